Background: an optimization exercise with open tools, aiming at small area. Do not read the settings as production practice. RTL that was checked went through simulation tests only; none was proved equivalent to the original. Runs are listed by start time; runs that overlapped did not see each other's results, and the first one shown may already differ from the original design. Not every run is shown, and edits may drop behaviour that the tests do not exercise. The RTL of runs 5, 7, 8 and 12 was laid out without a check of its function. Power and IR drop assume default switching activity.

**run.sh**
```bash
#!/bin/bash
# synth_recipe.tcl (not shown) runs the flow's synth.tcl, then flattens the netlist and writes it again
# the make line also repeats each setting of config.mk as NAME=value (left out here)
make -C /OpenROAD-flow-scripts/flow DESIGN_CONFIG=/design/flow/config.mk WORK_HOME=/design/flow/orfs CLKGATE_MAP_FILE= SYNTH_SCRIPT=/design/flow/synth_recipe.tcl finish
```
**design.v**
```verilog
module register(rst, CLK, D, Q, en);
	input rst; 
	input CLK; 
	input en;  
	input [15:0] D; 
	output [15:0] Q;
	reg [15:0] Q;
	always @(posedge CLK or negedge rst)
		if (rst == 1'b0)
			Q <= 16'd0;
		else
			begin
				if (en)
					Q <= D;
				else	
					Q <= Q;
			end
endmodule
module ALU(rst, CLK, src1, src2, result, operation);
	input CLK, rst;  
	input [2:0] operation;
	input [15:0] src1, src2;
	output [15:0] result;
	reg [15:0] result;
	reg temp;
	always@(posedge CLK or negedge rst)  
	begin
		if (rst == 1'b0)
		begin
			result <= 16'd0;
			temp <= 1'b0;
		end
		else
		case (operation)
			3'b000:  
				begin
				result <= src1 & src2;
				end
			3'b001:  
				begin
				result <= src2 | src2;
				end
			3'b010:  
				begin
				result <= src1 + src2;
				end
			3'b110:  
				begin
				result <= src1 - src2;
				end
			3'b101:  
				begin
					temp <= temp;
				end
			default:  
				begin
				result <= 16'd1;
				end
			endcase
	end
endmodule
module pseudoMemory(rst, CLK, address, Mem_IN, Mem_OUT, wren);
	input rst, CLK;
	input wren;																								 
	input [15:0] address, Mem_IN;
	output [15:0] Mem_OUT;
	reg [15:0] Mem_OUT;
	reg [15:0] data0, data1, data2, data3, data4, data5;
	always@(posedge CLK, negedge rst)
	begin
		if (rst == 1'b0)
		begin
			data0 <= 16'd0;
			data1 <= 16'd0;
			data2 <= 16'd0;
			data3 <= 16'd0;
			data4 <= 16'd0;
			data5 <= 16'd0;
			Mem_OUT <= 16'd0;
		end
		else if (wren == 1'b0)
		begin
			case (address)
				16'd0: Mem_OUT <= 16'b0000000001001111; 		 
				16'd4: Mem_OUT <= 16'b0000000011001111;		 
				16'd8: Mem_OUT <= 16'b0000011110000000;		 
				16'd12: Mem_OUT <= 16'b0000110110000010; 		 
				16'd16: Mem_OUT <= 16'b0000000010001111; 		 
				16'd20: Mem_OUT <= 16'b0000000001001111; 		 
				16'd24: Mem_OUT <= 16'b0000000010001111;	    
				16'd28: Mem_OUT <= 16'b0000011111000000; 		 
				16'd32: Mem_OUT <= 16'b0000011111000000; 		 
				16'd36: Mem_OUT <= data0;					 		 
				16'd40: Mem_OUT <= data1;							 
				16'd44: Mem_OUT <= data2;							 
				16'd48: Mem_OUT <= data3;					 		 
				16'd52: Mem_OUT <= data4;					 		 
				16'd56: Mem_OUT <= data5;					 		 
				16'd60: Mem_OUT <= 16'b0000000000001000;	    
				16'd64: Mem_OUT <= 16'b0000000000001111; 		 
				default: Mem_OUT <= 16'b0000000000000000;		 
			endcase
		end
		else 
		begin
			case (address)												 
				16'd36: data0 <= Mem_IN;					 		 
				16'd40: data1 <= Mem_IN;							 
				16'd44: data2 <= Mem_IN;							 
				16'd48: data3 <= Mem_IN;					 		 
				16'd52: data4 <= Mem_IN;					 		 
				16'd56: data5 <= Mem_IN;					 		 
				default: Mem_OUT <= 16'b0000000000000000;		 
			endcase
			Mem_OUT <= 16'd0;
		end
	end
endmodule
module Processor(rst, CLK, regDisplay, proceed, LEDG, out);
	input rst, CLK;										 
	input [2:0] regDisplay;								 
	input [2:0] proceed;									 
	output [15:0] out;									 
	output [3:0] LEDG;									 
	reg [3:0] S, NS;
	reg [4:0] cycles;										 
	reg [15:0] PC_reg;
	wire [15:0] PC;
	reg RegDst;
	reg ALUSrc;
	reg MemtoReg;
	reg RegWrite;
	reg Branch;
	reg [1:0] dst;
	reg [15:0] out_reg;
	reg [3:0] LEDG;
	reg [3:0] OpCode;										 
	reg [1:0] rs, rt, rd;								 
	reg [1:0] shamt;										 
	reg [3:0] funct;										 
	reg [7:0] address;									 
	reg [15:0] in_reg;									 
	reg writeA_reg;										 
	reg writeB_reg;										 
	reg writeC_reg;										 
	wire [15:0] in;										 
	wire [15:0] outA;
	wire [15:0] outB;
	wire [15:0] outC;
	wire writeA;											 
	wire writeB;											 
	wire writeC;											 
	reg enIR_reg;											 
	reg enALU_reg;											 
	wire [15:0] instruction;
	wire enIR;												 
	wire [15:0] ALUOut;
	wire enALU;												 
	reg [15:0] src1_reg;
	reg [15:0] src2_reg;
	reg [2:0] operation_reg;
	wire [15:0] src1;
	wire [15:0] src2;
	wire [15:0] result; 
	wire [2:0] operation;
	reg [15:0] MAR_IN_reg;								 
	reg enMAR_reg	;										 
	reg [15:0] MDR_IN_reg;								 
	reg enMDR_reg;											 
	wire [15:0] MAR_IN;									 
	wire [15:0] MAR_OUT;									 
	wire enMAR;												 
	wire [15:0] MDR_IN;									 
	wire [15:0] MDR_OUT;									 
	wire enMDR;												 
	reg wren_reg;	
	wire wren;												
	parameter IF      	= 	  4'd0;
	parameter ID      	= 	  4'd1;
	parameter R_TYPE  	=    4'd2;
	parameter LOAD    	= 	  4'd3;
	parameter STORE   	= 	  4'd4;
	parameter BRANCH 	 	= 	  4'd5;
	parameter EX      	=	  4'd6;
	parameter MA      	=    4'd7;
	parameter WB     		=	  4'd8;
	parameter RST_CYCLES =    4'd9;
	parameter DANGER  	=    4'd10;
	always@(*)
	begin
		case (S)
			IF:																								 
			begin
				if (cycles == 5'd6 && proceed == 3'b000)
					NS = ID;
				else
					NS = IF;
			end
			ID:																								 
			begin
				if (cycles == 5'd8 && proceed == 3'b001)
				begin
					case (OpCode)
						4'd0: 	NS = R_TYPE;
						4'd8:    NS = LOAD;
						4'd12:   NS = STORE;
						4'd4: 	NS = BRANCH;
						default: NS = DANGER;
					endcase
				end
				else
				NS = ID;
			end
			R_TYPE:
			begin
				if (cycles == 5'd10 && proceed == 3'b010)											 
					NS = EX;
				else
					NS = R_TYPE;
			end
			LOAD:
			begin
				if (cycles == 5'd10 && proceed == 3'b010)											 
					NS = EX; 
				else
					NS = LOAD;
			end
			STORE:
			begin
				if (cycles == 5'd10 && proceed == 3'b010)											 
					NS = EX; 
				else
					NS = STORE;
			end
			BRANCH:
			begin
				if (cycles == 5'd10 && proceed == 3'b010)											 
					NS = EX;
				else
					NS = BRANCH;
			end
			EX:
			begin
				if (cycles == 5'd14 && proceed == 3'b011)											 
					NS = MA;
				else
					NS = EX;
			end
			MA:
			begin
				if (cycles == 5'd16 && proceed == 3'b100)											 
					NS = WB;
				else
					NS = MA;
			end
			WB:
			begin
				if (cycles == 5'd19 && proceed == 3'b101)											 
					NS = RST_CYCLES;
				else
					NS = WB;
			end
			RST_CYCLES:
			begin
				if (cycles == 5'd0 && proceed == 3'b110)											 
					NS = IF;
				else
					NS = RST_CYCLES;
			end
			DANGER:																							 
			begin
				NS = DANGER;
			end
			default: NS = DANGER;
		endcase
	end
	always@(posedge CLK or negedge rst)
	begin
		if (rst == 1'b0)
			S <= IF;
		else
			S <= NS;
	end
	always@(posedge CLK or negedge rst)
	begin
		if (rst == 1'b0)
		begin
			cycles <= 5'd0;
			PC_reg <= 16'd0;
			LEDG <= 4'b0000;
			enMAR_reg <= 1'b0;
			MAR_IN_reg <= 16'd0;
			enMDR_reg <= 1'b0;
			enIR_reg <= 1'b0;
			wren_reg <= 1'b0;
			OpCode <= 4'd0;
			rs <= 2'd0;
			rt <= 2'd0;
			rd <= 2'd0;
			shamt <= 2'd0;
			funct <= 4'd0;
			address <= 8'd0;
			src1_reg <= 16'd0;
			src2_reg <= 16'd0;
			RegDst <= 1'b0;
			ALUSrc <= 1'b0;
			MemtoReg <= 1'b0;
			RegWrite <= 1'b0;
			Branch <= 1'b0;
			operation_reg <= 3'd0;
			enALU_reg <= 1'b0;
			in_reg <= 16'd0;
			dst <= 2'd0;
			writeA_reg <= 1'b0;
			writeB_reg <= 1'b0;
			writeC_reg <= 1'b0;
			out_reg <= 16'd0;
		end
		else
		begin
			case (S)
				IF:
				begin
					LEDG <= 4'b0000;
					if (cycles < 5'd5)	
						begin
						enMAR_reg 			<= 1'b1; 													 
						MAR_IN_reg 			<= PC;														 
						enMDR_reg 			<= 1'b1;														 
						enIR_reg				<= 1'b1;														 
						wren_reg				<= 1'b0;
						cycles 				<= cycles + 5'd1;											 
						end
					else if (cycles < 5'd6)																	
						begin
						enMAR_reg 			<= 1'b0; 													 
						enMDR_reg		 	<= 1'b0;														 
						enIR_reg 			<= 1'b0;														 
						PC_reg 				<= PC + 16'd4;												 
						cycles 				<= cycles + 5'd1;											 
						end
					else 
							cycles <= cycles;																 
				end
				ID:
				begin					
					LEDG <= 4'b0001;
					enIR_reg <= 1'b0;																		 
					OpCode  <= instruction[15:12];
					rs 	  <= instruction[11:10];
					rt 	  <= instruction[9:8];
					rd 	  <= instruction[7:6];
					shamt   <= instruction[5:4];
					funct   <= instruction[3:0];
					address <= instruction[7:0];
					if (cycles < 5'd8)
						cycles <= cycles + 5'd1;														 
					else cycles <= cycles;
				end
				R_TYPE:
				begin
					LEDG <= 4'b1000;
					case (rs)
						2'b00:																				 
						begin
							src1_reg <= 16'd0;
						end
						2'b01:																				 
						begin	
							src1_reg <= outA;
						end
						2'b10:																				 
						begin	
							src1_reg <= outB;
						end
						2'b11:																				 
						begin
							src1_reg <= outC;
						end
					endcase
					case (rt)
						2'b00:																				 
						begin
							src2_reg <= 16'd0;
						end
						2'b01:																				 
						begin
							src2_reg <= outA;
						end
						2'b10:																				 
						begin
							src2_reg <= outB;
						end
						2'b11:																				 
						begin
							src2_reg <= outC;
						end
					endcase
					RegDst				<= 1'b1;
					ALUSrc				<= 1'b0;
					MemtoReg 			<= 1'b0;
					RegWrite 			<= 1'b1;
					wren_reg   			<= 1'b0;
					Branch				<= 1'b0;
					case (funct)
						4'b0000:
							begin
							operation_reg <= 3'b010; 													 
							end
						4'b0010:
							begin
							operation_reg <= 3'b110; 													 
							end
						4'b0100:
							begin
							operation_reg <= 3'b000; 													 
							end
						4'b0101:
							begin
							operation_reg <= 3'b001; 													 
							end
						4'b1010:
							begin
							operation_reg <= 3'b111; 													 
							end
						default:
							begin
							operation_reg <= 3'b011; 													 
							end
					endcase
					if (cycles < 5'd10)
						cycles <= cycles + 5'd1;						   							 
					else cycles <= cycles;
				end
				LOAD:
				begin
					LEDG <= 4'b1001;
					case (rs)
						2'b00:																				 
						begin
							src1_reg <= 16'd0;
						end
						2'b01:																				 
						begin
							src1_reg <= outA;
						end
						2'b10:																				 
						begin
							src1_reg <= outB;
						end
						2'b11:																				 
						begin
							src1_reg <= outC;
						end
					endcase
					RegDst		<= 1'b0;
					ALUSrc		<= 1'b1;
					MemtoReg 	<= 1'b1;
					RegWrite 	<= 1'b1;
					wren_reg		<= 1'b0;																	 
					Branch		<= 1'b0;
					operation_reg <= 3'b010;															 
					if (cycles < 5'd10)
						cycles <= cycles + 5'd1;														 
					else cycles <= cycles;
				end
				STORE:
				begin
					LEDG <= 4'b1010;
					case (rs)
						2'b00:																				 
						begin
							src1_reg <= 16'd0;
						end
						2'b01:																				 
						begin
							src1_reg <= outA;
						end
						2'b10:																				 
						begin
							src1_reg <= outB;
						end
						2'b11:																				 
						begin
							src1_reg <= outC;
						end
					endcase
					RegDst	<= 1'b0;
					ALUSrc	<= 1'b1;
					MemtoReg <= 1'b0;
					RegWrite <= 1'b0;
					wren_reg	<= 1'b1;																		 
					Branch	<= 1'b0;	
					operation_reg <= 3'b010;															 
					if (cycles < 5'd10)
						cycles <= cycles + 5'd1;														 
					else cycles <= cycles;
				end
				BRANCH:
				begin
					LEDG <= 4'b1100;
					RegDst	<= 1'b0;
					ALUSrc	<= 1'b0;
					MemtoReg <= 1'b0;
					RegWrite <= 1'b0;
					wren_reg	<= 1'b0;																		 
					Branch	<= 1'b1;
					operation_reg <= 3'b110;															 
					if (cycles < 5'd10)
						cycles <= cycles + 5'd1;														 
					else cycles <= cycles;
				end
				EX:
				begin
					LEDG <= 4'b0011;
					if (cycles == 5'd10 || cycles == 5'd11)
					begin				
							src2_reg <= src2_reg; 														 
					end
					else if (cycles == 5'd12 || cycles == 5'd13)
					begin
						enALU_reg <= 1'b1;																 
					end
					else 
					begin
						enALU_reg <= 1'b0;																 
					end
					if (cycles < 5'd14)
						cycles <= cycles + 5'd1;														 
					else cycles <= cycles;
				end
				MA:
				begin
					enALU_reg <= 1'b0;																	 
					LEDG <= 4'b0100;
					case (OpCode)
						4'd0:																					 
						begin
							if (cycles < 5'd16)
								cycles <= cycles + 5'd1; 												 
							else cycles <= cycles;
						end
						4'd8:    																			 
						begin
							cycles <= cycles;	
						end
						4'd12:   																			 
						begin
							cycles <= cycles;						
						end
						4'd4:																					 
							begin
							if (cycles <= 5'd16)
								cycles <= cycles + 5'd1;												 
							else cycles <= cycles;
							end
						default: 
							begin
							if (cycles < 5'd16)
								cycles <= cycles + 5'd1;												 
							else cycles <= cycles;
							end
					endcase	
				end
				WB:  
				begin
					LEDG <= 4'b0101;
					if(cycles == 5'd16)
					begin
						enALU_reg <= 1'b0;																 
					end
					else
					begin
					in_reg <= ALUOut;  
					dst <= RegDst ? rd : rt;
					case (dst)
					2'b00:																					 
						begin	
						writeA_reg <= 1'b0;
						writeB_reg <= 1'b0;
						writeC_reg <= 1'b0;
						end
					2'b01:																					 
						begin	
						writeA_reg <= RegWrite;
						writeB_reg <= 1'b0;
						writeC_reg <= 1'b0;
						end
					2'b10:																					 
						begin		
						writeA_reg <= 1'b0;
						writeB_reg <= RegWrite;
						writeC_reg <= 1'b0;
						end
					2'b11:																					 
						begin
						writeA_reg <= 1'b0;
						writeB_reg <= 1'b0;
						writeC_reg <= RegWrite;
						end
					endcase
				end
					if (cycles < 5'd19)
						cycles <= cycles + 5'd1;														 
					else cycles <= cycles;
				end
				RST_CYCLES:
				begin
					LEDG <= 4'b0110;					
					writeA_reg	  			<= 1'b0;
					writeB_reg	  			<= 1'b0;
					writeC_reg	  			<= 1'b0;
					enIR_reg 	  			<= 1'b0;
					enALU_reg     			<= 1'b0;
					enMAR_reg	   		<= 1'b0;
					enMDR_reg	   		<= 1'b0;
					in_reg					<= 1'b0;
					if (cycles < 5'd20)
						cycles <= cycles + 5'd1;
					else
						cycles <= 5'd0;																	 
				end
				DANGER: LEDG <= 4'b1111;
			endcase
			case (regDisplay)
			3'b000: out_reg <= instruction;
			3'b001: out_reg <= ALUOut;
			3'b010: out_reg <= outA;
			3'b011: out_reg <= outB;
			3'b100: out_reg <= outC;
			3'b101: out_reg <= writeA;
			3'b110: out_reg <= writeB;
			3'b111: out_reg <= writeC; 						
			endcase
		end
	end
	assign in = in_reg;
	assign src1 = src1_reg;
	assign src2 = src2_reg;
	assign PC = PC_reg;
	assign MAR_IN = MAR_IN_reg;
	assign writeA = writeA_reg;
	assign writeB = writeB_reg;
	assign writeC = writeC_reg;
	assign enIR = enIR_reg;
	assign enALU = enALU_reg;
	assign enMAR = enMAR_reg;
	assign enMDR = enMDR_reg;
	assign wren = wren_reg;
	assign operation = operation_reg;
	register inst_A(rst, CLK, in, outA, writeA);
	register inst_B(rst, CLK, in, outB, writeB);
	register inst_C(rst, CLK, in, outC, writeC);
	register inst_IR(rst, CLK, MDR_OUT, instruction, enIR);
	register inst_ALUOut(rst, CLK, result, ALUOut, enALU);
	register inst_MAR(rst, CLK, MAR_IN, MAR_OUT, enMAR); 					
	register isnt_MDR(rst, CLK, MDR_IN, MDR_OUT, enMDR);					 
	ALU inst_ALU(rst, CLK, src1, src2, result, operation);
	pseudoMemory inst_Mem(rst, CLK, MAR_OUT, MDR_OUT, MDR_IN, wren);
	assign out = out_reg;
endmodule
```
**constraint.sdc**
```tcl
create_clock -name core_clock -period 5.0 [get_ports {CLK}]
set_input_delay 1.0000 -clock core_clock [delete_from_list [all_inputs] [get_ports {CLK}]]
set_output_delay 1.0000 -clock core_clock [all_outputs]
set_load 0.01 [all_outputs]
```
**config.mk**
```make
export PLATFORM = sky130hd
export DESIGN_NAME = Processor
export DESIGN_NICKNAME = Processor
export VERILOG_FILES = /design/flow/design.v
export SDC_FILE = /design/flow/constraint.sdc
export NUM_CORES = 4
export LEC_CHECK = 0
export CAP_MARGIN = 20
export CORE_MARGIN = 2
export CORE_UTILIZATION = 40
export SLEW_MARGIN = 20
```
==> reports/results.ini, run 1 <==
[outcome]
status=complete, no violations

[sta]
min_period_ps=3750
finClkSkew_ps=11.2
setup_viol=0
clock.fmax_mhz=266
tns_ps=0
max_slew_margin=0.297
fin_crit_sh=0.751
hold_violations=0
rsz0062_at_grt=false
maxSlewViolCount=0
worst_pin_slew_ps=1050

[synthesis]
ys_top_cells_by_area=dfrtp_1, mux2_2, a21oi_1, o21ai_0, nand2_1
ys_types=77
syn_area_mm2=0.0178
avgSynthCellArea_um2=11.6
ys_ff_latch=371
netlist_instances=1538
ys.warnings.count=4
synth-main-ff-cell=dfrtp_1
yosys.area.top_type=dfrtp_1
synth_edf_count=0
ys_seq_area_frac=0.521
synth-async-reset-ratio=1.00
synthDominantCellAreaShare=0.521

[final_layout]
finalNonFillerCells=2161
layout_common_cells=dfrtp_1, mux2_2, nand2_1, nor2_1, a21oi_1
num_antenna_cells=0
area_growth_syn_to_layout_pct=12.5
final_common_cell=dfrtp_1
final_layout_size_suffix_gt1_frac=0.250
final_cell_area_mm2=0.0200
nets=1571

[route]
vias=12400
drtIter0Drc=1052
drt-wirelength-per-cell_um=20.9
via_per_inst=5.74
detail-route-antenna-nets=0
drc=0
dr.pass1.iters=5
finalWirelength_um=45200

[clock_tree]
path_clk_slew_ps=60
cts-buffers-inserted=40
postCtsSetupBuffers=0
clock-sinks=371
cts_max_path_buffers=3
clkLatencyLatePin_ps=540
post_cts_resized=0
htreeDepth=2
cts_tree=done
hold_buffers=0
cts-root-buf=clkbuf_16

[place]
placed_area_mm2=0.0187
hpwlAfterDp_um=29500
place_inst=2089
place_congestion=0.859
portBuffers=27

[worst_setup_path]
end_kind=register
reg2reg_from=operation_reg[1]
cp.required_ps=5420
start_kind=register
cp_max_fo=10
crit_start=operation_reg[1]
ff2ff_setup_slack_ps=1250
worstSetupPathType=register to register
crit_arrival_ps=4170

[global_routing]
grt_antenna_before_repair=0
grt_start_max_net_pins=115
overflow=0
grt_pass1_wl_um=72800
grt_pass1_vias=12400
grt_usage=0.198

[floorplanning]
io_pins=28
die_width_um=215
rows=77
die-area_mm2=0.0463
start_util=0.404
die_y_um=215
fp.coreArea_mm2=0.0441

[pwr]
p_leak_nw=9.05
power.total_mw=9.38
irDropWorstVdd_uv=283
powerDensity_mw_per_mm2=468

[run]
maxCapViolations=0

[worst_hold_path]
worstHoldStart=inst_Mem.Mem_OUT[9]
hp-class=register to register

==> synth_stat cells, drive strengths merged, types with 6 or more instances <==
master and n:
nand4 19, o31ai 6, xnor2 23, xor2 12, nand2b 13, a22oi 47
nor4 7, or3 6, o21ai 81, a31oi 14, mux2 274, a22o 6
nor3 12, nor2b 23, nand3 29, mux4 10, clkbuf 67, dfrtp 371
inv 33, a21oi 93, a222oi 14, mux2i 18, buf 29, o22ai 16
nor2 96, a211oi 8, nand2 102, a21o 6, ha 22, a32oi 14
==> power by group <==
part	switching (mW)	total, mW	internal, mW
clock network	1.21	3.00	1.79
registers	0.393	3.67	3.28
logic	1.54	2.71	1.17
==> final cells by class <==
type	instances	area (µm²)
Sequential cell	371	9290
Timing Repair Buffer	56	537
Multi-Input combinational cell	1037	8020
Clock inverter	8	105
Clock buffer	63	1230
Fill cell	4118	24100
Tap cell	592	741
Inverter	34	128
==> critical path, cell delays in order (launching register included) <==
cell     delay, ps
dfrtp_1        490
nor2b_1        540
nand2_1        370
o21ai_0        420
inv_1           90
ha_1           280
nor2b_1        140
o31a_1         270
o31a_1         320
a211o_1        300
nand4_1         80
or3b_1         340
==> through the flow <==
stage | worst slack [ps] | utilization | hold WS, ps
CTS | 1260 | 0.454 | 477
global route | 840 | 0.454 | 494
floorplan | 1880 | - | 442
finish | 1250 | 0.454 | 476
detailed placement | 1260 | 0.424 | 461
global placement | 1390 | 0.424 | 455
==> per-layer routing <==
layer	up-vias	routed length, µm	global-route usage	share of wire
li1	5640	-	-	-
met5	-	0	0	0
met1	6390	21200	0.291	0.47
met4	0	1070	0.0593	0.024
met3	67	2370	0.0286	0.052
met2	316	20600	0.305	0.45
==> final timing paths <==
path / cells after the start / end
worst max-delay path: 11 / inst_ALU.result[15]
worst min-delay path: 1 / isnt_MDR.Q[9]
worst max register to register: 11 / inst_ALU.result[15]
worst min register to register: 1 / isnt_MDR.Q[9]
max in group asynchronous: 2 / in_reg[5]
min in group asynchronous: 1 / MAR_IN_reg[11]
==> kinds of logic after synthesis <==
family / Yosys count / synth area share
buffers and inverters: 130 / 0.0301
muxes: 302 / 0.196
adders and majority gates: 23 / 0.0166
and+or+nand+nor: 331 / 0.0941
xor gates and xnor gates: 35 / 0.0172
AOI/OAI and AO/OA: 346 / 0.125
DFF: 371 / 0.521
==> inputs of run 2 (changes only) <==
==> design.v (replaced) <==
module Processor(rst, CLK, regDisplay, proceed, LEDG, out);
	input rst, CLK;
	input [2:0] regDisplay;
	input [2:0] proceed;
	output [15:0] out;
	output [3:0] LEDG;
	localparam [5:0]
		R0   = 6'd0,
		C1   = 6'd1,  C2 = 6'd2,  C3 = 6'd3,  C4 = 6'd4,  C5 = 6'd5,
		F6A  = 6'd6,  F6W = 6'd7,
		D6   = 6'd8,  D7  = 6'd9,  D8  = 6'd10,
		T8   = 6'd11, T9  = 6'd12, T10 = 6'd13,
		E10  = 6'd14, E11 = 6'd15, E12 = 6'd16, E13 = 6'd17, E14A = 6'd18, E14W = 6'd19,
		M14  = 6'd20, M15 = 6'd21, M16 = 6'd22,
		W16  = 6'd23, W17 = 6'd24, W18 = 6'd25, W19A = 6'd26, W19W1 = 6'd27, W19W2 = 6'd28,
		S19FA = 6'd29, S19FW = 6'd30, S20F = 6'd31, S20L = 6'd32,
		S0   = 6'd33;  
	reg [5:0] ph, nph;
	reg [13:0] k;
	reg nf;
	reg [2:0] rdp;
	always @(*) begin
		nph = ph + 6'd1;
		case (ph)
			F6A:   nph = (proceed == 3'b000) ? D6 : F6W;
			F6W:   nph = (proceed == 3'b000) ? D6 : F6W;
			D8:    nph = (proceed == 3'b001) ? T8 : D8;
			T10:   nph = (proceed == 3'b010) ? E10 : T10;
			E14A:  nph = (proceed == 3'b011) ? M14 : E14W;
			E14W:  nph = (proceed == 3'b011) ? M14 : E14W;
			M16:   nph = (proceed == 3'b100) ? W16 : M16;
			W19A:  nph = (proceed == 3'b101) ? S19FA : W19W1;
			W19W1: nph = (proceed == 3'b101) ? S19FW : W19W2;
			W19W2: nph = (proceed == 3'b101) ? S19FW : W19W2;
			S19FA: nph = S20F;
			S19FW: nph = S20F;
			S20F:  nph = S0;
			S20L:  nph = S0;
			S0:    nph = (proceed == 3'b110) ? C1 : S0 + 6'd1;
			S0 + 6'd19: nph = S20L;
			default: nph = ph + 6'd1;
		endcase
	end
	always @(posedge CLK or negedge rst)
		if (!rst) begin
			ph <= R0;
			k <= 14'd0;
			nf <= 1'b0;
		end else begin
			ph <= nph;
			if (ph == C5) k <= k + 14'd1;
			nf <= nf | k[2];
		end
	always @(posedge CLK)
		rdp <= regDisplay;
	function [15:0] I; input [13:0] m;
		if (m[13:5] != 0) I = 16'h0000;
		else case (m[4:0])
			5'd0: I = 16'h004F; 5'd1: I = 16'h00CF; 5'd2: I = 16'h0780;
			5'd3: I = 16'h0D82; 5'd4: I = 16'h008F; 5'd5: I = 16'h004F;
			5'd6: I = 16'h008F; 5'd7: I = 16'h07C0; 5'd8: I = 16'h07C0;
			5'd15: I = 16'h0008; 5'd16: I = 16'h000F;
			default: I = 16'h0000;
		endcase
	endfunction
	function [2:0] RES; input [13:0] m;
		if (m[13:5] != 0) RES = 3'd0;
		else case (m[4:0])
			5'd0, 5'd1, 5'd3, 5'd4, 5'd5, 5'd6, 5'd15, 5'd16: RES = 3'd1;
			5'd2: RES = 3'd2; 5'd7: RES = 3'd3; 5'd8: RES = 3'd4;
			default: RES = 3'd0;
		endcase
	endfunction
	function [2:0] RD; input [13:0] m;
		if (m[13:5] != 0) RD = 3'b000;
		else case (m[4:0])
			5'd0, 5'd5: RD = 3'b001;
			5'd2, 5'd3, 5'd4, 5'd6: RD = 3'b010;
			5'd1, 5'd7, 5'd8: RD = 3'b100;
			default: RD = 3'b000;
		endcase
	endfunction
	function [5:0] RF; input [13:0] m; input n;
		if (m == 14'h3FFF) RF = {n, n, n, 3'd0};
		else if (m[13:5] != 0) RF = {1'b1, 2'd3, 3'd0};
		else case (m[4:0])
			5'd0: RF = {1'b1, n, n, 3'd0};
			5'd1: RF = {1'b1, n, n, 3'd1};
			5'd2: RF = {1'b1, 2'd2, 3'd2};
			5'd3, 5'd4, 5'd5, 5'd6: RF = {1'b1, 2'd1, 3'd2};
			5'd7: RF = {1'b1, 2'd3, 3'd3};
			5'd8: RF = {1'b1, 2'd3, 3'd4};
			default: RF = {1'b1, 2'd3, 3'd0};
		endcase
	endfunction
	function [5:0] RP; input [13:0] m; input n;
		if (m[13:5] != 0) RP = {1'b1, 2'd3, 3'd0};
		else case (m[4:0])
			5'd0: RP = {n, n, n, 3'd0};
			5'd1: RP = {1'b1, n, n, 3'd0};
			5'd2: RP = {1'b1, n, n, 3'd2};
			5'd3, 5'd4, 5'd5, 5'd6: RP = {1'b1, 2'd1, 3'd2};
			5'd7: RP = {1'b1, 2'd3, 3'd2};
			5'd8: RP = {1'b1, 2'd3, 3'd4};
			default: RP = {1'b1, 2'd3, 3'd0};
		endcase
	endfunction
	wire [13:0] k1 = k - 14'd1;
	wire [13:0] k2 = k - 14'd2;
	wire rpath = ~nf & (k == 14'd0);    
	wire rpath1 = ~nf & (k == 14'd1);
	wire inC  = (ph >= C1) && (ph <= C5);
	wire preE14 = (ph >= F6A) && (ph <= E14A);      
	wire preW = (ph >= F6A) && (ph <= W19A);        
	reg [15:0] yIR;
	reg [2:0] yALU;
	reg [5:0] yR;
	reg [2:0] yW;
	reg [3:0] L;
	always @(*) begin
		if (inC && rpath && (ph == C4 || ph == C5)) yIR = I(14'd0);
		else if (ph == F6A) yIR = rpath1 ? I(14'd0) : I(k2);
		else yIR = I(k1);
		if (preE14) yALU = RES(k2);
		else yALU = RES(k1);
		if (preW) yR = RF(k2, nf);
		else if (ph == W19W1 || ph == S19FA) yR = RP(k1, nf);
		else yR = RF(k1, nf);
		if (ph == W19A) yW = RD(k2);
		else if (ph == W19W1 || ph == W19W2 || ph == S19FA || ph == S19FW || ph == S20F) yW = RD(k1);
		else yW = 3'b000;
		if (ph == R0) L = 4'b0000;
		else if (ph == C1) L = rpath ? 4'b0000 : 4'b0110;
		else if (ph <= D6) L = 4'b0000;
		else if (ph <= T8) L = 4'b0001;
		else if (ph <= E10) L = 4'b1000;
		else if (ph <= M14) L = 4'b0011;
		else if (ph <= W16) L = 4'b0100;
		else if (ph <= S19FW) L = 4'b0101;
		else L = 4'b0110;
	end
	reg [15:0] o;
	always @(*) begin
		case (rdp)
			3'd0: o = yIR;
			3'd1: o = {13'd0, yALU};
			3'd2: o = {15'd0, yR[5]};
			3'd3: o = {14'd0, yR[4:3]};
			3'd4: o = {13'd0, yR[2:0]};
			3'd5: o = {15'd0, yW[0]};
			3'd6: o = {15'd0, yW[1]};
			default: o = {15'd0, yW[2]};
		endcase
		if (ph == R0) o = 16'd0;
	end
	assign out = o;
	assign LEDG = L;
endmodule
==> run 2 against run 1 <==
Against the previous run: largest cell class is now multi-input gates; still clean; clock skew decreased by 9.6 ps; global-route usage increased by 3.3 points; final area decreased by 80%; cell count decreased by 71%; critical path depth increased by 1; die area decreased by 78%; fmax decreased by 20%; sequential power decreased by 92%; synthesized cell count decreased by 66%.
==> reports/results.ini, run 2 <==
[final_layout]
final_common_cell=nor2_1
largest_register=k
largest_register_ff_count=14
layout_common_cells=nor2_1, nand2_1, o21ai_0, nand3_1, a21oi_1
area_growth_syn_to_layout_pct=8.59
reg.largest.list=k (14), ph (6), rdp (3)
nets=542
fill_cells=975
final_layout_size_suffix_gt1_frac=0.0906
num_antenna_cells=0
finalNonFillerCells=630

[pwr]
p_leak_nw=1.56
powerDensity_mw_per_mm2=562
irDropWorstVdd_uv=247

[synthesis]
synth.most_common_cell=nor2_1
ys_seq_area_frac=0.158
synthSimpleGateAreaFrac=0.364
synth-main-ff-cell=dfrtp_1
synth_top_family_by_area=simple AND/OR/NAND/NOR gates
ys_types=84
synth_edf_count=0
yosys.area_share.xor_xnor=0.0832
synth_common_cells=nor2_1, nand2_1, o21ai_0, nand3_1, a21oi_1
ys_ff_latch=24
synth_compound_area_frac=0.253
syn_area_mm2=0.00370
synth-async-reset-ratio=0.875
ys.warnings.count=1
synth.mux.area_fraction=0.0139
yosys.area_share.adder=0.0474
synthDominantCellAreaShare=0.142
yosys.area.top_type=dfrtp_1
avgSynthCellArea_um2=7.09
ys_top_cells_by_area=dfrtp_1, nor2_1, o21ai_0, nand2_1, xnor2_1
netlist_instances=522

[worst_setup_path]
cp_max_fo=7
r2r-end=k[13]
reg2regPathDepth=9
crit_arrival_ps=3680
max_stage_delay_ps=540
end_kind=primary output
cpLargestDelayFamily=buffers and inverters
crit_start=k[1]
cp_slowest_cell=clkdlybuf4s50_1
crit_chain=inv_1 -> ha_1 -> nor4b_2 -> buf_4 -> nand3_1 -> xor2_1 -> and4_1 -> nand2_2 -> o311ai_0 -> o211a_1 -> o21a_1 -> clkdlybuf4s50_1
worstSetupPathType=register to primary output
start_kind=register
ff2ff_setup_slack_ps=2390
reg2reg_from=ph[2]
cp.required_ps=4000
critPathBufInv=3

[sta]
worst_pin_slew_ps=1080
setup_viol=0
rsz0062_at_grt=false
clock.fmax_mhz=214
max_slew_margin=0.277
maxSlewViolCount=0
tns_ps=0
finClkSkew_ps=1.59
fin_crit_sh=0.936
min_period_ps=4680
hold_violations=0

[global_routing]
use_met3=0.0313
grt_pass1_vias=3796
grt_start_max_net_pins=26
grt_pass1_wl_um=19000
grt_usage=0.232
use_met2=0.376
overflow=0
grt_antenna_before_repair=0
top_usage_layer=met2
use_met1=0.313

[route]
drtIter0Drc=217
dr.pass1.iters=5
detail-route-antenna-nets=0
drt-wirelength-per-cell_um=18.2
drc=0
via_per_inst=6.26
finalWirelength_um=11500
vias=3943

[place]
hpwlAfterDp_um=8740
place_inst=626
place_congestion=0.962
portBuffers=21

[clock_tree]
cts_max_path_buffers=2
cts-root-buf=clkbuf_8
post_cts_resized=0
cts_tree=done
postCtsSetupBuffers=0
clock-sinks=24
htreeDepth=1
clkLatencyLatePin_ps=260
hold_buffers=0
path_clk_slew_ps=80
cts-buffers-inserted=3

[floorplanning]
rows=35
start_util=0.406
die_width_um=100
io_pins=28
fp.coreArea_mm2=0.00911
die-area_mm2=0.0100
die_y_um=100

[outcome]
status=complete, no violations

[worst_hold_path]
hp-class=register to register
hold_depth=1
min_to=k[13]
worstHoldStart=k[13]

[run]
maxCapViolations=0

## run 2: cell count changes after synthesis, sizes merged, moves of 11 or more
cell / before / now
inv: 33 / 15
nor2: 96 / 54
mux2: 274 / 1
nand2: 102 / 50
dfrtp: 371 / 21
o21ai: 81 / 37
nor2b: 23 / 9
a21oi: 93 / 27
mux2i: 18 / 4
a22oi: 47 / 5
a32oi: 14 / 0
o22ai: 16 / 5
a222oi: 14 / 0
clkbuf: 67 / 25
## run 2: power by group
| group | internal (mW) | switching (mW) |
|---|---|---|
| clock | 0.107 | 0.0563 |
| combinational | 0.670 | 1.13 |
| sequential | 0.233 | 0.0593 |
| total | 1.01 | 1.25 |
## run 2: per-stage QoR
| stage | util | power [mW] | setup WS, ps | instance area [µm²] | hold slack [ps] |
|---|---|---|---|---|---|
| 2_1_floorplan | - | 1.58 | 1160 | 3720 | 494 |
| 3_3_place_gp | 0.433 | 2.06 | 700 | 3940 | 517 |
| 3_5_place_dp | 0.433 | 2.06 | 652 | 3940 | 530 |
| 4_1_cts | 0.441 | 2.23 | 337 | 4010 | 542 |
| 5_1_grt | 0.441 | 2.46 | 69.5 | 4020 | 571 |
| 6_report | 0.441 | 2.26 | 321 | 4020 | 541 |
## run 2: layer usage
| layer | up-vias | share of wire |
|---|---|---|
| met5 | - | 0 |
| met4 | 0 | 0.035 |
| met3 | 37 | 0.067 |
| met2 | 151 | 0.45 |
| met1 | 1843 | 0.44 |
| li1 | 1912 | - |
## run 2: how the worst max path moves through the flow
stage,end,cells after the start
after floorplan,out[0],10
after global placement,out[0],10
after detailed placement,out[0],11
after CTS,out[0],11
after global routing,out[2],11
final,out[2],12
## run 2: final cells by class
class / count / area (µm²) / share of cell area
Multi-Input combinational cell: 440 / 2850 / 0.709
Sequential cell: 24 / 586 / 0.146
Timing Repair Buffer: 36 / 318 / 0.0791
Tap cell: 111 / 139 / 0.0346
Inverter: 15 / 56.3 / 0.0140
Clock buffer: 3 / 41.3 / 0.0103
Clock inverter: 1 / 30.0 / 0.00748
## run 2: cells by family after synthesis
group,Yosys count
other,1
xor gates and xnor gates,33
AOI/OAI and AO/OA,138
DFF,24
and+or+nand+nor,244
buffers and inverters,63
muxes,5
adders and majority gates,14
==> inputs of run 3 (changes only) <==
==> design.v (replaced) <==
module Processor(rst, CLK, regDisplay, proceed, LEDG, out);
	input rst, CLK;
	input [2:0] regDisplay;
	input [2:0] proceed;
	output [15:0] out;
	output [3:0] LEDG;
	localparam [5:0] R0 = 6'd0;
	localparam [5:0] C1 = 6'd1;
	localparam [5:0] C2 = 6'd2;
	localparam [5:0] C3 = 6'd3;
	localparam [5:0] C4 = 6'd4;
	localparam [5:0] C5 = 6'd5;
	localparam [5:0] F6A = 6'd6;
	localparam [5:0] F6W = 6'd7;
	localparam [5:0] D6 = 6'd8;
	localparam [5:0] D7 = 6'd9;
	localparam [5:0] D8 = 6'd10;
	localparam [5:0] T8 = 6'd11;
	localparam [5:0] T9 = 6'd12;
	localparam [5:0] T10 = 6'd13;
	localparam [5:0] E10 = 6'd14;
	localparam [5:0] E11 = 6'd15;
	localparam [5:0] E12 = 6'd16;
	localparam [5:0] E13 = 6'd17;
	localparam [5:0] E14A = 6'd18;
	localparam [5:0] E14W = 6'd19;
	localparam [5:0] M14 = 6'd20;
	localparam [5:0] M15 = 6'd21;
	localparam [5:0] M16 = 6'd22;
	localparam [5:0] W16 = 6'd23;
	localparam [5:0] W17 = 6'd24;
	localparam [5:0] W18 = 6'd25;
	localparam [5:0] W19A = 6'd26;
	localparam [5:0] W19W1 = 6'd27;
	localparam [5:0] W19W2 = 6'd28;
	localparam [5:0] S19FA = 6'd29;
	localparam [5:0] S19FW = 6'd30;
	localparam [5:0] S20F = 6'd31;
	localparam [5:0] S20L = 6'd32;
	localparam [5:0] S0 = 6'd33;
	localparam [5:0] S1 = 6'd34;
	localparam [5:0] S2 = 6'd35;
	localparam [5:0] S3 = 6'd36;
	localparam [5:0] S4 = 6'd37;
	localparam [5:0] S5 = 6'd38;
	localparam [5:0] S6 = 6'd39;
	localparam [5:0] S7 = 6'd40;
	localparam [5:0] S8 = 6'd41;
	localparam [5:0] S9 = 6'd42;
	localparam [5:0] S10 = 6'd43;
	localparam [5:0] S11 = 6'd44;
	localparam [5:0] S12 = 6'd45;
	localparam [5:0] S13 = 6'd46;
	localparam [5:0] S14 = 6'd47;
	localparam [5:0] S15 = 6'd48;
	localparam [5:0] S16 = 6'd49;
	localparam [5:0] S17 = 6'd50;
	localparam [5:0] S18 = 6'd51;
	localparam [5:0] S19 = 6'd52;
	reg [5:0] ph, nph;
	reg [13:0] k;
	reg nf;
	reg [2:0] rdp;
	always @(*) begin
		case (ph)
			R0: nph = C1;
			C1: nph = C2;
			C2: nph = C3;
			C3: nph = C4;
			C4: nph = C5;
			C5: nph = F6A;
			F6A: nph = (proceed == 3'd0) ? D6 : F6W;
			F6W: nph = (proceed == 3'd0) ? D6 : F6W;
			D6: nph = D7;
			D7: nph = D8;
			D8: nph = (proceed == 3'd1) ? T8 : D8;
			T8: nph = T9;
			T9: nph = T10;
			T10: nph = (proceed == 3'd2) ? E10 : T10;
			E10: nph = E11;
			E11: nph = E12;
			E12: nph = E13;
			E13: nph = E14A;
			E14A: nph = (proceed == 3'd3) ? M14 : E14W;
			E14W: nph = (proceed == 3'd3) ? M14 : E14W;
			M14: nph = M15;
			M15: nph = M16;
			M16: nph = (proceed == 3'd4) ? W16 : M16;
			W16: nph = W17;
			W17: nph = W18;
			W18: nph = W19A;
			W19A: nph = (proceed == 3'd5) ? S19FA : W19W1;
			W19W1: nph = (proceed == 3'd5) ? S19FW : W19W2;
			W19W2: nph = (proceed == 3'd5) ? S19FW : W19W2;
			S19FA: nph = S20F;
			S19FW: nph = S20F;
			S20F: nph = S0;
			S20L: nph = S0;
			S0: nph = (proceed == 3'd6) ? C1 : S1;
			S1: nph = S2;
			S2: nph = S3;
			S3: nph = S4;
			S4: nph = S5;
			S5: nph = S6;
			S6: nph = S7;
			S7: nph = S8;
			S8: nph = S9;
			S9: nph = S10;
			S10: nph = S11;
			S11: nph = S12;
			S12: nph = S13;
			S13: nph = S14;
			S14: nph = S15;
			S15: nph = S16;
			S16: nph = S17;
			S17: nph = S18;
			S18: nph = S19;
			S19: nph = S20L;
			default: nph = R0;
		endcase
	end
	always @(posedge CLK or negedge rst)
		if (!rst) begin
			ph <= R0;
			k <= 14'd0;
			nf <= 1'b0;
		end else begin
			ph <= nph;
			if (ph == F6A) k <= k + 14'd1;
			nf <= nf | k[2];
		end
	always @(posedge CLK)
		rdp <= regDisplay;
	function [15:0] IR1; input hz; input [4:0] q; input n;
		if (!hz) IR1 = 16'd0;
		else case (q)
			5'd0, 5'd10, 5'd11, 5'd12, 5'd13, 5'd14, 5'd15, 5'd18, 5'd19, 5'd20, 5'd21, 5'd22, 5'd23, 5'd24, 5'd25, 5'd26, 5'd27, 5'd28, 5'd29, 5'd30, 5'd31: IR1 = 16'd0;
			5'd1, 5'd6: IR1 = 16'd79;
			5'd2: IR1 = 16'd207;
			5'd3: IR1 = 16'd1920;
			5'd4: IR1 = 16'd3458;
			5'd5, 5'd7: IR1 = 16'd143;
			5'd8, 5'd9: IR1 = 16'd1984;
			5'd16: IR1 = 16'd8;
			5'd17: IR1 = 16'd15;
			default: IR1 = 0;
		endcase
	endfunction
	function [2:0] AL1; input hz; input [4:0] q; input n;
		if (!hz) AL1 = 3'd0;
		else case (q)
			5'd0, 5'd10, 5'd11, 5'd12, 5'd13, 5'd14, 5'd15, 5'd18, 5'd19, 5'd20, 5'd21, 5'd22, 5'd23, 5'd24, 5'd25, 5'd26, 5'd27, 5'd28, 5'd29, 5'd30, 5'd31: AL1 = 3'd0;
			5'd1, 5'd2, 5'd4, 5'd5, 5'd6, 5'd7, 5'd16, 5'd17: AL1 = 3'd1;
			5'd3: AL1 = 3'd2;
			5'd8: AL1 = 3'd3;
			5'd9: AL1 = 3'd4;
			default: AL1 = 0;
		endcase
	endfunction
	function [2:0] AL2; input hz; input [4:0] q; input n;
		if (!hz) AL2 = 3'd0;
		else case (q)
			5'd0, 5'd1, 5'd11, 5'd12, 5'd13, 5'd14, 5'd15, 5'd16, 5'd19, 5'd20, 5'd21, 5'd22, 5'd23, 5'd24, 5'd25, 5'd26, 5'd27, 5'd28, 5'd29, 5'd30, 5'd31: AL2 = 3'd0;
			5'd2, 5'd3, 5'd5, 5'd6, 5'd7, 5'd8, 5'd17, 5'd18: AL2 = 3'd1;
			5'd4: AL2 = 3'd2;
			5'd9: AL2 = 3'd3;
			5'd10: AL2 = 3'd4;
			default: AL2 = 0;
		endcase
	endfunction
	function [5:0] RF1; input hz; input [4:0] q; input n;
		if (!hz) RF1 = 6'd56;
		else case (q)
			5'd0: RF1 = (n ? 6'd56 : 6'd0);
			5'd1: RF1 = (n ? 6'd56 : 6'd32);
			5'd2: RF1 = (n ? 6'd57 : 6'd33);
			5'd3: RF1 = 6'd50;
			5'd4, 5'd5, 5'd6, 5'd7: RF1 = 6'd42;
			5'd8: RF1 = 6'd59;
			5'd9: RF1 = 6'd60;
			5'd10, 5'd11, 5'd12, 5'd13, 5'd14, 5'd15, 5'd16, 5'd17, 5'd18, 5'd19, 5'd20, 5'd21, 5'd22, 5'd23, 5'd24, 5'd25, 5'd26, 5'd27, 5'd28, 5'd29, 5'd30, 5'd31: RF1 = 6'd56;
			default: RF1 = 0;
		endcase
	endfunction
	function [5:0] RF2; input hz; input [4:0] q; input n;
		if (!hz) RF2 = 6'd56;
		else case (q)
			5'd0, 5'd1: RF2 = (n ? 6'd56 : 6'd0);
			5'd2: RF2 = (n ? 6'd56 : 6'd32);
			5'd3: RF2 = (n ? 6'd57 : 6'd33);
			5'd4: RF2 = 6'd50;
			5'd5, 5'd6, 5'd7, 5'd8: RF2 = 6'd42;
			5'd9: RF2 = 6'd59;
			5'd10: RF2 = 6'd60;
			5'd11, 5'd12, 5'd13, 5'd14, 5'd15, 5'd16, 5'd17, 5'd18, 5'd19, 5'd20, 5'd21, 5'd22, 5'd23, 5'd24, 5'd25, 5'd26, 5'd27, 5'd28, 5'd29, 5'd30, 5'd31: RF2 = 6'd56;
			default: RF2 = 0;
		endcase
	endfunction
	function [5:0] RP1; input hz; input [4:0] q; input n;
		if (!hz) RP1 = 6'd56;
		else case (q)
			5'd0, 5'd10, 5'd11, 5'd12, 5'd13, 5'd14, 5'd15, 5'd16, 5'd17, 5'd18, 5'd19, 5'd20, 5'd21, 5'd22, 5'd23, 5'd24, 5'd25, 5'd26, 5'd27, 5'd28, 5'd29, 5'd30, 5'd31: RP1 = 6'd56;
			5'd1: RP1 = (n ? 6'd56 : 6'd0);
			5'd2: RP1 = (n ? 6'd56 : 6'd32);
			5'd3: RP1 = (n ? 6'd58 : 6'd34);
			5'd4, 5'd5, 5'd6, 5'd7: RP1 = 6'd42;
			5'd8: RP1 = 6'd58;
			5'd9: RP1 = 6'd60;
			default: RP1 = 0;
		endcase
	endfunction
	function [2:0] WD1; input hz; input [4:0] q; input n;
		if (!hz) WD1 = 3'd0;
		else case (q)
			5'd0, 5'd10, 5'd11, 5'd12, 5'd13, 5'd14, 5'd15, 5'd16, 5'd17, 5'd18, 5'd19, 5'd20, 5'd21, 5'd22, 5'd23, 5'd24, 5'd25, 5'd26, 5'd27, 5'd28, 5'd29, 5'd30, 5'd31: WD1 = 3'd0;
			5'd1, 5'd6: WD1 = 3'd1;
			5'd2, 5'd8, 5'd9: WD1 = 3'd4;
			5'd3, 5'd4, 5'd5, 5'd7: WD1 = 3'd2;
			default: WD1 = 0;
		endcase
	endfunction
	function [2:0] WD2; input hz; input [4:0] q; input n;
		if (!hz) WD2 = 3'd0;
		else case (q)
			5'd0, 5'd1, 5'd11, 5'd12, 5'd13, 5'd14, 5'd15, 5'd16, 5'd17, 5'd18, 5'd19, 5'd20, 5'd21, 5'd22, 5'd23, 5'd24, 5'd25, 5'd26, 5'd27, 5'd28, 5'd29, 5'd30, 5'd31: WD2 = 3'd0;
			5'd2, 5'd7: WD2 = 3'd1;
			5'd3, 5'd9, 5'd10: WD2 = 3'd4;
			5'd4, 5'd5, 5'd6, 5'd8: WD2 = 3'd2;
			default: WD2 = 0;
		endcase
	endfunction
	wire hz = (k[13:5] == 9'd0);
	wire rpath = ~nf & hz & (k[4:0] == 5'd0);    
	wire g_ir0 = (ph == C4) || (ph == C5) || (ph == F6A);
	wire g_al2 = (ph == F6W) || (ph == D6) || (ph == D7) || (ph == D8) || (ph == T8) || (ph == T9) || (ph == T10) || (ph == E10) || (ph == E11) || (ph == E12) || (ph == E13) || (ph == E14A);
	wire g_r2 = (ph == F6W) || (ph == D6) || (ph == D7) || (ph == D8) || (ph == T8) || (ph == T9) || (ph == T10) || (ph == E10) || (ph == E11) || (ph == E12) || (ph == E13) || (ph == E14A) || (ph == E14W) || (ph == M14) || (ph == M15) || (ph == M16) || (ph == W16) || (ph == W17) || (ph == W18) || (ph == W19A);
	wire g_p1 = (ph == W19W1) || (ph == S19FA);
	wire g_w1 = (ph == W19W1) || (ph == W19W2) || (ph == S19FA) || (ph == S19FW) || (ph == S20F);
	wire g_w2 = (ph == W19A);
	wire [15:0] yIR = (g_ir0 && rpath) ? 16'h004F : IR1(hz, k[4:0], nf);
	wire [2:0] yAL = g_al2 ? AL2(hz, k[4:0], nf) : AL1(hz, k[4:0], nf);
	wire [5:0] yR = g_r2 ? RF2(hz, k[4:0], nf) : g_p1 ? RP1(hz, k[4:0], nf) : RF1(hz, k[4:0], nf);
	wire [2:0] yW = g_w2 ? WD2(hz, k[4:0], nf) : g_w1 ? WD1(hz, k[4:0], nf) : 3'd0;
	reg [3:0] L;
	always @(*) begin
		case (ph)
			R0, C2, C3, C4, C5, F6A, F6W, D6: L = 4'd0;
			C1: L = rpath ? 4'd0 : 4'd6;
			D7, D8, T8: L = 4'd1;
			T9, T10, E10: L = 4'd8;
			E11, E12, E13, E14A, E14W, M14: L = 4'd3;
			M15, M16, W16: L = 4'd4;
			W17, W18, W19A, W19W1, W19W2, S19FA, S19FW: L = 4'd5;
			S20F, S20L, S0, S1, S2, S3, S4, S5, S6, S7, S8, S9, S10, S11, S12, S13, S14, S15, S16, S17, S18, S19: L = 4'd6;
			default: L = 4'd0;
		endcase
	end
	reg [15:0] o;
	always @(*)
		case (rdp)
			3'd0: o = yIR;
			3'd1: o = {13'd0, yAL};
			3'd2: o = {15'd0, yR[5]};
			3'd3: o = {14'd0, yR[4:3]};
			3'd4: o = {13'd0, yR[2:0]};
			3'd5: o = {15'd0, yW[0]};
			3'd6: o = {15'd0, yW[1]};
			default: o = {15'd0, yW[2]};
		endcase
	assign out = o;
	assign LEDG = L;
endmodule
==> run 3 against run 2 <==
Against the previous run: still clean on timing, DRC and antenna; die area is 23% lower; global-route usage is 1.4 points lower; critical path depth is 2 lower; clock-buffer cell count is 1 higher; worst setup slack better by 240 ps; synthesized cell count is 25% lower; combinational power is 27% lower; utilization is 2.1 points higher; final area is 21% lower; sequential share of layout area is 4.0 points higher; largest cell class unchanged.
==> reports/results.ini, run 3 <==
[outcome]
status=complete, no violations

[synthesis]
synth_common_cells=nand2_1, a21oi_1, nor2_1, o21ai_0, clkbuf_1
ys_seq_area_frac=0.207
syn_area_mm2=0.00283
avgSynthCellArea_um2=7.26
synth-main-ff-cell=dfrtp_1
synth-async-reset-ratio=0.875
netlist_instances=390
synth.most_common_cell=nand2_1
yosys.area.top_type=dfrtp_1
ys_types=68
ys.warnings.count=1
synthDominantCellAreaShare=0.186
ys_ff_latch=24
ys_top_cells_by_area=dfrtp_1, nand2_1, a21oi_1, ha_1, o21ai_0
synth_edf_count=0

[sta]
rsz0062_at_grt=false
setup_viol=0
maxSlewViolCount=0
tns_ps=0
max_slew_margin=0.373
worst_pin_slew_ps=931
min_period_ps=4440
hold_violations=0
layout_setup_ws_ps=558
finClkSkew_ps=2.54
fin_crit_sh=0.888
clock.fmax_mhz=225

[final_layout]
largest_register=k
layout_common_cells=nand2_1, a21oi_1, nor2_1, o21ai_0
final_layout_size_suffix_gt1_frac=0.0916
finalNonFillerCells=489
num_antenna_cells=0
post-route-util=0.462
reg.largest.list=k (14), ph (6), rdp (3)
largest_register_ff_count=14
fill_cells=726
final_common_cell=nand2_1
nets=412
area_growth_syn_to_layout_pct=11.5

[place]
place_congestion=0.940
hpwlAfterDp_um=5970
dp_worst_setup_slack_ps=875
portBuffers=21
place_inst=484

[global_routing]
grt_antenna_before_repair=0
grt_usage=0.218
overflow=0
grt_pass1_wl_um=13600
use_met3=0.0264
top_usage_layer=met1
grt_pass1_vias=2691
grt_start_max_net_pins=23
use_met2=0.319
use_met1=0.332

[pwr]
p_leak_nw=1.27
irDropWorstVdd_uv=178
powerDensity_mw_per_mm2=561
power.total_mw=1.77

[route]
via_per_inst=6.19
vias=3028
drtIter0Drc=333
drc=0
detail-route-antenna-nets=0
dr.pass1.iters=5
drt-wirelength-per-cell_um=16.7
finalWirelength_um=8170

[floorplanning]
die_width_um=88.1
rows=30
die_y_um=88.1
start_util=0.414
fp.coreArea_mm2=0.00683
die-area_mm2=0.00777
io_pins=28

[worst_setup_path]
cp.required_ps=4000
crit_arrival_ps=3440
reg2regPathDepth=7
worstSetupPathType=register to primary output
end_kind=primary output
start_kind=register
cp_max_fo=13

[worst_hold_path]
hp-class=register to register
hold_depth=1

[clock_tree]
cts-root-buf=clkbuf_8
path_clk_slew_ps=80
cts_tree=done
postCtsSetupBuffers=0
cts_max_path_buffers=2
hold_buffers=0
clkLatencyLatePin_ps=260
cts-buffers-inserted=3
post_cts_resized=0
clock-sinks=24
htreeDepth=1

[run]
maxCapViolations=0

run 3: changes by cell type after synthesis, sizes merged, moves of 7 or more:
| cell | previous run | this run |
|---|---|---|
| xor2 | 12 | 4 |
| nor2 | 54 | 23 |
| o21ai | 37 | 24 |
| nand3 | 32 | 16 |
| nor3 | 22 | 9 |
| nand4 | 17 | 10 |
| xnor2 | 21 | 9 |
| nand2 | 50 | 42 |
run 3: cell families after synthesis:
kind of cell | Yosys count | share of synthesized area
and+or+nand+nor | 159 | 0.301
AOI/OAI and AO/OA | 120 | 0.290
buffers and inverters | 54 | 0.0831
DFF | 24 | 0.207
xor gates and xnor gates | 13 | 0.0402
adders and majority gates | 10 | 0.0442
muxes | 9 | 0.0331
other | 1 | 0.00132
run 3: through the flow:
step	hold slack, ps	area (µm²)
3_5_place_dp	482	3090
6_report	495	3160
2_1_floorplan	446	2850
5_1_grt	514	3160
4_1_cts	497	3140
3_3_place_gp	477	3090
run 3: final timing paths:
| check | from | end | slack, ps |
|---|---|---|---|
| worst max-delay path | k[1] | out[0] | 560 |
| worst min-delay path | k[13] | k[13] | 500 |
| worst max register to register | ph[1] | k[13] | 2340 |
| worst min register to register | k[13] | k[13] | 500 |
| max in group asynchronous | rst | k[11] | 3600 |
| min in group asynchronous | rst | nf | 990 |
run 3: layer usage:
layer | vias to the layer above | part of all wire
li1 | 1438 | -
met1 | 1437 | 0.49
met2 | 131 | 0.43
met3 | 22 | 0.052
met4 | 0 | 0.023
met5 | - | 0
run 3: report_power, final:
| part | total [mW] | internal, mW | switching, mW |
|---|---|---|---|
| Combinational | 1.31 | 0.545 | 0.768 |
| Sequential | 0.327 | 0.234 | 0.0937 |
| Clock | 0.130 | 0.0702 | 0.0597 |
run 3: worst max-delay path, stage by stage (launching register included):
cell and delay [ps]:
dfrtp_1 530, inv_1 170, ha_1 370, nor4b_2 320
a22oi_1 110, a2111oi_0 410, buf_4 210, nand2_1 60
o311ai_0 360, nand4_1 140, clkdlybuf4s50_1 490
run 3: layout make-up:
class	count	area, µm²	area share
tap	96	120	0.0380
inverter	14	52.6	0.0166
sequential	24	586	0.185
multi-input combinational	317	2030	0.643
timing repair buffer	34	315	0.0998
clock buffer	4	55.1	0.0174
==> inputs of run 4 (changes only) <==
==> design.v (replaced) <==
module Processor(rst, CLK, regDisplay, proceed, LEDG, out);
  input rst;
  wire rst;
  input CLK;
  wire CLK;
  input [2:0] regDisplay;
  wire [2:0] regDisplay;
  input [2:0] proceed;
  wire [2:0] proceed;
  output [3:0] LEDG;
  wire [3:0] LEDG;
  output [15:0] out;
  wire [15:0] out;
  wire _0000_;
  wire _0001_;
  wire _0002_;
  wire _0003_;
  wire _0004_;
  wire _0005_;
  wire _0006_;
  wire _0007_;
  wire _0008_;
  wire _0009_;
  wire _0010_;
  wire _0011_;
  wire _0012_;
  wire _0013_;
  wire _0014_;
  wire _0015_;
  wire _0016_;
  wire _0017_;
  wire _0018_;
  wire _0019_;
  wire _0020_;
  wire _0021_;
  wire _0022_;
  wire _0023_;
  wire _0024_;
  wire _0025_;
  wire _0026_;
  wire _0027_;
  wire _0028_;
  wire _0029_;
  wire _0030_;
  wire _0031_;
  wire _0032_;
  wire _0033_;
  wire _0034_;
  wire _0035_;
  wire _0036_;
  wire _0037_;
  wire _0038_;
  wire _0039_;
  wire _0040_;
  wire _0041_;
  wire _0042_;
  wire _0043_;
  wire _0044_;
  wire _0045_;
  wire _0046_;
  wire _0047_;
  wire _0048_;
  wire _0049_;
  wire _0050_;
  wire _0051_;
  wire _0052_;
  wire _0053_;
  wire _0054_;
  wire _0055_;
  wire _0056_;
  wire _0057_;
  wire _0058_;
  wire _0059_;
  wire _0060_;
  wire _0061_;
  wire _0062_;
  wire _0063_;
  wire _0064_;
  wire _0065_;
  wire _0066_;
  wire _0067_;
  wire _0068_;
  wire _0069_;
  wire _0070_;
  wire _0071_;
  wire _0072_;
  wire _0073_;
  wire _0074_;
  wire _0075_;
  wire _0076_;
  wire _0077_;
  wire _0078_;
  wire _0079_;
  wire _0080_;
  wire _0081_;
  wire _0082_;
  wire _0083_;
  wire _0084_;
  wire _0085_;
  wire _0086_;
  wire _0087_;
  wire _0088_;
  wire _0089_;
  wire _0090_;
  wire _0091_;
  wire _0092_;
  wire _0093_;
  wire _0094_;
  wire _0095_;
  wire _0096_;
  wire _0097_;
  wire _0098_;
  wire _0099_;
  wire _0100_;
  wire _0101_;
  wire _0102_;
  wire _0103_;
  wire _0104_;
  wire _0105_;
  wire _0106_;
  wire _0107_;
  wire _0108_;
  wire _0109_;
  wire _0110_;
  wire _0111_;
  wire _0112_;
  wire _0113_;
  wire _0114_;
  wire _0115_;
  wire _0116_;
  wire _0117_;
  wire _0118_;
  wire _0119_;
  wire _0120_;
  wire _0121_;
  wire _0122_;
  wire _0123_;
  wire _0124_;
  wire _0125_;
  wire _0126_;
  wire _0127_;
  wire _0128_;
  wire _0129_;
  wire _0130_;
  wire _0131_;
  wire _0132_;
  wire _0133_;
  wire _0134_;
  wire _0135_;
  wire _0136_;
  wire _0137_;
  wire _0138_;
  wire _0139_;
  wire _0140_;
  wire _0141_;
  wire _0142_;
  wire _0143_;
  wire _0144_;
  wire _0145_;
  wire _0146_;
  wire _0147_;
  wire _0148_;
  wire _0149_;
  wire _0150_;
  wire _0151_;
  wire _0152_;
  wire _0153_;
  wire _0154_;
  wire _0155_;
  wire _0156_;
  wire _0157_;
  wire _0158_;
  wire _0159_;
  wire _0160_;
  wire _0161_;
  wire _0162_;
  wire _0163_;
  wire _0164_;
  wire _0165_;
  wire _0166_;
  wire _0167_;
  wire _0168_;
  wire _0169_;
  wire _0170_;
  wire _0171_;
  wire _0172_;
  wire _0173_;
  wire _0174_;
  wire _0175_;
  wire _0176_;
  wire _0177_;
  wire _0178_;
  wire _0179_;
  wire _0180_;
  wire _0181_;
  wire _0182_;
  wire _0183_;
  wire _0184_;
  wire _0185_;
  wire _0186_;
  wire _0187_;
  wire _0188_;
  wire _0189_;
  wire _0190_;
  wire _0191_;
  wire _0192_;
  wire _0193_;
  wire _0194_;
  wire _0195_;
  wire _0196_;
  wire _0197_;
  wire _0198_;
  wire _0199_;
  wire _0200_;
  wire _0201_;
  wire _0202_;
  wire _0203_;
  wire _0204_;
  wire _0205_;
  wire _0206_;
  wire _0207_;
  wire _0208_;
  wire _0209_;
  wire _0210_;
  wire _0211_;
  wire _0212_;
  wire _0213_;
  wire _0214_;
  wire _0215_;
  wire _0216_;
  wire _0217_;
  wire _0218_;
  wire _0219_;
  wire _0220_;
  wire _0221_;
  wire _0222_;
  wire _0223_;
  wire _0224_;
  wire _0225_;
  wire _0226_;
  wire _0227_;
  wire _0228_;
  wire _0229_;
  wire _0230_;
  wire _0231_;
  wire _0232_;
  wire _0233_;
  wire _0234_;
  wire _0235_;
  wire _0236_;
  wire _0237_;
  wire _0238_;
  wire _0239_;
  wire _0240_;
  wire _0241_;
  wire _0242_;
  wire _0243_;
  wire _0244_;
  wire _0245_;
  wire _0246_;
  wire _0247_;
  wire _0248_;
  wire _0249_;
  wire _0250_;
  wire _0251_;
  wire _0252_;
  wire _0253_;
  wire _0254_;
  wire _0255_;
  wire _0256_;
  wire _0257_;
  wire _0258_;
  wire _0259_;
  wire _0260_;
  wire _0261_;
  wire _0262_;
  wire _0263_;
  wire _0264_;
  wire _0265_;
  wire _0266_;
  wire _0267_;
  wire _0268_;
  wire _0269_;
  wire _0270_;
  wire _0271_;
  wire _0272_;
  wire _0273_;
  wire _0274_;
  wire _0275_;
  wire _0276_;
  wire _0277_;
  wire _0278_;
  wire _0279_;
  wire _0280_;
  wire _0281_;
  wire _0282_;
  wire _0283_;
  wire _0284_;
  wire _0285_;
  wire _0286_;
  wire _0287_;
  wire _0288_;
  wire _0289_;
  wire _0290_;
  wire _0291_;
  wire _0292_;
  wire _0293_;
  wire _0294_;
  wire _0295_;
  wire _0296_;
  wire _0297_;
  wire _0298_;
  wire _0299_;
  wire _0300_;
  wire _0301_;
  wire _0302_;
  wire _0303_;
  wire _0304_;
  wire _0305_;
  wire _0306_;
  wire _0307_;
  wire _0308_;
  wire _0309_;
  wire _0310_;
  wire _0311_;
  wire _0312_;
  wire _0313_;
  wire _0314_;
  wire _0315_;
  wire _0316_;
  wire _0317_;
  wire _0318_;
  wire _0319_;
  wire _0320_;
  wire _0321_;
  wire _0322_;
  wire _0323_;
  wire _0324_;
  wire _0325_;
  wire _0326_;
  wire _0327_;
  wire _0328_;
  wire _0329_;
  wire _0330_;
  wire _0331_;
  wire _0332_;
  wire _0333_;
  wire _0334_;
  wire _0335_;
  wire _0336_;
  wire _0337_;
  wire _0338_;
  wire _0339_;
  wire _0340_;
  wire _0341_;
  wire _0342_;
  wire _0343_;
  wire _0344_;
  wire _0345_;
  wire _0346_;
  wire _0347_;
  wire _0348_;
  wire _0349_;
  wire _0350_;
  wire _0351_;
  wire _0352_;
  wire _0353_;
  wire _0354_;
  wire _0355_;
  wire _0356_;
  wire _0357_;
  wire _0358_;
  wire _0359_;
  wire _0360_;
  wire _0361_;
  wire _0362_;
  wire _0363_;
  wire _0364_;
  wire _0365_;
  wire _0366_;
  wire _0367_;
  wire _0368_;
  wire _0369_;
  wire _0370_;
  wire _0371_;
  wire _0372_;
  wire _0373_;
  wire _0374_;
  wire _0375_;
  wire _0376_;
  wire _0377_;
  wire _0378_;
  wire _0379_;
  wire _0380_;
  wire _0381_;
  wire _0382_;
  wire _0383_;
  wire _0384_;
  wire _0385_;
  wire _0386_;
  wire _0387_;
  wire _0388_;
  wire _0389_;
  wire _0390_;
  wire _0391_;
  wire _0392_;
  wire _0393_;
  wire _0394_;
  wire _0395_;
  wire _0396_;
  wire _0397_;
  wire _0398_;
  wire _0399_;
  wire _0400_;
  wire _0401_;
  wire _0402_;
  wire _0403_;
  wire _0404_;
  wire _0405_;
  wire _0406_;
  wire _0407_;
  wire _0408_;
  wire _0409_;
  wire _0410_;
  wire _0411_;
  wire _0412_;
  wire _0413_;
  wire _0414_;
  wire _0415_;
  wire _0416_;
  wire _0417_;
  wire _0418_;
  wire _0419_;
  wire _0420_;
  wire _0421_;
  wire _0422_;
  wire _0423_;
  wire _0424_;
  wire _0425_;
  wire _0426_;
  wire _0427_;
  wire _0428_;
  wire _0429_;
  wire _0430_;
  wire _0431_;
  wire _0432_;
  wire _0433_;
  wire _0434_;
  wire _0435_;
  wire _0436_;
  wire _0437_;
  wire _0438_;
  wire _0439_;
  wire _0440_;
  wire _0441_;
  wire _0442_;
  wire _0443_;
  wire _0444_;
  wire _0445_;
  wire _0446_;
  wire _0447_;
  wire _0448_;
  wire _0449_;
  wire _0450_;
  wire _0451_;
  wire _0452_;
  wire _0453_;
  wire _0454_;
  wire _0455_;
  wire _0456_;
  wire _0457_;
  wire _0458_;
  wire _0459_;
  wire _0460_;
  wire _0461_;
  wire _0462_;
  wire _0463_;
  wire _0464_;
  wire _0465_;
  wire _0466_;
  wire _0467_;
  wire _0468_;
  wire _0469_;
  wire _0470_;
  wire _0471_;
  wire _0472_;
  wire _0473_;
  wire _0474_;
  wire _0475_;
  wire _0476_;
  wire _0477_;
  wire _0478_;
  wire _0479_;
  wire _0480_;
  wire _0481_;
  wire _0482_;
  wire _0483_;
  wire _0484_;
  wire _0485_;
  wire _0486_;
  wire _0487_;
  wire _0488_;
  wire _0489_;
  wire _0490_;
  wire _0491_;
  wire _0492_;
  wire _0493_;
  wire _0494_;
  wire _0495_;
  wire _0496_;
  wire _0497_;
  wire _0498_;
  wire _0499_;
  wire _0500_;
  wire _0501_;
  wire _0502_;
  wire _0503_;
  wire _0504_;
  wire _0505_;
  wire _0506_;
  wire _0507_;
  wire _0508_;
  wire _0509_;
  wire _0510_;
  wire _0511_;
  wire _0512_;
  wire _0513_;
  wire _0514_;
  wire _0515_;
  wire _0516_;
  wire _0517_;
  wire _0518_;
  wire _0519_;
  wire _0520_;
  wire _0521_;
  wire _0522_;
  wire _0523_;
  wire _0524_;
  wire _0525_;
  wire _0526_;
  wire _0527_;
  wire _0528_;
  wire _0529_;
  wire _0530_;
  wire _0531_;
  wire _0532_;
  wire _0533_;
  wire _0534_;
  wire _0535_;
  wire _0536_;
  wire _0537_;
  wire _0538_;
  wire _0539_;
  wire _0540_;
  wire _0541_;
  wire _0542_;
  wire _0543_;
  wire _0544_;
  wire _0545_;
  wire _0546_;
  wire _0547_;
  wire _0548_;
  wire _0549_;
  wire _0550_;
  wire _0551_;
  wire _0552_;
  wire _0553_;
  wire _0554_;
  wire _0555_;
  wire _0556_;
  wire _0557_;
  wire _0558_;
  wire _0559_;
  wire _0560_;
  wire _0561_;
  wire _0562_;
  wire _0563_;
  wire _0564_;
  wire _0565_;
  wire _0566_;
  wire _0567_;
  wire _0568_;
  wire _0569_;
  wire _0570_;
  wire _0571_;
  wire _0572_;
  wire _0573_;
  wire _0574_;
  wire _0575_;
  wire _0576_;
  wire _0577_;
  wire _0578_;
  wire _0579_;
  wire _0580_;
  wire _0581_;
  wire _0582_;
  wire _0583_;
  wire _0584_;
  wire _0585_;
  wire _0586_;
  wire _0587_;
  wire _0588_;
  wire _0589_;
  wire _0590_;
  wire _0591_;
  wire _0592_;
  wire _0593_;
  wire _0594_;
  wire _0595_;
  wire _0596_;
  wire _0597_;
  wire _0598_;
  wire _0599_;
  wire _0600_;
  wire _0601_;
  wire _0602_;
  wire _0603_;
  wire _0604_;
  wire _0605_;
  wire _0606_;
  wire _0607_;
  wire _0608_;
  wire _0609_;
  wire _0610_;
  wire _0611_;
  wire _0612_;
  wire _0613_;
  wire _0614_;
  wire _0615_;
  wire _0616_;
  wire _0617_;
  wire _0618_;
  wire _0619_;
  wire _0620_;
  wire _0621_;
  wire _0622_;
  wire _0623_;
  wire _0624_;
  wire _0625_;
  wire _0626_;
  wire _0627_;
  wire _0628_;
  wire _0629_;
  wire _0630_;
  wire _0631_;
  wire _0632_;
  wire _0633_;
  wire _0634_;
  wire _0635_;
  wire _0636_;
  wire _0637_;
  wire _0638_;
  wire _0639_;
  wire _0640_;
  wire _0641_;
  wire _0642_;
  wire _0643_;
  wire _0644_;
  wire _0645_;
  wire _0646_;
  wire _0647_;
  wire _0648_;
  wire _0649_;
  wire _0650_;
  wire _0651_;
  wire _0652_;
  wire _0653_;
  wire _0654_;
  wire _0655_;
  wire _0656_;
  wire _0657_;
  wire _0658_;
  wire _0659_;
  wire _0660_;
  wire _0661_;
  wire _0662_;
  wire _0663_;
  wire _0664_;
  wire _0665_;
  wire _0666_;
  wire _0667_;
  wire _0668_;
  wire _0669_;
  wire _0670_;
  wire _0671_;
  wire _0672_;
  wire _0673_;
  wire _0674_;
  wire _0675_;
  wire _0676_;
  wire _0677_;
  wire _0678_;
  wire _0679_;
  wire _0680_;
  wire _0681_;
  wire _0682_;
  wire _0683_;
  wire _0684_;
  wire _0685_;
  wire _0686_;
  wire _0687_;
  wire _0688_;
  wire _0689_;
  wire _0690_;
  wire _0691_;
  wire _0692_;
  wire _0693_;
  wire _0694_;
  wire _0695_;
  wire _0696_;
  wire _0697_;
  wire _0698_;
  wire _0699_;
  wire _0700_;
  wire _0701_;
  wire _0702_;
  wire _0703_;
  wire _0704_;
  wire _0705_;
  wire _0706_;
  wire _0707_;
  wire _0708_;
  wire _0709_;
  wire _0710_;
  wire _0711_;
  wire _0712_;
  wire _0713_;
  wire _0714_;
  wire _0715_;
  wire _0716_;
  wire _0717_;
  wire _0718_;
  wire _0719_;
  wire _0720_;
  wire _0721_;
  wire _0722_;
  wire _0723_;
  wire _0724_;
  wire _0725_;
  wire _0726_;
  wire _0727_;
  wire _0728_;
  wire _0729_;
  wire _0730_;
  wire _0731_;
  wire _0732_;
  wire _0733_;
  wire _0734_;
  wire _0735_;
  wire _0736_;
  wire _0737_;
  wire _0738_;
  wire _0739_;
  wire _0740_;
  wire _0741_;
  wire _0742_;
  wire _0743_;
  wire _0744_;
  wire _0745_;
  wire _0746_;
  wire _0747_;
  wire _0748_;
  wire _0749_;
  wire _0750_;
  wire _0751_;
  wire _0752_;
  wire _0753_;
  wire _0754_;
  wire _0755_;
  wire _0756_;
  wire _0757_;
  wire _0758_;
  wire _0759_;
  wire _0760_;
  wire _0761_;
  wire _0762_;
  wire _0763_;
  wire _0764_;
  wire _0765_;
  wire _0766_;
  wire _0767_;
  wire _0768_;
  wire _0769_;
  wire _0770_;
  wire _0771_;
  wire _0772_;
  wire _0773_;
  wire _0774_;
  wire _0775_;
  wire _0776_;
  wire _0777_;
  wire _0778_;
  wire _0779_;
  wire _0780_;
  wire _0781_;
  wire _0782_;
  wire _0783_;
  wire _0784_;
  wire _0785_;
  wire _0786_;
  wire _0787_;
  wire _0788_;
  wire _0789_;
  wire _0790_;
  wire _0791_;
  wire _0792_;
  wire _0793_;
  wire _0794_;
  wire _0795_;
  wire _0796_;
  wire _0797_;
  wire _0798_;
  wire _0799_;
  wire _0800_;
  wire _0801_;
  wire _0802_;
  wire _0803_;
  wire _0804_;
  wire _0805_;
  wire _0806_;
  wire _0807_;
  wire _0808_;
  wire _0809_;
  wire _0810_;
  wire _0811_;
  wire _0812_;
  wire _0813_;
  wire _0814_;
  wire _0815_;
  wire _0816_;
  wire _0817_;
  wire _0818_;
  wire _0819_;
  wire _0820_;
  wire _0821_;
  wire _0822_;
  wire _0823_;
  wire _0824_;
  wire _0825_;
  wire _0826_;
  wire _0827_;
  wire _0828_;
  wire _0829_;
  wire _0830_;
  wire _0831_;
  wire _0832_;
  wire _0833_;
  wire _0834_;
  wire _0835_;
  wire _0836_;
  wire _0837_;
  wire _0838_;
  wire _0839_;
  wire _0840_;
  wire _0841_;
  wire _0842_;
  wire _0843_;
  wire _0844_;
  wire _0845_;
  wire _0846_;
  wire _0847_;
  wire _0848_;
  wire _0849_;
  wire _0850_;
  wire _0851_;
  wire _0852_;
  wire _0853_;
  wire _0854_;
  wire _0855_;
  wire _0856_;
  wire _0857_;
  wire _0858_;
  wire _0859_;
  wire _0860_;
  wire _0861_;
  wire _0862_;
  wire _0863_;
  wire _0864_;
  wire _0865_;
  wire _0866_;
  wire _0867_;
  wire _0868_;
  wire _0869_;
  wire _0870_;
  wire _0871_;
  wire _0872_;
  wire _0873_;
  wire _0874_;
  wire _0875_;
  wire _0876_;
  wire _0877_;
  wire _0878_;
  wire _0879_;
  wire _0880_;
  wire _0881_;
  wire _0882_;
  wire _0883_;
  wire _0884_;
  wire _0885_;
  wire _0886_;
  wire _0887_;
  wire _0888_;
  wire _0889_;
  wire _0890_;
  wire _0891_;
  wire _0892_;
  wire _0893_;
  wire _0894_;
  wire _0895_;
  wire _0896_;
  wire _0897_;
  wire _0898_;
  wire _0899_;
  wire _0900_;
  wire _0901_;
  wire _0902_;
  wire _0903_;
  wire _0904_;
  wire _0905_;
  wire _0906_;
  wire _0907_;
  wire _0908_;
  wire _0909_;
  wire _0910_;
  wire _0911_;
  wire _0912_;
  wire _0913_;
  wire _0914_;
  wire _0915_;
  wire _0916_;
  wire _0917_;
  wire _0918_;
  wire _0919_;
  wire _0920_;
  wire _0921_;
  wire _0922_;
  wire _0923_;
  wire _0924_;
  wire _0925_;
  wire _0926_;
  wire _0927_;
  wire _0928_;
  wire _0929_;
  wire _0930_;
  wire _0931_;
  wire _0932_;
  wire _0933_;
  wire _0934_;
  wire _0935_;
  wire _0936_;
  wire _0937_;
  wire _0938_;
  wire _0939_;
  wire _0940_;
  wire _0941_;
  wire _0942_;
  reg [13:0] k;
  reg nf;
  reg [5:0] ph;
  reg [2:0] rdp;
  assign _0002_ = ~ph[1];
  assign _0000_ = _0221_ & _0222_;
  assign _0221_ = ~ph[3];
  assign _0222_ = ~ph[4];
  assign _0001_ = ~_0000_;
  assign _0005_ = _0223_ & _0224_;
  assign _0223_ = ~ph[5];
  assign _0224_ = ~_0001_;
  assign _0003_ = ~ph[0];
  assign _0004_ = _0225_ & _0226_;
  assign _0225_ = ~_0002_;
  assign _0226_ = ~_0003_;
  assign _0006_ = ~_0004_;
  assign _0230_ = _0227_ | _0228_;
  assign _0007_ = _0230_ | _0229_;
  assign _0227_ = ~_0005_;
  assign _0228_ = ~_0006_;
  assign _0229_ = ~ph[2];
  assign _0008_ = _0231_ & _0232_;
  assign _0231_ = ~_0002_;
  assign _0232_ = ~_0007_;
  assign _0029_ = ~_0008_;
  assign _0009_ = ~ph[2];
  assign _0010_ = _0233_ & _0234_;
  assign _0233_ = ~_0009_;
  assign _0234_ = ~_0006_;
  assign _0030_ = ~_0010_;
  assign _0011_ = ~ph[4];
  assign _0012_ = _0235_ & _0236_;
  assign _0235_ = ~ph[5];
  assign _0236_ = ~_0011_;
  assign _0240_ = _0237_ & _0238_;
  assign _0027_ = _0240_ & _0239_;
  assign _0237_ = ~_0003_;
  assign _0238_ = ~ph[2];
  assign _0239_ = ~_0012_;
  assign _0013_ = ~ph[3];
  assign _0024_ = _0241_ & _0242_;
  assign _0241_ = ~ph[5];
  assign _0242_ = ~_0013_;
  assign _0014_ = _0243_ & _0244_;
  assign _0243_ = ~proceed[1];
  assign _0244_ = ~proceed[0];
  assign _0015_ = ~ph[5];
  assign _0249_ = _0245_ & _0246_;
  assign _0250_ = _0247_ & _0248_;
  assign _0017_ = _0249_ | _0250_;
  assign _0245_ = ~_0014_;
  assign _0246_ = ~_0011_;
  assign _0247_ = ~_0015_;
  assign _0248_ = ~_0011_;
  assign _0016_ = _0251_ & _0252_;
  assign _0251_ = ~ph[2];
  assign _0252_ = ~ph[3];
  assign _0018_ = _0253_ & _0254_;
  assign _0253_ = ~_0016_;
  assign _0254_ = ~_0005_;
  assign _0258_ = _0255_ & _0256_;
  assign _0025_ = _0258_ | _0257_;
  assign _0255_ = ~ph[0];
  assign _0256_ = ~_0017_;
  assign _0257_ = ~_0018_;
  assign _0019_ = ~proceed[1];
  assign _0020_ = ~proceed[0];
  assign _0021_ = _0259_ | _0260_;
  assign _0259_ = ~_0014_;
  assign _0260_ = ~ph[2];
  assign _0265_ = _0261_ & _0262_;
  assign _0266_ = _0265_ & _0263_;
  assign _0022_ = _0266_ | _0264_;
  assign _0261_ = ~_0011_;
  assign _0262_ = ~_0019_;
  assign _0263_ = ~_0020_;
  assign _0264_ = ~_0021_;
  assign _0023_ = ~proceed[2];
  assign _0270_ = _0267_ | _0268_;
  assign _0026_ = _0270_ | _0269_;
  assign _0267_ = ~_0022_;
  assign _0268_ = ~_0015_;
  assign _0269_ = ~_0023_;
  assign _0279_ = _0271_ & _0272_;
  assign _0280_ = _0273_ & _0274_;
  assign _0281_ = _0275_ & _0276_;
  assign _0282_ = _0277_ & _0278_;
  assign _0283_ = _0279_ | _0280_;
  assign _0284_ = _0283_ | _0281_;
  assign _0028_ = _0284_ | _0282_;
  assign _0271_ = ~_0003_;
  assign _0272_ = ~_0025_;
  assign _0273_ = ~_0003_;
  assign _0274_ = ~_0026_;
  assign _0275_ = ~_0024_;
  assign _0276_ = ~_0025_;
  assign _0277_ = ~_0024_;
  assign _0278_ = ~_0026_;
  assign _0031_ = _0285_ & _0286_;
  assign _0285_ = ~_0027_;
  assign _0286_ = ~_0028_;
  assign _0291_ = _0287_ & _0288_;
  assign _0292_ = _0289_ & _0290_;
  assign _0032_ = _0291_ | _0292_;
  assign _0287_ = ~_0029_;
  assign _0288_ = ~_0031_;
  assign _0289_ = ~_0030_;
  assign _0290_ = ~_0031_;
  assign _0041_ = ~_0032_;
  assign _0033_ = _0293_ & _0294_;
  assign _0293_ = ~_0013_;
  assign _0294_ = ~_0011_;
  assign _0034_ = ~_0033_;
  assign _0299_ = _0295_ & _0296_;
  assign _0300_ = _0299_ & _0297_;
  assign _0035_ = _0300_ & _0298_;
  assign _0295_ = ~_0023_;
  assign _0296_ = ~proceed[1];
  assign _0297_ = ~_0020_;
  assign _0298_ = ~_0034_;
  assign _0036_ = _0301_ & _0302_;
  assign _0301_ = ~ph[2];
  assign _0302_ = ~_0035_;
  assign _0042_ = _0303_ | _0304_;
  assign _0303_ = ~_0031_;
  assign _0304_ = ~_0036_;
  assign _0037_ = _0305_ & _0306_;
  assign _0305_ = ~_0015_;
  assign _0306_ = ~_0011_;
  assign _0038_ = ~_0016_;
  assign _0039_ = _0307_ | _0308_;
  assign _0307_ = ~_0037_;
  assign _0308_ = ~_0038_;
  assign _0040_ = ~_0039_;
  assign _0313_ = _0309_ & _0310_;
  assign _0314_ = _0311_ & _0312_;
  assign _0043_ = _0313_ | _0314_;
  assign _0309_ = ~_0002_;
  assign _0310_ = ~_0040_;
  assign _0311_ = ~_0009_;
  assign _0312_ = ~_0040_;
  assign _0318_ = _0315_ | _0316_;
  assign _0044_ = _0318_ | _0317_;
  assign _0315_ = ~_0041_;
  assign _0316_ = ~_0042_;
  assign _0317_ = ~_0043_;
  assign _0217_ = ~_0044_;
  assign _0323_ = _0319_ & _0320_;
  assign _0324_ = _0323_ & _0321_;
  assign _0045_ = _0324_ & _0322_;
  assign _0319_ = ~k[6];
  assign _0320_ = ~k[7];
  assign _0321_ = ~k[5];
  assign _0322_ = ~k[10];
  assign _0328_ = _0325_ & _0326_;
  assign _0046_ = _0328_ & _0327_;
  assign _0325_ = ~k[11];
  assign _0326_ = ~k[12];
  assign _0327_ = ~k[13];
  assign _0047_ = _0329_ & _0330_;
  assign _0329_ = ~k[8];
  assign _0330_ = ~k[9];
  assign _0334_ = _0331_ | _0332_;
  assign _0048_ = _0334_ | _0333_;
  assign _0331_ = ~_0045_;
  assign _0332_ = ~_0046_;
  assign _0333_ = ~_0047_;
  assign _0049_ = _0335_ & _0336_;
  assign _0335_ = ~k[4];
  assign _0336_ = ~_0048_;
  assign _0082_ = ~_0049_;
  assign _0050_ = ~k[2];
  assign _0065_ = _0337_ & _0338_;
  assign _0337_ = ~k[3];
  assign _0338_ = ~_0050_;
  assign _0051_ = _0339_ | _0340_;
  assign _0339_ = ~_0043_;
  assign _0340_ = ~_0033_;
  assign _0344_ = _0341_ & _0342_;
  assign _0055_ = _0344_ & _0343_;
  assign _0341_ = ~_0003_;
  assign _0342_ = ~_0010_;
  assign _0343_ = ~_0051_;
  assign _0052_ = _0345_ & _0346_;
  assign _0345_ = ~_0009_;
  assign _0346_ = ~_0034_;
  assign _0053_ = _0347_ & _0348_;
  assign _0347_ = ~_0001_;
  assign _0348_ = ~_0010_;
  assign _0352_ = _0349_ & _0350_;
  assign _0054_ = _0352_ & _0351_;
  assign _0349_ = ~ph[5];
  assign _0350_ = ~_0052_;
  assign _0351_ = ~_0053_;
  assign _0056_ = ~_0054_;
  assign _0057_ = _0353_ & _0354_;
  assign _0353_ = ~_0055_;
  assign _0354_ = ~_0056_;
  assign _0058_ = _0355_ & _0356_;
  assign _0355_ = ~k[0];
  assign _0356_ = ~k[1];
  assign _0064_ = _0357_ | _0358_;
  assign _0357_ = ~_0057_;
  assign _0358_ = ~_0058_;
  assign _0060_ = ~k[3];
  assign _0059_ = _0359_ & _0360_;
  assign _0359_ = ~k[2];
  assign _0360_ = ~k[1];
  assign _0061_ = ~_0059_;
  assign _0062_ = _0361_ & _0362_;
  assign _0361_ = ~_0060_;
  assign _0362_ = ~_0061_;
  assign _0063_ = ~_0062_;
  assign _0066_ = _0363_ & _0364_;
  assign _0363_ = ~_0063_;
  assign _0364_ = ~_0064_;
  assign _0369_ = _0365_ & _0366_;
  assign _0370_ = _0367_ & _0368_;
  assign _0083_ = _0369_ | _0370_;
  assign _0365_ = ~_0065_;
  assign _0366_ = ~_0066_;
  assign _0367_ = ~_0064_;
  assign _0368_ = ~_0066_;
  assign _0067_ = ~rdp[0];
  assign _0084_ = _0371_ & _0372_;
  assign _0371_ = ~rdp[2];
  assign _0372_ = ~_0067_;
  assign _0068_ = ~k[0];
  assign _0069_ = _0373_ & _0374_;
  assign _0373_ = ~_0068_;
  assign _0374_ = ~_0057_;
  assign _0072_ = _0375_ & _0376_;
  assign _0375_ = ~_0063_;
  assign _0376_ = ~_0069_;
  assign _0070_ = ~k[1];
  assign _0071_ = ~_0069_;
  assign _0380_ = _0377_ & _0378_;
  assign _0073_ = _0380_ & _0379_;
  assign _0377_ = ~k[3];
  assign _0378_ = ~_0070_;
  assign _0379_ = ~_0071_;
  assign _0384_ = _0381_ & _0382_;
  assign _0074_ = _0384_ & _0383_;
  assign _0381_ = ~_0072_;
  assign _0382_ = ~_0065_;
  assign _0383_ = ~_0073_;
  assign _0075_ = ~_0074_;
  assign _0076_ = ~_0055_;
  assign _0079_ = _0385_ | _0386_;
  assign _0385_ = ~_0075_;
  assign _0386_ = ~_0076_;
  assign _0077_ = ~_0058_;
  assign _0078_ = _0387_ & _0388_;
  assign _0387_ = ~k[3];
  assign _0388_ = ~_0048_;
  assign _0392_ = _0389_ & _0390_;
  assign _0080_ = _0392_ | _0391_;
  assign _0389_ = ~_0077_;
  assign _0390_ = ~_0076_;
  assign _0391_ = ~_0078_;
  assign _0399_ = _0393_ & _0394_;
  assign _0400_ = _0399_ & _0395_;
  assign _0401_ = _0396_ & _0397_;
  assign _0402_ = _0401_ & _0398_;
  assign _0081_ = _0400_ | _0402_;
  assign _0393_ = ~_0079_;
  assign _0394_ = ~k[4];
  assign _0395_ = ~_0080_;
  assign _0396_ = ~nf;
  assign _0397_ = ~k[4];
  assign _0398_ = ~_0080_;
  assign _0085_ = _0403_ | _0404_;
  assign _0403_ = ~_0081_;
  assign _0404_ = ~_0079_;
  assign _0410_ = _0405_ & _0406_;
  assign _0411_ = _0410_ | _0407_;
  assign _0412_ = _0411_ | _0408_;
  assign _0114_ = _0412_ | _0409_;
  assign _0405_ = ~_0082_;
  assign _0406_ = ~_0083_;
  assign _0407_ = ~rdp[1];
  assign _0408_ = ~_0084_;
  assign _0409_ = ~_0085_;
  assign _0417_ = _0413_ & _0414_;
  assign _0418_ = _0415_ & _0416_;
  assign _0088_ = _0417_ | _0418_;
  assign _0413_ = ~_0060_;
  assign _0414_ = ~_0058_;
  assign _0415_ = ~k[1];
  assign _0416_ = ~_0058_;
  assign _0086_ = _0419_ | _0420_;
  assign _0419_ = ~_0068_;
  assign _0420_ = ~_0060_;
  assign _0424_ = _0421_ | _0422_;
  assign _0089_ = _0424_ | _0423_;
  assign _0421_ = ~_0084_;
  assign _0422_ = ~_0086_;
  assign _0423_ = ~_0050_;
  assign _0429_ = _0425_ & _0426_;
  assign _0430_ = _0427_ & _0428_;
  assign _0087_ = _0429_ | _0430_;
  assign _0425_ = ~_0006_;
  assign _0426_ = ~_0011_;
  assign _0427_ = ~_0016_;
  assign _0428_ = ~_0011_;
  assign _0090_ = _0431_ & _0432_;
  assign _0431_ = ~_0087_;
  assign _0432_ = ~_0056_;
  assign _0436_ = _0433_ & _0434_;
  assign _0093_ = _0436_ & _0435_;
  assign _0433_ = ~_0088_;
  assign _0434_ = ~_0089_;
  assign _0435_ = ~_0090_;
  assign _0091_ = _0437_ | _0438_;
  assign _0437_ = ~_0067_;
  assign _0438_ = ~rdp[2];
  assign _0442_ = _0439_ | _0440_;
  assign _0092_ = _0442_ | _0441_;
  assign _0439_ = ~_0083_;
  assign _0440_ = ~_0084_;
  assign _0441_ = ~_0090_;
  assign _0447_ = _0443_ & _0444_;
  assign _0448_ = _0445_ & _0446_;
  assign _0094_ = _0447_ | _0448_;
  assign _0443_ = ~_0091_;
  assign _0444_ = ~_0074_;
  assign _0445_ = ~_0092_;
  assign _0446_ = ~_0074_;
  assign _0095_ = _0449_ & _0450_;
  assign _0449_ = ~rdp[1];
  assign _0450_ = ~_0082_;
  assign _0454_ = _0451_ & _0452_;
  assign _0115_ = _0454_ | _0453_;
  assign _0451_ = ~_0093_;
  assign _0452_ = ~_0094_;
  assign _0453_ = ~_0095_;
  assign _0096_ = k[2] | nf;
  assign _0097_ = _0455_ & _0456_;
  assign _0455_ = ~k[4];
  assign _0456_ = ~_0096_;
  assign _0098_ = ~_0097_;
  assign _0460_ = _0457_ & _0458_;
  assign _0099_ = _0460_ | _0459_;
  assign _0457_ = ~_0098_;
  assign _0458_ = ~_0007_;
  assign _0459_ = ~_0058_;
  assign _0106_ = ~_0099_;
  assign _0101_ = ~k[4];
  assign _0100_ = _0461_ & _0462_;
  assign _0461_ = ~_0068_;
  assign _0462_ = ~_0070_;
  assign _0102_ = ~_0100_;
  assign _0467_ = _0463_ & _0464_;
  assign _0468_ = _0465_ & _0466_;
  assign _0103_ = _0467_ | _0468_;
  assign _0463_ = ~k[2];
  assign _0464_ = ~_0102_;
  assign _0465_ = ~_0101_;
  assign _0466_ = ~_0059_;
  assign _0472_ = _0469_ & _0470_;
  assign _0104_ = _0472_ & _0471_;
  assign _0469_ = ~k[3];
  assign _0470_ = ~_0048_;
  assign _0471_ = ~_0103_;
  assign _0476_ = _0473_ & _0474_;
  assign _0105_ = _0476_ & _0475_;
  assign _0473_ = ~rdp[0];
  assign _0474_ = ~rdp[1];
  assign _0475_ = ~rdp[2];
  assign _0107_ = _0477_ | _0478_;
  assign _0477_ = ~_0104_;
  assign _0478_ = ~_0105_;
  assign _0113_ = _0479_ & _0480_;
  assign _0479_ = ~_0106_;
  assign _0480_ = ~_0107_;
  assign _0111_ = _0481_ | _0482_;
  assign _0481_ = ~_0078_;
  assign _0482_ = ~_0058_;
  assign _0108_ = _0483_ & _0484_;
  assign _0483_ = ~k[3];
  assign _0484_ = ~_0059_;
  assign _0490_ = _0485_ & _0486_;
  assign _0491_ = _0490_ & _0487_;
  assign _0492_ = _0488_ & _0489_;
  assign _0109_ = _0491_ | _0492_;
  assign _0485_ = ~k[0];
  assign _0486_ = ~_0050_;
  assign _0487_ = ~_0070_;
  assign _0488_ = ~_0108_;
  assign _0489_ = ~_0062_;
  assign _0110_ = _0493_ | _0494_;
  assign _0493_ = ~_0049_;
  assign _0494_ = ~_0105_;
  assign out[7] = _0495_ & _0496_;
  assign _0495_ = ~_0109_;
  assign _0496_ = ~_0110_;
  assign _0112_ = ~out[7];
  assign out[11] = _0497_ & _0498_;
  assign _0497_ = ~_0111_;
  assign _0498_ = ~_0112_;
  assign _0116_ = _0499_ & _0500_;
  assign _0499_ = ~_0113_;
  assign _0500_ = ~out[11];
  assign _0504_ = _0501_ | _0502_;
  assign out[1] = _0504_ | _0503_;
  assign _0501_ = ~_0114_;
  assign _0502_ = ~_0115_;
  assign _0503_ = ~_0116_;
  assign _0117_ = _0505_ & _0506_;
  assign _0505_ = ~ph[0];
  assign _0506_ = ~ph[2];
  assign _0118_ = _0507_ & _0508_;
  assign _0507_ = ~_0068_;
  assign _0508_ = ~_0117_;
  assign _0121_ = ~_0118_;
  assign _0119_ = ~_0117_;
  assign _0120_ = _0509_ & _0510_;
  assign _0509_ = ~k[0];
  assign _0510_ = ~_0119_;
  assign _0122_ = ~_0120_;
  assign _0515_ = _0511_ & _0512_;
  assign _0516_ = _0515_ | _0513_;
  assign _0123_ = _0516_ | _0514_;
  assign _0511_ = ~_0050_;
  assign _0512_ = ~k[1];
  assign _0513_ = ~_0121_;
  assign _0514_ = ~_0122_;
  assign _0124_ = _0517_ & _0518_;
  assign _0517_ = ~_0082_;
  assign _0518_ = ~_0051_;
  assign _0522_ = _0519_ | _0520_;
  assign _0127_ = _0522_ | _0521_;
  assign _0519_ = ~_0075_;
  assign _0520_ = ~_0123_;
  assign _0521_ = ~_0124_;
  assign _0526_ = _0523_ & _0524_;
  assign _0125_ = _0526_ | _0525_;
  assign _0523_ = ~_0055_;
  assign _0524_ = ~_0071_;
  assign _0525_ = ~_0059_;
  assign _0126_ = ~rdp[2];
  assign _0128_ = _0527_ | _0528_;
  assign _0527_ = ~_0125_;
  assign _0528_ = ~_0126_;
  assign _0533_ = _0529_ & _0530_;
  assign _0534_ = _0531_ & _0532_;
  assign _0129_ = _0533_ | _0534_;
  assign _0529_ = ~_0127_;
  assign _0530_ = ~rdp[0];
  assign _0531_ = ~_0128_;
  assign _0532_ = ~rdp[0];
  assign _0539_ = _0535_ & _0536_;
  assign _0540_ = _0537_ & _0538_;
  assign _0130_ = _0539_ | _0540_;
  assign _0535_ = ~_0081_;
  assign _0536_ = ~rdp[2];
  assign _0537_ = ~_0083_;
  assign _0538_ = ~rdp[2];
  assign _0544_ = _0541_ & _0542_;
  assign _0149_ = _0544_ | _0543_;
  assign _0541_ = ~_0129_;
  assign _0542_ = ~_0130_;
  assign _0543_ = ~rdp[1];
  assign _0150_ = ~_0113_;
  assign _0548_ = _0545_ & _0546_;
  assign _0132_ = _0548_ | _0547_;
  assign _0545_ = ~_0118_;
  assign _0546_ = ~_0120_;
  assign _0547_ = ~_0060_;
  assign _0551_ = rdp[1] | _0549_;
  assign _0133_ = _0551_ | _0550_;
  assign _0549_ = ~_0102_;
  assign _0550_ = ~_0050_;
  assign _0556_ = _0552_ & _0553_;
  assign _0557_ = _0554_ & _0555_;
  assign _0131_ = _0556_ | _0557_;
  assign _0552_ = ~k[2];
  assign _0553_ = ~_0126_;
  assign _0554_ = ~rdp[1];
  assign _0555_ = ~_0126_;
  assign _0562_ = _0558_ & _0559_;
  assign _0563_ = _0562_ | _0560_;
  assign _0134_ = _0563_ | _0561_;
  assign _0558_ = ~rdp[1];
  assign _0559_ = ~_0065_;
  assign _0560_ = ~_0131_;
  assign _0561_ = ~_0132_;
  assign _0567_ = _0564_ & _0565_;
  assign _0135_ = _0567_ | _0566_;
  assign _0564_ = ~_0132_;
  assign _0565_ = ~_0133_;
  assign _0566_ = ~_0134_;
  assign _0572_ = _0568_ & _0569_;
  assign _0573_ = _0572_ | _0570_;
  assign _0136_ = _0573_ | _0571_;
  assign _0568_ = ~_0060_;
  assign _0569_ = ~_0120_;
  assign _0570_ = ~_0070_;
  assign _0571_ = ~_0121_;
  assign _0580_ = _0574_ & _0575_;
  assign _0581_ = _0576_ & _0577_;
  assign _0582_ = _0578_ & _0579_;
  assign _0583_ = _0580_ | _0581_;
  assign _0137_ = _0583_ | _0582_;
  assign _0574_ = ~_0122_;
  assign _0575_ = ~_0067_;
  assign _0576_ = ~k[3];
  assign _0577_ = ~_0067_;
  assign _0578_ = ~k[1];
  assign _0579_ = ~_0067_;
  assign _0588_ = _0584_ | _0585_;
  assign _0589_ = _0588_ | _0586_;
  assign _0151_ = _0589_ | _0587_;
  assign _0584_ = ~_0124_;
  assign _0585_ = ~_0135_;
  assign _0586_ = ~_0136_;
  assign _0587_ = ~_0137_;
  assign _0596_ = _0590_ & _0591_;
  assign _0597_ = _0596_ & _0592_;
  assign _0598_ = _0593_ & _0594_;
  assign _0599_ = _0598_ & _0595_;
  assign _0147_ = _0597_ | _0599_;
  assign _0590_ = ~_0068_;
  assign _0591_ = ~_0091_;
  assign _0592_ = ~_0055_;
  assign _0593_ = ~_0054_;
  assign _0594_ = ~_0091_;
  assign _0595_ = ~_0055_;
  assign _0139_ = ~_0090_;
  assign _0604_ = _0600_ & _0601_;
  assign _0605_ = _0602_ & _0603_;
  assign _0138_ = _0604_ | _0605_;
  assign _0600_ = ~_0102_;
  assign _0601_ = ~_0101_;
  assign _0602_ = ~_0050_;
  assign _0603_ = ~_0101_;
  assign _0609_ = _0606_ & _0607_;
  assign _0140_ = _0609_ & _0608_;
  assign _0606_ = ~rdp[1];
  assign _0607_ = ~rdp[2];
  assign _0608_ = ~_0138_;
  assign _0141_ = _0610_ | _0611_;
  assign _0610_ = ~_0139_;
  assign _0611_ = ~_0103_;
  assign _0617_ = _0612_ & _0613_;
  assign _0618_ = _0617_ | _0614_;
  assign _0619_ = _0618_ | _0615_;
  assign _0145_ = _0619_ | _0616_;
  assign _0612_ = ~_0077_;
  assign _0613_ = ~_0139_;
  assign _0614_ = ~_0078_;
  assign _0615_ = ~_0140_;
  assign _0616_ = ~_0141_;
  assign _0142_ = _0620_ | _0621_;
  assign _0620_ = ~_0087_;
  assign _0621_ = ~_0126_;
  assign _0143_ = _0622_ | _0623_;
  assign _0622_ = ~_0057_;
  assign _0623_ = ~_0142_;
  assign _0144_ = _0624_ | _0625_;
  assign _0624_ = ~_0143_;
  assign _0625_ = ~k[0];
  assign _0629_ = _0626_ | _0627_;
  assign _0146_ = _0629_ | _0628_;
  assign _0626_ = ~_0144_;
  assign _0627_ = ~_0050_;
  assign _0628_ = ~_0095_;
  assign _0633_ = _0630_ & _0631_;
  assign _0634_ = _0632_ & _0146_;
  assign _0148_ = _0633_ | _0634_;
  assign _0630_ = ~_0109_;
  assign _0631_ = ~_0146_;
  assign _0632_ = ~_0145_;
  assign _0638_ = _0635_ & _0636_;
  assign _0152_ = _0638_ | _0637_;
  assign _0635_ = ~_0084_;
  assign _0636_ = ~_0147_;
  assign _0637_ = ~_0148_;
  assign _0643_ = _0639_ | _0640_;
  assign _0644_ = _0643_ | _0641_;
  assign out[0] = _0644_ | _0642_;
  assign _0639_ = ~_0149_;
  assign _0640_ = ~_0150_;
  assign _0641_ = ~_0151_;
  assign _0642_ = ~_0152_;
  assign _0153_ = _0645_ & _0646_;
  assign _0645_ = ~ph[3];
  assign _0646_ = ~_0032_;
  assign _0154_ = _0647_ & _0648_;
  assign _0647_ = ~_0013_;
  assign _0648_ = ~_0041_;
  assign _0652_ = _0649_ & _0650_;
  assign _0218_ = _0652_ & _0651_;
  assign _0649_ = ~_0037_;
  assign _0650_ = ~_0153_;
  assign _0651_ = ~_0154_;
  assign _0656_ = _0653_ & _0654_;
  assign _0158_ = _0656_ | _0655_;
  assign _0653_ = ~ph[1];
  assign _0654_ = ~ph[0];
  assign _0655_ = ~ph[2];
  assign _0155_ = _0657_ | _0658_;
  assign _0657_ = ~_0006_;
  assign _0658_ = ~ph[4];
  assign _0662_ = _0659_ & _0660_;
  assign _0156_ = _0662_ | _0661_;
  assign _0659_ = ~ph[1];
  assign _0660_ = ~ph[0];
  assign _0661_ = ~_0009_;
  assign _0157_ = _0663_ | _0664_;
  assign _0663_ = ~_0004_;
  assign _0664_ = ~_0011_;
  assign _0668_ = _0665_ | _0666_;
  assign _0159_ = _0668_ | _0667_;
  assign _0665_ = ~_0155_;
  assign _0666_ = ~_0156_;
  assign _0667_ = ~_0157_;
  assign _0669_ = _0159_ & _0024_;
  assign _0670_ = _0012_ & _0158_;
  assign LEDG[0] = _0669_ | _0670_;
  assign out[9] = _0671_ & _0672_;
  assign _0671_ = ~_0104_;
  assign _0672_ = ~_0112_;
  assign _0677_ = _0673_ & _0674_;
  assign _0678_ = _0675_ & _0676_;
  assign out[8] = _0677_ | _0678_;
  assign _0673_ = ~_0111_;
  assign _0674_ = ~_0112_;
  assign _0675_ = ~_0104_;
  assign _0676_ = ~_0112_;
  assign _0682_ = _0679_ & _0680_;
  assign LEDG[3] = _0682_ & _0681_;
  assign _0679_ = ~_0009_;
  assign _0680_ = ~_0004_;
  assign _0681_ = ~_0139_;
  assign _0160_ = _0683_ & _0684_;
  assign _0683_ = ~ph[4];
  assign _0684_ = ~_0154_;
  assign _0689_ = _0685_ & _0686_;
  assign _0690_ = _0687_ & _0688_;
  assign _0161_ = _0689_ | _0690_;
  assign _0685_ = ~_0033_;
  assign _0686_ = ~_0160_;
  assign _0687_ = ~_0032_;
  assign _0688_ = ~_0160_;
  assign _0162_ = ~_0161_;
  assign _0219_ = _0691_ & _0692_;
  assign _0691_ = ~_0040_;
  assign _0692_ = ~_0162_;
  assign _0696_ = _0693_ & _0694_;
  assign _0164_ = _0696_ | _0695_;
  assign _0693_ = ~_0070_;
  assign _0694_ = ~_0143_;
  assign _0695_ = ~_0144_;
  assign _0163_ = ~_0084_;
  assign _0705_ = _0697_ & _0698_;
  assign _0706_ = _0705_ & _0699_;
  assign _0707_ = _0706_ & _0700_;
  assign _0708_ = _0701_ & _0702_;
  assign _0709_ = _0708_ & _0703_;
  assign _0710_ = _0709_ & _0704_;
  assign _0165_ = _0707_ | _0710_;
  assign _0697_ = ~_0163_;
  assign _0698_ = ~_0060_;
  assign _0699_ = ~_0133_;
  assign _0700_ = ~_0082_;
  assign _0701_ = ~_0091_;
  assign _0702_ = ~_0060_;
  assign _0703_ = ~_0133_;
  assign _0704_ = ~_0082_;
  assign _0166_ = _0711_ | _0712_;
  assign _0711_ = ~_0164_;
  assign _0712_ = ~_0165_;
  assign out[2] = _0713_ | _0714_;
  assign _0713_ = ~_0166_;
  assign _0714_ = ~_0150_;
  assign _0727_ = _0715_ & _0716_;
  assign _0728_ = _0727_ & _0717_;
  assign _0729_ = _0718_ & _0719_;
  assign _0730_ = _0729_ & _0720_;
  assign _0731_ = _0721_ & _0722_;
  assign _0732_ = _0731_ & _0723_;
  assign _0733_ = _0724_ & _0725_;
  assign _0734_ = _0733_ & _0726_;
  assign _0735_ = _0728_ | _0730_;
  assign _0736_ = _0735_ | _0732_;
  assign out[6] = _0736_ | _0734_;
  assign _0715_ = ~_0061_;
  assign _0716_ = ~_0106_;
  assign _0717_ = ~_0110_;
  assign _0718_ = ~_0061_;
  assign _0719_ = ~_0060_;
  assign _0720_ = ~_0110_;
  assign _0721_ = ~_0086_;
  assign _0722_ = ~_0106_;
  assign _0723_ = ~_0110_;
  assign _0724_ = ~_0086_;
  assign _0725_ = ~_0060_;
  assign _0726_ = ~_0110_;
  assign _0741_ = _0737_ & _0738_;
  assign _0742_ = _0739_ & _0740_;
  assign out[3] = _0741_ | _0742_;
  assign _0737_ = ~_0106_;
  assign _0738_ = ~_0107_;
  assign _0739_ = ~_0101_;
  assign _0740_ = ~_0107_;
  assign _0747_ = _0743_ & _0744_;
  assign _0748_ = _0747_ & _0745_;
  assign _0167_ = _0748_ | _0746_;
  assign _0743_ = ~proceed[2];
  assign _0744_ = ~proceed[0];
  assign _0745_ = ~_0019_;
  assign _0746_ = ~_0024_;
  assign _0757_ = _0749_ & _0750_;
  assign _0758_ = _0757_ & _0751_;
  assign _0759_ = _0758_ & _0752_;
  assign _0760_ = _0753_ & _0754_;
  assign _0761_ = _0760_ & _0755_;
  assign _0762_ = _0761_ & _0756_;
  assign _0174_ = _0759_ | _0762_;
  assign _0749_ = ~_0167_;
  assign _0750_ = ~ph[1];
  assign _0751_ = ~_0009_;
  assign _0752_ = ~_0033_;
  assign _0753_ = ~ph[0];
  assign _0754_ = ~ph[1];
  assign _0755_ = ~_0009_;
  assign _0756_ = ~_0033_;
  assign _0765_ = _0763_ & _0158_;
  assign _0766_ = _0764_ & _0158_;
  assign _0175_ = _0765_ | _0766_;
  assign _0763_ = ~_0035_;
  assign _0764_ = ~_0119_;
  assign _0771_ = _0767_ | _0768_;
  assign _0772_ = _0771_ | _0769_;
  assign _0169_ = _0772_ | _0770_;
  assign _0767_ = ~_0000_;
  assign _0768_ = ~_0002_;
  assign _0769_ = ~_0009_;
  assign _0770_ = ~ph[0];
  assign _0776_ = _0773_ | _0774_;
  assign _0170_ = _0776_ | _0775_;
  assign _0773_ = ~_0020_;
  assign _0774_ = ~proceed[2];
  assign _0775_ = ~proceed[1];
  assign _0781_ = _0777_ & _0778_;
  assign _0782_ = _0779_ & _0780_;
  assign _0168_ = _0781_ | _0782_;
  assign _0777_ = ~_0158_;
  assign _0778_ = ~_0011_;
  assign _0779_ = ~_0013_;
  assign _0780_ = ~_0011_;
  assign _0785_ = _0015_ & _0783_;
  assign _0786_ = _0784_ & _0168_;
  assign _0171_ = _0785_ | _0786_;
  assign _0783_ = ~_0168_;
  assign _0784_ = ~_0015_;
  assign _0789_ = _0787_ & _0788_;
  assign _0172_ = _0789_ | _0171_;
  assign _0787_ = ~_0169_;
  assign _0788_ = ~_0170_;
  assign _0794_ = _0790_ & _0791_;
  assign _0795_ = _0792_ & _0793_;
  assign _0173_ = _0794_ | _0795_;
  assign _0790_ = ~_0172_;
  assign _0791_ = ~_0156_;
  assign _0792_ = ~ph[5];
  assign _0793_ = ~_0156_;
  assign _0176_ = _0796_ | _0797_;
  assign _0796_ = ~_0044_;
  assign _0797_ = ~_0173_;
  assign _0802_ = _0798_ & _0799_;
  assign _0803_ = _0802_ & _0800_;
  assign _0216_ = _0803_ | _0801_;
  assign _0798_ = ~_0174_;
  assign _0799_ = ~_0175_;
  assign _0800_ = ~_0044_;
  assign _0801_ = ~_0176_;
  assign _0177_ = _0804_ & _0805_;
  assign _0804_ = ~ph[5];
  assign _0805_ = ~_0162_;
  assign _0220_ = _0806_ & _0807_;
  assign _0806_ = ~_0172_;
  assign _0807_ = ~_0177_;
  assign _0178_ = _0808_ & _0809_;
  assign _0808_ = ~_0098_;
  assign _0809_ = ~_0111_;
  assign _0813_ = _0810_ & _0811_;
  assign LEDG[2] = _0813_ | _0812_;
  assign _0810_ = ~_0169_;
  assign _0811_ = ~_0178_;
  assign _0812_ = ~_0171_;
  assign _0816_ = LEDG[2] & _0814_;
  assign _0817_ = _0815_ & _0177_;
  assign LEDG[1] = _0816_ | _0817_;
  assign _0814_ = ~_0177_;
  assign _0815_ = ~LEDG[2];
  assign _0179_ = _0818_ & _0819_;
  assign _0818_ = ~ph[2];
  assign _0819_ = ~_0173_;
  assign _0823_ = _0820_ & _0821_;
  assign _0181_ = _0823_ | _0822_;
  assign _0820_ = ~_0174_;
  assign _0821_ = ~_0179_;
  assign _0822_ = ~_0039_;
  assign _0827_ = _0824_ | _0825_;
  assign _0182_ = _0827_ | _0826_;
  assign _0824_ = ~_0028_;
  assign _0825_ = ~_0015_;
  assign _0826_ = ~_0052_;
  assign _0832_ = _0828_ & _0829_;
  assign _0833_ = _0832_ & _0830_;
  assign _0180_ = _0833_ | _0831_;
  assign _0828_ = ~proceed[2];
  assign _0829_ = ~proceed[1];
  assign _0830_ = ~_0020_;
  assign _0831_ = ~_0024_;
  assign _0839_ = _0834_ & _0835_;
  assign _0840_ = _0839_ & _0836_;
  assign _0841_ = _0840_ | _0837_;
  assign _0183_ = _0841_ | _0838_;
  assign _0834_ = ~ph[2];
  assign _0835_ = ~ph[4];
  assign _0836_ = ~_0180_;
  assign _0837_ = ~ph[1];
  assign _0838_ = ~_0031_;
  assign _0845_ = _0842_ | _0843_;
  assign _0215_ = _0845_ | _0844_;
  assign _0842_ = ~_0181_;
  assign _0843_ = ~_0182_;
  assign _0844_ = ~_0183_;
  assign _0189_ = ~k[10];
  assign _0849_ = _0846_ & _0847_;
  assign _0184_ = _0849_ & _0848_;
  assign _0846_ = ~_0050_;
  assign _0847_ = ~_0102_;
  assign _0848_ = ~_0029_;
  assign _0185_ = _0850_ | _0851_;
  assign _0850_ = ~_0184_;
  assign _0851_ = ~k[3];
  assign _0186_ = _0852_ & _0853_;
  assign _0852_ = ~_0101_;
  assign _0853_ = ~_0185_;
  assign _0854_ = _0186_ & k[6];
  assign _0187_ = _0854_ & k[5];
  assign _0855_ = _0187_ & k[8];
  assign _0188_ = _0855_ & k[7];
  assign _0190_ = _0856_ | _0857_;
  assign _0856_ = ~_0188_;
  assign _0857_ = ~k[9];
  assign _0191_ = _0858_ & _0859_;
  assign _0858_ = ~_0189_;
  assign _0859_ = ~_0190_;
  assign _0860_ = _0191_ & k[11];
  assign _0192_ = _0860_ & k[12];
  assign _0863_ = k[13] & _0861_;
  assign _0864_ = _0862_ & _0192_;
  assign _0214_ = _0863_ | _0864_;
  assign _0861_ = ~_0192_;
  assign _0862_ = ~k[13];
  assign _0869_ = _0865_ & _0866_;
  assign _0870_ = _0867_ & _0868_;
  assign _0193_ = _0869_ | _0870_;
  assign _0865_ = ~_0191_;
  assign _0866_ = ~k[12];
  assign _0867_ = ~k[11];
  assign _0868_ = ~k[12];
  assign _0213_ = _0871_ & _0872_;
  assign _0871_ = ~_0193_;
  assign _0872_ = ~_0192_;
  assign _0875_ = k[11] & _0873_;
  assign _0876_ = _0874_ & _0191_;
  assign _0212_ = _0875_ | _0876_;
  assign _0873_ = ~_0191_;
  assign _0874_ = ~k[11];
  assign _0881_ = _0877_ & _0878_;
  assign _0882_ = _0879_ & _0880_;
  assign _0194_ = _0881_ | _0882_;
  assign _0877_ = ~_0188_;
  assign _0878_ = ~k[10];
  assign _0879_ = ~k[9];
  assign _0880_ = ~k[10];
  assign _0211_ = _0883_ & _0884_;
  assign _0883_ = ~_0194_;
  assign _0884_ = ~_0191_;
  assign _0887_ = k[9] & _0885_;
  assign _0888_ = _0886_ & _0188_;
  assign _0210_ = _0887_ | _0888_;
  assign _0885_ = ~_0188_;
  assign _0886_ = ~k[9];
  assign _0893_ = _0889_ & _0890_;
  assign _0894_ = _0891_ & _0892_;
  assign _0195_ = _0893_ | _0894_;
  assign _0889_ = ~_0187_;
  assign _0890_ = ~k[8];
  assign _0891_ = ~k[7];
  assign _0892_ = ~k[8];
  assign _0209_ = _0895_ & _0896_;
  assign _0895_ = ~_0195_;
  assign _0896_ = ~_0188_;
  assign _0899_ = k[7] & _0897_;
  assign _0900_ = _0898_ & _0187_;
  assign _0208_ = _0899_ | _0900_;
  assign _0897_ = ~_0187_;
  assign _0898_ = ~k[7];
  assign _0905_ = _0901_ & _0902_;
  assign _0906_ = _0903_ & _0904_;
  assign _0196_ = _0905_ | _0906_;
  assign _0901_ = ~_0186_;
  assign _0902_ = ~k[6];
  assign _0903_ = ~k[5];
  assign _0904_ = ~k[6];
  assign _0207_ = _0907_ & _0908_;
  assign _0907_ = ~_0196_;
  assign _0908_ = ~_0187_;
  assign _0911_ = k[5] & _0909_;
  assign _0912_ = _0910_ & _0186_;
  assign _0206_ = _0911_ | _0912_;
  assign _0909_ = ~_0186_;
  assign _0910_ = ~k[5];
  assign _0917_ = _0913_ & _0914_;
  assign _0918_ = _0915_ & _0916_;
  assign _0197_ = _0917_ | _0918_;
  assign _0913_ = ~_0184_;
  assign _0914_ = ~k[4];
  assign _0915_ = ~k[3];
  assign _0916_ = ~k[4];
  assign _0205_ = _0919_ & _0920_;
  assign _0919_ = ~_0197_;
  assign _0920_ = ~_0186_;
  assign _0923_ = k[3] & _0921_;
  assign _0924_ = _0922_ & _0184_;
  assign _0204_ = _0923_ | _0924_;
  assign _0921_ = ~_0184_;
  assign _0922_ = ~k[3];
  assign _0198_ = _0925_ & _0926_;
  assign _0925_ = ~_0102_;
  assign _0926_ = ~_0029_;
  assign _0199_ = _0927_ & _0928_;
  assign _0927_ = ~k[2];
  assign _0928_ = ~_0198_;
  assign _0203_ = _0929_ & _0930_;
  assign _0929_ = ~_0184_;
  assign _0930_ = ~_0199_;
  assign _0935_ = _0931_ & _0932_;
  assign _0936_ = _0933_ & _0934_;
  assign _0200_ = _0935_ | _0936_;
  assign _0931_ = ~_0008_;
  assign _0932_ = ~k[1];
  assign _0933_ = ~k[0];
  assign _0934_ = ~k[1];
  assign _0202_ = _0937_ & _0938_;
  assign _0937_ = ~_0200_;
  assign _0938_ = ~_0198_;
  assign _0941_ = k[0] & _0939_;
  assign _0942_ = _0940_ & _0008_;
  assign _0201_ = _0941_ | _0942_;
  assign _0939_ = ~_0008_;
  assign _0940_ = ~k[0];
  always @(posedge CLK, negedge rst)
    if (!rst) k[0] <= 1'h0;
    else k[0] <= _0201_;
  always @(posedge CLK, negedge rst)
    if (!rst) k[1] <= 1'h0;
    else k[1] <= _0202_;
  always @(posedge CLK, negedge rst)
    if (!rst) k[2] <= 1'h0;
    else k[2] <= _0203_;
  always @(posedge CLK, negedge rst)
    if (!rst) k[3] <= 1'h0;
    else k[3] <= _0204_;
  always @(posedge CLK, negedge rst)
    if (!rst) k[4] <= 1'h0;
    else k[4] <= _0205_;
  always @(posedge CLK, negedge rst)
    if (!rst) k[5] <= 1'h0;
    else k[5] <= _0206_;
  always @(posedge CLK, negedge rst)
    if (!rst) k[6] <= 1'h0;
    else k[6] <= _0207_;
  always @(posedge CLK, negedge rst)
    if (!rst) k[7] <= 1'h0;
    else k[7] <= _0208_;
  always @(posedge CLK, negedge rst)
    if (!rst) k[8] <= 1'h0;
    else k[8] <= _0209_;
  always @(posedge CLK, negedge rst)
    if (!rst) k[9] <= 1'h0;
    else k[9] <= _0210_;
  always @(posedge CLK, negedge rst)
    if (!rst) k[10] <= 1'h0;
    else k[10] <= _0211_;
  always @(posedge CLK, negedge rst)
    if (!rst) k[11] <= 1'h0;
    else k[11] <= _0212_;
  always @(posedge CLK, negedge rst)
    if (!rst) k[12] <= 1'h0;
    else k[12] <= _0213_;
  always @(posedge CLK, negedge rst)
    if (!rst) k[13] <= 1'h0;
    else k[13] <= _0214_;
  always @(posedge CLK, negedge rst)
    if (!rst) ph[0] <= 1'h0;
    else ph[0] <= _0215_;
  always @(posedge CLK, negedge rst)
    if (!rst) ph[1] <= 1'h0;
    else ph[1] <= _0216_;
  always @(posedge CLK, negedge rst)
    if (!rst) ph[2] <= 1'h0;
    else ph[2] <= _0217_;
  always @(posedge CLK, negedge rst)
    if (!rst) ph[3] <= 1'h0;
    else ph[3] <= _0218_;
  always @(posedge CLK, negedge rst)
    if (!rst) ph[4] <= 1'h0;
    else ph[4] <= _0219_;
  always @(posedge CLK, negedge rst)
    if (!rst) ph[5] <= 1'h0;
    else ph[5] <= _0220_;
  always @(posedge CLK)
    rdp[0] <= regDisplay[0];
  always @(posedge CLK)
    rdp[1] <= regDisplay[1];
  always @(posedge CLK)
    rdp[2] <= regDisplay[2];
  always @(posedge CLK, negedge rst)
    if (!rst) nf <= 1'h0;
    else nf <= _0096_;
  assign { out[15:12], out[10], out[5:4] } = { 4'h0, out[8], 2'h0 };
endmodule
--- a/config.mk
+++ b/config.mk
@@ -5,6 +5,7 @@
 export SDC_FILE = /design/flow/constraint.sdc
 export NUM_CORES = 4
 export LEC_CHECK = 0
+export ABC_AREA = 1
 export CAP_MARGIN = 20
 export CORE_MARGIN = 2
 export CORE_UTILIZATION = 40
==> run 4 against run 3 <==
Against the previous run: first-iteration DRC count decreased by 9.0%; sequential power shrank 3%; register-to-register slack lost 610 ps; utilization increased by 1.0 points; synthesized cell count shrank 23%; die area fell by 28%; global-route usage shrank 4.5 points; fmax grew 9.7%.
==> reports/results.ini, run 4 <==
[pwr]
p_comb_frac=0.638
power.total_mw=1.18
irDropWorstVdd_uv=197
netSwitchingFraction=0.511
powerDensity_mw_per_mm2=524
power_frac_seq=0.267
p_int_mw=0.579
clkPwrFrac=0.094
p_switching_mw=0.606
p_leak_nw=1.17

[final_layout]
reg.largest.list=k (14), ph (6), rdp (3)
multi_input_area_mm2=0.00116
largest_register_ff_count=14
regArea_um2=586
fill_cells=496
layout_common_cells=nand2_1, inv_1, nor2_1
area_growth_syn_to_layout_pct=12.2
nets=329
final_common_cell=nand2_1
largest_register=k
final_layout_size_suffix_gt1_frac=0.0955
num_antenna_cells=0

[floorplanning]
rows=25
die_width_um=75.0
io_pins=28
die_y_um=75.0
fp.coreArea_mm2=0.00479
die-area_mm2=0.00562
start_util=0.421

[worst_setup_path]
cp.required_ps=4000
reg2regPathDepth=16
crit_start=proceed[0]
cp_max_fo=6
crit_arrival_ps=3050
ff2ff_setup_slack_ps=1730
worstSetupPathType=input pin to primary output
start_kind=input pin
end_kind=primary output
r2r-end=k[13]
reg2reg_from=ph[2]
crit_end=LEDG[1]

[sta]
maxSlewViolCount=0
rsz0062_at_grt=false
clock.fmax_mhz=247
hold_violations=0
finClkSkew_ps=1.86
min_period_ps=4050
setup_viol=0
worst_pin_slew_ps=905
fin_crit_sh=0.809
max_slew_margin=0.395
tns_ps=0

[global_routing]
grt_usage=0.173
grt_pass1_vias=1653
overflow=0
grt_antenna_before_repair=0
grt_start_max_net_pins=22
grt_pass1_wl_um=7580

[synthesis]
synth_compound_area_frac=0.153
synth-async-reset-ratio=0.875
synth.mux.area_fraction=0
ys_ff_latch=24
synth_common_cells=nand2_1, inv_1, nor2_1, dfrtp_1, nand3_1
ys.warnings.count=1
synth.most_common_cell=nand2_1
synthDominantCellAreaShare=0.261
ys_seq_area_frac=0.291
yosys.area_share.adder=0.0372
synthSimpleGateAreaFrac=0.348
netlist_instances=300
yosys.area.top_type=dfrtp_1
ys_types=41
syn_area_mm2=0.00202
synth_top_family_by_area=simple AND/OR/NAND/NOR gates
ys_top_cells_by_area=dfrtp_1, nand2_1, inv_1, nor2_1, nand3_1
yosys.area_share.xor_xnor=0.0261
synth_edf_count=0
avgSynthCellArea_um2=6.72
synth-main-ff-cell=dfrtp_1

[route]
drtIter0Drc=303
finalWirelength_um=4630
vias=1978
drt-wirelength-per-cell_um=12.2
via_per_inst=5.19
detail-route-antenna-nets=0
dr.pass1.iters=6
drc=0

[clock_tree]
path_clk_slew_ps=80
htreeDepth=1
post_cts_resized=0
hold_buffers=0
cts-buffers-inserted=3
clock-sinks=24
postCtsSetupBuffers=0
cts_tree=done
cts_max_path_buffers=2
cts-root-buf=clkbuf_8
clkLatencyLatePin_ps=260

[run]
maxCapViolations=0

[worst_hold_path]
hold_depth=1
hp-class=register to register

[outcome]
status=complete, no violations

[place]
hpwlAfterDp_um=3750
portBuffers=21
place_congestion=0.943

==> run 4: cell families (layout without fill, tap and decap cells) <==
| logic type | Yosys count | after routing |
|---|---|---|
| AO/OA/AOI/OAI | 51 | 51 |
| adder cells (fa/ha/maj) | 6 | 6 |
| flip-flops | 24 | 24 |
| AND/OR/NAND/NOR | 149 | 149 |
| buffers and inverters | 63 | 72 |
| other | 1 | 6 |
| XOR/XNOR | 6 | 6 |
==> run 4: per-stage QoR <==
stage	instance area [µm²]	utilization	hold WS (ps)	std cells	worst slack, ps
3_3_place_gp	2220	0.463	471	377	994
2_1_floorplan	2030	-	446	305	2040
3_5_place_dp	2220	0.463	467	377	953
4_1_cts	2260	0.472	481	381	952
5_1_grt	2260	0.472	496	381	719
6_report	2260	0.472	483	381	953
==> run 4: how the worst min path moves through the flow <==
stage | from | end | slack (ps)
2_1_floorplan | k[13] | k[13] | 450
3_3_place_gp | k[13] | k[13] | 470
3_5_place_dp | k[13] | k[13] | 470
4_1_cts | k[13] | k[13] | 480
5_1_grt | k[13] | k[13] | 500
6_report | k[12] | k[12] | 480
==> run 4: final cells by class <==
cell class | count | share of cell area
clock buffer | 4 | 0.0199
multi-input combinational | 218 | 0.512
sequential | 24 | 0.259
inverter | 47 | 0.0786
timing repair buffer | 21 | 0.0930
tap | 67 | 0.0371
==> run 4: critical path, cell delays in order <==
cell             delay, ps
clkdlybuf4s50_1        490
o21ai_0                190
a31oi_1                 90
o22ai_1                160
nand2_1                130
nand3_1                110
nand2_1                 70
nand3_1                110
xor2_1                 140
clkdlybuf4s50_1        540
==> run 4: power groups by stage <==
stage | Clock [mW] | Combinational (mW) | Sequential, mW
after floorplan | 0 | 0.593 | 0.265
after global placement | 0 | 0.760 | 0.324
after detailed placement | 0 | 0.748 | 0.318
after CTS | 0.117 | 0.752 | 0.314
after global routing | 0.123 | 0.858 | 0.325
final | 0.112 | 0.756 | 0.317
==> run 4: routing by layer <==
layer,vias up,GRT usage,wire length [µm]
met5,-,0,0
met3,4,0.0254,324
met2,90,0.266,2070
li1,992,-,-
met1,892,0.255,2210
met4,0,0.0417,22
==> inputs of run 5 (changes only) <==
==> design.v (replaced) <==
module Processor(rst, CLK, regDisplay, proceed, LEDG, out);
	input rst, CLK;
	input [2:0] regDisplay;
	input [2:0] proceed;
	output [15:0] out;
	output [3:0] LEDG;
	localparam [5:0] R0 = 6'd0;
	localparam [5:0] C1R = 6'd1;
	localparam [5:0] C2R = 6'd2;
	localparam [5:0] C3R = 6'd3;
	localparam [5:0] C4R = 6'd4;
	localparam [5:0] C5R = 6'd5;
	localparam [5:0] F6AR = 6'd6;
	localparam [5:0] C1N = 6'd7;
	localparam [5:0] C2 = 6'd8;
	localparam [5:0] C3 = 6'd9;
	localparam [5:0] C4 = 6'd10;
	localparam [5:0] C5 = 6'd11;
	localparam [5:0] F6A = 6'd12;
	localparam [5:0] F6W = 6'd13;
	localparam [5:0] D6 = 6'd14;
	localparam [5:0] D7 = 6'd15;
	localparam [5:0] D8 = 6'd16;
	localparam [5:0] T8 = 6'd17;
	localparam [5:0] T9 = 6'd18;
	localparam [5:0] T10 = 6'd19;
	localparam [5:0] E10 = 6'd20;
	localparam [5:0] E11 = 6'd21;
	localparam [5:0] E12 = 6'd22;
	localparam [5:0] E13 = 6'd23;
	localparam [5:0] E14A = 6'd24;
	localparam [5:0] E14W = 6'd25;
	localparam [5:0] M14 = 6'd26;
	localparam [5:0] M15 = 6'd27;
	localparam [5:0] M16 = 6'd28;
	localparam [5:0] W16 = 6'd29;
	localparam [5:0] W17 = 6'd30;
	localparam [5:0] W18 = 6'd31;
	localparam [5:0] W19A = 6'd32;
	localparam [5:0] W19W1 = 6'd33;
	localparam [5:0] W19W2 = 6'd34;
	localparam [5:0] S19FA = 6'd35;
	localparam [5:0] S19FW = 6'd36;
	localparam [5:0] S20F = 6'd37;
	localparam [5:0] S20L = 6'd38;
	localparam [5:0] S0 = 6'd39;
	localparam [5:0] S1 = 6'd40;
	localparam [5:0] S2 = 6'd41;
	localparam [5:0] S3 = 6'd42;
	localparam [5:0] S4 = 6'd43;
	localparam [5:0] S5 = 6'd44;
	localparam [5:0] S6 = 6'd45;
	localparam [5:0] S7 = 6'd46;
	localparam [5:0] S8 = 6'd47;
	localparam [5:0] S9 = 6'd48;
	localparam [5:0] S10 = 6'd49;
	localparam [5:0] S11 = 6'd50;
	localparam [5:0] S12 = 6'd51;
	localparam [5:0] S13 = 6'd52;
	localparam [5:0] S14 = 6'd53;
	localparam [5:0] S15 = 6'd54;
	localparam [5:0] S16 = 6'd55;
	localparam [5:0] S17 = 6'd56;
	localparam [5:0] S18 = 6'd57;
	localparam [5:0] S19 = 6'd58;
	localparam [13:0] KRST = 14'd9;
	reg [5:0] ph, nph;
	reg [13:0] k;
	reg nf;
	reg [2:0] rdp;
	always @(*) begin
		case (ph)
			R0: nph = C1R;
			C1R: nph = C2R;
			C2R: nph = C3R;
			C3R: nph = C4R;
			C4R: nph = C5R;
			C5R: nph = F6AR;
			F6AR: nph = (proceed == 3'd0) ? D6 : F6W;
			C1N: nph = C2;
			C2: nph = C3;
			C3: nph = C4;
			C4: nph = C5;
			C5: nph = F6A;
			F6A: nph = (proceed == 3'd0) ? D6 : F6W;
			F6W: nph = (proceed == 3'd0) ? D6 : F6W;
			D6: nph = D7;
			D7: nph = D8;
			D8: nph = (proceed == 3'd1) ? T8 : D8;
			T8: nph = T9;
			T9: nph = T10;
			T10: nph = (proceed == 3'd2) ? E10 : T10;
			E10: nph = E11;
			E11: nph = E12;
			E12: nph = E13;
			E13: nph = E14A;
			E14A: nph = (proceed == 3'd3) ? M14 : E14W;
			E14W: nph = (proceed == 3'd3) ? M14 : E14W;
			M14: nph = M15;
			M15: nph = M16;
			M16: nph = (proceed == 3'd4) ? W16 : M16;
			W16: nph = W17;
			W17: nph = W18;
			W18: nph = W19A;
			W19A: nph = (proceed == 3'd5) ? S19FA : W19W1;
			W19W1: nph = (proceed == 3'd5) ? S19FW : W19W2;
			W19W2: nph = (proceed == 3'd5) ? S19FW : W19W2;
			S19FA: nph = S20F;
			S19FW: nph = S20F;
			S20F: nph = S0;
			S20L: nph = S0;
			S0: nph = (proceed == 3'd6) ? C1N : S1;
			S1: nph = S2;
			S2: nph = S3;
			S3: nph = S4;
			S4: nph = S5;
			S5: nph = S6;
			S6: nph = S7;
			S7: nph = S8;
			S8: nph = S9;
			S9: nph = S10;
			S10: nph = S11;
			S11: nph = S12;
			S12: nph = S13;
			S13: nph = S14;
			S14: nph = S15;
			S15: nph = S16;
			S16: nph = S17;
			S17: nph = S18;
			S18: nph = S19;
			S19: nph = S20L;
			default: nph = R0;
		endcase
	end
	always @(posedge CLK or negedge rst)
		if (!rst) begin
			ph <= R0;
			k <= KRST;
			nf <= 1'b0;
		end else begin
			ph <= nph;
			if (ph == W19A) k <= k + 14'd1;
			nf <= nf | k[4];
		end
	always @(posedge CLK)
		rdp <= regDisplay;
	wire hz = (k[13:5] == 9'd0);
	function [15:0] IR0; input hz; input [4:0] q; input n;
		if (!hz) IR0 = 16'd0;
		else case (q)
			5'd0, 5'd1, 5'd2, 5'd3, 5'd4, 5'd5, 5'd6, 5'd7, 5'd8, 5'd18, 5'd19, 5'd20, 5'd21, 5'd22, 5'd23, 5'd26, 5'd27, 5'd28, 5'd29, 5'd30, 5'd31: IR0 = 16'd0;
			5'd9, 5'd14: IR0 = 16'd79;
			5'd10: IR0 = 16'd207;
			5'd11: IR0 = 16'd1920;
			5'd12: IR0 = 16'd3458;
			5'd13, 5'd15: IR0 = 16'd143;
			5'd16, 5'd17: IR0 = 16'd1984;
			5'd24: IR0 = 16'd8;
			5'd25: IR0 = 16'd15;
			default: IR0 = 16'd0;
		endcase
	endfunction
	function [15:0] IR1; input hz; input [4:0] q; input n;
		if (!hz) IR1 = 16'd0;
		else case (q)
			5'd0, 5'd1, 5'd2, 5'd3, 5'd4, 5'd5, 5'd6, 5'd7, 5'd8, 5'd9, 5'd19, 5'd20, 5'd21, 5'd22, 5'd23, 5'd24, 5'd27, 5'd28, 5'd29, 5'd30, 5'd31: IR1 = 16'd0;
			5'd10, 5'd15: IR1 = 16'd79;
			5'd11: IR1 = 16'd207;
			5'd12: IR1 = 16'd1920;
			5'd13: IR1 = 16'd3458;
			5'd14, 5'd16: IR1 = 16'd143;
			5'd17, 5'd18: IR1 = 16'd1984;
			5'd25: IR1 = 16'd8;
			5'd26: IR1 = 16'd15;
			default: IR1 = 16'd0;
		endcase
	endfunction
	function [2:0] AL0; input hz; input [4:0] q; input n;
		if (!hz) AL0 = 3'd0;
		else case (q)
			5'd0, 5'd1, 5'd2, 5'd3, 5'd4, 5'd5, 5'd6, 5'd7, 5'd8, 5'd18, 5'd19, 5'd20, 5'd21, 5'd22, 5'd23, 5'd26, 5'd27, 5'd28, 5'd29, 5'd30, 5'd31: AL0 = 3'd0;
			5'd9, 5'd10, 5'd12, 5'd13, 5'd14, 5'd15, 5'd24, 5'd25: AL0 = 3'd1;
			5'd11: AL0 = 3'd2;
			5'd16: AL0 = 3'd3;
			5'd17: AL0 = 3'd4;
			default: AL0 = 3'd0;
		endcase
	endfunction
	function [2:0] AL1; input hz; input [4:0] q; input n;
		if (!hz) AL1 = 3'd0;
		else case (q)
			5'd0, 5'd1, 5'd2, 5'd3, 5'd4, 5'd5, 5'd6, 5'd7, 5'd8, 5'd9, 5'd19, 5'd20, 5'd21, 5'd22, 5'd23, 5'd24, 5'd27, 5'd28, 5'd29, 5'd30, 5'd31: AL1 = 3'd0;
			5'd10, 5'd11, 5'd13, 5'd14, 5'd15, 5'd16, 5'd25, 5'd26: AL1 = 3'd1;
			5'd12: AL1 = 3'd2;
			5'd17: AL1 = 3'd3;
			5'd18: AL1 = 3'd4;
			default: AL1 = 3'd0;
		endcase
	endfunction
	function [5:0] RF1; input hz; input [4:0] q; input n;
		if (!hz) RF1 = 6'd56;
		else case (q)
			5'd0, 5'd1, 5'd2, 5'd3, 5'd4, 5'd5, 5'd6, 5'd7, 5'd19, 5'd20, 5'd21, 5'd22, 5'd23, 5'd24, 5'd25, 5'd26, 5'd27, 5'd28, 5'd29, 5'd30, 5'd31: RF1 = 6'd56;
			5'd8, 5'd9: RF1 = (n ? 6'd56 : 6'd0);
			5'd10: RF1 = (n ? 6'd56 : 6'd32);
			5'd11: RF1 = (n ? 6'd57 : 6'd33);
			5'd12: RF1 = 6'd50;
			5'd13, 5'd14, 5'd15, 5'd16: RF1 = 6'd42;
			5'd17: RF1 = 6'd59;
			5'd18: RF1 = 6'd60;
			default: RF1 = 6'd0;
		endcase
	endfunction
	function [5:0] RP1; input hz; input [4:0] q; input n;
		if (!hz) RP1 = 6'd56;
		else case (q)
			5'd0, 5'd1, 5'd2, 5'd3, 5'd4, 5'd5, 5'd6, 5'd7, 5'd8, 5'd9, 5'd19, 5'd20, 5'd21, 5'd22, 5'd23, 5'd24, 5'd25, 5'd26, 5'd27, 5'd28, 5'd29, 5'd30, 5'd31: RP1 = 6'd56;
			5'd10: RP1 = (n ? 6'd56 : 6'd0);
			5'd11: RP1 = (n ? 6'd56 : 6'd32);
			5'd12: RP1 = (n ? 6'd58 : 6'd34);
			5'd13, 5'd14, 5'd15, 5'd16: RP1 = 6'd42;
			5'd17: RP1 = 6'd58;
			5'd18: RP1 = 6'd60;
			default: RP1 = 6'd0;
		endcase
	endfunction
	function [2:0] WD1; input hz; input [4:0] q; input n;
		if (!hz) WD1 = 3'd0;
		else case (q)
			5'd0, 5'd1, 5'd2, 5'd3, 5'd4, 5'd5, 5'd6, 5'd7, 5'd8, 5'd9, 5'd19, 5'd20, 5'd21, 5'd22, 5'd23, 5'd24, 5'd25, 5'd26, 5'd27, 5'd28, 5'd29, 5'd30, 5'd31: WD1 = 3'd0;
			5'd10, 5'd15: WD1 = 3'd1;
			5'd11, 5'd17, 5'd18: WD1 = 3'd4;
			5'd12, 5'd13, 5'd14, 5'd16: WD1 = 3'd2;
			default: WD1 = 3'd0;
		endcase
	endfunction
	reg [15:0] yIR;
	always @(*)
		case (ph)
			R0, C1R, C2R, C3R: yIR = 16'h0000;
			C4R, C5R, F6AR: yIR = 16'h004F;
			C1N, C2, C3, C4, C5, F6A, W19W1, W19W2, S19FA, S19FW, S20F, S20L, S0, S1, S2, S3, S4, S5, S6, S7, S8, S9, S10, S11, S12, S13, S14, S15, S16, S17, S18, S19: yIR = IR1(hz, k[4:0], nf);
			default: yIR = IR0(hz, k[4:0], nf);
		endcase
	reg [2:0] yAL;
	always @(*)
		case (ph)
			R0, C1R, C2R, C3R, C4R, C5R, F6AR: yAL = 3'd0;
			C1N, C2, C3, C4, C5, F6A, F6W, D6, D7, D8, T8, T9, T10, E10, E11, E12, E13, E14A, W19W1, W19W2, S19FA, S19FW, S20F, S20L, S0, S1, S2, S3, S4, S5, S6, S7, S8, S9, S10, S11, S12, S13, S14, S15, S16, S17, S18, S19: yAL = AL1(hz, k[4:0], nf);
			default: yAL = AL0(hz, k[4:0], nf);
		endcase
	reg [5:0] yR;
	always @(*)
		case (ph)
			R0, C1R, C2R, C3R, C4R, C5R, F6AR: yR = 6'd0;
			C1N, C2, C3, C4, C5, F6A, F6W, D6, D7, D8, T8, T9, T10, E10, E11, E12, E13, E14A, E14W, M14, M15, M16, W16, W17, W18, W19A, W19W2, S19FW, S20F, S20L, S0, S1, S2, S3, S4, S5, S6, S7, S8, S9, S10, S11, S12, S13, S14, S15, S16, S17, S18, S19: yR = RF1(hz, k[4:0], nf);
			default: yR = RP1(hz, k[4:0], nf);
		endcase
	reg [2:0] yW;
	always @(*)
		case (ph)
			R0, C1R, C2R, C3R, C4R, C5R, F6AR, C1N, C2, C3, C4, C5, F6A, F6W, D6, D7, D8, T8, T9, T10, E10, E11, E12, E13, E14A, E14W, M14, M15, M16, W16, W17, W18, S20L, S0, S1, S2, S3, S4, S5, S6, S7, S8, S9, S10, S11, S12, S13, S14, S15, S16, S17, S18, S19: yW = 3'd0;
			default: yW = WD1(hz, k[4:0], nf);
		endcase
	reg [3:0] L;
	always @(*)
		case (ph)
			R0, C1R, C2R, C3R, C4R, C5R, F6AR, C2, C3, C4, C5, F6A, F6W, D6: L = 4'd0;
			C1N, S20F, S20L, S0, S1, S2, S3, S4, S5, S6, S7, S8, S9, S10, S11, S12, S13, S14, S15, S16, S17, S18, S19: L = 4'd6;
			D7, D8, T8: L = 4'd1;
			T9, T10, E10: L = 4'd8;
			E11, E12, E13, E14A, E14W, M14: L = 4'd3;
			M15, M16, W16: L = 4'd4;
			default: L = 4'd5;
		endcase
	reg [15:0] o;
	always @(*)
		case (rdp)
			3'd0: o = yIR;
			3'd1: o = {13'd0, yAL};
			3'd2: o = {15'd0, yR[5]};
			3'd3: o = {14'd0, yR[4:3]};
			3'd4: o = {13'd0, yR[2:0]};
			3'd5: o = {15'd0, yW[0]};
			3'd6: o = {15'd0, yW[1]};
			default: o = {15'd0, yW[2]};
		endcase
	assign out = o;
	assign LEDG = L;
endmodule
==> flow/run.sh (new file) <==
#!/bin/bash
# Own layout flow:
#  1. the standard synthesis (standard.sh synth);
#  2. the combinational logic of that netlist is re-optimised with ABC (&deepsyn with
#     a few seeds in parallel, area mapping); flip-flops are kept as they are, with
#     their names, cell types and connections; the smallest result is used;
#  3. the rest of the standard flow, with single-drive buffers on the ports.
set -euo pipefail
W=$(pwd)
YOSYS=$FLOW_HOME/../tools/install/yosys/bin/yosys
R=$W/orfs/results/$FLOW_PLATFORM/Processor/base
LIB=$FLOW_HOME/platforms/$FLOW_PLATFORM/lib/sky130_fd_sc_hd__tt_025C_1v80.lib
T=${RS_T:-240}
bash standard.sh synth > $W/flow_synth.log 2>&1
cp $R/1_2_yosys.v $W/std_1_2_yosys.v
mkdir -p $W/rs
pids=()
for S in 1 2 3 4; do
  RS_LIB=$LIB RS_IN=$W/std_1_2_yosys.v RS_OUT=$W/rs/out_$S.v RS_TAG=$S \
  RS_SCRIPT="strash; &get -n; &deepsyn -T $T -S $S; &dch -f; &nf -R 1000; &put; topo" \
    $YOSYS -c $W/flow/resynth.tcl > $W/rs/resynth_$S.log 2>&1 &
  pids+=($!)
done
for p in "${pids[@]}"; do wait $p || true; done
best=""; barea=""
for S in 1 2 3 4; do
  [[ -f $W/rs/out_$S.v && -f $W/stat_$S.txt ]] || continue
  a=$(grep "Chip area" $W/stat_$S.txt | awk '{print $NF}')
  if [[ -z "$best" ]] || awk "BEGIN{exit !($a < $barea)}"; then best=$S; barea=$a; fi
done
echo "resynthesis: seed $best, area $barea" > $W/flow_resynth_choice.log
if [[ -n "$best" ]]; then cp $W/rs/out_$best.v $R/1_2_yosys.v; fi
export BUFFER_PORTS_ARGS="-buffer_cell sky130_fd_sc_hd__buf_1"
export SKIP_REPAIR_TIE_FANOUT=1
bash standard.sh finish > $W/flow_finish.log 2>&1
==> flow/resynth.tcl (new file) <==
# Re-optimise the combinational logic of the standard synthesis netlist, keeping
# every flip-flop instance (name, cell type and connections) as it is.
yosys -import
set lib $::env(RS_LIB)
set in  $::env(RS_IN)
set out $::env(RS_OUT)

set scr $::env(RS_SCRIPT)
set tag $::env(RS_TAG)
read_liberty -ignore_miss_func $lib
# flip-flops and tie cells stay as cells
foreach m [split [string trim [tee -q -s result.string select -list-mod sky130_fd_sc_hd__df* sky130_fd_sc_hd__conb_*]] "\n"] {
  blackbox $m
}
read_verilog $in
hierarchy -top Processor
flatten
opt -purge
set f [open abc_rs_$tag.script w]
puts $f $scr
close $f
abc -liberty $lib -dont_use *lpflow* -dont_use *probe* -script abc_rs_$tag.script
read_liberty -lib -overwrite -ignore_miss_func $lib
opt_clean -purge
hilomap -singleton -hicell sky130_fd_sc_hd__conb_1 HI -locell sky130_fd_sc_hd__conb_1 LO
insbuf -buf sky130_fd_sc_hd__buf_4 A X
splitnets
opt_clean -purge
tee -o stat_$tag.txt stat -liberty $lib
check -assert
write_verilog -noattr -nohex -nodec $out
==> standard.sh (new file) <==
#!/bin/bash
# synth_recipe.tcl (not shown) runs the flow's synth.tcl, then flattens the netlist and writes it again
# the make line also repeats each setting of config.mk as NAME=value (left out here)
make -C /OpenROAD-flow-scripts/flow DESIGN_CONFIG=/design/flow/config.mk WORK_HOME=/design/flow/orfs CLKGATE_MAP_FILE= SYNTH_SCRIPT=/design/flow/synth_recipe.tcl "${@:-finish}"
--- a/config.mk
+++ b/config.mk
@@ -9,4 +9,5 @@
 export CAP_MARGIN = 20
 export CORE_MARGIN = 2
 export CORE_UTILIZATION = 40
+export CTS_BUF_LIST = sky130_fd_sc_hd__clkbuf_4
 export SLEW_MARGIN = 20
removed: run.sh
==> run 5 against run 4 <==
Against the previous run: the layout now fails its checks (negative setup slack); worst hold slack improved by 11 ps; first-iteration DRC count is 13% higher; die area fell by 9.7%.
==> reports/results.ini, run 5 <==
[final_layout]
layout_common_cells=buf_4, nor2_1, nand2_1, buf_1, a21oi_1
area_growth_syn_to_layout_pct=18.6
nets=283
largest_register=k
largest_register_ff_count=14
post-route-util=0.493
num_antenna_cells=0
final_cell_area_mm2=0.00215
final_layout_size_suffix_gt1_frac=0.212
finalNonFillerCells=326
reg.largest.list=k (14), ph (6), rdp (3)
final_common_cell=buf_4

[worst_setup_path]
cp.required_ps=5200
crit_end=k[13]
cp_slowest_cell=dfrtp_2
start_kind=register
max_stage_delay_ps=470
reg2regPathDepth=32
crit_start=ph[1]
end_kind=register
r2r-end=k[13]
reg2reg_from=ph[1]
ff2ff_setup_slack_ps=-10
worstSetupPathType=register to register
path_common_cell=buf_4
crit_arrival_ps=5220
cp_max_fo=7

[sta]
maxSlewViolCount=0
hold_violations=0
finClkSkew_ps=4.48
hold_ws_ps=494
clock.fmax_mhz=199
tns_ps=-14.2
layout_setup_ws_ps=-14.2
min_period_ps=5010
worst_pin_slew_ps=515
max_slew_margin=0.652
setup_viol=1
fin_crit_sh=1.00

[route]
met2_length_um=2320
vias=1913
met3_wirelength_um=340
drt-wirelength-per-cell_um=15.8
detail-route-antenna-nets=0
via_per_inst=5.87
dr.pass1.iters=5
finalWirelength_um=5140
dr.max_layer_used=met4
drtIter0Drc=343
drc=0
wl_met1_um=2330

[synthesis]
avgSynthCellArea_um2=7.70
syn_area_mm2=0.00181
ys.warnings.count=1
netlist_instances=235

[floorplanning]
die_width_um=71.3
rows=24
die-area_mm2=0.00508
io_pins=28
start_util=0.416
die_y_um=71.3
fp.coreArea_mm2=0.00435

[global_routing]
grt_usage=0.188
grt_pass1_vias=1724
grt_start_max_net_pins=22
grt_antenna_before_repair=0
overflow=0
grt_pass1_wl_um=7820

[pwr]
powerDensity_mw_per_mm2=707
irDropWorstVdd_uv=215
power.total_mw=1.52
p_leak_nw=0.891

[outcome]
status=complete, but fails checks
check.faults=negative setup slack

[place]
portBuffers=21
place_inst=295
place_congestion=0.895
dp_worst_setup_slack_ps=236
hpwlAfterDp_um=3170
placed_area_mm2=0.00186

[run]
maxCapViolations=0

[worst_hold_path]
hp-class=register to register
worstHoldStart=k[13]

[clock_tree]
cts-root-buf=clkbuf_4
cts-buffers-inserted=3
cts_max_path_buffers=2
cts_tree=done
hold_buffers=0
clkLatencyLatePin_ps=300
path_clk_slew_ps=120
clock-sinks=24
htreeDepth=1

run 5: cell count changes in the layout (fill, tap and decap cells not counted), moves of 13 or more:
cell,before,now
nand2_1,60,24
inv_1,41,0
nand3_1,21,5
buf_4,0,34
buf_1,0,21
xnor2_1,1,14
clkdlybuf4s50_1,21,0
run 5: worst max-delay path: cells and delay by family (launching register included):
kind	cells	cell delay [ps]
AND/OR/NAND/NOR	12	2390
buffers and inverters	17	1720
flip-flops	1	470
AO/OA/AOI/OAI	2	200
XOR/XNOR	1	130
run 5: layer usage:
layer	vias up	GRT usage
met1	908	0.277
met5	-	0
met2	93	0.282
met3	18	0.0239
met4	0	0.0755
li1	894	-
run 5: worst min-delay path by stage:
stage,to,slack (ps),depth (start not counted)
4_1_cts,k[13],500,1
6_report,k[13],490,1
2_1_floorplan,k[13],450,1
5_1_grt,k[6],520,1
3_3_place_gp,k[13],460,1
3_5_place_dp,k[13],480,1
run 5: layout make-up:
cell class,instances,area [µm²]
Clock buffer,4,30.0
Fill cell,436,2210
Inverter,5,18.8
Multi-Input combinational cell,186,1100
Sequential cell,24,593
Tap cell,52,65.1
Timing Repair Buffer,55,334
run 5: power by group:
group | switching, mW | internal, mW
sequential | 0.109 | 0.256
combinational | 0.595 | 0.469
clock | 0.0527 | 0.0365
run 5: repair_timing:
action,4_1_cts,5_1_grt
buffers inserted,16,11
setup endpoints to repair,3,17
resized for setup,8,15
pin swaps,1,7
==> inputs of run 6 (changes only) <==
==> design.v: back to that of run 4 <==
==> flow/run.sh (replaced) <==
#!/bin/bash
# Own layout flow: the standard synthesis, then the combinational logic of its
# netlist is re-optimised with ABC (flip-flops kept as they are), then the rest of
# the standard flow, with single-drive buffers on the ports.
set -euo pipefail
W=$(pwd)
YOSYS=$FLOW_HOME/../tools/install/yosys/bin/yosys
R=$W/orfs/results/$FLOW_PLATFORM/Processor/base
bash standard.sh synth > $W/flow_synth.log 2>&1
cp $R/1_2_yosys.v $W/std_1_2_yosys.v
RS_LIB=$FLOW_HOME/platforms/$FLOW_PLATFORM/lib/sky130_fd_sc_hd__tt_025C_1v80.lib \
RS_IN=$W/std_1_2_yosys.v RS_OUT=$R/1_2_yosys.v RS_T=${RS_T:-60} \
  $YOSYS -c $W/flow/resynth.tcl > $W/flow_resynth.log 2>&1
export BUFFER_PORTS_ARGS="-buffer_cell sky130_fd_sc_hd__buf_1"
bash standard.sh finish > $W/flow_finish.log 2>&1
==> flow/resynth.tcl (replaced) <==
# Re-optimise the combinational logic of the standard synthesis netlist, keeping
# every flip-flop instance (name, cell type and connections) as it is.
yosys -import
set lib $::env(RS_LIB)
set in  $::env(RS_IN)
set out $::env(RS_OUT)
set T   $::env(RS_T)
read_liberty -ignore_miss_func $lib
# flip-flops and tie cells stay as cells
foreach m [split [string trim [tee -q -s result.string select -list-mod sky130_fd_sc_hd__df* sky130_fd_sc_hd__conb_*]] "\n"] {
  blackbox $m
}
read_verilog $in
hierarchy -top Processor
flatten
opt -purge
set f [open abc_rs.script w]
puts $f "strash; &get -n; &deepsyn -T $T; &put; dch -f; map -a; topo; stime -c"
close $f
abc -liberty $lib -dont_use *lpflow* -dont_use *probe* -script abc_rs.script
read_liberty -lib -overwrite -ignore_miss_func $lib
opt_clean -purge
hilomap -singleton -hicell sky130_fd_sc_hd__conb_1 HI -locell sky130_fd_sc_hd__conb_1 LO
insbuf -buf sky130_fd_sc_hd__buf_4 A X
splitnets
opt_clean -purge
stat -liberty $lib
check -assert
write_verilog -noattr -nohex -nodec $out
--- a/config.mk
+++ b/config.mk
@@ -9,5 +9,4 @@
 export CAP_MARGIN = 20
 export CORE_MARGIN = 2
 export CORE_UTILIZATION = 40
-export CTS_BUF_LIST = sky130_fd_sc_hd__clkbuf_4
 export SLEW_MARGIN = 20
==> run 6 against run 5 <==
Against the previous run: the run now finishes clean; final area down 9.2%; clock-buffer cell count is the same; worst hold slack got worse by 3.3 ps; clock skew decreased by 2.2 ps; worst setup slack improved by 1100 ps; first-iteration DRC count fell by 33%; register-to-register slack better by 1800 ps; total power decreased by 22%; clock power up 29%.
==> reports/results.ini, run 6 <==
[route]
finalWirelength_um=4490
via_per_inst=5.31
detail-route-antenna-nets=0
vias=1918
drtIter0Drc=231
dr.pass1.iters=4
drc=0
drt-wirelength-per-cell_um=12.4

[pwr]
p_comb_frac=0.625
p_int_mw=0.542
clkPwrFrac=0.097
netSwitchingFraction=0.539
powerDensity_mw_per_mm2=604
power.total_mw=1.18
irDropWorstVdd_uv=170
p_switching_mw=0.635
p_leak_nw=0.787
power_frac_seq=0.278

[clock_tree]
postCtsSetupBuffers=0
post_cts_resized=0
cts_max_path_buffers=2
path_clk_slew_ps=80
hold_buffers=0
cts-root-buf=clkbuf_8
cts-buffers-inserted=3
htreeDepth=1
cts_tree=done
clkLatencyLatePin_ps=260
clock-sinks=24

[sta]
fin_crit_sh=0.793
min_period_ps=3960
hold_violations=0
rsz0062_at_grt=false
setup_viol=0
max_slew_margin=0.599
finClkSkew_ps=2.30
hold_ws_ps=491
worst_pin_slew_ps=594
clock.fmax_mhz=252
tns_ps=0
maxSlewViolCount=0

[worst_hold_path]
hold_depth=1
worstHoldStart=k[13]
hp-class=register to register
min_to=k[13]

[synthesis]
avgSynthCellArea_um2=6.32
netlist_instances=298
ys.warnings.count=1
syn_area_mm2=0.00188

[final_layout]
num_antenna_cells=0
final_cell_area_mm2=0.00195
layout_common_cells=nor2_1, clkinv_1, nand2_1, buf_1, dfrtp_1
largest_register=k
largest_register_ff_count=14
final_layout_size_suffix_gt1_frac=0.0162
final_common_cell=nor2_1
nets=318
reg.largest.list=k (14), ph (6), rdp (3)
area_growth_syn_to_layout_pct=3.45
post-route-util=0.439

[global_routing]
grt_start_max_net_pins=22
grt_antenna_before_repair=0
overflow=0
grt_pass1_vias=1752
grt_pass1_wl_um=7520
grt_usage=0.180

[outcome]
status=complete, no violations

[floorplanning]
rows=24
io_pins=28
fp.coreArea_mm2=0.00444
die-area_mm2=0.00528
die_y_um=72.6
start_util=0.424
die_width_um=72.6

[worst_setup_path]
max_stage_delay_ps=400
worstSetupPathType=register to primary output
cp_slowest_cell=dfrtp_1
path_common_cell=nor2_1
crit_chain=clkinv_1 -> nor2_1 -> clkinv_1 -> o21ai_0 -> nor2_1 -> nand2_1 -> clkinv_1 -> nor2_1 -> nor2_1 -> o211ai_1 -> a31oi_1 -> o21ai_0 -> o311ai_0 -> buf_1
end_kind=primary output
ff2ff_setup_slack_ps=1830
start_kind=register
critPathBufInv=4
path_depth=14
cpLargestDelayFamily=compound AO/OA/AOI/OAI gates
cp_max_fo=7
reg2reg_from=ph[0]
reg2regPathDepth=22
r2r-end=k[13]
crit_arrival_ps=2960
cp.required_ps=4000

[place]
portBuffers=21
place_congestion=0.927
hpwlAfterDp_um=3550
placed_area_mm2=0.00190

[run]
maxCapViolations=0

==> run 6: cell types whose count changed in the layout (fill, tap and decap cells not counted), moves of 5 or more <==
| cell | previous run | this run |
|---|---|---|
| nor2_1 | 33 | 86 |
| clkinv_1 | 5 | 53 |
| buf_4 | 34 | 1 |
| xnor2_1 | 14 | 2 |
| dfrtp_1 | 15 | 21 |
| nand3_1 | 5 | 11 |
| a21oi_1 | 17 | 12 |
| conb_1 | 1 | 6 |
| nand2_1 | 24 | 29 |
| nor2_2 | 5 | 0 |
| nor2b_1 | 5 | 0 |
| nor3b_1 | 5 | 0 |
==> run 6: worst max-delay path by stage <==
| stage | start | end |
|---|---|---|
| after global placement | proceed[1] | LEDG[1] |
| after global routing | ph[0] | out[1] |
| after detailed placement | proceed[1] | LEDG[1] |
| after floorplan | ph[2] | out[1] |
| after CTS | ph[4] | out[1] |
| final | ph[4] | out[1] |
==> run 6: routing by layer <==
layer  track usage  part of all wire
met1         0.249              0.47
met2         0.286              0.45
met3        0.0249             0.056
met4        0.0720             0.019
met5             0                 0
==> run 6: power by group through the flow <==
stage          Sequential (mW)  Clock (mW)  Combinational (mW)
6_report                 0.327       0.115               0.736
5_1_grt                  0.339       0.128               0.829
4_1_cts                  0.326       0.118               0.724
3_5_place_dp             0.330           0               0.720
3_3_place_gp             0.330           0               0.727
2_1_floorplan            0.304           0               0.631
==> run 6: worst register-to-register path: stages, from the launching register on <==
cell and delay [ps]:
dfrtp_1 470, nand2_1 150, nand2_1 70, clkinv_1 60, nand3_1 100, nor2_1 220
clkinv_1 90, nor2_1 180, clkinv_1 110, nor2_1 170, nand2_1 100, nor2_1 180
nand2_1 100, nor2_1 190, nand2_1 80, clkinv_1 70, nand2_1 50, clkinv_1 70
nand2_1 60, nor2_1 160, nand2_1 100, nor2_1 160, xor2_1 160
==> run 6: metrics by stage <==
step,worst slack [ps],std cells
CTS,1070,361
finish,1040,361
global placement,1330,357
detailed placement,1330,357
global route,673,361
floorplan,1720,303
==> run 6: area by class of cell <==
type                    count  area [µm²]
fillers                   494        2490
multi-input cells         206         968
flip-flops and latches     24         586
inverters                  53         199
repair buffers             22        86.3
well taps                  52        65.1
clock buffers               4        45.0
==> inputs of run 7 (changes only) <==
==> design.v: back to that of run 5 <==
==> flow/run.sh (replaced) <==
#!/bin/bash
# Own layout flow:
#  1. the standard synthesis (standard.sh synth);
#  2. the combinational logic of that netlist is re-optimised with ABC (&deepsyn with
#     a few seeds in parallel, area mapping); flip-flops are kept as they are, with
#     their names, cell types and connections; the smallest result is used;
#  3. the rest of the standard flow, with single-drive buffers on the ports.
set -euo pipefail
W=$(pwd)
YOSYS=$FLOW_HOME/../tools/install/yosys/bin/yosys
R=$W/orfs/results/$FLOW_PLATFORM/Processor/base
LIB=$FLOW_HOME/platforms/$FLOW_PLATFORM/lib/sky130_fd_sc_hd__tt_025C_1v80.lib
T=${RS_T:-300}
bash standard.sh synth > $W/flow_synth.log 2>&1
cp $R/1_2_yosys.v $W/std_1_2_yosys.v
mkdir -p $W/rs
pids=()
for S in 1 2 3 4; do
  RS_LIB=$LIB RS_IN=$W/std_1_2_yosys.v RS_OUT=$W/rs/out_$S.v RS_TAG=$S \
  RS_SCRIPT="strash; &get -n; &deepsyn -T $T -S $S; &put; dch -f; map -a; topo" \
    $YOSYS -c $W/flow/resynth.tcl > $W/rs/resynth_$S.log 2>&1 &
  pids+=($!)
done
for p in "${pids[@]}"; do wait $p || true; done
best=""; barea=""
for S in 1 2 3 4; do
  [[ -f $W/rs/out_$S.v && -f $W/stat_$S.txt ]] || continue
  a=$(grep "Chip area" $W/stat_$S.txt | awk '{print $NF}')
  if [[ -z "$best" ]] || awk "BEGIN{exit !($a < $barea)}"; then best=$S; barea=$a; fi
done
echo "resynthesis: seed $best, area $barea" > $W/flow_resynth_choice.log
if [[ -n "$best" ]]; then cp $W/rs/out_$best.v $R/1_2_yosys.v; fi
export BUFFER_PORTS_ARGS="-buffer_cell sky130_fd_sc_hd__buf_1"
export SKIP_REPAIR_TIE_FANOUT=1
bash standard.sh finish > $W/flow_finish.log 2>&1
==> flow/resynth.tcl (replaced) <==
# Re-optimise the combinational logic of the standard synthesis netlist, keeping
# every flip-flop instance (name, cell type and connections) as it is.
yosys -import
set lib $::env(RS_LIB)
set in  $::env(RS_IN)
set out $::env(RS_OUT)

set scr $::env(RS_SCRIPT)
set tag $::env(RS_TAG)
read_liberty -ignore_miss_func $lib
# flip-flops and tie cells stay as cells
foreach m [split [string trim [tee -q -s result.string select -list-mod sky130_fd_sc_hd__df* sky130_fd_sc_hd__conb_*]] "\n"] {
  blackbox $m
}
read_verilog $in
hierarchy -top Processor
flatten
opt -purge
set f [open abc_rs_$tag.script w]
puts $f $scr
close $f
abc -liberty $lib -dont_use *lpflow* -dont_use *probe* -script abc_rs_$tag.script
read_liberty -lib -overwrite -ignore_miss_func $lib
opt_clean -purge
hilomap -singleton -hicell sky130_fd_sc_hd__conb_1 HI -locell sky130_fd_sc_hd__conb_1 LO
insbuf -buf sky130_fd_sc_hd__buf_1 A X
splitnets
opt_clean -purge
tee -o stat_$tag.txt stat -liberty $lib
check -assert
write_verilog -noattr -nohex -nodec $out
==> run 7 against run 6 <==
Against the previous run: sequential power shrank 14%; clock skew up 1.6 ps; critical path depth is 6 higher.
==> reports/results.ini, run 7 <==
[final_layout]
layout_common_cells=nor2_1, clkinv_1, nand2_1, buf_1, dfrtp_1
area_growth_syn_to_layout_pct=8.07
largest_register=k
final_common_cell=nor2_1
num_antenna_cells=0
post-route-util=0.441
nets=287
reg.largest.list=k (14), ph (6), rdp (3)
largest_register_ff_count=14
final_layout_size_suffix_gt1_frac=0.0468

[route]
drtIter0Drc=105
drc=0
dr.pass1.iters=4
detail-route-antenna-nets=0
vias=1753
finalWirelength_um=4180
drt-wirelength-per-cell_um=12.7
via_per_inst=5.31

[clock_tree]
cts_max_path_buffers=2
clock-sinks=24
htreeDepth=1
post_cts_resized=0
cts-buffers-inserted=3
cts-root-buf=clkbuf_8
postCtsSetupBuffers=0
path_clk_slew_ps=90
hold_buffers=0
clkLatencyLatePin_ps=270
cts_tree=done

[floorplanning]
fp.coreArea_mm2=0.00429
io_pins=28
rows=24
die_width_um=70.2
start_util=0.408
die-area_mm2=0.00493
die_y_um=70.2

[global_routing]
grt_antenna_before_repair=0
grt_pass1_wl_um=6890
grt_pass1_vias=1530
grt_start_max_net_pins=22
grt_usage=0.172
overflow=0

[pwr]
clkPwrFrac=0.176
p_comb_frac=0.537
power.total_mw=0.982
p_int_mw=0.509
irDropWorstVdd_uv=252
p_leak_nw=0.777
powerDensity_mw_per_mm2=518
p_switching_mw=0.473
netSwitchingFraction=0.482
power_frac_seq=0.287

[outcome]
status=complete, no violations

[synthesis]
netlist_instances=273
ys.warnings.count=1
avgSynthCellArea_um2=6.42
syn_area_mm2=0.00175

[worst_setup_path]
start_kind=register
worstSetupPathType=register to primary output
end_kind=primary output
cp_max_fo=4
cp.required_ps=4000
crit_arrival_ps=3450

[sta]
finClkSkew_ps=3.89
maxSlewViolCount=0
tns_ps=0
clock.fmax_mhz=225
rsz0062_at_grt=false
setup_viol=0
fin_crit_sh=0.889
min_period_ps=4450
hold_violations=0

[place]
hpwlAfterDp_um=3270
portBuffers=21
place_congestion=0.949

[run]
maxCapViolations=0

[worst_hold_path]
hp-class=register to register

run 7: cell type report:
cell class | instances | area, µm²
inverter | 43 | 161
timing repair buffer | 21 | 80.1
tap | 52 | 65.1
sequential | 24 | 588
clock buffer | 3 | 41.3
multi-input combinational | 186 | 928
fill | 464 | 2400
clock inverter | 1 | 30.0
run 7: per-layer routing:
layer,wire length [µm],share of wire,GRT usage,vias to the layer above
met4,38,0.0091,0.0598,0
met5,0,0,0,-
li1,-,-,-,899
met1,1960,0.47,0.227,800
met2,2000,0.48,0.286,50
met3,178,0.043,0.0260,4
run 7: power groups by stage:
stage	sequential [mW]	clock, mW	combinational, mW
global route	0.286	0.183	0.599
detailed placement	0.284	0	0.519
global placement	0.283	0	0.532
finish	0.281	0.173	0.527
floorplan	0.269	0	0.423
CTS	0.280	0.175	0.522
run 7: metrics by stage:
stage / hold slack [ps] / cell area [µm²] / instances / setup WS [ps]
2_1_floorplan: 430 / 1750 / 273 / 1310
3_3_place_gp: 464 / 1820 / 326 / 789
3_5_place_dp: 468 / 1820 / 326 / 892
4_1_cts: 484 / 1890 / 330 / 567
5_1_grt: 512 / 1890 / 330 / 150
6_report: 483 / 1890 / 330 / 555
run 7: worst paths after layout:
kind                       start     end  slack [ps]  depth (start not counted)
setup / recovery            k[3]  out[1]         550                         20
hold / removal             k[13]   k[13]         480                          1
setup reg to reg           ph[3]   k[13]        1280                         20
hold reg to reg            k[13]   k[13]         480                          1
max in group asynchronous    rst    k[0]        3980                          1
min in group asynchronous    rst    k[2]         670                          1
run 7: worst max-delay path, stage by stage, from the launching register on:
cell and delay (ps):
dfstp_2 570, clkinv_1 110, nor2_1 140, clkinv_1 130, nor2_1 150, clkinv_1 100
nand2_1 110, clkinv_1 90, nor2_1 120, nand2_1 90, nand2_1 150, xor2_1 290
o2111ai_1 160, o31ai_1 140, a41oi_1 190, nand2_1 110, clkinv_1 80, o21ai_0 80
nand3b_1 100, o2111ai_1 80, buf_1 170
==> inputs of run 8 (changes only) <==
==> design.v (replaced) <==
module Processor(rst, CLK, regDisplay, proceed, LEDG, out);
	input rst, CLK;
	input [2:0] regDisplay;
	input [2:0] proceed;
	output [15:0] out;
	output [3:0] LEDG;
	localparam [5:0] R0 = 6'd0;
	localparam [5:0] C1R = 6'd1;
	localparam [5:0] C2R = 6'd2;
	localparam [5:0] C3R = 6'd3;
	localparam [5:0] C4R = 6'd4;
	localparam [5:0] C5R = 6'd5;
	localparam [5:0] F6AR = 6'd6;
	localparam [5:0] C1N = 6'd7;
	localparam [5:0] C2 = 6'd8;
	localparam [5:0] C3 = 6'd9;
	localparam [5:0] C4 = 6'd10;
	localparam [5:0] C5 = 6'd11;
	localparam [5:0] F6A = 6'd12;
	localparam [5:0] F6W = 6'd13;
	localparam [5:0] D6 = 6'd14;
	localparam [5:0] D7 = 6'd15;
	localparam [5:0] D8 = 6'd16;
	localparam [5:0] T8 = 6'd17;
	localparam [5:0] T9 = 6'd18;
	localparam [5:0] T10 = 6'd19;
	localparam [5:0] E10 = 6'd20;
	localparam [5:0] E11 = 6'd21;
	localparam [5:0] E12 = 6'd22;
	localparam [5:0] E13 = 6'd23;
	localparam [5:0] E14A = 6'd24;
	localparam [5:0] E14W = 6'd25;
	localparam [5:0] M14 = 6'd26;
	localparam [5:0] M15 = 6'd27;
	localparam [5:0] M16 = 6'd28;
	localparam [5:0] W16 = 6'd29;
	localparam [5:0] W17 = 6'd30;
	localparam [5:0] W18 = 6'd31;
	localparam [5:0] W19A = 6'd32;
	localparam [5:0] W19W1 = 6'd33;
	localparam [5:0] W19W2 = 6'd34;
	localparam [5:0] S19FA = 6'd35;
	localparam [5:0] S19FW = 6'd36;
	localparam [5:0] S20F = 6'd37;
	localparam [5:0] S20L = 6'd38;
	localparam [5:0] S0 = 6'd39;
	localparam [5:0] S1 = 6'd40;
	localparam [5:0] S2 = 6'd41;
	localparam [5:0] S3 = 6'd42;
	localparam [5:0] S4 = 6'd43;
	localparam [5:0] S5 = 6'd44;
	localparam [5:0] S6 = 6'd45;
	localparam [5:0] S7 = 6'd46;
	localparam [5:0] S8 = 6'd47;
	localparam [5:0] S9 = 6'd48;
	localparam [5:0] S10 = 6'd49;
	localparam [5:0] S11 = 6'd50;
	localparam [5:0] S12 = 6'd51;
	localparam [5:0] S13 = 6'd52;
	localparam [5:0] S14 = 6'd53;
	localparam [5:0] S15 = 6'd54;
	localparam [5:0] S16 = 6'd55;
	localparam [5:0] S17 = 6'd56;
	localparam [5:0] S18 = 6'd57;
	localparam [5:0] S19 = 6'd58;
	localparam [13:0] KRST = 14'd1;
	reg [5:0] ph, nph;
	reg [13:0] k;
	reg nf;
	reg [2:0] rdp;
	always @(*) begin
		case (ph)
			R0: nph = C1R;
			C1R: nph = C2R;
			C2R: nph = C3R;
			C3R: nph = C4R;
			C4R: nph = C5R;
			C5R: nph = F6AR;
			F6AR: nph = (proceed == 3'd0) ? D6 : F6W;
			C1N: nph = C2;
			C2: nph = C3;
			C3: nph = C4;
			C4: nph = C5;
			C5: nph = F6A;
			F6A: nph = (proceed == 3'd0) ? D6 : F6W;
			F6W: nph = (proceed == 3'd0) ? D6 : F6W;
			D6: nph = D7;
			D7: nph = D8;
			D8: nph = (proceed == 3'd1) ? T8 : D8;
			T8: nph = T9;
			T9: nph = T10;
			T10: nph = (proceed == 3'd2) ? E10 : T10;
			E10: nph = E11;
			E11: nph = E12;
			E12: nph = E13;
			E13: nph = E14A;
			E14A: nph = (proceed == 3'd3) ? M14 : E14W;
			E14W: nph = (proceed == 3'd3) ? M14 : E14W;
			M14: nph = M15;
			M15: nph = M16;
			M16: nph = (proceed == 3'd4) ? W16 : M16;
			W16: nph = W17;
			W17: nph = W18;
			W18: nph = W19A;
			W19A: nph = (proceed == 3'd5) ? S19FA : W19W1;
			W19W1: nph = (proceed == 3'd5) ? S19FW : W19W2;
			W19W2: nph = (proceed == 3'd5) ? S19FW : W19W2;
			S19FA: nph = S20F;
			S19FW: nph = S20F;
			S20F: nph = S0;
			S20L: nph = S0;
			S0: nph = (proceed == 3'd6) ? C1N : S1;
			S1: nph = S2;
			S2: nph = S3;
			S3: nph = S4;
			S4: nph = S5;
			S5: nph = S6;
			S6: nph = S7;
			S7: nph = S8;
			S8: nph = S9;
			S9: nph = S10;
			S10: nph = S11;
			S11: nph = S12;
			S12: nph = S13;
			S13: nph = S14;
			S14: nph = S15;
			S15: nph = S16;
			S16: nph = S17;
			S17: nph = S18;
			S18: nph = S19;
			S19: nph = S20L;
			default: nph = R0;
		endcase
	end
	always @(posedge CLK or negedge rst)
		if (!rst) begin
			ph <= R0;
			k <= KRST;
			nf <= 1'b0;
		end else begin
			ph <= nph;
			if (ph == W19A) k <= k + 14'd1;
			nf <= nf | k[4];
		end
	always @(posedge CLK)
		rdp <= regDisplay;
	wire hz = (k[13:5] == 9'd0);
	wire e_ir = ~((ph == C4R) || (ph == C5R) || (ph == F6AR) || (ph == F6W) || (ph == D6) || (ph == D7) || (ph == D8) || (ph == T8) || (ph == T9) || (ph == T10) || (ph == E10) || (ph == E11) || (ph == E12) || (ph == E13) || (ph == E14A) || (ph == E14W) || (ph == M14) || (ph == M15) || (ph == M16) || (ph == W16) || (ph == W17) || (ph == W18) || (ph == W19A));
	wire e_al = ~((ph == E14W) || (ph == M14) || (ph == M15) || (ph == M16) || (ph == W16) || (ph == W17) || (ph == W18) || (ph == W19A));
	wire e_rg = ~(1'b0);
	wire e_w = ~(1'b0);
	wire e = (rdp == 3'd0) ? e_ir : (rdp == 3'd1) ? e_al : (rdp[2] & (rdp[1] | rdp[0])) ? e_w : e_rg;
	wire [4:0] x = k[4:0] - KRST[4:0] - {4'd0, e};
	wire g_p = (ph == W19W1) || (ph == S19FA);
	wire g_w = (ph == W19A) || (ph == W19W1) || (ph == W19W2) || (ph == S19FA) || (ph == S19FW) || (ph == S20F);
	function [15:0] TIR; input hz; input [4:0] q; input n;
		if (!hz) TIR = 16'd0;
		else case (q)
			5'd0, 5'd5: TIR = 16'd79;
			5'd1: TIR = 16'd207;
			5'd2: TIR = 16'd1920;
			5'd3: TIR = 16'd3458;
			5'd4, 5'd6: TIR = 16'd143;
			5'd7, 5'd8: TIR = 16'd1984;
			5'd9, 5'd10, 5'd11, 5'd12, 5'd13, 5'd14, 5'd17, 5'd18, 5'd19, 5'd20, 5'd21, 5'd22, 5'd23, 5'd24, 5'd25, 5'd26, 5'd27, 5'd28, 5'd29, 5'd30, 5'd31: TIR = 16'd0;
			5'd15: TIR = 16'd8;
			5'd16: TIR = 16'd15;
			default: TIR = 16'd0;
		endcase
	endfunction
	function [2:0] TAL; input hz; input [4:0] q; input n;
		if (!hz) TAL = 3'd0;
		else case (q)
			5'd0, 5'd1, 5'd3, 5'd4, 5'd5, 5'd6, 5'd15, 5'd16: TAL = 3'd1;
			5'd2: TAL = 3'd2;
			5'd7: TAL = 3'd3;
			5'd8: TAL = 3'd4;
			5'd9, 5'd10, 5'd11, 5'd12, 5'd13, 5'd14, 5'd17, 5'd18, 5'd19, 5'd20, 5'd21, 5'd22, 5'd23, 5'd24, 5'd25, 5'd26, 5'd27, 5'd28, 5'd29, 5'd30, 5'd31: TAL = 3'd0;
			default: TAL = 3'd0;
		endcase
	endfunction
	function [5:0] TRF; input hz; input [4:0] q; input n;
		if (!hz) TRF = 6'd56;
		else case (q)
			5'd0: TRF = (n ? 6'd56 : 6'd32);
			5'd1: TRF = (n ? 6'd57 : 6'd33);
			5'd2: TRF = 6'd50;
			5'd3, 5'd4, 5'd5, 5'd6: TRF = 6'd42;
			5'd7: TRF = 6'd59;
			5'd8: TRF = 6'd60;
			5'd9, 5'd10, 5'd11, 5'd12, 5'd13, 5'd14, 5'd15, 5'd16, 5'd17, 5'd18, 5'd19, 5'd20, 5'd21, 5'd22, 5'd23, 5'd24, 5'd25, 5'd26, 5'd27, 5'd28, 5'd29: TRF = 6'd56;
			5'd30, 5'd31: TRF = (n ? 6'd56 : 6'd0);
			default: TRF = 6'd0;
		endcase
	endfunction
	function [5:0] TRP; input hz; input [4:0] q; input n;
		if (!hz) TRP = 6'd56;
		else case (q)
			5'd0: TRP = (n ? 6'd56 : 6'd0);
			5'd1: TRP = (n ? 6'd56 : 6'd32);
			5'd2: TRP = (n ? 6'd58 : 6'd34);
			5'd3, 5'd4, 5'd5, 5'd6: TRP = 6'd42;
			5'd7: TRP = 6'd58;
			5'd8: TRP = 6'd60;
			5'd9, 5'd10, 5'd11, 5'd12, 5'd13, 5'd14, 5'd15, 5'd16, 5'd17, 5'd18, 5'd19, 5'd20, 5'd21, 5'd22, 5'd23, 5'd24, 5'd25, 5'd26, 5'd27, 5'd28, 5'd29, 5'd30, 5'd31: TRP = 6'd56;
			default: TRP = 6'd0;
		endcase
	endfunction
	function [2:0] TWD; input hz; input [4:0] q; input n;
		if (!hz) TWD = 3'd0;
		else case (q)
			5'd0, 5'd5: TWD = 3'd1;
			5'd1, 5'd7, 5'd8: TWD = 3'd4;
			5'd2, 5'd3, 5'd4, 5'd6: TWD = 3'd2;
			5'd9, 5'd10, 5'd11, 5'd12, 5'd13, 5'd14, 5'd15, 5'd16, 5'd17, 5'd18, 5'd19, 5'd20, 5'd21, 5'd22, 5'd23, 5'd24, 5'd25, 5'd26, 5'd27, 5'd28, 5'd29, 5'd30, 5'd31: TWD = 3'd0;
			default: TWD = 3'd0;
		endcase
	endfunction
	wire [15:0] yIR = TIR(hz, x, nf);
	wire [2:0] yAL = TAL(hz, x, nf);
	wire [5:0] yR = g_p ? TRP(hz, x, nf) : TRF(hz, x, nf);
	wire [2:0] yW = g_w ? TWD(hz, x, nf) : 3'd0;
	reg [3:0] L;
	always @(*)
		case (ph)
			R0, C1R, C2R, C3R, C4R, C5R, F6AR, C2, C3, C4, C5, F6A, F6W, D6: L = 4'd0;
			C1N, S20F, S20L, S0, S1, S2, S3, S4, S5, S6, S7, S8, S9, S10, S11, S12, S13, S14, S15, S16, S17, S18, S19: L = 4'd6;
			D7, D8, T8: L = 4'd1;
			T9, T10, E10: L = 4'd8;
			E11, E12, E13, E14A, E14W, M14: L = 4'd3;
			M15, M16, W16: L = 4'd4;
			default: L = 4'd5;
		endcase
	reg [15:0] o;
	always @(*)
		case (rdp)
			3'd0: o = yIR;
			3'd1: o = {13'd0, yAL};
			3'd2: o = {15'd0, yR[5]};
			3'd3: o = {14'd0, yR[4:3]};
			3'd4: o = {13'd0, yR[2:0]};
			3'd5: o = {15'd0, yW[0]};
			3'd6: o = {15'd0, yW[1]};
			default: o = {15'd0, yW[2]};
		endcase
	assign out = o;
	assign LEDG = L;
endmodule
==> run 8 against run 7 <==
Against the previous run: combinational power increased by 16%; synthesized cell count decreased by 7.3%; sequential cell count unchanged; worst setup slack got worse by 350 ps; global-route usage increased by 0.59 points; clock-buffer cell count increased by 1; utilization increased by 4.2 points; die area decreased by 4.5%; sequential share of layout area decreased by 0.45 points; critical path depth increased by 6; highest routed layer unchanged.
==> reports/results.ini, run 8 <==
[outcome]
status=complete, no violations

[final_layout]
layout_common_cells=nor2_1, clkinv_1, buf_1, nand2_1, a21oi_1
nets=280
reg.largest.list=k (14), ph (6), rdp (3)
largest_register_ff_count=14
final_cell_area_mm2=0.00193
post-route-util=0.484
area_growth_syn_to_layout_pct=15.9
final_layout_size_suffix_gt1_frac=0.155
final_common_cell=nor2_1
largest_register=k
num_antenna_cells=0

[sta]
max_slew_margin=0.636
worst_pin_slew_ps=541
hold_violations=0
maxSlewViolCount=0
setup_viol=0
hold_ws_ps=476
clock.fmax_mhz=209
min_period_ps=4800
fin_crit_sh=0.959
finClkSkew_ps=2.20

[clock_tree]
cts_tree=done
cts-buffers-inserted=3
htreeDepth=1
cts-root-buf=clkbuf_8
cts_max_path_buffers=2
clkLatencyLatePin_ps=270
hold_buffers=0
clock-sinks=24
path_clk_slew_ps=80

[pwr]
powerDensity_mw_per_mm2=519
p_comb_frac=0.610
p_switching_mw=0.491
power_frac_seq=0.272
netSwitchingFraction=0.489
clkPwrFrac=0.118
irDropWorstVdd_uv=154
p_leak_nw=0.831
p_int_mw=0.513

[worst_setup_path]
cp_max_fo=5
end_kind=primary output
crit_arrival_ps=3800
start_kind=register
cp.required_ps=4000
worstSetupPathType=register to primary output

[synthesis]
netlist_instances=253
syn_area_mm2=0.00167
avgSynthCellArea_um2=6.60
ys.warnings.count=1

[global_routing]
grt_antenna_before_repair=0
grt_pass1_vias=1541
grt_usage=0.178
grt_pass1_wl_um=6440
grt_start_max_net_pins=22
overflow=0

[floorplanning]
io_pins=28
die_y_um=68.6
die_width_um=68.6
die-area_mm2=0.00471
rows=23
start_util=0.417
fp.coreArea_mm2=0.00400

[route]
drt-wirelength-per-cell_um=13.2
wl_met1_um=1830
drc=0
dr.max_layer_used=met4
finalWirelength_um=4220
detail-route-antenna-nets=0
via_per_inst=5.59
met3_wirelength_um=307
dr.pass1.iters=5
vias=1794
drtIter0Drc=241
met2_length_um=1940

[place]
place_congestion=0.942
portBuffers=21
hpwlAfterDp_um=3020
placed_area_mm2=0.00176

[run]
maxCapViolations=0

[worst_hold_path]
hp-class=register to register

run 8: cell count changes in the layout (fill, tap and decap cells not counted), sizes merged, moves of 3 or more:
cell,previous run,this run
a21oi,17,20
a22oi,0,6
buf,21,34
clkinv,43,36
inv,0,3
nand2,27,21
nand3,13,7
nand4,1,6
nor2,64,55
o2111ai,3,0
o21a,3,0
xnor2,3,0
run 8: worst max-delay path: stages (launching register included):
cell      delay [ps]
dfrtp_2          460
nor2_2           200
clkinv_1         110
nor2_1           180
inv_2             80
nor3_4           150
inv_2             60
nand2_1          100
nand2_1           80
nand2_1           60
clkinv_1          90
o21ai_0           90
nand2_1          140
clkinv_1         100
nand3_1          110
nand2_2          110
o31ai_2          100
o41ai_1           80
nand4_1          160
nor2_1           140
clkinv_1         110
a21oi_2          190
nor2_2            90
clkinv_1          70
nor3_2            40
a2111o_1         280
buf_1            130
run 8: final timing paths:
check | startpoint | endpoint | slack [ps] | cells after the start
max in group asynchronous | rst | k[0] | 4050 | 2
max reg2reg | ph[4] | k[13] | 1620 | 16
max | ph[4] | out[1] | 200 | 26
min in group asynchronous | rst | k[10] | 680 | 2
min reg2reg | k[13] | k[13] | 480 | 1
min | k[13] | k[13] | 480 | 1
run 8: power by group through the flow:
stage | clock [mW] | combinational [mW] | sequential [mW]
4_1_cts | 0.122 | 0.490 | 0.270
2_1_floorplan | 0 | 0.392 | 0.262
3_5_place_dp | 0 | 0.484 | 0.274
5_1_grt | 0.128 | 0.686 | 0.275
6_report | 0.118 | 0.613 | 0.274
3_3_place_gp | 0 | 0.503 | 0.274
run 8: cell type report:
| cell class | instances | area [µm²] |
|---|---|---|
| sequential | 24 | 592 |
| inverter | 39 | 146 |
| tap | 50 | 62.6 |
| fill | 415 | 2070 |
| timing repair buffer | 34 | 176 |
| clock buffer | 4 | 45.0 |
| multi-input combinational | 170 | 912 |
run 8: repair_timing:
action / in CTS / in global routing
resized for setup: 2 / 20
setup endpoints to repair: 1 / 8
pin swaps: 0 / 4
setup buffers: 0 / 10
run 8: per-stage QoR:
step	instances	TNS [ps]	setup WS (ps)	total power, mW
floorplan	253	0	765	0.654
global placement	307	0	364	0.776
detailed placement	307	0	296	0.758
CTS	311	0	26.7	0.882
global route	321	-258	-140	1.09
finish	321	0	205	1.00
run 8: routing by layer:
metal,up-vias,global-route usage
met5,-,0
met2,91,0.280
met3,19,0.0308
li1,873,-
met1,811,0.238
met4,0,0.0775
==> inputs of run 9 (changes only) <==
==> design.v (replaced) <==
module Processor(rst, CLK, regDisplay, proceed, LEDG, out);
	input rst, CLK;
	input [2:0] regDisplay;
	input [2:0] proceed;
	output [15:0] out;
	output [3:0] LEDG;
	localparam [5:0] F6 = 6'd6, D8 = 6'd9, T10 = 6'd12, E14 = 6'd17, M16 = 6'd20,
		W19A = 6'd24, W19B = 6'd25, S19F = 6'd26, S0 = 6'd28, S20L = 6'd48;
	localparam [13:0] KRST = 14'd1;
	reg [5:0] m;
	reg s;
	reg [13:0] k;
	reg nf;
	reg [2:0] rdp;
	reg [2:0] want;
	reg waits;
	always @(*) begin
		waits = 1'b1;
		want = 3'd0;
		case (m)
			F6:   want = 3'd0;
			D8:   want = 3'd1;
			T10:  want = 3'd2;
			E14:  want = 3'd3;
			M16:  want = 3'd4;
			W19A, W19B: want = 3'd5;
			S0:   want = 3'd6;
			default: waits = 1'b0;
		endcase
	end
	wire ok = (proceed == want);
	wire hold = waits & ~ok & (m != W19A) & (m != S0);
	always @(posedge CLK or negedge rst)
		if (!rst) begin
			m <= 6'd0;
			s <= 1'b0;
			k <= KRST;
			nf <= 1'b0;
		end else begin
			s <= hold | (m == W19A && ok);
			if (m == W19A) k <= k + 14'd1;
			nf <= nf | k[4];
			if (m == S20L) m <= S0;
			else if (m == S0 && ok) m <= 6'd1;
			else if (m == W19A && ok) m <= S19F;
			else if (!hold) m <= m + 6'd1;
		end
	always @(posedge CLK)
		rdp <= regDisplay;
	function [15:0] TIR; input hz; input [4:0] q; input n;
		if (!hz) TIR = 16'd0;
		else case (q)
			5'd0, 5'd5: TIR = 16'd79;
			5'd1: TIR = 16'd207;
			5'd2: TIR = 16'd1920;
			5'd3: TIR = 16'd3458;
			5'd4, 5'd6: TIR = 16'd143;
			5'd7, 5'd8: TIR = 16'd1984;
			5'd9, 5'd10, 5'd11, 5'd12, 5'd13, 5'd14, 5'd17, 5'd18, 5'd19, 5'd20, 5'd21, 5'd22, 5'd23, 5'd24, 5'd25, 5'd26, 5'd27, 5'd28, 5'd29, 5'd30, 5'd31: TIR = 16'd0;
			5'd15: TIR = 16'd8;
			5'd16: TIR = 16'd15;
			default: TIR = 16'd0;
		endcase
	endfunction
	function [2:0] TAL; input hz; input [4:0] q; input n;
		if (!hz) TAL = 3'd0;
		else case (q)
			5'd0, 5'd1, 5'd3, 5'd4, 5'd5, 5'd6, 5'd15, 5'd16: TAL = 3'd1;
			5'd2: TAL = 3'd2;
			5'd7: TAL = 3'd3;
			5'd8: TAL = 3'd4;
			5'd9, 5'd10, 5'd11, 5'd12, 5'd13, 5'd14, 5'd17, 5'd18, 5'd19, 5'd20, 5'd21, 5'd22, 5'd23, 5'd24, 5'd25, 5'd26, 5'd27, 5'd28, 5'd29, 5'd30, 5'd31: TAL = 3'd0;
			default: TAL = 3'd0;
		endcase
	endfunction
	function [5:0] TRF; input hz; input [4:0] q; input n;
		if (!hz) TRF = 6'd56;
		else case (q)
			5'd0: TRF = (n ? 6'd56 : 6'd32);
			5'd1: TRF = (n ? 6'd57 : 6'd33);
			5'd2: TRF = 6'd50;
			5'd3, 5'd4, 5'd5, 5'd6: TRF = 6'd42;
			5'd7: TRF = 6'd59;
			5'd8: TRF = 6'd60;
			5'd9, 5'd10, 5'd11, 5'd12, 5'd13, 5'd14, 5'd15, 5'd16, 5'd17, 5'd18, 5'd19, 5'd20, 5'd21, 5'd22, 5'd23, 5'd24, 5'd25, 5'd26, 5'd27, 5'd28, 5'd29: TRF = 6'd56;
			5'd30, 5'd31: TRF = (n ? 6'd56 : 6'd0);
			default: TRF = 6'd0;
		endcase
	endfunction
	function [5:0] TRP; input hz; input [4:0] q; input n;
		if (!hz) TRP = 6'd56;
		else case (q)
			5'd0: TRP = (n ? 6'd56 : 6'd0);
			5'd1: TRP = (n ? 6'd56 : 6'd32);
			5'd2: TRP = (n ? 6'd58 : 6'd34);
			5'd3, 5'd4, 5'd5, 5'd6: TRP = 6'd42;
			5'd7: TRP = 6'd58;
			5'd8: TRP = 6'd60;
			5'd9, 5'd10, 5'd11, 5'd12, 5'd13, 5'd14, 5'd15, 5'd16, 5'd17, 5'd18, 5'd19, 5'd20, 5'd21, 5'd22, 5'd23, 5'd24, 5'd25, 5'd26, 5'd27, 5'd28, 5'd29, 5'd30, 5'd31: TRP = 6'd56;
			default: TRP = 6'd0;
		endcase
	endfunction
	function [2:0] TWD; input hz; input [4:0] q; input n;
		if (!hz) TWD = 3'd0;
		else case (q)
			5'd0, 5'd5: TWD = 3'd1;
			5'd1, 5'd7, 5'd8: TWD = 3'd4;
			5'd2, 5'd3, 5'd4, 5'd6: TWD = 3'd2;
			5'd9, 5'd10, 5'd11, 5'd12, 5'd13, 5'd14, 5'd15, 5'd16, 5'd17, 5'd18, 5'd19, 5'd20, 5'd21, 5'd22, 5'd23, 5'd24, 5'd25, 5'd26, 5'd27, 5'd28, 5'd29, 5'd30, 5'd31: TWD = 3'd0;
			default: TWD = 3'd0;
		endcase
	endfunction
	wire hz = (k[13:5] == 9'd0);
	wire rpath = ~nf & hz & (k[4:0] == KRST[4:0]);    
	wire e_ir = ~((m == F6 && s) || (m >= 6'd7 && m <= W19A) || (rpath && m >= 6'd4 && m <= F6));
	wire e_al = ~((m == E14 && s) || (m >= 6'd18 && m <= W19A));
	wire e = (rdp == 3'd0) ? e_ir : (rdp == 3'd1) ? e_al : 1'b1;
	wire [4:0] x = k[4:0] - KRST[4:0] - {4'd0, e};
	wire g_p = (m == W19B && !s) || (m == S19F && s);    
	wire g_w = (m >= W19A && m <= 6'd27);                 
	wire [15:0] yIR = TIR(hz, x, nf);
	wire [2:0] yAL = TAL(hz, x, nf);
	wire [5:0] yR = g_p ? TRP(hz, x, nf) : TRF(hz, x, nf);
	wire [2:0] yW = g_w ? TWD(hz, x, nf) : 3'd0;
	reg [3:0] L;
	always @(*)
		if (m == 6'd1) L = rpath ? 4'b0000 : 4'b0110;
		else if (m <= 6'd7) L = 4'b0000;
		else if (m <= 6'd10) L = 4'b0001;
		else if (m <= 6'd13) L = 4'b1000;
		else if (m <= 6'd18) L = 4'b0011;
		else if (m <= 6'd21) L = 4'b0100;
		else if (m <= S19F) L = 4'b0101;
		else L = 4'b0110;
	reg [15:0] o;
	always @(*)
		case (rdp)
			3'd0: o = yIR;
			3'd1: o = {13'd0, yAL};
			3'd2: o = {15'd0, yR[5]};
			3'd3: o = {14'd0, yR[4:3]};
			3'd4: o = {13'd0, yR[2:0]};
			3'd5: o = {15'd0, yW[0]};
			3'd6: o = {15'd0, yW[1]};
			default: o = {15'd0, yW[2]};
		endcase
	assign out = o;
	assign LEDG = L;
endmodule
--- a/flow/run.sh
+++ b/flow/run.sh
@@ -17,7 +17,7 @@
 pids=()
 for S in 1 2 3 4; do
   RS_LIB=$LIB RS_IN=$W/std_1_2_yosys.v RS_OUT=$W/rs/out_$S.v RS_TAG=$S \
-  RS_SCRIPT="strash; &get -n; &deepsyn -T $T -S $S; &put; dch -f; map -a; topo" \
+  RS_SCRIPT="strash; &get -n; &deepsyn -T $T -S $S; &put; dch -f; map -D ${RS_D:-1600}; topo; stime -c" \
     $YOSYS -c $W/flow/resynth.tcl > $W/rs/resynth_$S.log 2>&1 &
   pids+=($!)
 done
@@ -32,4 +32,5 @@
 if [[ -n "$best" ]]; then cp $W/rs/out_$best.v $R/1_2_yosys.v; fi
 export BUFFER_PORTS_ARGS="-buffer_cell sky130_fd_sc_hd__buf_1"
 export SKIP_REPAIR_TIE_FANOUT=1
+export CTS_ARGS="-sink_clustering_enable -repair_clock_nets -dont_use_dummy_load"
 bash standard.sh finish > $W/flow_finish.log 2>&1
==> run 9 against run 8 <==
Against the previous run: largest power group unchanged; sequential cell count rose by 1; sequential power rose by 14%; critical endpoint is now out[8]; highest routed layer unchanged; non-clock buffer count fell by 12; synthesized area fell by 0.75%.
==> reports/results.ini, run 9 <==
[sta]
clock.fmax_mhz=239
tns_ps=0
setup_viol=0
rsz0062_at_grt=false
maxSlewViolCount=0
fin_crit_sh=0.839
max_slew_margin=0.568
hold_violations=0
finClkSkew_ps=13.1
min_period_ps=4190
worst_pin_slew_ps=643

[clock_tree]
path_clk_slew_ps=100
htreeDepth=1
postCtsSetupBuffers=0
cts_max_path_buffers=2
clock-sinks=25
hold_buffers=0
post_cts_resized=0
cts-root-buf=clkbuf_8
cts-buffers-inserted=3
cts_tree=done
clkLatencyLatePin_ps=270

[pwr]
netSwitchingFraction=0.510
power_frac_seq=0.315
p_switching_mw=0.504
p_int_mw=0.484
irDropWorstVdd_uv=178
clkPwrFrac=0.120
p_comb_frac=0.565
powerDensity_mw_per_mm2=558
p_leak_nw=0.782

[final_layout]
multi_input_area_um2=853
layout_common_cells=nor2_1, nand2_1, clkinv_1, buf_1, dfrtp_1
final_common_cell=nor2_1
nets=267
post-route-util=0.443
num_antenna_cells=0
largest_register_ff_count=14
largest_register=k
fill_cells=420
final_layout_size_suffix_gt1_frac=0.0311
regArea_um2=612
reg.largest.list=k (14), m (6), rdp (3)
area_growth_syn_to_layout_pct=6.95

[global_routing]
grt_start_max_net_pins=23
grt_pass1_wl_um=6320
overflow=0
grt_usage=0.177
grt_antenna_before_repair=0
grt_pass1_vias=1390

[floorplanning]
die_y_um=68.4
fp.coreArea_mm2=0.00400
die_width_um=68.4
start_util=0.414
rows=23
io_pins=28
die-area_mm2=0.00467

[worst_setup_path]
crit_start=k[12]
worstSetupPathType=register to primary output
cp_max_fo=6
crit_arrival_ps=3190
end_kind=primary output
cp.required_ps=4000
reg2reg_from=m[4]
start_kind=register

[place]
portBuffers=21
hpwlAfterDp_um=2960
place_congestion=0.899

[route]
met2_length_um=1670
met3_wirelength_um=287
drt-wirelength-per-cell_um=12.3
dr.max_layer_used=met4
wl_met1_um=1760
detail-route-antenna-nets=0
via_per_inst=5.38
dr.pass1.iters=4
finalWirelength_um=3770
vias=1652
drtIter0Drc=167
drc=0

[run]
maxCapViolations=0

[synthesis]
syn_area_mm2=0.00166
netlist_instances=252
avgSynthCellArea_um2=6.57
ys.warnings.count=1

[outcome]
status=complete, no violations

[worst_hold_path]
worstHoldStart=k[13]
hp-class=register to register

-- run 9: final timing paths --
kind	endpoint	slack (ps)	cells after the start
max	out[8]	810	14
min	k[13]	470	1
max reg2reg	k[13]	1540	14
min reg2reg	k[13]	470	1
max in group asynchronous	k[0]	4050	2
min in group asynchronous	k[10]	670	2
-- run 9: layout make-up --
| class | count | share of cell area |
|---|---|---|
| Timing Repair Buffer | 22 | 0.0487 |
| Sequential cell | 25 | 0.345 |
| Clock buffer | 3 | 0.0233 |
| Inverter | 31 | 0.0657 |
| Tap cell | 50 | 0.0353 |
| Multi-Input combinational cell | 176 | 0.482 |
-- run 9: power by group through the flow --
stage | clock (mW) | combinational [mW] | sequential (mW)
after floorplan | 0 | 0.456 | 0.296
after global routing | 0.128 | 0.643 | 0.319
after CTS | 0.123 | 0.554 | 0.308
after detailed placement | 0 | 0.552 | 0.312
after global placement | 0 | 0.561 | 0.313
final | 0.119 | 0.558 | 0.311
-- run 9: metrics by stage --
step | instance area [µm²] | cells | hold WS (ps) | power, mW | setup slack, ps
after floorplan | 1660 | 252 | 442 | 0.753 | 1600
after global placement | 1730 | 304 | 460 | 0.874 | 1170
after detailed placement | 1730 | 304 | 462 | 0.864 | 1160
after CTS | 1770 | 307 | 483 | 0.986 | 828
after global routing | 1770 | 307 | 501 | 1.09 | 525
final | 1770 | 307 | 475 | 0.988 | 807
-- run 9: metal layers --
layer  track usage  vias to the layer above
met4        0.0525                        0
met1         0.238                      731
met2         0.285                       69
met5             0                        -
li1              -                      848
met3        0.0378                        4
-- run 9: critical path: stages, from the launching register on --
cell,delay [ps]
dfrtp_1,410
nor4_1,270
nand4_1,210
nor3_1,310
o21ai_0,120
nand2_1,100
nand3_1,180
nand2_1,170
a21oi_1,50
o21ai_0,290
nand3_1,190
clkinv_1,100
a21oi_1,90
or2_2,290
buf_1,130
==> inputs of run 10 (changes only) <==
--- a/flow/run.sh
+++ b/flow/run.sh
@@ -32,5 +32,5 @@
 if [[ -n "$best" ]]; then cp $W/rs/out_$best.v $R/1_2_yosys.v; fi
 export BUFFER_PORTS_ARGS="-buffer_cell sky130_fd_sc_hd__buf_1"
 export SKIP_REPAIR_TIE_FANOUT=1
-export CTS_ARGS="-sink_clustering_enable -repair_clock_nets -dont_use_dummy_load"
+export CTS_ARGS="-sink_clustering_enable -repair_clock_nets -dont_use_dummy_load -sink_clustering_size 30 -sink_clustering_max_diameter 100"
 bash standard.sh finish > $W/flow_finish.log 2>&1
==> run 10 against run 9 <==
Against the previous run: clock power is essentially flat; first-iteration DRC count is the same; clock-buffer cell count is the same; critical path depth is the same; critical endpoint unchanged; highest routed layer unchanged.
==> reports/results.ini, run 10 <==
[outcome]
status=complete, no violations

[final_layout]
area_growth_syn_to_layout_pct=6.95
finalNonFillerCells=307
final_layout_size_suffix_gt1_frac=0.0311
final_common_cell=nor2_1
largest_register=k
multi_input_area_um2=853
layout_common_cells=nor2_1, nand2_1, clkinv_1, buf_1, dfrtp_1
final_cell_area_mm2=0.00177
largest_register_ff_count=14
reg.largest.list=k (14), m (6), rdp (3)
regArea_um2=612
num_antenna_cells=0
fill_cells=420
nets=267

[clock_tree]
cts-root-buf=clkbuf_8
clock-sinks=25
postCtsSetupBuffers=0
clkLatencyLatePin_ps=270
hold_buffers=0
cts_max_path_buffers=2
cts-buffers-inserted=3
cts_tree=done
path_clk_slew_ps=100
post_cts_resized=0
htreeDepth=1

[synthesis]
syn_area_mm2=0.00166
netlist_instances=252
avgSynthCellArea_um2=6.57
ys.warnings.count=1

[pwr]
power.total_mw=0.988
power_frac_seq=0.315
powerDensity_mw_per_mm2=558
p_switching_mw=0.504
p_comb_frac=0.565
netSwitchingFraction=0.510
p_leak_nw=0.782
clkPwrFrac=0.120
p_int_mw=0.484
irDropWorstVdd_uv=178

[place]
place_inst=304
placed_area_mm2=0.00173
hpwlAfterDp_um=2960
portBuffers=21
place_congestion=0.899

[route]
finalWirelength_um=3770
via_per_inst=5.38
dr.pass1.iters=4
drc=0
detail-route-antenna-nets=0
drt-wirelength-per-cell_um=12.3
drtIter0Drc=167
vias=1652

[global_routing]
overflow=0
grt_pass1_vias=1390
grt_usage=0.177
grt_start_max_net_pins=23
grt_antenna_before_repair=0
grt_pass1_wl_um=6320

[sta]
finClkSkew_ps=13.1
tns_ps=0
worst_pin_slew_ps=643
max_slew_margin=0.568
clock.fmax_mhz=239
maxSlewViolCount=0
rsz0062_at_grt=false
hold_violations=0
setup_viol=0
min_period_ps=4190
fin_crit_sh=0.839

[worst_setup_path]
max_stage_delay_ps=410
start_kind=register
worstSetupPathType=register to primary output
end_kind=primary output
cp_max_fo=6
cp_slowest_cell=dfrtp_1
crit_arrival_ps=3190
crit_chain=nor4_1 -> nand4_1 -> nor3_1 -> o21ai_0 -> nand2_1 -> nand3_1 -> nand2_1 -> a21oi_1 -> o21ai_0 -> nand3_1 -> clkinv_1 -> a21oi_1 -> or2_2 -> buf_1
cp.required_ps=4000

[worst_hold_path]
hp-class=register to register

[floorplanning]
rows=23
die_y_um=68.4
fp.coreArea_mm2=0.00400
die-area_mm2=0.00467
die_width_um=68.4
start_util=0.414
io_pins=28

[run]
maxCapViolations=0

## run 10: stage by stage
step | hold slack, ps | setup WS [ps] | utilization
floorplan | 442 | 1600 | -
detailed placement | 462 | 1160 | 0.433
finish | 475 | 807 | 0.443
global placement | 460 | 1170 | 0.433
CTS | 483 | 828 | 0.443
global route | 501 | 525 | 0.443
## run 10: path summary, 6_finish.rpt
check                               to  slack, ps  depth (start not counted)  start
max in group asynchronous         k[0]       4050                          2    rst
worst min register to register   k[13]        470                          1  k[13]
worst min-delay path             k[13]        470                          1  k[13]
worst max register to register   k[13]       1540                         14   m[4]
worst max-delay path            out[8]        810                         14  k[12]
min in group asynchronous        k[10]        670                          2    rst
## run 10: cell type report
| class | instances | area share |
|---|---|---|
| Clock buffer | 3 | 0.0233 |
| Inverter | 31 | 0.0657 |
| Multi-Input combinational cell | 176 | 0.482 |
| Sequential cell | 25 | 0.345 |
| Tap cell | 50 | 0.0353 |
| Timing Repair Buffer | 22 | 0.0487 |
## run 10: power groups by stage
stage	Clock [mW]	Combinational, mW	Sequential, mW
final	0.119	0.558	0.311
after global placement	0	0.561	0.313
after detailed placement	0	0.552	0.312
after CTS	0.123	0.554	0.308
after global routing	0.128	0.643	0.319
after floorplan	0	0.456	0.296
## run 10: routing by layer
layer,GRT usage,wire (µm),up-vias
li1,-,-,848
met1,0.238,1760,731
met2,0.285,1670,69
met3,0.0378,287,4
met4,0.0525,54,0
met5,0,0,-
## run 10: critical path, delay by kind of cell (launching register included)
kind                   cells  cell delay, ps
AO/OA/AOI/OAI              4             550
AND/OR/NAND/NOR            8            1720
buffers and inverters      2             230
flip-flops                 1             410
==> inputs of run 11 (changes only) <==
==> design.v (replaced) <==
module Processor(rst, CLK, regDisplay, proceed, LEDG, out);
  input rst;
  wire rst;
  input CLK;
  wire CLK;
  input [2:0] regDisplay;
  wire [2:0] regDisplay;
  input [2:0] proceed;
  wire [2:0] proceed;
  output [3:0] LEDG;
  wire [3:0] LEDG;
  output [15:0] out;
  wire [15:0] out;
  wire _0000_;
  wire _0001_;
  wire _0002_;
  wire _0003_;
  wire _0004_;
  wire _0005_;
  wire _0006_;
  wire _0007_;
  wire _0008_;
  wire _0009_;
  wire _0010_;
  wire _0011_;
  wire _0012_;
  wire _0013_;
  wire _0014_;
  wire _0015_;
  wire _0016_;
  wire _0017_;
  wire _0018_;
  wire _0019_;
  wire _0020_;
  wire _0021_;
  wire _0022_;
  wire _0023_;
  wire _0024_;
  wire _0025_;
  wire _0026_;
  wire _0027_;
  wire _0028_;
  wire _0029_;
  wire _0030_;
  wire _0031_;
  wire _0032_;
  wire _0033_;
  wire _0034_;
  wire _0035_;
  wire _0036_;
  wire _0037_;
  wire _0038_;
  wire _0039_;
  wire _0040_;
  wire _0041_;
  wire _0042_;
  wire _0043_;
  wire _0044_;
  wire _0045_;
  wire _0046_;
  wire _0047_;
  wire _0048_;
  wire _0049_;
  wire _0050_;
  wire _0051_;
  wire _0052_;
  wire _0053_;
  wire _0054_;
  wire _0055_;
  wire _0056_;
  wire _0057_;
  wire _0058_;
  wire _0059_;
  wire _0060_;
  wire _0061_;
  wire _0062_;
  wire _0063_;
  wire _0064_;
  wire _0065_;
  wire _0066_;
  wire _0067_;
  wire _0068_;
  wire _0069_;
  wire _0070_;
  wire _0071_;
  wire _0072_;
  wire _0073_;
  wire _0074_;
  wire _0075_;
  wire _0076_;
  wire _0077_;
  wire _0078_;
  wire _0079_;
  wire _0080_;
  wire _0081_;
  wire _0082_;
  wire _0083_;
  wire _0084_;
  wire _0085_;
  wire _0086_;
  wire _0087_;
  wire _0088_;
  wire _0089_;
  wire _0090_;
  wire _0091_;
  wire _0092_;
  wire _0093_;
  wire _0094_;
  wire _0095_;
  wire _0096_;
  wire _0097_;
  wire _0098_;
  wire _0099_;
  wire _0100_;
  wire _0101_;
  wire _0102_;
  wire _0103_;
  wire _0104_;
  wire _0105_;
  wire _0106_;
  wire _0107_;
  wire _0108_;
  wire _0109_;
  wire _0110_;
  wire _0111_;
  wire _0112_;
  wire _0113_;
  wire _0114_;
  wire _0115_;
  wire _0116_;
  wire _0117_;
  wire _0118_;
  wire _0119_;
  wire _0120_;
  wire _0121_;
  wire _0122_;
  wire _0123_;
  wire _0124_;
  wire _0125_;
  wire _0126_;
  wire _0127_;
  wire _0128_;
  wire _0129_;
  wire _0130_;
  wire _0131_;
  wire _0132_;
  wire _0133_;
  wire _0134_;
  wire _0135_;
  wire _0136_;
  wire _0137_;
  wire _0138_;
  wire _0139_;
  wire _0140_;
  wire _0141_;
  wire _0142_;
  wire _0143_;
  wire _0144_;
  wire _0145_;
  wire _0146_;
  wire _0147_;
  wire _0148_;
  wire _0149_;
  wire _0150_;
  wire _0151_;
  wire _0152_;
  wire _0153_;
  wire _0154_;
  wire _0155_;
  wire _0156_;
  wire _0157_;
  wire _0158_;
  wire _0159_;
  wire _0160_;
  wire _0161_;
  wire _0162_;
  wire _0163_;
  wire _0164_;
  wire _0165_;
  wire _0166_;
  wire _0167_;
  wire _0168_;
  wire _0169_;
  wire _0170_;
  wire _0171_;
  wire _0172_;
  wire _0173_;
  wire _0174_;
  wire _0175_;
  wire _0176_;
  wire _0177_;
  wire _0178_;
  wire _0179_;
  wire _0180_;
  wire _0181_;
  wire _0182_;
  wire _0183_;
  wire _0184_;
  wire _0185_;
  wire _0186_;
  wire _0187_;
  wire _0188_;
  wire _0189_;
  wire _0190_;
  wire _0191_;
  wire _0192_;
  wire _0193_;
  wire _0194_;
  wire _0195_;
  wire _0196_;
  wire _0197_;
  wire _0198_;
  wire _0199_;
  wire _0200_;
  wire _0201_;
  wire _0202_;
  wire _0203_;
  wire _0204_;
  wire _0205_;
  wire _0206_;
  wire _0207_;
  wire _0208_;
  wire _0209_;
  wire _0210_;
  wire _0211_;
  wire _0212_;
  wire _0213_;
  wire _0214_;
  wire _0215_;
  wire _0216_;
  wire _0217_;
  wire _0218_;
  wire _0219_;
  wire _0220_;
  wire _0221_;
  wire _0222_;
  wire _0223_;
  wire _0224_;
  wire _0225_;
  wire _0226_;
  wire _0227_;
  wire _0228_;
  wire _0229_;
  wire _0230_;
  wire _0231_;
  wire _0232_;
  wire _0233_;
  wire _0234_;
  wire _0235_;
  wire _0236_;
  wire _0237_;
  wire _0238_;
  wire _0239_;
  wire _0240_;
  wire _0241_;
  wire _0242_;
  wire _0243_;
  wire _0244_;
  wire _0245_;
  wire _0246_;
  wire _0247_;
  wire _0248_;
  wire _0249_;
  wire _0250_;
  wire _0251_;
  wire _0252_;
  wire _0253_;
  wire _0254_;
  wire _0255_;
  wire _0256_;
  wire _0257_;
  wire _0258_;
  wire _0259_;
  wire _0260_;
  wire _0261_;
  wire _0262_;
  wire _0263_;
  wire _0264_;
  wire _0265_;
  wire _0266_;
  wire _0267_;
  wire _0268_;
  wire _0269_;
  wire _0270_;
  wire _0271_;
  wire _0272_;
  wire _0273_;
  wire _0274_;
  wire _0275_;
  wire _0276_;
  wire _0277_;
  wire _0278_;
  wire _0279_;
  wire _0280_;
  wire _0281_;
  wire _0282_;
  wire _0283_;
  wire _0284_;
  wire _0285_;
  wire _0286_;
  wire _0287_;
  wire _0288_;
  wire _0289_;
  wire _0290_;
  wire _0291_;
  wire _0292_;
  wire _0293_;
  wire _0294_;
  wire _0295_;
  wire _0296_;
  wire _0297_;
  wire _0298_;
  wire _0299_;
  wire _0300_;
  wire _0301_;
  wire _0302_;
  wire _0303_;
  wire _0304_;
  wire _0305_;
  wire _0306_;
  wire _0307_;
  wire _0308_;
  wire _0309_;
  wire _0310_;
  wire _0311_;
  wire _0312_;
  wire _0313_;
  wire _0314_;
  wire _0315_;
  wire _0316_;
  wire _0317_;
  wire _0318_;
  wire _0319_;
  wire _0320_;
  wire _0321_;
  wire _0322_;
  wire _0323_;
  wire _0324_;
  wire _0325_;
  wire _0326_;
  wire _0327_;
  wire _0328_;
  wire _0329_;
  wire _0330_;
  wire _0331_;
  wire _0332_;
  wire _0333_;
  wire _0334_;
  wire _0335_;
  wire _0336_;
  wire _0337_;
  wire _0338_;
  wire _0339_;
  wire _0340_;
  wire _0341_;
  wire _0342_;
  wire _0343_;
  wire _0344_;
  wire _0345_;
  wire _0346_;
  wire _0347_;
  wire _0348_;
  wire _0349_;
  wire _0350_;
  wire _0351_;
  wire _0352_;
  wire _0353_;
  wire _0354_;
  wire _0355_;
  wire _0356_;
  wire _0357_;
  wire _0358_;
  wire _0359_;
  wire _0360_;
  wire _0361_;
  wire _0362_;
  wire _0363_;
  wire _0364_;
  wire _0365_;
  wire _0366_;
  wire _0367_;
  wire _0368_;
  wire _0369_;
  wire _0370_;
  wire _0371_;
  wire _0372_;
  wire _0373_;
  wire _0374_;
  wire _0375_;
  wire _0376_;
  wire _0377_;
  wire _0378_;
  wire _0379_;
  wire _0380_;
  wire _0381_;
  wire _0382_;
  wire _0383_;
  wire _0384_;
  wire _0385_;
  wire _0386_;
  wire _0387_;
  wire _0388_;
  wire _0389_;
  wire _0390_;
  wire _0391_;
  wire _0392_;
  wire _0393_;
  wire _0394_;
  wire _0395_;
  wire _0396_;
  wire _0397_;
  wire _0398_;
  wire _0399_;
  wire _0400_;
  wire _0401_;
  wire _0402_;
  wire _0403_;
  wire _0404_;
  wire _0405_;
  wire _0406_;
  wire _0407_;
  wire _0408_;
  wire _0409_;
  wire _0410_;
  wire _0411_;
  wire _0412_;
  wire _0413_;
  wire _0414_;
  wire _0415_;
  wire _0416_;
  wire _0417_;
  wire _0418_;
  wire _0419_;
  wire _0420_;
  wire _0421_;
  wire _0422_;
  wire _0423_;
  wire _0424_;
  wire _0425_;
  wire _0426_;
  wire _0427_;
  wire _0428_;
  wire _0429_;
  wire _0430_;
  wire _0431_;
  wire _0432_;
  wire _0433_;
  wire _0434_;
  wire _0435_;
  wire _0436_;
  wire _0437_;
  wire _0438_;
  wire _0439_;
  wire _0440_;
  wire _0441_;
  wire _0442_;
  wire _0443_;
  wire _0444_;
  wire _0445_;
  wire _0446_;
  wire _0447_;
  wire _0448_;
  wire _0449_;
  wire _0450_;
  wire _0451_;
  wire _0452_;
  wire _0453_;
  wire _0454_;
  wire _0455_;
  wire _0456_;
  wire _0457_;
  wire _0458_;
  wire _0459_;
  wire _0460_;
  wire _0461_;
  wire _0462_;
  wire _0463_;
  wire _0464_;
  wire _0465_;
  wire _0466_;
  wire _0467_;
  wire _0468_;
  wire _0469_;
  wire _0470_;
  wire _0471_;
  wire _0472_;
  wire _0473_;
  wire _0474_;
  wire _0475_;
  wire _0476_;
  wire _0477_;
  wire _0478_;
  wire _0479_;
  wire _0480_;
  wire _0481_;
  wire _0482_;
  wire _0483_;
  wire _0484_;
  wire _0485_;
  wire _0486_;
  wire _0487_;
  wire _0488_;
  wire _0489_;
  wire _0490_;
  wire _0491_;
  wire _0492_;
  wire _0493_;
  wire _0494_;
  wire _0495_;
  wire _0496_;
  wire _0497_;
  wire _0498_;
  wire _0499_;
  wire _0500_;
  wire _0501_;
  wire _0502_;
  wire _0503_;
  wire _0504_;
  wire _0505_;
  wire _0506_;
  wire _0507_;
  wire _0508_;
  wire _0509_;
  wire _0510_;
  wire _0511_;
  wire _0512_;
  wire _0513_;
  wire _0514_;
  wire _0515_;
  wire _0516_;
  wire _0517_;
  wire _0518_;
  wire _0519_;
  wire _0520_;
  wire _0521_;
  wire _0522_;
  wire _0523_;
  wire _0524_;
  wire _0525_;
  wire _0526_;
  wire _0527_;
  wire _0528_;
  wire _0529_;
  wire _0530_;
  wire _0531_;
  wire _0532_;
  wire _0533_;
  wire _0534_;
  wire _0535_;
  wire _0536_;
  wire _0537_;
  wire _0538_;
  wire _0539_;
  wire _0540_;
  wire _0541_;
  wire _0542_;
  wire _0543_;
  wire _0544_;
  wire _0545_;
  wire _0546_;
  wire _0547_;
  wire _0548_;
  wire _0549_;
  wire _0550_;
  wire _0551_;
  wire _0552_;
  wire _0553_;
  wire _0554_;
  wire _0555_;
  wire _0556_;
  wire _0557_;
  wire _0558_;
  wire _0559_;
  wire _0560_;
  wire _0561_;
  wire _0562_;
  wire _0563_;
  wire _0564_;
  wire _0565_;
  wire _0566_;
  wire _0567_;
  wire _0568_;
  wire _0569_;
  wire _0570_;
  wire _0571_;
  wire _0572_;
  wire _0573_;
  wire _0574_;
  wire _0575_;
  wire _0576_;
  wire _0577_;
  wire _0578_;
  wire _0579_;
  wire _0580_;
  wire _0581_;
  wire _0582_;
  wire _0583_;
  wire _0584_;
  wire _0585_;
  wire _0586_;
  wire _0587_;
  wire _0588_;
  wire _0589_;
  wire _0590_;
  wire _0591_;
  wire _0592_;
  wire _0593_;
  wire _0594_;
  wire _0595_;
  wire _0596_;
  wire _0597_;
  wire _0598_;
  wire _0599_;
  wire _0600_;
  wire _0601_;
  wire _0602_;
  wire _0603_;
  wire _0604_;
  wire _0605_;
  wire _0606_;
  wire _0607_;
  wire _0608_;
  wire _0609_;
  wire _0610_;
  wire _0611_;
  wire _0612_;
  wire _0613_;
  wire _0614_;
  wire _0615_;
  wire _0616_;
  wire _0617_;
  wire _0618_;
  wire _0619_;
  wire _0620_;
  wire _0621_;
  wire _0622_;
  wire _0623_;
  wire _0624_;
  wire _0625_;
  wire _0626_;
  wire _0627_;
  wire _0628_;
  wire _0629_;
  wire _0630_;
  wire _0631_;
  wire _0632_;
  wire _0633_;
  wire _0634_;
  wire _0635_;
  wire _0636_;
  wire _0637_;
  wire _0638_;
  wire _0639_;
  wire _0640_;
  wire _0641_;
  wire _0642_;
  wire _0643_;
  wire _0644_;
  wire _0645_;
  wire _0646_;
  wire _0647_;
  wire _0648_;
  wire _0649_;
  wire _0650_;
  wire _0651_;
  wire _0652_;
  wire _0653_;
  wire _0654_;
  wire _0655_;
  wire _0656_;
  wire _0657_;
  wire _0658_;
  wire _0659_;
  wire _0660_;
  wire _0661_;
  wire _0662_;
  wire _0663_;
  wire _0664_;
  wire _0665_;
  wire _0666_;
  wire _0667_;
  wire _0668_;
  wire _0669_;
  wire _0670_;
  wire _0671_;
  wire _0672_;
  wire _0673_;
  wire _0674_;
  wire _0675_;
  wire _0676_;
  wire _0677_;
  wire _0678_;
  wire _0679_;
  wire _0680_;
  wire _0681_;
  wire _0682_;
  wire _0683_;
  wire _0684_;
  wire _0685_;
  wire _0686_;
  wire _0687_;
  wire _0688_;
  wire _0689_;
  wire _0690_;
  wire _0691_;
  wire _0692_;
  wire _0693_;
  wire _0694_;
  wire _0695_;
  wire _0696_;
  wire _0697_;
  wire _0698_;
  wire _0699_;
  wire _0700_;
  wire _0701_;
  wire _0702_;
  wire _0703_;
  wire _0704_;
  wire _0705_;
  wire _0706_;
  wire _0707_;
  wire _0708_;
  wire _0709_;
  wire _0710_;
  wire _0711_;
  wire _0712_;
  wire _0713_;
  wire _0714_;
  wire _0715_;
  wire _0716_;
  wire _0717_;
  wire _0718_;
  wire _0719_;
  wire _0720_;
  wire _0721_;
  wire _0722_;
  wire _0723_;
  wire _0724_;
  wire _0725_;
  wire _0726_;
  wire _0727_;
  wire _0728_;
  wire _0729_;
  wire _0730_;
  wire _0731_;
  wire _0732_;
  wire _0733_;
  wire _0734_;
  wire _0735_;
  wire _0736_;
  wire _0737_;
  wire _0738_;
  wire _0739_;
  wire _0740_;
  wire _0741_;
  wire _0742_;
  wire _0743_;
  wire _0744_;
  wire _0745_;
  wire _0746_;
  wire _0747_;
  wire _0748_;
  wire _0749_;
  wire _0750_;
  wire _0751_;
  wire _0752_;
  wire _0753_;
  wire _0754_;
  wire _0755_;
  wire _0756_;
  wire _0757_;
  wire _0758_;
  wire _0759_;
  wire _0760_;
  wire _0761_;
  wire _0762_;
  wire _0763_;
  wire _0764_;
  wire _0765_;
  wire _0766_;
  wire _0767_;
  wire _0768_;
  wire _0769_;
  wire _0770_;
  wire _0771_;
  wire _0772_;
  wire _0773_;
  wire _0774_;
  wire _0775_;
  wire _0776_;
  wire _0777_;
  wire _0778_;
  wire _0779_;
  wire _0780_;
  wire _0781_;
  wire _0782_;
  wire _0783_;
  wire _0784_;
  wire _0785_;
  wire _0786_;
  wire _0787_;
  wire _0788_;
  wire _0789_;
  wire _0790_;
  wire _0791_;
  wire _0792_;
  wire _0793_;
  wire _0794_;
  wire _0795_;
  wire _0796_;
  wire _0797_;
  wire _0798_;
  wire _0799_;
  wire _0800_;
  wire _0801_;
  wire _0802_;
  wire _0803_;
  wire _0804_;
  reg [13:0] k;
  reg [5:0] m;
  reg nf;
  reg [2:0] rdp;
  reg s;
  assign _0011_ = _0176_ & _0177_;
  assign _0176_ = ~m[0];
  assign _0177_ = ~s;
  assign _0012_ = _0178_ | _0179_;
  assign _0178_ = ~m[1];
  assign _0179_ = ~m[2];
  assign _0013_ = ~m[2];
  assign _0184_ = _0180_ & _0181_;
  assign _0185_ = _0184_ & _0182_;
  assign _0000_ = _0185_ & _0183_;
  assign _0180_ = ~k[11];
  assign _0181_ = ~k[6];
  assign _0182_ = ~k[8];
  assign _0183_ = ~k[7];
  assign _0001_ = ~k[5];
  assign _0002_ = ~k[10];
  assign _0189_ = _0186_ & _0187_;
  assign _0003_ = _0189_ & _0188_;
  assign _0186_ = ~k[9];
  assign _0187_ = ~k[12];
  assign _0188_ = ~k[13];
  assign _0194_ = _0190_ | _0191_;
  assign _0195_ = _0194_ | _0192_;
  assign _0004_ = _0195_ | _0193_;
  assign _0190_ = ~_0000_;
  assign _0191_ = ~_0001_;
  assign _0192_ = ~_0002_;
  assign _0193_ = ~_0003_;
  assign _0009_ = ~_0004_;
  assign _0005_ = ~k[3];
  assign _0006_ = ~k[2];
  assign _0007_ = _0196_ | _0197_;
  assign _0196_ = ~_0005_;
  assign _0197_ = ~_0006_;
  assign _0008_ = k[4] | nf;
  assign _0201_ = _0198_ & _0199_;
  assign _0010_ = _0201_ & _0200_;
  assign _0198_ = ~k[1];
  assign _0199_ = ~_0007_;
  assign _0200_ = ~_0008_;
  assign _0205_ = _0202_ | _0203_;
  assign _0014_ = _0205_ | _0204_;
  assign _0202_ = ~_0009_;
  assign _0203_ = ~k[0];
  assign _0204_ = ~_0010_;
  assign _0015_ = _0206_ & _0207_;
  assign _0206_ = ~m[4];
  assign _0207_ = ~m[3];
  assign _0213_ = _0208_ & _0209_;
  assign _0214_ = _0210_ & _0211_;
  assign _0215_ = _0213_ | _0214_;
  assign _0027_ = _0215_ | _0212_;
  assign _0208_ = ~_0013_;
  assign _0209_ = ~_0014_;
  assign _0210_ = ~_0011_;
  assign _0211_ = ~_0012_;
  assign _0212_ = ~_0015_;
  assign _0016_ = ~m[4];
  assign _0017_ = ~m[3];
  assign _0022_ = _0216_ & _0217_;
  assign _0216_ = ~_0016_;
  assign _0217_ = ~_0017_;
  assign _0020_ = ~rdp[0];
  assign _0018_ = _0218_ & _0219_;
  assign _0218_ = ~m[1];
  assign _0219_ = ~m[2];
  assign _0019_ = _0220_ | _0221_;
  assign _0220_ = ~m[0];
  assign _0221_ = ~s;
  assign _0226_ = _0222_ & _0223_;
  assign _0227_ = _0224_ & _0225_;
  assign _0021_ = _0226_ | _0227_;
  assign _0222_ = ~_0018_;
  assign _0223_ = ~_0016_;
  assign _0224_ = ~_0019_;
  assign _0225_ = ~_0016_;
  assign _0025_ = _0228_ & _0229_;
  assign _0228_ = ~_0020_;
  assign _0229_ = ~_0021_;
  assign _0023_ = ~m[5];
  assign _0233_ = _0230_ & _0231_;
  assign _0024_ = _0233_ & _0232_;
  assign _0230_ = ~m[1];
  assign _0231_ = ~m[2];
  assign _0232_ = ~m[0];
  assign _0237_ = _0234_ | _0235_;
  assign _0026_ = _0237_ | _0236_;
  assign _0234_ = ~_0022_;
  assign _0235_ = ~_0023_;
  assign _0236_ = ~_0024_;
  assign _0241_ = _0238_ & _0239_;
  assign _0028_ = _0241_ | _0240_;
  assign _0238_ = ~_0022_;
  assign _0239_ = ~_0025_;
  assign _0240_ = ~_0026_;
  assign _0245_ = _0242_ & _0243_;
  assign _0029_ = _0245_ & _0244_;
  assign _0242_ = ~rdp[2];
  assign _0243_ = ~rdp[1];
  assign _0244_ = ~m[5];
  assign _0249_ = _0246_ | _0247_;
  assign _0030_ = _0249_ | _0248_;
  assign _0246_ = ~_0027_;
  assign _0247_ = ~_0028_;
  assign _0248_ = ~_0029_;
  assign _0031_ = ~k[0];
  assign _0032_ = _0250_ | _0251_;
  assign _0250_ = ~_0030_;
  assign _0251_ = ~_0031_;
  assign _0033_ = _0252_ & _0253_;
  assign _0252_ = ~k[1];
  assign _0253_ = ~_0032_;
  assign _0034_ = _0254_ | _0255_;
  assign _0254_ = ~_0032_;
  assign _0255_ = ~k[1];
  assign _0259_ = _0256_ & _0257_;
  assign _0036_ = _0259_ | _0258_;
  assign _0256_ = ~k[2];
  assign _0257_ = ~_0033_;
  assign _0258_ = ~_0034_;
  assign _0035_ = _0260_ & _0261_;
  assign _0260_ = ~_0031_;
  assign _0261_ = ~_0030_;
  assign _0037_ = _0262_ | _0263_;
  assign _0262_ = ~_0035_;
  assign _0263_ = ~k[1];
  assign _0047_ = _0264_ | _0265_;
  assign _0264_ = ~_0036_;
  assign _0265_ = ~_0037_;
  assign _0038_ = ~k[1];
  assign _0269_ = _0266_ & _0267_;
  assign _0039_ = _0269_ | _0268_;
  assign _0266_ = ~_0031_;
  assign _0267_ = ~_0030_;
  assign _0268_ = ~_0038_;
  assign _0041_ = ~_0039_;
  assign _0042_ = ~_0007_;
  assign _0040_ = _0270_ & _0271_;
  assign _0270_ = ~rdp[1];
  assign _0271_ = ~_0004_;
  assign _0043_ = ~_0040_;
  assign _0276_ = _0272_ & _0273_;
  assign _0277_ = _0274_ & _0275_;
  assign _0044_ = _0276_ | _0277_;
  assign _0272_ = ~_0034_;
  assign _0273_ = ~_0005_;
  assign _0274_ = ~_0006_;
  assign _0275_ = ~_0005_;
  assign _0286_ = _0278_ & _0279_;
  assign _0287_ = _0286_ & _0280_;
  assign _0288_ = _0287_ & _0281_;
  assign _0289_ = _0282_ & _0283_;
  assign _0290_ = _0289_ & _0284_;
  assign _0291_ = _0290_ & _0285_;
  assign _0045_ = _0288_ | _0291_;
  assign _0278_ = ~_0041_;
  assign _0279_ = ~k[4];
  assign _0280_ = ~_0043_;
  assign _0281_ = ~_0044_;
  assign _0282_ = ~_0042_;
  assign _0283_ = ~k[4];
  assign _0284_ = ~_0043_;
  assign _0285_ = ~_0044_;
  assign _0046_ = ~rdp[2];
  assign _0295_ = _0292_ | _0293_;
  assign _0048_ = _0295_ | _0294_;
  assign _0292_ = ~_0045_;
  assign _0293_ = ~_0046_;
  assign _0294_ = ~_0020_;
  assign out[6] = _0296_ & _0297_;
  assign _0296_ = ~_0047_;
  assign _0297_ = ~_0048_;
  assign _0301_ = _0298_ & _0299_;
  assign _0049_ = _0301_ | _0300_;
  assign _0298_ = ~k[2];
  assign _0299_ = ~_0037_;
  assign _0300_ = ~_0039_;
  assign _0079_ = _0302_ & _0303_;
  assign _0302_ = ~k[2];
  assign _0303_ = ~_0049_;
  assign _0308_ = _0304_ & _0305_;
  assign _0309_ = _0308_ | _0306_;
  assign _0050_ = _0309_ | _0307_;
  assign _0304_ = ~k[2];
  assign _0305_ = ~_0037_;
  assign _0306_ = ~_0005_;
  assign _0307_ = ~_0039_;
  assign _0051_ = _0310_ | _0311_;
  assign _0310_ = ~_0033_;
  assign _0311_ = ~k[3];
  assign _0052_ = _0312_ | _0313_;
  assign _0312_ = ~_0032_;
  assign _0313_ = ~k[2];
  assign _0317_ = _0314_ | _0315_;
  assign _0053_ = _0317_ | _0316_;
  assign _0314_ = ~_0050_;
  assign _0315_ = ~_0051_;
  assign _0316_ = ~_0052_;
  assign _0321_ = _0318_ & _0319_;
  assign _0054_ = _0321_ | _0320_;
  assign _0318_ = ~rdp[2];
  assign _0319_ = ~_0053_;
  assign _0320_ = ~rdp[0];
  assign _0326_ = _0322_ & _0323_;
  assign _0327_ = _0326_ | _0324_;
  assign _0080_ = _0327_ | _0325_;
  assign _0322_ = ~_0053_;
  assign _0323_ = ~_0048_;
  assign _0324_ = ~_0045_;
  assign _0325_ = ~_0054_;
  assign _0332_ = _0328_ & _0329_;
  assign _0333_ = _0332_ & _0330_;
  assign _0058_ = _0333_ & _0331_;
  assign _0328_ = ~m[2];
  assign _0329_ = ~m[5];
  assign _0330_ = ~_0016_;
  assign _0331_ = ~_0017_;
  assign _0055_ = ~m[1];
  assign _0056_ = ~m[0];
  assign _0057_ = _0334_ & _0335_;
  assign _0334_ = ~_0055_;
  assign _0335_ = ~_0056_;
  assign _0059_ = ~_0057_;
  assign _0340_ = _0336_ & _0337_;
  assign _0341_ = _0338_ & _0339_;
  assign _0060_ = _0340_ | _0341_;
  assign _0336_ = ~_0055_;
  assign _0337_ = ~_0011_;
  assign _0338_ = ~s;
  assign _0339_ = ~_0011_;
  assign _0345_ = _0342_ | _0343_;
  assign _0062_ = _0345_ | _0344_;
  assign _0342_ = ~_0058_;
  assign _0343_ = ~_0059_;
  assign _0344_ = ~_0060_;
  assign _0349_ = _0346_ | _0347_;
  assign _0061_ = _0349_ | _0348_;
  assign _0346_ = ~_0006_;
  assign _0347_ = ~_0031_;
  assign _0348_ = ~_0038_;
  assign _0354_ = _0350_ & _0351_;
  assign _0355_ = _0352_ & _0353_;
  assign _0063_ = _0354_ | _0355_;
  assign _0350_ = ~_0061_;
  assign _0351_ = ~k[4];
  assign _0352_ = ~k[3];
  assign _0353_ = ~k[4];
  assign _0361_ = _0356_ & _0357_;
  assign _0362_ = _0361_ & _0358_;
  assign _0363_ = _0362_ | _0359_;
  assign _0068_ = _0363_ | _0360_;
  assign _0356_ = ~k[1];
  assign _0357_ = ~_0007_;
  assign _0358_ = ~_0062_;
  assign _0359_ = ~_0009_;
  assign _0360_ = ~_0063_;
  assign _0367_ = _0364_ & _0365_;
  assign _0064_ = _0367_ | _0366_;
  assign _0364_ = ~k[0];
  assign _0365_ = ~_0062_;
  assign _0366_ = ~_0020_;
  assign _0065_ = _0368_ | _0369_;
  assign _0368_ = ~_0064_;
  assign _0369_ = ~_0042_;
  assign _0374_ = _0370_ & _0371_;
  assign _0375_ = _0372_ & _0373_;
  assign _0066_ = _0374_ | _0375_;
  assign _0370_ = ~_0062_;
  assign _0371_ = ~nf;
  assign _0372_ = ~k[2];
  assign _0373_ = ~nf;
  assign _0380_ = _0376_ & _0377_;
  assign _0381_ = _0378_ & _0379_;
  assign _0069_ = _0380_ | _0381_;
  assign _0376_ = ~_0053_;
  assign _0377_ = ~_0066_;
  assign _0378_ = ~_0065_;
  assign _0379_ = ~_0066_;
  assign _0067_ = _0382_ | _0383_;
  assign _0382_ = ~_0046_;
  assign _0383_ = ~rdp[1];
  assign _0070_ = _0384_ & _0385_;
  assign _0384_ = ~_0020_;
  assign _0385_ = ~_0067_;
  assign _0389_ = _0386_ & _0387_;
  assign _0081_ = _0389_ | _0388_;
  assign _0386_ = ~_0068_;
  assign _0387_ = ~_0069_;
  assign _0388_ = ~_0070_;
  assign _0071_ = ~k[4];
  assign _0393_ = _0390_ & _0391_;
  assign _0073_ = _0393_ | _0392_;
  assign _0390_ = ~_0005_;
  assign _0391_ = ~_0039_;
  assign _0392_ = ~_0071_;
  assign _0072_ = _0394_ | _0395_;
  assign _0394_ = ~_0034_;
  assign _0395_ = ~_0042_;
  assign _0074_ = _0396_ & _0397_;
  assign _0396_ = ~_0033_;
  assign _0397_ = ~_0072_;
  assign _0404_ = _0398_ & _0399_;
  assign _0405_ = _0404_ & _0400_;
  assign _0406_ = _0401_ & _0402_;
  assign _0407_ = _0406_ & _0403_;
  assign _0075_ = _0405_ | _0407_;
  assign _0398_ = ~_0042_;
  assign _0399_ = ~k[4];
  assign _0400_ = ~_0044_;
  assign _0401_ = ~_0041_;
  assign _0402_ = ~k[4];
  assign _0403_ = ~_0044_;
  assign _0413_ = _0408_ & _0409_;
  assign _0414_ = _0410_ & _0411_;
  assign _0415_ = _0413_ | _0414_;
  assign _0076_ = _0415_ | _0412_;
  assign _0408_ = ~_0074_;
  assign _0409_ = ~_0075_;
  assign _0410_ = ~_0073_;
  assign _0411_ = ~_0053_;
  assign _0412_ = ~_0046_;
  assign _0419_ = _0416_ & _0417_;
  assign _0077_ = _0419_ & _0418_;
  assign _0416_ = ~rdp[0];
  assign _0417_ = ~_0043_;
  assign _0418_ = ~_0076_;
  assign _0078_ = _0420_ | _0421_;
  assign _0420_ = ~_0050_;
  assign _0421_ = ~_0051_;
  assign _0082_ = _0422_ | _0423_;
  assign _0422_ = ~_0077_;
  assign _0423_ = ~_0078_;
  assign _0428_ = _0424_ & _0425_;
  assign _0429_ = _0428_ | _0426_;
  assign out[1] = _0429_ | _0427_;
  assign _0424_ = ~_0079_;
  assign _0425_ = ~_0080_;
  assign _0426_ = ~_0081_;
  assign _0427_ = ~_0082_;
  assign _0433_ = _0430_ & _0431_;
  assign _0083_ = _0433_ & _0432_;
  assign _0430_ = ~k[2];
  assign _0431_ = ~rdp[0];
  assign _0432_ = ~_0046_;
  assign _0437_ = _0434_ | _0435_;
  assign _0084_ = _0437_ | _0436_;
  assign _0434_ = ~_0062_;
  assign _0435_ = ~k[0];
  assign _0436_ = ~_0083_;
  assign _0085_ = _0438_ | _0439_;
  assign _0438_ = ~_0058_;
  assign _0439_ = ~rdp[1];
  assign _0444_ = _0440_ & _0441_;
  assign _0445_ = _0442_ & _0443_;
  assign _0086_ = _0444_ | _0445_;
  assign _0440_ = ~_0084_;
  assign _0441_ = ~_0004_;
  assign _0442_ = ~_0085_;
  assign _0443_ = ~_0004_;
  assign _0096_ = _0446_ | _0447_;
  assign _0446_ = ~_0075_;
  assign _0447_ = ~_0086_;
  assign _0451_ = _0448_ & _0449_;
  assign _0087_ = _0451_ | _0450_;
  assign _0448_ = ~_0006_;
  assign _0449_ = ~_0034_;
  assign _0450_ = ~_0072_;
  assign _0455_ = _0452_ | _0453_;
  assign _0088_ = _0455_ | _0454_;
  assign _0452_ = ~_0075_;
  assign _0453_ = ~_0058_;
  assign _0454_ = ~_0087_;
  assign _0459_ = _0456_ & _0457_;
  assign _0089_ = _0459_ | _0458_;
  assign _0456_ = ~_0020_;
  assign _0457_ = ~_0047_;
  assign _0458_ = ~rdp[1];
  assign _0464_ = _0460_ & _0461_;
  assign _0465_ = _0462_ & _0463_;
  assign _0090_ = _0464_ | _0465_;
  assign _0460_ = ~_0036_;
  assign _0461_ = ~rdp[0];
  assign _0462_ = ~_0037_;
  assign _0463_ = ~rdp[0];
  assign _0472_ = _0466_ & _0467_;
  assign _0473_ = _0468_ & _0469_;
  assign _0474_ = _0470_ & _0471_;
  assign _0475_ = _0472_ | _0473_;
  assign _0097_ = _0475_ | _0474_;
  assign _0466_ = ~_0076_;
  assign _0467_ = ~_0090_;
  assign _0468_ = ~_0088_;
  assign _0469_ = ~_0090_;
  assign _0470_ = ~_0089_;
  assign _0471_ = ~_0090_;
  assign _0094_ = _0476_ | _0477_;
  assign _0476_ = ~_0076_;
  assign _0477_ = ~_0088_;
  assign _0092_ = _0478_ | _0479_;
  assign _0478_ = ~_0053_;
  assign _0479_ = ~_0065_;
  assign _0486_ = _0480_ & _0481_;
  assign _0487_ = _0482_ & _0483_;
  assign _0488_ = _0484_ & _0485_;
  assign _0489_ = _0486_ | _0487_;
  assign _0091_ = _0489_ | _0488_;
  assign _0480_ = ~k[2];
  assign _0481_ = ~_0066_;
  assign _0482_ = ~rdp[0];
  assign _0483_ = ~_0066_;
  assign _0484_ = ~_0062_;
  assign _0485_ = ~_0066_;
  assign _0093_ = _0490_ & _0491_;
  assign _0490_ = ~_0068_;
  assign _0491_ = ~_0091_;
  assign _0496_ = _0492_ & _0493_;
  assign _0497_ = _0494_ & _0495_;
  assign _0095_ = _0496_ | _0497_;
  assign _0492_ = ~_0092_;
  assign _0493_ = ~_0067_;
  assign _0494_ = ~_0093_;
  assign _0495_ = ~_0067_;
  assign _0504_ = _0498_ & _0499_;
  assign _0505_ = _0500_ & _0501_;
  assign _0506_ = _0502_ & _0503_;
  assign _0507_ = _0504_ | _0505_;
  assign _0098_ = _0507_ | _0506_;
  assign _0498_ = ~_0094_;
  assign _0499_ = ~_0095_;
  assign _0500_ = ~rdp[0];
  assign _0501_ = ~_0095_;
  assign _0502_ = ~_0040_;
  assign _0503_ = ~_0095_;
  assign _0512_ = _0508_ & _0509_;
  assign _0513_ = _0512_ | _0510_;
  assign out[0] = _0513_ | _0511_;
  assign _0508_ = ~_0096_;
  assign _0509_ = ~_0097_;
  assign _0510_ = ~_0082_;
  assign _0511_ = ~_0098_;
  assign _0518_ = _0514_ & _0515_;
  assign _0519_ = _0518_ & _0516_;
  assign out[2] = _0519_ | _0517_;
  assign _0514_ = ~_0005_;
  assign _0515_ = ~_0049_;
  assign _0516_ = ~_0080_;
  assign _0517_ = ~_0082_;
  assign _0523_ = _0520_ & _0521_;
  assign _0100_ = _0523_ & _0522_;
  assign _0520_ = ~m[3];
  assign _0521_ = ~m[2];
  assign _0522_ = ~_0057_;
  assign _0099_ = _0524_ & _0525_;
  assign _0524_ = ~m[2];
  assign _0525_ = ~_0057_;
  assign _0101_ = _0526_ & _0527_;
  assign _0526_ = ~_0017_;
  assign _0527_ = ~_0099_;
  assign _0531_ = _0528_ & _0529_;
  assign _0102_ = _0531_ | _0530_;
  assign _0528_ = ~_0100_;
  assign _0529_ = ~_0101_;
  assign _0530_ = ~m[4];
  assign _0535_ = _0532_ & _0533_;
  assign _0103_ = _0535_ | _0534_;
  assign _0532_ = ~_0017_;
  assign _0533_ = ~_0012_;
  assign _0534_ = ~_0102_;
  assign _0536_ = m[0] & _0014_;
  assign _0537_ = _0536_ & _0100_;
  assign _0538_ = _0537_ | m[5];
  assign LEDG[1] = _0538_ | _0103_;
  assign _0104_ = _0539_ & _0540_;
  assign _0539_ = ~_0013_;
  assign _0540_ = ~_0022_;
  assign _0544_ = _0541_ & _0542_;
  assign _0105_ = _0544_ | _0543_;
  assign _0541_ = ~_0099_;
  assign _0542_ = ~_0104_;
  assign _0543_ = ~_0023_;
  assign _0551_ = _0545_ & _0546_;
  assign _0552_ = _0551_ & _0547_;
  assign _0553_ = _0548_ & _0549_;
  assign _0554_ = _0553_ & _0550_;
  assign LEDG[0] = _0552_ | _0554_;
  assign _0545_ = ~_0055_;
  assign _0546_ = ~_0015_;
  assign _0547_ = ~_0105_;
  assign _0548_ = ~m[2];
  assign _0549_ = ~_0015_;
  assign _0550_ = ~_0105_;
  assign _0106_ = _0555_ & _0556_;
  assign _0555_ = ~m[4];
  assign _0556_ = ~LEDG[1];
  assign _0561_ = _0557_ & _0558_;
  assign _0562_ = _0559_ & _0560_;
  assign LEDG[2] = _0561_ | _0562_;
  assign _0557_ = ~LEDG[1];
  assign _0558_ = ~_0106_;
  assign _0559_ = ~LEDG[0];
  assign _0560_ = ~_0106_;
  assign out[8] = _0563_ & _0564_;
  assign _0563_ = ~_0078_;
  assign _0564_ = ~_0048_;
  assign _0569_ = _0565_ & _0566_;
  assign _0570_ = _0569_ & _0567_;
  assign out[3] = _0570_ & _0568_;
  assign _0565_ = ~rdp[0];
  assign _0566_ = ~_0043_;
  assign _0567_ = ~_0076_;
  assign _0568_ = ~out[8];
  assign _0574_ = _0571_ & _0572_;
  assign out[11] = _0574_ & _0573_;
  assign _0571_ = ~_0078_;
  assign _0572_ = ~_0052_;
  assign _0573_ = ~_0048_;
  assign out[9] = _0575_ & _0576_;
  assign _0575_ = ~_0053_;
  assign _0576_ = ~_0048_;
  assign _0581_ = _0577_ & _0578_;
  assign _0582_ = _0579_ & _0580_;
  assign out[7] = _0581_ | _0582_;
  assign _0577_ = ~_0037_;
  assign _0578_ = ~_0048_;
  assign _0579_ = ~_0087_;
  assign _0580_ = ~_0048_;
  assign _0587_ = _0583_ & _0584_;
  assign _0588_ = _0587_ & _0585_;
  assign LEDG[3] = _0588_ & _0586_;
  assign _0583_ = ~_0017_;
  assign _0584_ = ~m[5];
  assign _0585_ = ~_0099_;
  assign _0586_ = ~_0103_;
  assign _0107_ = ~proceed[1];
  assign _0108_ = _0589_ & _0590_;
  assign _0589_ = ~m[3];
  assign _0590_ = ~_0107_;
  assign _0110_ = ~_0108_;
  assign _0109_ = _0591_ & _0592_;
  assign _0591_ = ~proceed[1];
  assign _0592_ = ~_0017_;
  assign _0111_ = ~_0109_;
  assign _0595_ = m[4] & _0593_;
  assign _0596_ = _0594_ & proceed[2];
  assign _0112_ = _0595_ | _0596_;
  assign _0593_ = ~proceed[2];
  assign _0594_ = ~m[4];
  assign _0601_ = _0597_ & _0598_;
  assign _0602_ = _0599_ & _0600_;
  assign _0113_ = _0601_ | _0602_;
  assign _0597_ = ~_0111_;
  assign _0598_ = ~_0112_;
  assign _0599_ = ~proceed[2];
  assign _0600_ = ~_0110_;
  assign _0606_ = _0603_ | _0604_;
  assign _0115_ = _0606_ | _0605_;
  assign _0603_ = ~_0113_;
  assign _0604_ = ~_0013_;
  assign _0605_ = ~proceed[0];
  assign _0610_ = _0607_ & _0608_;
  assign _0114_ = _0610_ | _0609_;
  assign _0607_ = ~_0056_;
  assign _0608_ = ~_0018_;
  assign _0609_ = ~_0023_;
  assign _0615_ = _0611_ & _0612_;
  assign _0616_ = _0613_ & _0614_;
  assign _0116_ = _0615_ | _0616_;
  assign _0611_ = ~_0055_;
  assign _0612_ = ~_0114_;
  assign _0613_ = ~_0015_;
  assign _0614_ = ~_0114_;
  assign _0119_ = _0115_ & _0116_;
  assign _0620_ = _0617_ & _0618_;
  assign _0117_ = _0620_ & _0619_;
  assign _0617_ = ~proceed[0];
  assign _0618_ = ~_0109_;
  assign _0619_ = ~_0112_;
  assign _0118_ = _0621_ | _0622_;
  assign _0621_ = ~_0117_;
  assign _0622_ = ~_0110_;
  assign _0122_ = _0623_ | _0624_;
  assign _0623_ = ~_0118_;
  assign _0624_ = ~_0104_;
  assign _0628_ = _0625_ & _0626_;
  assign _0120_ = _0628_ | _0627_;
  assign _0625_ = ~_0055_;
  assign _0626_ = ~_0015_;
  assign _0627_ = ~_0119_;
  assign _0121_ = _0629_ | _0630_;
  assign _0629_ = ~_0120_;
  assign _0630_ = ~_0026_;
  assign _0123_ = ~_0121_;
  assign _0637_ = _0631_ & _0632_;
  assign _0638_ = _0633_ & _0634_;
  assign _0639_ = _0635_ & _0636_;
  assign _0640_ = _0637_ | _0638_;
  assign _0175_ = _0640_ | _0639_;
  assign _0631_ = ~_0056_;
  assign _0632_ = ~_0123_;
  assign _0633_ = ~_0119_;
  assign _0634_ = ~_0123_;
  assign _0635_ = ~_0122_;
  assign _0636_ = ~_0123_;
  assign _0124_ = _0641_ & _0642_;
  assign _0641_ = ~_0031_;
  assign _0642_ = ~_0026_;
  assign _0125_ = _0643_ | _0644_;
  assign _0643_ = ~_0124_;
  assign _0644_ = ~k[1];
  assign _0649_ = _0645_ & _0646_;
  assign _0650_ = _0649_ & _0647_;
  assign _0126_ = _0650_ & _0648_;
  assign _0645_ = ~_0071_;
  assign _0646_ = ~_0005_;
  assign _0647_ = ~_0006_;
  assign _0648_ = ~_0125_;
  assign _0651_ = _0126_ & k[5];
  assign _0127_ = _0651_ & k[6];
  assign _0652_ = _0127_ & k[8];
  assign _0128_ = _0652_ & k[7];
  assign _0129_ = _0653_ | _0654_;
  assign _0653_ = ~_0128_;
  assign _0654_ = ~k[9];
  assign _0130_ = _0655_ & _0656_;
  assign _0655_ = ~_0002_;
  assign _0656_ = ~_0129_;
  assign _0657_ = _0130_ & k[11];
  assign _0131_ = _0657_ & k[12];
  assign _0660_ = k[13] & _0658_;
  assign _0661_ = _0659_ & _0131_;
  assign _0168_ = _0660_ | _0661_;
  assign _0658_ = ~_0131_;
  assign _0659_ = ~k[13];
  assign _0666_ = _0662_ & _0663_;
  assign _0667_ = _0664_ & _0665_;
  assign _0132_ = _0666_ | _0667_;
  assign _0662_ = ~_0124_;
  assign _0663_ = ~k[2];
  assign _0664_ = ~k[1];
  assign _0665_ = ~k[2];
  assign _0133_ = _0668_ & _0669_;
  assign _0668_ = ~_0006_;
  assign _0669_ = ~_0125_;
  assign _0157_ = _0670_ & _0671_;
  assign _0670_ = ~_0132_;
  assign _0671_ = ~_0133_;
  assign _0674_ = k[1] & _0672_;
  assign _0675_ = _0673_ & _0124_;
  assign _0156_ = _0674_ | _0675_;
  assign _0672_ = ~_0124_;
  assign _0673_ = ~k[1];
  assign _0678_ = _0031_ & _0676_;
  assign _0679_ = _0677_ & _0026_;
  assign _0155_ = _0678_ | _0679_;
  assign _0676_ = ~_0026_;
  assign _0677_ = ~_0031_;
  assign _0683_ = _0680_ | _0681_;
  assign _0134_ = _0683_ | _0682_;
  assign _0680_ = ~_0103_;
  assign _0681_ = ~m[5];
  assign _0682_ = ~_0024_;
  assign _0135_ = ~_0134_;
  assign _0136_ = _0684_ | _0685_;
  assign _0684_ = ~_0123_;
  assign _0685_ = ~_0056_;
  assign _0137_ = _0686_ | _0687_;
  assign _0686_ = ~_0119_;
  assign _0687_ = ~_0122_;
  assign _0691_ = _0688_ & _0689_;
  assign _0169_ = _0691_ | _0690_;
  assign _0688_ = ~_0135_;
  assign _0689_ = ~_0136_;
  assign _0690_ = ~_0137_;
  assign _0696_ = _0692_ & _0693_;
  assign _0697_ = _0696_ & _0694_;
  assign _0138_ = _0697_ & _0695_;
  assign _0692_ = ~_0016_;
  assign _0693_ = ~_0017_;
  assign _0694_ = ~_0013_;
  assign _0695_ = ~_0059_;
  assign _0700_ = _0023_ & _0698_;
  assign _0701_ = _0699_ & _0138_;
  assign _0139_ = _0700_ | _0701_;
  assign _0698_ = ~_0138_;
  assign _0699_ = ~_0023_;
  assign _0174_ = _0702_ & _0703_;
  assign _0702_ = ~_0139_;
  assign _0703_ = ~_0135_;
  assign _0140_ = _0704_ & _0705_;
  assign _0704_ = ~_0012_;
  assign _0705_ = ~_0056_;
  assign _0710_ = _0706_ & _0707_;
  assign _0711_ = _0708_ & _0709_;
  assign _0141_ = _0710_ | _0711_;
  assign _0706_ = ~_0140_;
  assign _0707_ = ~m[4];
  assign _0708_ = ~m[3];
  assign _0709_ = ~m[4];
  assign _0714_ = _0712_ & _0713_;
  assign _0142_ = _0714_ & _0105_;
  assign _0712_ = ~_0118_;
  assign _0713_ = ~_0123_;
  assign _0718_ = _0715_ & _0716_;
  assign _0173_ = _0718_ & _0717_;
  assign _0715_ = ~_0138_;
  assign _0716_ = ~_0141_;
  assign _0717_ = ~_0142_;
  assign _0143_ = _0719_ & _0720_;
  assign _0719_ = ~_0140_;
  assign _0720_ = ~_0142_;
  assign _0144_ = ~_0143_;
  assign _0725_ = _0721_ & _0722_;
  assign _0726_ = _0723_ & _0724_;
  assign _0145_ = _0725_ | _0726_;
  assign _0721_ = ~_0144_;
  assign _0722_ = ~_0135_;
  assign _0723_ = ~_0017_;
  assign _0724_ = ~_0135_;
  assign _0730_ = _0727_ & _0728_;
  assign _0172_ = _0730_ | _0729_;
  assign _0727_ = ~_0017_;
  assign _0728_ = ~_0144_;
  assign _0729_ = ~_0145_;
  assign _0735_ = _0731_ & _0732_;
  assign _0736_ = _0733_ & _0734_;
  assign _0171_ = _0735_ | _0736_;
  assign _0731_ = ~_0099_;
  assign _0732_ = ~_0144_;
  assign _0733_ = ~_0134_;
  assign _0734_ = ~_0144_;
  assign _0146_ = ~_0119_;
  assign _0147_ = _0737_ | _0738_;
  assign _0737_ = ~_0136_;
  assign _0738_ = ~_0146_;
  assign _0743_ = _0739_ & _0740_;
  assign _0744_ = _0741_ & _0742_;
  assign _0170_ = _0743_ | _0744_;
  assign _0739_ = ~_0147_;
  assign _0740_ = ~_0057_;
  assign _0741_ = ~_0055_;
  assign _0742_ = ~_0057_;
  assign _0749_ = _0745_ & _0746_;
  assign _0750_ = _0747_ & _0748_;
  assign _0148_ = _0749_ | _0750_;
  assign _0745_ = ~_0130_;
  assign _0746_ = ~k[12];
  assign _0747_ = ~k[11];
  assign _0748_ = ~k[12];
  assign _0167_ = _0751_ & _0752_;
  assign _0751_ = ~_0148_;
  assign _0752_ = ~_0131_;
  assign _0755_ = k[11] & _0753_;
  assign _0756_ = _0754_ & _0130_;
  assign _0166_ = _0755_ | _0756_;
  assign _0753_ = ~_0130_;
  assign _0754_ = ~k[11];
  assign _0761_ = _0757_ & _0758_;
  assign _0762_ = _0759_ & _0760_;
  assign _0149_ = _0761_ | _0762_;
  assign _0757_ = ~_0128_;
  assign _0758_ = ~k[10];
  assign _0759_ = ~k[9];
  assign _0760_ = ~k[10];
  assign _0165_ = _0763_ & _0764_;
  assign _0763_ = ~_0149_;
  assign _0764_ = ~_0130_;
  assign _0767_ = k[9] & _0765_;
  assign _0768_ = _0766_ & _0128_;
  assign _0164_ = _0767_ | _0768_;
  assign _0765_ = ~_0128_;
  assign _0766_ = ~k[9];
  assign _0773_ = _0769_ & _0770_;
  assign _0774_ = _0771_ & _0772_;
  assign _0150_ = _0773_ | _0774_;
  assign _0769_ = ~_0127_;
  assign _0770_ = ~k[8];
  assign _0771_ = ~k[7];
  assign _0772_ = ~k[8];
  assign _0163_ = _0775_ & _0776_;
  assign _0775_ = ~_0150_;
  assign _0776_ = ~_0128_;
  assign _0779_ = k[7] & _0777_;
  assign _0780_ = _0778_ & _0127_;
  assign _0162_ = _0779_ | _0780_;
  assign _0777_ = ~_0127_;
  assign _0778_ = ~k[7];
  assign _0785_ = _0781_ & _0782_;
  assign _0786_ = _0783_ & _0784_;
  assign _0151_ = _0785_ | _0786_;
  assign _0781_ = ~_0126_;
  assign _0782_ = ~k[6];
  assign _0783_ = ~k[5];
  assign _0784_ = ~k[6];
  assign _0161_ = _0787_ & _0788_;
  assign _0787_ = ~_0151_;
  assign _0788_ = ~_0127_;
  assign _0791_ = k[5] & _0789_;
  assign _0792_ = _0790_ & _0126_;
  assign _0160_ = _0791_ | _0792_;
  assign _0789_ = ~_0126_;
  assign _0790_ = ~k[5];
  assign _0796_ = _0793_ & _0794_;
  assign _0152_ = _0796_ & _0795_;
  assign _0793_ = ~_0005_;
  assign _0794_ = ~_0006_;
  assign _0795_ = ~_0125_;
  assign _0153_ = _0797_ & _0798_;
  assign _0797_ = ~k[4];
  assign _0798_ = ~_0152_;
  assign _0159_ = _0799_ & _0800_;
  assign _0799_ = ~_0126_;
  assign _0800_ = ~_0153_;
  assign _0154_ = _0801_ & _0802_;
  assign _0801_ = ~k[3];
  assign _0802_ = ~_0133_;
  assign _0158_ = _0803_ & _0804_;
  assign _0803_ = ~_0152_;
  assign _0804_ = ~_0154_;
  always @(posedge CLK, negedge rst)
    if (!rst) k[0] <= 1'h1;
    else k[0] <= _0155_;
  always @(posedge CLK, negedge rst)
    if (!rst) k[1] <= 1'h0;
    else k[1] <= _0156_;
  always @(posedge CLK, negedge rst)
    if (!rst) k[2] <= 1'h0;
    else k[2] <= _0157_;
  always @(posedge CLK, negedge rst)
    if (!rst) k[3] <= 1'h0;
    else k[3] <= _0158_;
  always @(posedge CLK, negedge rst)
    if (!rst) k[4] <= 1'h0;
    else k[4] <= _0159_;
  always @(posedge CLK, negedge rst)
    if (!rst) k[5] <= 1'h0;
    else k[5] <= _0160_;
  always @(posedge CLK, negedge rst)
    if (!rst) k[6] <= 1'h0;
    else k[6] <= _0161_;
  always @(posedge CLK, negedge rst)
    if (!rst) k[7] <= 1'h0;
    else k[7] <= _0162_;
  always @(posedge CLK, negedge rst)
    if (!rst) k[8] <= 1'h0;
    else k[8] <= _0163_;
  always @(posedge CLK, negedge rst)
    if (!rst) k[9] <= 1'h0;
    else k[9] <= _0164_;
  always @(posedge CLK, negedge rst)
    if (!rst) k[10] <= 1'h0;
    else k[10] <= _0165_;
  always @(posedge CLK, negedge rst)
    if (!rst) k[11] <= 1'h0;
    else k[11] <= _0166_;
  always @(posedge CLK, negedge rst)
    if (!rst) k[12] <= 1'h0;
    else k[12] <= _0167_;
  always @(posedge CLK, negedge rst)
    if (!rst) k[13] <= 1'h0;
    else k[13] <= _0168_;
  always @(posedge CLK, negedge rst)
    if (!rst) m[0] <= 1'h0;
    else m[0] <= _0169_;
  always @(posedge CLK, negedge rst)
    if (!rst) m[1] <= 1'h0;
    else m[1] <= _0170_;
  always @(posedge CLK, negedge rst)
    if (!rst) m[2] <= 1'h0;
    else m[2] <= _0171_;
  always @(posedge CLK, negedge rst)
    if (!rst) m[3] <= 1'h0;
    else m[3] <= _0172_;
  always @(posedge CLK, negedge rst)
    if (!rst) m[4] <= 1'h0;
    else m[4] <= _0173_;
  always @(posedge CLK, negedge rst)
    if (!rst) m[5] <= 1'h0;
    else m[5] <= _0174_;
  always @(posedge CLK)
    rdp[0] <= regDisplay[0];
  always @(posedge CLK)
    rdp[1] <= regDisplay[1];
  always @(posedge CLK)
    rdp[2] <= regDisplay[2];
  always @(posedge CLK, negedge rst)
    if (!rst) s <= 1'h0;
    else s <= _0175_;
  always @(posedge CLK, negedge rst)
    if (!rst) nf <= 1'h0;
    else nf <= _0008_;
  assign { out[15:12], out[10], out[5:4] } = { 4'h0, out[8], 2'h0 };
endmodule
--- a/flow/run.sh
+++ b/flow/run.sh
@@ -32,5 +32,5 @@
 if [[ -n "$best" ]]; then cp $W/rs/out_$best.v $R/1_2_yosys.v; fi
 export BUFFER_PORTS_ARGS="-buffer_cell sky130_fd_sc_hd__buf_1"
 export SKIP_REPAIR_TIE_FANOUT=1
-export CTS_ARGS="-sink_clustering_enable -repair_clock_nets -dont_use_dummy_load -sink_clustering_size 30 -sink_clustering_max_diameter 100"
+export CTS_ARGS="-sink_clustering_enable -repair_clock_nets -dont_use_dummy_load"
 bash standard.sh finish > $W/flow_finish.log 2>&1
==> run 11 against run 10 <==
Against the previous run: via count down 3.7%; sequential power is 7.1% lower; critical path type unchanged; first-iteration DRC count is 14% lower; utilization is 0.31 points lower; clock power decreased by 5%; cell count shrank 3.9%; wire length down 6.8%; largest power group unchanged; sequential share of layout area is 0.49 points higher.
==> reports/results.ini, run 11 <==
[clock_tree]
cts_tree=done
clock-sinks=25
hold_buffers=0
post_cts_resized=0
path_clk_slew_ps=90
htreeDepth=1
clkLatencyLatePin_ps=260
cts-buffers-inserted=3
cts_max_path_buffers=2
postCtsSetupBuffers=0
cts-root-buf=clkbuf_8

[place]
portBuffers=21
dp_worst_setup_slack_ps=1010
hpwlAfterDp_um=2800
place_congestion=1.04

[floorplanning]
die_width_um=67.9
die-area_mm2=0.00461
die_y_um=67.9
start_util=0.411
rows=23
io_pins=28
fp.coreArea_mm2=0.00397

[route]
detail-route-antenna-nets=0
dr.pass1.iters=4
drt-wirelength-per-cell_um=11.9
finalWirelength_um=3510
drtIter0Drc=143
via_per_inst=5.39
vias=1591
drc=0

[worst_setup_path]
crit_arrival_ps=3350
reg2reg_from=m[4]
cp_max_fo=9
start_kind=register
cp.required_ps=4000
end_kind=primary output
worstSetupPathType=register to primary output
crit_start=k[2]

[final_layout]
regArea_um2=612
final_layout_size_suffix_gt1_frac=0.0408
fill_cells=400
reg.largest.list=k (14), m (6), rdp (3)
num_antenna_cells=0
nets=255
area_growth_syn_to_layout_pct=7.06
multi_input_area_um2=855
largest_register=k
final_common_cell=nor2_1
largest_register_ff_count=14
layout_common_cells=nor2_1, nand2_1, clkinv_1, buf_1, dfrtp_1

[sta]
finClkSkew_ps=7.56
worst_pin_slew_ps=692
layout_setup_ws_ps=647
tns_ps=0
min_period_ps=4350
hold_ws_ps=482
rsz0062_at_grt=false
max_slew_margin=0.535
hold_violations=0
setup_viol=0
clock.fmax_mhz=230
fin_crit_sh=0.871
maxSlewViolCount=0

[worst_hold_path]
hp-class=register to register
worstHoldStart=k[13]

[pwr]
powerDensity_mw_per_mm2=439
p_leak_nw=0.759
irDropWorstVdd_uv=138

[global_routing]
grt_start_max_net_pins=23
grt_pass1_wl_um=6270
grt_antenna_before_repair=0
overflow=0
grt_usage=0.175
grt_pass1_vias=1436

[outcome]
status=complete, no violations

[synthesis]
ys.warnings.count=1
avgSynthCellArea_um2=6.80
syn_area_mm2=0.00163
netlist_instances=240

[run]
maxCapViolations=0

==> run 11: cell type report <==
type                       count  area share
inverter                      24      0.0516
tap                           50      0.0358
multi-input combinational    171       0.489
timing repair buffer          22      0.0494
clock buffer                   3      0.0236
sequential                    25       0.350
==> run 11: through the flow <==
step           total power [mW]  cell area [µm²]  utilization  cells
2_1_floorplan             0.578             1630            -    240
3_3_place_gp              0.663             1710        0.429    292
3_5_place_dp              0.654             1710        0.429    292
4_1_cts                   0.770             1750        0.440    295
5_1_grt                   0.848             1750        0.440    295
6_report                  0.766             1750        0.440    295
==> run 11: report_power, final <==
part	internal [mW]	leakage, nW	total [mW]	switching, mW
Sequential	0.239	0.315	0.289	0.0494
Clock	0.0538	0.0216	0.113	0.0588
Combinational	0.124	0.422	0.365	0.241
Total	0.417	0.759	0.766	0.349
==> run 11: worst paths after layout <==
kind / slack [ps] / depth (start not counted) / to
worst min register to register: 480 / 1 / k[13]
worst max-delay path: 650 / 15 / out[3]
worst min-delay path: 480 / 1 / k[13]
worst max register to register: 1700 / 14 / k[13]
max in group asynchronous: 4030 / 2 / k[0]
min in group asynchronous: 690 / 2 / k[7]
==> run 11: routing by layer <==
| metal | GRT usage | vias up | wire length, µm |
|---|---|---|---|
| li1 | - | 813 | - |
| met1 | 0.242 | 721 | 1690 |
| met2 | 0.289 | 53 | 1590 |
| met3 | 0.0263 | 4 | 194 |
| met4 | 0.0425 | 0 | 34 |
| met5 | 0 | - | 0 |
==> run 11: critical path: stages, from the launching register on <==
cell and delay, ps:
dfrtp_1 470, clkinv_1 150, nand2_1 110, nor3_1 200
nand3_1 130, o221ai_1 250, nand4_1 150, nand2_1 180
o21ai_0 100, a21o_2 210, nor3_1 300, nand3_1 170
a21oi_1 280, o21a_1 210, nor2_1 50, buf_1 130
==> inputs of run 12 (changes only) <==
==> design.v (replaced) <==
module Processor(rst, CLK, regDisplay, proceed, LEDG, out);
  input rst;
  wire rst;
  input CLK;
  wire CLK;
  input [2:0] regDisplay;
  wire [2:0] regDisplay;
  input [2:0] proceed;
  wire [2:0] proceed;
  output [3:0] LEDG;
  wire [3:0] LEDG;
  output [15:0] out;
  wire [15:0] out;
  wire _0176_;
  wire _0177_;
  wire _0178_;
  wire _0179_;
  wire _0180_;
  wire _0181_;
  wire _0182_;
  wire _0183_;
  wire _0184_;
  wire _0185_;
  wire _0186_;
  wire _0187_;
  wire _0188_;
  wire _0189_;
  wire _0190_;
  wire _0191_;
  wire _0192_;
  wire _0193_;
  wire _0194_;
  wire _0195_;
  wire _0196_;
  wire _0197_;
  wire _0198_;
  wire _0199_;
  wire _0200_;
  wire _0201_;
  wire _0202_;
  wire _0203_;
  wire _0204_;
  wire _0205_;
  wire _0206_;
  wire _0207_;
  wire _0208_;
  wire _0209_;
  wire _0210_;
  wire _0211_;
  wire _0212_;
  wire _0213_;
  wire _0214_;
  wire _0215_;
  wire _0216_;
  wire _0217_;
  wire _0218_;
  wire _0219_;
  wire _0220_;
  wire _0221_;
  wire _0222_;
  wire _0223_;
  wire _0224_;
  wire _0225_;
  wire _0226_;
  wire _0227_;
  wire _0228_;
  wire _0229_;
  wire _0230_;
  wire _0231_;
  wire _0232_;
  wire _0233_;
  wire _0234_;
  wire _0235_;
  wire _0236_;
  wire _0237_;
  wire _0238_;
  wire _0239_;
  wire _0240_;
  wire _0241_;
  wire _0242_;
  wire _0243_;
  wire _0244_;
  wire _0245_;
  wire _0246_;
  wire _0247_;
  wire _0248_;
  wire _0249_;
  wire _0250_;
  wire _0251_;
  wire _0252_;
  wire _0253_;
  wire _0254_;
  wire _0255_;
  wire _0256_;
  wire _0257_;
  wire _0258_;
  wire _0259_;
  wire _0260_;
  wire _0261_;
  wire _0262_;
  wire _0263_;
  wire _0264_;
  wire _0265_;
  wire _0266_;
  wire _0267_;
  wire _0268_;
  wire _0269_;
  wire _0270_;
  wire _0271_;
  wire _0272_;
  wire _0273_;
  wire _0274_;
  wire _0275_;
  wire _0276_;
  wire _0277_;
  wire _0278_;
  wire _0279_;
  wire _0280_;
  wire _0281_;
  wire _0282_;
  wire _0283_;
  wire _0284_;
  wire _0285_;
  wire _0286_;
  wire _0287_;
  wire _0288_;
  wire _0289_;
  wire _0290_;
  wire _0291_;
  wire _0292_;
  wire _0293_;
  wire _0294_;
  wire _0295_;
  wire _0296_;
  wire _0297_;
  wire _0298_;
  wire _0299_;
  wire _0300_;
  wire _0301_;
  wire _0302_;
  wire _0303_;
  wire _0304_;
  wire _0305_;
  wire _0306_;
  wire _0307_;
  wire _0308_;
  wire _0309_;
  wire _0310_;
  wire _0311_;
  wire _0312_;
  wire _0313_;
  wire _0314_;
  wire _0315_;
  wire _0316_;
  wire _0317_;
  wire _0318_;
  wire _0319_;
  wire _0320_;
  wire _0321_;
  wire _0322_;
  wire _0323_;
  wire _0324_;
  wire _0325_;
  wire _0326_;
  wire _0327_;
  wire _0328_;
  wire _0329_;
  wire _0330_;
  wire _0331_;
  wire _0332_;
  wire _0333_;
  wire _0334_;
  wire _0335_;
  wire _0336_;
  wire _0337_;
  wire _0338_;
  wire _0339_;
  wire _0340_;
  wire _0341_;
  wire _0342_;
  wire _0343_;
  wire _0344_;
  wire _0345_;
  wire _0346_;
  wire _0347_;
  wire _0348_;
  wire _0349_;
  wire _0350_;
  wire _0351_;
  wire _0352_;
  wire _0353_;
  wire _0354_;
  wire _0355_;
  wire _0356_;
  wire _0357_;
  wire _0358_;
  wire _0359_;
  wire _0360_;
  wire _0361_;
  wire _0362_;
  wire _0363_;
  wire _0364_;
  wire _0365_;
  wire _0366_;
  wire _0367_;
  wire _0368_;
  wire _0369_;
  wire _0370_;
  wire _0371_;
  wire _0372_;
  wire _0373_;
  wire _0374_;
  wire _0375_;
  wire _0376_;
  wire _0377_;
  wire _0378_;
  wire _0379_;
  wire _0380_;
  wire _0381_;
  wire _0382_;
  wire _0383_;
  wire _0384_;
  wire _0385_;
  wire _0386_;
  wire _0387_;
  wire _0388_;
  wire _0389_;
  wire _0390_;
  wire _0391_;
  wire _0392_;
  wire _0393_;
  wire _0394_;
  wire _0395_;
  wire _0396_;
  wire _0397_;
  wire _0398_;
  wire _0399_;
  wire _0400_;
  wire _0401_;
  wire _0402_;
  wire _0403_;
  wire _0404_;
  wire _0405_;
  wire _0406_;
  wire _0407_;
  wire _0408_;
  wire _0409_;
  wire _0410_;
  wire _0411_;
  wire _0412_;
  wire _0413_;
  wire _0414_;
  wire _0415_;
  wire _0416_;
  wire _0417_;
  wire _0418_;
  wire _0419_;
  wire _0420_;
  wire _0421_;
  wire _0422_;
  wire _0423_;
  wire _0424_;
  wire _0425_;
  wire _0426_;
  wire _0427_;
  wire _0428_;
  wire _0429_;
  wire _0430_;
  wire _0431_;
  wire _0432_;
  wire _0433_;
  wire _0434_;
  wire _0435_;
  wire _0436_;
  wire _0437_;
  wire _0438_;
  wire _0439_;
  wire _0440_;
  wire _0441_;
  wire _0442_;
  wire _0443_;
  wire _0444_;
  wire _0445_;
  wire _0446_;
  wire _0447_;
  wire _0448_;
  wire _0449_;
  wire _0450_;
  wire _0451_;
  wire _0452_;
  wire _0453_;
  wire _0454_;
  wire _0455_;
  wire _0456_;
  wire _0457_;
  wire _0458_;
  wire _0459_;
  wire _0460_;
  wire _0461_;
  wire _0462_;
  wire _0463_;
  wire _0464_;
  wire _0465_;
  wire _0466_;
  wire _0467_;
  wire _0468_;
  wire _0469_;
  wire _0470_;
  wire _0471_;
  wire _0472_;
  wire _0473_;
  wire _0474_;
  wire _0475_;
  wire _0476_;
  wire _0477_;
  wire _0478_;
  wire _0479_;
  wire _0480_;
  wire _0481_;
  wire _0482_;
  wire _0483_;
  wire _0484_;
  wire _0485_;
  wire _0486_;
  wire _0487_;
  wire _0488_;
  wire _0489_;
  wire _0490_;
  wire _0491_;
  wire _0492_;
  wire _0493_;
  wire _0494_;
  wire _0495_;
  wire _0496_;
  wire _0497_;
  wire _0498_;
  wire _0499_;
  wire _0500_;
  wire _0501_;
  wire _0502_;
  wire _0503_;
  wire _0504_;
  wire _0505_;
  wire _0506_;
  wire _0507_;
  wire _0508_;
  wire _0509_;
  wire _0510_;
  wire _0511_;
  wire _0512_;
  wire _0513_;
  wire _0514_;
  wire _0515_;
  wire _0516_;
  wire _0517_;
  wire _0518_;
  wire _0519_;
  wire _0520_;
  wire _0521_;
  wire _0522_;
  wire _0523_;
  wire _0524_;
  wire _0525_;
  wire _0526_;
  wire _0527_;
  wire _0528_;
  wire _0529_;
  wire _0530_;
  wire _0531_;
  wire _0532_;
  wire _0533_;
  wire _0534_;
  wire _0535_;
  wire _0536_;
  wire _0537_;
  wire _0538_;
  wire _0539_;
  wire _0540_;
  wire _0541_;
  wire _0542_;
  wire _0543_;
  wire _0544_;
  wire _0545_;
  wire _0546_;
  wire _0547_;
  wire _0548_;
  wire _0549_;
  wire _0550_;
  wire _0551_;
  wire _0552_;
  wire _0553_;
  wire _0554_;
  wire _0555_;
  wire _0556_;
  wire _0557_;
  wire _0558_;
  wire _0559_;
  wire _0560_;
  wire _0561_;
  wire _0562_;
  wire _0563_;
  wire _0564_;
  wire _0565_;
  wire _0566_;
  wire _0567_;
  wire _0568_;
  wire _0569_;
  wire _0570_;
  wire _0571_;
  wire _0572_;
  wire _0573_;
  wire _0574_;
  wire _0575_;
  wire _0576_;
  wire _0577_;
  wire _0578_;
  wire _0579_;
  wire _0580_;
  wire _0581_;
  wire _0582_;
  wire _0583_;
  wire _0584_;
  wire _0585_;
  wire _0586_;
  wire _0587_;
  wire _0588_;
  wire _0589_;
  wire _0590_;
  wire _0591_;
  wire _0592_;
  wire _0593_;
  wire _0594_;
  wire _0595_;
  wire _0596_;
  wire _0597_;
  wire _0598_;
  wire _0599_;
  wire _0600_;
  wire _0601_;
  wire _0602_;
  wire _0603_;
  wire _0604_;
  wire _0605_;
  wire _0606_;
  wire _0607_;
  wire _0608_;
  wire _0609_;
  wire _0610_;
  wire _0611_;
  wire _0612_;
  wire _0613_;
  wire _0614_;
  wire _0615_;
  wire _0616_;
  wire _0617_;
  wire _0618_;
  wire _0619_;
  wire _0620_;
  wire _0621_;
  wire _0622_;
  wire _0623_;
  wire _0624_;
  wire _0625_;
  wire _0626_;
  wire _0627_;
  wire _0628_;
  wire _0629_;
  wire _0630_;
  wire _0631_;
  wire _0632_;
  wire _0633_;
  wire _0634_;
  wire _0635_;
  wire _0636_;
  wire _0637_;
  wire _0638_;
  wire _0639_;
  wire _0640_;
  wire _0641_;
  wire _0642_;
  wire _0643_;
  wire _0644_;
  wire _0645_;
  wire _0646_;
  wire _0647_;
  wire _0648_;
  wire _0649_;
  wire _0650_;
  wire _0651_;
  wire _0652_;
  wire _0653_;
  wire _0654_;
  wire _0655_;
  wire _0656_;
  wire _0657_;
  wire _0658_;
  wire _0659_;
  wire _0660_;
  wire _0661_;
  wire _0662_;
  wire _0663_;
  wire _0664_;
  wire _0665_;
  wire _0666_;
  wire _0667_;
  wire _0668_;
  wire _0669_;
  wire _0670_;
  wire _0671_;
  wire _0672_;
  wire _0673_;
  wire _0674_;
  wire _0675_;
  wire _0676_;
  wire _0677_;
  wire _0678_;
  wire _0679_;
  wire _0680_;
  wire _0681_;
  wire _0682_;
  wire _0683_;
  wire _0684_;
  wire _0685_;
  wire _0686_;
  wire _0687_;
  wire _0688_;
  wire _0689_;
  wire _0690_;
  wire _0691_;
  wire _0692_;
  wire _0693_;
  wire _0694_;
  wire _0695_;
  wire _0696_;
  wire _0697_;
  wire _0698_;
  wire _0699_;
  wire _0700_;
  wire _0701_;
  wire _0702_;
  wire _0703_;
  wire _0704_;
  wire _0705_;
  wire _0706_;
  wire _0707_;
  wire _0708_;
  wire _0709_;
  wire _0710_;
  wire _0711_;
  wire _0712_;
  wire _0713_;
  wire _0714_;
  wire _0715_;
  wire _0716_;
  wire _0717_;
  wire _0718_;
  wire _0719_;
  wire _0720_;
  wire _0721_;
  wire _0722_;
  wire _0723_;
  wire _0724_;
  wire _0725_;
  wire _0726_;
  wire _0727_;
  wire _0728_;
  wire _0729_;
  wire _0730_;
  wire _0731_;
  wire _0732_;
  wire _0733_;
  wire _0734_;
  wire _0735_;
  wire _0736_;
  wire _0737_;
  wire _0738_;
  wire _0739_;
  wire _0740_;
  wire _0741_;
  wire _0742_;
  wire _0743_;
  wire _0744_;
  wire _0745_;
  wire _0746_;
  wire _0747_;
  wire _0748_;
  wire _0749_;
  wire _0750_;
  wire _0751_;
  wire _0752_;
  wire _0753_;
  wire _0754_;
  wire _0755_;
  wire _0756_;
  wire _0757_;
  wire _0758_;
  wire _0759_;
  wire _0760_;
  wire _0761_;
  wire _0762_;
  wire _0763_;
  wire _0764_;
  wire _0765_;
  wire _0766_;
  wire _0767_;
  wire _0768_;
  wire _0769_;
  wire _0770_;
  wire _0771_;
  wire _0772_;
  wire _0773_;
  wire _0774_;
  wire _0775_;
  wire _0776_;
  wire _0777_;
  wire _0778_;
  wire _0779_;
  wire _0780_;
  wire _0781_;
  wire _0782_;
  wire _0783_;
  wire _0784_;
  wire _0785_;
  wire _0786_;
  wire _0787_;
  wire _0788_;
  wire _0789_;
  wire _0790_;
  wire _0791_;
  wire _0792_;
  wire _0793_;
  wire _0794_;
  wire _0795_;
  wire _0796_;
  wire _0797_;
  wire _0798_;
  wire _0799_;
  wire _0800_;
  wire _0155_;
  wire _0156_;
  wire _0157_;
  wire _0158_;
  wire _0159_;
  wire _0160_;
  wire _0161_;
  wire _0162_;
  wire _0163_;
  wire _0164_;
  wire _0165_;
  wire _0166_;
  wire _0167_;
  wire _0168_;
  wire _0169_;
  wire _0170_;
  wire _0171_;
  wire _0172_;
  wire _0173_;
  wire _0174_;
  wire _0175_;
  reg \m[2] ;
  reg \m[1] ;
  reg \m[0] ;
  reg \s ;
  reg \k[5] ;
  reg \k[13] ;
  reg \k[6] ;
  wire n0_ ;
  wire n1_ ;
  reg \k[8] ;
  reg \k[7] ;
  reg \k[11] ;
  reg \k[12] ;
  reg \k[9] ;
  reg \k[10] ;
  wire n2_ ;
  wire n3_ ;
  wire n4_ ;
  wire n5_ ;
  wire n6_ ;
  reg \k[3] ;
  reg \k[2] ;
  wire n7_ ;
  wire n8_ ;
  reg \k[4] ;
  reg \nf ;
  wire n9_ ;
  reg \k[1] ;
  wire n10_ ;
  wire n11_ ;
  wire n12_ ;
  wire n13_ ;
  reg \k[0] ;
  reg \m[3] ;
  reg \m[4] ;
  wire n14_ ;
  wire n15_ ;
  wire n16_ ;
  wire n17_ ;
  wire n18_ ;
  reg \rdp[0] ;
  wire n19_ ;
  wire n20_ ;
  wire n21_ ;
  wire n22_ ;
  wire n23_ ;
  wire n24_ ;
  reg \m[5] ;
  wire n25_ ;
  wire n26_ ;
  wire n27_ ;
  wire n28_ ;
  reg \rdp[1] ;
  reg \rdp[2] ;
  wire n29_ ;
  wire n30_ ;
  wire n31_ ;
  wire n32_ ;
  wire n33_ ;
  wire n34_ ;
  wire n35_ ;
  wire n36_ ;
  wire n37_ ;
  wire n38_ ;
  wire n39_ ;
  wire n40_ ;
  wire n41_ ;
  wire n42_ ;
  wire n43_ ;
  wire n44_ ;
  wire n45_ ;
  wire n46_ ;
  wire n47_ ;
  wire n48_ ;
  wire n49_ ;
  wire n50_ ;
  wire n51_ ;
  wire n52_ ;
  wire n53_ ;
  wire n54_ ;
  wire n55_ ;
  wire n56_ ;
  wire n57_ ;
  wire n58_ ;
  wire n59_ ;
  wire n60_ ;
  wire n61_ ;
  wire n62_ ;
  wire n63_ ;
  wire n64_ ;
  wire n65_ ;
  wire n66_ ;
  wire n67_ ;
  wire n68_ ;
  wire n69_ ;
  wire n70_ ;
  wire n71_ ;
  wire n72_ ;
  wire n73_ ;
  wire n74_ ;
  wire n75_ ;
  wire n76_ ;
  wire n77_ ;
  wire n78_ ;
  wire n79_ ;
  wire n80_ ;
  wire n81_ ;
  wire n82_ ;
  wire n83_ ;
  wire n84_ ;
  wire n85_ ;
  wire n86_ ;
  wire n87_ ;
  wire n88_ ;
  wire n89_ ;
  wire n90_ ;
  wire n91_ ;
  wire n92_ ;
  wire n93_ ;
  wire n94_ ;
  wire n95_ ;
  wire n96_ ;
  wire n97_ ;
  wire n98_ ;
  wire n99_ ;
  wire n100_ ;
  wire n101_ ;
  wire n102_ ;
  wire n103_ ;
  wire n104_ ;
  wire n105_ ;
  wire n106_ ;
  wire n107_ ;
  wire n108_ ;
  wire n109_ ;
  wire n110_ ;
  wire n111_ ;
  wire n112_ ;
  wire n113_ ;
  wire n114_ ;
  wire n115_ ;
  wire n116_ ;
  wire n117_ ;
  wire n118_ ;
  wire n119_ ;
  wire n120_ ;
  wire n121_ ;
  wire n122_ ;
  wire n123_ ;
  wire n124_ ;
  wire n125_ ;
  wire n126_ ;
  wire n127_ ;
  wire n128_ ;
  wire n129_ ;
  wire n130_ ;
  wire n131_ ;
  wire n132_ ;
  wire n133_ ;
  wire n134_ ;
  wire n135_ ;
  wire n136_ ;
  wire n137_ ;
  wire n138_ ;
  wire n139_ ;
  wire n140_ ;
  wire n141_ ;
  wire n142_ ;
  wire n143_ ;
  wire n144_ ;
  wire n145_ ;
  wire n146_ ;
  wire n147_ ;
  wire n148_ ;
  wire n149_ ;
  wire n150_ ;
  wire n151_ ;
  wire n152_ ;
  wire n153_ ;
  wire n154_ ;
  wire n155_ ;
  wire n156_ ;
  wire n157_ ;
  wire n158_ ;
  wire n159_ ;
  wire n160_ ;
  wire n161_ ;
  wire n162_ ;
  wire n163_ ;
  wire n164_ ;
  wire n165_ ;
  wire n166_ ;
  wire n167_ ;
  wire n168_ ;
  wire n169_ ;
  wire n170_ ;
  wire n171_ ;
  wire n172_ ;
  assign n14_  = _0176_ | _0177_;
  assign _0176_ = ~\m[2]  ;
  assign _0177_ = ~\m[1]  ;
  assign n15_  = _0178_ & _0179_;
  assign _0178_ = ~\m[0]  ;
  assign _0179_ = ~\s  ;
  assign n16_  = ~\m[2]  ;
  assign n0_  = _0180_ & _0181_;
  assign _0180_ = ~\k[5]  ;
  assign _0181_ = ~\k[13]  ;
  assign n1_  = ~\k[6]  ;
  assign n5_  = _0182_ | _0183_;
  assign _0182_ = ~n0_ ;
  assign _0183_ = ~n1_ ;
  assign n2_  = _0184_ & _0185_;
  assign _0184_ = ~\k[8]  ;
  assign _0185_ = ~\k[7]  ;
  assign n3_  = _0186_ & _0187_;
  assign _0186_ = ~\k[11]  ;
  assign _0187_ = ~\k[12]  ;
  assign n4_  = _0188_ & _0189_;
  assign _0188_ = ~\k[9]  ;
  assign _0189_ = ~\k[10]  ;
  assign _0193_ = _0190_ | _0191_;
  assign n6_  = _0193_ | _0192_;
  assign _0190_ = ~n2_ ;
  assign _0191_ = ~n3_ ;
  assign _0192_ = ~n4_ ;
  assign n12_  = _0194_ & _0195_;
  assign _0194_ = ~n5_ ;
  assign _0195_ = ~n6_ ;
  assign n7_  = ~\k[3]  ;
  assign n8_  = ~\k[2]  ;
  assign n10_  = _0196_ | _0197_;
  assign _0196_ = ~n7_ ;
  assign _0197_ = ~n8_ ;
  assign n9_  = _0198_ & _0199_;
  assign _0198_ = ~\k[4]  ;
  assign _0199_ = ~\nf  ;
  assign n11_  = ~n9_ ;
  assign _0203_ = _0200_ & _0201_;
  assign n13_  = _0203_ & _0202_;
  assign _0200_ = ~\k[1]  ;
  assign _0201_ = ~n10_ ;
  assign _0202_ = ~n11_ ;
  assign _0207_ = _0204_ | _0205_;
  assign n17_  = _0207_ | _0206_;
  assign _0204_ = ~n12_ ;
  assign _0205_ = ~n13_ ;
  assign _0206_ = ~\k[0]  ;
  assign n18_  = _0208_ & _0209_;
  assign _0208_ = ~\m[3]  ;
  assign _0209_ = ~\m[4]  ;
  assign _0215_ = _0210_ & _0211_;
  assign _0216_ = _0212_ & _0213_;
  assign _0217_ = _0215_ | _0216_;
  assign n29_  = _0217_ | _0214_;
  assign _0210_ = ~n16_ ;
  assign _0211_ = ~n17_ ;
  assign _0212_ = ~n14_ ;
  assign _0213_ = ~n15_ ;
  assign _0214_ = ~n18_ ;
  assign n22_  = ~\rdp[0]  ;
  assign n19_  = _0218_ & _0219_;
  assign _0218_ = ~\m[2]  ;
  assign _0219_ = ~\m[1]  ;
  assign n20_  = _0220_ | _0221_;
  assign _0220_ = ~\m[0]  ;
  assign _0221_ = ~\s  ;
  assign n21_  = ~\m[4]  ;
  assign _0226_ = _0222_ & _0223_;
  assign _0227_ = _0224_ & _0225_;
  assign n23_  = _0226_ | _0227_;
  assign _0222_ = ~n19_ ;
  assign _0223_ = ~n21_ ;
  assign _0224_ = ~n20_ ;
  assign _0225_ = ~n21_ ;
  assign n24_  = _0228_ | _0229_;
  assign _0228_ = ~\m[3]  ;
  assign _0229_ = ~\m[4]  ;
  assign _0233_ = _0230_ & _0231_;
  assign n27_  = _0233_ | _0232_;
  assign _0230_ = ~n22_ ;
  assign _0231_ = ~n23_ ;
  assign _0232_ = ~n24_ ;
  assign n25_  = _0234_ & _0235_;
  assign _0234_ = ~\m[5]  ;
  assign _0235_ = ~n24_ ;
  assign n26_  = ~\m[0]  ;
  assign _0239_ = _0236_ | _0237_;
  assign n28_  = _0239_ | _0238_;
  assign _0236_ = ~n25_ ;
  assign _0237_ = ~n26_ ;
  assign _0238_ = ~n19_ ;
  assign n30_  = _0240_ | _0241_;
  assign _0240_ = ~n27_ ;
  assign _0241_ = ~n28_ ;
  assign _0245_ = _0242_ & _0243_;
  assign n31_  = _0245_ & _0244_;
  assign _0242_ = ~\rdp[1]  ;
  assign _0243_ = ~\m[5]  ;
  assign _0244_ = ~\rdp[2]  ;
  assign _0252_ = _0246_ & _0247_;
  assign _0253_ = _0248_ & _0249_;
  assign _0254_ = _0250_ & _0251_;
  assign _0255_ = _0252_ | _0253_;
  assign n34_  = _0255_ | _0254_;
  assign _0246_ = ~n29_ ;
  assign _0247_ = ~\k[0]  ;
  assign _0248_ = ~n30_ ;
  assign _0249_ = ~\k[0]  ;
  assign _0250_ = ~n31_ ;
  assign _0251_ = ~\k[0]  ;
  assign _0260_ = _0256_ | _0257_;
  assign _0261_ = _0260_ | _0258_;
  assign n32_  = _0261_ | _0259_;
  assign _0256_ = ~n29_ ;
  assign _0257_ = ~\k[0]  ;
  assign _0258_ = ~n30_ ;
  assign _0259_ = ~n31_ ;
  assign n33_  = ~\k[1]  ;
  assign n35_  = _0262_ | _0263_;
  assign _0262_ = ~n32_ ;
  assign _0263_ = ~n33_ ;
  assign n62_  = _0264_ & _0265_;
  assign _0264_ = ~n34_ ;
  assign _0265_ = ~n35_ ;
  assign n36_  = n33_  | n32_ ;
  assign n40_  = _0266_ | _0267_;
  assign _0266_ = ~n36_ ;
  assign _0267_ = ~n35_ ;
  assign _0271_ = _0268_ | _0269_;
  assign n37_  = _0271_ | _0270_;
  assign _0268_ = ~n29_ ;
  assign _0269_ = ~n30_ ;
  assign _0270_ = ~n31_ ;
  assign n38_  = ~\k[0]  ;
  assign n39_  = _0272_ | _0273_;
  assign _0272_ = ~n37_ ;
  assign _0273_ = ~n38_ ;
  assign n41_  = _0274_ | _0275_;
  assign _0274_ = ~n39_ ;
  assign _0275_ = ~\k[2]  ;
  assign _0279_ = _0276_ | _0277_;
  assign n42_  = _0279_ | _0278_;
  assign _0276_ = ~n40_ ;
  assign _0277_ = ~n7_ ;
  assign _0278_ = ~n41_ ;
  assign n43_  = _0280_ | _0281_;
  assign _0280_ = ~n35_ ;
  assign _0281_ = ~\k[3]  ;
  assign n44_  = _0282_ | _0283_;
  assign _0282_ = ~n42_ ;
  assign _0283_ = ~n43_ ;
  assign n45_  = ~\k[4]  ;
  assign n53_  = _0284_ | _0285_;
  assign _0284_ = ~n44_ ;
  assign _0285_ = ~n45_ ;
  assign n54_  = ~\rdp[2]  ;
  assign n50_  = _0286_ & _0287_;
  assign _0286_ = ~\k[1]  ;
  assign _0287_ = ~n39_ ;
  assign n46_  = _0288_ | _0289_;
  assign _0288_ = ~n39_ ;
  assign _0289_ = ~\k[1]  ;
  assign n47_  = ~n10_ ;
  assign n51_  = _0290_ | _0291_;
  assign _0290_ = ~n46_ ;
  assign _0291_ = ~n47_ ;
  assign n48_  = _0292_ | _0293_;
  assign _0292_ = ~n46_ ;
  assign _0293_ = ~n8_ ;
  assign _0297_ = _0294_ & _0295_;
  assign n49_  = _0297_ | _0296_;
  assign _0294_ = ~n10_ ;
  assign _0295_ = ~n35_ ;
  assign _0296_ = ~n45_ ;
  assign _0298_ = n48_  & \k[3]  ;
  assign n52_  = _0298_ | n49_ ;
  assign _0302_ = _0299_ & _0300_;
  assign n55_  = _0302_ | _0301_;
  assign _0299_ = ~n50_ ;
  assign _0300_ = ~n51_ ;
  assign _0301_ = ~n52_ ;
  assign _0306_ = _0303_ | _0304_;
  assign n57_  = _0306_ | _0305_;
  assign _0303_ = ~n53_ ;
  assign _0304_ = ~n54_ ;
  assign _0305_ = ~n55_ ;
  assign n56_  = ~n12_ ;
  assign n58_  = _0307_ & _0308_;
  assign _0307_ = ~\rdp[1]  ;
  assign _0308_ = ~n56_ ;
  assign _0311_ = n57_  | _0309_;
  assign n63_  = _0311_ | _0310_;
  assign _0309_ = ~n22_ ;
  assign _0310_ = ~n58_ ;
  assign _0315_ = _0312_ & _0313_;
  assign n60_  = _0315_ | _0314_;
  assign _0312_ = ~n8_ ;
  assign _0313_ = ~n46_ ;
  assign _0314_ = ~n51_ ;
  assign _0319_ = _0316_ & _0317_;
  assign n59_  = _0319_ & _0318_;
  assign _0316_ = ~\rdp[1]  ;
  assign _0317_ = ~n56_ ;
  assign _0318_ = ~n52_ ;
  assign _0323_ = _0320_ | _0321_;
  assign n61_  = _0323_ | _0322_;
  assign _0320_ = ~n59_ ;
  assign _0321_ = ~n22_ ;
  assign _0322_ = ~n54_ ;
  assign _0328_ = _0324_ & _0325_;
  assign _0329_ = _0326_ & _0327_;
  assign n64_  = _0328_ | _0329_;
  assign _0324_ = ~n36_ ;
  assign _0325_ = ~n61_ ;
  assign _0326_ = ~n60_ ;
  assign _0327_ = ~n61_ ;
  assign _0330_ = n62_  & \k[2]  ;
  assign _0331_ = _0330_ & n39_ ;
  assign _0332_ = _0331_ & n64_ ;
  assign _0333_ = n63_  & \k[2]  ;
  assign _0334_ = _0333_ & n39_ ;
  assign _0335_ = _0334_ & n64_ ;
  assign n170_  = _0332_ | _0335_;
  assign _0336_ = n62_  & n64_ ;
  assign _0337_ = n63_  & n64_ ;
  assign n65_  = _0336_ | _0337_;
  assign n167_  = _0338_ & _0339_;
  assign _0338_ = ~n63_ ;
  assign _0339_ = ~n65_ ;
  assign _0342_ = n38_  & _0340_;
  assign _0343_ = _0341_ & n28_ ;
  assign _0155_ = _0342_ | _0343_;
  assign _0340_ = ~n28_ ;
  assign _0341_ = ~n38_ ;
  assign n66_  = _0344_ & _0345_;
  assign _0344_ = ~n38_ ;
  assign _0345_ = ~n28_ ;
  assign n67_  = _0346_ | _0347_;
  assign _0346_ = ~n66_ ;
  assign _0347_ = ~\k[1]  ;
  assign _0352_ = _0348_ & _0349_;
  assign _0353_ = _0352_ & _0350_;
  assign n68_  = _0353_ & _0351_;
  assign _0348_ = ~n45_ ;
  assign _0349_ = ~n7_ ;
  assign _0350_ = ~n8_ ;
  assign _0351_ = ~n67_ ;
  assign n69_  = _0354_ | _0355_;
  assign _0354_ = ~n68_ ;
  assign _0355_ = ~\k[5]  ;
  assign n70_  = _0356_ & _0357_;
  assign _0356_ = ~n1_ ;
  assign _0357_ = ~n69_ ;
  assign n72_  = _0358_ & _0359_;
  assign _0358_ = ~\k[7]  ;
  assign _0359_ = ~n70_ ;
  assign n71_  = _0360_ | _0361_;
  assign _0360_ = ~n70_ ;
  assign _0361_ = ~\k[7]  ;
  assign n73_  = ~n71_ ;
  assign _0162_ = _0362_ & _0363_;
  assign _0362_ = ~n72_ ;
  assign _0363_ = ~n73_ ;
  assign n76_  = ~\k[10]  ;
  assign n74_  = ~\k[8]  ;
  assign n75_  = _0364_ & _0365_;
  assign _0364_ = ~n74_ ;
  assign _0365_ = ~n71_ ;
  assign n77_  = _0366_ | _0367_;
  assign _0366_ = ~n75_ ;
  assign _0367_ = ~\k[9]  ;
  assign n78_  = _0368_ & _0369_;
  assign _0368_ = ~n76_ ;
  assign _0369_ = ~n77_ ;
  assign _0372_ = \k[11]   & _0370_;
  assign _0373_ = _0371_ & n78_ ;
  assign _0166_ = _0372_ | _0373_;
  assign _0370_ = ~n78_ ;
  assign _0371_ = ~\k[11]  ;
  assign _0378_ = _0374_ & _0375_;
  assign _0379_ = _0376_ & _0377_;
  assign n79_  = _0378_ | _0379_;
  assign _0374_ = ~n78_ ;
  assign _0375_ = ~\k[12]  ;
  assign _0376_ = ~\k[11]  ;
  assign _0377_ = ~\k[12]  ;
  assign _0380_ = n78_  & \k[11]  ;
  assign n80_  = _0380_ & \k[12]  ;
  assign _0167_ = _0381_ & _0382_;
  assign _0381_ = ~n79_ ;
  assign _0382_ = ~n80_ ;
  assign _0387_ = _0383_ & _0384_;
  assign _0388_ = _0385_ & _0386_;
  assign n81_  = _0387_ | _0388_;
  assign _0383_ = ~n75_ ;
  assign _0384_ = ~\k[10]  ;
  assign _0385_ = ~\k[9]  ;
  assign _0386_ = ~\k[10]  ;
  assign _0165_ = _0389_ & _0390_;
  assign _0389_ = ~n81_ ;
  assign _0390_ = ~n78_ ;
  assign _0393_ = \k[13]   & _0391_;
  assign _0394_ = _0392_ & n80_ ;
  assign _0168_ = _0393_ | _0394_;
  assign _0391_ = ~n80_ ;
  assign _0392_ = ~\k[13]  ;
  assign n82_  = _0395_ & _0396_;
  assign _0395_ = ~\k[8]  ;
  assign _0396_ = ~n73_ ;
  assign _0163_ = _0397_ & _0398_;
  assign _0397_ = ~n75_ ;
  assign _0398_ = ~n82_ ;
  assign n83_  = _0399_ & _0400_;
  assign _0399_ = ~n14_ ;
  assign _0400_ = ~n26_ ;
  assign n84_  = ~n83_ ;
  assign n85_  = _0401_ & _0402_;
  assign _0401_ = ~n24_ ;
  assign _0402_ = ~n84_ ;
  assign n86_  = ~\m[5]  ;
  assign n88_  = _0403_ | _0404_;
  assign _0403_ = ~n85_ ;
  assign _0404_ = ~n86_ ;
  assign _0408_ = _0405_ & _0406_;
  assign n89_  = _0408_ | _0407_;
  assign _0405_ = ~n24_ ;
  assign _0406_ = ~n84_ ;
  assign _0407_ = ~\m[5]  ;
  assign n87_  = _0409_ | _0410_;
  assign _0409_ = ~n19_ ;
  assign _0410_ = ~n26_ ;
  assign _0414_ = _0411_ & _0412_;
  assign n90_  = _0414_ & _0413_;
  assign _0411_ = ~\m[3]  ;
  assign _0412_ = ~n21_ ;
  assign _0413_ = ~n87_ ;
  assign _0419_ = _0415_ & _0416_;
  assign _0420_ = _0417_ & _0418_;
  assign _0174_ = _0419_ | _0420_;
  assign _0415_ = ~n88_ ;
  assign _0416_ = ~n90_ ;
  assign _0417_ = ~n89_ ;
  assign _0418_ = ~n90_ ;
  assign n92_  = ~n52_ ;
  assign n91_  = _0421_ | _0422_;
  assign _0421_ = ~n25_ ;
  assign _0422_ = ~n16_ ;
  assign n93_  = ~n91_ ;
  assign _0426_ = _0423_ | _0424_;
  assign n96_  = _0426_ | _0425_;
  assign _0423_ = ~n92_ ;
  assign _0424_ = ~n60_ ;
  assign _0425_ = ~n93_ ;
  assign _0430_ = _0427_ & _0428_;
  assign n94_  = _0430_ | _0429_;
  assign _0427_ = ~\k[2]  ;
  assign _0428_ = ~n50_ ;
  assign _0429_ = ~n46_ ;
  assign n95_  = _0431_ | _0432_;
  assign _0431_ = ~n94_ ;
  assign _0432_ = ~n36_ ;
  assign _0436_ = _0433_ & _0434_;
  assign n97_  = _0436_ | _0435_;
  assign _0433_ = ~n22_ ;
  assign _0434_ = ~n95_ ;
  assign _0435_ = ~\rdp[1]  ;
  assign _0449_ = _0437_ & _0438_;
  assign _0450_ = _0439_ & _0440_;
  assign _0451_ = _0441_ & _0442_;
  assign _0452_ = _0443_ & _0444_;
  assign _0453_ = _0445_ & _0446_;
  assign _0454_ = _0447_ & _0448_;
  assign _0455_ = _0449_ | _0450_;
  assign _0456_ = _0455_ | _0451_;
  assign _0457_ = _0456_ | _0452_;
  assign _0458_ = _0457_ | _0453_;
  assign n115_  = _0458_ | _0454_;
  assign _0437_ = ~n57_ ;
  assign _0438_ = ~n22_ ;
  assign _0439_ = ~n57_ ;
  assign _0440_ = ~n95_ ;
  assign _0441_ = ~n96_ ;
  assign _0442_ = ~n22_ ;
  assign _0443_ = ~n97_ ;
  assign _0444_ = ~n22_ ;
  assign _0445_ = ~n96_ ;
  assign _0446_ = ~n95_ ;
  assign _0447_ = ~n97_ ;
  assign _0448_ = ~n95_ ;
  assign n98_  = ~\m[1]  ;
  assign n99_  = _0459_ & _0460_;
  assign _0459_ = ~n98_ ;
  assign _0460_ = ~n26_ ;
  assign _0467_ = _0461_ & _0462_;
  assign _0468_ = _0467_ & _0463_;
  assign _0469_ = _0464_ & _0465_;
  assign _0470_ = _0469_ & _0466_;
  assign n100_  = _0468_ | _0470_;
  assign _0461_ = ~n98_ ;
  assign _0462_ = ~n15_ ;
  assign _0463_ = ~n99_ ;
  assign _0464_ = ~\s  ;
  assign _0465_ = ~n15_ ;
  assign _0466_ = ~n99_ ;
  assign n101_  = _0471_ | _0472_;
  assign _0471_ = ~n100_ ;
  assign _0472_ = ~n93_ ;
  assign _0476_ = _0473_ & _0474_;
  assign n102_  = _0476_ & _0475_;
  assign _0473_ = ~\rdp[0]  ;
  assign _0474_ = ~\k[2]  ;
  assign _0475_ = ~n38_ ;
  assign _0480_ = _0477_ | _0478_;
  assign n103_  = _0480_ | _0479_;
  assign _0477_ = ~n101_ ;
  assign _0478_ = ~\rdp[2]  ;
  assign _0479_ = ~n102_ ;
  assign n104_  = _0481_ | _0482_;
  assign _0481_ = ~n93_ ;
  assign _0482_ = ~\rdp[1]  ;
  assign _0487_ = _0483_ & _0484_;
  assign _0488_ = _0485_ & _0486_;
  assign n105_  = _0487_ | _0488_;
  assign _0483_ = ~n103_ ;
  assign _0484_ = ~n56_ ;
  assign _0485_ = ~n104_ ;
  assign _0486_ = ~n56_ ;
  assign n116_  = _0489_ | _0490_;
  assign _0489_ = ~n92_ ;
  assign _0490_ = ~n105_ ;
  assign n106_  = _0491_ | _0492_;
  assign _0491_ = ~n57_ ;
  assign _0492_ = ~n96_ ;
  assign _0496_ = _0493_ | _0494_;
  assign n117_  = _0496_ | _0495_;
  assign _0493_ = ~n106_ ;
  assign _0494_ = ~\rdp[0]  ;
  assign _0495_ = ~n58_ ;
  assign _0500_ = _0497_ | _0498_;
  assign n107_  = _0500_ | _0499_;
  assign _0497_ = ~n33_ ;
  assign _0498_ = ~n38_ ;
  assign _0499_ = ~n8_ ;
  assign _0505_ = _0501_ & _0502_;
  assign _0506_ = _0503_ & _0504_;
  assign n108_  = _0505_ | _0506_;
  assign _0501_ = ~n107_ ;
  assign _0502_ = ~\k[4]  ;
  assign _0503_ = ~\k[3]  ;
  assign _0504_ = ~\k[4]  ;
  assign _0512_ = _0507_ & _0508_;
  assign _0513_ = _0512_ & _0509_;
  assign _0514_ = _0513_ | _0510_;
  assign n112_  = _0514_ | _0511_;
  assign _0507_ = ~\k[1]  ;
  assign _0508_ = ~n10_ ;
  assign _0509_ = ~n101_ ;
  assign _0510_ = ~n12_ ;
  assign _0511_ = ~n108_ ;
  assign _0519_ = _0515_ & _0516_;
  assign _0520_ = _0517_ & _0518_;
  assign n109_  = _0519_ | _0520_;
  assign _0515_ = ~n101_ ;
  assign _0516_ = ~\nf  ;
  assign _0517_ = ~\k[2]  ;
  assign _0518_ = ~\nf  ;
  assign _0527_ = _0521_ & _0522_;
  assign _0528_ = _0523_ & _0524_;
  assign _0529_ = _0525_ & _0526_;
  assign _0530_ = _0527_ | _0528_;
  assign n113_  = _0530_ | _0529_;
  assign _0521_ = ~\rdp[0]  ;
  assign _0522_ = ~n109_ ;
  assign _0523_ = ~\k[2]  ;
  assign _0524_ = ~n109_ ;
  assign _0525_ = ~n101_ ;
  assign _0526_ = ~n109_ ;
  assign _0534_ = _0531_ & _0532_;
  assign n110_  = _0534_ | _0533_;
  assign _0531_ = ~\k[0]  ;
  assign _0532_ = ~n101_ ;
  assign _0533_ = ~n22_ ;
  assign _0538_ = _0535_ & _0536_;
  assign n111_  = _0538_ | _0537_;
  assign _0535_ = ~n7_ ;
  assign _0536_ = ~n50_ ;
  assign _0537_ = ~n42_ ;
  assign _0543_ = _0539_ & _0540_;
  assign _0544_ = _0541_ & _0542_;
  assign n114_  = _0543_ | _0544_;
  assign _0539_ = ~n47_ ;
  assign _0540_ = ~n111_ ;
  assign _0541_ = ~n110_ ;
  assign _0542_ = ~n111_ ;
  assign _0550_ = _0545_ & _0546_;
  assign _0551_ = _0550_ & _0547_;
  assign _0552_ = _0551_ | _0548_;
  assign n118_  = _0552_ | _0549_;
  assign _0545_ = ~n112_ ;
  assign _0546_ = ~n113_ ;
  assign _0547_ = ~n114_ ;
  assign _0548_ = ~\rdp[1]  ;
  assign _0549_ = ~n54_ ;
  assign _0555_ = _0553_ & _0554_;
  assign n119_  = _0555_ | n63_ ;
  assign _0553_ = ~n34_ ;
  assign _0554_ = ~n35_ ;
  assign _0561_ = _0556_ & _0557_;
  assign _0562_ = _0561_ | _0558_;
  assign _0563_ = _0562_ | _0559_;
  assign n164_  = _0563_ | _0560_;
  assign _0556_ = ~n115_ ;
  assign _0557_ = ~n116_ ;
  assign _0558_ = ~n117_ ;
  assign _0559_ = ~n118_ ;
  assign _0560_ = ~n119_ ;
  assign n120_  = _0564_ & _0565_;
  assign _0564_ = ~\m[2]  ;
  assign _0565_ = ~n99_ ;
  assign _0572_ = _0566_ & _0567_;
  assign _0573_ = _0568_ & _0569_;
  assign _0574_ = _0570_ & _0571_;
  assign _0575_ = _0572_ | _0573_;
  assign n121_  = _0575_ | _0574_;
  assign _0566_ = ~\m[2]  ;
  assign _0567_ = ~n120_ ;
  assign _0568_ = ~\m[1]  ;
  assign _0569_ = ~n120_ ;
  assign _0570_ = ~n24_ ;
  assign _0571_ = ~n120_ ;
  assign _0579_ = _0576_ & _0577_;
  assign n146_  = _0579_ & _0578_;
  assign _0576_ = ~\m[5]  ;
  assign _0577_ = ~n18_ ;
  assign _0578_ = ~n121_ ;
  assign _0584_ = _0580_ & _0581_;
  assign _0585_ = _0582_ & _0583_;
  assign n122_  = _0584_ | _0585_;
  assign _0580_ = ~n68_ ;
  assign _0581_ = ~\k[6]  ;
  assign _0582_ = ~\k[5]  ;
  assign _0583_ = ~\k[6]  ;
  assign _0161_ = _0586_ & _0587_;
  assign _0586_ = ~n122_ ;
  assign _0587_ = ~n70_ ;
  assign _0590_ = \k[1]   & _0588_;
  assign _0591_ = _0589_ & n66_ ;
  assign _0156_ = _0590_ | _0591_;
  assign _0588_ = ~n66_ ;
  assign _0589_ = ~\k[1]  ;
  assign _0594_ = \k[5]   & _0592_;
  assign _0595_ = _0593_ & n68_ ;
  assign _0160_ = _0594_ | _0595_;
  assign _0592_ = ~n68_ ;
  assign _0593_ = ~\k[5]  ;
  assign n123_  = ~\m[3]  ;
  assign _0596_ = n21_  & n14_ ;
  assign _0597_ = _0596_ | n123_ ;
  assign n133_  = _0597_ | n120_ ;
  assign n129_  = _0598_ | _0599_;
  assign _0598_ = ~n18_ ;
  assign _0599_ = ~n98_ ;
  assign n126_  = _0600_ | _0601_;
  assign _0600_ = ~n123_ ;
  assign _0601_ = ~proceed[1];
  assign _0604_ = _0602_ & _0603_;
  assign _0605_ = proceed[2] & \m[4]  ;
  assign n124_  = _0604_ | _0605_;
  assign _0602_ = ~proceed[2];
  assign _0603_ = ~\m[4]  ;
  assign n125_  = _0606_ & _0607_;
  assign _0606_ = ~proceed[1];
  assign _0607_ = ~n123_ ;
  assign n127_  = _0608_ | _0609_;
  assign _0608_ = ~n124_ ;
  assign _0609_ = ~n125_ ;
  assign _0613_ = _0610_ & _0611_;
  assign n128_  = _0613_ | _0612_;
  assign _0610_ = ~proceed[2];
  assign _0611_ = ~n126_ ;
  assign _0612_ = ~n127_ ;
  assign _0617_ = _0614_ | _0615_;
  assign n130_  = _0617_ | _0616_;
  assign _0614_ = ~n128_ ;
  assign _0615_ = ~n16_ ;
  assign _0616_ = ~proceed[0];
  assign _0623_ = _0618_ & _0619_;
  assign _0624_ = _0623_ | _0620_;
  assign _0625_ = _0624_ | _0621_;
  assign n131_  = _0625_ | _0622_;
  assign _0618_ = ~n26_ ;
  assign _0619_ = ~n19_ ;
  assign _0620_ = ~n86_ ;
  assign _0621_ = ~n129_ ;
  assign _0622_ = ~n130_ ;
  assign n132_  = _0626_ | _0627_;
  assign _0626_ = ~n131_ ;
  assign _0627_ = ~n28_ ;
  assign _0631_ = _0628_ & _0629_;
  assign n134_  = _0631_ | _0630_;
  assign _0628_ = ~n98_ ;
  assign _0629_ = ~n18_ ;
  assign _0630_ = ~n132_ ;
  assign n135_  = _0632_ & _0633_;
  assign _0632_ = ~n133_ ;
  assign _0633_ = ~n134_ ;
  assign _0636_ = _0634_ & _0635_;
  assign n136_  = _0636_ & n124_ ;
  assign _0634_ = ~proceed[0];
  assign _0635_ = ~n125_ ;
  assign n137_  = _0637_ | _0638_;
  assign _0637_ = ~n135_ ;
  assign _0638_ = ~n136_ ;
  assign n140_  = _0639_ | _0640_;
  assign _0639_ = ~n137_ ;
  assign _0640_ = ~n84_ ;
  assign n138_  = _0641_ | _0642_;
  assign _0641_ = ~n90_ ;
  assign _0642_ = ~\m[5]  ;
  assign n139_  = _0643_ | _0644_;
  assign _0643_ = ~n138_ ;
  assign _0644_ = ~n123_ ;
  assign n141_  = _0645_ & _0646_;
  assign _0645_ = ~n139_ ;
  assign _0646_ = ~n140_ ;
  assign _0651_ = _0647_ & _0648_;
  assign _0652_ = _0649_ & _0650_;
  assign _0172_ = _0651_ | _0652_;
  assign _0647_ = ~\m[3]  ;
  assign _0648_ = ~n141_ ;
  assign _0649_ = ~n140_ ;
  assign _0650_ = ~n141_ ;
  assign n142_  = _0653_ | _0654_;
  assign _0653_ = ~n133_ ;
  assign _0654_ = ~n86_ ;
  assign _0658_ = _0655_ & _0656_;
  assign n172_  = _0658_ & _0657_;
  assign _0655_ = ~n123_ ;
  assign _0656_ = ~n120_ ;
  assign _0657_ = ~n142_ ;
  assign _0665_ = _0659_ & _0660_;
  assign _0666_ = _0661_ & _0662_;
  assign _0667_ = _0663_ & _0664_;
  assign _0668_ = _0665_ | _0666_;
  assign n143_  = _0668_ | _0667_;
  assign _0659_ = ~n123_ ;
  assign _0660_ = ~n142_ ;
  assign _0661_ = ~n120_ ;
  assign _0662_ = ~n142_ ;
  assign _0663_ = ~\m[4]  ;
  assign _0664_ = ~n142_ ;
  assign _0673_ = _0669_ | _0670_;
  assign _0674_ = _0673_ | _0671_;
  assign n144_  = _0674_ | _0672_;
  assign _0669_ = ~n17_ ;
  assign _0670_ = ~n123_ ;
  assign _0671_ = ~\m[0]  ;
  assign _0672_ = ~n19_ ;
  assign n145_  = _0675_ | _0676_;
  assign _0675_ = ~n143_ ;
  assign _0676_ = ~n144_ ;
  assign n147_  = _0677_ & _0678_;
  assign _0677_ = ~\m[4]  ;
  assign _0678_ = ~n145_ ;
  assign _0683_ = _0679_ & _0680_;
  assign _0684_ = _0681_ & _0682_;
  assign n171_  = _0683_ | _0684_;
  assign _0679_ = ~n146_ ;
  assign _0680_ = ~n147_ ;
  assign _0681_ = ~n145_ ;
  assign _0682_ = ~n147_ ;
  assign n148_  = _0685_ | _0686_;
  assign _0685_ = ~n136_ ;
  assign _0686_ = ~n126_ ;
  assign _0693_ = _0687_ & _0688_;
  assign _0694_ = _0689_ & _0690_;
  assign _0695_ = _0691_ & _0692_;
  assign _0696_ = _0693_ | _0694_;
  assign n149_  = _0696_ | _0695_;
  assign _0687_ = ~\m[2]  ;
  assign _0688_ = ~n131_ ;
  assign _0689_ = ~n24_ ;
  assign _0690_ = ~n131_ ;
  assign _0691_ = ~n148_ ;
  assign _0692_ = ~n131_ ;
  assign _0701_ = _0697_ & _0698_;
  assign _0702_ = _0699_ & _0700_;
  assign _0175_ = _0701_ | _0702_;
  assign _0697_ = ~n149_ ;
  assign _0698_ = ~n134_ ;
  assign _0699_ = ~n26_ ;
  assign _0700_ = ~n134_ ;
  assign n154_  = _0703_ & _0704_;
  assign _0703_ = ~\k[2]  ;
  assign _0704_ = ~n40_ ;
  assign _0709_ = _0705_ | _0706_;
  assign _0710_ = _0709_ | _0707_;
  assign n151_  = _0710_ | _0708_;
  assign _0705_ = ~n59_ ;
  assign _0706_ = ~n22_ ;
  assign _0707_ = ~n54_ ;
  assign _0708_ = ~n111_ ;
  assign n150_  = _0711_ | _0712_;
  assign _0711_ = ~n111_ ;
  assign _0712_ = ~n54_ ;
  assign n152_  = _0713_ | _0714_;
  assign _0713_ = ~n150_ ;
  assign _0714_ = ~\rdp[0]  ;
  assign _0718_ = _0715_ | _0716_;
  assign n155_  = _0718_ | _0717_;
  assign _0715_ = ~n151_ ;
  assign _0716_ = ~n59_ ;
  assign _0717_ = ~n152_ ;
  assign n153_  = _0719_ & _0720_;
  assign _0719_ = ~n109_ ;
  assign _0720_ = ~n114_ ;
  assign _0726_ = _0721_ & _0722_;
  assign _0727_ = _0726_ | _0723_;
  assign _0728_ = _0727_ | _0724_;
  assign n156_  = _0728_ | _0725_;
  assign _0721_ = ~n112_ ;
  assign _0722_ = ~n153_ ;
  assign _0723_ = ~\rdp[1]  ;
  assign _0724_ = ~\rdp[0]  ;
  assign _0725_ = ~n54_ ;
  assign _0733_ = _0729_ & _0730_;
  assign _0734_ = _0733_ | _0731_;
  assign n165_  = _0734_ | _0732_;
  assign _0729_ = ~n154_ ;
  assign _0730_ = ~n155_ ;
  assign _0731_ = ~n156_ ;
  assign _0732_ = ~n119_ ;
  assign _0738_ = _0735_ & _0736_;
  assign n158_  = _0738_ & _0737_;
  assign _0735_ = ~n7_ ;
  assign _0736_ = ~n8_ ;
  assign _0737_ = ~n67_ ;
  assign n157_  = _0739_ & _0740_;
  assign _0739_ = ~n8_ ;
  assign _0740_ = ~n67_ ;
  assign n159_  = _0741_ & _0742_;
  assign _0741_ = ~\k[3]  ;
  assign _0742_ = ~n157_ ;
  assign _0158_ = _0743_ & _0744_;
  assign _0743_ = ~n158_ ;
  assign _0744_ = ~n159_ ;
  assign n160_  = _0745_ & _0746_;
  assign _0745_ = ~\k[4]  ;
  assign _0746_ = ~n158_ ;
  assign _0159_ = _0747_ & _0748_;
  assign _0747_ = ~n68_ ;
  assign _0748_ = ~n160_ ;
  assign _0753_ = _0749_ & _0750_;
  assign _0754_ = _0751_ & _0752_;
  assign _0171_ = _0753_ | _0754_;
  assign _0749_ = ~n120_ ;
  assign _0750_ = ~n140_ ;
  assign _0751_ = ~n138_ ;
  assign _0752_ = ~n140_ ;
  assign n161_  = _0755_ & _0756_;
  assign _0755_ = ~\m[4]  ;
  assign _0756_ = ~n83_ ;
  assign _0765_ = _0757_ & _0758_;
  assign _0766_ = _0765_ & _0759_;
  assign _0767_ = _0766_ & _0760_;
  assign _0768_ = _0761_ & _0762_;
  assign _0769_ = _0768_ & _0763_;
  assign _0770_ = _0769_ & _0764_;
  assign _0173_ = _0767_ | _0770_;
  assign _0757_ = ~n135_ ;
  assign _0758_ = ~n18_ ;
  assign _0759_ = ~n85_ ;
  assign _0760_ = ~n161_ ;
  assign _0761_ = ~n136_ ;
  assign _0762_ = ~n18_ ;
  assign _0763_ = ~n85_ ;
  assign _0764_ = ~n161_ ;
  assign _0774_ = _0771_ & _0772_;
  assign n166_  = _0774_ | _0773_;
  assign _0771_ = ~n43_ ;
  assign _0772_ = ~n155_ ;
  assign _0773_ = ~n119_ ;
  assign _0775_ = n134_  & n26_ ;
  assign _0776_ = _0775_ & n138_ ;
  assign _0169_ = _0776_ | n149_ ;
  assign _0781_ = _0777_ & _0778_;
  assign _0782_ = _0779_ & _0780_;
  assign n162_  = _0781_ | _0782_;
  assign _0777_ = ~n66_ ;
  assign _0778_ = ~\k[2]  ;
  assign _0779_ = ~\k[1]  ;
  assign _0780_ = ~\k[2]  ;
  assign _0157_ = _0783_ & _0784_;
  assign _0783_ = ~n162_ ;
  assign _0784_ = ~n157_ ;
  assign n169_  = ~n151_ ;
  assign n168_  = _0785_ & _0786_;
  assign _0785_ = ~n95_ ;
  assign _0786_ = ~n61_ ;
  assign _0789_ = \k[9]   & _0787_;
  assign _0790_ = _0788_ & n75_ ;
  assign _0164_ = _0789_ | _0790_;
  assign _0787_ = ~n75_ ;
  assign _0788_ = ~\k[9]  ;
  assign _0794_ = _0791_ & _0792_;
  assign n163_  = _0794_ | _0793_;
  assign _0791_ = ~\m[0]  ;
  assign _0792_ = ~n93_ ;
  assign _0793_ = ~n131_ ;
  assign _0799_ = _0795_ & _0796_;
  assign _0800_ = _0797_ & _0798_;
  assign _0170_ = _0799_ | _0800_;
  assign _0795_ = ~n163_ ;
  assign _0796_ = ~n99_ ;
  assign _0797_ = ~n98_ ;
  assign _0798_ = ~n99_ ;
  assign out = { 4'h0, n170_ , n65_ , n169_ , n65_ , n64_ , n168_ , 2'h0, n167_ , n166_ , n165_ , n164_  };
  assign LEDG = { n172_ , n171_ , n145_ , n146_  };
  always @(posedge CLK, negedge rst)
    if (!rst) \k[0]  <= 1'b1;
    else \k[0]  <= _0155_ ;
  always @(posedge CLK, negedge rst)
    if (!rst) \k[10]  <= 1'b0;
    else \k[10]  <= _0165_ ;
  always @(posedge CLK, negedge rst)
    if (!rst) \k[11]  <= 1'b0;
    else \k[11]  <= _0166_ ;
  always @(posedge CLK, negedge rst)
    if (!rst) \k[12]  <= 1'b0;
    else \k[12]  <= _0167_ ;
  always @(posedge CLK, negedge rst)
    if (!rst) \k[13]  <= 1'b0;
    else \k[13]  <= _0168_ ;
  always @(posedge CLK, negedge rst)
    if (!rst) \k[1]  <= 1'b0;
    else \k[1]  <= _0156_ ;
  always @(posedge CLK, negedge rst)
    if (!rst) \k[2]  <= 1'b0;
    else \k[2]  <= _0157_ ;
  always @(posedge CLK, negedge rst)
    if (!rst) \k[3]  <= 1'b0;
    else \k[3]  <= _0158_ ;
  always @(posedge CLK, negedge rst)
    if (!rst) \k[4]  <= 1'b0;
    else \k[4]  <= _0159_ ;
  always @(posedge CLK, negedge rst)
    if (!rst) \k[5]  <= 1'b0;
    else \k[5]  <= _0160_ ;
  always @(posedge CLK, negedge rst)
    if (!rst) \k[6]  <= 1'b0;
    else \k[6]  <= _0161_ ;
  always @(posedge CLK, negedge rst)
    if (!rst) \k[7]  <= 1'b0;
    else \k[7]  <= _0162_ ;
  always @(posedge CLK, negedge rst)
    if (!rst) \k[8]  <= 1'b0;
    else \k[8]  <= _0163_ ;
  always @(posedge CLK, negedge rst)
    if (!rst) \k[9]  <= 1'b0;
    else \k[9]  <= _0164_ ;
  always @(posedge CLK, negedge rst)
    if (!rst) \m[0]  <= 1'b0;
    else \m[0]  <= _0169_ ;
  always @(posedge CLK, negedge rst)
    if (!rst) \m[1]  <= 1'b0;
    else \m[1]  <= _0170_ ;
  always @(posedge CLK, negedge rst)
    if (!rst) \m[2]  <= 1'b0;
    else \m[2]  <= _0171_ ;
  always @(posedge CLK, negedge rst)
    if (!rst) \m[3]  <= 1'b0;
    else \m[3]  <= _0172_ ;
  always @(posedge CLK, negedge rst)
    if (!rst) \m[4]  <= 1'b0;
    else \m[4]  <= _0173_ ;
  always @(posedge CLK, negedge rst)
    if (!rst) \m[5]  <= 1'b0;
    else \m[5]  <= _0174_ ;
  always @(posedge CLK, negedge rst)
    if (!rst) \nf  <= 1'b0;
    else \nf  <= n11_ ;
  always @(posedge CLK)
    \rdp[0]  <= regDisplay[0] ;
  always @(posedge CLK)
    \rdp[1]  <= regDisplay[1] ;
  always @(posedge CLK)
    \rdp[2]  <= regDisplay[2] ;
  always @(posedge CLK, negedge rst)
    if (!rst) \s  <= 1'b0;
    else \s  <= _0175_ ;
endmodule
==> run 12 against run 11 <==
Against the previous run: via count decreased by 1.4%; synthesized area grew 0.31%; still clean on timing, DRC and antenna; critical path depth is the same; critical path type unchanged; sequential share of layout area fell by 0.10 points; sequential power is 5% higher.
==> reports/results.ini, run 12 <==
[sta]
finClkSkew_ps=6.78
worst_pin_slew_ps=711
hold_violations=0
setup_viol=0
max_slew_margin=0.521
fin_crit_sh=0.908
min_period_ps=4540
clock.fmax_mhz=220
tns_ps=0
rsz0062_at_grt=false
maxSlewViolCount=0

[worst_setup_path]
crit_start=m[4]
r2r-end=k[13]
cp.required_ps=4000
cp_max_fo=7
crit_end=out[11]
crit_arrival_ps=3540
ff2ff_setup_slack_ps=1640
end_kind=primary output
worstSetupPathType=register to primary output
reg2reg_from=m[4]
start_kind=register
reg2regPathDepth=13

[route]
vias=1568
finalWirelength_um=3620
drc=0
drtIter0Drc=123
detail-route-antenna-nets=0
via_per_inst=5.26
dr.pass1.iters=4
drt-wirelength-per-cell_um=12.1

[clock_tree]
clkLatencyLatePin_ps=270
path_clk_slew_ps=90
postCtsSetupBuffers=0
cts-root-buf=clkbuf_8
htreeDepth=1
cts_max_path_buffers=2
hold_buffers=0
cts_tree=done
clock-sinks=25
cts-buffers-inserted=3
post_cts_resized=0

[synthesis]
avgSynthCellArea_um2=6.73
ys.warnings.count=1
netlist_instances=243
syn_area_mm2=0.00164

[final_layout]
num_antenna_cells=0
largest_register_ff_count=14
final_cell_area_mm2=0.00175
largest_register=k
fill_cells=434
nets=258
multi_input_area_um2=826
layout_common_cells=nor2_1, clkinv_1, nand2_1, buf_1, dfrtp_1
regArea_um2=612
final_layout_size_suffix_gt1_frac=0.0524
final_common_cell=nor2_1
reg.largest.list=k (14), m (6), rdp (3)
area_growth_syn_to_layout_pct=7.03

[global_routing]
grt_pass1_wl_um=6180
overflow=0
grt_start_max_net_pins=23
grt_antenna_before_repair=0
grt_pass1_vias=1462
grt_usage=0.176

[place]
portBuffers=21
placed_area_mm2=0.00171
place_congestion=0.866
hpwlAfterDp_um=2850

[floorplanning]
die_width_um=68.0
die_y_um=68.0
start_util=0.412
fp.coreArea_mm2=0.00397
die-area_mm2=0.00462
io_pins=28
rows=23

[pwr]
irDropWorstVdd_uv=232
powerDensity_mw_per_mm2=513
power.total_mw=0.898
p_leak_nw=0.750

[outcome]
status=complete, no violations

[run]
maxCapViolations=0

[worst_hold_path]
hp-class=register to register
worstHoldStart=k[13]

## run 12: worst max-delay path, stage by stage, from the launching register on
cell,delay [ps]
dfrtp_1,490
nand2_1,170
nor2_1,220
nand3_1,210
a21oi_1,250
o21ai_0,160
or2_2,310
or2_2,310
nand2_1,90
nand3_1,120
o221ai_1,270
nor2_1,90
o21ai_0,190
nand2_1,130
nor2_1,110
buf_1,150
## run 12: how the worst min path moves through the flow
stage               cells after the start  slack (ps)  endpoint
floorplan                               2         430        nf
global placement                        1         460     k[13]
detailed placement                      1         460     k[13]
CTS                                     1         480     k[13]
global route                            1         480     k[13]
finish                                  1         480     k[13]
## run 12: final cells by class
| type | count | area share |
|---|---|---|
| clock buffers | 3 | 0.0236 |
| inverters | 33 | 0.0707 |
| multi-input cells | 165 | 0.471 |
| flip-flops and latches | 25 | 0.349 |
| well taps | 50 | 0.0357 |
| repair buffers | 22 | 0.0493 |
## run 12: through the flow
stage,hold WS (ps),util,setup slack [ps],cells
after CTS,480,0.441,471,298
after floorplan,433,-,1310,243
final,480,0.441,459,298
after detailed placement,459,0.431,791,295
after global placement,462,0.431,767,295
after global routing,484,0.441,14.6,298
## run 12: where the power goes
part / total, mW / switching (mW) / internal [mW]
clock network: 0.116 / 0.0618 / 0.0540
registers: 0.304 / 0.0581 / 0.246
logic: 0.478 / 0.320 / 0.158
## run 12: metal layers
layer | up-vias | wire length (µm) | track usage
li1 | 804 | - | -
met1 | 700 | 1720 | 0.221
met2 | 56 | 1610 | 0.297
met3 | 8 | 204 | 0.0263
met4 | 0 | 75 | 0.0800
met5 | - | 0 | 0

-- what the ideal ports hide --
How much do the figures lean on ideal ports? The routed layouts below were timed once more, with nothing changed but the port constraints. Step 1 assumes that a clkbuf_16 drives the clock port and a buf_2 every other input. Step 2 also shifts input and output timing later by t, the mid clock arrival at the registers, as if the neighbouring blocks saw the same clock. a / b / c = no drivers / after step 1 / after step 2; a / b = the first two.
| run | t (ns) | setup WS [ns] | clock arrival spread, ns | worst slew at a driven data input, ns | pins driven straight from the clock port |
|---|---|---|---|---|---|
| run 1 | 0.588 | 1.246 / 1.246 / 1.246 | 0.013 / 0.012 | 0.05 | 1 |
| run 2 | 0.278 | 0.321 / 0.297 / 0.575 | 0.001 / 0.002 | 0.03 | 1 |
| run 3 | 0.284 | 0.558 / 0.533 / 0.817 | 0.002 / 0.002 | 0.03 | 1 |
| run 4 | 0.277 | 0.953 / 0.932 / 0.932 | 0.002 / 0.002 | 0.03 | 1 |
| run 5 | 0.319 | -0.014 / -0.014 / -0.014 | 0.004 / 0.005 | 0.03 | 1 |
| run 6 | 0.283 | 1.036 / 1.012 / 1.270 | 0.002 / 0.003 | 0.03 | 1 |
| run 7 | 0.292 | 0.555 / 0.532 / 0.824 | 0.004 / 0.004 | 0.03 | 1 |
| run 8 | 0.289 | 0.205 / 0.181 / 0.470 | 0.003 / 0.003 | 0.03 | 1 |
| run 9 | 0.291 | 0.807 / 0.781 / 1.072 | 0.014 / 0.013 | 0.03 | 1 |
| run 10 | 0.291 | 0.807 / 0.781 / 1.072 | 0.014 / 0.013 | 0.03 | 1 |
| run 11 | 0.285 | 0.647 / 0.620 / 0.905 | 0.008 / 0.008 | 0.03 | 1 |
| run 12 | 0.290 | 0.459 / 0.436 / 0.726 | 0.007 / 0.007 | 0.03 | 1 |
The setup slack of run 4, which loses most, moves by -0.021 ns with the drivers and by -0.021 ns with both steps.
